This design comes from an exercise in tuning for small area on the open sky130 flow, not from production work. At most, simulation tests tie the RTL to the original design; equivalence was not proved. Order is by start time. A run may have started before the one above it ended, and the first run may already hold edits. The series may have gaps, and a smaller design here may also do less where the tests do not look. No functional check of the RTL was part of runs 2, 3, 9 and 12 to 14.

==> design.v <==
`timescale 1ns/1ns
module cpx_multiply #(parameter xi_bits = 12,
		                  parameter xq_bits = 12,
		                  parameter yi_bits = 12,
		                  parameter yq_bits = 12,
		                  parameter i_bits = 24,
		                  parameter q_bits = 24
		                  )
   (input clk,
    input                      rst,
    input                      m_axis_tready,
    input                      m_axis_tvalid,
    input signed [xi_bits-1:0] xi,
    input signed [xq_bits-1:0] xq,
    input signed [yi_bits-1:0] yi,
    input signed [yq_bits-1:0] yq,
    output reg                 s_axis_tready,
    output signed [i_bits-1:0] i,
    output signed [q_bits-1:0] q,
    output reg                 s_axis_tvalid
    );
   reg [2:0]                   pipeline;
   reg signed [(xi_bits + yi_bits)-1:0] 	   i_sub;
   reg signed [(xi_bits + yi_bits)-1:0]      i_sub_out;
   reg signed [(xq_bits + yq_bits)-1:0]      q_add;
   reg signed [(xq_bits + yq_bits)-1:0]      q_add_out;
   reg signed [(xi_bits + yi_bits)-1:0]      xu;
   reg signed [(xi_bits + yi_bits)-1:0]      xu_out;
   reg signed [(xq_bits + yq_bits)-1:0]      yv;
   reg signed [(xq_bits + yq_bits)-1:0]      yv_out;
   reg signed [(xi_bits + yq_bits)-1:0]      xv;
   reg signed [(xi_bits + yq_bits)-1:0]      xv_out;
   reg signed [(xq_bits + yi_bits)-1:0]      yu;
   reg signed [(xq_bits + yi_bits)-1:0]      yu_out;
   assign i = i_sub_out[(xi_bits+yi_bits)-1: (xi_bits+yi_bits-i_bits)];
   assign q = q_add_out[(xq_bits+yq_bits)-1: (xq_bits+yq_bits-q_bits)];
   always @(posedge clk) begin
      if (rst) begin
         xu <= 'd0;
         yv <= 'd0;
         xv <= 'd0;
         yu <= 'd0;
      end else if (m_axis_tvalid & s_axis_tready) begin
         xu <= xi * yi;
         yv <= xq * yq;
         xv <= xi * yq;
         yu <= xq * yi;
      end else begin
         xu <= xu;
         yv <= yv;
         xv <= xv;
         yu <= yu;
      end  
   end
   always @(posedge clk) begin
      if (rst) begin
         xu_out <= 'd0;
         yv_out <= 'd0;
         xv_out <= 'd0;
         yu_out <= 'd0;
         i_sub <= 'd0;
         i_sub_out <= 'd0;
         q_add <= 'd0;
         q_add_out <= 'd0;
      end else if(m_axis_tready) begin
         xu_out <= xu;
         yv_out <= yv;
         xv_out <= xv;
         yu_out <= yu;
         i_sub <= xu_out - yv_out;
         i_sub_out <= i_sub;
         q_add <= xv_out + yu_out;
         q_add_out <= q_add;
      end  
      else begin
         xu_out <= xu_out;
         yv_out <= yv_out;
         xv_out <= xv_out;
         yu_out <= yu_out;
         i_sub <= i_sub;
         i_sub_out <= i_sub_out;
         q_add <= q_add;
         q_add_out <= q_add_out;
      end  
   end  
   always @(posedge clk) begin
      if (rst) begin
         pipeline <= 3'b0;
         s_axis_tvalid <= 1'b0;
      end else begin
         if(m_axis_tvalid & s_axis_tready) begin
            pipeline <= (pipeline << 1) | {2'b00, m_axis_tready};
         end else if (m_axis_tready) begin
            pipeline <= (pipeline << 1);
         end
         s_axis_tvalid <= pipeline[2];
      end
   end  
   always @(posedge clk) begin
      if (rst) begin
         s_axis_tready <= 1'b0;
      end else begin
         s_axis_tready <= m_axis_tready | ~pipeline[0];
      end
   end
endmodule  
`timescale 1ns/1ns
module sig_gen #(parameter phase_bits = 12,
                 parameter n_bits = 8,
                 parameter lut_length = 511
                 )
   (input clk,
    input                            rst,
    input                            m_axis_freq_step_tvalid,
    input [phase_bits - 1: 0]        freq_step,
    input                            m_axis_data_tready,
    output reg signed [n_bits - 1:0] cosine,
    output reg signed [n_bits - 1:0] sine,
    output reg                       s_axis_data_tvalid);
   reg [phase_bits - 1:0] phase;
   reg [phase_bits - 1:0] phase_4;
   reg signed [n_bits -1:0] lut [0:lut_length];
   reg [phase_bits - 1:0]   freq_step_buff;
   reg [1:0]                freq_step_set;
   wire                     phase_increment_m_axis_condition;
   wire                     phase_increment_step_condition;
   wire                     s_axis_valid_condition;
   assign phase_increment_m_axis_condition = (m_axis_data_tready & (freq_step_set[1] | freq_step_set[0]));
   assign phase_increment_step_condition = freq_step_set[0] & ~freq_step_set[1];
   assign s_axis_valid_condition = (freq_step_set[0] & ~freq_step_set[1]) | (m_axis_data_tready & freq_step_set[1]);
   initial begin
      $readmemb("sine_lut.mem", lut);
   end
   always @(posedge clk) begin
      if (rst) begin
         freq_step_buff <= 'd0;
         freq_step_set <= 2'b0;
      end else begin
         if (m_axis_freq_step_tvalid) begin
            freq_step_buff <= freq_step;
            freq_step_set[0] <= 1'b1;
         end else begin
            freq_step_set[0] <= freq_step_set[0];
         end
         if (freq_step_set[1] & m_axis_freq_step_tvalid) begin
            if (freq_step_buff != freq_step) begin
               freq_step_set[1] <= 1'b0;
            end else begin
               freq_step_set[1] <= freq_step_set[0];
            end
         end
         else begin
            freq_step_set[1] <= freq_step_set[0];
         end
      end
   end
   always @(posedge clk) begin
      if (rst) begin
         phase <= {phase_bits{1'b0}};
         phase_4 <= {phase_bits{1'b1}} / 'd4;
      end
      else if (m_axis_freq_step_tvalid & phase_increment_m_axis_condition) begin
         phase <= phase + freq_step;
         phase_4 <= phase_4 + freq_step;
      end
      else if (phase_increment_step_condition | phase_increment_m_axis_condition) begin
         phase <= phase + freq_step_buff;
         phase_4 <= phase_4 + freq_step_buff;
      end
      else begin
         phase <= phase;
         phase_4 <= phase_4;
      end
   end  
   always @(posedge clk) begin
      if (rst) begin
         sine <= 'd0;
         cosine <= 'd0;
         s_axis_data_tvalid <= 1'b0;
      end
      else if (s_axis_valid_condition) begin
         sine <= lut[phase[phase_bits - 1:phase_bits - n_bits - 1]];
         cosine <= lut[phase_4[phase_bits - 1:phase_bits - n_bits - 1]];
         s_axis_data_tvalid <= 1'b1;
      end
      else begin
         sine <= sine;
         cosine <= cosine;
         s_axis_data_tvalid <= freq_step_set[1];
      end
   end  
endmodule  
`timescale 1ns/1ns
module freq_shift #(parameter phase_bits = 12,
                    parameter i_bits = 12,
                    parameter q_bits = 12
                    )
   (                        input clk,
                            input                        rst,
                            input                        m_axis_tvalid,
                            input [phase_bits - 1:0]     freq_step,
                            input                        freq_step_valid,
                            input                        neg_shift,
                            input signed [i_bits - 1:0]  xi,
                            input signed [q_bits - 1:0]  xq,
                            output                       s_axis_tready,
                            input                        m_axis_tready,
                            output signed [i_bits - 1:0] i,
                            output signed [q_bits - 1:0] q,
                            output                       s_axis_tvalid
                            );
   wire                                                  m_axis_sig_gen_tready;
   wire signed [7:0]                                     cosine;
   reg signed [7:0]                                      cosine_buff;
   wire signed [7:0]                                     sine;
   reg signed [7:0]                                      sine_buff;
   wire                                                  s_axis_sig_gen_tvalid;
   reg                                                   s_axis_sig_gen_tvalid_buff;
   wire                                                  m_axis_mult_tvalid;
   reg                                                   m_axis_tvalid_buff;
   wire                                                  s_axis_mult_tready;
   reg                                                   s_axis_mult_tready_buff;
   reg signed [i_bits - 1:0]                             xi_buff;
   reg signed [q_bits - 1:0]                             xq_buff;
   reg                                                   neg_shift_buff;
   reg                                                   freq_step_valid_set_buff;
   wire                                                  freq_step_set;
   assign freq_step_set = freq_step_valid_set_buff;
   always @(posedge clk) begin
      if (rst) begin
         s_axis_sig_gen_tvalid_buff <= 1'b0;
         s_axis_mult_tready_buff <= 1'b0;
         m_axis_tvalid_buff <= 1'b0;
         neg_shift_buff <= 1'b0;
         freq_step_valid_set_buff <= 1'b0;
      end else begin
         s_axis_sig_gen_tvalid_buff <= s_axis_sig_gen_tvalid;
         s_axis_mult_tready_buff <= s_axis_mult_tready;
         m_axis_tvalid_buff <= m_axis_tvalid;
         if (freq_step_valid) begin
            neg_shift_buff <= neg_shift;
            freq_step_valid_set_buff <= 1'b1;
         end
      end
   end
   always @(posedge clk) begin
      if (rst) begin
         cosine_buff <= 'd0;
         sine_buff <= 'd0;
         xi_buff <= 'd0;
         xq_buff <= 'd0;
      end
      else if (s_axis_sig_gen_tvalid && m_axis_tvalid) begin
         cosine_buff <= cosine;
         if (neg_shift_buff) begin
            sine_buff <= sine * -'d1;
         end else begin
            sine_buff <= sine;
         end
         xi_buff <= xi;
         xq_buff <= xq;
      end else begin
         cosine_buff <= cosine_buff;
         sine_buff <= sine_buff;
         xi_buff <= xi_buff;
         xq_buff <= xq_buff;
      end  
   end  
   assign m_axis_sig_gen_tready = m_axis_tvalid;
   assign s_axis_tready = s_axis_mult_tready_buff & freq_step_set;
   assign m_axis_mult_tvalid = s_axis_sig_gen_tvalid_buff & m_axis_tvalid_buff;
   sig_gen #(.phase_bits(12),
             .n_bits(8),
             .lut_length(511)) fq_sig_gen(.clk(clk),
                                          .rst(rst),
                                          .m_axis_data_tready(m_axis_sig_gen_tready),
                                          .m_axis_freq_step_tvalid(freq_step_valid),
                                          .freq_step(freq_step),
                                          .cosine(cosine),
                                          .sine(sine),
                                          .s_axis_data_tvalid(s_axis_sig_gen_tvalid));
   cpx_multiply #(.xi_bits(i_bits),
                  .xq_bits(q_bits),
                  .yi_bits(8),
                  .yq_bits(8),
                  .i_bits(i_bits),
                  .q_bits(q_bits)) freq_mult(.clk(clk),
                                             .rst(rst),
                                             .m_axis_tready(m_axis_tready),
                                             .m_axis_tvalid(m_axis_mult_tvalid),
                                             .xi(xi_buff),
                                             .xq(xq_buff),
                                             .yi(cosine_buff),
                                             .yq(sine_buff),
                                             .s_axis_tready(s_axis_mult_tready),
                                             .i(i),
                                             .q(q),
                                             .s_axis_tvalid(s_axis_tvalid));
endmodule
==> sine_lut.mem <==
00000000
00000001
00000011
00000100
00000110
00001000
00001001
00001011
00001100
00001110
00001111
00010001
00010011
00010100
00010110
00010111
00011001
00011010
00011100
00011101
00011111
00100000
00100010
00100011
00100101
00100110
00101000
00101001
00101011
00101100
00101110
00101111
00110001
00110010
00110100
00110101
00110110
00111000
00111001
00111011
00111100
00111101
00111111
01000000
01000001
01000010
01000100
01000101
01000110
01001000
01001001
01001010
01001011
01001101
01001110
01001111
01010000
01010010
01010011
01010100
01010101
01010110
01011000
01011001
01011010
01011011
01011100
01011101
01011110
01011111
01100000
01100001
01100010
01100011
01100100
01100101
01100110
01100111
01101000
01101001
01101010
01101011
01101011
01101100
01101101
01101110
01101111
01101111
01110000
01110001
01110010
01110010
01110011
01110100
01110100
01110101
01110110
01110110
01110111
01110111
01111000
01111000
01111001
01111001
01111010
01111010
01111011
01111011
01111011
01111100
01111100
01111100
01111101
01111101
01111101
01111110
01111110
01111110
01111110
01111110
01111111
01111111
01111111
01111111
01111111
01111111
01111111
01111111
01111111
01111111
01111111
01111111
01111111
01111111
01111111
01111111
01111111
01111110
01111110
01111110
01111110
01111110
01111101
01111101
01111101
01111100
01111100
01111100
01111011
01111011
01111011
01111010
01111010
01111001
01111001
01111000
01111000
01110111
01110111
01110110
01110110
01110101
01110100
01110100
01110011
01110010
01110010
01110001
01110000
01101111
01101111
01101110
01101101
01101100
01101011
01101011
01101010
01101001
01101000
01100111
01100110
01100101
01100100
01100011
01100010
01100001
01100000
01011111
01011110
01011101
01011100
01011011
01011010
01011001
01011000
01010110
01010101
01010100
01010011
01010010
01010000
01001111
01001110
01001101
01001011
01001010
01001001
01001000
01000110
01000101
01000100
01000010
01000001
01000000
00111111
00111101
00111100
00111011
00111001
00111000
00110110
00110101
00110100
00110010
00110001
00101111
00101110
00101100
00101011
00101001
00101000
00100110
00100101
00100011
00100010
00100000
00011111
00011101
00011100
00011010
00011001
00010111
00010110
00010100
00010011
00010001
00001111
00001110
00001100
00001011
00001001
00001000
00000110
00000100
00000011
00000001
00000000
11111111
11111101
11111100
11111010
11111000
11110111
11110101
11110100
11110010
11110001
11101111
11101101
11101100
11101010
11101001
11100111
11100110
11100100
11100011
11100001
11100000
11011110
11011101
11011011
11011010
11011000
11010111
11010101
11010100
11010010
11010001
11001111
11001110
11001100
11001011
11001010
11001000
11000111
11000101
11000100
11000011
11000001
11000000
10111111
10111110
10111100
10111011
10111010
10111000
10110111
10110110
10110101
10110011
10110010
10110001
10110000
10101110
10101101
10101100
10101011
10101010
10101000
10100111
10100110
10100101
10100100
10100011
10100010
10100001
10100000
10011111
10011110
10011101
10011100
10011011
10011010
10011001
10011000
10010111
10010110
10010101
10010101
10010100
10010011
10010010
10010001
10010001
10010000
10001111
10001110
10001110
10001101
10001100
10001100
10001011
10001010
10001010
10001001
10001001
10001000
10001000
10000111
10000111
10000110
10000110
10000101
10000101
10000101
10000100
10000100
10000100
10000011
10000011
10000011
10000010
10000010
10000010
10000010
10000010
10000001
10000001
10000001
10000001
10000001
10000001
10000001
10000001
10000001
10000001
10000001
10000001
10000001
10000001
10000001
10000001
10000001
10000010
10000010
10000010
10000010
10000010
10000011
10000011
10000011
10000100
10000100
10000100
10000101
10000101
10000101
10000110
10000110
10000111
10000111
10001000
10001000
10001001
10001001
10001010
10001010
10001011
10001100
10001100
10001101
10001110
10001110
10001111
10010000
10010001
10010001
10010010
10010011
10010100
10010101
10010101
10010110
10010111
10011000
10011001
10011010
10011011
10011100
10011101
10011110
10011111
10100000
10100001
10100010
10100011
10100100
10100101
10100110
10100111
10101000
10101010
10101011
10101100
10101101
10101110
10110000
10110001
10110010
10110011
10110101
10110110
10110111
10111000
10111010
10111011
10111100
10111110
10111111
11000000
11000001
11000011
11000100
11000101
11000111
11001000
11001010
11001011
11001100
11001110
11001111
11010001
11010010
11010100
11010101
11010111
11011000
11011010
11011011
11011101
11011110
11100000
11100001
11100011
11100100
11100110
11100111
11101001
11101010
11101100
11101101
11101111
11110001
11110010
11110100
11110101
11110111
11111000
11111010
11111100
11111101
11111111
==> run.sh <==
#!/bin/bash
# synth_recipe.tcl (not shown) runs the flow's synth.tcl, then flattens the netlist and writes it again
# the make line also repeats each setting of config.mk as NAME=value (left out here)
make -C /OpenROAD-flow-scripts/flow DESIGN_CONFIG=/design/flow/config.mk WORK_HOME=/design/flow/orfs CLKGATE_MAP_FILE= SYNTH_SCRIPT=/design/flow/synth_recipe.tcl finish
==> config.mk <==
export PLATFORM = sky130hd
export DESIGN_NAME = freq_shift
export DESIGN_NICKNAME = freq_shift
export VERILOG_FILES = /design/flow/design.v
export SDC_FILE = /design/flow/constraint.sdc
export NUM_CORES = 4
export LEC_CHECK = 0
export CAP_MARGIN = 20
export CORE_MARGIN = 2
export CORE_UTILIZATION = 40
export SLEW_MARGIN = 20
==> constraint.sdc <==
create_clock -name core_clock -period 6.0 [get_ports {clk}]
set_input_delay 1.2000 -clock core_clock [delete_from_list [all_inputs] [get_ports {clk}]]
set_output_delay 1.2000 -clock core_clock [all_outputs]
set_load 0.01 [all_outputs]
==> out/results.txt, run 1 <==
Hold Fails Final Rpt: 0
Arrival @ worst endpoint: 5.79 ns
Required @ worst endpoint: 6.47 ns
CTS Buf Count: 39
Vias in the first global route: 26800
Routed Antenna Nets: 0
R2R Setup Slk: 0.68 ns
Hold path endpoint: freq_mult.yu[6]$_SDFFE_PP0P_
Count of cell types in the netlist: 80
Post-synth top area cell: fa_1
CTS sink cnt: 312
Commonest non-fill, non-tap cells in the layout: inv_1 (471), nand2_1 (443), nor2_1 (337)
Max-cap violations: 0
Die area: 84500 sq um
Setup bufs post-CTS: 0
Row count: 105
Syn nets: 4656
H-tree depth: 2
Die extent in y: 291 um
Clk root buf: clkbuf_16
Area occupied by multi-input gates: 23900 sq um
Worst min-delay path category: reg2reg
Fmax: 188 MHz
RSZ-0062 raised after global routing: no
Crit-path max FO: 13
Most common cell after layout, fill and taps aside: inv_1
Reg2reg end: freq_mult.yu[18]$_SDFFE_PP0P_
Post-synthesis area per instance: 8.14 sq um
R2R depth: 17
# fillers: 8334
Number of synthesized flops with an enable pin: 0
Reg area: 6250 sq um
Post-Synthesis Cells: 4039
Global-route usage over all layers: 0.215
TritonCTS clock tree: yes
IO Pins: 68
Final wirelength: 91.5 mm
Worst-margin pin slew: 1.13 ns
Fin crit share: 0.886
First-pass GRT wire length: 148 mm
Syn-to-layout area delta: 8.93%
Most used flip-flop cell after synthesis: dfxtp_1
TritonRoute pass-1 iters: 6
#FFs+latches synth: 312
Clk_skew: 0.0534 ns
Setup-failing EPs final: 0
CTS resizes: 0
Hold-fix buffers at CTS: 0
Run status: timing/DRC/antenna clean
Crit. End Element: flop
GRT overflow: 0
Die X: 291 um
WL/cell: 18.1 um
Post-DP HPWL: 68.3 mm
Setup_tns: 0 ns
GP Congestion: 0.926
Drt drc: 0
Mapped Area: 32900 sq um
Synth top area share: 0.199
Largest net degree at the start of global routing: 118
Slew HR: 0.245
Nets: 4581
Min cycle time layout: 5.32 ns
Vias/cell: 5.45
Synth area leaders: fa_1 (20%), dfxtp_1 (19%), ha_1 (9.4%), inv_1 (5.4%), nand2_1 (5.1%)
Clk Latency, worst-skew pair: 0.60 ns
Startpoint Class: flop
Asr flop ratio synth: 0
R2r startpoint: cosine_buff[7]$_SDFFE_PP0P_
Yosys warns: 3
Core box area: 81700 sq um
DRT iter0 DRCs: 2083
Register area share after synthesis: 0.190
Detailed-route via count: 27600
Initial antenna violation count: 4
Final slew viol count: 0
Ant diodes: 0
Hold Path Depth: 2
Largest buffer count on any clock path: 3
Layout cells sized above 1: 0.0471
Starting Density: 0.402
CP Class: reg2reg
Hold path start: freq_mult.yu[6]$_SDFFE_PP0P_
Number of port buffers: 67
Reg clk slew, reported paths: 0.07 ns
==> metal layers <==
| layer | routed length (um) | vias to the layer above | global-route usage | share of wire |
|---|---|---|---|---|
| met1 | 40500 | 13400 | 0.288 | 0.44 |
| li1 | - | 13300 | - | - |
| met5 | 57 | - | 0 | 0.00062 |
| met2 | 44500 | 715 | 0.366 | 0.49 |
| met3 | 4150 | 148 | 0.0253 | 0.045 |
| met4 | 2260 | 8 | 0.0557 | 0.025 |
==> synthesized netlist by cell type (24+ instances only) <==
cell type / number
a211oi_1: 62
a21o_1: 27
a21oi_1: 277
a31oi_1: 28
and2_1: 237
buf_1: 40
buf_2: 37
clkbuf_1: 182
dfxtp_1: 312
fa_1: 327
ha_1: 248
inv_1: 471
mux2i_1: 147
nand2_1: 443
nand2b_1: 40
nand3_1: 71
nor2_1: 337
nor3_1: 67
o211ai_1: 49
o21ai_0: 173
or3_1: 24
xnor2_1: 88
xor2_1: 35
==> through the flow <==
stage / worst slack [ns] / instances / util / hold slack, ns / instance area [sq um]
2_1_floorplan: 1.20 / 4039 / - / 0.425 / 32900
3_3_place_gp: 0.800 / 4993 / 0.422 / 0.439 / 34500
3_5_place_dp: 0.721 / 4993 / 0.422 / 0.446 / 34500
4_1_cts: 0.703 / 5064 / 0.438 / 0.453 / 35800
5_1_grt: 0.375 / 5064 / 0.438 / 0.465 / 35800
6_report: 0.683 / 5064 / 0.438 / 0.450 / 35800
==> cell type report <==
| cell class | count | area share |
|---|---|---|
| Sequential cell | 312 | 0.175 |
| Clock buffer | 53 | 0.0304 |
| Clock inverter | 18 | 0.00709 |
| Inverter | 473 | 0.0496 |
| Timing Repair Buffer | 143 | 0.0348 |
| Multi-Input combinational cell | 2995 | 0.666 |
| Tap cell | 1070 | 0.0374 |
==> critical path, cell delays in order, from the launching register on <==
cell	delay, ns
dfxtp_1	0.51
inv_1	0.36
buf_4	0.30
fa_1	0.51
fa_1	0.51
inv_1	0.05
fa_1	0.53
inv_1	0.05
fa_1	0.47
inv_1	0.04
ha_1	0.29
o21ai_0	0.11
a21boi_0	0.18
o211ai_1	0.24
a21oi_1	0.14
nor3_1	0.42
nor3_1	0.11
or3_1	0.37
==> kinds of logic (layout without fill, tap and decap cells) <==
group / count (synthesis) / after routing / share of synthesized area
simple gates: 1292 / 1292 / 0.182
compound gates: 837 / 837 / 0.163
buf+inv: 732 / 687 / 0.0850
fa+ha+maj: 575 / 575 / 0.293
flops: 312 / 312 / 0.190
mux: 168 / 168 / 0.0540
xor+xnor: 123 / 123 / 0.0328
==> worst max path at each step <==
stage	from	endpoint	slack [ns]	depth (start not counted)
4_1_cts	cosine_buff[7]$_SDFFE_PP0P_	freq_mult.yu[18]$_SDFFE_PP0P_	0.70	17
2_1_floorplan	cosine_buff[7]$_SDFFE_PP0P_	freq_mult.xu[19]$_SDFFE_PP0P_	1.20	18
5_1_grt	sine_buff[1]$_SDFFE_PP0P_	freq_mult.xv[18]$_SDFFE_PP0P_	0.38	19
6_report	cosine_buff[7]$_SDFFE_PP0P_	freq_mult.yu[18]$_SDFFE_PP0P_	0.68	17
3_3_place_gp	cosine_buff[7]$_SDFFE_PP0P_	freq_mult.yu[18]$_SDFFE_PP0P_	0.80	17
3_5_place_dp	cosine_buff[7]$_SDFFE_PP0P_	freq_mult.yu[18]$_SDFFE_PP0P_	0.72	17
==> flip-flops by register name, summed over array words and instances (netlist names), 20 cells and up <==
register and cells:
freq_mult.xv_out 20, freq_mult.xu 20, freq_mult.yu_out 20, freq_mult.yv_out 20, freq_mult.xu_out 20, freq_mult.xv 20
freq_mult.yv 20, freq_mult.yu 20
Power of run 1 is not shown: the default activity estimate is doubtful for this run.
==> run 2, diff against run 1 <==
==> design.v (replaced) <==
`timescale 1ns/1ns
module cpx_multiply
  (input             clk,
   input             rst,
   input             m_axis_tready,
   input             m_axis_tvalid,
   input [23:0]      din,
   input             din_zero,
   output reg        s_axis_tready,
   output [11:0]     i,
   output [11:0]     q,
   output reg        s_axis_tvalid);
   reg [2:0]         pipeline;
   reg [23:0]        sa, sb, sc, sd;
   reg               za, zb, zc;
   wire              load = m_axis_tvalid & s_axis_tready;
   assign i = sd[23:12];
   assign q = sd[11:0];
   always @(posedge clk) begin
      if (rst) begin
         pipeline <= 3'b0;
         s_axis_tvalid <= 1'b0;
         s_axis_tready <= 1'b0;
         za <= 1'b1;
         zb <= 1'b1;
         zc <= 1'b1;
      end else begin
         if (load)
           pipeline <= {pipeline[1:0], m_axis_tready};
         else if (m_axis_tready)
           pipeline <= {pipeline[1:0], 1'b0};
         s_axis_tvalid <= pipeline[2];
         s_axis_tready <= m_axis_tready | ~pipeline[0];
         if (load)
           za <= din_zero;
         if (m_axis_tready) begin
            zb <= za;
            zc <= zb;
         end
      end
   end
   always @(posedge clk) begin
      if (load)
        sa <= din;
      if (m_axis_tready) begin
         sb <= sa;
         sc <= sb;
         sd <= zc ? 24'd0 : sc;
      end
   end
endmodule
`timescale 1ns/1ns
module sig_gen
  (input clk,
   input             rst,
   input             m_axis_freq_step_tvalid,
   input [11:0]      freq_step,
   input             m_axis_data_tready,
   output reg        freq_step_set0,
   output reg        s_axis_data_tvalid,
   output reg [8:0]  sidx,
   output reg        sidx_z);
   reg               freq_step_set1;
   reg [11:0]        freq_step_buff;
   reg [11:0]        phase;
   wire              inc = freq_step_set0 & (~freq_step_set1 | m_axis_data_tready);
   wire              use_in = m_axis_freq_step_tvalid & m_axis_data_tready & freq_step_set0;
   always @(posedge clk) begin
      if (rst) begin
         freq_step_set0 <= 1'b0;
         freq_step_set1 <= 1'b0;
         s_axis_data_tvalid <= 1'b0;
      end else begin
         freq_step_set0 <= freq_step_set0 | m_axis_freq_step_tvalid;
         if (freq_step_set1 & m_axis_freq_step_tvalid & (freq_step_buff != freq_step))
           freq_step_set1 <= 1'b0;
         else
           freq_step_set1 <= freq_step_set0;
         s_axis_data_tvalid <= inc | freq_step_set1;
      end
   end
   always @(posedge clk) begin
      if (m_axis_freq_step_tvalid)
        freq_step_buff <= freq_step;
   end
   always @(posedge clk) begin
      if (rst)
        phase <= 12'd0;
      else if (inc)
        phase <= phase + (use_in ? freq_step : freq_step_buff);
   end
   always @(posedge clk) begin
      if (inc) begin
         sidx <= phase[11:3];
         sidx_z <= (phase[2:0] == 3'd0);
      end
   end
endmodule
module sin_cos
  (input [8:0]         sidx,
   input               sidx_z,
   output signed [7:0] sine,
   output signed [7:0] cosine);
   function [6:0] mag;
      input [7:0] r;
      begin
         case (r)
           8'd0: mag = 7'd0;
           8'd1: mag = 7'd1;
           8'd2: mag = 7'd3;
           8'd3: mag = 7'd4;
           8'd4: mag = 7'd6;
           8'd5: mag = 7'd8;
           8'd6: mag = 7'd9;
           8'd7: mag = 7'd11;
           8'd8: mag = 7'd12;
           8'd9: mag = 7'd14;
           8'd10: mag = 7'd15;
           8'd11: mag = 7'd17;
           8'd12: mag = 7'd19;
           8'd13: mag = 7'd20;
           8'd14: mag = 7'd22;
           8'd15: mag = 7'd23;
           8'd16: mag = 7'd25;
           8'd17: mag = 7'd26;
           8'd18: mag = 7'd28;
           8'd19: mag = 7'd29;
           8'd20: mag = 7'd31;
           8'd21: mag = 7'd32;
           8'd22: mag = 7'd34;
           8'd23: mag = 7'd35;
           8'd24: mag = 7'd37;
           8'd25: mag = 7'd38;
           8'd26: mag = 7'd40;
           8'd27: mag = 7'd41;
           8'd28: mag = 7'd43;
           8'd29: mag = 7'd44;
           8'd30: mag = 7'd46;
           8'd31: mag = 7'd47;
           8'd32: mag = 7'd49;
           8'd33: mag = 7'd50;
           8'd34: mag = 7'd52;
           8'd35: mag = 7'd53;
           8'd36: mag = 7'd54;
           8'd37: mag = 7'd56;
           8'd38: mag = 7'd57;
           8'd39: mag = 7'd59;
           8'd40: mag = 7'd60;
           8'd41: mag = 7'd61;
           8'd42: mag = 7'd63;
           8'd43: mag = 7'd64;
           8'd44: mag = 7'd65;
           8'd45: mag = 7'd66;
           8'd46: mag = 7'd68;
           8'd47: mag = 7'd69;
           8'd48: mag = 7'd70;
           8'd49: mag = 7'd72;
           8'd50: mag = 7'd73;
           8'd51: mag = 7'd74;
           8'd52: mag = 7'd75;
           8'd53: mag = 7'd77;
           8'd54: mag = 7'd78;
           8'd55: mag = 7'd79;
           8'd56: mag = 7'd80;
           8'd57: mag = 7'd82;
           8'd58: mag = 7'd83;
           8'd59: mag = 7'd84;
           8'd60: mag = 7'd85;
           8'd61: mag = 7'd86;
           8'd62: mag = 7'd88;
           8'd63: mag = 7'd89;
           8'd64: mag = 7'd90;
           8'd65: mag = 7'd91;
           8'd66: mag = 7'd92;
           8'd67: mag = 7'd93;
           8'd68: mag = 7'd94;
           8'd69: mag = 7'd95;
           8'd70: mag = 7'd96;
           8'd71: mag = 7'd97;
           8'd72: mag = 7'd98;
           8'd73: mag = 7'd99;
           8'd74: mag = 7'd100;
           8'd75: mag = 7'd101;
           8'd76: mag = 7'd102;
           8'd77: mag = 7'd103;
           8'd78: mag = 7'd104;
           8'd79: mag = 7'd105;
           8'd80: mag = 7'd106;
           8'd81: mag = 7'd107;
           8'd82: mag = 7'd107;
           8'd83: mag = 7'd108;
           8'd84: mag = 7'd109;
           8'd85: mag = 7'd110;
           8'd86: mag = 7'd111;
           8'd87: mag = 7'd111;
           8'd88: mag = 7'd112;
           8'd89: mag = 7'd113;
           8'd90: mag = 7'd114;
           8'd91: mag = 7'd114;
           8'd92: mag = 7'd115;
           8'd93: mag = 7'd116;
           8'd94: mag = 7'd116;
           8'd95: mag = 7'd117;
           8'd96: mag = 7'd118;
           8'd97: mag = 7'd118;
           8'd98: mag = 7'd119;
           8'd99: mag = 7'd119;
           8'd100: mag = 7'd120;
           8'd101: mag = 7'd120;
           8'd102: mag = 7'd121;
           8'd103: mag = 7'd121;
           8'd104: mag = 7'd122;
           8'd105: mag = 7'd122;
           8'd106: mag = 7'd123;
           8'd107: mag = 7'd123;
           8'd108: mag = 7'd123;
           8'd109: mag = 7'd124;
           8'd110: mag = 7'd124;
           8'd111: mag = 7'd124;
           8'd112: mag = 7'd125;
           8'd113: mag = 7'd125;
           8'd114: mag = 7'd125;
           8'd115: mag = 7'd126;
           8'd116: mag = 7'd126;
           8'd117: mag = 7'd126;
           8'd118: mag = 7'd126;
           8'd119: mag = 7'd126;
           8'd120: mag = 7'd127;
           8'd121: mag = 7'd127;
           8'd122: mag = 7'd127;
           8'd123: mag = 7'd127;
           8'd124: mag = 7'd127;
           8'd125: mag = 7'd127;
           8'd126: mag = 7'd127;
           8'd127: mag = 7'd127;
           8'd128: mag = 7'd127;
           8'd129: mag = 7'd127;
           8'd130: mag = 7'd127;
           8'd131: mag = 7'd127;
           8'd132: mag = 7'd127;
           8'd133: mag = 7'd127;
           8'd134: mag = 7'd127;
           8'd135: mag = 7'd127;
           8'd136: mag = 7'd127;
           8'd137: mag = 7'd126;
           8'd138: mag = 7'd126;
           8'd139: mag = 7'd126;
           8'd140: mag = 7'd126;
           8'd141: mag = 7'd126;
           8'd142: mag = 7'd125;
           8'd143: mag = 7'd125;
           8'd144: mag = 7'd125;
           8'd145: mag = 7'd124;
           8'd146: mag = 7'd124;
           8'd147: mag = 7'd124;
           8'd148: mag = 7'd123;
           8'd149: mag = 7'd123;
           8'd150: mag = 7'd123;
           8'd151: mag = 7'd122;
           8'd152: mag = 7'd122;
           8'd153: mag = 7'd121;
           8'd154: mag = 7'd121;
           8'd155: mag = 7'd120;
           8'd156: mag = 7'd120;
           8'd157: mag = 7'd119;
           8'd158: mag = 7'd119;
           8'd159: mag = 7'd118;
           8'd160: mag = 7'd118;
           8'd161: mag = 7'd117;
           8'd162: mag = 7'd116;
           8'd163: mag = 7'd116;
           8'd164: mag = 7'd115;
           8'd165: mag = 7'd114;
           8'd166: mag = 7'd114;
           8'd167: mag = 7'd113;
           8'd168: mag = 7'd112;
           8'd169: mag = 7'd111;
           8'd170: mag = 7'd111;
           8'd171: mag = 7'd110;
           8'd172: mag = 7'd109;
           8'd173: mag = 7'd108;
           8'd174: mag = 7'd107;
           8'd175: mag = 7'd107;
           8'd176: mag = 7'd106;
           8'd177: mag = 7'd105;
           8'd178: mag = 7'd104;
           8'd179: mag = 7'd103;
           8'd180: mag = 7'd102;
           8'd181: mag = 7'd101;
           8'd182: mag = 7'd100;
           8'd183: mag = 7'd99;
           8'd184: mag = 7'd98;
           8'd185: mag = 7'd97;
           8'd186: mag = 7'd96;
           8'd187: mag = 7'd95;
           8'd188: mag = 7'd94;
           8'd189: mag = 7'd93;
           8'd190: mag = 7'd92;
           8'd191: mag = 7'd91;
           8'd192: mag = 7'd90;
           8'd193: mag = 7'd89;
           8'd194: mag = 7'd88;
           8'd195: mag = 7'd86;
           8'd196: mag = 7'd85;
           8'd197: mag = 7'd84;
           8'd198: mag = 7'd83;
           8'd199: mag = 7'd82;
           8'd200: mag = 7'd80;
           8'd201: mag = 7'd79;
           8'd202: mag = 7'd78;
           8'd203: mag = 7'd77;
           8'd204: mag = 7'd75;
           8'd205: mag = 7'd74;
           8'd206: mag = 7'd73;
           8'd207: mag = 7'd72;
           8'd208: mag = 7'd70;
           8'd209: mag = 7'd69;
           8'd210: mag = 7'd68;
           8'd211: mag = 7'd66;
           8'd212: mag = 7'd65;
           8'd213: mag = 7'd64;
           8'd214: mag = 7'd63;
           8'd215: mag = 7'd61;
           8'd216: mag = 7'd60;
           8'd217: mag = 7'd59;
           8'd218: mag = 7'd57;
           8'd219: mag = 7'd56;
           8'd220: mag = 7'd54;
           8'd221: mag = 7'd53;
           8'd222: mag = 7'd52;
           8'd223: mag = 7'd50;
           8'd224: mag = 7'd49;
           8'd225: mag = 7'd47;
           8'd226: mag = 7'd46;
           8'd227: mag = 7'd44;
           8'd228: mag = 7'd43;
           8'd229: mag = 7'd41;
           8'd230: mag = 7'd40;
           8'd231: mag = 7'd38;
           8'd232: mag = 7'd37;
           8'd233: mag = 7'd35;
           8'd234: mag = 7'd34;
           8'd235: mag = 7'd32;
           8'd236: mag = 7'd31;
           8'd237: mag = 7'd29;
           8'd238: mag = 7'd28;
           8'd239: mag = 7'd26;
           8'd240: mag = 7'd25;
           8'd241: mag = 7'd23;
           8'd242: mag = 7'd22;
           8'd243: mag = 7'd20;
           8'd244: mag = 7'd19;
           8'd245: mag = 7'd17;
           8'd246: mag = 7'd15;
           8'd247: mag = 7'd14;
           8'd248: mag = 7'd12;
           8'd249: mag = 7'd11;
           8'd250: mag = 7'd9;
           8'd251: mag = 7'd8;
           8'd252: mag = 7'd6;
           8'd253: mag = 7'd4;
           8'd254: mag = 7'd3;
           8'd255: mag = 7'd1;
           default: mag = 7'd0;
         endcase
      end
   endfunction
   wire [8:0] cidx = sidx - {8'd0, sidx_z};
   wire [6:0] smag = mag(sidx[7:0]);
   wire [6:0] cmag = mag({~cidx[7], cidx[6:0]});
   wire       csgn = cidx[8] ^ cidx[7];
   assign sine = sidx[8] ? -{1'b0, smag} : {1'b0, smag};
   assign cosine = csgn ? -{1'b0, cmag} : {1'b0, cmag};
endmodule
`timescale 1ns/1ns
module freq_shift
  (input                clk,
   input                rst,
   input                m_axis_tvalid,
   input [11:0]         freq_step,
   input                freq_step_valid,
   input                neg_shift,
   input signed [11:0]  xi,
   input signed [11:0]  xq,
   output               s_axis_tready,
   input                m_axis_tready,
   output signed [11:0] i,
   output signed [11:0] q,
   output               s_axis_tvalid);
   wire                 freq_step_set;
   wire                 sig_tvalid;
   wire [8:0]           sidx;
   wire                 sidx_z;
   wire signed [7:0]    sine, cosine;
   wire                 mult_tready;
   reg                  sig_tvalid_buff;
   reg                  mult_tready_buff;
   reg                  tvalid_buff;
   reg                  neg_shift_buff;
   reg [23:0]           prod;
   reg                  prod_zero;
   sig_gen fq_sig_gen(.clk(clk), .rst(rst),
                      .m_axis_freq_step_tvalid(freq_step_valid),
                      .freq_step(freq_step),
                      .m_axis_data_tready(m_axis_tvalid),
                      .freq_step_set0(freq_step_set),
                      .s_axis_data_tvalid(sig_tvalid),
                      .sidx(sidx), .sidx_z(sidx_z));
   sin_cos fq_sin_cos(.sidx(sidx), .sidx_z(sidx_z), .sine(sine), .cosine(cosine));
   wire signed [7:0]    s = neg_shift_buff ? -sine : sine;
   wire signed [19:0]   pi = xi * cosine - xq * s;
   wire signed [19:0]   pq = xi * s + xq * cosine;
   wire                 load = sig_tvalid & m_axis_tvalid;
   always @(posedge clk) begin
      if (rst) begin
         sig_tvalid_buff <= 1'b0;
         mult_tready_buff <= 1'b0;
         tvalid_buff <= 1'b0;
         prod_zero <= 1'b1;
      end else begin
         sig_tvalid_buff <= sig_tvalid;
         mult_tready_buff <= mult_tready;
         tvalid_buff <= m_axis_tvalid;
         if (load)
           prod_zero <= 1'b0;
      end
   end
   always @(posedge clk) begin
      if (freq_step_valid)
        neg_shift_buff <= neg_shift;
      if (load)
        prod <= {pi[19:8], pq[19:8]};
   end
   assign s_axis_tready = mult_tready_buff & freq_step_set;
   cpx_multiply freq_mult(.clk(clk), .rst(rst),
                          .m_axis_tready(m_axis_tready),
                          .m_axis_tvalid(sig_tvalid_buff & tvalid_buff),
                          .din(prod), .din_zero(prod_zero),
                          .s_axis_tready(mult_tready),
                          .i(i), .q(q),
                          .s_axis_tvalid(s_axis_tvalid));
endmodule
removed: sine_lut.mem
==> run 2 against run 1 <==
Now fails the layout checks on negative setup slack. Clock-buffer cell count shrank 36. Flip-flop and latch count fell by 135. Utilization up 6.7 points. Hold slack got worse by 0.035 ns. First-iteration DRC count decreased by 21%. Highest routed layer is now met4.
==> out/results.txt, run 2 <==
Run status: complete, but fails checks
Layout Check Fails: negative setup slack
Vias/cell: 5.20 (-4.6%)
Startpoint Class: flop
GP Congestion: 0.950 (+2.5%)
Die extent in y: 256 um (-12%)
Initial antenna violation count: 0 (-4)
Hold Fails Final Rpt: 0 (unchanged)
Die area: 65400 sq um (-23%)
Layout cells sized above 1: 0.221 (+0.174)
Number of port buffers: 67 (unchanged)
Crit-path leading delay family: adder cells
First-pass GRT wire length: 119 mm (-20%)
Final wirelength: 73.4 mm (-20%)
Most used flip-flop cell after synthesis: edfxtp_1
Clk Latency, worst-skew pair: 0.48 ns (-0.12 ns)
Asr flop ratio synth: 0 (unchanged)
TritonCTS clock tree: yes
Worst min-delay path category: reg2reg
Nets: 3704 (-19%)
Drt drc: 0 (unchanged)
Fmax: 112 MHz (-40%)
TritonRoute pass-1 iters: 5 (-1)
Register area share after synthesis: 0.196 (+0.00636)
Die X: 256 um (-12%)
Fin worst setup slack: -2.93 ns (-3.61 ns)
Post-synthesis area per instance: 9.27 sq um (+14%)
RSZ-0062 raised after global routing: yes
Post-synth top area cell: fa_1
Required @ worst endpoint: 6.24 ns (-0.23 ns)
Reg clk slew, reported paths: 0.08 ns (about the same)
GRT overflow: 0 (unchanged)
Post-DP HPWL: 57.9 mm (-15%)
Vias in the first global route: 21600 (-19%)
DP Area: 30500 sq um (-12%)
Count of cell types in the netlist: 90 (+13%)
Synth area leaders: fa_1 (30%), edfxtp_1 (17%), ha_1 (7.8%), inv_1 (6.7%), and2_1 (4.9%)
Slew HR: 0.355 (+0.110)
Core box area: 62900 sq um (-23%)
Most common cell after layout, fill and taps aside: buf_4
Post-Synthesis Cells: 2734 (-32%)
Clk root buf: clkbuf_16
DRT iter0 DRCs: 1646 (-21%)
Row count: 92 (-12%)
Global-route usage over all layers: 0.230 (+0.0155)
Max incr delay on CP: 0.52 ns (about the same)
Min cycle time layout: 8.93 ns (+3.61 ns)
Setup-failing EPs final: 24 (+24)
Ant diodes: 0 (unchanged)
Cell mode on critical path: fa_1
IO Pins: 68 (unchanged)
Yosys warns: 4 (+1)
WP buf/inv: 11 (+6)
Arrival @ worst endpoint: 9.17 ns (+3.38 ns)
CTS Buf Count: 17 (-56%)
Number of synthesized flops with an enable pin: 143 (+143)
Crit. End Element: flop
Syn nets: 3309 (-29%)
Slowest cell on crit path: fa_1
Fin crit share: 1.49 (+0.602)
Largest net degree at the start of global routing: 53 (-55%)
Crit-path max FO: 7 (-6)
Setup_tns: -63.06 ns (-63.06 ns)
Post-synth top cells: inv_1 (450), fa_1 (376), nand2_1 (257)
Clk_skew: 0.0118 ns (-0.0416 ns)
Top-count cell post-synth: inv_1
Max-cap violations: 0 (unchanged)
Mapped Area: 25300 sq um (-23%)
Syn-to-layout area delta: 25.4%
Largest buffer count on any clock path: 2 (-1)
Detailed-route via count: 20700 (-25%)
WL/cell: 18.4 um (+1.9%)
CTS sink cnt: 177 (-43%)
Final slew viol count: 0 (unchanged)
Commonest non-fill, non-tap cells in the layout: buf_4 (435), inv_1 (433), fa_1 (372)
Starting Density: 0.403 (+0.000811)
H-tree depth: 4 (+2)
Routed Antenna Nets: 0 (unchanged)
Hold-fix buffers at CTS: 0 (unchanged)
#FFs+latches synth: 177 (-43%)
Synth top area share: 0.297 (+0.0980)
CP Class: reg2reg
Worst-margin pin slew: 0.962 ns (-0.169 ns)
Design area: 31800 sq um (-11%)
[run 2: timing repair]
action                                  4_1_cts  5_1_grt
endpoints found under the setup margin       24       24
setup buffers                                20        2
hold endpoints to repair                      0        0
gates resized for setup                      99       30
pin swaps                                    29        9
[run 2: area by class of cell]
class / count / area, sq um
clock buffer: 17 / 425
clock inverter: 14 / 165
fill: 5916 / 31100
inverter: 451 / 1710
multi-input combinational: 1938 / 18800
sequential: 177 / 4970
tap: 846 / 1060
timing repair buffer: 544 / 4620
[run 2: path summary, 6_finish.rpt]
path              depth (start not counted)  slack, ns                         to                          from
setup / recovery                         39      -2.93         prod[23]$_DFFE_PP_  fq_sig_gen.sidx[0]$_DFFE_PP_
setup reg to reg                         39      -2.93         prod[23]$_DFFE_PP_  fq_sig_gen.sidx[0]$_DFFE_PP_
hold reg to reg                           0       0.42  freq_mult.sc[9]$_DFFE_PP_     freq_mult.sb[9]$_DFFE_PP_
hold / removal                            0       0.42  freq_mult.sc[9]$_DFFE_PP_     freq_mult.sb[9]$_DFFE_PP_
[run 2: cells by family (layout without fill, tap and decap cells)]
group,count (synthesis),after routing,synth area share
simple gates,801,801,0.158
compound gates,467,467,0.125
mux,33,33,0.0148
flops,177,177,0.196
fa+ha+maj,537,537,0.376
buf+inv,619,1026,0.0940
xor+xnor,100,100,0.0360
[run 2: per-stage QoR]
stage | util | hold WS, ns | cells | setup slack [ns]
after global routing | 0.506 | 0.421 | 3987 | -3.26
after detailed placement | 0.485 | 0.405 | 3936 | -3.24
after floorplan | - | 0.400 | 2734 | -2.65
after CTS | 0.503 | 0.419 | 3985 | -2.83
after global placement | 0.485 | 0.401 | 3936 | -3.19
final | 0.506 | 0.415 | 3987 | -2.93
[run 2: metal layers]
metal  vias to the layer above  wire length [um]  track usage  part of all wire
met1                     10300             34200        0.332              0.47
li1                       9691                 -            -                 -
met2                       674             33500        0.363              0.46
met5                         -                 0            0                 0
met3                        88              4160       0.0326             0.057
met4                         0              1550       0.0611             0.021
Power of run 2 is left out: the tool's default activity adds up to more than one toggle a clock period on the data nets, which glitch-free logic cannot reach.
==> run 3, diff against run 2 <==
==> design.v (replaced) <==
`timescale 1ns/1ns
module cpx_multiply
  (input             clk,
   input             rst,
   input             m_axis_tready,
   input             m_axis_tvalid,
   input [11:0]      xi,
   input [11:0]      xq,
   input [7:0]       yi,
   input [7:0]       yq,
   input             din_zero,
   output reg        s_axis_tready,
   output [11:0]     i,
   output [11:0]     q,
   output reg        s_axis_tvalid);
   reg [2:0]         pipeline;
   reg [23:0]        sa, sb, sc, sd;
   reg               za, zb, zc;
   wire [11:0]       pi, pq;
   wire              load = m_axis_tvalid & s_axis_tready;
   cmul mul(.x(xi), .y(xq), .c(yi), .s(yq), .i(pi), .q(pq));
   assign i = sd[23:12];
   assign q = sd[11:0];
   always @(posedge clk) begin
      if (rst) begin
         pipeline <= 3'b0;
         s_axis_tvalid <= 1'b0;
         s_axis_tready <= 1'b0;
         za <= 1'b1;
         zb <= 1'b1;
         zc <= 1'b1;
      end else begin
         if (load)
           pipeline <= {pipeline[1:0], m_axis_tready};
         else if (m_axis_tready)
           pipeline <= {pipeline[1:0], 1'b0};
         s_axis_tvalid <= pipeline[2];
         s_axis_tready <= m_axis_tready | ~pipeline[0];
         if (load)
           za <= din_zero;
         if (m_axis_tready) begin
            zb <= za;
            zc <= zb;
         end
      end
   end
   always @(posedge clk) begin
      if (load)
        sa <= {pi, pq};
      if (m_axis_tready) begin
         sb <= sa;
         sc <= sb;
         sd <= zc ? 24'd0 : sc;
      end
   end
endmodule
module cmul
  (input signed [11:0] x,
   input signed [11:0] y,
   input signed [7:0]  c,
   input signed [7:0]  s,
   output [11:0]       i,
   output [11:0]       q);
   wire [7:0]          ax = c & ~s;
   wire [7:0]          bx = ~c & s;
   wire [7:0]          cx = c & s;
   wire [12:0]         xe = {x[11], x};
   wire [12:0]         ye = {y[11], y};
   wire [12:0]         d = xe - ye;
   wire [12:0]         e = xe + ye;
   wire i_pp1, i_pp2, i_pp3, i_pp4, i_pp5, i_pp6, i_pp7, i_pp8, i_pp9, i_pp10, i_pp11, i_pp12, i_pp13, i_pp14, i_pp15, i_pp16, i_pp17, i_pp18, i_pp19, i_pp20, i_pp21, i_pp22, i_pp23, i_pp24, i_pp25, i_pp26, i_pp27, i_pp28, i_pp29, i_pp30, i_pp31, i_pp32, i_pp33, i_pp34, i_pp35, i_pp36, i_pp37, i_pp38, i_pp39, i_pp40, i_pp41, i_pp42, i_pp43, i_pp44, i_pp45, i_pp46, i_pp47, i_pp48, i_pp49, i_pp50, i_pp51, i_pp52, i_pp53, i_pp54, i_pp55, i_pp56, i_pp57, i_pp58, i_pp59, i_pp60, i_pp61, i_pp62, i_pp63, i_pp64, i_pp65, i_pp66, i_pp67, i_pp68, i_pp69, i_pp70, i_pp71, i_pp72, i_pp73, i_pp74, i_pp75, i_pp76, i_pp77, i_pp78, i_pp79, i_pp80, i_pp81, i_pp82, i_pp83, i_pp84, i_pp85, i_pp86, i_pp87, i_pp88, i_pp89, i_pp90, i_pp91, i_pp92, i_pp93, i_pp94, i_pp95, i_pp96, i_pp97, i_pp98, i_pp99, i_pp100, i_pp101, i_pp102, i_pp103, i_pp104, i_cr105, i_cr106, i_cr107, i_cr108, i_cr109, i_cr110, i_cr111, i_cr112, i_s113, i_c114, i_s115, i_c116, i_s117, i_c118, i_s119, i_c120, i_s121, i_c122, i_s123, i_c124, i_s125, i_c126, i_s127, i_c128, i_s129, i_c130, i_s131, i_c132, i_s133, i_c134, i_s135, i_c136, i_s137, i_c138, i_s139, i_c140, i_s141, i_c142, i_s143, i_c144, i_s145, i_c146, i_s147, i_c148, i_s149, i_c150, i_s151, i_c152, i_s153, i_c154, i_s155, i_c156, i_s157, i_c158, i_s159, i_c160, i_s161, i_c162, i_s163, i_c164, i_s165, i_c166, i_s167, i_c168, i_s169, i_c170, i_s171, i_c172, i_s173, i_c174, i_s175, i_c176, i_s177, i_c178, i_s179, i_c180, i_s181, i_c182, i_s183, i_c184, i_s185, i_c186, i_s187, i_c188, i_s189, i_c190, i_s191, i_c192, i_s193, i_c194, i_s195, i_c196, i_s197, i_c198, i_s199, i_c200, i_s201, i_c202, i_s203, i_c204, i_s205, i_c206, i_s207, i_c208, i_s209, i_c210, i_s211, i_c212, i_s213, i_c214, i_s215, i_c216, i_s217, i_c218, i_s219, i_c220, i_s221, i_c222, i_s223, i_c224, i_s225, i_c226, i_s227, i_c228, i_s229, i_c230, i_s231, i_c232, i_s233, i_c234, i_s235, i_c236, i_s237, i_c238, i_s239, i_c240, i_s241, i_c242, i_s243, i_c244, i_s245, i_c246, i_s247, i_c248, i_s249, i_c250, i_s251, i_c252, i_s253, i_c254, i_s255, i_c256, i_s257, i_c258, i_s259, i_c260, i_s261, i_c262, i_s263, i_c264, i_s265, i_c266, i_s267, i_c268, i_s269, i_c270, i_s271, i_c272, i_s273, i_c274, i_s275, i_c276, i_s277, i_c278, i_s279, i_c280, q_pp281, q_pp282, q_pp283, q_pp284, q_pp285, q_pp286, q_pp287, q_pp288, q_pp289, q_pp290, q_pp291, q_pp292, q_pp293, q_pp294, q_pp295, q_pp296, q_pp297, q_pp298, q_pp299, q_pp300, q_pp301, q_pp302, q_pp303, q_pp304, q_pp305, q_pp306, q_pp307, q_pp308, q_pp309, q_pp310, q_pp311, q_pp312, q_pp313, q_pp314, q_pp315, q_pp316, q_pp317, q_pp318, q_pp319, q_pp320, q_pp321, q_pp322, q_pp323, q_pp324, q_pp325, q_pp326, q_pp327, q_pp328, q_pp329, q_pp330, q_pp331, q_pp332, q_pp333, q_pp334, q_pp335, q_pp336, q_pp337, q_pp338, q_pp339, q_pp340, q_pp341, q_pp342, q_pp343, q_pp344, q_pp345, q_pp346, q_pp347, q_pp348, q_pp349, q_pp350, q_pp351, q_pp352, q_pp353, q_pp354, q_pp355, q_pp356, q_pp357, q_pp358, q_pp359, q_pp360, q_pp361, q_pp362, q_pp363, q_pp364, q_pp365, q_pp366, q_pp367, q_pp368, q_pp369, q_pp370, q_pp371, q_pp372, q_pp373, q_pp374, q_pp375, q_pp376, q_pp377, q_pp378, q_pp379, q_pp380, q_pp381, q_pp382, q_pp383, q_pp384, q_cr385, q_s386, q_c387, q_s388, q_c389, q_s390, q_c391, q_s392, q_c393, q_s394, q_c395, q_s396, q_c397, q_s398, q_c399, q_s400, q_c401, q_s402, q_c403, q_s404, q_c405, q_s406, q_c407, q_s408, q_c409, q_s410, q_c411, q_s412, q_c413, q_s414, q_c415, q_s416, q_c417, q_s418, q_c419, q_s420, q_c421, q_s422, q_c423, q_s424, q_c425, q_s426, q_c427, q_s428, q_c429, q_s430, q_c431, q_s432, q_c433, q_s434, q_c435, q_s436, q_c437, q_s438, q_c439, q_s440, q_c441, q_s442, q_c443, q_s444, q_c445, q_s446, q_c447, q_s448, q_c449, q_s450, q_c451, q_s452, q_c453, q_s454, q_c455, q_s456, q_c457, q_s458, q_c459, q_s460, q_c461, q_s462, q_c463, q_s464, q_c465, q_s466, q_c467, q_s468, q_c469, q_s470, q_c471, q_s472, q_c473, q_s474, q_c475, q_s476, q_c477, q_s478, q_c479, q_s480, q_c481, q_s482, q_c483, q_s484, q_c485, q_s486, q_c487, q_s488, q_c489, q_s490, q_c491, q_s492, q_c493, q_s494, q_c495, q_s496, q_c497, q_s498, q_c499, q_s500, q_c501, q_s502, q_c503, q_s504, q_c505, q_s506, q_c507, q_s508, q_c509, q_s510, q_c511, q_s512, q_c513, q_s514, q_c515, q_s516, q_c517, q_s518, q_c519, q_s520, q_c521, q_s522, q_c523, q_s524, q_c525, q_s526, q_c527, q_s528, q_c529, q_s530, q_c531;
   assign i_pp1 = (ax[0] & xe[0]) | (bx[0] & ~ye[0]) | (cx[0] & d[0]);
   assign i_pp2 = (ax[0] & xe[1]) | (bx[0] & ~ye[1]) | (cx[0] & d[1]);
   assign i_pp3 = (ax[0] & xe[2]) | (bx[0] & ~ye[2]) | (cx[0] & d[2]);
   assign i_pp4 = (ax[0] & xe[3]) | (bx[0] & ~ye[3]) | (cx[0] & d[3]);
   assign i_pp5 = (ax[0] & xe[4]) | (bx[0] & ~ye[4]) | (cx[0] & d[4]);
   assign i_pp6 = (ax[0] & xe[5]) | (bx[0] & ~ye[5]) | (cx[0] & d[5]);
   assign i_pp7 = (ax[0] & xe[6]) | (bx[0] & ~ye[6]) | (cx[0] & d[6]);
   assign i_pp8 = (ax[0] & xe[7]) | (bx[0] & ~ye[7]) | (cx[0] & d[7]);
   assign i_pp9 = (ax[0] & xe[8]) | (bx[0] & ~ye[8]) | (cx[0] & d[8]);
   assign i_pp10 = (ax[0] & xe[9]) | (bx[0] & ~ye[9]) | (cx[0] & d[9]);
   assign i_pp11 = (ax[0] & xe[10]) | (bx[0] & ~ye[10]) | (cx[0] & d[10]);
   assign i_pp12 = (ax[0] & xe[11]) | (bx[0] & ~ye[11]) | (cx[0] & d[11]);
   assign i_pp13 = ~((ax[0] & xe[12]) | (bx[0] & ~ye[12]) | (cx[0] & d[12]));
   assign i_pp14 = (ax[1] & xe[0]) | (bx[1] & ~ye[0]) | (cx[1] & d[0]);
   assign i_pp15 = (ax[1] & xe[1]) | (bx[1] & ~ye[1]) | (cx[1] & d[1]);
   assign i_pp16 = (ax[1] & xe[2]) | (bx[1] & ~ye[2]) | (cx[1] & d[2]);
   assign i_pp17 = (ax[1] & xe[3]) | (bx[1] & ~ye[3]) | (cx[1] & d[3]);
   assign i_pp18 = (ax[1] & xe[4]) | (bx[1] & ~ye[4]) | (cx[1] & d[4]);
   assign i_pp19 = (ax[1] & xe[5]) | (bx[1] & ~ye[5]) | (cx[1] & d[5]);
   assign i_pp20 = (ax[1] & xe[6]) | (bx[1] & ~ye[6]) | (cx[1] & d[6]);
   assign i_pp21 = (ax[1] & xe[7]) | (bx[1] & ~ye[7]) | (cx[1] & d[7]);
   assign i_pp22 = (ax[1] & xe[8]) | (bx[1] & ~ye[8]) | (cx[1] & d[8]);
   assign i_pp23 = (ax[1] & xe[9]) | (bx[1] & ~ye[9]) | (cx[1] & d[9]);
   assign i_pp24 = (ax[1] & xe[10]) | (bx[1] & ~ye[10]) | (cx[1] & d[10]);
   assign i_pp25 = (ax[1] & xe[11]) | (bx[1] & ~ye[11]) | (cx[1] & d[11]);
   assign i_pp26 = ~((ax[1] & xe[12]) | (bx[1] & ~ye[12]) | (cx[1] & d[12]));
   assign i_pp27 = (ax[2] & xe[0]) | (bx[2] & ~ye[0]) | (cx[2] & d[0]);
   assign i_pp28 = (ax[2] & xe[1]) | (bx[2] & ~ye[1]) | (cx[2] & d[1]);
   assign i_pp29 = (ax[2] & xe[2]) | (bx[2] & ~ye[2]) | (cx[2] & d[2]);
   assign i_pp30 = (ax[2] & xe[3]) | (bx[2] & ~ye[3]) | (cx[2] & d[3]);
   assign i_pp31 = (ax[2] & xe[4]) | (bx[2] & ~ye[4]) | (cx[2] & d[4]);
   assign i_pp32 = (ax[2] & xe[5]) | (bx[2] & ~ye[5]) | (cx[2] & d[5]);
   assign i_pp33 = (ax[2] & xe[6]) | (bx[2] & ~ye[6]) | (cx[2] & d[6]);
   assign i_pp34 = (ax[2] & xe[7]) | (bx[2] & ~ye[7]) | (cx[2] & d[7]);
   assign i_pp35 = (ax[2] & xe[8]) | (bx[2] & ~ye[8]) | (cx[2] & d[8]);
   assign i_pp36 = (ax[2] & xe[9]) | (bx[2] & ~ye[9]) | (cx[2] & d[9]);
   assign i_pp37 = (ax[2] & xe[10]) | (bx[2] & ~ye[10]) | (cx[2] & d[10]);
   assign i_pp38 = (ax[2] & xe[11]) | (bx[2] & ~ye[11]) | (cx[2] & d[11]);
   assign i_pp39 = ~((ax[2] & xe[12]) | (bx[2] & ~ye[12]) | (cx[2] & d[12]));
   assign i_pp40 = (ax[3] & xe[0]) | (bx[3] & ~ye[0]) | (cx[3] & d[0]);
   assign i_pp41 = (ax[3] & xe[1]) | (bx[3] & ~ye[1]) | (cx[3] & d[1]);
   assign i_pp42 = (ax[3] & xe[2]) | (bx[3] & ~ye[2]) | (cx[3] & d[2]);
   assign i_pp43 = (ax[3] & xe[3]) | (bx[3] & ~ye[3]) | (cx[3] & d[3]);
   assign i_pp44 = (ax[3] & xe[4]) | (bx[3] & ~ye[4]) | (cx[3] & d[4]);
   assign i_pp45 = (ax[3] & xe[5]) | (bx[3] & ~ye[5]) | (cx[3] & d[5]);
   assign i_pp46 = (ax[3] & xe[6]) | (bx[3] & ~ye[6]) | (cx[3] & d[6]);
   assign i_pp47 = (ax[3] & xe[7]) | (bx[3] & ~ye[7]) | (cx[3] & d[7]);
   assign i_pp48 = (ax[3] & xe[8]) | (bx[3] & ~ye[8]) | (cx[3] & d[8]);
   assign i_pp49 = (ax[3] & xe[9]) | (bx[3] & ~ye[9]) | (cx[3] & d[9]);
   assign i_pp50 = (ax[3] & xe[10]) | (bx[3] & ~ye[10]) | (cx[3] & d[10]);
   assign i_pp51 = (ax[3] & xe[11]) | (bx[3] & ~ye[11]) | (cx[3] & d[11]);
   assign i_pp52 = ~((ax[3] & xe[12]) | (bx[3] & ~ye[12]) | (cx[3] & d[12]));
   assign i_pp53 = (ax[4] & xe[0]) | (bx[4] & ~ye[0]) | (cx[4] & d[0]);
   assign i_pp54 = (ax[4] & xe[1]) | (bx[4] & ~ye[1]) | (cx[4] & d[1]);
   assign i_pp55 = (ax[4] & xe[2]) | (bx[4] & ~ye[2]) | (cx[4] & d[2]);
   assign i_pp56 = (ax[4] & xe[3]) | (bx[4] & ~ye[3]) | (cx[4] & d[3]);
   assign i_pp57 = (ax[4] & xe[4]) | (bx[4] & ~ye[4]) | (cx[4] & d[4]);
   assign i_pp58 = (ax[4] & xe[5]) | (bx[4] & ~ye[5]) | (cx[4] & d[5]);
   assign i_pp59 = (ax[4] & xe[6]) | (bx[4] & ~ye[6]) | (cx[4] & d[6]);
   assign i_pp60 = (ax[4] & xe[7]) | (bx[4] & ~ye[7]) | (cx[4] & d[7]);
   assign i_pp61 = (ax[4] & xe[8]) | (bx[4] & ~ye[8]) | (cx[4] & d[8]);
   assign i_pp62 = (ax[4] & xe[9]) | (bx[4] & ~ye[9]) | (cx[4] & d[9]);
   assign i_pp63 = (ax[4] & xe[10]) | (bx[4] & ~ye[10]) | (cx[4] & d[10]);
   assign i_pp64 = (ax[4] & xe[11]) | (bx[4] & ~ye[11]) | (cx[4] & d[11]);
   assign i_pp65 = ~((ax[4] & xe[12]) | (bx[4] & ~ye[12]) | (cx[4] & d[12]));
   assign i_pp66 = (ax[5] & xe[0]) | (bx[5] & ~ye[0]) | (cx[5] & d[0]);
   assign i_pp67 = (ax[5] & xe[1]) | (bx[5] & ~ye[1]) | (cx[5] & d[1]);
   assign i_pp68 = (ax[5] & xe[2]) | (bx[5] & ~ye[2]) | (cx[5] & d[2]);
   assign i_pp69 = (ax[5] & xe[3]) | (bx[5] & ~ye[3]) | (cx[5] & d[3]);
   assign i_pp70 = (ax[5] & xe[4]) | (bx[5] & ~ye[4]) | (cx[5] & d[4]);
   assign i_pp71 = (ax[5] & xe[5]) | (bx[5] & ~ye[5]) | (cx[5] & d[5]);
   assign i_pp72 = (ax[5] & xe[6]) | (bx[5] & ~ye[6]) | (cx[5] & d[6]);
   assign i_pp73 = (ax[5] & xe[7]) | (bx[5] & ~ye[7]) | (cx[5] & d[7]);
   assign i_pp74 = (ax[5] & xe[8]) | (bx[5] & ~ye[8]) | (cx[5] & d[8]);
   assign i_pp75 = (ax[5] & xe[9]) | (bx[5] & ~ye[9]) | (cx[5] & d[9]);
   assign i_pp76 = (ax[5] & xe[10]) | (bx[5] & ~ye[10]) | (cx[5] & d[10]);
   assign i_pp77 = (ax[5] & xe[11]) | (bx[5] & ~ye[11]) | (cx[5] & d[11]);
   assign i_pp78 = ~((ax[5] & xe[12]) | (bx[5] & ~ye[12]) | (cx[5] & d[12]));
   assign i_pp79 = (ax[6] & xe[0]) | (bx[6] & ~ye[0]) | (cx[6] & d[0]);
   assign i_pp80 = (ax[6] & xe[1]) | (bx[6] & ~ye[1]) | (cx[6] & d[1]);
   assign i_pp81 = (ax[6] & xe[2]) | (bx[6] & ~ye[2]) | (cx[6] & d[2]);
   assign i_pp82 = (ax[6] & xe[3]) | (bx[6] & ~ye[3]) | (cx[6] & d[3]);
   assign i_pp83 = (ax[6] & xe[4]) | (bx[6] & ~ye[4]) | (cx[6] & d[4]);
   assign i_pp84 = (ax[6] & xe[5]) | (bx[6] & ~ye[5]) | (cx[6] & d[5]);
   assign i_pp85 = (ax[6] & xe[6]) | (bx[6] & ~ye[6]) | (cx[6] & d[6]);
   assign i_pp86 = (ax[6] & xe[7]) | (bx[6] & ~ye[7]) | (cx[6] & d[7]);
   assign i_pp87 = (ax[6] & xe[8]) | (bx[6] & ~ye[8]) | (cx[6] & d[8]);
   assign i_pp88 = (ax[6] & xe[9]) | (bx[6] & ~ye[9]) | (cx[6] & d[9]);
   assign i_pp89 = (ax[6] & xe[10]) | (bx[6] & ~ye[10]) | (cx[6] & d[10]);
   assign i_pp90 = (ax[6] & xe[11]) | (bx[6] & ~ye[11]) | (cx[6] & d[11]);
   assign i_pp91 = ~((ax[6] & xe[12]) | (bx[6] & ~ye[12]) | (cx[6] & d[12]));
   assign i_pp92 = (ax[7] & ~xe[0]) | (bx[7] & ye[0]) | (cx[7] & ~d[0]);
   assign i_pp93 = (ax[7] & ~xe[1]) | (bx[7] & ye[1]) | (cx[7] & ~d[1]);
   assign i_pp94 = (ax[7] & ~xe[2]) | (bx[7] & ye[2]) | (cx[7] & ~d[2]);
   assign i_pp95 = (ax[7] & ~xe[3]) | (bx[7] & ye[3]) | (cx[7] & ~d[3]);
   assign i_pp96 = (ax[7] & ~xe[4]) | (bx[7] & ye[4]) | (cx[7] & ~d[4]);
   assign i_pp97 = (ax[7] & ~xe[5]) | (bx[7] & ye[5]) | (cx[7] & ~d[5]);
   assign i_pp98 = (ax[7] & ~xe[6]) | (bx[7] & ye[6]) | (cx[7] & ~d[6]);
   assign i_pp99 = (ax[7] & ~xe[7]) | (bx[7] & ye[7]) | (cx[7] & ~d[7]);
   assign i_pp100 = (ax[7] & ~xe[8]) | (bx[7] & ye[8]) | (cx[7] & ~d[8]);
   assign i_pp101 = (ax[7] & ~xe[9]) | (bx[7] & ye[9]) | (cx[7] & ~d[9]);
   assign i_pp102 = (ax[7] & ~xe[10]) | (bx[7] & ye[10]) | (cx[7] & ~d[10]);
   assign i_pp103 = (ax[7] & ~xe[11]) | (bx[7] & ye[11]) | (cx[7] & ~d[11]);
   assign i_pp104 = ~((ax[7] & ~xe[12]) | (bx[7] & ye[12]) | (cx[7] & ~d[12]));
   assign i_cr105 = bx[0];
   assign i_cr106 = bx[1];
   assign i_cr107 = bx[2];
   assign i_cr108 = bx[3];
   assign i_cr109 = bx[4];
   assign i_cr110 = bx[5];
   assign i_cr111 = bx[6];
   assign i_cr112 = c[7];
   assign i_s113 = i_pp6 ^ i_pp18;
   assign i_c114 = i_pp6 & i_pp18;
   assign i_s115 = i_pp7 ^ i_pp19 ^ i_pp31;
   assign i_c116 = (i_pp7 & i_pp19) | (i_pp7 & i_pp31) | (i_pp19 & i_pp31);
   assign i_s117 = i_pp43 ^ i_pp55;
   assign i_c118 = i_pp43 & i_pp55;
   assign i_s119 = i_pp8 ^ i_pp20 ^ i_pp32;
   assign i_c120 = (i_pp8 & i_pp20) | (i_pp8 & i_pp32) | (i_pp20 & i_pp32);
   assign i_s121 = i_pp44 ^ i_pp56 ^ i_pp68;
   assign i_c122 = (i_pp44 & i_pp56) | (i_pp44 & i_pp68) | (i_pp56 & i_pp68);
   assign i_s123 = i_pp80 ^ i_pp92;
   assign i_c124 = i_pp80 & i_pp92;
   assign i_s125 = i_pp9 ^ i_pp21 ^ i_pp33;
   assign i_c126 = (i_pp9 & i_pp21) | (i_pp9 & i_pp33) | (i_pp21 & i_pp33);
   assign i_s127 = i_pp45 ^ i_pp57 ^ i_pp69;
   assign i_c128 = (i_pp45 & i_pp57) | (i_pp45 & i_pp69) | (i_pp57 & i_pp69);
   assign i_s129 = i_pp81 ^ i_pp93;
   assign i_c130 = i_pp81 & i_pp93;
   assign i_s131 = i_pp10 ^ i_pp22 ^ i_pp34;
   assign i_c132 = (i_pp10 & i_pp22) | (i_pp10 & i_pp34) | (i_pp22 & i_pp34);
   assign i_s133 = i_pp46 ^ i_pp58 ^ i_pp70;
   assign i_c134 = (i_pp46 & i_pp58) | (i_pp46 & i_pp70) | (i_pp58 & i_pp70);
   assign i_s135 = i_pp82 ^ i_pp94;
   assign i_c136 = i_pp82 & i_pp94;
   assign i_s137 = i_pp11 ^ i_pp23 ^ i_pp35;
   assign i_c138 = (i_pp11 & i_pp23) | (i_pp11 & i_pp35) | (i_pp23 & i_pp35);
   assign i_s139 = i_pp47 ^ i_pp59 ^ i_pp71;
   assign i_c140 = (i_pp47 & i_pp59) | (i_pp47 & i_pp71) | (i_pp59 & i_pp71);
   assign i_s141 = i_pp83 ^ i_pp95;
   assign i_c142 = i_pp83 & i_pp95;
   assign i_s143 = i_pp12 ^ i_pp24 ^ i_pp36;
   assign i_c144 = (i_pp12 & i_pp24) | (i_pp12 & i_pp36) | (i_pp24 & i_pp36);
   assign i_s145 = i_pp48 ^ i_pp60 ^ i_pp72;
   assign i_c146 = (i_pp48 & i_pp60) | (i_pp48 & i_pp72) | (i_pp60 & i_pp72);
   assign i_s147 = i_pp84 ^ i_pp96;
   assign i_c148 = i_pp84 & i_pp96;
   assign i_s149 = i_pp13 ^ i_pp25 ^ i_pp37;
   assign i_c150 = (i_pp13 & i_pp25) | (i_pp13 & i_pp37) | (i_pp25 & i_pp37);
   assign i_s151 = i_pp49 ^ i_pp61 ^ i_pp73;
   assign i_c152 = (i_pp49 & i_pp61) | (i_pp49 & i_pp73) | (i_pp61 & i_pp73);
   assign i_s153 = i_pp85 ^ i_pp97 ^ 1'b1;
   assign i_c154 = (i_pp85 & i_pp97) | (i_pp85 & 1'b1) | (i_pp97 & 1'b1);
   assign i_s155 = i_pp26 ^ i_pp38 ^ i_pp50;
   assign i_c156 = (i_pp26 & i_pp38) | (i_pp26 & i_pp50) | (i_pp38 & i_pp50);
   assign i_s157 = i_pp62 ^ i_pp74 ^ i_pp86;
   assign i_c158 = (i_pp62 & i_pp74) | (i_pp62 & i_pp86) | (i_pp74 & i_pp86);
   assign i_s159 = i_pp39 ^ i_pp51 ^ i_pp63;
   assign i_c160 = (i_pp39 & i_pp51) | (i_pp39 & i_pp63) | (i_pp51 & i_pp63);
   assign i_s161 = i_pp4 ^ i_pp16;
   assign i_c162 = i_pp4 & i_pp16;
   assign i_s163 = i_pp5 ^ i_pp17 ^ i_pp29;
   assign i_c164 = (i_pp5 & i_pp17) | (i_pp5 & i_pp29) | (i_pp17 & i_pp29);
   assign i_s165 = i_pp41 ^ i_pp53;
   assign i_c166 = i_pp41 & i_pp53;
   assign i_s167 = i_pp30 ^ i_pp42 ^ i_pp54;
   assign i_c168 = (i_pp30 & i_pp42) | (i_pp30 & i_pp54) | (i_pp42 & i_pp54);
   assign i_s169 = i_pp66 ^ i_cr110 ^ i_s113;
   assign i_c170 = (i_pp66 & i_cr110) | (i_pp66 & i_s113) | (i_cr110 & i_s113);
   assign i_s171 = i_pp67 ^ i_pp79 ^ i_cr111;
   assign i_c172 = (i_pp67 & i_pp79) | (i_pp67 & i_cr111) | (i_pp79 & i_cr111);
   assign i_s173 = i_c114 ^ i_s115 ^ i_s117;
   assign i_c174 = (i_c114 & i_s115) | (i_c114 & i_s117) | (i_s115 & i_s117);
   assign i_s175 = i_cr112 ^ i_c116 ^ i_c118;
   assign i_c176 = (i_cr112 & i_c116) | (i_cr112 & i_c118) | (i_c116 & i_c118);
   assign i_s177 = i_s119 ^ i_s121 ^ i_s123;
   assign i_c178 = (i_s119 & i_s121) | (i_s119 & i_s123) | (i_s121 & i_s123);
   assign i_s179 = i_c120 ^ i_c122 ^ i_c124;
   assign i_c180 = (i_c120 & i_c122) | (i_c120 & i_c124) | (i_c122 & i_c124);
   assign i_s181 = i_s125 ^ i_s127 ^ i_s129;
   assign i_c182 = (i_s125 & i_s127) | (i_s125 & i_s129) | (i_s127 & i_s129);
   assign i_s183 = i_c126 ^ i_c128 ^ i_c130;
   assign i_c184 = (i_c126 & i_c128) | (i_c126 & i_c130) | (i_c128 & i_c130);
   assign i_s185 = i_s131 ^ i_s133 ^ i_s135;
   assign i_c186 = (i_s131 & i_s133) | (i_s131 & i_s135) | (i_s133 & i_s135);
   assign i_s187 = i_c132 ^ i_c134 ^ i_c136;
   assign i_c188 = (i_c132 & i_c134) | (i_c132 & i_c136) | (i_c134 & i_c136);
   assign i_s189 = i_s137 ^ i_s139 ^ i_s141;
   assign i_c190 = (i_s137 & i_s139) | (i_s137 & i_s141) | (i_s139 & i_s141);
   assign i_s191 = i_c138 ^ i_c140 ^ i_c142;
   assign i_c192 = (i_c138 & i_c140) | (i_c138 & i_c142) | (i_c140 & i_c142);
   assign i_s193 = i_s143 ^ i_s145 ^ i_s147;
   assign i_c194 = (i_s143 & i_s145) | (i_s143 & i_s147) | (i_s145 & i_s147);
   assign i_s195 = i_c144 ^ i_c146 ^ i_c148;
   assign i_c196 = (i_c144 & i_c146) | (i_c144 & i_c148) | (i_c146 & i_c148);
   assign i_s197 = i_s149 ^ i_s151 ^ i_s153;
   assign i_c198 = (i_s149 & i_s151) | (i_s149 & i_s153) | (i_s151 & i_s153);
   assign i_s199 = i_pp98 ^ i_c150 ^ i_c152;
   assign i_c200 = (i_pp98 & i_c150) | (i_pp98 & i_c152) | (i_c150 & i_c152);
   assign i_s201 = i_c154 ^ i_s155 ^ i_s157;
   assign i_c202 = (i_c154 & i_s155) | (i_c154 & i_s157) | (i_s155 & i_s157);
   assign i_s203 = i_pp75 ^ i_pp87 ^ i_pp99;
   assign i_c204 = (i_pp75 & i_pp87) | (i_pp75 & i_pp99) | (i_pp87 & i_pp99);
   assign i_s205 = i_c156 ^ i_c158 ^ i_s159;
   assign i_c206 = (i_c156 & i_c158) | (i_c156 & i_s159) | (i_c158 & i_s159);
   assign i_s207 = i_pp52 ^ i_pp64 ^ i_pp76;
   assign i_c208 = (i_pp52 & i_pp64) | (i_pp52 & i_pp76) | (i_pp64 & i_pp76);
   assign i_s209 = i_pp88 ^ i_pp100 ^ i_c160;
   assign i_c210 = (i_pp88 & i_pp100) | (i_pp88 & i_c160) | (i_pp100 & i_c160);
   assign i_s211 = i_pp65 ^ i_pp77 ^ i_pp89;
   assign i_c212 = (i_pp65 & i_pp77) | (i_pp65 & i_pp89) | (i_pp77 & i_pp89);
   assign i_s213 = i_pp3 ^ i_pp15;
   assign i_c214 = i_pp3 & i_pp15;
   assign i_s215 = i_pp28 ^ i_pp40 ^ i_cr108;
   assign i_c216 = (i_pp28 & i_pp40) | (i_pp28 & i_cr108) | (i_pp40 & i_cr108);
   assign i_s217 = i_cr109 ^ i_c162 ^ i_s163;
   assign i_c218 = (i_cr109 & i_c162) | (i_cr109 & i_s163) | (i_c162 & i_s163);
   assign i_s219 = i_c164 ^ i_c166 ^ i_s167;
   assign i_c220 = (i_c164 & i_c166) | (i_c164 & i_s167) | (i_c166 & i_s167);
   assign i_s221 = i_c168 ^ i_c170 ^ i_s171;
   assign i_c222 = (i_c168 & i_c170) | (i_c168 & i_s171) | (i_c170 & i_s171);
   assign i_s223 = i_c172 ^ i_c174 ^ i_s175;
   assign i_c224 = (i_c172 & i_c174) | (i_c172 & i_s175) | (i_c174 & i_s175);
   assign i_s225 = i_c176 ^ i_c178 ^ i_s179;
   assign i_c226 = (i_c176 & i_c178) | (i_c176 & i_s179) | (i_c178 & i_s179);
   assign i_s227 = i_c180 ^ i_c182 ^ i_s183;
   assign i_c228 = (i_c180 & i_c182) | (i_c180 & i_s183) | (i_c182 & i_s183);
   assign i_s229 = i_c184 ^ i_c186 ^ i_s187;
   assign i_c230 = (i_c184 & i_c186) | (i_c184 & i_s187) | (i_c186 & i_s187);
   assign i_s231 = i_c188 ^ i_c190 ^ i_s191;
   assign i_c232 = (i_c188 & i_c190) | (i_c188 & i_s191) | (i_c190 & i_s191);
   assign i_s233 = i_c192 ^ i_c194 ^ i_s195;
   assign i_c234 = (i_c192 & i_c194) | (i_c192 & i_s195) | (i_c194 & i_s195);
   assign i_s235 = i_c196 ^ i_c198 ^ i_s199;
   assign i_c236 = (i_c196 & i_c198) | (i_c196 & i_s199) | (i_c198 & i_s199);
   assign i_s237 = i_c200 ^ i_c202 ^ i_s203;
   assign i_c238 = (i_c200 & i_c202) | (i_c200 & i_s203) | (i_c202 & i_s203);
   assign i_s239 = i_c204 ^ i_c206 ^ i_s207;
   assign i_c240 = (i_c204 & i_c206) | (i_c204 & i_s207) | (i_c206 & i_s207);
   assign i_s241 = i_pp101 ^ i_c208 ^ i_c210;
   assign i_c242 = (i_pp101 & i_c208) | (i_pp101 & i_c210) | (i_c208 & i_c210);
   assign i_s243 = i_pp78 ^ i_pp90 ^ i_pp102;
   assign i_c244 = (i_pp78 & i_pp90) | (i_pp78 & i_pp102) | (i_pp90 & i_pp102);
   assign i_s245 = i_pp2 ^ i_pp14;
   assign i_c246 = i_pp2 & i_pp14;
   assign i_s247 = i_pp27 ^ i_cr107 ^ i_s213;
   assign i_c248 = (i_pp27 & i_cr107) | (i_pp27 & i_s213) | (i_cr107 & i_s213);
   assign i_s249 = i_s161 ^ i_c214 ^ i_s215;
   assign i_c250 = (i_s161 & i_c214) | (i_s161 & i_s215) | (i_c214 & i_s215);
   assign i_s251 = i_s165 ^ i_c216 ^ i_s217;
   assign i_c252 = (i_s165 & i_c216) | (i_s165 & i_s217) | (i_c216 & i_s217);
   assign i_s253 = i_s169 ^ i_c218 ^ i_s219;
   assign i_c254 = (i_s169 & i_c218) | (i_s169 & i_s219) | (i_c218 & i_s219);
   assign i_s255 = i_s173 ^ i_c220 ^ i_s221;
   assign i_c256 = (i_s173 & i_c220) | (i_s173 & i_s221) | (i_c220 & i_s221);
   assign i_s257 = i_s177 ^ i_c222 ^ i_s223;
   assign i_c258 = (i_s177 & i_c222) | (i_s177 & i_s223) | (i_c222 & i_s223);
   assign i_s259 = i_s181 ^ i_c224 ^ i_s225;
   assign i_c260 = (i_s181 & i_c224) | (i_s181 & i_s225) | (i_c224 & i_s225);
   assign i_s261 = i_s185 ^ i_c226 ^ i_s227;
   assign i_c262 = (i_s185 & i_c226) | (i_s185 & i_s227) | (i_c226 & i_s227);
   assign i_s263 = i_s189 ^ i_c228 ^ i_s229;
   assign i_c264 = (i_s189 & i_c228) | (i_s189 & i_s229) | (i_c228 & i_s229);
   assign i_s265 = i_s193 ^ i_c230 ^ i_s231;
   assign i_c266 = (i_s193 & i_c230) | (i_s193 & i_s231) | (i_c230 & i_s231);
   assign i_s267 = i_s197 ^ i_c232 ^ i_s233;
   assign i_c268 = (i_s197 & i_c232) | (i_s197 & i_s233) | (i_c232 & i_s233);
   assign i_s269 = i_s201 ^ i_c234 ^ i_s235;
   assign i_c270 = (i_s201 & i_c234) | (i_s201 & i_s235) | (i_c234 & i_s235);
   assign i_s271 = i_s205 ^ i_c236 ^ i_s237;
   assign i_c272 = (i_s205 & i_c236) | (i_s205 & i_s237) | (i_c236 & i_s237);
   assign i_s273 = i_s209 ^ i_c238 ^ i_s239;
   assign i_c274 = (i_s209 & i_c238) | (i_s209 & i_s239) | (i_c238 & i_s239);
   assign i_s275 = i_s211 ^ i_c240 ^ i_s241;
   assign i_c276 = (i_s211 & i_c240) | (i_s211 & i_s241) | (i_c240 & i_s241);
   assign i_s277 = i_c212 ^ i_c242 ^ i_s243;
   assign i_c278 = (i_c212 & i_c242) | (i_c212 & i_s243) | (i_c242 & i_s243);
   assign i_s279 = i_pp91 ^ i_pp103 ^ i_c244;
   assign i_c280 = (i_pp91 & i_pp103) | (i_pp91 & i_c244) | (i_pp103 & i_c244);
   wire [19:0] i_ra = {i_pp104, i_c278, i_c276, i_c274, i_c272, i_c270, i_c268, i_c266, i_c264, i_c262, i_c260, i_c258, i_c256, i_c254, i_c252, i_c250, i_c248, i_c246, i_cr106, i_pp1};
   wire [19:0] i_rb = {i_c280, i_s279, i_s277, i_s275, i_s273, i_s271, i_s269, i_s267, i_s265, i_s263, i_s261, i_s259, i_s257, i_s255, i_s253, i_s251, i_s249, i_s247, i_s245, i_cr105};
   wire [19:0] i_sum = i_ra + i_rb;
   assign i = i_sum[19:8];
   assign q_pp281 = (bx[0] & xe[0]) | (ax[0] & ye[0]) | (cx[0] & e[0]);
   assign q_pp282 = (bx[0] & xe[1]) | (ax[0] & ye[1]) | (cx[0] & e[1]);
   assign q_pp283 = (bx[0] & xe[2]) | (ax[0] & ye[2]) | (cx[0] & e[2]);
   assign q_pp284 = (bx[0] & xe[3]) | (ax[0] & ye[3]) | (cx[0] & e[3]);
   assign q_pp285 = (bx[0] & xe[4]) | (ax[0] & ye[4]) | (cx[0] & e[4]);
   assign q_pp286 = (bx[0] & xe[5]) | (ax[0] & ye[5]) | (cx[0] & e[5]);
   assign q_pp287 = (bx[0] & xe[6]) | (ax[0] & ye[6]) | (cx[0] & e[6]);
   assign q_pp288 = (bx[0] & xe[7]) | (ax[0] & ye[7]) | (cx[0] & e[7]);
   assign q_pp289 = (bx[0] & xe[8]) | (ax[0] & ye[8]) | (cx[0] & e[8]);
   assign q_pp290 = (bx[0] & xe[9]) | (ax[0] & ye[9]) | (cx[0] & e[9]);
   assign q_pp291 = (bx[0] & xe[10]) | (ax[0] & ye[10]) | (cx[0] & e[10]);
   assign q_pp292 = (bx[0] & xe[11]) | (ax[0] & ye[11]) | (cx[0] & e[11]);
   assign q_pp293 = ~((bx[0] & xe[12]) | (ax[0] & ye[12]) | (cx[0] & e[12]));
   assign q_pp294 = (bx[1] & xe[0]) | (ax[1] & ye[0]) | (cx[1] & e[0]);
   assign q_pp295 = (bx[1] & xe[1]) | (ax[1] & ye[1]) | (cx[1] & e[1]);
   assign q_pp296 = (bx[1] & xe[2]) | (ax[1] & ye[2]) | (cx[1] & e[2]);
   assign q_pp297 = (bx[1] & xe[3]) | (ax[1] & ye[3]) | (cx[1] & e[3]);
   assign q_pp298 = (bx[1] & xe[4]) | (ax[1] & ye[4]) | (cx[1] & e[4]);
   assign q_pp299 = (bx[1] & xe[5]) | (ax[1] & ye[5]) | (cx[1] & e[5]);
   assign q_pp300 = (bx[1] & xe[6]) | (ax[1] & ye[6]) | (cx[1] & e[6]);
   assign q_pp301 = (bx[1] & xe[7]) | (ax[1] & ye[7]) | (cx[1] & e[7]);
   assign q_pp302 = (bx[1] & xe[8]) | (ax[1] & ye[8]) | (cx[1] & e[8]);
   assign q_pp303 = (bx[1] & xe[9]) | (ax[1] & ye[9]) | (cx[1] & e[9]);
   assign q_pp304 = (bx[1] & xe[10]) | (ax[1] & ye[10]) | (cx[1] & e[10]);
   assign q_pp305 = (bx[1] & xe[11]) | (ax[1] & ye[11]) | (cx[1] & e[11]);
   assign q_pp306 = ~((bx[1] & xe[12]) | (ax[1] & ye[12]) | (cx[1] & e[12]));
   assign q_pp307 = (bx[2] & xe[0]) | (ax[2] & ye[0]) | (cx[2] & e[0]);
   assign q_pp308 = (bx[2] & xe[1]) | (ax[2] & ye[1]) | (cx[2] & e[1]);
   assign q_pp309 = (bx[2] & xe[2]) | (ax[2] & ye[2]) | (cx[2] & e[2]);
   assign q_pp310 = (bx[2] & xe[3]) | (ax[2] & ye[3]) | (cx[2] & e[3]);
   assign q_pp311 = (bx[2] & xe[4]) | (ax[2] & ye[4]) | (cx[2] & e[4]);
   assign q_pp312 = (bx[2] & xe[5]) | (ax[2] & ye[5]) | (cx[2] & e[5]);
   assign q_pp313 = (bx[2] & xe[6]) | (ax[2] & ye[6]) | (cx[2] & e[6]);
   assign q_pp314 = (bx[2] & xe[7]) | (ax[2] & ye[7]) | (cx[2] & e[7]);
   assign q_pp315 = (bx[2] & xe[8]) | (ax[2] & ye[8]) | (cx[2] & e[8]);
   assign q_pp316 = (bx[2] & xe[9]) | (ax[2] & ye[9]) | (cx[2] & e[9]);
   assign q_pp317 = (bx[2] & xe[10]) | (ax[2] & ye[10]) | (cx[2] & e[10]);
   assign q_pp318 = (bx[2] & xe[11]) | (ax[2] & ye[11]) | (cx[2] & e[11]);
   assign q_pp319 = ~((bx[2] & xe[12]) | (ax[2] & ye[12]) | (cx[2] & e[12]));
   assign q_pp320 = (bx[3] & xe[0]) | (ax[3] & ye[0]) | (cx[3] & e[0]);
   assign q_pp321 = (bx[3] & xe[1]) | (ax[3] & ye[1]) | (cx[3] & e[1]);
   assign q_pp322 = (bx[3] & xe[2]) | (ax[3] & ye[2]) | (cx[3] & e[2]);
   assign q_pp323 = (bx[3] & xe[3]) | (ax[3] & ye[3]) | (cx[3] & e[3]);
   assign q_pp324 = (bx[3] & xe[4]) | (ax[3] & ye[4]) | (cx[3] & e[4]);
   assign q_pp325 = (bx[3] & xe[5]) | (ax[3] & ye[5]) | (cx[3] & e[5]);
   assign q_pp326 = (bx[3] & xe[6]) | (ax[3] & ye[6]) | (cx[3] & e[6]);
   assign q_pp327 = (bx[3] & xe[7]) | (ax[3] & ye[7]) | (cx[3] & e[7]);
   assign q_pp328 = (bx[3] & xe[8]) | (ax[3] & ye[8]) | (cx[3] & e[8]);
   assign q_pp329 = (bx[3] & xe[9]) | (ax[3] & ye[9]) | (cx[3] & e[9]);
   assign q_pp330 = (bx[3] & xe[10]) | (ax[3] & ye[10]) | (cx[3] & e[10]);
   assign q_pp331 = (bx[3] & xe[11]) | (ax[3] & ye[11]) | (cx[3] & e[11]);
   assign q_pp332 = ~((bx[3] & xe[12]) | (ax[3] & ye[12]) | (cx[3] & e[12]));
   assign q_pp333 = (bx[4] & xe[0]) | (ax[4] & ye[0]) | (cx[4] & e[0]);
   assign q_pp334 = (bx[4] & xe[1]) | (ax[4] & ye[1]) | (cx[4] & e[1]);
   assign q_pp335 = (bx[4] & xe[2]) | (ax[4] & ye[2]) | (cx[4] & e[2]);
   assign q_pp336 = (bx[4] & xe[3]) | (ax[4] & ye[3]) | (cx[4] & e[3]);
   assign q_pp337 = (bx[4] & xe[4]) | (ax[4] & ye[4]) | (cx[4] & e[4]);
   assign q_pp338 = (bx[4] & xe[5]) | (ax[4] & ye[5]) | (cx[4] & e[5]);
   assign q_pp339 = (bx[4] & xe[6]) | (ax[4] & ye[6]) | (cx[4] & e[6]);
   assign q_pp340 = (bx[4] & xe[7]) | (ax[4] & ye[7]) | (cx[4] & e[7]);
   assign q_pp341 = (bx[4] & xe[8]) | (ax[4] & ye[8]) | (cx[4] & e[8]);
   assign q_pp342 = (bx[4] & xe[9]) | (ax[4] & ye[9]) | (cx[4] & e[9]);
   assign q_pp343 = (bx[4] & xe[10]) | (ax[4] & ye[10]) | (cx[4] & e[10]);
   assign q_pp344 = (bx[4] & xe[11]) | (ax[4] & ye[11]) | (cx[4] & e[11]);
   assign q_pp345 = ~((bx[4] & xe[12]) | (ax[4] & ye[12]) | (cx[4] & e[12]));
   assign q_pp346 = (bx[5] & xe[0]) | (ax[5] & ye[0]) | (cx[5] & e[0]);
   assign q_pp347 = (bx[5] & xe[1]) | (ax[5] & ye[1]) | (cx[5] & e[1]);
   assign q_pp348 = (bx[5] & xe[2]) | (ax[5] & ye[2]) | (cx[5] & e[2]);
   assign q_pp349 = (bx[5] & xe[3]) | (ax[5] & ye[3]) | (cx[5] & e[3]);
   assign q_pp350 = (bx[5] & xe[4]) | (ax[5] & ye[4]) | (cx[5] & e[4]);
   assign q_pp351 = (bx[5] & xe[5]) | (ax[5] & ye[5]) | (cx[5] & e[5]);
   assign q_pp352 = (bx[5] & xe[6]) | (ax[5] & ye[6]) | (cx[5] & e[6]);
   assign q_pp353 = (bx[5] & xe[7]) | (ax[5] & ye[7]) | (cx[5] & e[7]);
   assign q_pp354 = (bx[5] & xe[8]) | (ax[5] & ye[8]) | (cx[5] & e[8]);
   assign q_pp355 = (bx[5] & xe[9]) | (ax[5] & ye[9]) | (cx[5] & e[9]);
   assign q_pp356 = (bx[5] & xe[10]) | (ax[5] & ye[10]) | (cx[5] & e[10]);
   assign q_pp357 = (bx[5] & xe[11]) | (ax[5] & ye[11]) | (cx[5] & e[11]);
   assign q_pp358 = ~((bx[5] & xe[12]) | (ax[5] & ye[12]) | (cx[5] & e[12]));
   assign q_pp359 = (bx[6] & xe[0]) | (ax[6] & ye[0]) | (cx[6] & e[0]);
   assign q_pp360 = (bx[6] & xe[1]) | (ax[6] & ye[1]) | (cx[6] & e[1]);
   assign q_pp361 = (bx[6] & xe[2]) | (ax[6] & ye[2]) | (cx[6] & e[2]);
   assign q_pp362 = (bx[6] & xe[3]) | (ax[6] & ye[3]) | (cx[6] & e[3]);
   assign q_pp363 = (bx[6] & xe[4]) | (ax[6] & ye[4]) | (cx[6] & e[4]);
   assign q_pp364 = (bx[6] & xe[5]) | (ax[6] & ye[5]) | (cx[6] & e[5]);
   assign q_pp365 = (bx[6] & xe[6]) | (ax[6] & ye[6]) | (cx[6] & e[6]);
   assign q_pp366 = (bx[6] & xe[7]) | (ax[6] & ye[7]) | (cx[6] & e[7]);
   assign q_pp367 = (bx[6] & xe[8]) | (ax[6] & ye[8]) | (cx[6] & e[8]);
   assign q_pp368 = (bx[6] & xe[9]) | (ax[6] & ye[9]) | (cx[6] & e[9]);
   assign q_pp369 = (bx[6] & xe[10]) | (ax[6] & ye[10]) | (cx[6] & e[10]);
   assign q_pp370 = (bx[6] & xe[11]) | (ax[6] & ye[11]) | (cx[6] & e[11]);
   assign q_pp371 = ~((bx[6] & xe[12]) | (ax[6] & ye[12]) | (cx[6] & e[12]));
   assign q_pp372 = (bx[7] & ~xe[0]) | (ax[7] & ~ye[0]) | (cx[7] & ~e[0]);
   assign q_pp373 = (bx[7] & ~xe[1]) | (ax[7] & ~ye[1]) | (cx[7] & ~e[1]);
   assign q_pp374 = (bx[7] & ~xe[2]) | (ax[7] & ~ye[2]) | (cx[7] & ~e[2]);
   assign q_pp375 = (bx[7] & ~xe[3]) | (ax[7] & ~ye[3]) | (cx[7] & ~e[3]);
   assign q_pp376 = (bx[7] & ~xe[4]) | (ax[7] & ~ye[4]) | (cx[7] & ~e[4]);
   assign q_pp377 = (bx[7] & ~xe[5]) | (ax[7] & ~ye[5]) | (cx[7] & ~e[5]);
   assign q_pp378 = (bx[7] & ~xe[6]) | (ax[7] & ~ye[6]) | (cx[7] & ~e[6]);
   assign q_pp379 = (bx[7] & ~xe[7]) | (ax[7] & ~ye[7]) | (cx[7] & ~e[7]);
   assign q_pp380 = (bx[7] & ~xe[8]) | (ax[7] & ~ye[8]) | (cx[7] & ~e[8]);
   assign q_pp381 = (bx[7] & ~xe[9]) | (ax[7] & ~ye[9]) | (cx[7] & ~e[9]);
   assign q_pp382 = (bx[7] & ~xe[10]) | (ax[7] & ~ye[10]) | (cx[7] & ~e[10]);
   assign q_pp383 = (bx[7] & ~xe[11]) | (ax[7] & ~ye[11]) | (cx[7] & ~e[11]);
   assign q_pp384 = ~((bx[7] & ~xe[12]) | (ax[7] & ~ye[12]) | (cx[7] & ~e[12]));
   assign q_cr385 = (c[7] | s[7]);
   assign q_s386 = q_pp287 ^ q_pp299;
   assign q_c387 = q_pp287 & q_pp299;
   assign q_s388 = q_pp288 ^ q_pp300 ^ q_pp312;
   assign q_c389 = (q_pp288 & q_pp300) | (q_pp288 & q_pp312) | (q_pp300 & q_pp312);
   assign q_s390 = q_pp324 ^ q_pp336 ^ q_pp348;
   assign q_c391 = (q_pp324 & q_pp336) | (q_pp324 & q_pp348) | (q_pp336 & q_pp348);
   assign q_s392 = q_pp289 ^ q_pp301 ^ q_pp313;
   assign q_c393 = (q_pp289 & q_pp301) | (q_pp289 & q_pp313) | (q_pp301 & q_pp313);
   assign q_s394 = q_pp325 ^ q_pp337 ^ q_pp349;
   assign q_c395 = (q_pp325 & q_pp337) | (q_pp325 & q_pp349) | (q_pp337 & q_pp349);
   assign q_s396 = q_pp290 ^ q_pp302 ^ q_pp314;
   assign q_c397 = (q_pp290 & q_pp302) | (q_pp290 & q_pp314) | (q_pp302 & q_pp314);
   assign q_s398 = q_pp326 ^ q_pp338 ^ q_pp350;
   assign q_c399 = (q_pp326 & q_pp338) | (q_pp326 & q_pp350) | (q_pp338 & q_pp350);
   assign q_s400 = q_pp291 ^ q_pp303 ^ q_pp315;
   assign q_c401 = (q_pp291 & q_pp303) | (q_pp291 & q_pp315) | (q_pp303 & q_pp315);
   assign q_s402 = q_pp327 ^ q_pp339 ^ q_pp351;
   assign q_c403 = (q_pp327 & q_pp339) | (q_pp327 & q_pp351) | (q_pp339 & q_pp351);
   assign q_s404 = q_pp292 ^ q_pp304 ^ q_pp316;
   assign q_c405 = (q_pp292 & q_pp304) | (q_pp292 & q_pp316) | (q_pp304 & q_pp316);
   assign q_s406 = q_pp328 ^ q_pp340 ^ q_pp352;
   assign q_c407 = (q_pp328 & q_pp340) | (q_pp328 & q_pp352) | (q_pp340 & q_pp352);
   assign q_s408 = q_pp293 ^ q_pp305 ^ q_pp317;
   assign q_c409 = (q_pp293 & q_pp305) | (q_pp293 & q_pp317) | (q_pp305 & q_pp317);
   assign q_s410 = q_pp329 ^ q_pp341 ^ q_pp353;
   assign q_c411 = (q_pp329 & q_pp341) | (q_pp329 & q_pp353) | (q_pp341 & q_pp353);
   assign q_s412 = q_pp365 ^ q_pp377;
   assign q_c413 = q_pp365 & q_pp377;
   assign q_s414 = q_pp306 ^ q_pp318 ^ q_pp330;
   assign q_c415 = (q_pp306 & q_pp318) | (q_pp306 & q_pp330) | (q_pp318 & q_pp330);
   assign q_s416 = q_pp342 ^ q_pp354 ^ q_pp366;
   assign q_c417 = (q_pp342 & q_pp354) | (q_pp342 & q_pp366) | (q_pp354 & q_pp366);
   assign q_s418 = q_pp319 ^ q_pp331 ^ q_pp343;
   assign q_c419 = (q_pp319 & q_pp331) | (q_pp319 & q_pp343) | (q_pp331 & q_pp343);
   assign q_s420 = q_pp285 ^ q_pp297;
   assign q_c421 = q_pp285 & q_pp297;
   assign q_s422 = q_pp286 ^ q_pp298 ^ q_pp310;
   assign q_c423 = (q_pp286 & q_pp298) | (q_pp286 & q_pp310) | (q_pp298 & q_pp310);
   assign q_s424 = q_pp322 ^ q_pp334;
   assign q_c425 = q_pp322 & q_pp334;
   assign q_s426 = q_pp311 ^ q_pp323 ^ q_pp335;
   assign q_c427 = (q_pp311 & q_pp323) | (q_pp311 & q_pp335) | (q_pp323 & q_pp335);
   assign q_s428 = q_pp347 ^ q_pp359 ^ q_s386;
   assign q_c429 = (q_pp347 & q_pp359) | (q_pp347 & q_s386) | (q_pp359 & q_s386);
   assign q_s430 = q_pp360 ^ q_pp372 ^ q_cr385;
   assign q_c431 = (q_pp360 & q_pp372) | (q_pp360 & q_cr385) | (q_pp372 & q_cr385);
   assign q_s432 = q_c387 ^ q_s388 ^ q_s390;
   assign q_c433 = (q_c387 & q_s388) | (q_c387 & q_s390) | (q_s388 & q_s390);
   assign q_s434 = q_pp361 ^ q_pp373 ^ q_c389;
   assign q_c435 = (q_pp361 & q_pp373) | (q_pp361 & q_c389) | (q_pp373 & q_c389);
   assign q_s436 = q_c391 ^ q_s392 ^ q_s394;
   assign q_c437 = (q_c391 & q_s392) | (q_c391 & q_s394) | (q_s392 & q_s394);
   assign q_s438 = q_pp362 ^ q_pp374 ^ q_c393;
   assign q_c439 = (q_pp362 & q_pp374) | (q_pp362 & q_c393) | (q_pp374 & q_c393);
   assign q_s440 = q_c395 ^ q_s396 ^ q_s398;
   assign q_c441 = (q_c395 & q_s396) | (q_c395 & q_s398) | (q_s396 & q_s398);
   assign q_s442 = q_pp363 ^ q_pp375 ^ q_c397;
   assign q_c443 = (q_pp363 & q_pp375) | (q_pp363 & q_c397) | (q_pp375 & q_c397);
   assign q_s444 = q_c399 ^ q_s400 ^ q_s402;
   assign q_c445 = (q_c399 & q_s400) | (q_c399 & q_s402) | (q_s400 & q_s402);
   assign q_s446 = q_pp364 ^ q_pp376 ^ q_c401;
   assign q_c447 = (q_pp364 & q_pp376) | (q_pp364 & q_c401) | (q_pp376 & q_c401);
   assign q_s448 = q_c403 ^ q_s404 ^ q_s406;
   assign q_c449 = (q_c403 & q_s404) | (q_c403 & q_s406) | (q_s404 & q_s406);
   assign q_s450 = 1'b1 ^ q_c405 ^ q_c407;
   assign q_c451 = (1'b1 & q_c405) | (1'b1 & q_c407) | (q_c405 & q_c407);
   assign q_s452 = q_s408 ^ q_s410 ^ q_s412;
   assign q_c453 = (q_s408 & q_s410) | (q_s408 & q_s412) | (q_s410 & q_s412);
   assign q_s454 = q_pp378 ^ q_c409 ^ q_c411;
   assign q_c455 = (q_pp378 & q_c409) | (q_pp378 & q_c411) | (q_c409 & q_c411);
   assign q_s456 = q_c413 ^ q_s414 ^ q_s416;
   assign q_c457 = (q_c413 & q_s414) | (q_c413 & q_s416) | (q_s414 & q_s416);
   assign q_s458 = q_pp355 ^ q_pp367 ^ q_pp379;
   assign q_c459 = (q_pp355 & q_pp367) | (q_pp355 & q_pp379) | (q_pp367 & q_pp379);
   assign q_s460 = q_c415 ^ q_c417 ^ q_s418;
   assign q_c461 = (q_c415 & q_c417) | (q_c415 & q_s418) | (q_c417 & q_s418);
   assign q_s462 = q_pp332 ^ q_pp344 ^ q_pp356;
   assign q_c463 = (q_pp332 & q_pp344) | (q_pp332 & q_pp356) | (q_pp344 & q_pp356);
   assign q_s464 = q_pp368 ^ q_pp380 ^ q_c419;
   assign q_c465 = (q_pp368 & q_pp380) | (q_pp368 & q_c419) | (q_pp380 & q_c419);
   assign q_s466 = q_pp345 ^ q_pp357 ^ q_pp369;
   assign q_c467 = (q_pp345 & q_pp357) | (q_pp345 & q_pp369) | (q_pp357 & q_pp369);
   assign q_s468 = q_pp284 ^ q_pp296;
   assign q_c469 = q_pp284 & q_pp296;
   assign q_s470 = q_pp309 ^ q_pp321 ^ q_pp333;
   assign q_c471 = (q_pp309 & q_pp321) | (q_pp309 & q_pp333) | (q_pp321 & q_pp333);
   assign q_s472 = q_pp346 ^ q_c421 ^ q_s422;
   assign q_c473 = (q_pp346 & q_c421) | (q_pp346 & q_s422) | (q_c421 & q_s422);
   assign q_s474 = q_c423 ^ q_c425 ^ q_s426;
   assign q_c475 = (q_c423 & q_c425) | (q_c423 & q_s426) | (q_c425 & q_s426);
   assign q_s476 = q_c427 ^ q_c429 ^ q_s430;
   assign q_c477 = (q_c427 & q_c429) | (q_c427 & q_s430) | (q_c429 & q_s430);
   assign q_s478 = q_c431 ^ q_c433 ^ q_s434;
   assign q_c479 = (q_c431 & q_c433) | (q_c431 & q_s434) | (q_c433 & q_s434);
   assign q_s480 = q_c435 ^ q_c437 ^ q_s438;
   assign q_c481 = (q_c435 & q_c437) | (q_c435 & q_s438) | (q_c437 & q_s438);
   assign q_s482 = q_c439 ^ q_c441 ^ q_s442;
   assign q_c483 = (q_c439 & q_c441) | (q_c439 & q_s442) | (q_c441 & q_s442);
   assign q_s484 = q_c443 ^ q_c445 ^ q_s446;
   assign q_c485 = (q_c443 & q_c445) | (q_c443 & q_s446) | (q_c445 & q_s446);
   assign q_s486 = q_c447 ^ q_c449 ^ q_s450;
   assign q_c487 = (q_c447 & q_c449) | (q_c447 & q_s450) | (q_c449 & q_s450);
   assign q_s488 = q_c451 ^ q_c453 ^ q_s454;
   assign q_c489 = (q_c451 & q_c453) | (q_c451 & q_s454) | (q_c453 & q_s454);
   assign q_s490 = q_c455 ^ q_c457 ^ q_s458;
   assign q_c491 = (q_c455 & q_c457) | (q_c455 & q_s458) | (q_c457 & q_s458);
   assign q_s492 = q_c459 ^ q_c461 ^ q_s462;
   assign q_c493 = (q_c459 & q_c461) | (q_c459 & q_s462) | (q_c461 & q_s462);
   assign q_s494 = q_pp381 ^ q_c463 ^ q_c465;
   assign q_c495 = (q_pp381 & q_c463) | (q_pp381 & q_c465) | (q_c463 & q_c465);
   assign q_s496 = q_pp358 ^ q_pp370 ^ q_pp382;
   assign q_c497 = (q_pp358 & q_pp370) | (q_pp358 & q_pp382) | (q_pp370 & q_pp382);
   assign q_s498 = q_pp283 ^ q_pp295;
   assign q_c499 = q_pp283 & q_pp295;
   assign q_s500 = q_pp308 ^ q_pp320 ^ q_s468;
   assign q_c501 = (q_pp308 & q_pp320) | (q_pp308 & q_s468) | (q_pp320 & q_s468);
   assign q_s502 = q_s420 ^ q_c469 ^ q_s470;
   assign q_c503 = (q_s420 & q_c469) | (q_s420 & q_s470) | (q_c469 & q_s470);
   assign q_s504 = q_s424 ^ q_c471 ^ q_s472;
   assign q_c505 = (q_s424 & q_c471) | (q_s424 & q_s472) | (q_c471 & q_s472);
   assign q_s506 = q_s428 ^ q_c473 ^ q_s474;
   assign q_c507 = (q_s428 & q_c473) | (q_s428 & q_s474) | (q_c473 & q_s474);
   assign q_s508 = q_s432 ^ q_c475 ^ q_s476;
   assign q_c509 = (q_s432 & q_c475) | (q_s432 & q_s476) | (q_c475 & q_s476);
   assign q_s510 = q_s436 ^ q_c477 ^ q_s478;
   assign q_c511 = (q_s436 & q_c477) | (q_s436 & q_s478) | (q_c477 & q_s478);
   assign q_s512 = q_s440 ^ q_c479 ^ q_s480;
   assign q_c513 = (q_s440 & q_c479) | (q_s440 & q_s480) | (q_c479 & q_s480);
   assign q_s514 = q_s444 ^ q_c481 ^ q_s482;
   assign q_c515 = (q_s444 & q_c481) | (q_s444 & q_s482) | (q_c481 & q_s482);
   assign q_s516 = q_s448 ^ q_c483 ^ q_s484;
   assign q_c517 = (q_s448 & q_c483) | (q_s448 & q_s484) | (q_c483 & q_s484);
   assign q_s518 = q_s452 ^ q_c485 ^ q_s486;
   assign q_c519 = (q_s452 & q_c485) | (q_s452 & q_s486) | (q_c485 & q_s486);
   assign q_s520 = q_s456 ^ q_c487 ^ q_s488;
   assign q_c521 = (q_s456 & q_c487) | (q_s456 & q_s488) | (q_c487 & q_s488);
   assign q_s522 = q_s460 ^ q_c489 ^ q_s490;
   assign q_c523 = (q_s460 & q_c489) | (q_s460 & q_s490) | (q_c489 & q_s490);
   assign q_s524 = q_s464 ^ q_c491 ^ q_s492;
   assign q_c525 = (q_s464 & q_c491) | (q_s464 & q_s492) | (q_c491 & q_s492);
   assign q_s526 = q_s466 ^ q_c493 ^ q_s494;
   assign q_c527 = (q_s466 & q_c493) | (q_s466 & q_s494) | (q_c493 & q_s494);
   assign q_s528 = q_c467 ^ q_c495 ^ q_s496;
   assign q_c529 = (q_c467 & q_c495) | (q_c467 & q_s496) | (q_c495 & q_s496);
   assign q_s530 = q_pp371 ^ q_pp383 ^ q_c497;
   assign q_c531 = (q_pp371 & q_pp383) | (q_pp371 & q_c497) | (q_pp383 & q_c497);
   wire [19:0] q_ra = {q_pp384, q_c529, q_c527, q_c525, q_c523, q_c521, q_c519, q_c517, q_c515, q_c513, q_c511, q_c509, q_c507, q_c505, q_c503, q_c501, q_c499, q_pp307, q_pp282, q_pp281};
   wire [19:0] q_rb = {q_c531, q_s530, q_s528, q_s526, q_s524, q_s522, q_s520, q_s518, q_s516, q_s514, q_s512, q_s510, q_s508, q_s506, q_s504, q_s502, q_s500, q_s498, q_pp294, 1'b0};
   wire [19:0] q_sum = q_ra + q_rb;
   assign q = q_sum[19:8];
endmodule
`timescale 1ns/1ns
module sig_gen
  (input clk,
   input             rst,
   input             m_axis_freq_step_tvalid,
   input [11:0]      freq_step,
   input             m_axis_data_tready,
   output reg        freq_step_set0,
   output reg        s_axis_data_tvalid,
   output reg [8:0]  sidx,
   output reg        sidx_z);
   reg               freq_step_set1;
   reg [11:0]        freq_step_buff;
   reg [11:0]        phase;
   wire              inc = freq_step_set0 & (~freq_step_set1 | m_axis_data_tready);
   wire              use_in = m_axis_freq_step_tvalid & m_axis_data_tready & freq_step_set0;
   always @(posedge clk) begin
      if (rst) begin
         freq_step_set0 <= 1'b0;
         freq_step_set1 <= 1'b0;
         s_axis_data_tvalid <= 1'b0;
      end else begin
         freq_step_set0 <= freq_step_set0 | m_axis_freq_step_tvalid;
         if (freq_step_set1 & m_axis_freq_step_tvalid & (freq_step_buff != freq_step))
           freq_step_set1 <= 1'b0;
         else
           freq_step_set1 <= freq_step_set0;
         s_axis_data_tvalid <= inc | freq_step_set1;
      end
   end
   always @(posedge clk) begin
      if (m_axis_freq_step_tvalid)
        freq_step_buff <= freq_step;
   end
   always @(posedge clk) begin
      if (rst)
        phase <= 12'd0;
      else if (inc)
        phase <= phase + (use_in ? freq_step : freq_step_buff);
   end
   always @(posedge clk) begin
      if (inc) begin
         sidx <= phase[11:3];
         sidx_z <= (phase[2:0] == 3'd0);
      end
   end
endmodule
module sin_cos
  (input [8:0]         sidx,
   input               sidx_z,
   input               neg,
   output signed [7:0] sine,
   output signed [7:0] cosine);
   function [6:0] qt;
      input [6:0] j;
      begin
         case (j)
           7'd0: qt = 7'd0;
           7'd1: qt = 7'd1;
           7'd2: qt = 7'd3;
           7'd3: qt = 7'd4;
           7'd4: qt = 7'd6;
           7'd5: qt = 7'd8;
           7'd6: qt = 7'd9;
           7'd7: qt = 7'd11;
           7'd8: qt = 7'd12;
           7'd9: qt = 7'd14;
           7'd10: qt = 7'd15;
           7'd11: qt = 7'd17;
           7'd12: qt = 7'd19;
           7'd13: qt = 7'd20;
           7'd14: qt = 7'd22;
           7'd15: qt = 7'd23;
           7'd16: qt = 7'd25;
           7'd17: qt = 7'd26;
           7'd18: qt = 7'd28;
           7'd19: qt = 7'd29;
           7'd20: qt = 7'd31;
           7'd21: qt = 7'd32;
           7'd22: qt = 7'd34;
           7'd23: qt = 7'd35;
           7'd24: qt = 7'd37;
           7'd25: qt = 7'd38;
           7'd26: qt = 7'd40;
           7'd27: qt = 7'd41;
           7'd28: qt = 7'd43;
           7'd29: qt = 7'd44;
           7'd30: qt = 7'd46;
           7'd31: qt = 7'd47;
           7'd32: qt = 7'd49;
           7'd33: qt = 7'd50;
           7'd34: qt = 7'd52;
           7'd35: qt = 7'd53;
           7'd36: qt = 7'd54;
           7'd37: qt = 7'd56;
           7'd38: qt = 7'd57;
           7'd39: qt = 7'd59;
           7'd40: qt = 7'd60;
           7'd41: qt = 7'd61;
           7'd42: qt = 7'd63;
           7'd43: qt = 7'd64;
           7'd44: qt = 7'd65;
           7'd45: qt = 7'd66;
           7'd46: qt = 7'd68;
           7'd47: qt = 7'd69;
           7'd48: qt = 7'd70;
           7'd49: qt = 7'd72;
           7'd50: qt = 7'd73;
           7'd51: qt = 7'd74;
           7'd52: qt = 7'd75;
           7'd53: qt = 7'd77;
           7'd54: qt = 7'd78;
           7'd55: qt = 7'd79;
           7'd56: qt = 7'd80;
           7'd57: qt = 7'd82;
           7'd58: qt = 7'd83;
           7'd59: qt = 7'd84;
           7'd60: qt = 7'd85;
           7'd61: qt = 7'd86;
           7'd62: qt = 7'd88;
           7'd63: qt = 7'd89;
           7'd64: qt = 7'd90;
           7'd65: qt = 7'd91;
           7'd66: qt = 7'd92;
           7'd67: qt = 7'd93;
           7'd68: qt = 7'd94;
           7'd69: qt = 7'd95;
           7'd70: qt = 7'd96;
           7'd71: qt = 7'd97;
           7'd72: qt = 7'd98;
           7'd73: qt = 7'd99;
           7'd74: qt = 7'd100;
           7'd75: qt = 7'd101;
           7'd76: qt = 7'd102;
           7'd77: qt = 7'd103;
           7'd78: qt = 7'd104;
           7'd79: qt = 7'd105;
           7'd80: qt = 7'd106;
           7'd81: qt = 7'd107;
           7'd82: qt = 7'd107;
           7'd83: qt = 7'd108;
           7'd84: qt = 7'd109;
           7'd85: qt = 7'd110;
           7'd86: qt = 7'd111;
           7'd87: qt = 7'd111;
           7'd88: qt = 7'd112;
           7'd89: qt = 7'd113;
           7'd90: qt = 7'd114;
           7'd91: qt = 7'd114;
           7'd92: qt = 7'd115;
           7'd93: qt = 7'd116;
           7'd94: qt = 7'd116;
           7'd95: qt = 7'd117;
           7'd96: qt = 7'd118;
           7'd97: qt = 7'd118;
           7'd98: qt = 7'd119;
           7'd99: qt = 7'd119;
           7'd100: qt = 7'd120;
           7'd101: qt = 7'd120;
           7'd102: qt = 7'd121;
           7'd103: qt = 7'd121;
           7'd104: qt = 7'd122;
           7'd105: qt = 7'd122;
           7'd106: qt = 7'd123;
           7'd107: qt = 7'd123;
           7'd108: qt = 7'd123;
           7'd109: qt = 7'd124;
           7'd110: qt = 7'd124;
           7'd111: qt = 7'd124;
           7'd112: qt = 7'd125;
           7'd113: qt = 7'd125;
           7'd114: qt = 7'd125;
           7'd115: qt = 7'd126;
           7'd116: qt = 7'd126;
           7'd117: qt = 7'd126;
           7'd118: qt = 7'd126;
           7'd119: qt = 7'd126;
           7'd120: qt = 7'd127;
           7'd121: qt = 7'd127;
           7'd122: qt = 7'd127;
           7'd123: qt = 7'd127;
           7'd124: qt = 7'd127;
           7'd125: qt = 7'd127;
           7'd126: qt = 7'd127;
           7'd127: qt = 7'd127;
         endcase
      end
   endfunction
   function [6:0] mag;
      input [7:0] r;
      reg [7:0]   m;
      begin
         m = r[7] ? (8'd0 - r) : r;
         mag = m[7] ? 7'd127 : qt(m[6:0]);
      end
   endfunction
   wire [8:0]          cidx = sidx - {8'd0, sidx_z};
   wire [6:0]          smag = mag(sidx[7:0]);
   wire [6:0]          cmag = mag({~cidx[7], cidx[6:0]});
   wire                sneg = sidx[8] ^ neg;
   wire                cneg = cidx[8] ^ cidx[7];
   assign sine = sneg ? -{1'b0, smag} : {1'b0, smag};
   assign cosine = cneg ? -{1'b0, cmag} : {1'b0, cmag};
endmodule
`timescale 1ns/1ns
module freq_shift
  (input                clk,
   input                rst,
   input                m_axis_tvalid,
   input [11:0]         freq_step,
   input                freq_step_valid,
   input                neg_shift,
   input signed [11:0]  xi,
   input signed [11:0]  xq,
   output               s_axis_tready,
   input                m_axis_tready,
   output signed [11:0] i,
   output signed [11:0] q,
   output               s_axis_tvalid);
   wire                 freq_step_set;
   wire                 sig_tvalid;
   wire [8:0]           sidx;
   wire                 sidx_z;
   wire [7:0]           sine, cosine;
   wire                 mult_tready;
   reg                  sig_tvalid_buff;
   reg                  mult_tready_buff;
   reg                  tvalid_buff;
   reg                  neg_shift_buff;
   reg [11:0]           xi_buff, xq_buff;
   reg [7:0]            cosine_buff, sine_buff;
   reg                  buff_zero;
   sig_gen fq_sig_gen(.clk(clk), .rst(rst),
                      .m_axis_freq_step_tvalid(freq_step_valid),
                      .freq_step(freq_step),
                      .m_axis_data_tready(m_axis_tvalid),
                      .freq_step_set0(freq_step_set),
                      .s_axis_data_tvalid(sig_tvalid),
                      .sidx(sidx), .sidx_z(sidx_z));
   sin_cos fq_sin_cos(.sidx(sidx), .sidx_z(sidx_z), .neg(neg_shift_buff),
                      .sine(sine), .cosine(cosine));
   wire                 load = sig_tvalid & m_axis_tvalid;
   always @(posedge clk) begin
      if (rst) begin
         sig_tvalid_buff <= 1'b0;
         mult_tready_buff <= 1'b0;
         tvalid_buff <= 1'b0;
         buff_zero <= 1'b1;
      end else begin
         sig_tvalid_buff <= sig_tvalid;
         mult_tready_buff <= mult_tready;
         tvalid_buff <= m_axis_tvalid;
         if (load)
           buff_zero <= 1'b0;
      end
   end
   always @(posedge clk) begin
      if (freq_step_valid)
        neg_shift_buff <= neg_shift;
      if (load) begin
         xi_buff <= xi;
         xq_buff <= xq;
         cosine_buff <= cosine;
         sine_buff <= sine;
      end
   end
   assign s_axis_tready = mult_tready_buff & freq_step_set;
   cpx_multiply freq_mult(.clk(clk), .rst(rst),
                          .m_axis_tready(m_axis_tready),
                          .m_axis_tvalid(sig_tvalid_buff & tvalid_buff),
                          .xi(xi_buff), .xq(xq_buff),
                          .yi(cosine_buff), .yq(sine_buff),
                          .din_zero(buff_zero),
                          .s_axis_tready(mult_tready),
                          .i(i), .q(q),
                          .s_axis_tvalid(s_axis_tvalid));
endmodule
==> run 3 against run 2 <==
Still fails the layout checks on negative setup slack. First-iteration DRC count rose by 5.7%. Global-route usage rose by 0.71 points. Die area fell by 23%. Utilization fell by 2.1 points. Highest routed layer is now met5.
==> out/results.txt, run 3 <==
Synth area leaders: edfxtp_1 (25%), fa_1 (15%), ha_1 (7.3%), a21oi_1 (4.1%), inv_1 (4.0%)
Post-Synthesis Cells: 2136 (-22%)
Min cycle time layout: 6.51 ns (-2.42 ns)
Layout Cells excl Fill: 2906 (-27%)
Fin worst setup slack: -0.510 ns (+2.42 ns)
Run status: complete, but fails checks
Starting Density: 0.405 (+0.00226)
Initial antenna violation count: 1 (+1)
Fin crit share: 1.09 (-0.403)
Setup-failing EPs final: 11 (-54%)
Largest net degree at the start of global routing: 81 (+53%)
GP Congestion: 0.904 (-4.9%)
TritonRoute pass-1 iters: 9 (+4)
Mapped Area: 19400 sq um (-24%)
Syn-to-layout area delta: 19.5%
R2R depth: 29 (-26%)
Hold Fails Final Rpt: 0 (unchanged)
Vias/cell: 5.83 (+12%)
Vias in the first global route: 16600 (-23%)
Layout cells sized above 1: 0.193 (-0.0280)
RSZ-0062 raised after global routing: yes
IO Pins: 68 (unchanged)
GRT overflow: 0 (unchanged)
Adder-Cell Fraction of Synth Area: 0.219 (-0.157)
Global-route usage over all layers: 0.237 (+0.00712)
Die area: 50200 sq um (-23%)
Post-synthesis simple-gate area fraction: 0.130 (-0.0277)
Clk root buf: clkbuf_16
Post-synthesis mux area share: 0.0423 (+0.0275)
DRT iter0 DRCs: 1740 (+5.7%)
Final wirelength: 59.4 mm (-19%)
Setup_tns: -3.38 ns (+59.68 ns)
Synth Area in XOR/XNOR: 0.0411 (+0.00511)
CTS sink cnt: 186 (+5.1%)
Top-count cell post-synth: inv_1
Startpoint Class: flop
Core box area: 47700 sq um (-24%)
CTS Buf Count: 17 (unchanged)
Design area: 23100 sq um (-27%)
Arrival @ worst endpoint: 6.73 ns (-2.44 ns)
Max incr delay on CP: 0.64 ns (+0.12 ns)
Post-synthesis area per instance: 9.06 sq um (-2.2%)
Largest buffer count on any clock path: 2 (unchanged)
CP Class: reg2reg
Post-synth top cells: inv_1 (207), nand2_1 (164), edfxtp_1 (159)
Slew HR: 0.291 (-0.0647)
# fillers: 4444 (-25%)
Crit. End Element: flop
Layout Check Fails: negative setup slack
Crit-path max FO: 3 (-4)
Number of synthesized flops with an enable pin: 159 (+11%)
Synth top area share: 0.247 (-0.0504)
Number of port buffers: 67 (unchanged)
Largest family of logic cells by synthesized area: compound AO/OA/AOI/OAI gates
Detailed-route via count: 16900 (-18%)
Drt drc: 0 (unchanged)
Slowest cell on crit path: fa_1
Die X: 224 um (-12%)
Hold Path Depth: 0 (unchanged)
WL/cell: 20.4 um (+11%)
Post-synth top area cell: edfxtp_1
Worst-margin pin slew: 1.06 ns (+0.0982 ns)
Routed Antenna Nets: 0 (unchanged)
DP Area: 21700 sq um (-29%)
Placed insts: 2846 (-28%)
Row count: 80 (-13%)
Required @ worst endpoint: 6.22 ns (-0.02 ns)
Fmax: 154 MHz (+37%)
First-pass GRT wire length: 92.9 mm (-22%)
Crit-path leading delay family: adder cells
Hold-fix buffers at CTS: 0 (unchanged)
Asr flop ratio synth: 0 (unchanged)
Compound-gate portion of the synthesized area: 0.219 (+0.0946)
Worst min-delay path category: reg2reg
TritonCTS clock tree: yes
Max-cap violations: 0 (unchanged)
Clk_skew: 0.0203 ns (+0.00846 ns)
Commonest non-fill, non-tap cells in the layout: buf_4 (202), inv_1 (188), nand2_1 (164)
Post-DP HPWL: 43.1 mm (-25%)
Final slew viol count: 0 (unchanged)
Reg clk slew, reported paths: 0.07 ns (about the same)
Register area share after synthesis: 0.275 (+0.0783)
Die extent in y: 224 um (-12%)
Yosys warns: 4 (unchanged)
H-tree depth: 4 (unchanged)
#FFs+latches synth: 186 (+5.1%)
Count of cell types in the netlist: 92 (+2.2%)
Most used flip-flop cell after synthesis: edfxtp_1
Nets: 2574 (-31%)
Syn nets: 2432 (-27%)
CP Depth: 29 (-26%)
Most common cell after layout, fill and taps aside: buf_4
Ant diodes: 0 (unchanged)
Clk Latency, worst-skew pair: 0.50 ns (+0.02 ns)
WP buf/inv: 5 (-6)
Pre-CTS setup slack: -0.716 ns (+2.52 ns)
[run 3: cell types whose count changed after synthesis, moves of 16 or more]
cell,before,now
a211oi_1,35,15
buf_2,27,6
mux2_2,16,33
inv_1,450,207
nand2_1,257,164
fa_1,376,141
a22oi_1,10,79
and2_1,200,8
o21ai_0,85,129
a21oi_1,108,158
edfxtp_1,143,159
a22o_1,2,57
ha_1,157,113
mux2i_1,15,38
[run 3: stage by stage]
| stage | util | hold WS (ns) |
|---|---|---|
| floorplan | - | 0.400 |
| CTS | 0.476 | 0.411 |
| detailed placement | 0.455 | 0.405 |
| global route | 0.484 | 0.420 |
| finish | 0.484 | 0.411 |
| global placement | 0.455 | 0.400 |
[run 3: final cells by class]
class	count	area [sq um]	share of cell area
timing repair buffer	280	2320	0.100
tap	615	769	0.0333
inverter	211	800	0.0346
clock buffer	21	440	0.0190
clock inverter	11	163	0.00703
sequential	186	5320	0.230
multi-input combinational	1582	13300	0.576
[run 3: path summary, 6_finish.rpt]
path	start	end	slack [ns]
worst max-delay path	xi_buff[0]$_DFFE_PP_	freq_mult.sa[23]$_DFFE_PP_	-0.51
worst min-delay path	freq_mult.sb[17]$_DFFE_PP_	freq_mult.sc[17]$_DFFE_PP_	0.41
worst max register to register	xi_buff[0]$_DFFE_PP_	freq_mult.sa[23]$_DFFE_PP_	-0.51
worst min register to register	freq_mult.sb[17]$_DFFE_PP_	freq_mult.sc[17]$_DFFE_PP_	0.41
[run 3: kinds of logic after synthesis]
group | count (synthesis)
adders and majority gates | 254
and+or+nand+nor | 526
DFF | 186
muxes | 74
buffers and inverters | 368
xor gates and xnor gates | 90
AOI/OAI and AO/OA | 638
[run 3: what timing repair did]
action / CTS / global route
setup endpoints to repair: 17 / 19
buffers inserted: 16 / 15
resized for setup: 71 / 73
pin swaps: 74 / 50
[run 3: layer usage]
metal,vias to the layer above,track usage,share of wire
met5,-,0,0.00022
met4,2,0.0860,0.030
met3,118,0.0501,0.085
met2,801,0.379,0.46
li1,7861,-,-
met1,8167,0.317,0.43
Power of run 3 is not shown: the default activity estimate is doubtful for this run.
==> run 4, diff against run 3 <==
--- a/design.v
+++ b/design.v
@@ -10,2 +10,4 @@
    input [7:0]       yq,
+   input [12:0]      xd,
+   input [12:0]      xs,
    input             din_zero,
@@ -20,3 +22,3 @@
    wire              load = m_axis_tvalid & s_axis_tready;
-   cmul mul(.x(xi), .y(xq), .c(yi), .s(yq), .i(pi), .q(pq));
+   cmul mul(.x(xi), .y(xq), .c(yi), .s(yq), .d(xd), .e(xs), .i(pi), .q(pq));
    assign i = sd[23:12];
@@ -61,2 +63,4 @@
    input signed [7:0]  s,
+   input [12:0]        d,
+   input [12:0]        e,
    output [11:0]       i,
@@ -68,4 +72,2 @@
    wire [12:0]         ye = {y[11], y};
-   wire [12:0]         d = xe - ye;
-   wire [12:0]         e = xe + ye;
    wire i_pp1, i_pp2, i_pp3, i_pp4, i_pp5, i_pp6, i_pp7, i_pp8, i_pp9, i_pp10, i_pp11, i_pp12, i_pp13, i_pp14, i_pp15, i_pp16, i_pp17, i_pp18, i_pp19, i_pp20, i_pp21, i_pp22, i_pp23, i_pp24, i_pp25, i_pp26, i_pp27, i_pp28, i_pp29, i_pp30, i_pp31, i_pp32, i_pp33, i_pp34, i_pp35, i_pp36, i_pp37, i_pp38, i_pp39, i_pp40, i_pp41, i_pp42, i_pp43, i_pp44, i_pp45, i_pp46, i_pp47, i_pp48, i_pp49, i_pp50, i_pp51, i_pp52, i_pp53, i_pp54, i_pp55, i_pp56, i_pp57, i_pp58, i_pp59, i_pp60, i_pp61, i_pp62, i_pp63, i_pp64, i_pp65, i_pp66, i_pp67, i_pp68, i_pp69, i_pp70, i_pp71, i_pp72, i_pp73, i_pp74, i_pp75, i_pp76, i_pp77, i_pp78, i_pp79, i_pp80, i_pp81, i_pp82, i_pp83, i_pp84, i_pp85, i_pp86, i_pp87, i_pp88, i_pp89, i_pp90, i_pp91, i_pp92, i_pp93, i_pp94, i_pp95, i_pp96, i_pp97, i_pp98, i_pp99, i_pp100, i_pp101, i_pp102, i_pp103, i_pp104, i_cr105, i_cr106, i_cr107, i_cr108, i_cr109, i_cr110, i_cr111, i_cr112, i_s113, i_c114, i_s115, i_c116, i_s117, i_c118, i_s119, i_c120, i_s121, i_c122, i_s123, i_c124, i_s125, i_c126, i_s127, i_c128, i_s129, i_c130, i_s131, i_c132, i_s133, i_c134, i_s135, i_c136, i_s137, i_c138, i_s139, i_c140, i_s141, i_c142, i_s143, i_c144, i_s145, i_c146, i_s147, i_c148, i_s149, i_c150, i_s151, i_c152, i_s153, i_c154, i_s155, i_c156, i_s157, i_c158, i_s159, i_c160, i_s161, i_c162, i_s163, i_c164, i_s165, i_c166, i_s167, i_c168, i_s169, i_c170, i_s171, i_c172, i_s173, i_c174, i_s175, i_c176, i_s177, i_c178, i_s179, i_c180, i_s181, i_c182, i_s183, i_c184, i_s185, i_c186, i_s187, i_c188, i_s189, i_c190, i_s191, i_c192, i_s193, i_c194, i_s195, i_c196, i_s197, i_c198, i_s199, i_c200, i_s201, i_c202, i_s203, i_c204, i_s205, i_c206, i_s207, i_c208, i_s209, i_c210, i_s211, i_c212, i_s213, i_c214, i_s215, i_c216, i_s217, i_c218, i_s219, i_c220, i_s221, i_c222, i_s223, i_c224, i_s225, i_c226, i_s227, i_c228, i_s229, i_c230, i_s231, i_c232, i_s233, i_c234, i_s235, i_c236, i_s237, i_c238, i_s239, i_c240, i_s241, i_c242, i_s243, i_c244, i_s245, i_c246, i_s247, i_c248, i_s249, i_c250, i_s251, i_c252, i_s253, i_c254, i_s255, i_c256, i_s257, i_c258, i_s259, i_c260, i_s261, i_c262, i_s263, i_c264, i_s265, i_c266, i_s267, i_c268, i_s269, i_c270, i_s271, i_c272, i_s273, i_c274, i_s275, i_c276, i_s277, i_c278, i_s279, i_c280, q_pp281, q_pp282, q_pp283, q_pp284, q_pp285, q_pp286, q_pp287, q_pp288, q_pp289, q_pp290, q_pp291, q_pp292, q_pp293, q_pp294, q_pp295, q_pp296, q_pp297, q_pp298, q_pp299, q_pp300, q_pp301, q_pp302, q_pp303, q_pp304, q_pp305, q_pp306, q_pp307, q_pp308, q_pp309, q_pp310, q_pp311, q_pp312, q_pp313, q_pp314, q_pp315, q_pp316, q_pp317, q_pp318, q_pp319, q_pp320, q_pp321, q_pp322, q_pp323, q_pp324, q_pp325, q_pp326, q_pp327, q_pp328, q_pp329, q_pp330, q_pp331, q_pp332, q_pp333, q_pp334, q_pp335, q_pp336, q_pp337, q_pp338, q_pp339, q_pp340, q_pp341, q_pp342, q_pp343, q_pp344, q_pp345, q_pp346, q_pp347, q_pp348, q_pp349, q_pp350, q_pp351, q_pp352, q_pp353, q_pp354, q_pp355, q_pp356, q_pp357, q_pp358, q_pp359, q_pp360, q_pp361, q_pp362, q_pp363, q_pp364, q_pp365, q_pp366, q_pp367, q_pp368, q_pp369, q_pp370, q_pp371, q_pp372, q_pp373, q_pp374, q_pp375, q_pp376, q_pp377, q_pp378, q_pp379, q_pp380, q_pp381, q_pp382, q_pp383, q_pp384, q_cr385, q_s386, q_c387, q_s388, q_c389, q_s390, q_c391, q_s392, q_c393, q_s394, q_c395, q_s396, q_c397, q_s398, q_c399, q_s400, q_c401, q_s402, q_c403, q_s404, q_c405, q_s406, q_c407, q_s408, q_c409, q_s410, q_c411, q_s412, q_c413, q_s414, q_c415, q_s416, q_c417, q_s418, q_c419, q_s420, q_c421, q_s422, q_c423, q_s424, q_c425, q_s426, q_c427, q_s428, q_c429, q_s430, q_c431, q_s432, q_c433, q_s434, q_c435, q_s436, q_c437, q_s438, q_c439, q_s440, q_c441, q_s442, q_c443, q_s444, q_c445, q_s446, q_c447, q_s448, q_c449, q_s450, q_c451, q_s452, q_c453, q_s454, q_c455, q_s456, q_c457, q_s458, q_c459, q_s460, q_c461, q_s462, q_c463, q_s464, q_c465, q_s466, q_c467, q_s468, q_c469, q_s470, q_c471, q_s472, q_c473, q_s474, q_c475, q_s476, q_c477, q_s478, q_c479, q_s480, q_c481, q_s482, q_c483, q_s484, q_c485, q_s486, q_c487, q_s488, q_c489, q_s490, q_c491, q_s492, q_c493, q_s494, q_c495, q_s496, q_c497, q_s498, q_c499, q_s500, q_c501, q_s502, q_c503, q_s504, q_c505, q_s506, q_c507, q_s508, q_c509, q_s510, q_c511, q_s512, q_c513, q_s514, q_c515, q_s516, q_c517, q_s518, q_c519, q_s520, q_c521, q_s522, q_c523, q_s524, q_c525, q_s526, q_c527, q_s528, q_c529, q_s530, q_c531;
@@ -842,2 +844,3 @@
    reg [7:0]            cosine_buff, sine_buff;
+   reg [12:0]           xd_buff, xs_buff;
    reg                  buff_zero;
@@ -873,2 +876,4 @@
          xq_buff <= xq;
+         xd_buff <= {xi[11], xi} - {xq[11], xq};
+         xs_buff <= {xi[11], xi} + {xq[11], xq};
          cosine_buff <= cosine;
@@ -883,2 +888,3 @@
                           .yi(cosine_buff), .yq(sine_buff),
+                          .xd(xd_buff), .xs(xs_buff),
                           .din_zero(buff_zero),
==> run 4 against run 3 <==
Now clean on timing, DRC and antenna. Flip-flop and latch count increased by 25. Wire length is 5.6% lower. Highest routed layer is now met4. Die area up 3.3%. Design area shrank 3.4%. Sequential share of layout area rose by 4.2 points. Fmax is 17% higher. Non-clock buffer count is 141 lower. Clock skew is 0.0083 ns higher. Critical path type unchanged. Critical path depth is 10 lower.
==> out/results.txt, run 4 <==
CTS resizes: 0 (-100%)
Post-Synthesis Cells: 2031 (-4.9%)
Count of cell types in the netlist: 95 (+3.3%)
Asr flop ratio synth: 0 (unchanged)
Die area: 51800 sq um (+3.3%)
Setup-failing EPs final: 0 (-11)
# fillers: 4626 (+4.1%)
Synth top area share: 0.276 (+0.0294)
Post-synth top cells: inv_1 (223), edfxtp_1 (184), nand2_1 (148)
TritonRoute pass-1 iters: 8 (-1)
Detailed-route via count: 15700 (-7.3%)
Fmax: 179 MHz (+17%)
Synth area leaders: edfxtp_1 (28%), fa_1 (14%), mux2_2 (7.1%), ha_1 (7.1%), inv_1 (4.2%)
Hold-fix buffers at CTS: 0 (unchanged)
Max-cap violations: 0 (unchanged)
Most used flip-flop cell after synthesis: edfxtp_1
Register area share after synthesis: 0.303 (+0.0285)
R2r startpoint: cosine_buff[1]$_DFFE_PP_
Row count: 81 (+1.3%)
Vias/cell: 5.72 (-1.8%)
Top-count cell post-synth: inv_1
Vias in the first global route: 15600 (-6.3%)
Setup_tns: 0 ns (+3.38 ns)
Worst-margin pin slew: 1.08 ns (+0.0195 ns)
Hold path start: freq_mult.sb[6]$_DFFE_PP_
Starting Density: 0.407 (+0.00175)
Layout cells sized above 1: 0.130 (-0.0628)
Post-DP HPWL: 40.8 mm (-5.5%)
Slew HR: 0.275 (-0.0158)
Critical Path Source: cosine_buff[1]$_DFFE_PP_
Largest net degree at the start of global routing: 80 (-1.2%)
Die X: 228 um (+1.7%)
Initial antenna violation count: 0 (-1)
Syn-to-layout area delta: 11.6%
CTS sink cnt: 211 (+13%)
Min cycle time layout: 5.58 ns (-0.927 ns)
TritonCTS clock tree: yes
Worst min-delay path category: reg2reg
CP Class: reg2reg
Final wirelength: 56.0 mm (-5.6%)
First-pass GRT wire length: 88.5 mm (-4.7%)
Run status: timing/DRC/antenna clean
Largest buffer count on any clock path: 3 (+1)
Post-synth top area cell: edfxtp_1
Die extent in y: 228 um (+1.7%)
Startpoint Class: flop
Number of synthesized flops with an enable pin: 184 (+16%)
Clk root buf: clkbuf_16
Routed Antenna Nets: 0 (unchanged)
Post-synthesis area per instance: 9.85 sq um (+8.7%)
Drt drc: 0 (unchanged)
Final slew viol count: 0 (unchanged)
IO Pins: 68 (unchanged)
Mapped Area: 20000 sq um (+3.4%)
Core box area: 49200 sq um (+2.9%)
Clk_skew: 0.0286 ns (+0.00835 ns)
Most common cell after layout, fill and taps aside: inv_1
Arrival @ worst endpoint: 5.85 ns (-0.88 ns)
Commonest non-fill, non-tap cells in the layout: inv_1 (222), edfxtp_1 (184), nand2_1 (148)
RSZ-0062 raised after global routing: no
#FFs+latches synth: 211 (+13%)
Hold Fails Final Rpt: 0 (unchanged)
Reg clk slew, reported paths: 0.07 ns (about the same)
H-tree depth: 1 (-3)
Nets: 2360 (-8.3%)
Crit-path max FO: 22 (+19)
Global-route usage over all layers: 0.219 (-0.0187)
Number of port buffers: 67 (unchanged)
Yosys warns: 4 (unchanged)
WL/cell: 20.4 um (-0.14%)
Clk Latency, worst-skew pair: 0.55 ns (+0.05 ns)
Fin crit share: 0.930 (-0.155)
Ant diodes: 0 (unchanged)
GP Congestion: 0.943 (+4.3%)
Crit. End Element: flop
DRT iter0 DRCs: 1408 (-19%)
Syn nets: 2327 (-4.3%)
CTS Buf Count: 24 (+7)
Required @ worst endpoint: 6.27 ns (+0.05 ns)
GRT overflow: 0 (unchanged)
## run 4: cell count changes in the layout (fill, tap and decap cells not counted), sizes merged, moves of 25 or more
cell,previous run,this run
mux2i,38,71
nor2,153,119
a21oi,159,126
buf,215,73
o21ai,140,102
mux2,33,127
edfxtp,159,184
a22oi,79,48
## run 4: final timing paths
kind | cells past startpoint | slack (ns) | end
worst max-delay path | 19 | 0.42 | freq_mult.sa[10]$_DFFE_PP_
worst max register to register | 19 | 0.42 | freq_mult.sa[10]$_DFFE_PP_
worst min-delay path | 0 | 0.42 | freq_mult.sc[6]$_DFFE_PP_
worst min register to register | 0 | 0.42 | freq_mult.sc[6]$_DFFE_PP_
## run 4: layout make-up
cell class	count	area, sq um	area share
flip-flops and latches	211	6070	0.272
well taps	664	831	0.0372
clock buffers	31	679	0.0304
repair buffers	139	1210	0.0541
clock inverters	13	149	0.00667
multi-input cells	1462	12500	0.562
inverters	226	853	0.0382
## run 4: stage by stage
step	setup WS [ns]	hold WS (ns)	instance area [sq um]	std cells	util
detailed placement	0.436	0.405	21500	2699	0.437
finish	0.417	0.417	22300	2746	0.454
floorplan	0.610	0.400	20000	2031	-
global route	0.0146	0.423	22300	2746	0.454
global placement	0.549	0.401	21500	2699	0.437
CTS	0.388	0.418	22300	2743	0.454
## run 4: timing repair
| action | CTS | global route |
|---|---|---|
| buffers inserted | 0 | 3 |
| endpoints found under the hold margin | 0 | 0 |
| setup endpoints to repair | 0 | 1 |
## run 4: worst max-delay path, stage by stage, from the launching register on
cell	delay (ns)
edfxtp_1	0.46
inv_1	0.60
o21ai_0	0.26
fa_1	0.54
fa_1	0.43
fa_1	0.52
inv_1	0.05
fa_1	0.48
inv_1	0.04
ha_1	0.32
o21ai_0	0.17
nand2b_1	0.11
and3_1	0.19
nand3_1	0.12
a311oi_1	0.15
o21a_1	0.22
o21ai_0	0.23
nand2b_1	0.13
a21oi_1	0.19
xnor2_1	0.10
## run 4: routing by layer
layer | share of wire | track usage | vias to the layer above
li1 | - | - | 7226
met1 | 0.44 | 0.306 | 7680
met2 | 0.45 | 0.344 | 711
met3 | 0.079 | 0.0359 | 103
met4 | 0.030 | 0.0751 | 0
met5 | 0 | 0 | -
## run 4: cell families (layout without fill, tap and decap cells)
kind of cell	count (synthesis)	in the layout	synth area share
AOI/OAI and AO/OA	484	484	0.162
and+or+nand+nor	434	434	0.103
buffers and inverters	358	409	0.0699
adders and majority gates	255	255	0.212
DFF	211	211	0.303
muxes	200	200	0.110
xor gates and xnor gates	89	89	0.0404
Power of run 4 is not shown: the default activity estimate is doubtful for this run.
==> run 5, diff against run 4 <==
--- a/config.mk
+++ b/config.mk
@@ -7,2 +7,3 @@
 export LEC_CHECK = 0
+export ABC_AREA = 1
 export CAP_MARGIN = 20
==> run 5 against run 4 <==
Global-route usage is 1.3 points higher. Still clean on timing, DRC and antenna. Hold slack worse by 0.0045 ns. Worst setup slack better by 0.30 ns. Via count is 3.3% higher.
==> out/results.txt, run 5 <==
CTS sink cnt: 211 (unchanged)
Run status: timing/DRC/antenna clean
Synth area leaders: edfxtp_1 (29%), fa_1 (15%), inv_1 (7.7%), ha_1 (7.4%), nand2_1 (7.4%)
Post-Synthesis Cells: 2191 (+7.9%)
Hold Fails Final Rpt: 0 (unchanged)
Setup-failing EPs final: 0 (unchanged)
Largest buffer count on any clock path: 3 (unchanged)
Synth top area share: 0.291 (+0.0149)
Critical Path Source: sine_buff[5]$_DFFE_PP_
TritonCTS clock tree: yes
Syn nets: 2487 (+6.9%)
Count of cell types in the netlist: 53 (-44%)
CTS resizes: 0 (unchanged)
Post-synth top area cell: edfxtp_1
Setup bufs post-CTS: 0 (unchanged)
Arrival @ worst endpoint: 5.58 ns (-0.27 ns)
Die area: 49200 sq um (-5.0%)
Startpoint Class: flop
Final slew viol count: 0 (unchanged)
Mapped Area: 19000 sq um (-5.1%)
Syn-to-layout area delta: 11.2%
R2r startpoint: sine_buff[5]$_DFFE_PP_
Max-cap violations: 0 (unchanged)
R2R depth: 19 (unchanged)
Worst-margin pin slew: 0.955 ns (-0.125 ns)
Fmax: 189 MHz (+5.7%)
Fin worst setup slack: 0.720 ns (+0.302 ns)
Fin crit share: 0.880 (-0.0504)
Vias in the first global route: 15800 (+1.7%)
Crit-path max FO: 17 (-23%)
DRT iter0 DRCs: 1863 (+32%)
Layout cells sized above 1: 0.0665 (-0.0636)
CTS Buf Count: 25 (+4.2%)
GRT overflow: 0 (unchanged)
Commonest non-fill, non-tap cells in the layout: inv_1 (389), nand2_1 (376), edfxtp_1 (184)
Most common cell after layout, fill and taps aside: inv_1
Number of synthesized flops with an enable pin: 184 (unchanged)
Crit path to: freq_mult.sa[10]$_DFFE_PP_
Ant diodes: 0 (unchanged)
Starting Density: 0.407 (about the same)
Yosys warns: 4 (unchanged)
Final wirelength: 58.5 mm (+4.3%)
R2R Setup Slk: 0.72 ns (+0.30 ns)
Core box area: 46700 sq um (-5.1%)
GP Congestion: 1.06 (+12%)
DP Area: 20300 sq um (-5.4%)
WL/cell: 20.4 um (about the same)
RSZ-0062 raised after global routing: no
TritonRoute pass-1 iters: 7 (-1)
First-pass GRT wire length: 90.3 mm (+1.9%)
Post-synthesis area per instance: 8.67 sq um (-12%)
Slew HR: 0.362 (+0.0872)
Vias/cell: 5.67 (-0.87%)
Top-count cell post-synth: inv_1
Initial antenna violation count: 0 (unchanged)
Detailed-route via count: 16200 (+3.3%)
Clk root buf: clkbuf_16
Routed Antenna Nets: 0 (unchanged)
Row count: 79 (-2.5%)
Die extent in y: 222 um (-2.6%)
Worst min-delay path category: reg2reg
Crit. End Element: flop
Post-DP HPWL: 44.7 mm (+9.7%)
Hold slack: 0.413 ns (-0.00453 ns)
Clk_skew: 0.0121 ns (-0.0165 ns)
H-tree depth: 1 (unchanged)
Setup_tns: 0 ns (unchanged)
#FFs+latches synth: 211 (unchanged)
Reg clk slew, reported paths: 0.06 ns (about the same)
Global-route usage over all layers: 0.232 (+0.0132)
Die X: 222 um (-2.6%)
Most used flip-flop cell after synthesis: edfxtp_1
Largest net degree at the start of global routing: 47 (-41%)
Asr flop ratio synth: 0 (unchanged)
Nets: 2533 (+7.3%)
Design area: 21100 sq um (-5.4%)
Pre-CTS setup slack: 0.822 ns (+0.386 ns)
Reg2reg end: freq_mult.sa[10]$_DFFE_PP_
Clk Latency, worst-skew pair: 0.56 ns (about the same)
Register area share after synthesis: 0.319 (+0.0164)
CP Class: reg2reg
Post-synth top cells: inv_1 (390), nand2_1 (376), edfxtp_1 (184)
Required @ worst endpoint: 6.30 ns (+0.03 ns)
Min cycle time layout: 5.28 ns (-0.302 ns)
Hold-fix buffers at CTS: 0 (unchanged)
Drt drc: 0 (unchanged)
Number of port buffers: 67 (unchanged)
IO Pins: 68 (unchanged)
[run 5: worst min-delay path by stage]
stage                     cells after the start                       start  slack, ns                          to
final                                         0  freq_mult.sb[17]$_DFFE_PP_       0.41  freq_mult.sc[17]$_DFFE_PP_
after global routing                          0  freq_mult.sa[16]$_DFFE_PP_       0.42  freq_mult.sb[16]$_DFFE_PP_
after CTS                                     0  freq_mult.sb[17]$_DFFE_PP_       0.41  freq_mult.sc[17]$_DFFE_PP_
after floorplan                               0   freq_mult.sa[0]$_DFFE_PP_       0.40   freq_mult.sb[0]$_DFFE_PP_
after global placement                        0  freq_mult.sb[21]$_DFFE_PP_       0.40  freq_mult.sc[21]$_DFFE_PP_
after detailed placement                      0   freq_mult.sa[0]$_DFFE_PP_       0.40   freq_mult.sb[0]$_DFFE_PP_
[run 5: area by class of cell]
class | count | area (sq um)
timing repair buffer | 109 | 981
multi-input combinational | 1482 | 11000
tap | 607 | 759
clock buffer | 26 | 629
clock inverter | 19 | 159
fill | 4558 | 25500
sequential | 211 | 6070
inverter | 408 | 1530
[run 5: stage by stage]
stage	instances	util
after CTS	2862	0.453
after global placement	2817	0.436
final	2862	0.453
after detailed placement	2817	0.436
after floorplan	2191	-
after global routing	2862	0.453
[run 5: worst max-delay path, cell delays in order, from the launching register on]
cell and delay, ns:
edfxtp_1 0.39, inv_1 0.08, nand2_1 0.55, o22ai_1 0.34, a21oi_1 0.19, fa_1 0.55, inv_1 0.05, fa_1 0.39
fa_1 0.52, inv_1 0.05, fa_1 0.47, inv_1 0.04, ha_1 0.37, nand2_1 0.12, nor2_1 0.05, nand2_1 0.06
o211ai_1 0.16, a21oi_1 0.29, o221ai_1 0.17, xor2_1 0.16
[run 5: logic make-up (layout without fill, tap and decap cells)]
group | Yosys count | in the layout | share of synthesized area
AOI/OAI and AO/OA | 495 | 495 | 0.166
xor gates and xnor gates | 72 | 72 | 0.0342
adders and majority gates | 254 | 254 | 0.223
buffers and inverters | 498 | 562 | 0.101
DFF | 211 | 211 | 0.319
muxes | 12 | 12 | 0.00705
and+or+nand+nor | 649 | 649 | 0.149
[run 5: per-layer routing]
layer | GRT usage | vias up | wire, um
met4 | 0.0976 | 0 | 2650
met1 | 0.323 | 7640 | 25100
met2 | 0.348 | 906 | 24500
met5 | 0 | - | 0
met3 | 0.0501 | 191 | 6160
li1 | - | 7504 | -
Power of run 5 is not shown: the default activity estimate is doubtful for this run.
==> run 6, diff against run 5 <==
--- a/config.mk
+++ b/config.mk
@@ -11,2 +11,3 @@
 export CORE_UTILIZATION = 40
+export CTS_BUF_LIST = sky130_fd_sc_hd__clkbuf_4
 export SLEW_MARGIN = 20
==> run 6 against run 5 <==
Critical path depth down 3. Register-to-register slack worse by 0.02 ns. Flip-flop and latch count unchanged. First-iteration DRC count up 4.0%. Clock-buffer cell count up 64. Design area down 0.18%. Synthesized area unchanged. Highest routed layer unchanged.
==> out/results.txt, run 6 <==
TritonCTS clock tree: yes
Layout cells sized above 1: 0.0900 (+0.0235)
Largest buffer count on any clock path: 3 (unchanged)
Run status: timing/DRC/antenna clean
Routed Antenna Nets: 0 (unchanged)
Post-synth top cells: inv_1 (390), nand2_1 (376), edfxtp_1 (184)
CTS Buf Count: 56 (+120%)
Final slew viol count: 0 (unchanged)
Slowest cell on crit path: nand2_1
Post-DP HPWL: 44.7 mm (unchanged)
Hold-fix buffers at CTS: 0 (unchanged)
Post-synth top area cell: edfxtp_1
Fmax: 189 MHz (-0.30%)
Clk Latency, worst-skew pair: 0.82 ns (+0.26 ns)
First-pass GRT wire length: 90.5 mm (+0.33%)
GRT overflow: 0 (unchanged)
IO Pins: 68 (unchanged)
R2r startpoint: cosine_buff[5]$_DFFE_PP_
Syn-to-layout area delta: 11.1%
GP Congestion: 1.06 (unchanged)
R2R Setup Slk: 0.70 ns (-0.02 ns)
Mapped Area: 19000 sq um (unchanged)
Clk_skew: 0.0721 ns (+0.0599 ns)
Synth top area share: 0.291 (unchanged)
Most common cell after layout, fill and taps aside: inv_1
Pre-CTS setup slack: 0.822 ns (unchanged)
RSZ-0062 raised after global routing: no
Vias in the first global route: 16000 (+0.84%)
CTS resizes: 0 (unchanged)
Post-Synthesis Cells: 2191 (unchanged)
R2R depth: 16 (-3)
TritonRoute pass-1 iters: 10 (+3)
Vias/cell: 5.62 (-0.92%)
Cell mode on critical path: fa_1
Slew HR: 0.373 (+0.0109)
Max-cap violations: 0 (unchanged)
Crit-path leading delay family: adder cells
Setup bufs post-CTS: 0 (unchanged)
Max incr delay on CP: 0.71 ns (+0.16 ns)
Asr flop ratio synth: 0 (unchanged)
CTS sink cnt: 211 (unchanged)
Arrival @ worst endpoint: 5.80 ns (+0.22 ns)
Worst min-delay path category: reg2reg
Crit. End Element: flop
Final wirelength: 58.5 mm (about the same)
Number of port buffers: 67 (unchanged)
Setup_tns: 0 ns (unchanged)
Placed insts: 2817 (unchanged)
Fin worst setup slack: 0.704 ns (-0.0160 ns)
Reg area: 6070 sq um (unchanged)
H-tree depth: 2 (+1)
Critical Path Source: cosine_buff[5]$_DFFE_PP_
Reg clk slew, reported paths: 0.07 ns (about the same)
Fin crit share: 0.883 (+0.00266)
Die area: 49200 sq um (unchanged)
Yosys warns: 4 (unchanged)
Row count: 79 (unchanged)
Syn nets: 2487 (unchanged)
Nets: 2564 (+1.2%)
Starting Density: 0.407 (unchanged)
# fillers: 4617 (+1.3%)
Number of synthesized flops with an enable pin: 184 (unchanged)
Reg2reg end: freq_mult.sa[9]$_DFFE_PP_
Crit-path max FO: 17 (unchanged)
Hold Fails Final Rpt: 0 (unchanged)
Largest net degree at the start of global routing: 47 (unchanged)
Post-synthesis area per instance: 8.67 sq um (unchanged)
Initial antenna violation count: 2 (+2)
Cell Chain, Critical Path: nand2_1, o22ai_1, a21oi_1, fa_1, fa_1, fa_1, fa_1, inv_1, ha_1, a21oi_1, o21ai_0, a21oi_1, o21ai_0, nand4_1, nand2_1, xor2_1
Most used flip-flop cell after synthesis: edfxtp_1
Synth area leaders: edfxtp_1 (29%), fa_1 (15%), inv_1 (7.7%), ha_1 (7.4%), nand2_1 (7.4%)
DRT iter0 DRCs: 1937 (+4.0%)
Crit path to: freq_mult.sa[9]$_DFFE_PP_
Drt drc: 0 (unchanged)
Worst-margin pin slew: 0.938 ns (-0.0164 ns)
Area occupied by multi-input gates: 11000 sq um (unchanged)
Required @ worst endpoint: 6.50 ns (+0.20 ns)
WL/cell: 20.0 um (-2.0%)
Clk root buf: clkbuf_4
#FFs+latches synth: 211 (unchanged)
CP Depth: 16 (-3)
Register area share after synthesis: 0.319 (unchanged)
Commonest non-fill, non-tap cells in the layout: inv_1 (389), nand2_1 (376), edfxtp_1 (184)
Detailed-route via count: 16400 (+1.1%)
Die extent in y: 222 um (unchanged)
Die X: 222 um (unchanged)
Top-count cell post-synth: inv_1
CP Class: reg2reg
Min cycle time layout: 5.30 ns (+0.0160 ns)
Startpoint Class: flop
Count of cell types in the netlist: 53 (unchanged)
Core box area: 46700 sq um (unchanged)
Global-route usage over all layers: 0.234 (+0.00234)
Layout Cells excl Fill: 2921 (+2.1%)
Setup-failing EPs final: 0 (unchanged)
WP buf/inv: 1 (-3)
[run 6: changes by cell type in the layout (fill, tap and decap cells not counted), sizes merged]
cell / change
clkinv: -2
diode: +3
bufinv: -1
clkbuf: +64
inv: -2
clkinvlp: -3
[run 6: worst min-delay path by stage]
stage	from	depth (start not counted)	end	slack (ns)
floorplan	freq_mult.sa[0]$_DFFE_PP_	0	freq_mult.sb[0]$_DFFE_PP_	0.40
global placement	freq_mult.sb[21]$_DFFE_PP_	0	freq_mult.sc[21]$_DFFE_PP_	0.40
finish	freq_mult.sa[9]$_DFFE_PP_	0	freq_mult.sb[9]$_DFFE_PP_	0.40
CTS	freq_mult.sb[16]$_DFFE_PP_	0	freq_mult.sc[16]$_DFFE_PP_	0.41
global route	freq_mult.sb[16]$_DFFE_PP_	0	freq_mult.sc[16]$_DFFE_PP_	0.40
detailed placement	freq_mult.sa[0]$_DFFE_PP_	0	freq_mult.sb[0]$_DFFE_PP_	0.40
[run 6: layout make-up]
| class | instances | area share |
|---|---|---|
| multi-input combinational | 1482 | 0.521 |
| clock inverter | 11 | 0.00320 |
| clock buffer | 90 | 0.0320 |
| sequential | 211 | 0.288 |
| inverter | 408 | 0.0727 |
| antenna | 3 | 0.000356 |
| timing repair buffer | 109 | 0.0465 |
| tap | 607 | 0.0360 |
[run 6: cells by family (layout without fill, tap and decap cells)]
| family | Yosys count | in the layout | share of synthesized area |
|---|---|---|---|
| XOR/XNOR | 72 | 72 | 0.0342 |
| adder cells (fa/ha/maj) | 254 | 254 | 0.223 |
| multiplexers | 12 | 12 | 0.00705 |
| buffers and inverters | 498 | 618 | 0.101 |
| AO/OA/AOI/OAI | 495 | 495 | 0.166 |
| flip-flops | 211 | 211 | 0.319 |
| other | 0 | 3 | 0 |
| AND/OR/NAND/NOR | 649 | 649 | 0.149 |
[run 6: per-layer routing]
| layer | share of wire | track usage | up-vias |
|---|---|---|---|
| met3 | 0.10 | 0.0596 | 225 |
| met1 | 0.43 | 0.321 | 7666 |
| met5 | 0 | 0 | - |
| met2 | 0.42 | 0.350 | 927 |
| li1 | - | - | 7605 |
| met4 | 0.049 | 0.101 | 0 |
[run 6: metrics by stage]
stage / hold slack [ns] / cell area [sq um] / utilization
floorplan: 0.400 / 19000 / -
global placement: 0.401 / 20300 / 0.436
detailed placement: 0.405 / 20300 / 0.436
CTS: 0.406 / 21100 / 0.452
global route: 0.398 / 21100 / 0.452
finish: 0.403 / 21100 / 0.452
Power of run 6 is not shown: the default activity estimate is doubtful for this run.
==> run 7, diff against run 6 <==
==> design.v (replaced) <==
`timescale 1ns/1ns
module cpx_multiply
  (input             clk,
   input             rst,
   input             m_axis_tready,
   input             m_axis_tvalid,
   input [11:0]      xi,
   input [11:0]      xq,
   input [7:0]       yi,
   input [7:0]       yq,
   input             din_zero,
   output reg        s_axis_tready,
   output [11:0]     i,
   output [11:0]     q,
   output reg        s_axis_tvalid);
   reg [2:0]         pipeline;
   reg [23:0]        sa, sb, sc, sd;
   reg               za, zb, zc;
   wire [11:0]       pi, pq;
   wire              load = m_axis_tvalid & s_axis_tready;
   cmul mul(.x(xi), .y(xq), .c(yi), .s(yq), .i(pi), .q(pq));
   assign i = sd[23:12];
   assign q = sd[11:0];
   always @(posedge clk) begin
      if (rst) begin
         pipeline <= 3'b0;
         s_axis_tvalid <= 1'b0;
         s_axis_tready <= 1'b0;
         za <= 1'b1;
         zb <= 1'b1;
         zc <= 1'b1;
      end else begin
         if (load)
           pipeline <= {pipeline[1:0], m_axis_tready};
         else if (m_axis_tready)
           pipeline <= {pipeline[1:0], 1'b0};
         s_axis_tvalid <= pipeline[2];
         s_axis_tready <= m_axis_tready | ~pipeline[0];
         if (load)
           za <= din_zero;
         if (m_axis_tready) begin
            zb <= za;
            zc <= zb;
         end
      end
   end
   always @(posedge clk) begin
      if (load)
        sa <= {pi, pq};
      if (m_axis_tready) begin
         sb <= sa;
         sc <= sb;
         sd <= zc ? 24'd0 : sc;
      end
   end
endmodule
module cmul
  (input signed [11:0] x,
   input signed [11:0] y,
   input signed [7:0]  c,
   input signed [7:0]  s,
   output [11:0]       i,
   output [11:0]       q);
   wire [8:0]          ce = {c, 1'b0};
   wire [8:0]          se = {s, 1'b0};
   wire c0_1 = ce[1] ^ ce[0];
   wire c0_2 = (ce[2] & ~ce[1] & ~ce[0]) | (~ce[2] & ce[1] & ce[0]);
   wire c0_n = ce[2];
   wire s0_1 = se[1] ^ se[0];
   wire s0_2 = (se[2] & ~se[1] & ~se[0]) | (~se[2] & se[1] & se[0]);
   wire s0_n = se[2];
   wire c1_1 = ce[3] ^ ce[2];
   wire c1_2 = (ce[4] & ~ce[3] & ~ce[2]) | (~ce[4] & ce[3] & ce[2]);
   wire c1_n = ce[4];
   wire s1_1 = se[3] ^ se[2];
   wire s1_2 = (se[4] & ~se[3] & ~se[2]) | (~se[4] & se[3] & se[2]);
   wire s1_n = se[4];
   wire c2_1 = ce[5] ^ ce[4];
   wire c2_2 = (ce[6] & ~ce[5] & ~ce[4]) | (~ce[6] & ce[5] & ce[4]);
   wire c2_n = ce[6];
   wire s2_1 = se[5] ^ se[4];
   wire s2_2 = (se[6] & ~se[5] & ~se[4]) | (~se[6] & se[5] & se[4]);
   wire s2_n = se[6];
   wire c3_1 = ce[7] ^ ce[6];
   wire c3_2 = (ce[8] & ~ce[7] & ~ce[6]) | (~ce[8] & ce[7] & ce[6]);
   wire c3_n = ce[8];
   wire s3_1 = se[7] ^ se[6];
   wire s3_2 = (se[8] & ~se[7] & ~se[6]) | (~se[8] & se[7] & se[6]);
   wire s3_n = se[8];
   wire i_pp1, i_pp2, i_pp3, i_pp4, i_pp5, i_pp6, i_pp7, i_pp8, i_pp9, i_pp10, i_pp11, i_pp12, i_pp13, i_pp14, i_pp15, i_pp16, i_pp17, i_pp18, i_pp19, i_pp20, i_pp21, i_pp22, i_pp23, i_pp24, i_pp25, i_pp26, i_pp27, i_pp28, i_pp29, i_pp30, i_pp31, i_pp32, i_pp33, i_pp34, i_pp35, i_pp36, i_pp37, i_pp38, i_pp39, i_pp40, i_pp41, i_pp42, i_pp43, i_pp44, i_pp45, i_pp46, i_pp47, i_pp48, i_pp49, i_pp50, i_pp51, i_pp52, i_pp53, i_pp54, i_pp55, i_pp56, i_pp57, i_pp58, i_pp59, i_pp60, i_pp61, i_pp62, i_pp63, i_pp64, i_pp65, i_pp66, i_pp67, i_pp68, i_pp69, i_pp70, i_pp71, i_pp72, i_pp73, i_pp74, i_pp75, i_pp76, i_pp77, i_pp78, i_pp79, i_pp80, i_pp81, i_pp82, i_pp83, i_pp84, i_pp85, i_pp86, i_pp87, i_pp88, i_pp89, i_pp90, i_pp91, i_pp92, i_pp93, i_pp94, i_pp95, i_pp96, i_pp97, i_pp98, i_pp99, i_pp100, i_pp101, i_pp102, i_pp103, i_pp104, i_s105, i_c106, i_s107, i_c108, i_s109, i_c110, i_s111, i_c112, i_s113, i_c114, i_s115, i_c116, i_s117, i_c118, i_s119, i_c120, i_s121, i_c122, i_s123, i_c124, i_s125, i_c126, i_s127, i_c128, i_s129, i_c130, i_s131, i_c132, i_s133, i_c134, i_s135, i_c136, i_s137, i_c138, i_s139, i_c140, i_s141, i_c142, i_s143, i_c144, i_s145, i_c146, i_s147, i_c148, i_s149, i_c150, i_s151, i_c152, i_s153, i_c154, i_s155, i_c156, i_s157, i_c158, i_s159, i_c160, i_s161, i_c162, i_s163, i_c164, i_s165, i_c166, i_s167, i_c168, i_s169, i_c170, i_s171, i_c172, i_s173, i_c174, i_s175, i_c176, i_s177, i_c178, i_s179, i_c180, i_s181, i_c182, i_s183, i_c184, i_s185, i_c186, i_s187, i_c188, i_s189, i_c190, i_s191, i_c192, i_s193, i_c194, i_s195, i_c196, i_s197, i_c198, i_s199, i_c200, i_s201, i_c202, i_s203, i_c204, i_s205, i_c206, i_s207, i_c208, i_s209, i_c210, i_s211, i_c212, i_s213, i_c214, i_s215, i_c216, i_s217, i_c218, i_s219, i_c220, i_s221, i_c222, i_s223, i_c224, i_s225, i_c226, i_s227, i_c228, i_s229, i_c230, i_s231, i_c232, i_s233, i_c234, i_s235, i_c236, i_s237, i_c238, i_s239, i_c240, i_s241, i_c242, i_s243, i_c244, i_s245, i_c246, i_s247, i_c248, i_s249, i_c250, i_s251, i_c252, i_s253, i_c254, i_s255, i_c256, i_s257, i_c258, i_s259, i_c260, i_s261, i_c262, i_s263, i_c264, i_s265, i_c266, i_s267, i_c268, i_s269, i_c270, i_s271, i_c272, i_s273, i_c274, i_s275, i_c276, i_s277, i_c278, i_s279, i_c280, i_s281, i_c282, i_s283, i_c284, i_s285, i_c286, i_s287, i_c288, i_s289, i_c290, i_s291, i_c292, q_pp293, q_pp294, q_pp295, q_pp296, q_pp297, q_pp298, q_pp299, q_pp300, q_pp301, q_pp302, q_pp303, q_pp304, q_pp305, q_pp306, q_pp307, q_pp308, q_pp309, q_pp310, q_pp311, q_pp312, q_pp313, q_pp314, q_pp315, q_pp316, q_pp317, q_pp318, q_pp319, q_pp320, q_pp321, q_pp322, q_pp323, q_pp324, q_pp325, q_pp326, q_pp327, q_pp328, q_pp329, q_pp330, q_pp331, q_pp332, q_pp333, q_pp334, q_pp335, q_pp336, q_pp337, q_pp338, q_pp339, q_pp340, q_pp341, q_pp342, q_pp343, q_pp344, q_pp345, q_pp346, q_pp347, q_pp348, q_pp349, q_pp350, q_pp351, q_pp352, q_pp353, q_pp354, q_pp355, q_pp356, q_pp357, q_pp358, q_pp359, q_pp360, q_pp361, q_pp362, q_pp363, q_pp364, q_pp365, q_pp366, q_pp367, q_pp368, q_pp369, q_pp370, q_pp371, q_pp372, q_pp373, q_pp374, q_pp375, q_pp376, q_pp377, q_pp378, q_pp379, q_pp380, q_pp381, q_pp382, q_pp383, q_pp384, q_pp385, q_pp386, q_pp387, q_pp388, q_pp389, q_pp390, q_pp391, q_pp392, q_pp393, q_pp394, q_pp395, q_pp396, q_s397, q_c398, q_s399, q_c400, q_s401, q_c402, q_s403, q_c404, q_s405, q_c406, q_s407, q_c408, q_s409, q_c410, q_s411, q_c412, q_s413, q_c414, q_s415, q_c416, q_s417, q_c418, q_s419, q_c420, q_s421, q_c422, q_s423, q_c424, q_s425, q_c426, q_s427, q_c428, q_s429, q_c430, q_s431, q_c432, q_s433, q_c434, q_s435, q_c436, q_s437, q_c438, q_s439, q_c440, q_s441, q_c442, q_s443, q_c444, q_s445, q_c446, q_s447, q_c448, q_s449, q_c450, q_s451, q_c452, q_s453, q_c454, q_s455, q_c456, q_s457, q_c458, q_s459, q_c460, q_s461, q_c462, q_s463, q_c464, q_s465, q_c466, q_s467, q_c468, q_s469, q_c470, q_s471, q_c472, q_s473, q_c474, q_s475, q_c476, q_s477, q_c478, q_s479, q_c480, q_s481, q_c482, q_s483, q_c484, q_s485, q_c486, q_s487, q_c488, q_s489, q_c490, q_s491, q_c492, q_s493, q_c494, q_s495, q_c496, q_s497, q_c498, q_s499, q_c500, q_s501, q_c502, q_s503, q_c504, q_s505, q_c506, q_s507, q_c508, q_s509, q_c510, q_s511, q_c512, q_s513, q_c514, q_s515, q_c516, q_s517, q_c518, q_s519, q_c520, q_s521, q_c522, q_s523, q_c524, q_s525, q_c526, q_s527, q_c528, q_s529, q_c530, q_s531, q_c532, q_s533, q_c534, q_s535, q_c536, q_s537, q_c538, q_s539, q_c540, q_s541, q_c542, q_s543, q_c544, q_s545, q_c546, q_s547, q_c548, q_s549, q_c550, q_s551, q_c552, q_s553, q_c554, q_s555, q_c556, q_s557, q_c558, q_s559, q_c560, q_s561, q_c562, q_s563, q_c564, q_s565, q_c566, q_s567, q_c568, q_s569, q_c570, q_s571, q_c572, q_s573, q_c574, q_s575, q_c576, q_s577, q_c578, q_s579, q_c580, q_s581, q_c582, q_s583, q_c584;
   assign i_pp1 = ((c0_1 & x[0])) ^ c0_n;
   assign i_pp2 = ((c0_1 & x[1]) | (c0_2 & x[0])) ^ c0_n;
   assign i_pp3 = ((c0_1 & x[2]) | (c0_2 & x[1])) ^ c0_n;
   assign i_pp4 = ((c0_1 & x[3]) | (c0_2 & x[2])) ^ c0_n;
   assign i_pp5 = ((c0_1 & x[4]) | (c0_2 & x[3])) ^ c0_n;
   assign i_pp6 = ((c0_1 & x[5]) | (c0_2 & x[4])) ^ c0_n;
   assign i_pp7 = ((c0_1 & x[6]) | (c0_2 & x[5])) ^ c0_n;
   assign i_pp8 = ((c0_1 & x[7]) | (c0_2 & x[6])) ^ c0_n;
   assign i_pp9 = ((c0_1 & x[8]) | (c0_2 & x[7])) ^ c0_n;
   assign i_pp10 = ((c0_1 & x[9]) | (c0_2 & x[8])) ^ c0_n;
   assign i_pp11 = ((c0_1 & x[10]) | (c0_2 & x[9])) ^ c0_n;
   assign i_pp12 = ((c0_1 & x[11]) | (c0_2 & x[10])) ^ c0_n;
   assign i_pp13 = ~(((c0_1 & x[11]) | (c0_2 & x[11])) ^ c0_n);
   assign i_pp14 = ((c1_1 & x[0])) ^ c1_n;
   assign i_pp15 = ((c1_1 & x[1]) | (c1_2 & x[0])) ^ c1_n;
   assign i_pp16 = ((c1_1 & x[2]) | (c1_2 & x[1])) ^ c1_n;
   assign i_pp17 = ((c1_1 & x[3]) | (c1_2 & x[2])) ^ c1_n;
   assign i_pp18 = ((c1_1 & x[4]) | (c1_2 & x[3])) ^ c1_n;
   assign i_pp19 = ((c1_1 & x[5]) | (c1_2 & x[4])) ^ c1_n;
   assign i_pp20 = ((c1_1 & x[6]) | (c1_2 & x[5])) ^ c1_n;
   assign i_pp21 = ((c1_1 & x[7]) | (c1_2 & x[6])) ^ c1_n;
   assign i_pp22 = ((c1_1 & x[8]) | (c1_2 & x[7])) ^ c1_n;
   assign i_pp23 = ((c1_1 & x[9]) | (c1_2 & x[8])) ^ c1_n;
   assign i_pp24 = ((c1_1 & x[10]) | (c1_2 & x[9])) ^ c1_n;
   assign i_pp25 = ((c1_1 & x[11]) | (c1_2 & x[10])) ^ c1_n;
   assign i_pp26 = ~(((c1_1 & x[11]) | (c1_2 & x[11])) ^ c1_n);
   assign i_pp27 = ((c2_1 & x[0])) ^ c2_n;
   assign i_pp28 = ((c2_1 & x[1]) | (c2_2 & x[0])) ^ c2_n;
   assign i_pp29 = ((c2_1 & x[2]) | (c2_2 & x[1])) ^ c2_n;
   assign i_pp30 = ((c2_1 & x[3]) | (c2_2 & x[2])) ^ c2_n;
   assign i_pp31 = ((c2_1 & x[4]) | (c2_2 & x[3])) ^ c2_n;
   assign i_pp32 = ((c2_1 & x[5]) | (c2_2 & x[4])) ^ c2_n;
   assign i_pp33 = ((c2_1 & x[6]) | (c2_2 & x[5])) ^ c2_n;
   assign i_pp34 = ((c2_1 & x[7]) | (c2_2 & x[6])) ^ c2_n;
   assign i_pp35 = ((c2_1 & x[8]) | (c2_2 & x[7])) ^ c2_n;
   assign i_pp36 = ((c2_1 & x[9]) | (c2_2 & x[8])) ^ c2_n;
   assign i_pp37 = ((c2_1 & x[10]) | (c2_2 & x[9])) ^ c2_n;
   assign i_pp38 = ((c2_1 & x[11]) | (c2_2 & x[10])) ^ c2_n;
   assign i_pp39 = ~(((c2_1 & x[11]) | (c2_2 & x[11])) ^ c2_n);
   assign i_pp40 = ((c3_1 & x[0])) ^ c3_n;
   assign i_pp41 = ((c3_1 & x[1]) | (c3_2 & x[0])) ^ c3_n;
   assign i_pp42 = ((c3_1 & x[2]) | (c3_2 & x[1])) ^ c3_n;
   assign i_pp43 = ((c3_1 & x[3]) | (c3_2 & x[2])) ^ c3_n;
   assign i_pp44 = ((c3_1 & x[4]) | (c3_2 & x[3])) ^ c3_n;
   assign i_pp45 = ((c3_1 & x[5]) | (c3_2 & x[4])) ^ c3_n;
   assign i_pp46 = ((c3_1 & x[6]) | (c3_2 & x[5])) ^ c3_n;
   assign i_pp47 = ((c3_1 & x[7]) | (c3_2 & x[6])) ^ c3_n;
   assign i_pp48 = ((c3_1 & x[8]) | (c3_2 & x[7])) ^ c3_n;
   assign i_pp49 = ((c3_1 & x[9]) | (c3_2 & x[8])) ^ c3_n;
   assign i_pp50 = ((c3_1 & x[10]) | (c3_2 & x[9])) ^ c3_n;
   assign i_pp51 = ((c3_1 & x[11]) | (c3_2 & x[10])) ^ c3_n;
   assign i_pp52 = ~(((c3_1 & x[11]) | (c3_2 & x[11])) ^ c3_n);
   assign i_pp53 = ((s0_1 & y[0])) ^ ~s0_n;
   assign i_pp54 = ((s0_1 & y[1]) | (s0_2 & y[0])) ^ ~s0_n;
   assign i_pp55 = ((s0_1 & y[2]) | (s0_2 & y[1])) ^ ~s0_n;
   assign i_pp56 = ((s0_1 & y[3]) | (s0_2 & y[2])) ^ ~s0_n;
   assign i_pp57 = ((s0_1 & y[4]) | (s0_2 & y[3])) ^ ~s0_n;
   assign i_pp58 = ((s0_1 & y[5]) | (s0_2 & y[4])) ^ ~s0_n;
   assign i_pp59 = ((s0_1 & y[6]) | (s0_2 & y[5])) ^ ~s0_n;
   assign i_pp60 = ((s0_1 & y[7]) | (s0_2 & y[6])) ^ ~s0_n;
   assign i_pp61 = ((s0_1 & y[8]) | (s0_2 & y[7])) ^ ~s0_n;
   assign i_pp62 = ((s0_1 & y[9]) | (s0_2 & y[8])) ^ ~s0_n;
   assign i_pp63 = ((s0_1 & y[10]) | (s0_2 & y[9])) ^ ~s0_n;
   assign i_pp64 = ((s0_1 & y[11]) | (s0_2 & y[10])) ^ ~s0_n;
   assign i_pp65 = ~(((s0_1 & y[11]) | (s0_2 & y[11])) ^ ~s0_n);
   assign i_pp66 = ((s1_1 & y[0])) ^ ~s1_n;
   assign i_pp67 = ((s1_1 & y[1]) | (s1_2 & y[0])) ^ ~s1_n;
   assign i_pp68 = ((s1_1 & y[2]) | (s1_2 & y[1])) ^ ~s1_n;
   assign i_pp69 = ((s1_1 & y[3]) | (s1_2 & y[2])) ^ ~s1_n;
   assign i_pp70 = ((s1_1 & y[4]) | (s1_2 & y[3])) ^ ~s1_n;
   assign i_pp71 = ((s1_1 & y[5]) | (s1_2 & y[4])) ^ ~s1_n;
   assign i_pp72 = ((s1_1 & y[6]) | (s1_2 & y[5])) ^ ~s1_n;
   assign i_pp73 = ((s1_1 & y[7]) | (s1_2 & y[6])) ^ ~s1_n;
   assign i_pp74 = ((s1_1 & y[8]) | (s1_2 & y[7])) ^ ~s1_n;
   assign i_pp75 = ((s1_1 & y[9]) | (s1_2 & y[8])) ^ ~s1_n;
   assign i_pp76 = ((s1_1 & y[10]) | (s1_2 & y[9])) ^ ~s1_n;
   assign i_pp77 = ((s1_1 & y[11]) | (s1_2 & y[10])) ^ ~s1_n;
   assign i_pp78 = ~(((s1_1 & y[11]) | (s1_2 & y[11])) ^ ~s1_n);
   assign i_pp79 = ((s2_1 & y[0])) ^ ~s2_n;
   assign i_pp80 = ((s2_1 & y[1]) | (s2_2 & y[0])) ^ ~s2_n;
   assign i_pp81 = ((s2_1 & y[2]) | (s2_2 & y[1])) ^ ~s2_n;
   assign i_pp82 = ((s2_1 & y[3]) | (s2_2 & y[2])) ^ ~s2_n;
   assign i_pp83 = ((s2_1 & y[4]) | (s2_2 & y[3])) ^ ~s2_n;
   assign i_pp84 = ((s2_1 & y[5]) | (s2_2 & y[4])) ^ ~s2_n;
   assign i_pp85 = ((s2_1 & y[6]) | (s2_2 & y[5])) ^ ~s2_n;
   assign i_pp86 = ((s2_1 & y[7]) | (s2_2 & y[6])) ^ ~s2_n;
   assign i_pp87 = ((s2_1 & y[8]) | (s2_2 & y[7])) ^ ~s2_n;
   assign i_pp88 = ((s2_1 & y[9]) | (s2_2 & y[8])) ^ ~s2_n;
   assign i_pp89 = ((s2_1 & y[10]) | (s2_2 & y[9])) ^ ~s2_n;
   assign i_pp90 = ((s2_1 & y[11]) | (s2_2 & y[10])) ^ ~s2_n;
   assign i_pp91 = ~(((s2_1 & y[11]) | (s2_2 & y[11])) ^ ~s2_n);
   assign i_pp92 = ((s3_1 & y[0])) ^ ~s3_n;
   assign i_pp93 = ((s3_1 & y[1]) | (s3_2 & y[0])) ^ ~s3_n;
   assign i_pp94 = ((s3_1 & y[2]) | (s3_2 & y[1])) ^ ~s3_n;
   assign i_pp95 = ((s3_1 & y[3]) | (s3_2 & y[2])) ^ ~s3_n;
   assign i_pp96 = ((s3_1 & y[4]) | (s3_2 & y[3])) ^ ~s3_n;
   assign i_pp97 = ((s3_1 & y[5]) | (s3_2 & y[4])) ^ ~s3_n;
   assign i_pp98 = ((s3_1 & y[6]) | (s3_2 & y[5])) ^ ~s3_n;
   assign i_pp99 = ((s3_1 & y[7]) | (s3_2 & y[6])) ^ ~s3_n;
   assign i_pp100 = ((s3_1 & y[8]) | (s3_2 & y[7])) ^ ~s3_n;
   assign i_pp101 = ((s3_1 & y[9]) | (s3_2 & y[8])) ^ ~s3_n;
   assign i_pp102 = ((s3_1 & y[10]) | (s3_2 & y[9])) ^ ~s3_n;
   assign i_pp103 = ((s3_1 & y[11]) | (s3_2 & y[10])) ^ ~s3_n;
   assign i_pp104 = ~(((s3_1 & y[11]) | (s3_2 & y[11])) ^ ~s3_n);
   assign i_s105 = (c0_n) ^ (~s0_n);
   assign i_c106 = (c0_n) & (~s0_n);
   assign i_s107 = (c1_n) ^ (~s1_n);
   assign i_c108 = (c1_n) & (~s1_n);
   assign i_s109 = (c2_n) ^ (~s2_n);
   assign i_c110 = (c2_n) & (~s2_n);
   assign i_s111 = (c3_n) ^ (~s3_n);
   assign i_c112 = (c3_n) & (~s3_n);
   assign i_s113 = i_pp5 ^ i_pp16;
   assign i_c114 = i_pp5 & i_pp16;
   assign i_s115 = i_pp6 ^ i_pp17 ^ i_pp28;
   assign i_c116 = (i_pp6 & i_pp17) | (i_pp6 & i_pp28) | (i_pp17 & i_pp28);
   assign i_s117 = i_pp7 ^ i_pp18 ^ i_pp29;
   assign i_c118 = (i_pp7 & i_pp18) | (i_pp7 & i_pp29) | (i_pp18 & i_pp29);
   assign i_s119 = i_pp40 ^ i_pp59 ^ i_pp70;
   assign i_c120 = (i_pp40 & i_pp59) | (i_pp40 & i_pp70) | (i_pp59 & i_pp70);
   assign i_s121 = i_pp8 ^ i_pp19 ^ i_pp30;
   assign i_c122 = (i_pp8 & i_pp19) | (i_pp8 & i_pp30) | (i_pp19 & i_pp30);
   assign i_s123 = i_pp41 ^ i_pp60 ^ i_pp71;
   assign i_c124 = (i_pp41 & i_pp60) | (i_pp41 & i_pp71) | (i_pp60 & i_pp71);
   assign i_s125 = i_pp82 ^ i_pp93;
   assign i_c126 = i_pp82 & i_pp93;
   assign i_s127 = i_pp9 ^ i_pp20 ^ i_pp31;
   assign i_c128 = (i_pp9 & i_pp20) | (i_pp9 & i_pp31) | (i_pp20 & i_pp31);
   assign i_s129 = i_pp42 ^ i_pp61 ^ i_pp72;
   assign i_c130 = (i_pp42 & i_pp61) | (i_pp42 & i_pp72) | (i_pp61 & i_pp72);
   assign i_s131 = i_pp83 ^ i_pp94;
   assign i_c132 = i_pp83 & i_pp94;
   assign i_s133 = i_pp10 ^ i_pp21 ^ i_pp32;
   assign i_c134 = (i_pp10 & i_pp21) | (i_pp10 & i_pp32) | (i_pp21 & i_pp32);
   assign i_s135 = i_pp43 ^ i_pp62 ^ i_pp73;
   assign i_c136 = (i_pp43 & i_pp62) | (i_pp43 & i_pp73) | (i_pp62 & i_pp73);
   assign i_s137 = i_pp84 ^ i_pp95;
   assign i_c138 = i_pp84 & i_pp95;
   assign i_s139 = i_pp11 ^ i_pp22 ^ i_pp33;
   assign i_c140 = (i_pp11 & i_pp22) | (i_pp11 & i_pp33) | (i_pp22 & i_pp33);
   assign i_s141 = i_pp44 ^ i_pp63 ^ i_pp74;
   assign i_c142 = (i_pp44 & i_pp63) | (i_pp44 & i_pp74) | (i_pp63 & i_pp74);
   assign i_s143 = i_pp85 ^ i_pp96;
   assign i_c144 = i_pp85 & i_pp96;
   assign i_s145 = i_pp12 ^ i_pp23 ^ i_pp34;
   assign i_c146 = (i_pp12 & i_pp23) | (i_pp12 & i_pp34) | (i_pp23 & i_pp34);
   assign i_s147 = i_pp45 ^ i_pp64 ^ i_pp75;
   assign i_c148 = (i_pp45 & i_pp64) | (i_pp45 & i_pp75) | (i_pp64 & i_pp75);
   assign i_s149 = i_pp86 ^ i_pp97;
   assign i_c150 = i_pp86 & i_pp97;
   assign i_s151 = i_pp13 ^ i_pp24 ^ i_pp35;
   assign i_c152 = (i_pp13 & i_pp24) | (i_pp13 & i_pp35) | (i_pp24 & i_pp35);
   assign i_s153 = i_pp46 ^ i_pp65 ^ i_pp76;
   assign i_c154 = (i_pp46 & i_pp65) | (i_pp46 & i_pp76) | (i_pp65 & i_pp76);
   assign i_s155 = i_pp87 ^ i_pp98;
   assign i_c156 = i_pp87 & i_pp98;
   assign i_s157 = i_pp25 ^ i_pp36 ^ i_pp47;
   assign i_c158 = (i_pp25 & i_pp36) | (i_pp25 & i_pp47) | (i_pp36 & i_pp47);
   assign i_s159 = i_pp77 ^ i_pp88 ^ i_pp99;
   assign i_c160 = (i_pp77 & i_pp88) | (i_pp77 & i_pp99) | (i_pp88 & i_pp99);
   assign i_s161 = i_pp26 ^ i_pp37 ^ i_pp48;
   assign i_c162 = (i_pp26 & i_pp37) | (i_pp26 & i_pp48) | (i_pp37 & i_pp48);
   assign i_s163 = i_pp78 ^ i_pp89;
   assign i_c164 = i_pp78 & i_pp89;
   assign i_s165 = i_pp3 ^ i_pp14;
   assign i_c166 = i_pp3 & i_pp14;
   assign i_s167 = i_pp4 ^ i_pp15 ^ i_pp56;
   assign i_c168 = (i_pp4 & i_pp15) | (i_pp4 & i_pp56) | (i_pp15 & i_pp56);
   assign i_s169 = i_pp27 ^ i_pp57 ^ i_pp68;
   assign i_c170 = (i_pp27 & i_pp57) | (i_pp27 & i_pp68) | (i_pp57 & i_pp68);
   assign i_s171 = i_pp79 ^ i_s109;
   assign i_c172 = i_pp79 & i_s109;
   assign i_s173 = i_pp58 ^ i_pp69 ^ i_pp80;
   assign i_c174 = (i_pp58 & i_pp69) | (i_pp58 & i_pp80) | (i_pp69 & i_pp80);
   assign i_s175 = i_c110 ^ i_c114 ^ i_s115;
   assign i_c176 = (i_c110 & i_c114) | (i_c110 & i_s115) | (i_c114 & i_s115);
   assign i_s177 = i_pp81 ^ i_pp92 ^ i_s111;
   assign i_c178 = (i_pp81 & i_pp92) | (i_pp81 & i_s111) | (i_pp92 & i_s111);
   assign i_s179 = i_c116 ^ i_s117 ^ i_s119;
   assign i_c180 = (i_c116 & i_s117) | (i_c116 & i_s119) | (i_s117 & i_s119);
   assign i_s181 = i_c112 ^ i_c118 ^ i_c120;
   assign i_c182 = (i_c112 & i_c118) | (i_c112 & i_c120) | (i_c118 & i_c120);
   assign i_s183 = i_s121 ^ i_s123 ^ i_s125;
   assign i_c184 = (i_s121 & i_s123) | (i_s121 & i_s125) | (i_s123 & i_s125);
   assign i_s185 = i_c122 ^ i_c124 ^ i_c126;
   assign i_c186 = (i_c122 & i_c124) | (i_c122 & i_c126) | (i_c124 & i_c126);
   assign i_s187 = i_s127 ^ i_s129 ^ i_s131;
   assign i_c188 = (i_s127 & i_s129) | (i_s127 & i_s131) | (i_s129 & i_s131);
   assign i_s189 = i_c128 ^ i_c130 ^ i_c132;
   assign i_c190 = (i_c128 & i_c130) | (i_c128 & i_c132) | (i_c130 & i_c132);
   assign i_s191 = i_s133 ^ i_s135 ^ i_s137;
   assign i_c192 = (i_s133 & i_s135) | (i_s133 & i_s137) | (i_s135 & i_s137);
   assign i_s193 = i_c134 ^ i_c136 ^ i_c138;
   assign i_c194 = (i_c134 & i_c136) | (i_c134 & i_c138) | (i_c136 & i_c138);
   assign i_s195 = i_s139 ^ i_s141 ^ i_s143;
   assign i_c196 = (i_s139 & i_s141) | (i_s139 & i_s143) | (i_s141 & i_s143);
   assign i_s197 = i_c140 ^ i_c142 ^ i_c144;
   assign i_c198 = (i_c140 & i_c142) | (i_c140 & i_c144) | (i_c142 & i_c144);
   assign i_s199 = i_s145 ^ i_s147 ^ i_s149;
   assign i_c200 = (i_s145 & i_s147) | (i_s145 & i_s149) | (i_s147 & i_s149);
   assign i_s201 = i_c146 ^ i_c148 ^ i_c150;
   assign i_c202 = (i_c146 & i_c148) | (i_c146 & i_c150) | (i_c148 & i_c150);
   assign i_s203 = i_s151 ^ i_s153 ^ i_s155;
   assign i_c204 = (i_s151 & i_s153) | (i_s151 & i_s155) | (i_s153 & i_s155);
   assign i_s205 = 1'b1 ^ i_c152 ^ i_c154;
   assign i_c206 = (1'b1 & i_c152) | (1'b1 & i_c154) | (i_c152 & i_c154);
   assign i_s207 = i_c156 ^ i_s157 ^ i_s159;
   assign i_c208 = (i_c156 & i_s157) | (i_c156 & i_s159) | (i_s157 & i_s159);
   assign i_s209 = i_pp100 ^ 1'b1 ^ i_c158;
   assign i_c210 = (i_pp100 & 1'b1) | (i_pp100 & i_c158) | (1'b1 & i_c158);
   assign i_s211 = i_c160 ^ i_s161 ^ i_s163;
   assign i_c212 = (i_c160 & i_s161) | (i_c160 & i_s163) | (i_s161 & i_s163);
   assign i_s213 = i_pp38 ^ i_pp49 ^ i_pp90;
   assign i_c214 = (i_pp38 & i_pp49) | (i_pp38 & i_pp90) | (i_pp49 & i_pp90);
   assign i_s215 = i_pp101 ^ i_c162 ^ i_c164;
   assign i_c216 = (i_pp101 & i_c162) | (i_pp101 & i_c164) | (i_c162 & i_c164);
   assign i_s217 = i_pp39 ^ i_pp50 ^ i_pp91;
   assign i_c218 = (i_pp39 & i_pp50) | (i_pp39 & i_pp91) | (i_pp50 & i_pp91);
   assign i_s219 = i_pp102 ^ 1'b1;
   assign i_c220 = i_pp102 & 1'b1;
   assign i_s221 = i_pp55 ^ i_pp66;
   assign i_c222 = i_pp55 & i_pp66;
   assign i_s223 = i_pp67 ^ i_c108 ^ i_c166;
   assign i_c224 = (i_pp67 & i_c108) | (i_pp67 & i_c166) | (i_c108 & i_c166);
   assign i_s225 = i_s113 ^ i_c168 ^ i_s169;
   assign i_c226 = (i_s113 & i_c168) | (i_s113 & i_s169) | (i_c168 & i_s169);
   assign i_s227 = i_c170 ^ i_c172 ^ i_s173;
   assign i_c228 = (i_c170 & i_c172) | (i_c170 & i_s173) | (i_c172 & i_s173);
   assign i_s229 = i_c174 ^ i_c176 ^ i_s177;
   assign i_c230 = (i_c174 & i_c176) | (i_c174 & i_s177) | (i_c176 & i_s177);
   assign i_s231 = i_c178 ^ i_c180 ^ i_s181;
   assign i_c232 = (i_c178 & i_c180) | (i_c178 & i_s181) | (i_c180 & i_s181);
   assign i_s233 = i_c182 ^ i_c184 ^ i_s185;
   assign i_c234 = (i_c182 & i_c184) | (i_c182 & i_s185) | (i_c184 & i_s185);
   assign i_s235 = i_c186 ^ i_c188 ^ i_s189;
   assign i_c236 = (i_c186 & i_c188) | (i_c186 & i_s189) | (i_c188 & i_s189);
   assign i_s237 = i_c190 ^ i_c192 ^ i_s193;
   assign i_c238 = (i_c190 & i_c192) | (i_c190 & i_s193) | (i_c192 & i_s193);
   assign i_s239 = i_c194 ^ i_c196 ^ i_s197;
   assign i_c240 = (i_c194 & i_c196) | (i_c194 & i_s197) | (i_c196 & i_s197);
   assign i_s241 = i_c198 ^ i_c200 ^ i_s201;
   assign i_c242 = (i_c198 & i_c200) | (i_c198 & i_s201) | (i_c200 & i_s201);
   assign i_s243 = i_c202 ^ i_c204 ^ i_s205;
   assign i_c244 = (i_c202 & i_c204) | (i_c202 & i_s205) | (i_c204 & i_s205);
   assign i_s245 = i_c206 ^ i_c208 ^ i_s209;
   assign i_c246 = (i_c206 & i_c208) | (i_c206 & i_s209) | (i_c208 & i_s209);
   assign i_s247 = i_c210 ^ i_c212 ^ i_s213;
   assign i_c248 = (i_c210 & i_c212) | (i_c210 & i_s213) | (i_c212 & i_s213);
   assign i_s249 = i_c214 ^ i_c216 ^ i_s217;
   assign i_c250 = (i_c214 & i_c216) | (i_c214 & i_s217) | (i_c216 & i_s217);
   assign i_s251 = i_pp51 ^ i_pp103 ^ i_c218;
   assign i_c252 = (i_pp51 & i_pp103) | (i_pp51 & i_c218) | (i_pp103 & i_c218);
   assign i_s253 = i_pp52 ^ i_pp104;
   assign i_c254 = i_pp52 & i_pp104;
   assign i_s255 = i_pp1 ^ i_pp53;
   assign i_c256 = i_pp1 & i_pp53;
   assign i_s257 = i_pp2 ^ i_pp54 ^ i_c106;
   assign i_c258 = (i_pp2 & i_pp54) | (i_pp2 & i_c106) | (i_pp54 & i_c106);
   assign i_s259 = i_s107 ^ i_s165 ^ i_s221;
   assign i_c260 = (i_s107 & i_s165) | (i_s107 & i_s221) | (i_s165 & i_s221);
   assign i_s261 = i_s167 ^ i_c222 ^ i_s223;
   assign i_c262 = (i_s167 & i_c222) | (i_s167 & i_s223) | (i_c222 & i_s223);
   assign i_s263 = i_s171 ^ i_c224 ^ i_s225;
   assign i_c264 = (i_s171 & i_c224) | (i_s171 & i_s225) | (i_c224 & i_s225);
   assign i_s265 = i_s175 ^ i_c226 ^ i_s227;
   assign i_c266 = (i_s175 & i_c226) | (i_s175 & i_s227) | (i_c226 & i_s227);
   assign i_s267 = i_s179 ^ i_c228 ^ i_s229;
   assign i_c268 = (i_s179 & i_c228) | (i_s179 & i_s229) | (i_c228 & i_s229);
   assign i_s269 = i_s183 ^ i_c230 ^ i_s231;
   assign i_c270 = (i_s183 & i_c230) | (i_s183 & i_s231) | (i_c230 & i_s231);
   assign i_s271 = i_s187 ^ i_c232 ^ i_s233;
   assign i_c272 = (i_s187 & i_c232) | (i_s187 & i_s233) | (i_c232 & i_s233);
   assign i_s273 = i_s191 ^ i_c234 ^ i_s235;
   assign i_c274 = (i_s191 & i_c234) | (i_s191 & i_s235) | (i_c234 & i_s235);
   assign i_s275 = i_s195 ^ i_c236 ^ i_s237;
   assign i_c276 = (i_s195 & i_c236) | (i_s195 & i_s237) | (i_c236 & i_s237);
   assign i_s277 = i_s199 ^ i_c238 ^ i_s239;
   assign i_c278 = (i_s199 & i_c238) | (i_s199 & i_s239) | (i_c238 & i_s239);
   assign i_s279 = i_s203 ^ i_c240 ^ i_s241;
   assign i_c280 = (i_s203 & i_c240) | (i_s203 & i_s241) | (i_c240 & i_s241);
   assign i_s281 = i_s207 ^ i_c242 ^ i_s243;
   assign i_c282 = (i_s207 & i_c242) | (i_s207 & i_s243) | (i_c242 & i_s243);
   assign i_s283 = i_s211 ^ i_c244 ^ i_s245;
   assign i_c284 = (i_s211 & i_c244) | (i_s211 & i_s245) | (i_c244 & i_s245);
   assign i_s285 = i_s215 ^ i_c246 ^ i_s247;
   assign i_c286 = (i_s215 & i_c246) | (i_s215 & i_s247) | (i_c246 & i_s247);
   assign i_s287 = i_s219 ^ i_c248 ^ i_s249;
   assign i_c288 = (i_s219 & i_c248) | (i_s219 & i_s249) | (i_c248 & i_s249);
   assign i_s289 = i_c220 ^ i_c250 ^ i_s251;
   assign i_c290 = (i_c220 & i_c250) | (i_c220 & i_s251) | (i_c250 & i_s251);
   assign i_s291 = 1'b1 ^ i_c252 ^ i_s253;
   assign i_c292 = (1'b1 & i_c252) | (1'b1 & i_s253) | (i_c252 & i_s253);
   wire [19:0] i_ra = {i_c254, i_c290, i_c288, i_c286, i_c284, i_c282, i_c280, i_c278, i_c276, i_c274, i_c272, i_c270, i_c268, i_c266, i_c264, i_c262, i_c260, i_c258, i_c256, i_s105};
   wire [19:0] i_rb = {i_c292, i_s291, i_s289, i_s287, i_s285, i_s283, i_s281, i_s279, i_s277, i_s275, i_s273, i_s271, i_s269, i_s267, i_s265, i_s263, i_s261, i_s259, i_s257, i_s255};
   wire [19:0] i_sum = i_ra + i_rb;
   assign i = i_sum[19:8];
   assign q_pp293 = ((s0_1 & x[0])) ^ s0_n;
   assign q_pp294 = ((s0_1 & x[1]) | (s0_2 & x[0])) ^ s0_n;
   assign q_pp295 = ((s0_1 & x[2]) | (s0_2 & x[1])) ^ s0_n;
   assign q_pp296 = ((s0_1 & x[3]) | (s0_2 & x[2])) ^ s0_n;
   assign q_pp297 = ((s0_1 & x[4]) | (s0_2 & x[3])) ^ s0_n;
   assign q_pp298 = ((s0_1 & x[5]) | (s0_2 & x[4])) ^ s0_n;
   assign q_pp299 = ((s0_1 & x[6]) | (s0_2 & x[5])) ^ s0_n;
   assign q_pp300 = ((s0_1 & x[7]) | (s0_2 & x[6])) ^ s0_n;
   assign q_pp301 = ((s0_1 & x[8]) | (s0_2 & x[7])) ^ s0_n;
   assign q_pp302 = ((s0_1 & x[9]) | (s0_2 & x[8])) ^ s0_n;
   assign q_pp303 = ((s0_1 & x[10]) | (s0_2 & x[9])) ^ s0_n;
   assign q_pp304 = ((s0_1 & x[11]) | (s0_2 & x[10])) ^ s0_n;
   assign q_pp305 = ~(((s0_1 & x[11]) | (s0_2 & x[11])) ^ s0_n);
   assign q_pp306 = ((s1_1 & x[0])) ^ s1_n;
   assign q_pp307 = ((s1_1 & x[1]) | (s1_2 & x[0])) ^ s1_n;
   assign q_pp308 = ((s1_1 & x[2]) | (s1_2 & x[1])) ^ s1_n;
   assign q_pp309 = ((s1_1 & x[3]) | (s1_2 & x[2])) ^ s1_n;
   assign q_pp310 = ((s1_1 & x[4]) | (s1_2 & x[3])) ^ s1_n;
   assign q_pp311 = ((s1_1 & x[5]) | (s1_2 & x[4])) ^ s1_n;
   assign q_pp312 = ((s1_1 & x[6]) | (s1_2 & x[5])) ^ s1_n;
   assign q_pp313 = ((s1_1 & x[7]) | (s1_2 & x[6])) ^ s1_n;
   assign q_pp314 = ((s1_1 & x[8]) | (s1_2 & x[7])) ^ s1_n;
   assign q_pp315 = ((s1_1 & x[9]) | (s1_2 & x[8])) ^ s1_n;
   assign q_pp316 = ((s1_1 & x[10]) | (s1_2 & x[9])) ^ s1_n;
   assign q_pp317 = ((s1_1 & x[11]) | (s1_2 & x[10])) ^ s1_n;
   assign q_pp318 = ~(((s1_1 & x[11]) | (s1_2 & x[11])) ^ s1_n);
   assign q_pp319 = ((s2_1 & x[0])) ^ s2_n;
   assign q_pp320 = ((s2_1 & x[1]) | (s2_2 & x[0])) ^ s2_n;
   assign q_pp321 = ((s2_1 & x[2]) | (s2_2 & x[1])) ^ s2_n;
   assign q_pp322 = ((s2_1 & x[3]) | (s2_2 & x[2])) ^ s2_n;
   assign q_pp323 = ((s2_1 & x[4]) | (s2_2 & x[3])) ^ s2_n;
   assign q_pp324 = ((s2_1 & x[5]) | (s2_2 & x[4])) ^ s2_n;
   assign q_pp325 = ((s2_1 & x[6]) | (s2_2 & x[5])) ^ s2_n;
   assign q_pp326 = ((s2_1 & x[7]) | (s2_2 & x[6])) ^ s2_n;
   assign q_pp327 = ((s2_1 & x[8]) | (s2_2 & x[7])) ^ s2_n;
   assign q_pp328 = ((s2_1 & x[9]) | (s2_2 & x[8])) ^ s2_n;
   assign q_pp329 = ((s2_1 & x[10]) | (s2_2 & x[9])) ^ s2_n;
   assign q_pp330 = ((s2_1 & x[11]) | (s2_2 & x[10])) ^ s2_n;
   assign q_pp331 = ~(((s2_1 & x[11]) | (s2_2 & x[11])) ^ s2_n);
   assign q_pp332 = ((s3_1 & x[0])) ^ s3_n;
   assign q_pp333 = ((s3_1 & x[1]) | (s3_2 & x[0])) ^ s3_n;
   assign q_pp334 = ((s3_1 & x[2]) | (s3_2 & x[1])) ^ s3_n;
   assign q_pp335 = ((s3_1 & x[3]) | (s3_2 & x[2])) ^ s3_n;
   assign q_pp336 = ((s3_1 & x[4]) | (s3_2 & x[3])) ^ s3_n;
   assign q_pp337 = ((s3_1 & x[5]) | (s3_2 & x[4])) ^ s3_n;
   assign q_pp338 = ((s3_1 & x[6]) | (s3_2 & x[5])) ^ s3_n;
   assign q_pp339 = ((s3_1 & x[7]) | (s3_2 & x[6])) ^ s3_n;
   assign q_pp340 = ((s3_1 & x[8]) | (s3_2 & x[7])) ^ s3_n;
   assign q_pp341 = ((s3_1 & x[9]) | (s3_2 & x[8])) ^ s3_n;
   assign q_pp342 = ((s3_1 & x[10]) | (s3_2 & x[9])) ^ s3_n;
   assign q_pp343 = ((s3_1 & x[11]) | (s3_2 & x[10])) ^ s3_n;
   assign q_pp344 = ~(((s3_1 & x[11]) | (s3_2 & x[11])) ^ s3_n);
   assign q_pp345 = ((c0_1 & y[0])) ^ c0_n;
   assign q_pp346 = ((c0_1 & y[1]) | (c0_2 & y[0])) ^ c0_n;
   assign q_pp347 = ((c0_1 & y[2]) | (c0_2 & y[1])) ^ c0_n;
   assign q_pp348 = ((c0_1 & y[3]) | (c0_2 & y[2])) ^ c0_n;
   assign q_pp349 = ((c0_1 & y[4]) | (c0_2 & y[3])) ^ c0_n;
   assign q_pp350 = ((c0_1 & y[5]) | (c0_2 & y[4])) ^ c0_n;
   assign q_pp351 = ((c0_1 & y[6]) | (c0_2 & y[5])) ^ c0_n;
   assign q_pp352 = ((c0_1 & y[7]) | (c0_2 & y[6])) ^ c0_n;
   assign q_pp353 = ((c0_1 & y[8]) | (c0_2 & y[7])) ^ c0_n;
   assign q_pp354 = ((c0_1 & y[9]) | (c0_2 & y[8])) ^ c0_n;
   assign q_pp355 = ((c0_1 & y[10]) | (c0_2 & y[9])) ^ c0_n;
   assign q_pp356 = ((c0_1 & y[11]) | (c0_2 & y[10])) ^ c0_n;
   assign q_pp357 = ~(((c0_1 & y[11]) | (c0_2 & y[11])) ^ c0_n);
   assign q_pp358 = ((c1_1 & y[0])) ^ c1_n;
   assign q_pp359 = ((c1_1 & y[1]) | (c1_2 & y[0])) ^ c1_n;
   assign q_pp360 = ((c1_1 & y[2]) | (c1_2 & y[1])) ^ c1_n;
   assign q_pp361 = ((c1_1 & y[3]) | (c1_2 & y[2])) ^ c1_n;
   assign q_pp362 = ((c1_1 & y[4]) | (c1_2 & y[3])) ^ c1_n;
   assign q_pp363 = ((c1_1 & y[5]) | (c1_2 & y[4])) ^ c1_n;
   assign q_pp364 = ((c1_1 & y[6]) | (c1_2 & y[5])) ^ c1_n;
   assign q_pp365 = ((c1_1 & y[7]) | (c1_2 & y[6])) ^ c1_n;
   assign q_pp366 = ((c1_1 & y[8]) | (c1_2 & y[7])) ^ c1_n;
   assign q_pp367 = ((c1_1 & y[9]) | (c1_2 & y[8])) ^ c1_n;
   assign q_pp368 = ((c1_1 & y[10]) | (c1_2 & y[9])) ^ c1_n;
   assign q_pp369 = ((c1_1 & y[11]) | (c1_2 & y[10])) ^ c1_n;
   assign q_pp370 = ~(((c1_1 & y[11]) | (c1_2 & y[11])) ^ c1_n);
   assign q_pp371 = ((c2_1 & y[0])) ^ c2_n;
   assign q_pp372 = ((c2_1 & y[1]) | (c2_2 & y[0])) ^ c2_n;
   assign q_pp373 = ((c2_1 & y[2]) | (c2_2 & y[1])) ^ c2_n;
   assign q_pp374 = ((c2_1 & y[3]) | (c2_2 & y[2])) ^ c2_n;
   assign q_pp375 = ((c2_1 & y[4]) | (c2_2 & y[3])) ^ c2_n;
   assign q_pp376 = ((c2_1 & y[5]) | (c2_2 & y[4])) ^ c2_n;
   assign q_pp377 = ((c2_1 & y[6]) | (c2_2 & y[5])) ^ c2_n;
   assign q_pp378 = ((c2_1 & y[7]) | (c2_2 & y[6])) ^ c2_n;
   assign q_pp379 = ((c2_1 & y[8]) | (c2_2 & y[7])) ^ c2_n;
   assign q_pp380 = ((c2_1 & y[9]) | (c2_2 & y[8])) ^ c2_n;
   assign q_pp381 = ((c2_1 & y[10]) | (c2_2 & y[9])) ^ c2_n;
   assign q_pp382 = ((c2_1 & y[11]) | (c2_2 & y[10])) ^ c2_n;
   assign q_pp383 = ~(((c2_1 & y[11]) | (c2_2 & y[11])) ^ c2_n);
   assign q_pp384 = ((c3_1 & y[0])) ^ c3_n;
   assign q_pp385 = ((c3_1 & y[1]) | (c3_2 & y[0])) ^ c3_n;
   assign q_pp386 = ((c3_1 & y[2]) | (c3_2 & y[1])) ^ c3_n;
   assign q_pp387 = ((c3_1 & y[3]) | (c3_2 & y[2])) ^ c3_n;
   assign q_pp388 = ((c3_1 & y[4]) | (c3_2 & y[3])) ^ c3_n;
   assign q_pp389 = ((c3_1 & y[5]) | (c3_2 & y[4])) ^ c3_n;
   assign q_pp390 = ((c3_1 & y[6]) | (c3_2 & y[5])) ^ c3_n;
   assign q_pp391 = ((c3_1 & y[7]) | (c3_2 & y[6])) ^ c3_n;
   assign q_pp392 = ((c3_1 & y[8]) | (c3_2 & y[7])) ^ c3_n;
   assign q_pp393 = ((c3_1 & y[9]) | (c3_2 & y[8])) ^ c3_n;
   assign q_pp394 = ((c3_1 & y[10]) | (c3_2 & y[9])) ^ c3_n;
   assign q_pp395 = ((c3_1 & y[11]) | (c3_2 & y[10])) ^ c3_n;
   assign q_pp396 = ~(((c3_1 & y[11]) | (c3_2 & y[11])) ^ c3_n);
   assign q_s397 = (s0_n) ^ (c0_n);
   assign q_c398 = (s0_n) & (c0_n);
   assign q_s399 = (s1_n) ^ (c1_n);
   assign q_c400 = (s1_n) & (c1_n);
   assign q_s401 = (s2_n) ^ (c2_n);
   assign q_c402 = (s2_n) & (c2_n);
   assign q_s403 = (s3_n) ^ (c3_n);
   assign q_c404 = (s3_n) & (c3_n);
   assign q_s405 = q_pp297 ^ q_pp308;
   assign q_c406 = q_pp297 & q_pp308;
   assign q_s407 = q_pp298 ^ q_pp309 ^ q_pp320;
   assign q_c408 = (q_pp298 & q_pp309) | (q_pp298 & q_pp320) | (q_pp309 & q_pp320);
   assign q_s409 = q_pp299 ^ q_pp310 ^ q_pp321;
   assign q_c410 = (q_pp299 & q_pp310) | (q_pp299 & q_pp321) | (q_pp310 & q_pp321);
   assign q_s411 = q_pp332 ^ q_pp351 ^ q_pp362;
   assign q_c412 = (q_pp332 & q_pp351) | (q_pp332 & q_pp362) | (q_pp351 & q_pp362);
   assign q_s413 = q_pp300 ^ q_pp311 ^ q_pp322;
   assign q_c414 = (q_pp300 & q_pp311) | (q_pp300 & q_pp322) | (q_pp311 & q_pp322);
   assign q_s415 = q_pp333 ^ q_pp352 ^ q_pp363;
   assign q_c416 = (q_pp333 & q_pp352) | (q_pp333 & q_pp363) | (q_pp352 & q_pp363);
   assign q_s417 = q_pp374 ^ q_pp385;
   assign q_c418 = q_pp374 & q_pp385;
   assign q_s419 = q_pp301 ^ q_pp312 ^ q_pp323;
   assign q_c420 = (q_pp301 & q_pp312) | (q_pp301 & q_pp323) | (q_pp312 & q_pp323);
   assign q_s421 = q_pp334 ^ q_pp353 ^ q_pp364;
   assign q_c422 = (q_pp334 & q_pp353) | (q_pp334 & q_pp364) | (q_pp353 & q_pp364);
   assign q_s423 = q_pp375 ^ q_pp386;
   assign q_c424 = q_pp375 & q_pp386;
   assign q_s425 = q_pp302 ^ q_pp313 ^ q_pp324;
   assign q_c426 = (q_pp302 & q_pp313) | (q_pp302 & q_pp324) | (q_pp313 & q_pp324);
   assign q_s427 = q_pp335 ^ q_pp354 ^ q_pp365;
   assign q_c428 = (q_pp335 & q_pp354) | (q_pp335 & q_pp365) | (q_pp354 & q_pp365);
   assign q_s429 = q_pp376 ^ q_pp387;
   assign q_c430 = q_pp376 & q_pp387;
   assign q_s431 = q_pp303 ^ q_pp314 ^ q_pp325;
   assign q_c432 = (q_pp303 & q_pp314) | (q_pp303 & q_pp325) | (q_pp314 & q_pp325);
   assign q_s433 = q_pp336 ^ q_pp355 ^ q_pp366;
   assign q_c434 = (q_pp336 & q_pp355) | (q_pp336 & q_pp366) | (q_pp355 & q_pp366);
   assign q_s435 = q_pp377 ^ q_pp388;
   assign q_c436 = q_pp377 & q_pp388;
   assign q_s437 = q_pp304 ^ q_pp315 ^ q_pp326;
   assign q_c438 = (q_pp304 & q_pp315) | (q_pp304 & q_pp326) | (q_pp315 & q_pp326);
   assign q_s439 = q_pp337 ^ q_pp356 ^ q_pp367;
   assign q_c440 = (q_pp337 & q_pp356) | (q_pp337 & q_pp367) | (q_pp356 & q_pp367);
   assign q_s441 = q_pp378 ^ q_pp389;
   assign q_c442 = q_pp378 & q_pp389;
   assign q_s443 = q_pp305 ^ q_pp316 ^ q_pp327;
   assign q_c444 = (q_pp305 & q_pp316) | (q_pp305 & q_pp327) | (q_pp316 & q_pp327);
   assign q_s445 = q_pp338 ^ q_pp357 ^ q_pp368;
   assign q_c446 = (q_pp338 & q_pp357) | (q_pp338 & q_pp368) | (q_pp357 & q_pp368);
   assign q_s447 = q_pp379 ^ q_pp390;
   assign q_c448 = q_pp379 & q_pp390;
   assign q_s449 = q_pp317 ^ q_pp328 ^ q_pp339;
   assign q_c450 = (q_pp317 & q_pp328) | (q_pp317 & q_pp339) | (q_pp328 & q_pp339);
   assign q_s451 = q_pp369 ^ q_pp380 ^ q_pp391;
   assign q_c452 = (q_pp369 & q_pp380) | (q_pp369 & q_pp391) | (q_pp380 & q_pp391);
   assign q_s453 = q_pp318 ^ q_pp329 ^ q_pp340;
   assign q_c454 = (q_pp318 & q_pp329) | (q_pp318 & q_pp340) | (q_pp329 & q_pp340);
   assign q_s455 = q_pp370 ^ q_pp381;
   assign q_c456 = q_pp370 & q_pp381;
   assign q_s457 = q_pp295 ^ q_pp306;
   assign q_c458 = q_pp295 & q_pp306;
   assign q_s459 = q_pp296 ^ q_pp307 ^ q_pp348;
   assign q_c460 = (q_pp296 & q_pp307) | (q_pp296 & q_pp348) | (q_pp307 & q_pp348);
   assign q_s461 = q_pp319 ^ q_pp349 ^ q_pp360;
   assign q_c462 = (q_pp319 & q_pp349) | (q_pp319 & q_pp360) | (q_pp349 & q_pp360);
   assign q_s463 = q_pp371 ^ q_s401;
   assign q_c464 = q_pp371 & q_s401;
   assign q_s465 = q_pp350 ^ q_pp361 ^ q_pp372;
   assign q_c466 = (q_pp350 & q_pp361) | (q_pp350 & q_pp372) | (q_pp361 & q_pp372);
   assign q_s467 = q_c402 ^ q_c406 ^ q_s407;
   assign q_c468 = (q_c402 & q_c406) | (q_c402 & q_s407) | (q_c406 & q_s407);
   assign q_s469 = q_pp373 ^ q_pp384 ^ q_s403;
   assign q_c470 = (q_pp373 & q_pp384) | (q_pp373 & q_s403) | (q_pp384 & q_s403);
   assign q_s471 = q_c408 ^ q_s409 ^ q_s411;
   assign q_c472 = (q_c408 & q_s409) | (q_c408 & q_s411) | (q_s409 & q_s411);
   assign q_s473 = q_c404 ^ q_c410 ^ q_c412;
   assign q_c474 = (q_c404 & q_c410) | (q_c404 & q_c412) | (q_c410 & q_c412);
   assign q_s475 = q_s413 ^ q_s415 ^ q_s417;
   assign q_c476 = (q_s413 & q_s415) | (q_s413 & q_s417) | (q_s415 & q_s417);
   assign q_s477 = q_c414 ^ q_c416 ^ q_c418;
   assign q_c478 = (q_c414 & q_c416) | (q_c414 & q_c418) | (q_c416 & q_c418);
   assign q_s479 = q_s419 ^ q_s421 ^ q_s423;
   assign q_c480 = (q_s419 & q_s421) | (q_s419 & q_s423) | (q_s421 & q_s423);
   assign q_s481 = q_c420 ^ q_c422 ^ q_c424;
   assign q_c482 = (q_c420 & q_c422) | (q_c420 & q_c424) | (q_c422 & q_c424);
   assign q_s483 = q_s425 ^ q_s427 ^ q_s429;
   assign q_c484 = (q_s425 & q_s427) | (q_s425 & q_s429) | (q_s427 & q_s429);
   assign q_s485 = q_c426 ^ q_c428 ^ q_c430;
   assign q_c486 = (q_c426 & q_c428) | (q_c426 & q_c430) | (q_c428 & q_c430);
   assign q_s487 = q_s431 ^ q_s433 ^ q_s435;
   assign q_c488 = (q_s431 & q_s433) | (q_s431 & q_s435) | (q_s433 & q_s435);
   assign q_s489 = q_c432 ^ q_c434 ^ q_c436;
   assign q_c490 = (q_c432 & q_c434) | (q_c432 & q_c436) | (q_c434 & q_c436);
   assign q_s491 = q_s437 ^ q_s439 ^ q_s441;
   assign q_c492 = (q_s437 & q_s439) | (q_s437 & q_s441) | (q_s439 & q_s441);
   assign q_s493 = q_c438 ^ q_c440 ^ q_c442;
   assign q_c494 = (q_c438 & q_c440) | (q_c438 & q_c442) | (q_c440 & q_c442);
   assign q_s495 = q_s443 ^ q_s445 ^ q_s447;
   assign q_c496 = (q_s443 & q_s445) | (q_s443 & q_s447) | (q_s445 & q_s447);
   assign q_s497 = 1'b1 ^ q_c444 ^ q_c446;
   assign q_c498 = (1'b1 & q_c444) | (1'b1 & q_c446) | (q_c444 & q_c446);
   assign q_s499 = q_c448 ^ q_s449 ^ q_s451;
   assign q_c500 = (q_c448 & q_s449) | (q_c448 & q_s451) | (q_s449 & q_s451);
   assign q_s501 = q_pp392 ^ 1'b1 ^ q_c450;
   assign q_c502 = (q_pp392 & 1'b1) | (q_pp392 & q_c450) | (1'b1 & q_c450);
   assign q_s503 = q_c452 ^ q_s453 ^ q_s455;
   assign q_c504 = (q_c452 & q_s453) | (q_c452 & q_s455) | (q_s453 & q_s455);
   assign q_s505 = q_pp330 ^ q_pp341 ^ q_pp382;
   assign q_c506 = (q_pp330 & q_pp341) | (q_pp330 & q_pp382) | (q_pp341 & q_pp382);
   assign q_s507 = q_pp393 ^ q_c454 ^ q_c456;
   assign q_c508 = (q_pp393 & q_c454) | (q_pp393 & q_c456) | (q_c454 & q_c456);
   assign q_s509 = q_pp331 ^ q_pp342 ^ q_pp383;
   assign q_c510 = (q_pp331 & q_pp342) | (q_pp331 & q_pp383) | (q_pp342 & q_pp383);
   assign q_s511 = q_pp394 ^ 1'b1;
   assign q_c512 = q_pp394 & 1'b1;
   assign q_s513 = q_pp347 ^ q_pp358;
   assign q_c514 = q_pp347 & q_pp358;
   assign q_s515 = q_pp359 ^ q_c400 ^ q_c458;
   assign q_c516 = (q_pp359 & q_c400) | (q_pp359 & q_c458) | (q_c400 & q_c458);
   assign q_s517 = q_s405 ^ q_c460 ^ q_s461;
   assign q_c518 = (q_s405 & q_c460) | (q_s405 & q_s461) | (q_c460 & q_s461);
   assign q_s519 = q_c462 ^ q_c464 ^ q_s465;
   assign q_c520 = (q_c462 & q_c464) | (q_c462 & q_s465) | (q_c464 & q_s465);
   assign q_s521 = q_c466 ^ q_c468 ^ q_s469;
   assign q_c522 = (q_c466 & q_c468) | (q_c466 & q_s469) | (q_c468 & q_s469);
   assign q_s523 = q_c470 ^ q_c472 ^ q_s473;
   assign q_c524 = (q_c470 & q_c472) | (q_c470 & q_s473) | (q_c472 & q_s473);
   assign q_s525 = q_c474 ^ q_c476 ^ q_s477;
   assign q_c526 = (q_c474 & q_c476) | (q_c474 & q_s477) | (q_c476 & q_s477);
   assign q_s527 = q_c478 ^ q_c480 ^ q_s481;
   assign q_c528 = (q_c478 & q_c480) | (q_c478 & q_s481) | (q_c480 & q_s481);
   assign q_s529 = q_c482 ^ q_c484 ^ q_s485;
   assign q_c530 = (q_c482 & q_c484) | (q_c482 & q_s485) | (q_c484 & q_s485);
   assign q_s531 = q_c486 ^ q_c488 ^ q_s489;
   assign q_c532 = (q_c486 & q_c488) | (q_c486 & q_s489) | (q_c488 & q_s489);
   assign q_s533 = q_c490 ^ q_c492 ^ q_s493;
   assign q_c534 = (q_c490 & q_c492) | (q_c490 & q_s493) | (q_c492 & q_s493);
   assign q_s535 = q_c494 ^ q_c496 ^ q_s497;
   assign q_c536 = (q_c494 & q_c496) | (q_c494 & q_s497) | (q_c496 & q_s497);
   assign q_s537 = q_c498 ^ q_c500 ^ q_s501;
   assign q_c538 = (q_c498 & q_c500) | (q_c498 & q_s501) | (q_c500 & q_s501);
   assign q_s539 = q_c502 ^ q_c504 ^ q_s505;
   assign q_c540 = (q_c502 & q_c504) | (q_c502 & q_s505) | (q_c504 & q_s505);
   assign q_s541 = q_c506 ^ q_c508 ^ q_s509;
   assign q_c542 = (q_c506 & q_c508) | (q_c506 & q_s509) | (q_c508 & q_s509);
   assign q_s543 = q_pp343 ^ q_pp395 ^ q_c510;
   assign q_c544 = (q_pp343 & q_pp395) | (q_pp343 & q_c510) | (q_pp395 & q_c510);
   assign q_s545 = q_pp344 ^ q_pp396;
   assign q_c546 = q_pp344 & q_pp396;
   assign q_s547 = q_pp293 ^ q_pp345;
   assign q_c548 = q_pp293 & q_pp345;
   assign q_s549 = q_pp294 ^ q_pp346 ^ q_c398;
   assign q_c550 = (q_pp294 & q_pp346) | (q_pp294 & q_c398) | (q_pp346 & q_c398);
   assign q_s551 = q_s399 ^ q_s457 ^ q_s513;
   assign q_c552 = (q_s399 & q_s457) | (q_s399 & q_s513) | (q_s457 & q_s513);
   assign q_s553 = q_s459 ^ q_c514 ^ q_s515;
   assign q_c554 = (q_s459 & q_c514) | (q_s459 & q_s515) | (q_c514 & q_s515);
   assign q_s555 = q_s463 ^ q_c516 ^ q_s517;
   assign q_c556 = (q_s463 & q_c516) | (q_s463 & q_s517) | (q_c516 & q_s517);
   assign q_s557 = q_s467 ^ q_c518 ^ q_s519;
   assign q_c558 = (q_s467 & q_c518) | (q_s467 & q_s519) | (q_c518 & q_s519);
   assign q_s559 = q_s471 ^ q_c520 ^ q_s521;
   assign q_c560 = (q_s471 & q_c520) | (q_s471 & q_s521) | (q_c520 & q_s521);
   assign q_s561 = q_s475 ^ q_c522 ^ q_s523;
   assign q_c562 = (q_s475 & q_c522) | (q_s475 & q_s523) | (q_c522 & q_s523);
   assign q_s563 = q_s479 ^ q_c524 ^ q_s525;
   assign q_c564 = (q_s479 & q_c524) | (q_s479 & q_s525) | (q_c524 & q_s525);
   assign q_s565 = q_s483 ^ q_c526 ^ q_s527;
   assign q_c566 = (q_s483 & q_c526) | (q_s483 & q_s527) | (q_c526 & q_s527);
   assign q_s567 = q_s487 ^ q_c528 ^ q_s529;
   assign q_c568 = (q_s487 & q_c528) | (q_s487 & q_s529) | (q_c528 & q_s529);
   assign q_s569 = q_s491 ^ q_c530 ^ q_s531;
   assign q_c570 = (q_s491 & q_c530) | (q_s491 & q_s531) | (q_c530 & q_s531);
   assign q_s571 = q_s495 ^ q_c532 ^ q_s533;
   assign q_c572 = (q_s495 & q_c532) | (q_s495 & q_s533) | (q_c532 & q_s533);
   assign q_s573 = q_s499 ^ q_c534 ^ q_s535;
   assign q_c574 = (q_s499 & q_c534) | (q_s499 & q_s535) | (q_c534 & q_s535);
   assign q_s575 = q_s503 ^ q_c536 ^ q_s537;
   assign q_c576 = (q_s503 & q_c536) | (q_s503 & q_s537) | (q_c536 & q_s537);
   assign q_s577 = q_s507 ^ q_c538 ^ q_s539;
   assign q_c578 = (q_s507 & q_c538) | (q_s507 & q_s539) | (q_c538 & q_s539);
   assign q_s579 = q_s511 ^ q_c540 ^ q_s541;
   assign q_c580 = (q_s511 & q_c540) | (q_s511 & q_s541) | (q_c540 & q_s541);
   assign q_s581 = q_c512 ^ q_c542 ^ q_s543;
   assign q_c582 = (q_c512 & q_c542) | (q_c512 & q_s543) | (q_c542 & q_s543);
   assign q_s583 = 1'b1 ^ q_c544 ^ q_s545;
   assign q_c584 = (1'b1 & q_c544) | (1'b1 & q_s545) | (q_c544 & q_s545);
   wire [19:0] q_ra = {q_c546, q_c582, q_c580, q_c578, q_c576, q_c574, q_c572, q_c570, q_c568, q_c566, q_c564, q_c562, q_c560, q_c558, q_c556, q_c554, q_c552, q_c550, q_c548, q_s397};
   wire [19:0] q_rb = {q_c584, q_s583, q_s581, q_s579, q_s577, q_s575, q_s573, q_s571, q_s569, q_s567, q_s565, q_s563, q_s561, q_s559, q_s557, q_s555, q_s553, q_s551, q_s549, q_s547};
   wire [19:0] q_sum = q_ra + q_rb;
   assign q = q_sum[19:8];
endmodule
`timescale 1ns/1ns
module sig_gen
  (input clk,
   input             rst,
   input             m_axis_freq_step_tvalid,
   input [11:0]      freq_step,
   input             m_axis_data_tready,
   output reg        freq_step_set0,
   output reg        s_axis_data_tvalid,
   output reg [8:0]  sidx,
   output reg        sidx_z);
   reg               freq_step_set1;
   reg [11:0]        freq_step_buff;
   reg [11:0]        phase;
   wire              inc = freq_step_set0 & (~freq_step_set1 | m_axis_data_tready);
   wire              use_in = m_axis_freq_step_tvalid & m_axis_data_tready & freq_step_set0;
   always @(posedge clk) begin
      if (rst) begin
         freq_step_set0 <= 1'b0;
         freq_step_set1 <= 1'b0;
         s_axis_data_tvalid <= 1'b0;
      end else begin
         freq_step_set0 <= freq_step_set0 | m_axis_freq_step_tvalid;
         if (freq_step_set1 & m_axis_freq_step_tvalid & (freq_step_buff != freq_step))
           freq_step_set1 <= 1'b0;
         else
           freq_step_set1 <= freq_step_set0;
         s_axis_data_tvalid <= inc | freq_step_set1;
      end
   end
   always @(posedge clk) begin
      if (m_axis_freq_step_tvalid)
        freq_step_buff <= freq_step;
   end
   always @(posedge clk) begin
      if (rst)
        phase <= 12'd0;
      else if (inc)
        phase <= phase + (use_in ? freq_step : freq_step_buff);
   end
   always @(posedge clk) begin
      if (inc) begin
         sidx <= phase[11:3];
         sidx_z <= (phase[2:0] == 3'd0);
      end
   end
endmodule
module sin_cos
  (input [8:0]         sidx,
   input               sidx_z,
   input               neg,
   output signed [7:0] sine,
   output signed [7:0] cosine);
   function [6:0] qt;
      input [6:0] j;
      begin
         case (j)
           7'd0: qt = 7'd0;
           7'd1: qt = 7'd1;
           7'd2: qt = 7'd3;
           7'd3: qt = 7'd4;
           7'd4: qt = 7'd6;
           7'd5: qt = 7'd8;
           7'd6: qt = 7'd9;
           7'd7: qt = 7'd11;
           7'd8: qt = 7'd12;
           7'd9: qt = 7'd14;
           7'd10: qt = 7'd15;
           7'd11: qt = 7'd17;
           7'd12: qt = 7'd19;
           7'd13: qt = 7'd20;
           7'd14: qt = 7'd22;
           7'd15: qt = 7'd23;
           7'd16: qt = 7'd25;
           7'd17: qt = 7'd26;
           7'd18: qt = 7'd28;
           7'd19: qt = 7'd29;
           7'd20: qt = 7'd31;
           7'd21: qt = 7'd32;
           7'd22: qt = 7'd34;
           7'd23: qt = 7'd35;
           7'd24: qt = 7'd37;
           7'd25: qt = 7'd38;
           7'd26: qt = 7'd40;
           7'd27: qt = 7'd41;
           7'd28: qt = 7'd43;
           7'd29: qt = 7'd44;
           7'd30: qt = 7'd46;
           7'd31: qt = 7'd47;
           7'd32: qt = 7'd49;
           7'd33: qt = 7'd50;
           7'd34: qt = 7'd52;
           7'd35: qt = 7'd53;
           7'd36: qt = 7'd54;
           7'd37: qt = 7'd56;
           7'd38: qt = 7'd57;
           7'd39: qt = 7'd59;
           7'd40: qt = 7'd60;
           7'd41: qt = 7'd61;
           7'd42: qt = 7'd63;
           7'd43: qt = 7'd64;
           7'd44: qt = 7'd65;
           7'd45: qt = 7'd66;
           7'd46: qt = 7'd68;
           7'd47: qt = 7'd69;
           7'd48: qt = 7'd70;
           7'd49: qt = 7'd72;
           7'd50: qt = 7'd73;
           7'd51: qt = 7'd74;
           7'd52: qt = 7'd75;
           7'd53: qt = 7'd77;
           7'd54: qt = 7'd78;
           7'd55: qt = 7'd79;
           7'd56: qt = 7'd80;
           7'd57: qt = 7'd82;
           7'd58: qt = 7'd83;
           7'd59: qt = 7'd84;
           7'd60: qt = 7'd85;
           7'd61: qt = 7'd86;
           7'd62: qt = 7'd88;
           7'd63: qt = 7'd89;
           7'd64: qt = 7'd90;
           7'd65: qt = 7'd91;
           7'd66: qt = 7'd92;
           7'd67: qt = 7'd93;
           7'd68: qt = 7'd94;
           7'd69: qt = 7'd95;
           7'd70: qt = 7'd96;
           7'd71: qt = 7'd97;
           7'd72: qt = 7'd98;
           7'd73: qt = 7'd99;
           7'd74: qt = 7'd100;
           7'd75: qt = 7'd101;
           7'd76: qt = 7'd102;
           7'd77: qt = 7'd103;
           7'd78: qt = 7'd104;
           7'd79: qt = 7'd105;
           7'd80: qt = 7'd106;
           7'd81: qt = 7'd107;
           7'd82: qt = 7'd107;
           7'd83: qt = 7'd108;
           7'd84: qt = 7'd109;
           7'd85: qt = 7'd110;
           7'd86: qt = 7'd111;
           7'd87: qt = 7'd111;
           7'd88: qt = 7'd112;
           7'd89: qt = 7'd113;
           7'd90: qt = 7'd114;
           7'd91: qt = 7'd114;
           7'd92: qt = 7'd115;
           7'd93: qt = 7'd116;
           7'd94: qt = 7'd116;
           7'd95: qt = 7'd117;
           7'd96: qt = 7'd118;
           7'd97: qt = 7'd118;
           7'd98: qt = 7'd119;
           7'd99: qt = 7'd119;
           7'd100: qt = 7'd120;
           7'd101: qt = 7'd120;
           7'd102: qt = 7'd121;
           7'd103: qt = 7'd121;
           7'd104: qt = 7'd122;
           7'd105: qt = 7'd122;
           7'd106: qt = 7'd123;
           7'd107: qt = 7'd123;
           7'd108: qt = 7'd123;
           7'd109: qt = 7'd124;
           7'd110: qt = 7'd124;
           7'd111: qt = 7'd124;
           7'd112: qt = 7'd125;
           7'd113: qt = 7'd125;
           7'd114: qt = 7'd125;
           7'd115: qt = 7'd126;
           7'd116: qt = 7'd126;
           7'd117: qt = 7'd126;
           7'd118: qt = 7'd126;
           7'd119: qt = 7'd126;
           7'd120: qt = 7'd127;
           7'd121: qt = 7'd127;
           7'd122: qt = 7'd127;
           7'd123: qt = 7'd127;
           7'd124: qt = 7'd127;
           7'd125: qt = 7'd127;
           7'd126: qt = 7'd127;
           7'd127: qt = 7'd127;
         endcase
      end
   endfunction
   function [6:0] mag;
      input [7:0] r;
      reg [7:0]   m;
      begin
         m = r[7] ? (8'd0 - r) : r;
         mag = m[7] ? 7'd127 : qt(m[6:0]);
      end
   endfunction
   wire [8:0]          cidx = sidx - {8'd0, sidx_z};
   wire [6:0]          smag = mag(sidx[7:0]);
   wire [6:0]          cmag = mag({~cidx[7], cidx[6:0]});
   wire                sneg = sidx[8] ^ neg;
   wire                cneg = cidx[8] ^ cidx[7];
   assign sine = sneg ? -{1'b0, smag} : {1'b0, smag};
   assign cosine = cneg ? -{1'b0, cmag} : {1'b0, cmag};
endmodule
`timescale 1ns/1ns
module freq_shift
  (input                clk,
   input                rst,
   input                m_axis_tvalid,
   input [11:0]         freq_step,
   input                freq_step_valid,
   input                neg_shift,
   input signed [11:0]  xi,
   input signed [11:0]  xq,
   output               s_axis_tready,
   input                m_axis_tready,
   output signed [11:0] i,
   output signed [11:0] q,
   output               s_axis_tvalid);
   wire                 freq_step_set;
   wire                 sig_tvalid;
   wire [8:0]           sidx;
   wire                 sidx_z;
   wire [7:0]           sine, cosine;
   wire                 mult_tready;
   reg                  sig_tvalid_buff;
   reg                  mult_tready_buff;
   reg                  tvalid_buff;
   reg                  neg_shift_buff;
   reg [11:0]           xi_buff, xq_buff;
   reg [7:0]            cosine_buff, sine_buff;
   reg                  buff_zero;
   sig_gen fq_sig_gen(.clk(clk), .rst(rst),
                      .m_axis_freq_step_tvalid(freq_step_valid),
                      .freq_step(freq_step),
                      .m_axis_data_tready(m_axis_tvalid),
                      .freq_step_set0(freq_step_set),
                      .s_axis_data_tvalid(sig_tvalid),
                      .sidx(sidx), .sidx_z(sidx_z));
   sin_cos fq_sin_cos(.sidx(sidx), .sidx_z(sidx_z), .neg(neg_shift_buff),
                      .sine(sine), .cosine(cosine));
   wire                 load = sig_tvalid & m_axis_tvalid;
   always @(posedge clk) begin
      if (rst) begin
         sig_tvalid_buff <= 1'b0;
         mult_tready_buff <= 1'b0;
         tvalid_buff <= 1'b0;
         buff_zero <= 1'b1;
      end else begin
         sig_tvalid_buff <= sig_tvalid;
         mult_tready_buff <= mult_tready;
         tvalid_buff <= m_axis_tvalid;
         if (load)
           buff_zero <= 1'b0;
      end
   end
   always @(posedge clk) begin
      if (freq_step_valid)
        neg_shift_buff <= neg_shift;
      if (load) begin
         xi_buff <= xi;
         xq_buff <= xq;
         cosine_buff <= cosine;
         sine_buff <= sine;
      end
   end
   assign s_axis_tready = mult_tready_buff & freq_step_set;
   cpx_multiply freq_mult(.clk(clk), .rst(rst),
                          .m_axis_tready(m_axis_tready),
                          .m_axis_tvalid(sig_tvalid_buff & tvalid_buff),
                          .xi(xi_buff), .xq(xq_buff),
                          .yi(cosine_buff), .yq(sine_buff),
                          .din_zero(buff_zero),
                          .s_axis_tready(mult_tready),
                          .i(i), .q(q),
                          .s_axis_tvalid(s_axis_tvalid));
endmodule
--- a/config.mk
+++ b/config.mk
@@ -11,3 +11,2 @@
 export CORE_UTILIZATION = 40
-export CTS_BUF_LIST = sky130_fd_sc_hd__clkbuf_4
 export SLEW_MARGIN = 20
==> run 7 against run 6 <==
Highest routed layer unchanged. First-iteration DRC count shrank 34%. Critical path type unchanged. Largest cell class unchanged. Hold slack gained 0.018 ns. Worst setup slack got worse by 0.35 ns. Via count fell by 12%.
==> out/results.txt, run 7 <==
GRT overflow: 0 (unchanged)
CTS Buf Count: 17 (-70%)
Die area: 47100 sq um (-4.3%)
Register area share after synthesis: 0.293 (-0.0266)
CP Class: reg2reg
Arrival @ worst endpoint: 5.87 ns (+0.07 ns)
Die extent in y: 217 um (-2.2%)
DRT iter0 DRCs: 1283 (-34%)
Number of synthesized flops with an enable pin: 159 (-14%)
Hold path start: freq_mult.sa[14]$_DFFE_PP_
Worst-margin pin slew: 0.861 ns (-0.0775 ns)
Worst min-delay path category: reg2reg
TritonRoute pass-1 iters: 5 (-5)
Final slew viol count: 0 (unchanged)
Post-synth top area cell: edfxtp_1
Hold path endpoint: freq_mult.sb[14]$_DFFE_PP_
Number of port buffers: 67 (unchanged)
Hold Path Depth: 0 (unchanged)
Detailed-route via count: 14500 (-12%)
Most common cell after layout, fill and taps aside: inv_1
Slew HR: 0.422 (+0.0493)
Clk_skew: 0.00994 ns (-0.0621 ns)
R2r startpoint: cosine_buff[1]$_DFFE_PP_
Syn nets: 2336 (-6.1%)
Fmax: 177 MHz (-6.2%)
Routed Antenna Nets: 0 (unchanged)
Die X: 217 um (-2.2%)
CTS sink cnt: 186 (-12%)
Final wirelength: 48.4 mm (-17%)
Required @ worst endpoint: 6.22 ns (-0.28 ns)
Post-DP HPWL: 37.0 mm (-17%)
Vias/cell: 5.36 (-4.7%)
Startpoint Class: flop
Post-synth top cells: inv_1 (308), nand2_1 (286), xor2_1 (236)
#FFs+latches synth: 186 (-12%)
Max-cap violations: 0 (unchanged)
Synth area leaders: edfxtp_1 (26%), fa_1 (16%), xor2_1 (11%), ha_1 (7.7%), inv_1 (6.4%)
Largest net degree at the start of global routing: 42 (-11%)
Ant diodes: 0 (-3)
Global-route usage over all layers: 0.210 (-0.0242)
Setup-failing EPs final: 0 (unchanged)
Post-Synthesis Cells: 2036 (-7.1%)
Mapped Area: 18200 sq um (-4.4%)
R2R Setup Slk: 0.35 ns (-0.35 ns)
Starting Density: 0.403 (-0.00440)
R2R depth: 19 (+3)
WL/cell: 17.9 um (-11%)
IO Pins: 68 (unchanged)
GP Congestion: 0.923 (-13%)
Nets: 2393 (-6.7%)
Asr flop ratio synth: 0 (unchanged)
Reg clk slew, reported paths: 0.08 ns (about the same)
Clk root buf: clkbuf_16
Yosys warns: 4 (unchanged)
Commonest non-fill, non-tap cells in the layout: inv_1 (306), nand2_1 (286), xor2_1 (236)
Post-synthesis area per instance: 8.92 sq um (+2.9%)
Min cycle time layout: 5.65 ns (+0.349 ns)
Fin crit share: 0.941 (+0.0581)
Most used flip-flop cell after synthesis: edfxtp_1
Syn-to-layout area delta: 11.9%
Hold-fix buffers at CTS: 0 (unchanged)
TritonCTS clock tree: yes
Top-count cell post-synth: inv_1
Crit-path max FO: 21 (+4)
Synth top area share: 0.263 (-0.0280)
Clk Latency, worst-skew pair: 0.47 ns (-0.35 ns)
Setup_tns: 0 ns (unchanged)
Drt drc: 0 (unchanged)
Crit. End Element: flop
Run status: timing/DRC/antenna clean
Row count: 78 (-1.3%)
Layout cells sized above 1: 0.0812 (-0.00881)
Hold Fails Final Rpt: 0 (unchanged)
First-pass GRT wire length: 77.5 mm (-14%)
RSZ-0062 raised after global routing: no
Largest buffer count on any clock path: 2 (-1)
Core box area: 45100 sq um (-3.4%)
Count of cell types in the netlist: 54 (+1.9%)
Initial antenna violation count: 0 (-2)
H-tree depth: 4 (+2)
Reg2reg end: freq_mult.sa[21]$_DFFE_PP_
Vias in the first global route: 14500 (-8.8%)
-- run 7: cell families (layout without fill, tap and decap cells) --
kind of cell / count (synthesis) / after routing / share of synthesized area
AOI/OAI and AO/OA: 371 / 371 / 0.121
DFF: 186 / 186 / 0.293
buffers and inverters: 421 / 491 / 0.0904
and+or+nand+nor: 543 / 543 / 0.131
muxes: 12 / 12 / 0.00738
xor gates and xnor gates: 245 / 245 / 0.119
adders and majority gates: 258 / 258 / 0.239
-- run 7: cell type report --
type	count	area (sq um)
fill	4363	24800
multi-input combinational	1429	11200
sequential	186	5320
inverter	323	1220
timing repair buffer	136	1200
tap	600	751
clock buffer	17	425
clock inverter	15	194
-- run 7: routing by layer --
layer	wire (um)	global-route usage
met2	23000	0.345
met1	21200	0.276
met5	0	0
met4	1150	0.0731
met3	2970	0.0412
-- run 7: how the worst max path moves through the flow --
| stage | from | to | slack (ns) | cells after the start |
|---|---|---|---|---|
| 6_report | cosine_buff[1]$_DFFE_PP_ | freq_mult.sa[21]$_DFFE_PP_ | 0.35 | 19 |
| 5_1_grt | cosine_buff[3]$_DFFE_PP_ | freq_mult.sa[21]$_DFFE_PP_ | 0.02 | 23 |
| 4_1_cts | cosine_buff[1]$_DFFE_PP_ | freq_mult.sa[21]$_DFFE_PP_ | 0.24 | 19 |
| 3_5_place_dp | cosine_buff[1]$_DFFE_PP_ | freq_mult.sa[21]$_DFFE_PP_ | 0.24 | 19 |
| 3_3_place_gp | cosine_buff[1]$_DFFE_PP_ | freq_mult.sa[11]$_DFFE_PP_ | 0.33 | 17 |
| 2_1_floorplan | sine_buff[3]$_DFFE_PP_ | freq_mult.sa[10]$_DFFE_PP_ | 0.65 | 23 |
-- run 7: worst max-delay path, stage by stage, from the launching register on --
cell      delay, ns
edfxtp_1       0.45
buf_4          0.37
nand2_1        0.34
o22ai_1        0.26
xor2_1         0.25
fa_1           0.47
fa_1           0.46
fa_1           0.53
fa_1           0.43
ha_1           0.36
nand2_1        0.09
nor2_1         0.22
nand2_1        0.08
o211ai_1       0.15
a31oi_1        0.09
inv_1          0.10
a21oi_1        0.11
o21ai_0        0.34
a21oi_1        0.14
xnor2_1        0.14
-- run 7: per-stage QoR --
step | hold WS, ns | util | cell area [sq um] | std cells | setup WS, ns
6_report | 0.421 | 0.450 | 20300 | 2706 | 0.355
5_1_grt | 0.421 | 0.450 | 20300 | 2706 | 0.0232
4_1_cts | 0.422 | 0.449 | 20300 | 2703 | 0.245
3_5_place_dp | 0.405 | 0.436 | 19600 | 2671 | 0.245
3_3_place_gp | 0.401 | 0.436 | 19600 | 2671 | 0.330
2_1_floorplan | 0.400 | - | 18200 | 2036 | 0.650
-- run 7: what timing repair did --
item	4_1_cts	5_1_grt
hold endpoints to repair	0	0
resized for setup	0	4
setup buffers	0	2
endpoints found under the setup margin	0	5
Power of run 7 is not shown: the default activity estimate is doubtful for this run.
==> run 8, diff against run 7 <==
--- a/config.mk
+++ b/config.mk
@@ -11,2 +11,5 @@
 export CORE_UTILIZATION = 40
+export CTS_BUF_LIST = sky130_fd_sc_hd__clkbuf_8
+export CTS_CLUSTER_DIAMETER = 100
+export CTS_CLUSTER_SIZE = 30
 export SLEW_MARGIN = 20
==> run 8 against run 7 <==
Still clean on timing, DRC and antenna. Clock skew rose by 0.0052 ns. Utilization shrank 0.42 points. Fmax barely moved. Synthesized cell count unchanged. Worst setup slack better by 0.0027 ns. Critical path type unchanged. Critical endpoint unchanged.
==> out/results.txt, run 8 <==
Hold Path Depth: 0 (unchanged)
Compound-gate portion of the synthesized area: 0.121 (unchanged)
Nets: 2393 (unchanged)
Cell Chain, Critical Path: buf_4, nand2_1, o22ai_1, xor2_1, fa_1, fa_1, fa_1, fa_1, ha_1, nand2_1, nor2_1, nand2_1, o211ai_1, a31oi_1, inv_1, a21oi_1, o21ai_0, a21oi_1, xnor2_1
Hold-fix buffers at CTS: 0 (unchanged)
Die X: 217 um (unchanged)
Drt drc: 0 (unchanged)
Die extent in y: 217 um (unchanged)
Row count: 78 (unchanged)
Synth area leaders: edfxtp_1 (26%), fa_1 (16%), xor2_1 (11%), ha_1 (7.7%), inv_1 (6.4%)
RSZ-0062 raised after global routing: no
Fmax: 177 MHz (about the same)
Most used flip-flop cell after synthesis: edfxtp_1
Clk Latency, worst-skew pair: 0.52 ns (+0.05 ns)
Final Core Density: 0.446 (-0.00425)
First-pass GRT wire length: 77.4 mm (-0.19%)
Area occupied by multi-input gates: 11200 sq um (unchanged)
Number of port buffers: 67 (unchanged)
Post-DP HPWL: 37.0 mm (unchanged)
Crit-path max FO: 21 (unchanged)
Count of cell types in the netlist: 54 (unchanged)
Number of synthesized flops with an enable pin: 159 (unchanged)
CTS Buf Count: 17 (unchanged)
Yosys warns: 4 (unchanged)
Final wirelength: 48.3 mm (-0.14%)
Clk_skew: 0.0151 ns (+0.00519 ns)
TritonCTS clock tree: yes
Reg area: 5320 sq um (unchanged)
Fin crit share: 0.940 (about the same)
Hold Fails Final Rpt: 0 (unchanged)
Top-count cell post-synth: inv_1
WL/cell: 17.8 um (-0.14%)
Vias/cell: 5.36 (about the same)
Post-synthesis simple-gate area fraction: 0.131 (unchanged)
Slew HR: 0.412 (-0.0106)
Design area: 20100 sq um (-0.94%)
Synth Area in XOR/XNOR: 0.119 (unchanged)
Routed Antenna Nets: 0 (unchanged)
Final slew viol count: 0 (unchanged)
Worst-margin pin slew: 0.877 ns (+0.0158 ns)
Post-synthesis mux area share: 0.00738 (unchanged)
Reg clk slew, reported paths: 0.11 ns (+0.03 ns)
R2R depth: 19 (unchanged)
Global-route usage over all layers: 0.209 (-0.000733)
Layout Cells excl Fill: 2706 (unchanged)
Commonest non-fill, non-tap cells in the layout: inv_1 (306), nand2_1 (286), xor2_1 (236)
Starting Density: 0.403 (unchanged)
Setup_tns: 0 ns (unchanged)
Min cycle time layout: 5.64 ns (-0.00268 ns)
Layout cells sized above 1: 0.0812 (unchanged)
Core box area: 45100 sq um (unchanged)
Asr flop ratio synth: 0 (unchanged)
# fillers: 4392 (+0.66%)
Arrival @ worst endpoint: 5.93 ns (+0.06 ns)
Required @ worst endpoint: 6.28 ns (+0.06 ns)
Synth top area share: 0.263 (unchanged)
Adder-Cell Fraction of Synth Area: 0.239 (unchanged)
Die area: 47100 sq um (unchanged)
Largest family of logic cells by synthesized area: adder cells
TritonRoute pass-1 iters: 6 (+1)
H-tree depth: 4 (unchanged)
DP Area: 19600 sq um (unchanged)
CP Class: reg2reg
Startpoint Class: flop
Slowest cell on crit path: fa_1
Detailed-route via count: 14500 (-0.069%)
Max incr delay on CP: 0.53 ns (about the same)
Mapped Area: 18200 sq um (unchanged)
Register area share after synthesis: 0.293 (unchanged)
Ant diodes: 0 (unchanged)
Clk root buf: clkbuf_8
Post-synth top cells: inv_1 (308), nand2_1 (286), xor2_1 (236)
DRT iter0 DRCs: 1222 (-4.8%)
Worst min-delay path category: reg2reg
Cell mode on critical path: fa_1
Post-Synthesis Cells: 2036 (unchanged)
#FFs+latches synth: 186 (unchanged)
Placed insts: 2671 (unchanged)
Max-cap violations: 0 (unchanged)
Setup-failing EPs final: 0 (unchanged)
Largest buffer count on any clock path: 2 (unchanged)
IO Pins: 68 (unchanged)
Largest net degree at the start of global routing: 42 (unchanged)
Post-synthesis area per instance: 8.92 sq um (unchanged)
Vias in the first global route: 14500 (-0.11%)
Post-synth top area cell: edfxtp_1
GRT overflow: 0 (unchanged)
Syn-to-layout area delta: 10.8%
GP Congestion: 0.923 (unchanged)
Crit. End Element: flop
CTS sink cnt: 186 (unchanged)
Syn nets: 2336 (unchanged)
Initial antenna violation count: 0 (unchanged)
Run status: timing/DRC/antenna clean
Most common cell after layout, fill and taps aside: inv_1
[run 8: cell counts after synthesis]
No cell type changed its count.
[run 8: cell type report]
cell class	count	area share
inverters	323	0.0605
multi-input cells	1429	0.557
flip-flops and latches	186	0.264
repair buffers	136	0.0596
clock inverters	15	0.00964
well taps	600	0.0373
clock buffers	17	0.0116
[run 8: cell families (layout without fill, tap and decap cells)]
logic type	count (synthesis)	in the layout
flip-flops	186	186
XOR/XNOR	245	245
AND/OR/NAND/NOR	543	543
buffers and inverters	421	491
adder cells (fa/ha/maj)	258	258
multiplexers	12	12
AO/OA/AOI/OAI	371	371
[run 8: metrics by stage]
step                      hold slack (ns)  setup WS (ns)
after global placement              0.401          0.330
final                               0.427          0.357
after detailed placement            0.405          0.245
after floorplan                     0.400          0.650
after global routing                0.423         0.0283
after CTS                           0.428          0.247
[run 8: worst max-delay path, delay by kind of cell (launching register included)]
family / cells / cell delay, ns
adder cells (fa/ha/maj): 5 / 2.24
AO/OA/AOI/OAI: 6 / 1.08
AND/OR/NAND/NOR: 4 / 0.72
buffers and inverters: 2 / 0.47
flip-flops: 1 / 0.46
XOR/XNOR: 2 / 0.40
[run 8: worst paths after layout]
kind,start,to,slack (ns)
max,cosine_buff[1]$_DFFE_PP_,freq_mult.sa[21]$_DFFE_PP_,0.36
min,freq_mult.sa[14]$_DFFE_PP_,freq_mult.sb[14]$_DFFE_PP_,0.43
max reg2reg,cosine_buff[1]$_DFFE_PP_,freq_mult.sa[21]$_DFFE_PP_,0.36
min reg2reg,freq_mult.sa[14]$_DFFE_PP_,freq_mult.sb[14]$_DFFE_PP_,0.43
[run 8: routing by layer]
metal  vias to the layer above  GRT usage  share of wire
li1                       6845          -              -
met1                      7083      0.277           0.44
met5                         -          0              0
met3                        82     0.0373          0.056
met4                         0     0.0733          0.026
met2                       486      0.344           0.48
[run 8: repair_timing]
action	4_1_cts	5_1_grt
gates resized for setup	0	4
buffers inserted	0	2
endpoints found under the hold margin	0	0
endpoints found under the setup margin	0	4
Power of run 8 is not shown: the default activity estimate is doubtful for this run.
==> run 9, diff against run 8 <==
--- a/design.v
+++ b/design.v
@@ -8,4 +8,6 @@
    input [11:0]      xq,
-   input [7:0]       yi,
-   input [7:0]       yq,
+   input [6:0]       yi_mag,
+   input             yi_neg,
+   input [6:0]       yq_mag,
+   input             yq_neg,
    input             din_zero,
@@ -20,3 +22,3 @@
    wire              load = m_axis_tvalid & s_axis_tready;
-   cmul mul(.x(xi), .y(xq), .c(yi), .s(yq), .i(pi), .q(pq));
+   cmul mul(.x(xi), .y(xq), .cm(yi_mag), .cn(yi_neg), .sm(yq_mag), .sn(yq_neg), .i(pi), .q(pq));
    assign i = sd[23:12];
@@ -59,32 +61,34 @@
    input signed [11:0] y,
-   input signed [7:0]  c,
-   input signed [7:0]  s,
+   input [6:0]         cm,
+   input               cn,
+   input [6:0]         sm,
+   input               sn,
    output [11:0]       i,
    output [11:0]       q);
-   wire [8:0]          ce = {c, 1'b0};
-   wire [8:0]          se = {s, 1'b0};
+   wire [8:0]          ce = {1'b0, cm, 1'b0};
+   wire [8:0]          se = {1'b0, sm, 1'b0};
    wire c0_1 = ce[1] ^ ce[0];
    wire c0_2 = (ce[2] & ~ce[1] & ~ce[0]) | (~ce[2] & ce[1] & ce[0]);
-   wire c0_n = ce[2];
+   wire c0_n = ce[2] ^ cn;
    wire s0_1 = se[1] ^ se[0];
    wire s0_2 = (se[2] & ~se[1] & ~se[0]) | (~se[2] & se[1] & se[0]);
-   wire s0_n = se[2];
+   wire s0_n = se[2] ^ sn;
    wire c1_1 = ce[3] ^ ce[2];
    wire c1_2 = (ce[4] & ~ce[3] & ~ce[2]) | (~ce[4] & ce[3] & ce[2]);
-   wire c1_n = ce[4];
+   wire c1_n = ce[4] ^ cn;
    wire s1_1 = se[3] ^ se[2];
    wire s1_2 = (se[4] & ~se[3] & ~se[2]) | (~se[4] & se[3] & se[2]);
-   wire s1_n = se[4];
+   wire s1_n = se[4] ^ sn;
    wire c2_1 = ce[5] ^ ce[4];
    wire c2_2 = (ce[6] & ~ce[5] & ~ce[4]) | (~ce[6] & ce[5] & ce[4]);
-   wire c2_n = ce[6];
+   wire c2_n = ce[6] ^ cn;
    wire s2_1 = se[5] ^ se[4];
    wire s2_2 = (se[6] & ~se[5] & ~se[4]) | (~se[6] & se[5] & se[4]);
-   wire s2_n = se[6];
+   wire s2_n = se[6] ^ sn;
    wire c3_1 = ce[7] ^ ce[6];
    wire c3_2 = (ce[8] & ~ce[7] & ~ce[6]) | (~ce[8] & ce[7] & ce[6]);
-   wire c3_n = ce[8];
+   wire c3_n = ce[8] ^ cn;
    wire s3_1 = se[7] ^ se[6];
    wire s3_2 = (se[8] & ~se[7] & ~se[6]) | (~se[8] & se[7] & se[6]);
-   wire s3_n = se[8];
+   wire s3_n = se[8] ^ sn;
    wire i_pp1, i_pp2, i_pp3, i_pp4, i_pp5, i_pp6, i_pp7, i_pp8, i_pp9, i_pp10, i_pp11, i_pp12, i_pp13, i_pp14, i_pp15, i_pp16, i_pp17, i_pp18, i_pp19, i_pp20, i_pp21, i_pp22, i_pp23, i_pp24, i_pp25, i_pp26, i_pp27, i_pp28, i_pp29, i_pp30, i_pp31, i_pp32, i_pp33, i_pp34, i_pp35, i_pp36, i_pp37, i_pp38, i_pp39, i_pp40, i_pp41, i_pp42, i_pp43, i_pp44, i_pp45, i_pp46, i_pp47, i_pp48, i_pp49, i_pp50, i_pp51, i_pp52, i_pp53, i_pp54, i_pp55, i_pp56, i_pp57, i_pp58, i_pp59, i_pp60, i_pp61, i_pp62, i_pp63, i_pp64, i_pp65, i_pp66, i_pp67, i_pp68, i_pp69, i_pp70, i_pp71, i_pp72, i_pp73, i_pp74, i_pp75, i_pp76, i_pp77, i_pp78, i_pp79, i_pp80, i_pp81, i_pp82, i_pp83, i_pp84, i_pp85, i_pp86, i_pp87, i_pp88, i_pp89, i_pp90, i_pp91, i_pp92, i_pp93, i_pp94, i_pp95, i_pp96, i_pp97, i_pp98, i_pp99, i_pp100, i_pp101, i_pp102, i_pp103, i_pp104, i_s105, i_c106, i_s107, i_c108, i_s109, i_c110, i_s111, i_c112, i_s113, i_c114, i_s115, i_c116, i_s117, i_c118, i_s119, i_c120, i_s121, i_c122, i_s123, i_c124, i_s125, i_c126, i_s127, i_c128, i_s129, i_c130, i_s131, i_c132, i_s133, i_c134, i_s135, i_c136, i_s137, i_c138, i_s139, i_c140, i_s141, i_c142, i_s143, i_c144, i_s145, i_c146, i_s147, i_c148, i_s149, i_c150, i_s151, i_c152, i_s153, i_c154, i_s155, i_c156, i_s157, i_c158, i_s159, i_c160, i_s161, i_c162, i_s163, i_c164, i_s165, i_c166, i_s167, i_c168, i_s169, i_c170, i_s171, i_c172, i_s173, i_c174, i_s175, i_c176, i_s177, i_c178, i_s179, i_c180, i_s181, i_c182, i_s183, i_c184, i_s185, i_c186, i_s187, i_c188, i_s189, i_c190, i_s191, i_c192, i_s193, i_c194, i_s195, i_c196, i_s197, i_c198, i_s199, i_c200, i_s201, i_c202, i_s203, i_c204, i_s205, i_c206, i_s207, i_c208, i_s209, i_c210, i_s211, i_c212, i_s213, i_c214, i_s215, i_c216, i_s217, i_c218, i_s219, i_c220, i_s221, i_c222, i_s223, i_c224, i_s225, i_c226, i_s227, i_c228, i_s229, i_c230, i_s231, i_c232, i_s233, i_c234, i_s235, i_c236, i_s237, i_c238, i_s239, i_c240, i_s241, i_c242, i_s243, i_c244, i_s245, i_c246, i_s247, i_c248, i_s249, i_c250, i_s251, i_c252, i_s253, i_c254, i_s255, i_c256, i_s257, i_c258, i_s259, i_c260, i_s261, i_c262, i_s263, i_c264, i_s265, i_c266, i_s267, i_c268, i_s269, i_c270, i_s271, i_c272, i_s273, i_c274, i_s275, i_c276, i_s277, i_c278, i_s279, i_c280, i_s281, i_c282, i_s283, i_c284, i_s285, i_c286, i_s287, i_c288, i_s289, i_c290, i_s291, i_c292, q_pp293, q_pp294, q_pp295, q_pp296, q_pp297, q_pp298, q_pp299, q_pp300, q_pp301, q_pp302, q_pp303, q_pp304, q_pp305, q_pp306, q_pp307, q_pp308, q_pp309, q_pp310, q_pp311, q_pp312, q_pp313, q_pp314, q_pp315, q_pp316, q_pp317, q_pp318, q_pp319, q_pp320, q_pp321, q_pp322, q_pp323, q_pp324, q_pp325, q_pp326, q_pp327, q_pp328, q_pp329, q_pp330, q_pp331, q_pp332, q_pp333, q_pp334, q_pp335, q_pp336, q_pp337, q_pp338, q_pp339, q_pp340, q_pp341, q_pp342, q_pp343, q_pp344, q_pp345, q_pp346, q_pp347, q_pp348, q_pp349, q_pp350, q_pp351, q_pp352, q_pp353, q_pp354, q_pp355, q_pp356, q_pp357, q_pp358, q_pp359, q_pp360, q_pp361, q_pp362, q_pp363, q_pp364, q_pp365, q_pp366, q_pp367, q_pp368, q_pp369, q_pp370, q_pp371, q_pp372, q_pp373, q_pp374, q_pp375, q_pp376, q_pp377, q_pp378, q_pp379, q_pp380, q_pp381, q_pp382, q_pp383, q_pp384, q_pp385, q_pp386, q_pp387, q_pp388, q_pp389, q_pp390, q_pp391, q_pp392, q_pp393, q_pp394, q_pp395, q_pp396, q_s397, q_c398, q_s399, q_c400, q_s401, q_c402, q_s403, q_c404, q_s405, q_c406, q_s407, q_c408, q_s409, q_c410, q_s411, q_c412, q_s413, q_c414, q_s415, q_c416, q_s417, q_c418, q_s419, q_c420, q_s421, q_c422, q_s423, q_c424, q_s425, q_c426, q_s427, q_c428, q_s429, q_c430, q_s431, q_c432, q_s433, q_c434, q_s435, q_c436, q_s437, q_c438, q_s439, q_c440, q_s441, q_c442, q_s443, q_c444, q_s445, q_c446, q_s447, q_c448, q_s449, q_c450, q_s451, q_c452, q_s453, q_c454, q_s455, q_c456, q_s457, q_c458, q_s459, q_c460, q_s461, q_c462, q_s463, q_c464, q_s465, q_c466, q_s467, q_c468, q_s469, q_c470, q_s471, q_c472, q_s473, q_c474, q_s475, q_c476, q_s477, q_c478, q_s479, q_c480, q_s481, q_c482, q_s483, q_c484, q_s485, q_c486, q_s487, q_c488, q_s489, q_c490, q_s491, q_c492, q_s493, q_c494, q_s495, q_c496, q_s497, q_c498, q_s499, q_c500, q_s501, q_c502, q_s503, q_c504, q_s505, q_c506, q_s507, q_c508, q_s509, q_c510, q_s511, q_c512, q_s513, q_c514, q_s515, q_c516, q_s517, q_c518, q_s519, q_c520, q_s521, q_c522, q_s523, q_c524, q_s525, q_c526, q_s527, q_c528, q_s529, q_c530, q_s531, q_c532, q_s533, q_c534, q_s535, q_c536, q_s537, q_c538, q_s539, q_c540, q_s541, q_c542, q_s543, q_c544, q_s545, q_c546, q_s547, q_c548, q_s549, q_c550, q_s551, q_c552, q_s553, q_c554, q_s555, q_c556, q_s557, q_c558, q_s559, q_c560, q_s561, q_c562, q_s563, q_c564, q_s565, q_c566, q_s567, q_c568, q_s569, q_c570, q_s571, q_c572, q_s573, q_c574, q_s575, q_c576, q_s577, q_c578, q_s579, q_c580, q_s581, q_c582, q_s583, q_c584;
@@ -731,7 +735,9 @@
 module sin_cos
-  (input [8:0]         sidx,
-   input               sidx_z,
-   input               neg,
-   output signed [7:0] sine,
-   output signed [7:0] cosine);
+  (input [8:0]  sidx,
+   input        sidx_z,
+   input        neg,
+   output [6:0] smag,
+   output       sneg,
+   output [6:0] cmag,
+   output       cneg);
    function [6:0] qt;
@@ -879,9 +885,7 @@
    endfunction
-   wire [8:0]          cidx = sidx - {8'd0, sidx_z};
-   wire [6:0]          smag = mag(sidx[7:0]);
-   wire [6:0]          cmag = mag({~cidx[7], cidx[6:0]});
-   wire                sneg = sidx[8] ^ neg;
-   wire                cneg = cidx[8] ^ cidx[7];
-   assign sine = sneg ? -{1'b0, smag} : {1'b0, smag};
-   assign cosine = cneg ? -{1'b0, cmag} : {1'b0, cmag};
+   wire [8:0]   cidx = sidx - {8'd0, sidx_z};
+   assign smag = mag(sidx[7:0]);
+   assign cmag = mag({~cidx[7], cidx[6:0]});
+   assign sneg = sidx[8] ^ neg;
+   assign cneg = cidx[8] ^ cidx[7];
 endmodule
@@ -906,3 +910,4 @@
    wire                 sidx_z;
-   wire [7:0]           sine, cosine;
+   wire [6:0]           sine_mag, cosine_mag;
+   wire                 sine_neg, cosine_neg;
    wire                 mult_tready;
@@ -913,3 +918,4 @@
    reg [11:0]           xi_buff, xq_buff;
-   reg [7:0]            cosine_buff, sine_buff;
+   reg [6:0]            cosine_buff, sine_buff;
+   reg                  cosine_neg_buff, sine_neg_buff;
    reg                  buff_zero;
@@ -923,3 +929,4 @@
    sin_cos fq_sin_cos(.sidx(sidx), .sidx_z(sidx_z), .neg(neg_shift_buff),
-                      .sine(sine), .cosine(cosine));
+                      .smag(sine_mag), .sneg(sine_neg),
+                      .cmag(cosine_mag), .cneg(cosine_neg));
    wire                 load = sig_tvalid & m_axis_tvalid;
@@ -945,4 +952,6 @@
          xq_buff <= xq;
-         cosine_buff <= cosine;
-         sine_buff <= sine;
+         cosine_buff <= cosine_mag;
+         cosine_neg_buff <= cosine_neg;
+         sine_buff <= sine_mag;
+         sine_neg_buff <= sine_neg;
       end
@@ -954,3 +963,4 @@
                           .xi(xi_buff), .xq(xq_buff),
-                          .yi(cosine_buff), .yq(sine_buff),
+                          .yi_mag(cosine_buff), .yi_neg(cosine_neg_buff),
+                          .yq_mag(sine_buff), .yq_neg(sine_neg_buff),
                           .din_zero(buff_zero),
==> flow/run.sh (new file) <==
#!/bin/bash
set -uo pipefail
W=$(pwd)
R=$W/orfs/results/$FLOW_PLATFORM/freq_shift/base
OWN=$W/orfs_own/results/$FLOW_PLATFORM/freq_shift/base

bash standard.sh synth > std_synth.log 2>&1 || { echo "standard synthesis failed"; exit 1; }
cp "$R/1_2_yosys.v" ref_1_2_yosys.v

# 2. the same synthesis script without the early abc pass
sed 's/yosys synth -nofsm -noshare /yosys synth -nofsm -noshare -noabc /' synth_recipe.tcl > own_synth.tcl
if grep -q -- '-noabc' own_synth.tcl &&
   make -C "$FLOW_HOME" DESIGN_CONFIG="$W/config.mk" WORK_HOME="$W/orfs_own" CLKGATE_MAP_FILE= \
        SYNTH_SCRIPT="$W/own_synth.tcl" synth > own_synth.log 2>&1 &&
   python3 flow/match_regs.py ref_1_2_yosys.v "$OWN/1_2_yosys.v" own_1_2_yosys.v > match_regs.log 2>&1
then
  echo "using the own synthesis"
  cp own_1_2_yosys.v "$R/1_2_yosys.v"
  rm -f "$R/1_synth.odb" "$R/1_synth.sdc"
else
  echo "own synthesis not used; keeping the standard netlist"
fi

# 3. the rest of the standard layout
bash standard.sh > std_layout.log 2>&1 || { echo "layout failed"; exit 1; }
test -f out/final.def
==> flow/match_regs.py (new file) <==
#!/usr/bin/env python3
"""match_regs.py REF.v MINE.v OUT.v

Gives the flip-flops of netlist MINE the instance names that the same
registers have in the reference netlist REF (the standard synthesis).  A
register is identified by its instance name without Yosys's cell-type
suffix ($_DFFE_PP_ and the like).  Exits non-zero, writing nothing, unless
both netlists have the same registers in the same cell types.
"""
import re
import sys

DECL = re.compile(r'^(\s*)sky130_fd_sc_hd__(\w+)\s+(\\\S+|[A-Za-z_]\w*)(\s*\()', re.M)
FLOP = re.compile(r'^(s?e?df\w+)_\d+$')


def flops(text):
    out = {}
    for m in DECL.finditer(text):
        typ, name = m.group(2), m.group(3)
        fm = FLOP.match(typ)
        if not fm:
            continue
        base = name.split('$_')[0]
        if base in out:
            sys.exit('duplicate register base name %s' % base)
        out[base] = (fm.group(1), name)
    return out


ref_text = open(sys.argv[1]).read()
my_text = open(sys.argv[2]).read()
ref = flops(ref_text)
mine = flops(my_text)
print('registers: reference %d, own synthesis %d' % (len(ref), len(mine)))
if set(ref) != set(mine):
    print('only in reference:', sorted(set(ref) - set(mine))[:20])
    print('only in own synthesis:', sorted(set(mine) - set(ref))[:20])
    sys.exit(1)
bad = [b for b in ref if ref[b][0] != mine[b][0]]
if bad:
    print('cell types differ:', [(b, ref[b][0], mine[b][0]) for b in bad[:20]])
    sys.exit(1)
rename = {mine[b][1]: ref[b][1] for b in ref if mine[b][1] != ref[b][1]}
print('renamed %d registers' % len(rename))


def sub(m):
    name = m.group(3)
    if name in rename:
        return '%ssky130_fd_sc_hd__%s %s%s' % (m.group(1), m.group(2), rename[name], m.group(4))
    return m.group(0)


new_text = DECL.sub(sub, my_text)
check = flops(new_text)
assert {b: v for b, v in check.items()} == ref, 'renaming failed'
open(sys.argv[3], 'w').write(new_text)
==> standard.sh (new file) <==
#!/bin/bash
# synth_recipe.tcl (not shown) runs the flow's synth.tcl, then flattens the netlist and writes it again
# the make line also repeats each setting of config.mk as NAME=value (left out here)
make -C /OpenROAD-flow-scripts/flow DESIGN_CONFIG=/design/flow/config.mk WORK_HOME=/design/flow/orfs CLKGATE_MAP_FILE= SYNTH_SCRIPT=/design/flow/synth_recipe.tcl "${@:-finish}"
removed: run.sh
==> run 9 against run 8 <==
Register-to-register slack gained 0.16 ns. Non-clock buffer count shrank 22. Clock skew grew 0.0060 ns. Still clean on timing, DRC and antenna. Hold slack lost 0.0091 ns. Highest routed layer unchanged. Final cell count shrank 7.8%. Clock-buffer cell count is the same. Synthesized cell count shrank 8.5%. Via count shrank 6.2%. Worst setup slack gained 0.16 ns. Critical path depth shrank 3. Global-route usage shrank 0.19 points.
==> out/results.txt, run 9 <==
Vias/cell: 5.45 (+1.8%)
Startpoint Class: flop
TritonRoute pass-1 iters: 5 (-1)
Largest buffer count on any clock path: 2 (unchanged)
Commonest non-fill, non-tap cells in the layout: nand2_1 (248), xor2_1 (225), inv_1 (184)
Die X: 213 um (-2.0%)
First-pass GRT wire length: 72.5 mm (-6.3%)
Post-synthesis area per instance: 9.36 sq um (+5.0%)
Mapped Area: 17400 sq um (-4.0%)
Number of port buffers: 67 (unchanged)
Routed Antenna Nets: 0 (unchanged)
CTS Buf Count: 17 (unchanged)
Setup_tns: 0 ns (unchanged)
CP Class: reg2reg
WL/cell: 17.9 um (+0.50%)
DRT iter0 DRCs: 1138 (-6.9%)
Crit. End Element: flop
Detailed-route via count: 13600 (-6.2%)
Setup bufs post-CTS: 0 (unchanged)
Arrival @ worst endpoint: 5.78 ns (-0.15 ns)
Nets: 2186 (-8.7%)
Reg clk slew, reported paths: 0.11 ns (about the same)
DP Area: 18900 sq um (-4.0%)
Initial antenna violation count: 0 (unchanged)
Max-cap violations: 0 (unchanged)
Yosys warns: 4 (unchanged)
Ant diodes: 0 (unchanged)
R2R Setup Slk: 0.51 ns (+0.16 ns)
Final Core Density: 0.447 (+0.00103)
Min cycle time layout: 5.49 ns (-0.157 ns)
Fmax: 182 MHz (+2.9%)
Post-DP HPWL: 33.4 mm (-9.7%)
H-tree depth: 4 (unchanged)
Die extent in y: 213 um (-2.0%)
Post-Synthesis Cells: 1862 (-8.5%)
Hold Fails Final Rpt: 0 (unchanged)
GP Congestion: 0.954 (+3.3%)
Layout cells sized above 1: 0.0686 (-0.0126)
RSZ-0062 raised after global routing: no
Slew HR: 0.343 (-0.0684)
IO Pins: 68 (unchanged)
Core box area: 43100 sq um (-4.5%)
CTS sink cnt: 186 (unchanged)
GRT overflow: 0 (unchanged)
Clk_skew: 0.0211 ns (+0.00597 ns)
Design area: 19300 sq um (-4.2%)
Die area: 45300 sq um (-3.9%)
Syn nets: 2151 (-7.9%)
Run status: timing/DRC/antenna clean
Hold-fix buffers at CTS: 0 (unchanged)
Most common cell after layout, fill and taps aside: nand2_1
Final slew viol count: 0 (unchanged)
Syn-to-layout area delta: 10.5%
Final wirelength: 44.7 mm (-7.3%)
Global-route usage over all layers: 0.207 (-0.00193)
Row count: 76 (-2.6%)
Required @ worst endpoint: 6.30 ns (+0.02 ns)
Worst min-delay path category: reg2reg
Fin crit share: 0.914 (-0.0261)
Drt drc: 0 (unchanged)
Placed insts: 2463 (-7.8%)
Vias in the first global route: 13700 (-5.5%)
CTS resizes: 0 (unchanged)
Clk root buf: clkbuf_8
Largest net degree at the start of global routing: 44 (+4.8%)
Clk Latency, worst-skew pair: 0.56 ns (+0.04 ns)
Layout Cells excl Fill: 2495 (-7.8%)
Setup-failing EPs final: 0 (unchanged)
Starting Density: 0.405 (+0.00210)
Worst-margin pin slew: 0.984 ns (+0.107 ns)
TritonCTS clock tree: yes
Crit-path max FO: 22 (+4.8%)
run 9: layout make-up:
class	instances	area [sq um]
Tap cell	585	732
Clock buffer	17	234
Timing Repair Buffer	114	1060
Fill cell	4122	23800
Multi-Input combinational cell	1382	11000
Sequential cell	186	5320
Clock inverter	15	169
Inverter	196	737
run 9: final timing paths:
kind	to	from	depth (start not counted)
worst min register to register	freq_mult.sb[13]$_DFFE_PP_	freq_mult.sa[13]$_DFFE_PP_	0
worst min-delay path	freq_mult.sb[13]$_DFFE_PP_	freq_mult.sa[13]$_DFFE_PP_	0
worst max-delay path	freq_mult.sa[9]$_DFFE_PP_	cosine_buff[1]$_SDFFCE_PP1P_	16
worst max register to register	freq_mult.sa[9]$_DFFE_PP_	cosine_buff[1]$_SDFFCE_PP1P_	16
run 9: per-stage QoR:
stage          worst slack (ns)  hold slack [ns]
3_5_place_dp              0.568            0.405
2_1_floorplan             0.775            0.400
3_3_place_gp              0.598            0.402
6_report                  0.514            0.418
4_1_cts                   0.542            0.421
5_1_grt                   0.145            0.416
run 9: layer usage:
| metal | GRT usage | part of all wire |
|---|---|---|
| met3 | 0.0477 | 0.070 |
| met4 | 0.0789 | 0.027 |
| met5 | 0 | 0 |
| met2 | 0.339 | 0.48 |
| met1 | 0.268 | 0.42 |
run 9: worst max-delay path: stages, from the launching register on:
cell and delay, ns:
edfxtp_1 0.62, nand2_1 0.58, o22ai_1 0.33, xor2_1 0.27, fa_1 0.50, fa_1 0.44, fa_1 0.54, fa_1 0.41
ha_1 0.36, nand2_1 0.08, nor2_1 0.14, nand2_1 0.07, o21ai_0 0.39, nand3_1 0.12, nand2_1 0.14, a21oi_1 0.09
xor2_1 0.14
Power of run 9 is not shown: default switching activity piles up to over one toggle a cycle in this logic, so the estimate is an artifact.
==> run 10: too many edits to list; what changed since run 9 <==
design.v: 970 -> 1015 lines; modules unchanged: 3
  cpx_multiply: edited, 57 -> 80 lines
  cmul: edited, 629 -> 651 lines, shown in part
==> module cpx_multiply, changes in run 10 <==
@@ -17,7 +17,24 @@
    reg [2:0]         pipeline;
-   reg [23:0]        sa, sb, sc, sd;
+   reg [11:0]        sa_ia, sa_ib, sa_qa, sa_qb;
+   reg               sa_ic, sa_qc;
+   reg [23:0]        sb, sc, sd;
    reg               za, zb, zc;
-   wire [11:0]       pi, pq;
+   wire [11:0]       pi_a, pi_b, pq_a, pq_b;
+   wire              pi_c, pq_c;
+   wire [12:0]       ci, cq;
+   wire [11:0]       si, sq;
    wire              load = m_axis_tvalid & s_axis_tready;
-   cmul mul(.x(xi), .y(xq), .cm(yi_mag), .cn(yi_neg), .sm(yq_mag), .sn(yq_neg), .i(pi), .q(pq));
+   cmul mul(.x(xi), .y(xq), .cm(yi_mag), .cn(yi_neg), .sm(yq_mag), .sn(yq_neg),
+            .i_a(pi_a), .i_b(pi_b), .i_c(pi_c), .q_a(pq_a), .q_b(pq_b), .q_c(pq_c));
+   assign ci[0] = sa_ic;
+   assign cq[0] = sa_qc;
+   genvar            g;
+   generate
+      for (g = 0; g < 12; g = g + 1) begin : rca
+         assign si[g] = sa_ia[g] ^ sa_ib[g] ^ ci[g];
+         assign ci[g + 1] = (sa_ia[g] & sa_ib[g]) | (sa_ia[g] & ci[g]) | (sa_ib[g] & ci[g]);
+         assign sq[g] = sa_qa[g] ^ sa_qb[g] ^ cq[g];
+         assign cq[g + 1] = (sa_qa[g] & sa_qb[g]) | (sa_qa[g] & cq[g]) | (sa_qb[g] & cq[g]);
+      end
+   endgenerate
    assign i = sd[23:12];
@@ -48,6 +65,12 @@
    always @(posedge clk) begin
-      if (load)
-        sa <= {pi, pq};
+      if (load) begin
+         sa_ia <= pi_a;
+         sa_ib <= pi_b;
+         sa_ic <= pi_c;
+         sa_qa <= pq_a;
+         sa_qb <= pq_b;
+         sa_qc <= pq_c;
+      end
       if (m_axis_tready) begin
-         sb <= sa;
+         sb <= {si, sq};
          sc <= sb;
==> module cmul, changes in run 10, first 13 of 633 lines <==
@@ -7,4 +7,8 @@
    input               sn,
-   output [11:0]       i,
-   output [11:0]       q);
+   output [11:0]       i_a,
+   output [11:0]       i_b,
+   output              i_c,
+   output [11:0]       q_a,
+   output [11:0]       q_b,
+   output              q_c);
    wire [8:0]          ce = {1'b0, cm, 1'b0};
@@ -35,3 +39,3 @@
    wire s3_n = se[8] ^ sn;
--- a/flow/run.sh
+++ b/flow/run.sh
@@ -9,5 +9,11 @@
 
-# 2. the same synthesis script without the early abc pass
-sed 's/yosys synth -nofsm -noshare /yosys synth -nofsm -noshare -noabc /' synth_recipe.tcl > own_synth.tcl
-if grep -q -- '-noabc' own_synth.tcl &&
+# 2. the same synthesis scripts, without the early abc pass and with the
+#    area-only ABC script
+sed "s#^source \$::env(SCRIPTS_DIR)/synth_preamble.tcl#&\nset abc_args [lreplace \$abc_args 1 1 $W/flow/area.abc]#" \
+    "$FLOW_HOME/scripts/synth.tcl" > own_synth_main.tcl
+sed -e 's/yosys synth -nofsm -noshare /yosys synth -nofsm -noshare -noabc /' \
+    -e "s#^source \$::env(SCRIPTS_DIR)/synth.tcl#source $W/own_synth_main.tcl#" \
+    synth_recipe.tcl > own_synth.tcl
+if grep -q -- '-noabc' own_synth.tcl && grep -q own_synth_main own_synth.tcl &&
+   grep -q 'flow/area.abc' own_synth_main.tcl &&
    make -C "$FLOW_HOME" DESIGN_CONFIG="$W/config.mk" WORK_HOME="$W/orfs_own" CLKGATE_MAP_FILE= \
==> flow/area.abc (new file) <==
strash
dch -f
amap
topo
stime -c
--- a/config.mk
+++ b/config.mk
@@ -12,4 +12,4 @@
 export CTS_BUF_LIST = sky130_fd_sc_hd__clkbuf_8
-export CTS_CLUSTER_DIAMETER = 100
-export CTS_CLUSTER_SIZE = 30
+export CTS_CLUSTER_DIAMETER = 80
+export CTS_CLUSTER_SIZE = 16
 export SLEW_MARGIN = 20
==> run 10 against run 9 <==
Synthesized area down 5.7%. Clock-buffer cell count rose by 6. Via count rose by 1.4%. Final cell count down 4.6%. Utilization is 1.1 points higher. Critical path depth is 1 lower. Still clean. First-iteration DRC count up 9.2%. Design area down 3.0%. Non-clock buffer count stayed put. Fmax down 4.9%. Register-to-register slack got worse by 0.28 ns.
==> out/results.txt, run 10 <==
Fmax: 173 MHz (-4.9%)
Slew HR: 0.336 (-0.00731)
GRT overflow: 0 (unchanged)
Fin worst setup slack: 0.232 ns (-0.282 ns)
TritonCTS clock tree: yes
Syn-to-layout area delta: 13.6%
Arrival @ worst endpoint: 6.10 ns (+0.32 ns)
GP Congestion: 0.896 (-6.0%)
Critical Path Source: freq_mult.sa_qc$_DFFE_PP_
Worst min-delay path category: reg2reg
Worst-margin pin slew: 0.992 ns (+0.00768 ns)
Final wirelength: 45.5 mm (+1.7%)
Hold path start: freq_mult.sb[1]$_DFFE_PP_
TritonRoute pass-1 iters: 5 (unchanged)
Clk root buf: clkbuf_8
Pre-CTS setup slack: -0.180 ns (-0.748 ns)
Routed Antenna Nets: 0 (unchanged)
Met2 wire length: 21.3 mm (-0.88%)
Startpoint Class: flop
Routed wl met3: 3.59 mm (+15%)
R2R depth: 15 (-1)
WL/cell: 19.1 um (+6.6%)
Number of port buffers: 67 (unchanged)
H-tree depth: 1 (-3)
Setup_tns: 0 ns (unchanged)
Reg2reg end: freq_mult.sb[11]$_DFFE_PP_
Highest Signal Layer: met4
Cell Chain, Critical Path: fa_2, fa_2, fa_1, fa_1, fa_2, fa_2, fa_1, fa_1, fa_2, fa_2, fa_1, nor2_1, a21oi_1, nor2_1, a21oi_1
Required @ worst endpoint: 6.33 ns (+0.03 ns)
Max incr delay on CP: 0.48 ns (-0.14 ns)
Initial antenna violation count: 0 (unchanged)
Mapped Area: 16400 sq um (-5.7%)
Top flop regs: freq_mult.sb x24, freq_mult.sc x24, freq_mult.sd x24
Nets: 2109 (-3.5%)
Fin crit share: 0.961 (+0.0470)
R2r startpoint: freq_mult.sa_qc$_DFFE_PP_
Detailed-route via count: 13800 (+1.4%)
Clk Latency, worst-skew pair: 0.59 ns (+0.03 ns)
Drt drc: 0 (unchanged)
Slowest cell on crit path: fa_1
Row count: 74 (-2.6%)
Syn nets: 1971 (-8.4%)
DRT iter0 DRCs: 1243 (+9.2%)
# fillers: 3875 (-6.0%)
IO Pins: 68 (unchanged)
Clk_skew: 0.0484 ns (+0.0273 ns)
Hold Fails Final Rpt: 0 (unchanged)
Post-DP HPWL: 31.1 mm (-6.8%)
Setup bufs post-CTS: 0 (unchanged)
Vias/cell: 5.79 (+6.3%)
Run status: timing/DRC/antenna clean
Post-Synthesis Cells: 1696 (-8.9%)
RSZ-0062 raised after global routing: no
DP Area: 18200 sq um (-3.6%)
Max-cap violations: 0 (unchanged)
Commonest non-fill, non-tap cells in the layout: o21ai_0 (245), nand2_1 (233), o22ai_1 (225)
Final slew viol count: 0 (unchanged)
Die X: 207 um (-2.8%)
Starting Density: 0.404 (-0.000983)
Final Core Density: 0.459 (+0.0113)
Cell mode on critical path: fa_2
Hold Path Depth: 0 (unchanged)
Layout cells sized above 1: 0.0547 (-0.0139)
Vias in the first global route: 13600 (-0.65%)
Core box area: 40700 sq um (-5.4%)
Global-route usage over all layers: 0.217 (+0.0103)
Ant diodes: 0 (unchanged)
Min cycle time layout: 5.77 ns (+0.282 ns)
Most common cell after layout, fill and taps aside: o21ai_0
Reg area: 6100 sq um (+15%)
CTS Buf Count: 22 (+5)
CP Class: reg2reg
Largest net degree at the start of global routing: 65 (+48%)
Post-synthesis area per instance: 9.70 sq um (+3.6%)
CTS sink cnt: 212 (+14%)
Die area: 42800 sq um (-5.6%)
Yosys warns: 4 (unchanged)
Setup-failing EPs final: 0 (unchanged)
Hold path endpoint: freq_mult.sc[1]$_DFFE_PP_
Largest buffer count on any clock path: 3 (+1)
Area occupied by multi-input gates: 9730 sq um (-12%)
R2R Setup Slk: 0.23 ns (-0.28 ns)
Crit. End Element: flop
Crit-path max FO: 2 (-91%)
Die extent in y: 207 um (-2.8%)
Reg clk slew, reported paths: 0.10 ns (about the same)
Met1 WL: 18.9 mm (-0.55%)
First-pass GRT wire length: 72.4 mm (about the same)
Design area: 18700 sq um (-3.0%)
==> run 10: cell type report <==
type / instances / area share
Clock inverter: 15 / 0.00864
Clock buffer: 23 / 0.0169
Multi-Input combinational cell: 1301 / 0.521
Timing Repair Buffer: 114 / 0.0547
Sequential cell: 212 / 0.326
Inverter: 183 / 0.0368
Tap cell: 532 / 0.0356
==> run 10: repair_timing <==
item                                    in CTS  in global routing
hold buffers                                 0                  0
endpoints found under the setup margin       2                  2
gates resized for setup                      5                  7
==> run 10: worst max-delay path, delay by kind of cell (launching register included) <==
family / cells / cell delay, ns
adders and majority gates: 11 / 4.80
and+or+nand+nor: 2 / 0.21
DFF: 1 / 0.42
AOI/OAI and AO/OA: 2 / 0.10
==> run 10: how the worst max path moves through the flow <==
stage / endpoint / slack [ns] / depth (start not counted)
final: freq_mult.sb[11]$_DFFE_PP_ / 0.23 / 15
after global routing: freq_mult.sb[11]$_DFFE_PP_ / 0.01 / 15
after CTS: freq_mult.sb[23]$_DFFE_PP_ / 0.009 / 15
after detailed placement: freq_mult.sb[11]$_DFFE_PP_ / -0.18 / 15
after global placement: freq_mult.sb[11]$_DFFE_PP_ / -0.15 / 15
after floorplan: freq_mult.sa_qc$_DFFE_PP_ / 0.09 / 9
==> run 10: per-layer routing <==
layer	GRT usage	vias up
met1	0.282	6520
li1	-	6507
met4	0.0932	0
met5	0	-
met3	0.0311	111
met2	0.365	651
==> run 10: metrics by stage <==
step,std cells,hold WS [ns]
floorplan,1696,0.398
global placement,2342,0.401
detailed placement,2342,0.406
CTS,2380,0.419
global route,2380,0.434
finish,2380,0.419
Power of run 10 is not shown: the default activity estimate is doubtful for this run.
==> run 11, diff against run 10 <==
--- a/config.mk
+++ b/config.mk
@@ -11,5 +11,5 @@
 export CORE_UTILIZATION = 40
-export CTS_BUF_LIST = sky130_fd_sc_hd__clkbuf_8
-export CTS_CLUSTER_DIAMETER = 80
-export CTS_CLUSTER_SIZE = 16
+export CTS_BUF_LIST = sky130_fd_sc_hd__clkbuf_16
+export CTS_CLUSTER_DIAMETER = 100
+export CTS_CLUSTER_SIZE = 30
 export SLEW_MARGIN = 20
==> run 11 against run 10 <==
Synthesized cell count did not move. Synthesized area unchanged. Wire length barely moved. Still clean. Largest cell class unchanged.
==> out/results.txt, run 11 <==
Hold path start: freq_mult.sb[18]$_DFFE_PP_
IO Pins: 68 (unchanged)
Drt drc: 0 (unchanged)
Vias in the first global route: 13600 (-0.34%)
R2R Setup Slk: 0.24 ns (about the same)
Clk Latency, worst-skew pair: 0.50 ns (-0.09 ns)
Area occupied by multi-input gates: 9730 sq um (unchanged)
Crit-path max FO: 2 (unchanged)
Global-route usage over all layers: 0.217 (-0.000579)
CP Class: reg2reg
Commonest non-fill, non-tap cells in the layout: o21ai_0 (245), nand2_1 (233), o22ai_1 (225)
Hold path endpoint: freq_mult.sc[18]$_DFFE_PP_
Most common cell after layout, fill and taps aside: o21ai_0
CTS sink cnt: 212 (unchanged)
First-pass GRT wire length: 72.3 mm (-0.17%)
DRT iter0 DRCs: 1155 (-7.1%)
Reg area: 6100 sq um (unchanged)
Ant diodes: 0 (unchanged)
Top flop regs: freq_mult.sb x24, freq_mult.sc x24, freq_mult.sd x24
Die area: 42800 sq um (unchanged)
Largest net degree at the start of global routing: 65 (unchanged)
Worst min-delay path category: reg2reg
Syn nets: 1971 (unchanged)
Initial antenna violation count: 0 (unchanged)
Required @ worst endpoint: 6.24 ns (-0.09 ns)
H-tree depth: 1 (unchanged)
Crit. End Element: flop
Clk root buf: clkbuf_16
Hold Fails Final Rpt: 0 (unchanged)
Fin crit share: 0.960 (-0.00104)
Final wirelength: 45.6 mm (about the same)
Post-DP HPWL: 31.1 mm (unchanged)
Largest buffer count on any clock path: 3 (unchanged)
Yosys warns: 4 (unchanged)
R2R depth: 15 (unchanged)
GRT overflow: 0 (unchanged)
Routed Antenna Nets: 0 (unchanged)
Final slew viol count: 0 (unchanged)
Setup-failing EPs final: 0 (unchanged)
TritonRoute pass-1 iters: 6 (+1)
Slowest cell on crit path: fa_1
Vias/cell: 5.81 (+0.35%)
GP Congestion: 0.896 (unchanged)
Row count: 74 (unchanged)
Detailed-route via count: 13700 (-0.37%)
Layout cells sized above 1: 0.0475 (-0.00714)
Reg2reg end: freq_mult.sb[11]$_DFFE_PP_
Nets: 2100 (-0.43%)
Startpoint Class: flop
R2r startpoint: freq_mult.sa_qc$_DFFE_PP_
Starting Density: 0.404 (unchanged)
Cell mode on critical path: fa_2
WL/cell: 19.3 um (+0.79%)
Clk_skew: 0.0285 ns (-0.0199 ns)
Fin worst setup slack: 0.239 ns (+0.00626 ns)
Post-Synthesis Cells: 1696 (unchanged)
Arrival @ worst endpoint: 6.00 ns (-0.10 ns)
Placed insts: 2342 (unchanged)
Number of port buffers: 67 (unchanged)
Min cycle time layout: 5.76 ns (-0.00627 ns)
Layout Cells excl Fill: 2363 (-0.71%)
Die extent in y: 207 um (unchanged)
Run status: timing/DRC/antenna clean
Max-cap violations: 0 (unchanged)
Worst-margin pin slew: 1.01 ns (+0.0225 ns)
Setup bufs post-CTS: 0 (unchanged)
Post-synthesis area per instance: 9.70 sq um (unchanged)
Core box area: 40700 sq um (unchanged)
Slew HR: 0.321 (-0.0151)
Reg clk slew, reported paths: 0.11 ns (about the same)
Die X: 207 um (unchanged)
Pre-CTS setup slack: -0.180 ns (unchanged)
# fillers: 3875 (unchanged)
Hold-fix buffers at CTS: 0 (unchanged)
TritonCTS clock tree: yes
Hold Path Depth: 0 (unchanged)
Fmax: 174 MHz (+0.11%)
Cell Chain, Critical Path: fa_2, fa_2, fa_1, fa_1, fa_2, fa_2, fa_1, fa_1, fa_2, fa_2, fa_1, nor2_1, a21oi_1, nor2_1, a21oi_1
CTS Buf Count: 13 (-41%)
Mapped Area: 16400 sq um (unchanged)
Syn-to-layout area delta: 13.3%
Max incr delay on CP: 0.48 ns (about the same)
run 11: final cells by class:
class                   count  area share
multi-input cells        1301       0.522
inverters                 183      0.0368
clock inverters             8     0.00611
flip-flops and latches    212       0.327
repair buffers            114      0.0548
well taps                 532      0.0357
clock buffers              13      0.0175
run 11: layer usage:
| metal | track usage | vias up | part of all wire |
|---|---|---|---|
| met1 | 0.284 | 6519 | 0.42 |
| li1 | - | 6477 | - |
| met2 | 0.367 | 625 | 0.47 |
| met5 | 0 | - | 0 |
| met3 | 0.0278 | 117 | 0.075 |
| met4 | 0.0849 | 0 | 0.038 |
run 11: through the flow:
stage	setup TNS [ns]	area [sq um]	utilization	hold slack (ns)
6_report	0	18600	0.458	0.430
3_5_place_dp	-0.294	18200	0.446	0.406
2_1_floorplan	0	16500	-	0.398
5_1_grt	-0.00225	18600	0.458	0.438
4_1_cts	0	18600	0.457	0.433
3_3_place_gp	-0.280	18200	0.446	0.401
run 11: critical path, delay by kind of cell (launching register included):
kind / cells / cell delay [ns]
compound gates: 2 / 0.10
fa+ha+maj: 11 / 4.80
flops: 1 / 0.42
simple gates: 2 / 0.21
run 11: how the worst max path moves through the flow:
stage | start | endpoint | slack (ns) | depth (start not counted)
final | freq_mult.sa_qc$_DFFE_PP_ | freq_mult.sb[11]$_DFFE_PP_ | 0.24 | 15
after global routing | freq_mult.sa_qc$_DFFE_PP_ | freq_mult.sb[11]$_DFFE_PP_ | -0.002 | 15
after CTS | freq_mult.sa_qc$_DFFE_PP_ | freq_mult.sb[11]$_DFFE_PP_ | 0.007 | 15
after detailed placement | freq_mult.sa_qc$_DFFE_PP_ | freq_mult.sb[11]$_DFFE_PP_ | -0.18 | 15
after global placement | freq_mult.sa_qc$_DFFE_PP_ | freq_mult.sb[11]$_DFFE_PP_ | -0.15 | 15
after floorplan | sine_neg_buff$_DFFE_PP_ | freq_mult.sa_qc$_DFFE_PP_ | 0.09 | 9
run 11: repair_timing:
| item | CTS | global route |
|---|---|---|
| cloned | 0 | 0 |
| setup endpoints to repair | 2 | 2 |
| gates resized for setup | 5 | 7 |
Power of run 11 is not shown: the default activity estimate is doubtful for this run.
--- run 12: outline of the changes from run 11 ---
design.v: 1015 -> 1019 lines; modules unchanged: 4
  cmul: edited, 651 -> 655 lines, shown in part
==> module cmul as of run 12, first 39 of 655 lines <==
module cmul
  (input signed [11:0] x,
   input signed [11:0] y,
   input [6:0]         cm,
   input               cn,
   input [6:0]         sm,
   input               sn,
   output [11:0]       i_a,
   output [11:0]       i_b,
   output              i_c,
   output [11:0]       q_a,
   output [11:0]       q_b,
   output              q_c);
   wire [8:0]          ce = {1'b0, cm, 1'b0};
   wire [8:0]          se = {1'b0, sm, 1'b0};
   wire c0_1 = ce[1] ^ ce[0];
   wire c0_2 = (ce[2] & ~ce[1] & ~ce[0]) | (~ce[2] & ce[1] & ce[0]);
   wire c0_n = ce[2] ^ cn;
   wire s0_1 = se[1] ^ se[0];
   wire s0_2 = (se[2] & ~se[1] & ~se[0]) | (~se[2] & se[1] & se[0]);
   wire s0_n = se[2] ^ sn;
   wire c1_1 = ce[3] ^ ce[2];
   wire c1_2 = (ce[4] & ~ce[3] & ~ce[2]) | (~ce[4] & ce[3] & ce[2]);
   wire c1_n = ce[4] ^ cn;
   wire s1_1 = se[3] ^ se[2];
   wire s1_2 = (se[4] & ~se[3] & ~se[2]) | (~se[4] & se[3] & se[2]);
   wire s1_n = se[4] ^ sn;
   wire c2_1 = ce[5] ^ ce[4];
   wire c2_2 = (ce[6] & ~ce[5] & ~ce[4]) | (~ce[6] & ce[5] & ce[4]);
   wire c2_n = ce[6] ^ cn;
   wire s2_1 = se[5] ^ se[4];
   wire s2_2 = (se[6] & ~se[5] & ~se[4]) | (~se[6] & se[5] & se[4]);
   wire s2_n = se[6] ^ sn;
   wire c3_1 = ce[7] ^ ce[6];
   wire c3_2 = (ce[8] & ~ce[7] & ~ce[6]) | (~ce[8] & ce[7] & ce[6]);
   wire c3_n = ce[8] ^ cn;
   wire s3_1 = se[7] ^ se[6];
   wire s3_2 = (se[8] & ~se[7] & ~se[6]) | (~se[8] & se[7] & se[6]);
   wire s3_n = se[8] ^ sn;
--- a/config.mk
+++ b/config.mk
@@ -8,3 +8,3 @@
 export ABC_AREA = 1
-export CAP_MARGIN = 20
+export CAP_MARGIN = 0
 export CORE_MARGIN = 2
@@ -14,2 +14,2 @@
 export CTS_CLUSTER_SIZE = 30
-export SLEW_MARGIN = 20
+export SLEW_MARGIN = 0
==> run 12 against run 11 <==
Clock-buffer cell count grew 2. Worst setup slack worse by 0.020 ns. First-iteration DRC count is 0.87% lower. Utilization increased by 0.098 points. Clock skew increased by 0.0013 ns. Via count shrank 1.3%. Register-to-register slack lost 0.02 ns. Largest cell class unchanged. Critical path type unchanged. Final cell count fell by 0.30%. Design area about the same. Sequential share of layout area hardly changed. Fmax fell by 0.34%. Flip-flop and latch count unchanged.
==> out/results.txt, run 12 <==
Run status: timing/DRC/antenna clean
TritonCTS clock tree: yes
Slowest cell on crit path: fa_1
IO Pins: 68 (unchanged)
Arrival @ worst endpoint: 6.05 ns (+0.05 ns)
Required @ worst endpoint: 6.26 ns (+0.02 ns)
Starting Density: 0.403 (-0.000589)
Crit. End Element: flop
Die X: 206 um (-0.18%)
Post-DP HPWL: 31.2 mm (+0.31%)
Reg clk slew, reported paths: 0.10 ns (about the same)
Min cycle time layout: 5.78 ns (+0.0196 ns)
# fillers: 3811 (-1.7%)
Global-route usage over all layers: 0.214 (-0.00241)
Detailed-route via count: 13600 (-1.3%)
Slew HR: 0.317 (-0.00370)
CTS sink cnt: 212 (unchanged)
Worst min-delay path category: reg2reg
Post-Synthesis Cells: 1690 (-0.35%)
Routed Antenna Nets: 0 (unchanged)
TritonRoute pass-1 iters: 5 (-1)
Startpoint Class: flop
Max-cap violations: 0 (unchanged)
WL/cell: 19.0 um (-1.5%)
Nets: 2086 (-0.67%)
Syn nets: 1960 (-0.56%)
RSZ-0062 raised after global routing: no
Clk root buf: clkbuf_16
Vias in the first global route: 13500 (-0.68%)
Die extent in y: 206 um (-0.18%)
Die area: 42600 sq um (-0.37%)
CP Class: reg2reg
Number of port buffers: 67 (unchanged)
H-tree depth: 1 (unchanged)
Clk_skew: 0.0298 ns (+0.00131 ns)
Setup bufs post-CTS: 0 (unchanged)
Layout cells sized above 1: 0.0455 (-0.00201)
Worst-margin pin slew: 1.02 ns (+0.0103 ns)
Initial antenna violation count: 0 (unchanged)
DRT iter0 DRCs: 1145 (-0.87%)
Cell Chain, Critical Path: fa_1, fa_1, fa_1, fa_2, fa_1, fa_2, fa_2, fa_1, fa_1, fa_2, fa_1, nor2_1, a21oi_1, nor2_1, a21oi_1
Top flop regs: freq_mult.sb x24, freq_mult.sc x24, freq_mult.sd x24
Crit-path max FO: 2 (unchanged)
Ant diodes: 0 (unchanged)
Setup-failing EPs final: 0 (unchanged)
Fmax: 173 MHz (-0.34%)
Largest net degree at the start of global routing: 54 (-17%)
Core box area: 40600 sq um (-0.23%)
GRT overflow: 0 (unchanged)
Hold Fails Final Rpt: 0 (unchanged)
GP Congestion: 0.868 (-3.1%)
Post-synthesis area per instance: 9.70 sq um (about the same)
First-pass GRT wire length: 71.5 mm (-1.1%)
Setup_tns: 0 ns (unchanged)
Max incr delay on CP: 0.47 ns (about the same)
Yosys warns: 4 (unchanged)
Vias/cell: 5.76 (-1.0%)
Syn-to-layout area delta: 13.8%
Reg area: 6100 sq um (unchanged)
Drt drc: 0 (unchanged)
Final slew viol count: 0 (unchanged)
Area occupied by multi-input gates: 9640 sq um (-0.98%)
Most common cell after layout, fill and taps aside: o21ai_0
Crit-path leading delay family: adder cells
WP buf/inv: 0 (unchanged)
Hold-fix buffers at CTS: 0 (unchanged)
Clk Latency, worst-skew pair: 0.51 ns (about the same)
Largest buffer count on any clock path: 3 (unchanged)
Final wirelength: 44.7 mm (-1.8%)
Mapped Area: 16400 sq um (-0.37%)
CTS Buf Count: 14 (+1)
Row count: 74 (unchanged)
Cell mode on critical path: fa_1
Commonest non-fill, non-tap cells in the layout: o21ai_0 (240), o22ai_1 (227), nand2_1 (226)
Fin crit share: 0.963 (+0.00326)
[run 12: changes by cell type in the layout (fill, tap and decap cells not counted), sizes merged, moves of 3 or more]
cell | previous run | this run
buf | 48 | 44
or3 | 4 | 1
a21oi | 78 | 75
o21a | 2 | 5
a31oi | 10 | 15
clkinv | 187 | 192
o32a | 10 | 6
nand2 | 233 | 226
inv | 4 | 7
o21ai | 245 | 240
ha | 64 | 59
[run 12: worst reg2reg max path, stage by stage, from the launching register on]
cell and delay [ns]:
edfxtp_1 0.41, fa_1 0.46, fa_1 0.46, fa_1 0.47, fa_2 0.41, fa_1 0.45, fa_2 0.40, fa_2 0.41
fa_1 0.45, fa_1 0.46, fa_2 0.41, fa_1 0.45, nor2_1 0.11, a21oi_1 0.06, nor2_1 0.09, a21oi_1 0.05
[run 12: through the flow]
step | hold slack, ns | std cells | utilization | cell area (sq um) | setup WS [ns]
CTS | 0.428 | 2356 | 0.458 | 18600 | 0.0103
detailed placement | 0.405 | 2332 | 0.445 | 18100 | -0.127
finish | 0.427 | 2356 | 0.459 | 18600 | 0.219
global route | 0.435 | 2356 | 0.459 | 18600 | 0.00650
global placement | 0.401 | 2332 | 0.445 | 18100 | -0.135
floorplan | 0.398 | 1690 | - | 16400 | 0.0789
[run 12: path summary, 6_finish.rpt]
kind | from | end | slack, ns | cells past startpoint
setup / recovery | freq_mult.sa_qc$_DFFE_PP_ | freq_mult.sb[11]$_DFFE_PP_ | 0.22 | 15
hold / removal | freq_mult.sb[5]$_DFFE_PP_ | freq_mult.sc[5]$_DFFE_PP_ | 0.43 | 0
setup reg to reg | freq_mult.sa_qc$_DFFE_PP_ | freq_mult.sb[11]$_DFFE_PP_ | 0.22 | 15
hold reg to reg | freq_mult.sb[5]$_DFFE_PP_ | freq_mult.sc[5]$_DFFE_PP_ | 0.43 | 0
[run 12: final cells by class]
cell class,count,area share
clock buffers,15,0.0201
clock inverters,9,0.00792
inverters,190,0.0383
repair buffers,110,0.0538
multi-input cells,1288,0.517
flip-flops and latches,212,0.327
well taps,532,0.0357
[run 12: per-layer routing]
metal	wire, um	GRT usage
met5	0	0
met4	1510	0.0872
met3	3120	0.0306
met2	21600	0.364
met1	18500	0.275
[run 12: timing repair]
action / 4_1_cts / 5_1_grt
pin swaps: 1 / 0
gates resized for setup: 3 / 6
endpoints found under the setup margin: 2 / 2
Power of run 12 is not shown: the default activity estimate is doubtful for this run.
==> run 13, diff against run 12 <==
--- a/config.mk
+++ b/config.mk
@@ -8,5 +8,5 @@
 export ABC_AREA = 1
-export CAP_MARGIN = 0
+export CAP_MARGIN = 20
 export CORE_MARGIN = 2
-export CORE_UTILIZATION = 40
+export CORE_UTILIZATION = 60
 export CTS_BUF_LIST = sky130_fd_sc_hd__clkbuf_16
@@ -14,2 +14,2 @@
 export CTS_CLUSTER_SIZE = 30
-export SLEW_MARGIN = 0
+export SLEW_MARGIN = 20
==> run 13 against run 12 <==
Still clean. Worst setup slack better by 0.031 ns. Clock skew fell by 0.0057 ns. Synthesized area did not move. Non-clock buffer count grew 4. Global-route usage grew 9.6 points. Clock-buffer cell count fell by 2. Wire length shrank 2.4%.
==> out/results.txt, run 13 <==
Run status: timing/DRC/antenna clean
Starting Density: 0.610 (+0.207)
Slew HR: 0.318 (+0.000818)
Setup-failing EPs final: 0 (unchanged)
Global-route usage over all layers: 0.311 (+0.0961)
Row count: 60 (-19%)
Die area: 28600 sq um (-33%)
Vias in the first global route: 13700 (+1.5%)
Mapped Area: 16400 sq um (unchanged)
Most common cell after layout, fill and taps aside: o21ai_0
DRT iter0 DRCs: 1371 (+20%)
Syn nets: 1960 (unchanged)
H-tree depth: 1 (unchanged)
Final wirelength: 43.6 mm (-2.4%)
Required @ worst endpoint: 6.25 ns (about the same)
Setup bufs post-CTS: 0 (unchanged)
Reg2reg end: freq_mult.sb[11]$_DFFE_PP_
Nets: 2088 (+0.096%)
WL/cell: 20.2 um (+6.3%)
Ant diodes: 0 (unchanged)
Slowest cell on crit path: fa_1
Final slew viol count: 0 (unchanged)
Number of port buffers: 67 (unchanged)
Hold Fails Final Rpt: 0 (unchanged)
Core box area: 26900 sq um (-34%)
Clk Latency, worst-skew pair: 0.50 ns (about the same)
Vias/cell: 6.37 (+11%)
Cell mode on critical path: fa_2
R2R Setup Slk: 0.25 ns (+0.03 ns)
Critical Path Source: freq_mult.sa_qc$_DFFE_PP_
Die extent in y: 169 um (-18%)
Worst-margin pin slew: 1.02 ns (-0.00123 ns)
Layout cells sized above 1: 0.0483 (+0.00279)
Arrival @ worst endpoint: 6.00 ns (-0.05 ns)
TritonCTS clock tree: yes
Detailed-route via count: 13800 (+1.7%)
R2R depth: 15 (unchanged)
Post-DP HPWL: 30.9 mm (-0.89%)
Max-cap violations: 0 (unchanged)
CTS Buf Count: 12 (-2)
Largest net degree at the start of global routing: 58 (+7.4%)
RSZ-0062 raised after global routing: no
Post-synthesis area per instance: 9.70 sq um (unchanged)
Final Core Density: 0.682 (+0.224)
IO Pins: 68 (unchanged)
Initial antenna violation count: 0 (unchanged)
CTS sink cnt: 212 (unchanged)
First-pass GRT wire length: 70.4 mm (-1.6%)
Clk root buf: clkbuf_16
Routed Antenna Nets: 0 (unchanged)
Min cycle time layout: 5.75 ns (-0.0309 ns)
Cell Chain, Critical Path: fa_2, fa_2, fa_1, fa_2, fa_2, fa_2, fa_1, fa_2, fa_2, fa_1, fa_1, nor2_1, a21oi_1, nor2_1, a21oi_1
Max incr delay on CP: 0.47 ns (about the same)
R2r startpoint: freq_mult.sa_qc$_DFFE_PP_
Hold Path Depth: 0 (unchanged)
Startpoint Class: flop
TritonRoute pass-1 iters: 6 (+1)
Top flop regs: freq_mult.sb x24, freq_mult.sc x24, freq_mult.sd x24
Clk_skew: 0.0241 ns (-0.00573 ns)
Pre-CTS setup slack: -0.183 ns (-0.0558 ns)
Fin worst setup slack: 0.250 ns (+0.0309 ns)
Crit. End Element: flop
Post-Synthesis Cells: 1690 (unchanged)
Reg clk slew, reported paths: 0.11 ns (about the same)
Fmax: 174 MHz (+0.54%)
Hold-fix buffers at CTS: 0 (unchanged)
GRT overflow: 0 (unchanged)
Crit-path max FO: 2 (unchanged)
Syn-to-layout area delta: 11.9%
Yosys warns: 4 (unchanged)
Hold path endpoint: freq_mult.sc[1]$_DFFE_PP_
CTS resizes: 7 (+4)
Hold path start: freq_mult.sb[1]$_DFFE_PP_
Largest buffer count on any clock path: 3 (unchanged)
GP Congestion: 0.949 (+9.3%)
Hold slack: 0.427 ns (+0.000533 ns)
Worst min-delay path category: reg2reg
CP Class: reg2reg
Commonest non-fill, non-tap cells in the layout: o21ai_0 (240), o22ai_1 (227), nand2_1 (226)
Die X: 169 um (-18%)
Drt drc: 0 (unchanged)
Fin crit share: 0.958 (-0.00516)
[run 13: how the worst max path moves through the flow]
stage                                            end  slack, ns  depth (start not counted)
after global routing      freq_mult.sb[23]$_DFFE_PP_       0.04                         15
final                     freq_mult.sb[11]$_DFFE_PP_       0.25                         15
after CTS                 freq_mult.sb[23]$_DFFE_PP_       0.05                         15
after floorplan            freq_mult.sa_ic$_DFFE_PP_       0.08                         11
after detailed placement  freq_mult.sb[11]$_DFFE_PP_      -0.18                         15
after global placement    freq_mult.sb[11]$_DFFE_PP_      -0.11                         15
[run 13: critical path, delay by kind of cell, from the launching register on]
| family | cells | cell delay, ns |
|---|---|---|
| DFF | 1 | 0.42 |
| AOI/OAI and AO/OA | 2 | 0.10 |
| adders and majority gates | 11 | 4.76 |
| and+or+nand+nor | 2 | 0.21 |
[run 13: final cells by class]
class,instances,area (sq um)
Sequential cell,212,6100
Timing Repair Buffer,114,1030
Clock inverter,5,95.1
Fill cell,2090,8530
Clock buffer,13,325
Multi-Input combinational cell,1288,9650
Tap cell,341,427
Inverter,190,714
[run 13: routing by layer]
metal  part of all wire  vias up  track usage
met5                  0        -            0
met4              0.041        0        0.134
met3              0.092      166       0.0560
met2               0.47      747        0.511
met1               0.40     6409        0.408
li1                   -     6464            -
[run 13: metrics by stage]
stage / cell area, sq um / setup TNS, ns / std cells
6_report: 18300 / 0 / 2163
4_1_cts: 18300 / 0 / 2162
3_5_place_dp: 17900 / -0.330 / 2144
5_1_grt: 18300 / 0 / 2163
2_1_floorplan: 16400 / 0 / 1690
3_3_place_gp: 17900 / -0.201 / 2144
Power of run 13 is not shown: the default activity estimate is doubtful for this run.
## Run 14: large edit since run 13, in outline
design.v: 1019 -> 1041 lines; modules unchanged: 3
  cpx_multiply: edited, 80 -> 90 lines
  cmul: edited, 655 -> 667 lines, shown in part
==> module cpx_multiply, changes in run 14 <==
@@ -17,13 +17,19 @@
    reg [2:0]         pipeline;
-   reg [11:0]        sa_ia, sa_ib, sa_qa, sa_qb;
+   localparam        LO = 2;
+   reg [11-LO:0]     sa_ia, sa_qa;
+   reg [10-LO:0]     sa_ib, sa_qb;
    reg               sa_ic, sa_qc;
+   reg [LO-1:0]      sa_is, sa_qs;
    reg [23:0]        sb, sc, sd;
    reg               za, zb, zc;
-   wire [11:0]       pi_a, pi_b, pq_a, pq_b;
+   wire [11-LO:0]    pi_a, pq_a;
+   wire [10-LO:0]    pi_b, pq_b;
    wire              pi_c, pq_c;
-   wire [12:0]       ci, cq;
-   wire [11:0]       si, sq;
+   wire [LO-1:0]     pi_s, pq_s;
+   wire [11-LO:0]    ci, cq;
+   wire [11-LO:0]    si, sq;
    wire              load = m_axis_tvalid & s_axis_tready;
    cmul mul(.x(xi), .y(xq), .cm(yi_mag), .cn(yi_neg), .sm(yq_mag), .sn(yq_neg),
-            .i_a(pi_a), .i_b(pi_b), .i_c(pi_c), .q_a(pq_a), .q_b(pq_b), .q_c(pq_c));
+            .i_a(pi_a), .i_b(pi_b), .i_c(pi_c), .i_s(pi_s),
+            .q_a(pq_a), .q_b(pq_b), .q_c(pq_c), .q_s(pq_s));
    assign ci[0] = sa_ic;
@@ -32,3 +38,3 @@
    generate
-      for (g = 0; g < 12; g = g + 1) begin : rca
+      for (g = 0; g < 11 - LO; g = g + 1) begin : rca
          assign si[g] = sa_ia[g] ^ sa_ib[g] ^ ci[g];
@@ -39,2 +45,4 @@
    endgenerate
+   assign si[11-LO] = sa_ia[11-LO] ^ ci[11-LO];
+   assign sq[11-LO] = sa_qa[11-LO] ^ cq[11-LO];
    assign i = sd[23:12];
@@ -72,5 +80,7 @@
          sa_qc <= pq_c;
+         sa_is <= pi_s;
+         sa_qs <= pq_s;
       end
       if (m_axis_tready) begin
-         sb <= {si, sq};
+         sb <= {si, sa_is, sq, sa_qs};
          sc <= sb;
==> module cmul, changes in run 14, first 18 of 652 lines <==
@@ -7,8 +7,10 @@
    input               sn,
-   output [11:0]       i_a,
-   output [11:0]       i_b,
+   output [9:0]       i_a,
+   output [8:0]       i_b,
    output              i_c,
-   output [11:0]       q_a,
-   output [11:0]       q_b,
-   output              q_c);
+   output [9:0]       q_a,
+   output [8:0]       q_b,
+   output              q_c,
+   output [1:0]       i_s,
+   output [1:0]       q_s);
    wire [8:0]          ce = {1'b0, cm, 1'b0};
@@ -39,3 +41,3 @@
    wire s3_n = se[8] ^ sn;
--- a/config.mk
+++ b/config.mk
@@ -8,5 +8,5 @@
 export ABC_AREA = 1
-export CAP_MARGIN = 20
+export CAP_MARGIN = 0
 export CORE_MARGIN = 2
-export CORE_UTILIZATION = 60
+export CORE_UTILIZATION = 40
 export CTS_BUF_LIST = sky130_fd_sc_hd__clkbuf_16
@@ -14,2 +14,2 @@
 export CTS_CLUSTER_SIZE = 30
-export SLEW_MARGIN = 20
+export SLEW_MARGIN = 0
==> run 14 against run 13 <==
Worst setup slack better by 0.28 ns. Critical path type unchanged. Global-route usage is 9.0 points lower. Flip-flop and latch count is 6 lower. Sequential share of layout area is 1.0 points lower. First-iteration DRC count is 25% lower. Clock skew is 0.0018 ns lower. Non-clock buffer count is 10 higher.
==> out/results.txt, run 14 <==
Ant diodes: 0 (unchanged)
Final wirelength: 45.6 mm (+4.4%)
Hold Fails Final Rpt: 0 (unchanged)
Die area: 42100 sq um (+47%)
DRT iter0 DRCs: 1033 (-25%)
Nets: 2088 (unchanged)
Post-synthesis area per instance: 9.64 sq um (-0.57%)
CTS sink cnt: 206 (-2.8%)
Hold-fix buffers at CTS: 0 (unchanged)
RSZ-0062 raised after global routing: no
Fin crit share: 0.912 (-0.0465)
Commonest non-fill, non-tap cells in the layout: o21ai_0 (243), nand2_1 (238), o22ai_1 (220)
Setup_tns: 0 ns (unchanged)
Initial antenna violation count: 0 (unchanged)
Final slew viol count: 0 (unchanged)
Clk root buf: clkbuf_16
Top flop regs: freq_mult.sb x24, freq_mult.sc x24, freq_mult.sd x24
Largest buffer count on any clock path: 3 (unchanged)
Drt drc: 0 (unchanged)
Number of port buffers: 67 (unchanged)
Max-cap violations: 0 (unchanged)
Met3 usage: 0.0301 (-0.0259)
Grt met2 use: 0.372 (-0.139)
Min cycle time layout: 5.47 ns (-0.279 ns)
Gr busiest metal: met2
Setup-failing EPs final: 0 (unchanged)
Starting Density: 0.407 (-0.203)
Clk Latency, worst-skew pair: 0.49 ns (about the same)
Reg clk slew, reported paths: 0.11 ns (about the same)
H-tree depth: 1 (unchanged)
Routing usage on met1: 0.298 (-0.110)
TritonCTS clock tree: yes
Row count: 73 (+22%)
TritonRoute pass-1 iters: 7 (+1)
Post-DP HPWL: 33.3 mm (+7.6%)
Fmax: 183 MHz (+5.1%)
Crit-path max FO: 11 (+9)
Syn-to-layout area delta: 13.2%
Required @ worst endpoint: 6.23 ns (-0.02 ns)
Vias/cell: 5.74 (-9.9%)
CTS Buf Count: 11 (-1)
Post-Synthesis Cells: 1681 (-0.53%)
GP Congestion: 0.935 (-1.4%)
Syn nets: 1951 (-0.46%)
Detailed-route via count: 13500 (-2.2%)
Most common cell after layout, fill and taps aside: o21ai_0
WL/cell: 19.4 um (-3.8%)
First-pass GRT wire length: 72.4 mm (+2.9%)
Routed Antenna Nets: 0 (unchanged)
IO Pins: 68 (unchanged)
Worst-margin pin slew: 1.10 ns (+0.0794 ns)
Startpoint Class: flop
Core box area: 39800 sq um (+48%)
R2R depth: 14 (-1)
Worst min-delay path category: reg2reg
Hold Path Depth: 0 (unchanged)
Yosys warns: 4 (unchanged)
Clk_skew: 0.0222 ns (-0.00183 ns)
Crit. End Element: flop
Largest net degree at the start of global routing: 58 (unchanged)
Die X: 205 um (+21%)
Global-route usage over all layers: 0.221 (-0.0898)
CP Class: reg2reg
GRT overflow: 0 (unchanged)
Slew HR: 0.263 (-0.0547)
Die extent in y: 205 um (+21%)
Vias in the first global route: 13100 (-4.4%)
CTS resizes: 0 (-7)
Mapped Area: 16200 sq um (-1.1%)
Arrival @ worst endpoint: 5.70 ns (-0.30 ns)
Run status: timing/DRC/antenna clean
Setup bufs post-CTS: 0 (unchanged)
Layout cells sized above 1: 0.0439 (-0.00439)
## run 14: area by class of cell
| class | count | area (sq um) |
|---|---|---|
| Fill cell | 3848 | 21500 |
| Multi-Input combinational cell | 1295 | 9670 |
| Sequential cell | 206 | 5920 |
| Timing Repair Buffer | 124 | 1100 |
| Inverter | 180 | 677 |
| Tap cell | 525 | 657 |
| Clock buffer | 11 | 275 |
| Clock inverter | 6 | 53.8 |
## run 14: final timing paths
| kind | from | end | slack [ns] |
|---|---|---|---|
| worst min-delay path | freq_mult.sb[1]$_DFFE_PP_ | freq_mult.sc[1]$_DFFE_PP_ | 0.43 |
| worst min register to register | freq_mult.sb[1]$_DFFE_PP_ | freq_mult.sc[1]$_DFFE_PP_ | 0.43 |
| worst max register to register | cosine_buff[3]$_SDFFCE_PP1P_ | freq_mult.sa_qs[1]$_DFFE_PP_ | 0.53 |
| worst max-delay path | cosine_buff[3]$_SDFFCE_PP1P_ | freq_mult.sa_qs[1]$_DFFE_PP_ | 0.53 |
## run 14: per-layer routing
layer / vias to the layer above / routed length (um)
li1: 6445 / -
met1: 6412 / 19600
met2: 516 / 21400
met3: 108 / 3070
met4: 0 / 1440
met5: - / 0
## run 14: metrics by stage
stage	instances	util	setup WS [ns]	instance area (sq um)	hold slack [ns]
global placement	2330	0.452	0.679	18000	0.400
finish	2347	0.461	0.529	18300	0.430
detailed placement	2330	0.452	0.621	18000	0.405
CTS	2347	0.461	0.571	18300	0.431
floorplan	1681	-	0.00110	16300	0.398
global route	2347	0.461	0.239	18300	0.438
## run 14: critical path: stages, from the launching register on
cell      delay, ns
edfxtp_1       0.53
clkinv_1       0.20
o22ai_1        0.29
clkinv_1       0.42
o22ai_1        0.30
nand2_1        0.08
o21ai_0        0.16
fa_1           0.49
fa_1           0.41
fa_1           0.54
fa_1           0.43
and2_0         0.17
o32a_1         0.36
fa_1           0.39
fa_1           0.44
Power of run 14 is not shown: the default activity estimate is doubtful for this run.
==> run 15, diff against run 14 <==
--- a/design.v
+++ b/design.v
@@ -18,3 +18,3 @@
    reg [2:0]         pipeline;
-   localparam        LO = 2;
+   localparam        LO = 3;
    reg [11-LO:0]     sa_ia, sa_qa;
@@ -98,10 +98,10 @@
    input               sn,
-   output [9:0]       i_a,
-   output [8:0]       i_b,
+   output [8:0]       i_a,
+   output [7:0]       i_b,
    output              i_c,
-   output [9:0]       q_a,
-   output [8:0]       q_b,
+   output [8:0]       q_a,
+   output [7:0]       q_b,
    output              q_c,
-   output [1:0]       i_s,
-   output [1:0]       q_s);
+   output [2:0]       i_s,
+   output [2:0]       q_s);
    wire [8:0]          ce = {1'b0, cm, 1'b0};
@@ -132,3 +132,3 @@
    wire s3_n = se[8] ^ sn;
-   wire i_pp1, i_pp2, i_pp3, i_pp4, i_pp5, i_pp6, i_pp7, i_pp8, i_pp9, i_pp10, i_pp11, i_pp12, i_pp13, i_pp14, i_pp15, i_pp16, i_pp17, i_pp18, i_pp19, i_pp20, i_pp21, i_pp22, i_pp23, i_pp24, i_pp25, i_pp26, i_pp27, i_pp28, i_pp29, i_pp30, i_pp31, i_pp32, i_pp33, i_pp34, i_pp35, i_pp36, i_pp37, i_pp38, i_pp39, i_pp40, i_pp41, i_pp42, i_pp43, i_pp44, i_pp45, i_pp46, i_pp47, i_pp48, i_pp49, i_pp50, i_pp51, i_pp52, i_pp53, i_pp54, i_pp55, i_pp56, i_pp57, i_pp58, i_pp59, i_pp60, i_pp61, i_pp62, i_pp63, i_pp64, i_pp65, i_pp66, i_pp67, i_pp68, i_pp69, i_pp70, i_pp71, i_pp72, i_pp73, i_pp74, i_pp75, i_pp76, i_pp77, i_pp78, i_pp79, i_pp80, i_pp81, i_pp82, i_pp83, i_pp84, i_pp85, i_pp86, i_pp87, i_pp88, i_pp89, i_pp90, i_pp91, i_pp92, i_pp93, i_pp94, i_pp95, i_pp96, i_pp97, i_pp98, i_pp99, i_pp100, i_pp101, i_pp102, i_pp103, i_pp104, i_ng105, i_ng106, i_ng107, i_ng108, i_ng109, i_ng110, i_s111, i_c112, i_s113, i_c114, i_s115, i_c116, i_s117, i_c118, i_s119, i_c120, i_s121, i_c122, i_s123, i_c124, i_s125, i_c126, i_s127, i_c128, i_s129, i_c130, i_s131, i_c132, i_s133, i_c134, i_s135, i_c136, i_s137, i_c138, i_s139, i_c140, i_s141, i_c142, i_s143, i_c144, i_s145, i_c146, i_s147, i_c148, i_s149, i_c150, i_s151, i_c152, i_s153, i_c154, i_s155, i_c156, i_s157, i_c158, i_s159, i_c160, i_s161, i_c162, i_s163, i_c164, i_s165, i_c166, i_s167, i_c168, i_s169, i_c170, i_s171, i_c172, i_s173, i_c174, i_s175, i_c176, i_s177, i_c178, i_s179, i_c180, i_s181, i_c182, i_s183, i_c184, i_s185, i_c186, i_s187, i_c188, i_s189, i_c190, i_s191, i_c192, i_s193, i_c194, i_s195, i_c196, i_s197, i_c198, i_s199, i_c200, i_s201, i_c202, i_s203, i_c204, i_s205, i_c206, i_s207, i_c208, i_s209, i_c210, i_s211, i_c212, i_s213, i_c214, i_s215, i_c216, i_s217, i_c218, i_s219, i_c220, i_s221, i_c222, i_s223, i_c224, i_s225, i_c226, i_s227, i_c228, i_s229, i_c230, i_s231, i_c232, i_s233, i_c234, i_s235, i_c236, i_s237, i_c238, i_s239, i_c240, i_s241, i_c242, i_s243, i_c244, i_s245, i_c246, i_s247, i_c248, i_s249, i_c250, i_s251, i_c252, i_s253, i_c254, i_s255, i_c256, i_s257, i_c258, i_s259, i_c260, i_s261, i_c262, i_s263, i_c264, i_s265, i_c266, i_s267, i_c268, i_s269, i_c270, i_s271, i_c272, i_s273, i_c274, i_s275, i_c276, i_s277, i_c278, i_s279, i_c280, i_s281, i_c282, i_s283, i_c284, i_s285, i_c286, i_s287, i_c288, i_s289, i_c290, i_s291, i_c292, i_s293, i_c294, i_k295, i_k296, i_k297, i_k298, i_k299, i_k300, i_k301, i_k302, i_o303, i_k304, i_o305, i_k306, q_pp307, q_pp308, q_pp309, q_pp310, q_pp311, q_pp312, q_pp313, q_pp314, q_pp315, q_pp316, q_pp317, q_pp318, q_pp319, q_pp320, q_pp321, q_pp322, q_pp323, q_pp324, q_pp325, q_pp326, q_pp327, q_pp328, q_pp329, q_pp330, q_pp331, q_pp332, q_pp333, q_pp334, q_pp335, q_pp336, q_pp337, q_pp338, q_pp339, q_pp340, q_pp341, q_pp342, q_pp343, q_pp344, q_pp345, q_pp346, q_pp347, q_pp348, q_pp349, q_pp350, q_pp351, q_pp352, q_pp353, q_pp354, q_pp355, q_pp356, q_pp357, q_pp358, q_pp359, q_pp360, q_pp361, q_pp362, q_pp363, q_pp364, q_pp365, q_pp366, q_pp367, q_pp368, q_pp369, q_pp370, q_pp371, q_pp372, q_pp373, q_pp374, q_pp375, q_pp376, q_pp377, q_pp378, q_pp379, q_pp380, q_pp381, q_pp382, q_pp383, q_pp384, q_pp385, q_pp386, q_pp387, q_pp388, q_pp389, q_pp390, q_pp391, q_pp392, q_pp393, q_pp394, q_pp395, q_pp396, q_pp397, q_pp398, q_pp399, q_pp400, q_pp401, q_pp402, q_pp403, q_pp404, q_pp405, q_pp406, q_pp407, q_pp408, q_pp409, q_pp410, q_ng411, q_ng412, q_ng413, q_ng414, q_ng415, q_ng416, q_s417, q_c418, q_s419, q_c420, q_s421, q_c422, q_s423, q_c424, q_s425, q_c426, q_s427, q_c428, q_s429, q_c430, q_s431, q_c432, q_s433, q_c434, q_s435, q_c436, q_s437, q_c438, q_s439, q_c440, q_s441, q_c442, q_s443, q_c444, q_s445, q_c446, q_s447, q_c448, q_s449, q_c450, q_s451, q_c452, q_s453, q_c454, q_s455, q_c456, q_s457, q_c458, q_s459, q_c460, q_s461, q_c462, q_s463, q_c464, q_s465, q_c466, q_s467, q_c468, q_s469, q_c470, q_s471, q_c472, q_s473, q_c474, q_s475, q_c476, q_s477, q_c478, q_s479, q_c480, q_s481, q_c482, q_s483, q_c484, q_s485, q_c486, q_s487, q_c488, q_s489, q_c490, q_s491, q_c492, q_s493, q_c494, q_s495, q_c496, q_s497, q_c498, q_s499, q_c500, q_s501, q_c502, q_s503, q_c504, q_s505, q_c506, q_s507, q_c508, q_s509, q_c510, q_s511, q_c512, q_s513, q_c514, q_s515, q_c516, q_s517, q_c518, q_s519, q_c520, q_s521, q_c522, q_s523, q_c524, q_s525, q_c526, q_s527, q_c528, q_s529, q_c530, q_s531, q_c532, q_s533, q_c534, q_s535, q_c536, q_s537, q_c538, q_s539, q_c540, q_s541, q_c542, q_s543, q_c544, q_s545, q_c546, q_s547, q_c548, q_s549, q_c550, q_s551, q_c552, q_s553, q_c554, q_s555, q_c556, q_s557, q_c558, q_s559, q_c560, q_s561, q_c562, q_s563, q_c564, q_s565, q_c566, q_s567, q_c568, q_s569, q_c570, q_s571, q_c572, q_s573, q_c574, q_s575, q_c576, q_s577, q_c578, q_s579, q_c580, q_s581, q_c582, q_s583, q_c584, q_s585, q_c586, q_s587, q_c588, q_s589, q_c590, q_s591, q_c592, q_s593, q_c594, q_s595, q_c596, q_s597, q_c598, q_s599, q_c600, q_k601, q_k602, q_k603, q_k604, q_k605, q_k606, q_k607, q_k608, q_o609, q_k610, q_o611, q_k612;
+   wire i_pp1, i_pp2, i_pp3, i_pp4, i_pp5, i_pp6, i_pp7, i_pp8, i_pp9, i_pp10, i_pp11, i_pp12, i_pp13, i_pp14, i_pp15, i_pp16, i_pp17, i_pp18, i_pp19, i_pp20, i_pp21, i_pp22, i_pp23, i_pp24, i_pp25, i_pp26, i_pp27, i_pp28, i_pp29, i_pp30, i_pp31, i_pp32, i_pp33, i_pp34, i_pp35, i_pp36, i_pp37, i_pp38, i_pp39, i_pp40, i_pp41, i_pp42, i_pp43, i_pp44, i_pp45, i_pp46, i_pp47, i_pp48, i_pp49, i_pp50, i_pp51, i_pp52, i_pp53, i_pp54, i_pp55, i_pp56, i_pp57, i_pp58, i_pp59, i_pp60, i_pp61, i_pp62, i_pp63, i_pp64, i_pp65, i_pp66, i_pp67, i_pp68, i_pp69, i_pp70, i_pp71, i_pp72, i_pp73, i_pp74, i_pp75, i_pp76, i_pp77, i_pp78, i_pp79, i_pp80, i_pp81, i_pp82, i_pp83, i_pp84, i_pp85, i_pp86, i_pp87, i_pp88, i_pp89, i_pp90, i_pp91, i_pp92, i_pp93, i_pp94, i_pp95, i_pp96, i_pp97, i_pp98, i_pp99, i_pp100, i_pp101, i_pp102, i_pp103, i_pp104, i_ng105, i_ng106, i_ng107, i_ng108, i_ng109, i_ng110, i_s111, i_c112, i_s113, i_c114, i_s115, i_c116, i_s117, i_c118, i_s119, i_c120, i_s121, i_c122, i_s123, i_c124, i_s125, i_c126, i_s127, i_c128, i_s129, i_c130, i_s131, i_c132, i_s133, i_c134, i_s135, i_c136, i_s137, i_c138, i_s139, i_c140, i_s141, i_c142, i_s143, i_c144, i_s145, i_c146, i_s147, i_c148, i_s149, i_c150, i_s151, i_c152, i_s153, i_c154, i_s155, i_c156, i_s157, i_c158, i_s159, i_c160, i_s161, i_c162, i_s163, i_c164, i_s165, i_c166, i_s167, i_c168, i_s169, i_c170, i_s171, i_c172, i_s173, i_c174, i_s175, i_c176, i_s177, i_c178, i_s179, i_c180, i_s181, i_c182, i_s183, i_c184, i_s185, i_c186, i_s187, i_c188, i_s189, i_c190, i_s191, i_c192, i_s193, i_c194, i_s195, i_c196, i_s197, i_c198, i_s199, i_c200, i_s201, i_c202, i_s203, i_c204, i_s205, i_c206, i_s207, i_c208, i_s209, i_c210, i_s211, i_c212, i_s213, i_c214, i_s215, i_c216, i_s217, i_c218, i_s219, i_c220, i_s221, i_c222, i_s223, i_c224, i_s225, i_c226, i_s227, i_c228, i_s229, i_c230, i_s231, i_c232, i_s233, i_c234, i_s235, i_c236, i_s237, i_c238, i_s239, i_c240, i_s241, i_c242, i_s243, i_c244, i_s245, i_c246, i_s247, i_c248, i_s249, i_c250, i_s251, i_c252, i_s253, i_c254, i_s255, i_c256, i_s257, i_c258, i_s259, i_c260, i_s261, i_c262, i_s263, i_c264, i_s265, i_c266, i_s267, i_c268, i_s269, i_c270, i_s271, i_c272, i_s273, i_c274, i_s275, i_c276, i_s277, i_c278, i_s279, i_c280, i_s281, i_c282, i_s283, i_c284, i_s285, i_c286, i_s287, i_c288, i_s289, i_c290, i_s291, i_c292, i_s293, i_c294, i_k295, i_k296, i_k297, i_k298, i_k299, i_k300, i_k301, i_k302, i_o303, i_k304, i_o305, i_k306, i_o307, i_k308, q_pp309, q_pp310, q_pp311, q_pp312, q_pp313, q_pp314, q_pp315, q_pp316, q_pp317, q_pp318, q_pp319, q_pp320, q_pp321, q_pp322, q_pp323, q_pp324, q_pp325, q_pp326, q_pp327, q_pp328, q_pp329, q_pp330, q_pp331, q_pp332, q_pp333, q_pp334, q_pp335, q_pp336, q_pp337, q_pp338, q_pp339, q_pp340, q_pp341, q_pp342, q_pp343, q_pp344, q_pp345, q_pp346, q_pp347, q_pp348, q_pp349, q_pp350, q_pp351, q_pp352, q_pp353, q_pp354, q_pp355, q_pp356, q_pp357, q_pp358, q_pp359, q_pp360, q_pp361, q_pp362, q_pp363, q_pp364, q_pp365, q_pp366, q_pp367, q_pp368, q_pp369, q_pp370, q_pp371, q_pp372, q_pp373, q_pp374, q_pp375, q_pp376, q_pp377, q_pp378, q_pp379, q_pp380, q_pp381, q_pp382, q_pp383, q_pp384, q_pp385, q_pp386, q_pp387, q_pp388, q_pp389, q_pp390, q_pp391, q_pp392, q_pp393, q_pp394, q_pp395, q_pp396, q_pp397, q_pp398, q_pp399, q_pp400, q_pp401, q_pp402, q_pp403, q_pp404, q_pp405, q_pp406, q_pp407, q_pp408, q_pp409, q_pp410, q_pp411, q_pp412, q_ng413, q_ng414, q_ng415, q_ng416, q_ng417, q_ng418, q_s419, q_c420, q_s421, q_c422, q_s423, q_c424, q_s425, q_c426, q_s427, q_c428, q_s429, q_c430, q_s431, q_c432, q_s433, q_c434, q_s435, q_c436, q_s437, q_c438, q_s439, q_c440, q_s441, q_c442, q_s443, q_c444, q_s445, q_c446, q_s447, q_c448, q_s449, q_c450, q_s451, q_c452, q_s453, q_c454, q_s455, q_c456, q_s457, q_c458, q_s459, q_c460, q_s461, q_c462, q_s463, q_c464, q_s465, q_c466, q_s467, q_c468, q_s469, q_c470, q_s471, q_c472, q_s473, q_c474, q_s475, q_c476, q_s477, q_c478, q_s479, q_c480, q_s481, q_c482, q_s483, q_c484, q_s485, q_c486, q_s487, q_c488, q_s489, q_c490, q_s491, q_c492, q_s493, q_c494, q_s495, q_c496, q_s497, q_c498, q_s499, q_c500, q_s501, q_c502, q_s503, q_c504, q_s505, q_c506, q_s507, q_c508, q_s509, q_c510, q_s511, q_c512, q_s513, q_c514, q_s515, q_c516, q_s517, q_c518, q_s519, q_c520, q_s521, q_c522, q_s523, q_c524, q_s525, q_c526, q_s527, q_c528, q_s529, q_c530, q_s531, q_c532, q_s533, q_c534, q_s535, q_c536, q_s537, q_c538, q_s539, q_c540, q_s541, q_c542, q_s543, q_c544, q_s545, q_c546, q_s547, q_c548, q_s549, q_c550, q_s551, q_c552, q_s553, q_c554, q_s555, q_c556, q_s557, q_c558, q_s559, q_c560, q_s561, q_c562, q_s563, q_c564, q_s565, q_c566, q_s567, q_c568, q_s569, q_c570, q_s571, q_c572, q_s573, q_c574, q_s575, q_c576, q_s577, q_c578, q_s579, q_c580, q_s581, q_c582, q_s583, q_c584, q_s585, q_c586, q_s587, q_c588, q_s589, q_c590, q_s591, q_c592, q_s593, q_c594, q_s595, q_c596, q_s597, q_c598, q_s599, q_c600, q_s601, q_c602, q_k603, q_k604, q_k605, q_k606, q_k607, q_k608, q_k609, q_k610, q_o611, q_k612, q_o613, q_k614, q_o615, q_k616;
    assign i_pp1 = ((c0_1 & x[0])) ^ c0_n;
@@ -441,318 +441,322 @@
    assign i_k306 = (i_c274 & i_s275) | (i_c274 & i_k304) | (i_s275 & i_k304);
-   assign i_a = {i_ra[19] ^ i_rb[19], i_ra[18:10]};
-   assign i_b = i_rb[18:10];
-   assign i_c = i_k306;
-   assign i_s = {i_o305, i_o303};
-   assign q_pp307 = ((s0_1 & x[0])) ^ s0_n;
-   assign q_pp308 = ((s0_1 & x[1]) | (s0_2 & x[0])) ^ s0_n;
-   assign q_pp309 = ((s0_1 & x[2]) | (s0_2 & x[1])) ^ s0_n;
-   assign q_pp310 = ((s0_1 & x[3]) | (s0_2 & x[2])) ^ s0_n;
-   assign q_pp311 = ((s0_1 & x[4]) | (s0_2 & x[3])) ^ s0_n;
-   assign q_pp312 = ((s0_1 & x[5]) | (s0_2 & x[4])) ^ s0_n;
-   assign q_pp313 = ((s0_1 & x[6]) | (s0_2 & x[5])) ^ s0_n;
-   assign q_pp314 = ((s0_1 & x[7]) | (s0_2 & x[6])) ^ s0_n;
-   assign q_pp315 = ((s0_1 & x[8]) | (s0_2 & x[7])) ^ s0_n;
-   assign q_pp316 = ((s0_1 & x[9]) | (s0_2 & x[8])) ^ s0_n;
-   assign q_pp317 = ((s0_1 & x[10]) | (s0_2 & x[9])) ^ s0_n;
-   assign q_pp318 = ((s0_1 & x[11]) | (s0_2 & x[10])) ^ s0_n;
-   assign q_pp319 = ~(((s0_1 & x[11]) | (s0_2 & x[11])) ^ s0_n);
-   assign q_pp320 = ((s1_1 & x[0])) ^ s1_n;
-   assign q_pp321 = ((s1_1 & x[1]) | (s1_2 & x[0])) ^ s1_n;
-   assign q_pp322 = ((s1_1 & x[2]) | (s1_2 & x[1])) ^ s1_n;
-   assign q_pp323 = ((s1_1 & x[3]) | (s1_2 & x[2])) ^ s1_n;
-   assign q_pp324 = ((s1_1 & x[4]) | (s1_2 & x[3])) ^ s1_n;
-   assign q_pp325 = ((s1_1 & x[5]) | (s1_2 & x[4])) ^ s1_n;
-   assign q_pp326 = ((s1_1 & x[6]) | (s1_2 & x[5])) ^ s1_n;
-   assign q_pp327 = ((s1_1 & x[7]) | (s1_2 & x[6])) ^ s1_n;
-   assign q_pp328 = ((s1_1 & x[8]) | (s1_2 & x[7])) ^ s1_n;
-   assign q_pp329 = ((s1_1 & x[9]) | (s1_2 & x[8])) ^ s1_n;
-   assign q_pp330 = ((s1_1 & x[10]) | (s1_2 & x[9])) ^ s1_n;
-   assign q_pp331 = ((s1_1 & x[11]) | (s1_2 & x[10])) ^ s1_n;
-   assign q_pp332 = ~(((s1_1 & x[11]) | (s1_2 & x[11])) ^ s1_n);
-   assign q_pp333 = ((s2_1 & x[0])) ^ s2_n;
-   assign q_pp334 = ((s2_1 & x[1]) | (s2_2 & x[0])) ^ s2_n;
-   assign q_pp335 = ((s2_1 & x[2]) | (s2_2 & x[1])) ^ s2_n;
-   assign q_pp336 = ((s2_1 & x[3]) | (s2_2 & x[2])) ^ s2_n;
-   assign q_pp337 = ((s2_1 & x[4]) | (s2_2 & x[3])) ^ s2_n;
-   assign q_pp338 = ((s2_1 & x[5]) | (s2_2 & x[4])) ^ s2_n;
-   assign q_pp339 = ((s2_1 & x[6]) | (s2_2 & x[5])) ^ s2_n;
-   assign q_pp340 = ((s2_1 & x[7]) | (s2_2 & x[6])) ^ s2_n;
-   assign q_pp341 = ((s2_1 & x[8]) | (s2_2 & x[7])) ^ s2_n;
-   assign q_pp342 = ((s2_1 & x[9]) | (s2_2 & x[8])) ^ s2_n;
-   assign q_pp343 = ((s2_1 & x[10]) | (s2_2 & x[9])) ^ s2_n;
-   assign q_pp344 = ((s2_1 & x[11]) | (s2_2 & x[10])) ^ s2_n;
-   assign q_pp345 = ~(((s2_1 & x[11]) | (s2_2 & x[11])) ^ s2_n);
-   assign q_pp346 = ((s3_1 & x[0])) ^ s3_n;
-   assign q_pp347 = ((s3_1 & x[1]) | (s3_2 & x[0])) ^ s3_n;
-   assign q_pp348 = ((s3_1 & x[2]) | (s3_2 & x[1])) ^ s3_n;
-   assign q_pp349 = ((s3_1 & x[3]) | (s3_2 & x[2])) ^ s3_n;
-   assign q_pp350 = ((s3_1 & x[4]) | (s3_2 & x[3])) ^ s3_n;
-   assign q_pp351 = ((s3_1 & x[5]) | (s3_2 & x[4])) ^ s3_n;
-   assign q_pp352 = ((s3_1 & x[6]) | (s3_2 & x[5])) ^ s3_n;
-   assign q_pp353 = ((s3_1 & x[7]) | (s3_2 & x[6])) ^ s3_n;
-   assign q_pp354 = ((s3_1 & x[8]) | (s3_2 & x[7])) ^ s3_n;
-   assign q_pp355 = ((s3_1 & x[9]) | (s3_2 & x[8])) ^ s3_n;
-   assign q_pp356 = ((s3_1 & x[10]) | (s3_2 & x[9])) ^ s3_n;
-   assign q_pp357 = ((s3_1 & x[11]) | (s3_2 & x[10])) ^ s3_n;
-   assign q_pp358 = ~(((s3_1 & x[11]) | (s3_2 & x[11])) ^ s3_n);
-   assign q_pp359 = ((c0_1 & y[0])) ^ c0_n;
-   assign q_pp360 = ((c0_1 & y[1]) | (c0_2 & y[0])) ^ c0_n;
-   assign q_pp361 = ((c0_1 & y[2]) | (c0_2 & y[1])) ^ c0_n;
-   assign q_pp362 = ((c0_1 & y[3]) | (c0_2 & y[2])) ^ c0_n;
-   assign q_pp363 = ((c0_1 & y[4]) | (c0_2 & y[3])) ^ c0_n;
-   assign q_pp364 = ((c0_1 & y[5]) | (c0_2 & y[4])) ^ c0_n;
-   assign q_pp365 = ((c0_1 & y[6]) | (c0_2 & y[5])) ^ c0_n;
-   assign q_pp366 = ((c0_1 & y[7]) | (c0_2 & y[6])) ^ c0_n;
-   assign q_pp367 = ((c0_1 & y[8]) | (c0_2 & y[7])) ^ c0_n;
-   assign q_pp368 = ((c0_1 & y[9]) | (c0_2 & y[8])) ^ c0_n;
-   assign q_pp369 = ((c0_1 & y[10]) | (c0_2 & y[9])) ^ c0_n;
-   assign q_pp370 = ((c0_1 & y[11]) | (c0_2 & y[10])) ^ c0_n;
-   assign q_pp371 = ~(((c0_1 & y[11]) | (c0_2 & y[11])) ^ c0_n);
-   assign q_pp372 = ((c1_1 & y[0])) ^ c1_n;
-   assign q_pp373 = ((c1_1 & y[1]) | (c1_2 & y[0])) ^ c1_n;
-   assign q_pp374 = ((c1_1 & y[2]) | (c1_2 & y[1])) ^ c1_n;
-   assign q_pp375 = ((c1_1 & y[3]) | (c1_2 & y[2])) ^ c1_n;
-   assign q_pp376 = ((c1_1 & y[4]) | (c1_2 & y[3])) ^ c1_n;
-   assign q_pp377 = ((c1_1 & y[5]) | (c1_2 & y[4])) ^ c1_n;
-   assign q_pp378 = ((c1_1 & y[6]) | (c1_2 & y[5])) ^ c1_n;
-   assign q_pp379 = ((c1_1 & y[7]) | (c1_2 & y[6])) ^ c1_n;
-   assign q_pp380 = ((c1_1 & y[8]) | (c1_2 & y[7])) ^ c1_n;
-   assign q_pp381 = ((c1_1 & y[9]) | (c1_2 & y[8])) ^ c1_n;
-   assign q_pp382 = ((c1_1 & y[10]) | (c1_2 & y[9])) ^ c1_n;
-   assign q_pp383 = ((c1_1 & y[11]) | (c1_2 & y[10])) ^ c1_n;
-   assign q_pp384 = ~(((c1_1 & y[11]) | (c1_2 & y[11])) ^ c1_n);
-   assign q_pp385 = ((c2_1 & y[0])) ^ c2_n;
-   assign q_pp386 = ((c2_1 & y[1]) | (c2_2 & y[0])) ^ c2_n;
-   assign q_pp387 = ((c2_1 & y[2]) | (c2_2 & y[1])) ^ c2_n;
-   assign q_pp388 = ((c2_1 & y[3]) | (c2_2 & y[2])) ^ c2_n;
-   assign q_pp389 = ((c2_1 & y[4]) | (c2_2 & y[3])) ^ c2_n;
-   assign q_pp390 = ((c2_1 & y[5]) | (c2_2 & y[4])) ^ c2_n;
-   assign q_pp391 = ((c2_1 & y[6]) | (c2_2 & y[5])) ^ c2_n;
-   assign q_pp392 = ((c2_1 & y[7]) | (c2_2 & y[6])) ^ c2_n;
-   assign q_pp393 = ((c2_1 & y[8]) | (c2_2 & y[7])) ^ c2_n;
-   assign q_pp394 = ((c2_1 & y[9]) | (c2_2 & y[8])) ^ c2_n;
-   assign q_pp395 = ((c2_1 & y[10]) | (c2_2 & y[9])) ^ c2_n;
-   assign q_pp396 = ((c2_1 & y[11]) | (c2_2 & y[10])) ^ c2_n;
-   assign q_pp397 = ~(((c2_1 & y[11]) | (c2_2 & y[11])) ^ c2_n);
-   assign q_pp398 = ((c3_1 & y[0])) ^ c3_n;
-   assign q_pp399 = ((c3_1 & y[1]) | (c3_2 & y[0])) ^ c3_n;
-   assign q_pp400 = ((c3_1 & y[2]) | (c3_2 & y[1])) ^ c3_n;
-   assign q_pp401 = ((c3_1 & y[3]) | (c3_2 & y[2])) ^ c3_n;
-   assign q_pp402 = ((c3_1 & y[4]) | (c3_2 & y[3])) ^ c3_n;
-   assign q_pp403 = ((c3_1 & y[5]) | (c3_2 & y[4])) ^ c3_n;
-   assign q_pp404 = ((c3_1 & y[6]) | (c3_2 & y[5])) ^ c3_n;
-   assign q_pp405 = ((c3_1 & y[7]) | (c3_2 & y[6])) ^ c3_n;
-   assign q_pp406 = ((c3_1 & y[8]) | (c3_2 & y[7])) ^ c3_n;
-   assign q_pp407 = ((c3_1 & y[9]) | (c3_2 & y[8])) ^ c3_n;
-   assign q_pp408 = ((c3_1 & y[10]) | (c3_2 & y[9])) ^ c3_n;
-   assign q_pp409 = ((c3_1 & y[11]) | (c3_2 & y[10])) ^ c3_n;
-   assign q_pp410 = ~(((c3_1 & y[11]) | (c3_2 & y[11])) ^ c3_n);
-   assign q_ng411 = s0_n;
-   assign q_ng412 = c0_n;
-   assign q_ng413 = s1_n;
-   assign q_ng414 = c1_n;
-   assign q_ng415 = s2_n;
-   assign q_ng416 = c2_n;
-   assign q_s417 = (s3_n) ^ (c3_n);
-   assign q_c418 = (s3_n) & (c3_n);
-   assign q_s419 = q_pp311 ^ q_pp322 ^ q_pp333;
-   assign q_c420 = (q_pp311 & q_pp322) | (q_pp311 & q_pp333) | (q_pp322 & q_pp333);
-   assign q_s421 = q_pp312 ^ q_pp323;
-   assign q_c422 = q_pp312 & q_pp323;
-   assign q_s423 = q_pp313 ^ q_pp324 ^ q_pp335;
-   assign q_c424 = (q_pp313 & q_pp324) | (q_pp313 & q_pp335) | (q_pp324 & q_pp335);
-   assign q_s425 = q_pp346 ^ q_pp365 ^ q_pp376;
-   assign q_c426 = (q_pp346 & q_pp365) | (q_pp346 & q_pp376) | (q_pp365 & q_pp376);
-   assign q_s427 = q_pp314 ^ q_pp325 ^ q_pp336;
-   assign q_c428 = (q_pp314 & q_pp325) | (q_pp314 & q_pp336) | (q_pp325 & q_pp336);
-   assign q_s429 = q_pp347 ^ q_pp366 ^ q_pp377;
-   assign q_c430 = (q_pp347 & q_pp366) | (q_pp347 & q_pp377) | (q_pp366 & q_pp377);
-   assign q_s431 = q_pp388 ^ q_pp399;
-   assign q_c432 = q_pp388 & q_pp399;
-   assign q_s433 = q_pp315 ^ q_pp326 ^ q_pp337;
-   assign q_c434 = (q_pp315 & q_pp326) | (q_pp315 & q_pp337) | (q_pp326 & q_pp337);
-   assign q_s435 = q_pp348 ^ q_pp367 ^ q_pp378;
-   assign q_c436 = (q_pp348 & q_pp367) | (q_pp348 & q_pp378) | (q_pp367 & q_pp378);
-   assign q_s437 = q_pp389 ^ q_pp400;
-   assign q_c438 = q_pp389 & q_pp400;
-   assign q_s439 = q_pp316 ^ q_pp327 ^ q_pp338;
-   assign q_c440 = (q_pp316 & q_pp327) | (q_pp316 & q_pp338) | (q_pp327 & q_pp338);
-   assign q_s441 = q_pp349 ^ q_pp368 ^ q_pp379;
-   assign q_c442 = (q_pp349 & q_pp368) | (q_pp349 & q_pp379) | (q_pp368 & q_pp379);
-   assign q_s443 = q_pp390 ^ q_pp401;
-   assign q_c444 = q_pp390 & q_pp401;
-   assign q_s445 = q_pp317 ^ q_pp328 ^ q_pp339;
-   assign q_c446 = (q_pp317 & q_pp328) | (q_pp317 & q_pp339) | (q_pp328 & q_pp339);
-   assign q_s447 = q_pp350 ^ q_pp369 ^ q_pp380;
-   assign q_c448 = (q_pp350 & q_pp369) | (q_pp350 & q_pp380) | (q_pp369 & q_pp380);
-   assign q_s449 = q_pp391 ^ q_pp402;
-   assign q_c450 = q_pp391 & q_pp402;
-   assign q_s451 = q_pp318 ^ q_pp329 ^ q_pp340;
-   assign q_c452 = (q_pp318 & q_pp329) | (q_pp318 & q_pp340) | (q_pp329 & q_pp340);
-   assign q_s453 = q_pp351 ^ q_pp370 ^ q_pp381;
-   assign q_c454 = (q_pp351 & q_pp370) | (q_pp351 & q_pp381) | (q_pp370 & q_pp381);
-   assign q_s455 = q_pp392 ^ q_pp403;
-   assign q_c456 = q_pp392 & q_pp403;
-   assign q_s457 = q_pp319 ^ q_pp330 ^ q_pp341;
-   assign q_c458 = (q_pp319 & q_pp330) | (q_pp319 & q_pp341) | (q_pp330 & q_pp341);
-   assign q_s459 = q_pp352 ^ q_pp371 ^ q_pp382;
-   assign q_c460 = (q_pp352 & q_pp371) | (q_pp352 & q_pp382) | (q_pp371 & q_pp382);
-   assign q_s461 = q_pp393 ^ q_pp404;
-   assign q_c462 = q_pp393 & q_pp404;
-   assign q_s463 = q_pp331 ^ q_pp342 ^ q_pp353;
-   assign q_c464 = (q_pp331 & q_pp342) | (q_pp331 & q_pp353) | (q_pp342 & q_pp353);
-   assign q_s465 = q_pp383 ^ q_pp394 ^ q_pp405;
-   assign q_c466 = (q_pp383 & q_pp394) | (q_pp383 & q_pp405) | (q_pp394 & q_pp405);
-   assign q_s467 = q_pp332 ^ q_pp343 ^ q_pp354;
-   assign q_c468 = (q_pp332 & q_pp343) | (q_pp332 & q_pp354) | (q_pp343 & q_pp354);
-   assign q_s469 = q_pp384 ^ q_pp395;
-   assign q_c470 = q_pp384 & q_pp395;
-   assign q_s471 = q_pp309 ^ q_pp320 ^ q_pp361;
-   assign q_c472 = (q_pp309 & q_pp320) | (q_pp309 & q_pp361) | (q_pp320 & q_pp361);
-   assign q_s473 = q_pp310 ^ q_pp321;
-   assign q_c474 = q_pp310 & q_pp321;
-   assign q_s475 = q_pp363 ^ q_pp374 ^ q_pp385;
-   assign q_c476 = (q_pp363 & q_pp374) | (q_pp363 & q_pp385) | (q_pp374 & q_pp385);
-   assign q_s477 = q_ng415 ^ q_ng416;
-   assign q_c478 = q_ng415 & q_ng416;
-   assign q_s479 = q_pp334 ^ q_pp364 ^ q_pp375;
-   assign q_c480 = (q_pp334 & q_pp364) | (q_pp334 & q_pp375) | (q_pp364 & q_pp375);
-   assign q_s481 = q_pp386 ^ q_c420 ^ q_s421;
-   assign q_c482 = (q_pp386 & q_c420) | (q_pp386 & q_s421) | (q_c420 & q_s421);
-   assign q_s483 = q_pp387 ^ q_pp398 ^ q_s417;
-   assign q_c484 = (q_pp387 & q_pp398) | (q_pp387 & q_s417) | (q_pp398 & q_s417);
-   assign q_s485 = q_c422 ^ q_s423 ^ q_s425;
-   assign q_c486 = (q_c422 & q_s423) | (q_c422 & q_s425) | (q_s423 & q_s425);
-   assign q_s487 = q_c418 ^ q_c424 ^ q_c426;
-   assign q_c488 = (q_c418 & q_c424) | (q_c418 & q_c426) | (q_c424 & q_c426);
-   assign q_s489 = q_s427 ^ q_s429 ^ q_s431;
-   assign q_c490 = (q_s427 & q_s429) | (q_s427 & q_s431) | (q_s429 & q_s431);
-   assign q_s491 = q_c428 ^ q_c430 ^ q_c432;
-   assign q_c492 = (q_c428 & q_c430) | (q_c428 & q_c432) | (q_c430 & q_c432);
-   assign q_s493 = q_s433 ^ q_s435 ^ q_s437;
-   assign q_c494 = (q_s433 & q_s435) | (q_s433 & q_s437) | (q_s435 & q_s437);
-   assign q_s495 = q_c434 ^ q_c436 ^ q_c438;
-   assign q_c496 = (q_c434 & q_c436) | (q_c434 & q_c438) | (q_c436 & q_c438);
-   assign q_s497 = q_s439 ^ q_s441 ^ q_s443;
-   assign q_c498 = (q_s439 & q_s441) | (q_s439 & q_s443) | (q_s441 & q_s443);
-   assign q_s499 = q_c440 ^ q_c442 ^ q_c444;
-   assign q_c500 = (q_c440 & q_c442) | (q_c440 & q_c444) | (q_c442 & q_c444);
-   assign q_s501 = q_s445 ^ q_s447 ^ q_s449;
-   assign q_c502 = (q_s445 & q_s447) | (q_s445 & q_s449) | (q_s447 & q_s449);
-   assign q_s503 = q_c446 ^ q_c448 ^ q_c450;
-   assign q_c504 = (q_c446 & q_c448) | (q_c446 & q_c450) | (q_c448 & q_c450);
-   assign q_s505 = q_s451 ^ q_s453 ^ q_s455;
-   assign q_c506 = (q_s451 & q_s453) | (q_s451 & q_s455) | (q_s453 & q_s455);
-   assign q_s507 = q_c452 ^ q_c454 ^ q_c456;
-   assign q_c508 = (q_c452 & q_c454) | (q_c452 & q_c456) | (q_c454 & q_c456);
-   assign q_s509 = q_s457 ^ q_s459 ^ q_s461;
-   assign q_c510 = (q_s457 & q_s459) | (q_s457 & q_s461) | (q_s459 & q_s461);
-   assign q_s511 = 1'b1 ^ q_c458 ^ q_c460;
-   assign q_c512 = (1'b1 & q_c458) | (1'b1 & q_c460) | (q_c458 & q_c460);
-   assign q_s513 = q_c462 ^ q_s463 ^ q_s465;
-   assign q_c514 = (q_c462 & q_s463) | (q_c462 & q_s465) | (q_s463 & q_s465);
-   assign q_s515 = q_pp406 ^ 1'b1 ^ q_c464;
-   assign q_c516 = (q_pp406 & 1'b1) | (q_pp406 & q_c464) | (1'b1 & q_c464);
-   assign q_s517 = q_c466 ^ q_s467 ^ q_s469;
-   assign q_c518 = (q_c466 & q_s467) | (q_c466 & q_s469) | (q_s467 & q_s469);
-   assign q_s519 = q_pp344 ^ q_pp355 ^ q_pp396;
-   assign q_c520 = (q_pp344 & q_pp355) | (q_pp344 & q_pp396) | (q_pp355 & q_pp396);
-   assign q_s521 = q_pp407 ^ q_c468 ^ q_c470;
-   assign q_c522 = (q_pp407 & q_c468) | (q_pp407 & q_c470) | (q_c468 & q_c470);
-   assign q_s523 = q_pp345 ^ q_pp356 ^ q_pp397;
-   assign q_c524 = (q_pp345 & q_pp356) | (q_pp345 & q_pp397) | (q_pp356 & q_pp397);
-   assign q_s525 = q_pp408 ^ 1'b1;
-   assign q_c526 = q_pp408 & 1'b1;
-   assign q_s527 = q_pp307 ^ q_pp359;
-   assign q_c528 = q_pp307 & q_pp359;
-   assign q_s529 = q_pp372 ^ q_ng413;
-   assign q_c530 = q_pp372 & q_ng413;
-   assign q_s531 = q_pp362 ^ q_pp373 ^ q_c472;
-   assign q_c532 = (q_pp362 & q_pp373) | (q_pp362 & q_c472) | (q_pp373 & q_c472);
-   assign q_s533 = q_s419 ^ q_c474 ^ q_s475;
-   assign q_c534 = (q_s419 & q_c474) | (q_s419 & q_s475) | (q_c474 & q_s475);
-   assign q_s535 = q_c476 ^ q_c478 ^ q_s479;
-   assign q_c536 = (q_c476 & q_c478) | (q_c476 & q_s479) | (q_c478 & q_s479);
-   assign q_s537 = q_c480 ^ q_c482 ^ q_s483;
-   assign q_c538 = (q_c480 & q_c482) | (q_c480 & q_s483) | (q_c482 & q_s483);
-   assign q_s539 = q_c484 ^ q_c486 ^ q_s487;
-   assign q_c540 = (q_c484 & q_c486) | (q_c484 & q_s487) | (q_c486 & q_s487);
-   assign q_s541 = q_c488 ^ q_c490 ^ q_s491;
-   assign q_c542 = (q_c488 & q_c490) | (q_c488 & q_s491) | (q_c490 & q_s491);
-   assign q_s543 = q_c492 ^ q_c494 ^ q_s495;
-   assign q_c544 = (q_c492 & q_c494) | (q_c492 & q_s495) | (q_c494 & q_s495);
-   assign q_s545 = q_c496 ^ q_c498 ^ q_s499;
-   assign q_c546 = (q_c496 & q_c498) | (q_c496 & q_s499) | (q_c498 & q_s499);
-   assign q_s547 = q_c500 ^ q_c502 ^ q_s503;
-   assign q_c548 = (q_c500 & q_c502) | (q_c500 & q_s503) | (q_c502 & q_s503);
-   assign q_s549 = q_c504 ^ q_c506 ^ q_s507;
-   assign q_c550 = (q_c504 & q_c506) | (q_c504 & q_s507) | (q_c506 & q_s507);
-   assign q_s551 = q_c508 ^ q_c510 ^ q_s511;
-   assign q_c552 = (q_c508 & q_c510) | (q_c508 & q_s511) | (q_c510 & q_s511);
-   assign q_s553 = q_c512 ^ q_c514 ^ q_s515;
-   assign q_c554 = (q_c512 & q_c514) | (q_c512 & q_s515) | (q_c514 & q_s515);
-   assign q_s555 = q_c516 ^ q_c518 ^ q_s519;
-   assign q_c556 = (q_c516 & q_c518) | (q_c516 & q_s519) | (q_c518 & q_s519);
-   assign q_s557 = q_c520 ^ q_c522 ^ q_s523;
-   assign q_c558 = (q_c520 & q_c522) | (q_c520 & q_s523) | (q_c522 & q_s523);
-   assign q_s559 = q_pp357 ^ q_pp409 ^ q_c524;
-   assign q_c560 = (q_pp357 & q_pp409) | (q_pp357 & q_c524) | (q_pp409 & q_c524);
-   assign q_s561 = q_pp358 ^ q_pp410;
-   assign q_c562 = q_pp358 & q_pp410;
-   assign q_s563 = q_ng411 ^ q_ng412;
-   assign q_c564 = q_ng411 & q_ng412;
-   assign q_s565 = q_pp308 ^ q_pp360 ^ q_c528;
-   assign q_c566 = (q_pp308 & q_pp360) | (q_pp308 & q_c528) | (q_pp360 & q_c528);
-   assign q_s567 = q_ng414 ^ q_s471 ^ q_s529;
-   assign q_c568 = (q_ng414 & q_s471) | (q_ng414 & q_s529) | (q_s471 & q_s529);
-   assign q_s569 = q_s473 ^ q_c530 ^ q_s531;
-   assign q_c570 = (q_s473 & q_c530) | (q_s473 & q_s531) | (q_c530 & q_s531);
-   assign q_s571 = q_s477 ^ q_c532 ^ q_s533;
-   assign q_c572 = (q_s477 & q_c532) | (q_s477 & q_s533) | (q_c532 & q_s533);
-   assign q_s573 = q_s481 ^ q_c534 ^ q_s535;
-   assign q_c574 = (q_s481 & q_c534) | (q_s481 & q_s535) | (q_c534 & q_s535);
-   assign q_s575 = q_s485 ^ q_c536 ^ q_s537;
-   assign q_c576 = (q_s485 & q_c536) | (q_s485 & q_s537) | (q_c536 & q_s537);
-   assign q_s577 = q_s489 ^ q_c538 ^ q_s539;
-   assign q_c578 = (q_s489 & q_c538) | (q_s489 & q_s539) | (q_c538 & q_s539);
-   assign q_s579 = q_s493 ^ q_c540 ^ q_s541;
-   assign q_c580 = (q_s493 & q_c540) | (q_s493 & q_s541) | (q_c540 & q_s541);
-   assign q_s581 = q_s497 ^ q_c542 ^ q_s543;
-   assign q_c582 = (q_s497 & q_c542) | (q_s497 & q_s543) | (q_c542 & q_s543);
-   assign q_s583 = q_s501 ^ q_c544 ^ q_s545;
-   assign q_c584 = (q_s501 & q_c544) | (q_s501 & q_s545) | (q_c544 & q_s545);
-   assign q_s585 = q_s505 ^ q_c546 ^ q_s547;
-   assign q_c586 = (q_s505 & q_c546) | (q_s505 & q_s547) | (q_c546 & q_s547);
-   assign q_s587 = q_s509 ^ q_c548 ^ q_s549;
-   assign q_c588 = (q_s509 & q_c548) | (q_s509 & q_s549) | (q_c548 & q_s549);
-   assign q_s589 = q_s513 ^ q_c550 ^ q_s551;
-   assign q_c590 = (q_s513 & q_c550) | (q_s513 & q_s551) | (q_c550 & q_s551);
-   assign q_s591 = q_s517 ^ q_c552 ^ q_s553;
-   assign q_c592 = (q_s517 & q_c552) | (q_s517 & q_s553) | (q_c552 & q_s553);
-   assign q_s593 = q_s521 ^ q_c554 ^ q_s555;
-   assign q_c594 = (q_s521 & q_c554) | (q_s521 & q_s555) | (q_c554 & q_s555);
-   assign q_s595 = q_s525 ^ q_c556 ^ q_s557;
-   assign q_c596 = (q_s525 & q_c556) | (q_s525 & q_s557) | (q_c556 & q_s557);
-   assign q_s597 = q_c526 ^ q_c558 ^ q_s559;
-   assign q_c598 = (q_c526 & q_c558) | (q_c526 & q_s559) | (q_c558 & q_s559);
-   assign q_s599 = 1'b1 ^ q_c560 ^ q_s561;
-   assign q_c600 = (1'b1 & q_c560) | (1'b1 & q_s561) | (q_c560 & q_s561);
-   wire [19:0] q_ra = {q_c562, q_c598, q_c596, q_c594, q_c592, q_c590, q_c588, q_c586, q_c584, q_c582, q_c580, q_c578, q_c576, q_c574, q_c572, q_c570, q_c568, q_c566, q_c564, q_s527};
-   wire [19:0] q_rb = {q_c600, q_s599, q_s597, q_s595, q_s593, q_s591, q_s589, q_s587, q_s585, q_s583, q_s581, q_s579, q_s577, q_s575, q_s573, q_s571, q_s569, q_s567, q_s565, q_s563};
-   assign q_k601 = q_s527 & q_s563;
-   assign q_k602 = (q_c564 & q_s565) | (q_c564 & q_k601) | (q_s565 & q_k601);
-   assign q_k603 = (q_c566 & q_s567) | (q_c566 & q_k602) | (q_s567 & q_k602);
-   assign q_k604 = (q_c568 & q_s569) | (q_c568 & q_k603) | (q_s569 & q_k603);
-   assign q_k605 = (q_c570 & q_s571) | (q_c570 & q_k604) | (q_s571 & q_k604);
-   assign q_k606 = (q_c572 & q_s573) | (q_c572 & q_k605) | (q_s573 & q_k605);
-   assign q_k607 = (q_c574 & q_s575) | (q_c574 & q_k606) | (q_s575 & q_k606);
-   assign q_k608 = (q_c576 & q_s577) | (q_c576 & q_k607) | (q_s577 & q_k607);
-   assign q_o609 = q_c578 ^ q_s579 ^ q_k608;
-   assign q_k610 = (q_c578 & q_s579) | (q_c578 & q_k608) | (q_s579 & q_k608);
+   assign i_o307 = i_c276 ^ i_s277 ^ i_k306;
+   assign i_k308 = (i_c276 & i_s277) | (i_c276 & i_k306) | (i_s277 & i_k306);
+   assign i_a = {i_ra[19] ^ i_rb[19], i_ra[18:11]};
+   assign i_b = i_rb[18:11];
+   assign i_c = i_k308;
+   assign i_s = {i_o307, i_o305, i_o303};
+   assign q_pp309 = ((s0_1 & x[0])) ^ s0_n;
+   assign q_pp310 = ((s0_1 & x[1]) | (s0_2 & x[0])) ^ s0_n;
+   assign q_pp311 = ((s0_1 & x[2]) | (s0_2 & x[1])) ^ s0_n;
+   assign q_pp312 = ((s0_1 & x[3]) | (s0_2 & x[2])) ^ s0_n;
+   assign q_pp313 = ((s0_1 & x[4]) | (s0_2 & x[3])) ^ s0_n;
+   assign q_pp314 = ((s0_1 & x[5]) | (s0_2 & x[4])) ^ s0_n;
+   assign q_pp315 = ((s0_1 & x[6]) | (s0_2 & x[5])) ^ s0_n;
+   assign q_pp316 = ((s0_1 & x[7]) | (s0_2 & x[6])) ^ s0_n;
+   assign q_pp317 = ((s0_1 & x[8]) | (s0_2 & x[7])) ^ s0_n;
+   assign q_pp318 = ((s0_1 & x[9]) | (s0_2 & x[8])) ^ s0_n;
+   assign q_pp319 = ((s0_1 & x[10]) | (s0_2 & x[9])) ^ s0_n;
+   assign q_pp320 = ((s0_1 & x[11]) | (s0_2 & x[10])) ^ s0_n;
+   assign q_pp321 = ~(((s0_1 & x[11]) | (s0_2 & x[11])) ^ s0_n);
+   assign q_pp322 = ((s1_1 & x[0])) ^ s1_n;
+   assign q_pp323 = ((s1_1 & x[1]) | (s1_2 & x[0])) ^ s1_n;
+   assign q_pp324 = ((s1_1 & x[2]) | (s1_2 & x[1])) ^ s1_n;
+   assign q_pp325 = ((s1_1 & x[3]) | (s1_2 & x[2])) ^ s1_n;
+   assign q_pp326 = ((s1_1 & x[4]) | (s1_2 & x[3])) ^ s1_n;
+   assign q_pp327 = ((s1_1 & x[5]) | (s1_2 & x[4])) ^ s1_n;
+   assign q_pp328 = ((s1_1 & x[6]) | (s1_2 & x[5])) ^ s1_n;
+   assign q_pp329 = ((s1_1 & x[7]) | (s1_2 & x[6])) ^ s1_n;
+   assign q_pp330 = ((s1_1 & x[8]) | (s1_2 & x[7])) ^ s1_n;
+   assign q_pp331 = ((s1_1 & x[9]) | (s1_2 & x[8])) ^ s1_n;
+   assign q_pp332 = ((s1_1 & x[10]) | (s1_2 & x[9])) ^ s1_n;
+   assign q_pp333 = ((s1_1 & x[11]) | (s1_2 & x[10])) ^ s1_n;
+   assign q_pp334 = ~(((s1_1 & x[11]) | (s1_2 & x[11])) ^ s1_n);
+   assign q_pp335 = ((s2_1 & x[0])) ^ s2_n;
+   assign q_pp336 = ((s2_1 & x[1]) | (s2_2 & x[0])) ^ s2_n;
+   assign q_pp337 = ((s2_1 & x[2]) | (s2_2 & x[1])) ^ s2_n;
+   assign q_pp338 = ((s2_1 & x[3]) | (s2_2 & x[2])) ^ s2_n;
+   assign q_pp339 = ((s2_1 & x[4]) | (s2_2 & x[3])) ^ s2_n;
+   assign q_pp340 = ((s2_1 & x[5]) | (s2_2 & x[4])) ^ s2_n;
+   assign q_pp341 = ((s2_1 & x[6]) | (s2_2 & x[5])) ^ s2_n;
+   assign q_pp342 = ((s2_1 & x[7]) | (s2_2 & x[6])) ^ s2_n;
+   assign q_pp343 = ((s2_1 & x[8]) | (s2_2 & x[7])) ^ s2_n;
+   assign q_pp344 = ((s2_1 & x[9]) | (s2_2 & x[8])) ^ s2_n;
+   assign q_pp345 = ((s2_1 & x[10]) | (s2_2 & x[9])) ^ s2_n;
+   assign q_pp346 = ((s2_1 & x[11]) | (s2_2 & x[10])) ^ s2_n;
+   assign q_pp347 = ~(((s2_1 & x[11]) | (s2_2 & x[11])) ^ s2_n);
+   assign q_pp348 = ((s3_1 & x[0])) ^ s3_n;
+   assign q_pp349 = ((s3_1 & x[1]) | (s3_2 & x[0])) ^ s3_n;
+   assign q_pp350 = ((s3_1 & x[2]) | (s3_2 & x[1])) ^ s3_n;
+   assign q_pp351 = ((s3_1 & x[3]) | (s3_2 & x[2])) ^ s3_n;
+   assign q_pp352 = ((s3_1 & x[4]) | (s3_2 & x[3])) ^ s3_n;
+   assign q_pp353 = ((s3_1 & x[5]) | (s3_2 & x[4])) ^ s3_n;
+   assign q_pp354 = ((s3_1 & x[6]) | (s3_2 & x[5])) ^ s3_n;
+   assign q_pp355 = ((s3_1 & x[7]) | (s3_2 & x[6])) ^ s3_n;
+   assign q_pp356 = ((s3_1 & x[8]) | (s3_2 & x[7])) ^ s3_n;
+   assign q_pp357 = ((s3_1 & x[9]) | (s3_2 & x[8])) ^ s3_n;
+   assign q_pp358 = ((s3_1 & x[10]) | (s3_2 & x[9])) ^ s3_n;
+   assign q_pp359 = ((s3_1 & x[11]) | (s3_2 & x[10])) ^ s3_n;
+   assign q_pp360 = ~(((s3_1 & x[11]) | (s3_2 & x[11])) ^ s3_n);
+   assign q_pp361 = ((c0_1 & y[0])) ^ c0_n;
+   assign q_pp362 = ((c0_1 & y[1]) | (c0_2 & y[0])) ^ c0_n;
+   assign q_pp363 = ((c0_1 & y[2]) | (c0_2 & y[1])) ^ c0_n;
+   assign q_pp364 = ((c0_1 & y[3]) | (c0_2 & y[2])) ^ c0_n;
+   assign q_pp365 = ((c0_1 & y[4]) | (c0_2 & y[3])) ^ c0_n;
+   assign q_pp366 = ((c0_1 & y[5]) | (c0_2 & y[4])) ^ c0_n;
+   assign q_pp367 = ((c0_1 & y[6]) | (c0_2 & y[5])) ^ c0_n;
+   assign q_pp368 = ((c0_1 & y[7]) | (c0_2 & y[6])) ^ c0_n;
+   assign q_pp369 = ((c0_1 & y[8]) | (c0_2 & y[7])) ^ c0_n;
+   assign q_pp370 = ((c0_1 & y[9]) | (c0_2 & y[8])) ^ c0_n;
+   assign q_pp371 = ((c0_1 & y[10]) | (c0_2 & y[9])) ^ c0_n;
+   assign q_pp372 = ((c0_1 & y[11]) | (c0_2 & y[10])) ^ c0_n;
+   assign q_pp373 = ~(((c0_1 & y[11]) | (c0_2 & y[11])) ^ c0_n);
+   assign q_pp374 = ((c1_1 & y[0])) ^ c1_n;
+   assign q_pp375 = ((c1_1 & y[1]) | (c1_2 & y[0])) ^ c1_n;
+   assign q_pp376 = ((c1_1 & y[2]) | (c1_2 & y[1])) ^ c1_n;
+   assign q_pp377 = ((c1_1 & y[3]) | (c1_2 & y[2])) ^ c1_n;
+   assign q_pp378 = ((c1_1 & y[4]) | (c1_2 & y[3])) ^ c1_n;
+   assign q_pp379 = ((c1_1 & y[5]) | (c1_2 & y[4])) ^ c1_n;
+   assign q_pp380 = ((c1_1 & y[6]) | (c1_2 & y[5])) ^ c1_n;
+   assign q_pp381 = ((c1_1 & y[7]) | (c1_2 & y[6])) ^ c1_n;
+   assign q_pp382 = ((c1_1 & y[8]) | (c1_2 & y[7])) ^ c1_n;
+   assign q_pp383 = ((c1_1 & y[9]) | (c1_2 & y[8])) ^ c1_n;
+   assign q_pp384 = ((c1_1 & y[10]) | (c1_2 & y[9])) ^ c1_n;
+   assign q_pp385 = ((c1_1 & y[11]) | (c1_2 & y[10])) ^ c1_n;
+   assign q_pp386 = ~(((c1_1 & y[11]) | (c1_2 & y[11])) ^ c1_n);
+   assign q_pp387 = ((c2_1 & y[0])) ^ c2_n;
+   assign q_pp388 = ((c2_1 & y[1]) | (c2_2 & y[0])) ^ c2_n;
+   assign q_pp389 = ((c2_1 & y[2]) | (c2_2 & y[1])) ^ c2_n;
+   assign q_pp390 = ((c2_1 & y[3]) | (c2_2 & y[2])) ^ c2_n;
+   assign q_pp391 = ((c2_1 & y[4]) | (c2_2 & y[3])) ^ c2_n;
+   assign q_pp392 = ((c2_1 & y[5]) | (c2_2 & y[4])) ^ c2_n;
+   assign q_pp393 = ((c2_1 & y[6]) | (c2_2 & y[5])) ^ c2_n;
+   assign q_pp394 = ((c2_1 & y[7]) | (c2_2 & y[6])) ^ c2_n;
+   assign q_pp395 = ((c2_1 & y[8]) | (c2_2 & y[7])) ^ c2_n;
+   assign q_pp396 = ((c2_1 & y[9]) | (c2_2 & y[8])) ^ c2_n;
+   assign q_pp397 = ((c2_1 & y[10]) | (c2_2 & y[9])) ^ c2_n;
+   assign q_pp398 = ((c2_1 & y[11]) | (c2_2 & y[10])) ^ c2_n;
+   assign q_pp399 = ~(((c2_1 & y[11]) | (c2_2 & y[11])) ^ c2_n);
+   assign q_pp400 = ((c3_1 & y[0])) ^ c3_n;
+   assign q_pp401 = ((c3_1 & y[1]) | (c3_2 & y[0])) ^ c3_n;
+   assign q_pp402 = ((c3_1 & y[2]) | (c3_2 & y[1])) ^ c3_n;
+   assign q_pp403 = ((c3_1 & y[3]) | (c3_2 & y[2])) ^ c3_n;
+   assign q_pp404 = ((c3_1 & y[4]) | (c3_2 & y[3])) ^ c3_n;
+   assign q_pp405 = ((c3_1 & y[5]) | (c3_2 & y[4])) ^ c3_n;
+   assign q_pp406 = ((c3_1 & y[6]) | (c3_2 & y[5])) ^ c3_n;
+   assign q_pp407 = ((c3_1 & y[7]) | (c3_2 & y[6])) ^ c3_n;
+   assign q_pp408 = ((c3_1 & y[8]) | (c3_2 & y[7])) ^ c3_n;
+   assign q_pp409 = ((c3_1 & y[9]) | (c3_2 & y[8])) ^ c3_n;
+   assign q_pp410 = ((c3_1 & y[10]) | (c3_2 & y[9])) ^ c3_n;
+   assign q_pp411 = ((c3_1 & y[11]) | (c3_2 & y[10])) ^ c3_n;
+   assign q_pp412 = ~(((c3_1 & y[11]) | (c3_2 & y[11])) ^ c3_n);
+   assign q_ng413 = s0_n;
+   assign q_ng414 = c0_n;
+   assign q_ng415 = s1_n;
+   assign q_ng416 = c1_n;
+   assign q_ng417 = s2_n;
+   assign q_ng418 = c2_n;
+   assign q_s419 = (s3_n) ^ (c3_n);
+   assign q_c420 = (s3_n) & (c3_n);
+   assign q_s421 = q_pp313 ^ q_pp324 ^ q_pp335;
+   assign q_c422 = (q_pp313 & q_pp324) | (q_pp313 & q_pp335) | (q_pp324 & q_pp335);
+   assign q_s423 = q_pp314 ^ q_pp325;
+   assign q_c424 = q_pp314 & q_pp325;
+   assign q_s425 = q_pp315 ^ q_pp326 ^ q_pp337;
+   assign q_c426 = (q_pp315 & q_pp326) | (q_pp315 & q_pp337) | (q_pp326 & q_pp337);
+   assign q_s427 = q_pp348 ^ q_pp367 ^ q_pp378;
+   assign q_c428 = (q_pp348 & q_pp367) | (q_pp348 & q_pp378) | (q_pp367 & q_pp378);
+   assign q_s429 = q_pp316 ^ q_pp327 ^ q_pp338;
+   assign q_c430 = (q_pp316 & q_pp327) | (q_pp316 & q_pp338) | (q_pp327 & q_pp338);
+   assign q_s431 = q_pp349 ^ q_pp368 ^ q_pp379;
+   assign q_c432 = (q_pp349 & q_pp368) | (q_pp349 & q_pp379) | (q_pp368 & q_pp379);
+   assign q_s433 = q_pp390 ^ q_pp401;
+   assign q_c434 = q_pp390 & q_pp401;
+   assign q_s435 = q_pp317 ^ q_pp328 ^ q_pp339;
+   assign q_c436 = (q_pp317 & q_pp328) | (q_pp317 & q_pp339) | (q_pp328 & q_pp339);
+   assign q_s437 = q_pp350 ^ q_pp369 ^ q_pp380;
+   assign q_c438 = (q_pp350 & q_pp369) | (q_pp350 & q_pp380) | (q_pp369 & q_pp380);
+   assign q_s439 = q_pp391 ^ q_pp402;
+   assign q_c440 = q_pp391 & q_pp402;
+   assign q_s441 = q_pp318 ^ q_pp329 ^ q_pp340;
+   assign q_c442 = (q_pp318 & q_pp329) | (q_pp318 & q_pp340) | (q_pp329 & q_pp340);
+   assign q_s443 = q_pp351 ^ q_pp370 ^ q_pp381;
+   assign q_c444 = (q_pp351 & q_pp370) | (q_pp351 & q_pp381) | (q_pp370 & q_pp381);
+   assign q_s445 = q_pp392 ^ q_pp403;
+   assign q_c446 = q_pp392 & q_pp403;
+   assign q_s447 = q_pp319 ^ q_pp330 ^ q_pp341;
+   assign q_c448 = (q_pp319 & q_pp330) | (q_pp319 & q_pp341) | (q_pp330 & q_pp341);
+   assign q_s449 = q_pp352 ^ q_pp371 ^ q_pp382;
+   assign q_c450 = (q_pp352 & q_pp371) | (q_pp352 & q_pp382) | (q_pp371 & q_pp382);
+   assign q_s451 = q_pp393 ^ q_pp404;
+   assign q_c452 = q_pp393 & q_pp404;
+   assign q_s453 = q_pp320 ^ q_pp331 ^ q_pp342;
+   assign q_c454 = (q_pp320 & q_pp331) | (q_pp320 & q_pp342) | (q_pp331 & q_pp342);
+   assign q_s455 = q_pp353 ^ q_pp372 ^ q_pp383;
+   assign q_c456 = (q_pp353 & q_pp372) | (q_pp353 & q_pp383) | (q_pp372 & q_pp383);
+   assign q_s457 = q_pp394 ^ q_pp405;
+   assign q_c458 = q_pp394 & q_pp405;
+   assign q_s459 = q_pp321 ^ q_pp332 ^ q_pp343;
+   assign q_c460 = (q_pp321 & q_pp332) | (q_pp321 & q_pp343) | (q_pp332 & q_pp343);
+   assign q_s461 = q_pp354 ^ q_pp373 ^ q_pp384;
+   assign q_c462 = (q_pp354 & q_pp373) | (q_pp354 & q_pp384) | (q_pp373 & q_pp384);
+   assign q_s463 = q_pp395 ^ q_pp406;
+   assign q_c464 = q_pp395 & q_pp406;
+   assign q_s465 = q_pp333 ^ q_pp344 ^ q_pp355;
+   assign q_c466 = (q_pp333 & q_pp344) | (q_pp333 & q_pp355) | (q_pp344 & q_pp355);
+   assign q_s467 = q_pp385 ^ q_pp396 ^ q_pp407;
+   assign q_c468 = (q_pp385 & q_pp396) | (q_pp385 & q_pp407) | (q_pp396 & q_pp407);
+   assign q_s469 = q_pp334 ^ q_pp345 ^ q_pp356;
+   assign q_c470 = (q_pp334 & q_pp345) | (q_pp334 & q_pp356) | (q_pp345 & q_pp356);
+   assign q_s471 = q_pp386 ^ q_pp397;
+   assign q_c472 = q_pp386 & q_pp397;
+   assign q_s473 = q_pp311 ^ q_pp322 ^ q_pp363;
+   assign q_c474 = (q_pp311 & q_pp322) | (q_pp311 & q_pp363) | (q_pp322 & q_pp363);
+   assign q_s475 = q_pp312 ^ q_pp323;
+   assign q_c476 = q_pp312 & q_pp323;
+   assign q_s477 = q_pp365 ^ q_pp376 ^ q_pp387;
+   assign q_c478 = (q_pp365 & q_pp376) | (q_pp365 & q_pp387) | (q_pp376 & q_pp387);
+   assign q_s479 = q_ng417 ^ q_ng418;
+   assign q_c480 = q_ng417 & q_ng418;
+   assign q_s481 = q_pp336 ^ q_pp366 ^ q_pp377;
+   assign q_c482 = (q_pp336 & q_pp366) | (q_pp336 & q_pp377) | (q_pp366 & q_pp377);
+   assign q_s483 = q_pp388 ^ q_c422 ^ q_s423;
+   assign q_c484 = (q_pp388 & q_c422) | (q_pp388 & q_s423) | (q_c422 & q_s423);
+   assign q_s485 = q_pp389 ^ q_pp400 ^ q_s419;
+   assign q_c486 = (q_pp389 & q_pp400) | (q_pp389 & q_s419) | (q_pp400 & q_s419);
+   assign q_s487 = q_c424 ^ q_s425 ^ q_s427;
+   assign q_c488 = (q_c424 & q_s425) | (q_c424 & q_s427) | (q_s425 & q_s427);
+   assign q_s489 = q_c420 ^ q_c426 ^ q_c428;
+   assign q_c490 = (q_c420 & q_c426) | (q_c420 & q_c428) | (q_c426 & q_c428);
+   assign q_s491 = q_s429 ^ q_s431 ^ q_s433;
+   assign q_c492 = (q_s429 & q_s431) | (q_s429 & q_s433) | (q_s431 & q_s433);
+   assign q_s493 = q_c430 ^ q_c432 ^ q_c434;
+   assign q_c494 = (q_c430 & q_c432) | (q_c430 & q_c434) | (q_c432 & q_c434);
+   assign q_s495 = q_s435 ^ q_s437 ^ q_s439;
+   assign q_c496 = (q_s435 & q_s437) | (q_s435 & q_s439) | (q_s437 & q_s439);
+   assign q_s497 = q_c436 ^ q_c438 ^ q_c440;
+   assign q_c498 = (q_c436 & q_c438) | (q_c436 & q_c440) | (q_c438 & q_c440);
+   assign q_s499 = q_s441 ^ q_s443 ^ q_s445;
+   assign q_c500 = (q_s441 & q_s443) | (q_s441 & q_s445) | (q_s443 & q_s445);
+   assign q_s501 = q_c442 ^ q_c444 ^ q_c446;
+   assign q_c502 = (q_c442 & q_c444) | (q_c442 & q_c446) | (q_c444 & q_c446);
+   assign q_s503 = q_s447 ^ q_s449 ^ q_s451;
+   assign q_c504 = (q_s447 & q_s449) | (q_s447 & q_s451) | (q_s449 & q_s451);
+   assign q_s505 = q_c448 ^ q_c450 ^ q_c452;
+   assign q_c506 = (q_c448 & q_c450) | (q_c448 & q_c452) | (q_c450 & q_c452);
+   assign q_s507 = q_s453 ^ q_s455 ^ q_s457;
+   assign q_c508 = (q_s453 & q_s455) | (q_s453 & q_s457) | (q_s455 & q_s457);
+   assign q_s509 = q_c454 ^ q_c456 ^ q_c458;
+   assign q_c510 = (q_c454 & q_c456) | (q_c454 & q_c458) | (q_c456 & q_c458);
+   assign q_s511 = q_s459 ^ q_s461 ^ q_s463;
+   assign q_c512 = (q_s459 & q_s461) | (q_s459 & q_s463) | (q_s461 & q_s463);
+   assign q_s513 = 1'b1 ^ q_c460 ^ q_c462;
+   assign q_c514 = (1'b1 & q_c460) | (1'b1 & q_c462) | (q_c460 & q_c462);
+   assign q_s515 = q_c464 ^ q_s465 ^ q_s467;
+   assign q_c516 = (q_c464 & q_s465) | (q_c464 & q_s467) | (q_s465 & q_s467);
+   assign q_s517 = q_pp408 ^ 1'b1 ^ q_c466;
+   assign q_c518 = (q_pp408 & 1'b1) | (q_pp408 & q_c466) | (1'b1 & q_c466);
+   assign q_s519 = q_c468 ^ q_s469 ^ q_s471;
+   assign q_c520 = (q_c468 & q_s469) | (q_c468 & q_s471) | (q_s469 & q_s471);
+   assign q_s521 = q_pp346 ^ q_pp357 ^ q_pp398;
+   assign q_c522 = (q_pp346 & q_pp357) | (q_pp346 & q_pp398) | (q_pp357 & q_pp398);
+   assign q_s523 = q_pp409 ^ q_c470 ^ q_c472;
+   assign q_c524 = (q_pp409 & q_c470) | (q_pp409 & q_c472) | (q_c470 & q_c472);
+   assign q_s525 = q_pp347 ^ q_pp358 ^ q_pp399;
+   assign q_c526 = (q_pp347 & q_pp358) | (q_pp347 & q_pp399) | (q_pp358 & q_pp399);
+   assign q_s527 = q_pp410 ^ 1'b1;
+   assign q_c528 = q_pp410 & 1'b1;
+   assign q_s529 = q_pp309 ^ q_pp361;
+   assign q_c530 = q_pp309 & q_pp361;
+   assign q_s531 = q_pp374 ^ q_ng415;
+   assign q_c532 = q_pp374 & q_ng415;
+   assign q_s533 = q_pp364 ^ q_pp375 ^ q_c474;
+   assign q_c534 = (q_pp364 & q_pp375) | (q_pp364 & q_c474) | (q_pp375 & q_c474);
+   assign q_s535 = q_s421 ^ q_c476 ^ q_s477;
+   assign q_c536 = (q_s421 & q_c476) | (q_s421 & q_s477) | (q_c476 & q_s477);
+   assign q_s537 = q_c478 ^ q_c480 ^ q_s481;
+   assign q_c538 = (q_c478 & q_c480) | (q_c478 & q_s481) | (q_c480 & q_s481);
+   assign q_s539 = q_c482 ^ q_c484 ^ q_s485;
+   assign q_c540 = (q_c482 & q_c484) | (q_c482 & q_s485) | (q_c484 & q_s485);
+   assign q_s541 = q_c486 ^ q_c488 ^ q_s489;
+   assign q_c542 = (q_c486 & q_c488) | (q_c486 & q_s489) | (q_c488 & q_s489);
+   assign q_s543 = q_c490 ^ q_c492 ^ q_s493;
+   assign q_c544 = (q_c490 & q_c492) | (q_c490 & q_s493) | (q_c492 & q_s493);
+   assign q_s545 = q_c494 ^ q_c496 ^ q_s497;
+   assign q_c546 = (q_c494 & q_c496) | (q_c494 & q_s497) | (q_c496 & q_s497);
+   assign q_s547 = q_c498 ^ q_c500 ^ q_s501;
+   assign q_c548 = (q_c498 & q_c500) | (q_c498 & q_s501) | (q_c500 & q_s501);
+   assign q_s549 = q_c502 ^ q_c504 ^ q_s505;
+   assign q_c550 = (q_c502 & q_c504) | (q_c502 & q_s505) | (q_c504 & q_s505);
+   assign q_s551 = q_c506 ^ q_c508 ^ q_s509;
+   assign q_c552 = (q_c506 & q_c508) | (q_c506 & q_s509) | (q_c508 & q_s509);
+   assign q_s553 = q_c510 ^ q_c512 ^ q_s513;
+   assign q_c554 = (q_c510 & q_c512) | (q_c510 & q_s513) | (q_c512 & q_s513);
+   assign q_s555 = q_c514 ^ q_c516 ^ q_s517;
+   assign q_c556 = (q_c514 & q_c516) | (q_c514 & q_s517) | (q_c516 & q_s517);
+   assign q_s557 = q_c518 ^ q_c520 ^ q_s521;
+   assign q_c558 = (q_c518 & q_c520) | (q_c518 & q_s521) | (q_c520 & q_s521);
+   assign q_s559 = q_c522 ^ q_c524 ^ q_s525;
+   assign q_c560 = (q_c522 & q_c524) | (q_c522 & q_s525) | (q_c524 & q_s525);
+   assign q_s561 = q_pp359 ^ q_pp411 ^ q_c526;
+   assign q_c562 = (q_pp359 & q_pp411) | (q_pp359 & q_c526) | (q_pp411 & q_c526);
+   assign q_s563 = q_pp360 ^ q_pp412;
+   assign q_c564 = q_pp360 & q_pp412;
+   assign q_s565 = q_ng413 ^ q_ng414;
+   assign q_c566 = q_ng413 & q_ng414;
+   assign q_s567 = q_pp310 ^ q_pp362 ^ q_c530;
+   assign q_c568 = (q_pp310 & q_pp362) | (q_pp310 & q_c530) | (q_pp362 & q_c530);
+   assign q_s569 = q_ng416 ^ q_s473 ^ q_s531;
+   assign q_c570 = (q_ng416 & q_s473) | (q_ng416 & q_s531) | (q_s473 & q_s531);
+   assign q_s571 = q_s475 ^ q_c532 ^ q_s533;
+   assign q_c572 = (q_s475 & q_c532) | (q_s475 & q_s533) | (q_c532 & q_s533);
+   assign q_s573 = q_s479 ^ q_c534 ^ q_s535;
+   assign q_c574 = (q_s479 & q_c534) | (q_s479 & q_s535) | (q_c534 & q_s535);
+   assign q_s575 = q_s483 ^ q_c536 ^ q_s537;
+   assign q_c576 = (q_s483 & q_c536) | (q_s483 & q_s537) | (q_c536 & q_s537);
+   assign q_s577 = q_s487 ^ q_c538 ^ q_s539;
+   assign q_c578 = (q_s487 & q_c538) | (q_s487 & q_s539) | (q_c538 & q_s539);
+   assign q_s579 = q_s491 ^ q_c540 ^ q_s541;
+   assign q_c580 = (q_s491 & q_c540) | (q_s491 & q_s541) | (q_c540 & q_s541);
+   assign q_s581 = q_s495 ^ q_c542 ^ q_s543;
+   assign q_c582 = (q_s495 & q_c542) | (q_s495 & q_s543) | (q_c542 & q_s543);
+   assign q_s583 = q_s499 ^ q_c544 ^ q_s545;
+   assign q_c584 = (q_s499 & q_c544) | (q_s499 & q_s545) | (q_c544 & q_s545);
+   assign q_s585 = q_s503 ^ q_c546 ^ q_s547;
+   assign q_c586 = (q_s503 & q_c546) | (q_s503 & q_s547) | (q_c546 & q_s547);
+   assign q_s587 = q_s507 ^ q_c548 ^ q_s549;
+   assign q_c588 = (q_s507 & q_c548) | (q_s507 & q_s549) | (q_c548 & q_s549);
+   assign q_s589 = q_s511 ^ q_c550 ^ q_s551;
+   assign q_c590 = (q_s511 & q_c550) | (q_s511 & q_s551) | (q_c550 & q_s551);
+   assign q_s591 = q_s515 ^ q_c552 ^ q_s553;
+   assign q_c592 = (q_s515 & q_c552) | (q_s515 & q_s553) | (q_c552 & q_s553);
+   assign q_s593 = q_s519 ^ q_c554 ^ q_s555;
+   assign q_c594 = (q_s519 & q_c554) | (q_s519 & q_s555) | (q_c554 & q_s555);
+   assign q_s595 = q_s523 ^ q_c556 ^ q_s557;
+   assign q_c596 = (q_s523 & q_c556) | (q_s523 & q_s557) | (q_c556 & q_s557);
+   assign q_s597 = q_s527 ^ q_c558 ^ q_s559;
+   assign q_c598 = (q_s527 & q_c558) | (q_s527 & q_s559) | (q_c558 & q_s559);
+   assign q_s599 = q_c528 ^ q_c560 ^ q_s561;
+   assign q_c600 = (q_c528 & q_c560) | (q_c528 & q_s561) | (q_c560 & q_s561);
+   assign q_s601 = 1'b1 ^ q_c562 ^ q_s563;
+   assign q_c602 = (1'b1 & q_c562) | (1'b1 & q_s563) | (q_c562 & q_s563);
+   wire [19:0] q_ra = {q_c564, q_c600, q_c598, q_c596, q_c594, q_c592, q_c590, q_c588, q_c586, q_c584, q_c582, q_c580, q_c578, q_c576, q_c574, q_c572, q_c570, q_c568, q_c566, q_s529};
+   wire [19:0] q_rb = {q_c602, q_s601, q_s599, q_s597, q_s595, q_s593, q_s591, q_s589, q_s587, q_s585, q_s583, q_s581, q_s579, q_s577, q_s575, q_s573, q_s571, q_s569, q_s567, q_s565};
+   assign q_k603 = q_s529 & q_s565;
+   assign q_k604 = (q_c566 & q_s567) | (q_c566 & q_k603) | (q_s567 & q_k603);
+   assign q_k605 = (q_c568 & q_s569) | (q_c568 & q_k604) | (q_s569 & q_k604);
+   assign q_k606 = (q_c570 & q_s571) | (q_c570 & q_k605) | (q_s571 & q_k605);
+   assign q_k607 = (q_c572 & q_s573) | (q_c572 & q_k606) | (q_s573 & q_k606);
+   assign q_k608 = (q_c574 & q_s575) | (q_c574 & q_k607) | (q_s575 & q_k607);
+   assign q_k609 = (q_c576 & q_s577) | (q_c576 & q_k608) | (q_s577 & q_k608);
+   assign q_k610 = (q_c578 & q_s579) | (q_c578 & q_k609) | (q_s579 & q_k609);
    assign q_o611 = q_c580 ^ q_s581 ^ q_k610;
    assign q_k612 = (q_c580 & q_s581) | (q_c580 & q_k610) | (q_s581 & q_k610);
-   assign q_a = {q_ra[19] ^ q_rb[19], q_ra[18:10]};
-   assign q_b = q_rb[18:10];
-   assign q_c = q_k612;
-   assign q_s = {q_o611, q_o609};
+   assign q_o613 = q_c582 ^ q_s583 ^ q_k612;
+   assign q_k614 = (q_c582 & q_s583) | (q_c582 & q_k612) | (q_s583 & q_k612);
+   assign q_o615 = q_c584 ^ q_s585 ^ q_k614;
+   assign q_k616 = (q_c584 & q_s585) | (q_c584 & q_k614) | (q_s585 & q_k614);
+   assign q_a = {q_ra[19] ^ q_rb[19], q_ra[18:11]};
+   assign q_b = q_rb[18:11];
+   assign q_c = q_k616;
+   assign q_s = {q_o615, q_o613, q_o611};
 endmodule
==> run 15 against run 14 <==
Critical path depth up 1. Worst setup slack lost 0.17 ns. Synthesized area is 0.59% lower. Global-route usage decreased by 0.089 points. Largest cell class unchanged.
==> out/results.txt, run 15 <==
Run status: timing/DRC/antenna clean
Mapped Area: 16100 sq um (-0.59%)
Fmax: 177 MHz (-2.9%)
WL/cell: 19.4 um (+0.13%)
Post-Synthesis Cells: 1674 (-0.42%)
Final Core Density: 0.461 (about the same)
Reg area: 5860 sq um (-1.0%)
Min cycle time layout: 5.64 ns (+0.165 ns)
TritonCTS clock tree: yes
Slowest cell on crit path: fa_1
Cell mode on critical path: fa_1
CP Class: reg2reg
Largest net degree at the start of global routing: 66 (+14%)
Core box area: 39700 sq um (-0.23%)
GRT overflow: 0 (unchanged)
Starting Density: 0.405 (-0.00149)
Global-route usage over all layers: 0.220 (-0.000887)
Commonest non-fill, non-tap cells in the layout: o21ai_0 (247), nand2_1 (241), o22ai_1 (222)
Largest buffer count on any clock path: 3 (unchanged)
Crit-path max FO: 5 (-6)
Worst-margin pin slew: 1.18 ns (+0.0774 ns)
Setup bufs post-CTS: 0 (unchanged)
Max-cap violations: 0 (unchanged)
Most common cell after layout, fill and taps aside: o21ai_0
Worst min-delay path category: reg2reg
Pre-CTS setup slack: 0.385 ns (-0.236 ns)
Final slew viol count: 0 (unchanged)
Placed insts: 2329 (-0.043%)
Layout Cells excl Fill: 2344 (-0.13%)
Crit. End Element: flop
Hold Fails Final Rpt: 0 (unchanged)
Arrival @ worst endpoint: 5.85 ns (+0.15 ns)
IO Pins: 68 (unchanged)
Setup-failing EPs final: 0 (unchanged)
Clk_skew: 0.0263 ns (+0.00402 ns)
Clk Latency, worst-skew pair: 0.49 ns (about the same)
Fin worst setup slack: 0.364 ns (-0.165 ns)
Initial antenna violation count: 0 (unchanged)
CTS sink cnt: 204 (-0.97%)
CTS resizes: 0 (unchanged)
Detailed-route via count: 13400 (-0.24%)
Nets: 2087 (-0.048%)
Syn nets: 1944 (-0.36%)
Post-synthesis area per instance: 9.62 sq um (-0.18%)
Slew HR: 0.211 (-0.0517)
Drt drc: 0 (unchanged)
Fin crit share: 0.939 (+0.0275)
Vias in the first global route: 13200 (+0.83%)
RSZ-0062 raised after global routing: no
Final wirelength: 45.6 mm (about the same)
Area occupied by multi-input gates: 9660 sq um (-0.10%)
Row count: 73 (unchanged)
Reg clk slew, reported paths: 0.10 ns (about the same)
Startpoint Class: flop
TritonRoute pass-1 iters: 7 (unchanged)
Hold-fix buffers at CTS: 0 (unchanged)
First-pass GRT wire length: 71.8 mm (-0.79%)
Ant diodes: 0 (unchanged)
H-tree depth: 1 (unchanged)
Die extent in y: 205 um (-0.29%)
Cell Chain, Critical Path: or2_0, o22ai_1, clkinv_1, o22ai_1, nand2_1, o21ai_0, fa_1, fa_1, fa_1, fa_1, and2_0, o32a_1, fa_1, fa_1, fa_1
Clk root buf: clkbuf_16
# fillers: 3770 (-2.0%)
DRT iter0 DRCs: 1380 (+34%)
Required @ worst endpoint: 6.22 ns (about the same)
Layout cells sized above 1: 0.0489 (+0.00502)
Yosys warns: 4 (unchanged)
Routed Antenna Nets: 0 (unchanged)
Die area: 41900 sq um (-0.58%)
Number of port buffers: 67 (unchanged)
CTS Buf Count: 11 (unchanged)
Post-DP HPWL: 33.4 mm (+0.20%)
Top flop regs: freq_mult.sb x24, freq_mult.sc x24, freq_mult.sd x24
GP Congestion: 0.928 (-0.75%)
Die X: 205 um (-0.29%)
Vias/cell: 5.74 (-0.11%)
Max incr delay on CP: 0.54 ns (about the same)
Syn-to-layout area delta: 13.7%
run 15: metal layers:
layer	up-vias	global-route usage	routed length (um)
li1	6423	-	-
met1	6437	0.294	19700
met2	506	0.371	21600
met4	0	0.0660	1270
met5	-	0	0
met3	83	0.0317	2940
run 15: per-stage QoR:
step	hold slack [ns]	cell area [sq um]	setup TNS, ns
2_1_floorplan	0.398	16200	-0.00696
4_1_cts	0.409	18300	0
3_5_place_dp	0.405	18000	0
5_1_grt	0.429	18300	0
6_report	0.411	18300	0
3_3_place_gp	0.401	18000	0
run 15: cell type report:
type                    count  area share
well taps                 525      0.0359
multi-input cells        1293       0.528
clock buffers              11      0.0150
inverters                 177      0.0370
clock inverters             4     0.00260
flip-flops and latches    204       0.320
repair buffers            130      0.0623
run 15: final timing paths:
| path | from | depth (start not counted) | endpoint | slack, ns |
|---|---|---|---|---|
| min | freq_mult.sb[0]$_DFFE_PP_ | 0 | freq_mult.sc[0]$_DFFE_PP_ | 0.41 |
| max reg2reg | sine_buff[3]$_SDFFCE_PP1P_ | 15 | freq_mult.sa_qs[2]$_DFFE_PP_ | 0.36 |
| min reg2reg | freq_mult.sb[0]$_DFFE_PP_ | 0 | freq_mult.sc[0]$_DFFE_PP_ | 0.41 |
| max | sine_buff[3]$_SDFFCE_PP1P_ | 15 | freq_mult.sa_qs[2]$_DFFE_PP_ | 0.36 |
run 15: critical path: cells and delay by family, from the launching register on:
family / cells / cell delay [ns]
AOI/OAI and AO/OA: 4 / 1.05
buffers and inverters: 1 / 0.17
and+or+nand+nor: 3 / 0.50
DFF: 1 / 0.50
adders and majority gates: 7 / 3.13
Power of run 15 is not shown: the default activity estimate is doubtful for this run.
==> run 16, diff against run 15 <==
--- a/config.mk
+++ b/config.mk
@@ -14,2 +14,3 @@
 export CTS_CLUSTER_SIZE = 30
+export PLACE_DENSITY = 0.8
 export SLEW_MARGIN = 0
==> run 16 against run 15 <==
Still clean. Fmax shrank 0.18%. Final cell count grew 0.21%. Die area is the same. Synthesized area is the same. Synthesized cell count is the same. Non-clock buffer count is the same. Clock-buffer cell count grew 2. Sequential share of layout area shrank 0.21 points. Critical path depth is the same. Register-to-register slack is essentially flat. First-iteration DRC count shrank 1.5%. Utilization grew 0.30 points. Largest cell class unchanged.
==> out/results.txt, run 16 <==
DRT iter0 DRCs: 1359 (-1.5%)
Fin worst setup slack: 0.354 ns (-0.00995 ns)
Final wirelength: 44.2 mm (-3.0%)
CTS sink cnt: 204 (unchanged)
Arrival @ worst endpoint: 5.89 ns (+0.04 ns)
Area occupied by multi-input gates: 9660 sq um (unchanged)
Row count: 73 (unchanged)
# fillers: 3738 (-0.85%)
Die X: 205 um (unchanged)
Setup_tns: 0 ns (unchanged)
Detailed-route via count: 13600 (+1.2%)
Pre-CTS setup slack: 0.407 ns (+0.0226 ns)
Ant diodes: 0 (unchanged)
GRT overflow: 0 (unchanged)
Post-DP HPWL: 32.4 mm (-2.9%)
Layout cells sized above 1: 0.0515 (+0.00261)
Clk_skew: 0.0470 ns (+0.0208 ns)
GP Congestion: 0.975 (+5.1%)
Die extent in y: 205 um (unchanged)
IO Pins: 68 (unchanged)
Crit. End Element: flop
Fin crit share: 0.941 (+0.00166)
Most common cell after layout, fill and taps aside: o21ai_0
Largest net degree at the start of global routing: 59 (-11%)
Commonest non-fill, non-tap cells in the layout: o21ai_0 (247), nand2_1 (241), o22ai_1 (222)
WL/cell: 18.8 um (-3.2%)
Hold-fix buffers at CTS: 0 (unchanged)
Max-cap violations: 0 (unchanged)
Drt drc: 0 (unchanged)
Mapped Area: 16100 sq um (unchanged)
Post-synthesis area per instance: 9.62 sq um (unchanged)
Starting Density: 0.405 (unchanged)
Slew HR: 0.230 (+0.0187)
Vias in the first global route: 13800 (+4.6%)
CTS resizes: 0 (unchanged)
Fmax: 177 MHz (-0.18%)
Setup bufs post-CTS: 0 (unchanged)
Die area: 41900 sq um (unchanged)
Crit-path max FO: 7 (+2)
Clk Latency, worst-skew pair: 0.50 ns (about the same)
Startpoint Class: flop
Reg area: 5860 sq um (unchanged)
First-pass GRT wire length: 71.6 mm (-0.33%)
Top flop regs: freq_mult.sb x24, freq_mult.sc x24, freq_mult.sd x24
Global-route usage over all layers: 0.215 (-0.00450)
TritonCTS clock tree: yes
Required @ worst endpoint: 6.24 ns (+0.02 ns)
Reg clk slew, reported paths: 0.11 ns (about the same)
Core box area: 39700 sq um (unchanged)
Routed Antenna Nets: 0 (unchanged)
Number of port buffers: 67 (unchanged)
Worst min-delay path category: reg2reg
Final slew viol count: 0 (unchanged)
CP Class: reg2reg
R2R Setup Slk: 0.35 ns (about the same)
TritonRoute pass-1 iters: 6 (-1)
Clk root buf: clkbuf_16
Largest buffer count on any clock path: 3 (unchanged)
Syn nets: 1944 (unchanged)
H-tree depth: 1 (unchanged)
Min cycle time layout: 5.65 ns (+0.00995 ns)
Nets: 2088 (+0.048%)
CTS Buf Count: 12 (+1)
Initial antenna violation count: 0 (unchanged)
Syn-to-layout area delta: 14.4%
Run status: timing/DRC/antenna clean
RSZ-0062 raised after global routing: no
Hold Fails Final Rpt: 0 (unchanged)
Vias/cell: 5.80 (+1.0%)
Post-Synthesis Cells: 1674 (unchanged)
Worst-margin pin slew: 1.15 ns (-0.0279 ns)
Yosys warns: 4 (unchanged)
Setup-failing EPs final: 0 (unchanged)
==> run 16: final timing paths <==
path,start,end,cells after the start
min reg2reg,freq_mult.sb[22]$_DFFE_PP_,freq_mult.sc[22]$_DFFE_PP_,0
min,freq_mult.sb[22]$_DFFE_PP_,freq_mult.sc[22]$_DFFE_PP_,0
max reg2reg,sine_buff[1]$_SDFFCE_PP1P_,freq_mult.sa_is[2]$_DFFE_PP_,15
max,sine_buff[1]$_SDFFCE_PP1P_,freq_mult.sa_is[2]$_DFFE_PP_,15
==> run 16: critical path: stages (launching register included) <==
cell,delay (ns)
edfxtp_1,0.51
or2_0,0.27
o22ai_1,0.21
clkinv_1,0.30
o22ai_1,0.22
nand2_1,0.07
o21ai_0,0.10
fa_1,0.48
fa_1,0.41
fa_1,0.55
fa_1,0.46
and2_0,0.19
o32a_1,0.37
fa_1,0.40
fa_1,0.41
fa_1,0.44
==> run 16: area by class of cell <==
class	count	area share
clock buffer	13	0.0176
clock inverter	7	0.00563
inverter	177	0.0367
multi-input combinational	1293	0.524
sequential	204	0.318
tap	525	0.0356
timing repair buffer	130	0.0626
==> run 16: metrics by stage <==
| stage | hold WS (ns) | instances | instance area, sq um | util |
|---|---|---|---|---|
| final | 0.424 | 2349 | 18400 | 0.464 |
| after floorplan | 0.398 | 1674 | 16200 | - |
| after global routing | 0.437 | 2349 | 18400 | 0.464 |
| after detailed placement | 0.405 | 2329 | 18000 | 0.453 |
| after global placement | 0.401 | 2329 | 18000 | 0.453 |
| after CTS | 0.429 | 2349 | 18400 | 0.464 |
==> run 16: layer usage <==
| metal | share of wire | global-route usage | routed length (um) | vias to the layer above |
|---|---|---|---|---|
| met2 | 0.49 | 0.377 | 21800 | 681 |
| met5 | 0 | 0 | 0 | - |
| li1 | - | - | - | 6428 |
| met3 | 0.081 | 0.0326 | 3600 | 144 |
| met4 | 0.040 | 0.0846 | 1760 | 0 |
| met1 | 0.38 | 0.266 | 17000 | 6364 |
Power of run 16 is not shown: the default activity estimate is doubtful for this run.
==> run 17, diff against run 16 <==
--- a/design.v
+++ b/design.v
@@ -12,3 +12,2 @@
    input             yq_neg,
-   input             din_zero,
    output reg        s_axis_tready,
@@ -66,3 +65,3 @@
          if (load)
-           za <= din_zero;
+           za <= 1'b0;
          if (m_axis_tready) begin
@@ -988,5 +987,4 @@
    wire                 mult_tready;
-   reg                  sig_tvalid_buff;
+   reg                  load_buff;
    reg                  mult_tready_buff;
-   reg                  tvalid_buff;
    reg                  neg_shift_buff;
@@ -995,3 +993,2 @@
    reg                  cosine_neg_buff, sine_neg_buff;
-   reg                  buff_zero;
    sig_gen fq_sig_gen(.clk(clk), .rst(rst),
@@ -1006,15 +1003,9 @@
                       .cmag(cosine_mag), .cneg(cosine_neg));
-   wire                 load = sig_tvalid & m_axis_tvalid;
    always @(posedge clk) begin
       if (rst) begin
-         sig_tvalid_buff <= 1'b0;
+         load_buff <= 1'b0;
          mult_tready_buff <= 1'b0;
-         tvalid_buff <= 1'b0;
-         buff_zero <= 1'b1;
       end else begin
-         sig_tvalid_buff <= sig_tvalid;
+         load_buff <= sig_tvalid & m_axis_tvalid;
          mult_tready_buff <= mult_tready;
-         tvalid_buff <= m_axis_tvalid;
-         if (load)
-           buff_zero <= 1'b0;
       end
@@ -1024,10 +1015,10 @@
         neg_shift_buff <= neg_shift;
-      if (load) begin
-         xi_buff <= xi;
-         xq_buff <= xq;
-         cosine_buff <= cosine_mag;
-         cosine_neg_buff <= cosine_neg;
-         sine_buff <= sine_mag;
-         sine_neg_buff <= sine_neg;
-      end
+   end
+   always @(posedge clk) begin
+      xi_buff <= xi;
+      xq_buff <= xq;
+      cosine_buff <= cosine_mag;
+      cosine_neg_buff <= cosine_neg;
+      sine_buff <= sine_mag;
+      sine_neg_buff <= sine_neg;
    end
@@ -1036,3 +1027,3 @@
                           .m_axis_tready(m_axis_tready),
-                          .m_axis_tvalid(sig_tvalid_buff & tvalid_buff),
+                          .m_axis_tvalid(load_buff),
                           .xi(xi_buff), .xq(xq_buff),
@@ -1040,3 +1031,2 @@
                           .yq_mag(sine_buff), .yq_neg(sine_neg_buff),
-                          .din_zero(buff_zero),
                           .s_axis_tready(mult_tready),
--- a/config.mk
+++ b/config.mk
@@ -14,3 +14,2 @@
 export CTS_CLUSTER_SIZE = 30
-export PLACE_DENSITY = 0.8
 export SLEW_MARGIN = 0
==> run 17 against run 16 <==
Final cell count fell by 0.77%. Critical path depth did not move. Hold slack got worse by 0.0082 ns. Register-to-register slack got worse by 0.07 ns. Design area fell by 2.7%. Largest cell class unchanged.
==> out/results.txt, run 17 <==
Reg area: 5420 sq um (-7.5%)
Hold slack: 0.415 ns (-0.00815 ns)
Area occupied by multi-input gates: 9650 sq um (-0.10%)
Crit. End Element: flop
Final wirelength: 43.7 mm (-1.1%)
WL/cell: 18.7 um (-0.39%)
Routed Antenna Nets: 0 (unchanged)
Clk_skew: 0.0291 ns (-0.0179 ns)
GP Congestion: 1.01 (+3.3%)
Die X: 202 um (-1.4%)
Global-route usage over all layers: 0.218 (+0.00281)
Critical Path Source: cosine_buff[3]$_SDFF_PP1_
Vias/cell: 5.65 (-2.5%)
Arrival @ worst endpoint: 5.95 ns (+0.06 ns)
Required @ worst endpoint: 6.23 ns (about the same)
Reg2reg end: freq_mult.sa_qs[2]$_DFFE_PP_
R2R depth: 15 (unchanged)
DRT iter0 DRCs: 1168 (-14%)
Clk Latency, worst-skew pair: 0.50 ns (about the same)
Setup-failing EPs final: 0 (unchanged)
Post-DP HPWL: 32.0 mm (-1.2%)
Fmax: 175 MHz (-1.3%)
Mapped Area: 15600 sq um (-2.9%)
CTS Buf Count: 13 (+1)
CTS sink cnt: 202 (-0.98%)
Post-Synthesis Cells: 1662 (-0.72%)
Clk root buf: clkbuf_16
Top flop regs: freq_mult.sb x24, freq_mult.sc x24, freq_mult.sd x24
Crit path to: freq_mult.sa_qs[2]$_DFFE_PP_
TritonRoute pass-1 iters: 8 (+2)
IO Pins: 68 (unchanged)
Die area: 40700 sq um (-2.9%)
Startpoint Class: flop
Setup_tns: 0 ns (unchanged)
Slew HR: 0.359 (+0.129)
GRT overflow: 0 (unchanged)
First-pass GRT wire length: 70.7 mm (-1.3%)
R2R Setup Slk: 0.28 ns (-0.07 ns)
Worst-margin pin slew: 0.961 ns (-0.191 ns)
Setup bufs post-CTS: 0 (unchanged)
Layout cells sized above 1: 0.0502 (-0.00134)
Pre-CTS setup slack: 0.376 ns (-0.0314 ns)
Largest net degree at the start of global routing: 49 (-17%)
Die extent in y: 202 um (-1.4%)
Row count: 72 (-1.4%)
Vias in the first global route: 12800 (-7.4%)
Run status: timing/DRC/antenna clean
Most common cell after layout, fill and taps aside: o21ai_0
Min cycle time layout: 5.72 ns (+0.0726 ns)
# fillers: 3680 (-1.6%)
Syn nets: 1932 (-0.62%)
RSZ-0062 raised after global routing: no
Drt drc: 0 (unchanged)
Syn-to-layout area delta: 14.7%
Post-synthesis area per instance: 9.41 sq um (-2.2%)
Fin worst setup slack: 0.282 ns (-0.0726 ns)
Max-cap violations: 0 (unchanged)
Reg clk slew, reported paths: 0.11 ns (about the same)
Number of port buffers: 67 (unchanged)
Hold-fix buffers at CTS: 0 (unchanged)
Commonest non-fill, non-tap cells in the layout: o21ai_0 (252), nand2_1 (239), o22ai_1 (218)
Nets: 2077 (-0.53%)
Worst min-delay path category: reg2reg
Fin crit share: 0.953 (+0.0121)
R2r startpoint: cosine_buff[3]$_SDFF_PP1_
Final slew viol count: 0 (unchanged)
CP Class: reg2reg
Largest buffer count on any clock path: 3 (unchanged)
Core box area: 38600 sq um (-2.7%)
Crit-path max FO: 9 (+2)
Initial antenna violation count: 0 (unchanged)
TritonCTS clock tree: yes
Yosys warns: 4 (unchanged)
CTS resizes: 0 (unchanged)
Detailed-route via count: 13200 (-3.3%)
Starting Density: 0.405 (-0.000760)
Ant diodes: 0 (unchanged)
Hold Fails Final Rpt: 0 (unchanged)
H-tree depth: 1 (unchanged)
-- run 17: worst min path at each step --
| stage | from | depth (start not counted) | slack (ns) | endpoint |
|---|---|---|---|---|
| 2_1_floorplan | freq_mult.sa_qs[0]$_DFFE_PP_ | 0 | 0.40 | freq_mult.sb[0]$_DFFE_PP_ |
| 3_3_place_gp | freq_mult.sa_is[2]$_DFFE_PP_ | 0 | 0.40 | freq_mult.sb[14]$_DFFE_PP_ |
| 3_5_place_dp | freq_mult.sa_qs[1]$_DFFE_PP_ | 0 | 0.40 | freq_mult.sb[1]$_DFFE_PP_ |
| 4_1_cts | freq_mult.sa_is[0]$_DFFE_PP_ | 0 | 0.42 | freq_mult.sb[12]$_DFFE_PP_ |
| 5_1_grt | freq_mult.sa_is[0]$_DFFE_PP_ | 0 | 0.43 | freq_mult.sb[12]$_DFFE_PP_ |
| 6_report | freq_mult.sa_is[0]$_DFFE_PP_ | 0 | 0.42 | freq_mult.sb[12]$_DFFE_PP_ |
-- run 17: area by class of cell --
type / instances / area share
multi-input combinational: 1294 / 0.538
sequential: 202 / 0.302
timing repair buffer: 130 / 0.0636
tap: 518 / 0.0361
inverter: 166 / 0.0349
clock buffer: 13 / 0.0181
clock inverter: 8 / 0.00718
-- run 17: worst max-delay path: stages, from the launching register on --
cell      delay (ns)
dfxtp_1         0.47
clkinv_1        0.19
o22ai_1         0.26
clkinv_1        0.37
o22ai_1         0.27
nand2_1         0.08
o21ai_0         0.12
fa_1            0.47
fa_1            0.40
fa_1            0.55
fa_1            0.45
and2_0          0.18
o32a_1          0.39
fa_1            0.41
fa_1            0.40
fa_1            0.44
-- run 17: per-layer routing --
metal | routed length [um] | GRT usage
met5 | 0 | 0
met4 | 1050 | 0.0601
met2 | 20200 | 0.356
met3 | 3250 | 0.0347
met1 | 19200 | 0.302
-- run 17: per-stage QoR --
step	utilization	std cells	instance area, sq um
after floorplan	-	1662	15700
after global placement	0.452	2310	17500
after detailed placement	0.452	2310	17500
after CTS	0.464	2331	17900
after global routing	0.464	2331	17900
final	0.464	2331	17900
Power of run 17 is not shown: the default activity estimate is doubtful for this run.
==> run 18, diff against run 17 <==
--- a/config.mk
+++ b/config.mk
@@ -10,3 +10,3 @@
 export CORE_MARGIN = 2
-export CORE_UTILIZATION = 40
+export CORE_UTILIZATION = 50
 export CTS_BUF_LIST = sky130_fd_sc_hd__clkbuf_16
==> run 18 against run 17 <==
Clock-buffer cell count is the same. Synthesized area is the same. Clock skew shrank 0.0060 ns. Utilization grew 12 points. Die area shrank 20%. Register-to-register slack gained 0.12 ns. Synthesized cell count is the same. Flip-flop and latch count is the same. Design area shrank 0.89%. Global-route usage grew 4.7 points. Critical path type unchanged. Critical endpoint is now freq_mult.sa_is[2]$_DFFE_PP_. Largest cell class unchanged. Highest routed layer unchanged.
==> out/results.txt, run 18 <==
Run status: timing/DRC/antenna clean
Reg2reg end: freq_mult.sa_is[2]$_DFFE_PP_
GP Congestion: 0.903 (-10%)
Crit-path max FO: 22 (+13)
# fillers: 2678 (-27%)
Layout cells sized above 1: 0.0508 (+0.000608)
Most common cell after layout, fill and taps aside: o21ai_0
Row count: 64 (-11%)
Slowest cell on crit path: fa_1
Crit. End Element: flop
Clk_skew: 0.0231 ns (-0.00601 ns)
CTS sink cnt: 202 (unchanged)
Die extent in y: 181 um (-10%)
Setup-failing EPs final: 0 (unchanged)
Hold Fails Final Rpt: 0 (unchanged)
Hold path endpoint: freq_mult.sc[10]$_DFFE_PP_
Cell mode on critical path: fa_1
Core box area: 30700 sq um (-21%)
Routed Antenna Nets: 0 (unchanged)
Global-route usage over all layers: 0.266 (+0.0475)
Detailed-route via count: 13100 (-0.57%)
R2R Setup Slk: 0.40 ns (+0.12 ns)
Ant diodes: 0 (unchanged)
CP Class: reg2reg
TritonRoute pass-1 iters: 5 (-3)
Die X: 181 um (-10%)
Final wirelength: 43.2 mm (-1.1%)
Die area: 32700 sq um (-20%)
Largest buffer count on any clock path: 3 (unchanged)
Vias in the first global route: 12800 (-0.48%)
CTS Buf Count: 12 (-1)
Top flop regs: freq_mult.sb x24, freq_mult.sc x24, freq_mult.sd x24
Cell Chain, Critical Path: clkinv_1, o22ai_1, clkinv_1, buf_4, o22ai_1, nand2_1, o21ai_0, fa_1, fa_1, fa_1, fa_1, and2_0, o32a_1, fa_1, fa_1, fa_1
Required @ worst endpoint: 6.23 ns (about the same)
Post-DP HPWL: 31.9 mm (-0.30%)
Starting Density: 0.510 (+0.105)
Vias/cell: 5.93 (+5.0%)
Fmax: 179 MHz (+2.1%)
Clk root buf: clkbuf_16
R2r startpoint: sine_buff[3]$_SDFF_PP1_
Largest net degree at the start of global routing: 78 (+59%)
Initial antenna violation count: 0 (unchanged)
Arrival @ worst endpoint: 5.82 ns (-0.13 ns)
Area occupied by multi-input gates: 9650 sq um (unchanged)
R2R depth: 16 (+1)
CTS resizes: 0 (unchanged)
Slew HR: 0.307 (-0.0525)
Fin crit share: 0.933 (-0.0199)
RSZ-0062 raised after global routing: no
Post-synthesis area per instance: 9.41 sq um (unchanged)
Post-Synthesis Cells: 1662 (unchanged)
Hold-fix buffers at CTS: 0 (unchanged)
Max-cap violations: 0 (unchanged)
Syn nets: 1932 (unchanged)
Max incr delay on CP: 0.56 ns (about the same)
TritonCTS clock tree: yes
CP Depth: 16 (+1)
Nets: 2075 (-0.096%)
IO Pins: 68 (unchanged)
Startpoint Class: flop
Yosys warns: 4 (unchanged)
Crit-path leading delay family: adder cells
First-pass GRT wire length: 69.0 mm (-2.4%)
Hold Path Depth: 0 (unchanged)
H-tree depth: 1 (unchanged)
GRT overflow: 0 (unchanged)
Setup bufs post-CTS: 0 (unchanged)
Mapped Area: 15600 sq um (unchanged)
Clk Latency, worst-skew pair: 0.50 ns (about the same)
Drt drc: 0 (unchanged)
Syn-to-layout area delta: 13.7%
Worst min-delay path category: reg2reg
Worst-margin pin slew: 1.04 ns (+0.0773 ns)
Number of port buffers: 67 (unchanged)
Hold path start: freq_mult.sb[10]$_DFFE_PP_
Reg clk slew, reported paths: 0.10 ns (about the same)
Reg area: 5420 sq um (unchanged)
Commonest non-fill, non-tap cells in the layout: o21ai_0 (252), nand2_1 (239), o22ai_1 (218)
Final slew viol count: 0 (unchanged)
DRT iter0 DRCs: 981 (-16%)
Setup_tns: 0 ns (unchanged)
WL/cell: 19.6 um (+4.4%)
Min cycle time layout: 5.60 ns (-0.119 ns)
WP buf/inv: 3 (+1)
run 18: layer usage:
layer	vias up	global-route usage	wire, um
li1	6381	-	-
met1	6093	0.358	18200
met4	0	0.0897	1430
met2	525	0.447	20600
met5	-	0	0
met3	99	0.0320	2960
run 18: cell type report:
cell class                 count  area share
sequential                   202       0.305
clock inverter                 7     0.00725
inverter                     166      0.0353
timing repair buffer         129      0.0638
tap                          396      0.0279
multi-input combinational   1294       0.543
clock buffer                  13      0.0183
run 18: worst max-delay path by stage:
stage / from / slack, ns / endpoint
after global routing: sine_buff[3]$_SDFF_PP1_ / 0.18 / freq_mult.sa_is[2]$_DFFE_PP_
after floorplan: sine_neg_buff$_DFF_P_ / 0.0009 / freq_mult.sa_qs[2]$_DFFE_PP_
after CTS: sine_buff[3]$_SDFF_PP1_ / 0.47 / freq_mult.sa_is[2]$_DFFE_PP_
after detailed placement: sine_buff[3]$_SDFF_PP1_ / 0.50 / freq_mult.sa_qs[2]$_DFFE_PP_
final: sine_buff[3]$_SDFF_PP1_ / 0.40 / freq_mult.sa_is[2]$_DFFE_PP_
after global placement: sine_buff[3]$_SDFF_PP1_ / 0.60 / freq_mult.sa_is[2]$_DFFE_PP_
run 18: stage by stage:
step	instances	hold WS (ns)	utilization	setup WS, ns	cell area [sq um]
final	2207	0.430	0.580	0.401	17800
after global routing	2207	0.435	0.580	0.178	17800
after CTS	2207	0.431	0.580	0.467	17800
after detailed placement	2187	0.405	0.565	0.498	17300
after global placement	2187	0.401	0.565	0.599	17300
after floorplan	1662	0.400	-	0.000909	15700
Power of run 18 is not shown: the default activity estimate is doubtful for this run.
==> run 19, diff against run 18 <==
--- a/config.mk
+++ b/config.mk
@@ -10,6 +10,6 @@
 export CORE_MARGIN = 2
-export CORE_UTILIZATION = 50
-export CTS_BUF_LIST = sky130_fd_sc_hd__clkbuf_16
-export CTS_CLUSTER_DIAMETER = 100
-export CTS_CLUSTER_SIZE = 30
+export CORE_UTILIZATION = 40
+export CTS_BUF_LIST = sky130_fd_sc_hd__clkbuf_8
+export CTS_CLUSTER_DIAMETER = 80
+export CTS_CLUSTER_SIZE = 20
 export SLEW_MARGIN = 0
==> run 19 against run 18 <==
Clock-buffer cell count grew 5. Global-route usage down 4.6 points. Non-clock buffer count increased by 1. Design area grew 0.55%. Flip-flop and latch count unchanged. Fmax down 2.5%. Die area up 24%. Highest routed layer unchanged.
==> out/results.txt, run 19 <==
Run status: timing/DRC/antenna clean
Clk Latency, worst-skew pair: 0.62 ns (+0.12 ns)
Setup bufs post-CTS: 0 (unchanged)
Clk_skew: 0.0545 ns (+0.0314 ns)
TritonCTS clock tree: yes
TritonRoute pass-1 iters: 7 (+2)
Setup-failing EPs final: 0 (unchanged)
First-pass GRT wire length: 70.9 mm (+2.8%)
Post-Synthesis Cells: 1662 (unchanged)
Post-synthesis area per instance: 9.41 sq um (unchanged)
DRT iter0 DRCs: 1225 (+25%)
Clk root buf: clkbuf_8
WP buf/inv: 2 (-1)
Crit-path leading delay family: adder cells
Syn nets: 1932 (unchanged)
Nets: 2082 (+0.34%)
Crit-path max FO: 19 (-14%)
Placed insts: 2310 (+5.6%)
H-tree depth: 1 (unchanged)
Drt drc: 0 (unchanged)
CTS Buf Count: 18 (+6)
WL/cell: 18.8 um (-4.2%)
Most common cell after layout, fill and taps aside: o21ai_0
Required @ worst endpoint: 6.33 ns (+0.10 ns)
Top flop regs: freq_mult.sb x24, freq_mult.sc x24, freq_mult.sd x24
Routed Antenna Nets: 0 (unchanged)
Final slew viol count: 0 (unchanged)
Reg clk slew, reported paths: 0.11 ns (about the same)
Number of port buffers: 67 (unchanged)
Die area: 40700 sq um (+24%)
Hold Fails Final Rpt: 0 (unchanged)
Final wirelength: 43.9 mm (+1.7%)
Post-DP HPWL: 32.0 mm (+0.31%)
Detailed-route via count: 13200 (+0.82%)
CP Class: reg2reg
GP Congestion: 1.01 (+12%)
Ant diodes: 0 (unchanged)
Hold-fix buffers at CTS: 0 (unchanged)
Cell mode on critical path: fa_1
Worst-margin pin slew: 0.965 ns (-0.0739 ns)
CTS sink cnt: 202 (unchanged)
Worst min-delay path category: reg2reg
Hold slack: 0.430 ns (+0.000132 ns)
Vias in the first global route: 12900 (+1.1%)
Min cycle time layout: 5.74 ns (+0.141 ns)
Starting Density: 0.405 (-0.105)
Arrival @ worst endpoint: 6.07 ns (+0.25 ns)
Vias/cell: 5.64 (-5.0%)
DP Area: 17500 sq um (+0.92%)
RSZ-0062 raised after global routing: no
CTS resizes: 0 (unchanged)
Startpoint Class: flop
Design area: 17900 sq um (+0.55%)
Layout Cells excl Fill: 2342 (+6.1%)
Cell Chain, Critical Path: nor2_1, a21oi_1, clkinv_1, buf_4, o21ai_0, fa_1, fa_1, fa_1, fa_1, and2_0, o32a_1, fa_1, fa_1, fa_1
Max-cap violations: 0 (unchanged)
Fin crit share: 0.957 (+0.0235)
Row count: 72 (+13%)
Core box area: 38600 sq um (+26%)
Layout cells sized above 1: 0.0559 (+0.00512)
Slowest cell on crit path: dfxtp_1
Initial antenna violation count: 0 (unchanged)
Largest net degree at the start of global routing: 49 (-37%)
IO Pins: 68 (unchanged)
Crit. End Element: flop
Commonest non-fill, non-tap cells in the layout: o21ai_0 (252), nand2_1 (239), o22ai_1 (218)
Syn-to-layout area delta: 14.3%
Fmax: 174 MHz (-2.5%)
Mapped Area: 15600 sq um (unchanged)
GRT overflow: 0 (unchanged)
Setup_tns: 0 ns (unchanged)
Die extent in y: 202 um (+12%)
Max incr delay on CP: 0.67 ns (+0.11 ns)
Slew HR: 0.357 (+0.0502)
Yosys warns: 4 (unchanged)
Global-route usage over all layers: 0.219 (-0.0464)
Die X: 202 um (+12%)
Largest buffer count on any clock path: 3 (unchanged)
==> run 19: stage by stage <==
| stage | worst slack (ns) | util |
|---|---|---|
| after floorplan | 0.000909 | - |
| after global placement | 0.479 | 0.452 |
| after detailed placement | 0.376 | 0.452 |
| after CTS | 0.292 | 0.463 |
| after global routing | 0.0508 | 0.463 |
| final | 0.260 | 0.463 |
==> run 19: path summary, 6_finish.rpt <==
path | startpoint | endpoint | slack (ns) | cells after the start
max | cosine_neg_buff$_DFF_P_ | freq_mult.sa_qs[2]$_DFFE_PP_ | 0.26 | 14
min | freq_mult.sa_qs[1]$_DFFE_PP_ | freq_mult.sb[1]$_DFFE_PP_ | 0.43 | 0
max reg2reg | cosine_neg_buff$_DFF_P_ | freq_mult.sa_qs[2]$_DFFE_PP_ | 0.26 | 14
min reg2reg | freq_mult.sa_qs[1]$_DFFE_PP_ | freq_mult.sb[1]$_DFFE_PP_ | 0.43 | 0
==> run 19: routing by layer <==
metal / GRT usage / vias to the layer above / wire length (um)
li1: - / 6394 / -
met1: 0.301 / 6238 / 19200
met2: 0.356 / 491 / 20300
met3: 0.0377 / 82 / 3240
met4: 0.0667 / 0 / 1140
met5: 0 / - / 0
==> run 19: final cells by class <==
class                           count  area (sq um)
Clock buffer                       18           248
Tap cell                          518           648
Inverter                          166           627
Clock inverter                     14           144
Sequential cell                   202          5420
Fill cell                        3688         20800
Multi-Input combinational cell   1294          9650
Timing Repair Buffer              130          1140
Power of run 19 is not shown: the default activity estimate is doubtful for this run.
==> run 20, diff against run 19 <==
--- a/config.mk
+++ b/config.mk
@@ -11,5 +11,5 @@
 export CORE_UTILIZATION = 40
-export CTS_BUF_LIST = sky130_fd_sc_hd__clkbuf_8
-export CTS_CLUSTER_DIAMETER = 80
-export CTS_CLUSTER_SIZE = 20
+export CTS_BUF_LIST = sky130_fd_sc_hd__clkbuf_16
+export CTS_CLUSTER_DIAMETER = 150
+export CTS_CLUSTER_SIZE = 24
 export SLEW_MARGIN = 0
==> run 20 against run 19 <==
Hold slack worse by 0.0055 ns. Wire length down 0.23%. Worst setup slack better by 0.031 ns. Fmax up 0.53%. Synthesized cell count unchanged. Still clean. First-iteration DRC count down 12%. Utilization down 0.071 points. Critical endpoint is now freq_mult.sa_is[2]$_DFFE_PP_. Global-route usage down 0.13 points. Critical path depth up 1.
==> out/results.txt, run 20 <==
Hold path start: freq_mult.sb[21]$_DFFE_PP_
Reg clk slew, reported paths: 0.10 ns (about the same)
Setup bufs post-CTS: 0 (unchanged)
Cell mode on critical path: fa_1
Detailed-route via count: 13200 (-0.14%)
Syn nets: 1932 (unchanged)
First-pass GRT wire length: 70.7 mm (-0.28%)
Mapped Area: 15600 sq um (unchanged)
WL/cell: 18.8 um (+0.28%)
Crit-path leading delay family: adder cells
TritonCTS clock tree: yes
CP Class: reg2reg
Arrival @ worst endpoint: 5.94 ns (-0.13 ns)
Nets: 2076 (-0.29%)
Routed wl met3: 3.08 mm (-5.1%)
Layout cells sized above 1: 0.0480 (-0.00791)
Syn-to-layout area delta: 14.1%
Row count: 72 (unchanged)
# fillers: 3686 (-0.054%)
GP Congestion: 1.01 (unchanged)
CTS Buf Count: 12 (-6)
Die X: 202 um (unchanged)
Top flop regs: freq_mult.sb x24, freq_mult.sc x24, freq_mult.sd x24
Initial antenna violation count: 0 (unchanged)
Startpoint Class: flop
Largest net degree at the start of global routing: 49 (unchanged)
Number of port buffers: 67 (unchanged)
DRT iter0 DRCs: 1084 (-12%)
Most common cell after layout, fill and taps aside: o21ai_0
Drt drc: 0 (unchanged)
WP buf/inv: 2 (unchanged)
IO Pins: 68 (unchanged)
Vias in the first global route: 12900 (-0.28%)
Met2 wire length: 20.4 mm (+0.37%)
Post-Synthesis Cells: 1662 (unchanged)
Clk_skew: 0.0157 ns (-0.0389 ns)
Post-DP HPWL: 32.0 mm (unchanged)
Setup_tns: 0 ns (unchanged)
Critical Path Source: cosine_buff[3]$_SDFF_PP1_
Starting Density: 0.405 (unchanged)
Setup-failing EPs final: 0 (unchanged)
Slowest cell on crit path: fa_1
Worst min-delay path category: reg2reg
Final wirelength: 43.8 mm (-0.23%)
Highest Signal Layer: met4
Yosys warns: 4 (unchanged)
TritonRoute pass-1 iters: 6 (-1)
Ant diodes: 0 (unchanged)
Cell Chain, Critical Path: clkinv_1, o22ai_1, clkinv_1, o22ai_1, nand2_1, o21ai_0, fa_1, fa_1, fa_1, fa_1, and2_0, o32a_1, fa_1, fa_1, fa_1
H-tree depth: 1 (unchanged)
Die extent in y: 202 um (unchanged)
Met1 WL: 19.2 mm (-0.19%)
Final slew viol count: 0 (unchanged)
Required @ worst endpoint: 6.23 ns (-0.10 ns)
RSZ-0062 raised after global routing: no
Commonest non-fill, non-tap cells in the layout: o21ai_0 (252), nand2_1 (239), o22ai_1 (218)
Crit-path max FO: 9 (-10)
Crit. End Element: flop
Largest buffer count on any clock path: 3 (unchanged)
Die area: 40700 sq um (unchanged)
Global-route usage over all layers: 0.218 (-0.00129)
GRT overflow: 0 (unchanged)
Post-synthesis area per instance: 9.41 sq um (unchanged)
Max-cap violations: 0 (unchanged)
Hold-fix buffers at CTS: 0 (unchanged)
Routed Antenna Nets: 0 (unchanged)
Max incr delay on CP: 0.54 ns (-0.13 ns)
Clk Latency, worst-skew pair: 0.48 ns (-0.14 ns)
Area occupied by multi-input gates: 9650 sq um (unchanged)
Reg area: 5420 sq um (unchanged)
Slew HR: 0.355 (-0.00161)
CTS resizes: 0 (unchanged)
Clk root buf: clkbuf_16
Fmax: 175 MHz (+0.53%)
Core box area: 38600 sq um (unchanged)
Worst-margin pin slew: 0.967 ns (+0.00241 ns)
Run status: timing/DRC/antenna clean
Min cycle time layout: 5.71 ns (-0.0305 ns)
R2r startpoint: cosine_buff[3]$_SDFF_PP1_
Fin crit share: 0.952 (-0.00509)
Vias/cell: 5.66 (+0.37%)
CTS sink cnt: 202 (unchanged)
Hold Fails Final Rpt: 0 (unchanged)
-- run 20: path summary, 6_finish.rpt --
| check | end | slack [ns] | depth (start not counted) |
|---|---|---|---|
| setup / recovery | freq_mult.sa_is[2]$_DFFE_PP_ | 0.29 | 15 |
| setup reg to reg | freq_mult.sa_is[2]$_DFFE_PP_ | 0.29 | 15 |
| hold reg to reg | freq_mult.sc[21]$_DFFE_PP_ | 0.42 | 0 |
| hold / removal | freq_mult.sc[21]$_DFFE_PP_ | 0.42 | 0 |
-- run 20: area by class of cell --
class | instances | area share
well taps | 518 | 0.0363
multi-input cells | 1294 | 0.541
clock buffers | 13 | 0.0182
inverters | 166 | 0.0351
repair buffers | 130 | 0.0639
flip-flops and latches | 202 | 0.303
clock inverters | 7 | 0.00217
-- run 20: metrics by stage --
stage	util	area (sq um)	cells	setup WS (ns)	hold WS (ns)
3_3_place_gp	0.452	17500	2310	0.479	0.402
3_5_place_dp	0.452	17500	2310	0.376	0.405
6_report	0.462	17800	2330	0.290	0.425
2_1_floorplan	-	15700	1662	0.000909	0.400
4_1_cts	0.462	17800	2330	0.357	0.428
5_1_grt	0.462	17800	2330	0.0669	0.437
-- run 20: worst register-to-register path, cell delays in order, from the launching register on --
cell and delay (ns):
dfxtp_1 0.47, clkinv_1 0.18, o22ai_1 0.26, clkinv_1 0.38, o22ai_1 0.27, nand2_1 0.07, o21ai_0 0.14, fa_1 0.48
fa_1 0.44, fa_1 0.54, fa_1 0.43, and2_0 0.17, o32a_1 0.37, fa_1 0.40, fa_1 0.40, fa_1 0.45
-- run 20: layer usage --
metal / global-route usage / up-vias
li1: - / 6376
met1: 0.304 / 6227
met2: 0.356 / 503
met3: 0.0316 / 80
met4: 0.0599 / 0
met5: 0 / -
Power of run 20 is not shown: the default activity estimate is doubtful for this run.

==> static timing again, ports no longer ideal <==
How much do the figures lean on ideal ports? The routed layouts below were timed once more, with nothing changed but the port constraints. Step 1 (the two cells are an assumption about what drives the block):
set clk [get_ports {clk}]
set_driving_cell -lib_cell sky130_fd_sc_hd__clkbuf_16 $clk
set_driving_cell -lib_cell sky130_fd_sc_hd__buf_2 [delete_from_list [all_inputs] $clk]
Step 2 adds t to the input delays and takes it off the output delays; t is the mean of the earliest and latest rising clock arrival at the registers after step 1. Input paths then give back, and output paths get back, about the clock's delay inside the block. a / b / c = no drivers / after step 1 / after step 2; a / b = the first two.
run | t (ns) | setup slack, ns | clock arrival spread, ns | slew at the worst register clock pin (ns)
run 1 | 0.643 | 0.683 / 0.683 / 0.683 | 0.053 / 0.053 | 0.07 / 0.07
run 2 | 0.532 | -2.929 / -2.929 / -2.929 | 0.013 / 0.012 | 0.08 / 0.08
run 3 | 0.537 | -0.510 / -0.510 / -0.510 | 0.022 / 0.022 | 0.08 / 0.08
run 4 | 0.588 | 0.417 / 0.417 / 0.417 | 0.028 / 0.028 | 0.07 / 0.07
run 5 | 0.605 | 0.720 / 0.720 / 0.720 | 0.013 / 0.013 | 0.07 / 0.07
run 6 | 0.832 | 0.704 / 0.704 / 0.704 | 0.072 / 0.073 | 0.07 / 0.07
run 7 | 0.516 | 0.355 / 0.355 / 0.355 | 0.013 / 0.013 | 0.08 / 0.08
run 8 | 0.565 | 0.357 / 0.357 / 0.357 | 0.018 / 0.019 | 0.11 / 0.11
run 9 | 0.599 | 0.514 / 0.514 / 0.514 | 0.023 / 0.024 | 0.11 / 0.11
run 10 | 0.612 | 0.232 / 0.232 / 0.232 | 0.049 / 0.048 | 0.10 / 0.10
run 11 | 0.534 | 0.239 / 0.239 / 0.239 | 0.030 / 0.030 | 0.11 / 0.11
run 12 | 0.551 | 0.219 / 0.219 / 0.219 | 0.031 / 0.032 | 0.11 / 0.11
run 13 | 0.538 | 0.250 / 0.250 / 0.250 | 0.024 / 0.025 | 0.11 / 0.11
run 14 | 0.532 | 0.529 / 0.529 / 0.529 | 0.023 / 0.023 | 0.11 / 0.11
run 15 | 0.534 | 0.364 / 0.364 / 0.364 | 0.028 / 0.027 | 0.11 / 0.11
run 16 | 0.530 | 0.354 / 0.354 / 0.354 | 0.047 / 0.047 | 0.11 / 0.11
run 17 | 0.542 | 0.282 / 0.282 / 0.282 | 0.035 / 0.035 | 0.11 / 0.11
run 18 | 0.536 | 0.401 / 0.401 / 0.401 | 0.026 / 0.025 | 0.11 / 0.11
run 19 | 0.637 | 0.260 / 0.260 / 0.260 | 0.055 / 0.055 | 0.12 / 0.12
run 20 | 0.532 | 0.290 / 0.290 / 0.290 | 0.025 / 0.025 | 0.10 / 0.10
